What follows belongs to an exercise in optimizing a design on an open flow for small area and a short achievable clock period; a production flow would make more cautious choices. At most, simulation tests tie the RTL to the original design; equivalence was not proved. Order is by start time. A run may have started before the one above it ended, and the first run may already hold edits. Not every run is shown, and edits may drop behaviour that the tests do not exercise. For runs 2 to 17, 19 to 22, 30, 33 and 34, only the layout was checked, not whether the RTL still works. No activity file was given, so power comes from the tool's default toggle rates.

File: flow/run.sh
#!/bin/bash
# synth_recipe.tcl (not shown) runs the flow's synth.tcl, then flattens the netlist and writes it again
# the make line also repeats each setting of config.mk as NAME=value (left out here)
make -C /OpenROAD-flow-scripts/flow DESIGN_CONFIG=/design/flow/config.mk WORK_HOME=/design/flow/orfs CLKGATE_MAP_FILE= SYNTH_SCRIPT=/design/flow/synth_recipe.tcl finish
File: flow/design.v
`timescale 1ns / 1ps
module pe(
    input wire clk,
    input wire rst,
    input wire load_weight,         
    input wire signed [7:0] in_n,   
    input wire signed [23:0] in_w,  
    output reg signed [7:0] out_s,  
    output reg signed [23:0] out_e  
    );
    reg signed [7:0] weight_reg;
    wire signed [15:0] mult_result;
    assign mult_result = in_n * weight_reg;
    always @(posedge clk or posedge rst) begin
        if (rst) begin
            weight_reg <= 8'd0;
            out_s <= 8'd0;
            out_e <= 24'd0;
        end
        else begin
            if (load_weight) begin
                weight_reg <= in_n;
                out_s <= in_n; 
                out_e <= in_w;
            end
            else begin
                out_s <= in_n;
                out_e <= in_w + {{8{mult_result[15]}}, mult_result}; 
            end
        end
    end
endmodule
`timescale 1ns / 1ps
module skew_buffer(
    input wire clk,
    input wire rst,             
    input wire [31:0] raw_input, 
    output wire [31:0] skewed_output 
    );
    wire [7:0] in0 = raw_input[7:0];
    wire [7:0] in1 = raw_input[15:8];
    wire [7:0] in2 = raw_input[23:16];
    wire [7:0] in3 = raw_input[31:24];
    reg [7:0] d1_1;
    reg [7:0] d2_1, d2_2;
    reg [7:0] d3_1, d3_2, d3_3;
    always @(posedge clk or posedge rst) begin
        if (rst) begin
            d1_1 <= 0;
            d2_1 <= 0; d2_2 <= 0;
            d3_1 <= 0; d3_2 <= 0; d3_3 <= 0;
        end
        else begin
            d1_1 <= in1;
            d2_1 <= in2;
            d2_2 <= d2_1;
            d3_1 <= in3;
            d3_2 <= d3_1;
            d3_3 <= d3_2;
        end
    end
    assign skewed_output[7:0]   = in0;   
    assign skewed_output[15:8]  = d1_1;  
    assign skewed_output[23:16] = d2_2;  
    assign skewed_output[31:24] = d3_3;  
endmodule
`timescale 1ns / 1ps
module systolic_array(
    input wire clk,
    input wire rst,
    input wire load_weight,        
    input wire [31:0] in_n,        
    input wire [95:0] in_w,        
    output wire [31:0] out_s,      
    output wire [95:0] out_e       
    );
    parameter ROWS = 4;
    parameter COLS = 4;
    wire signed [7:0]  conn_n [ROWS:0][COLS-1:0]; 
    wire signed [23:0] conn_w [ROWS-1:0][COLS:0]; 
    genvar i, j;
    generate
        for (j = 0; j < COLS; j = j + 1) begin : INPUT_MAP_N
            assign conn_n[0][j] = in_n[8*j +: 8]; 
        end
        for (i = 0; i < ROWS; i = i + 1) begin : INPUT_MAP_W
            assign conn_w[i][0] = in_w[24*i +: 24];
        end
        for (i = 0; i < ROWS; i = i + 1) begin : ROW_LOOP
            for (j = 0; j < COLS; j = j + 1) begin : COL_LOOP
                pe pe_inst (
                    .clk(clk),
                    .rst(rst),
                    .load_weight(load_weight),
                    .in_n(conn_n[i][j]),      
                    .in_w(conn_w[i][j]),      
                    .out_s(conn_n[i+1][j]),   
                    .out_e(conn_w[i][j+1])    
                );
            end
        end
        for (j = 0; j < COLS; j = j + 1) begin : OUTPUT_MAP_S
            assign out_s[8*j +: 8] = conn_n[ROWS][j];
        end
        for (i = 0; i < ROWS; i = i + 1) begin : OUTPUT_MAP_E
            assign out_e[24*i +: 24] = conn_w[i][COLS];
        end
    endgenerate
endmodule
`timescale 1ns / 1ps
module matrix_accelerator(
    input wire clk,
    input wire rst,
    input wire load_weight,
    input wire [31:0] activation_in, 
    output wire [95:0] result_out    
    );
    wire [31:0] skewed_activations;
    wire [95:0] zero_west_input;
    wire [31:0] array_input_n;
    assign zero_west_input = 96'd0;
    skew_buffer skew_unit (
        .clk(clk),
        .rst(rst),
        .raw_input(activation_in),
        .skewed_output(skewed_activations)
    );
    assign array_input_n = (load_weight) ? activation_in : skewed_activations;
    systolic_array array_core (
        .clk(clk),
        .rst(rst),
        .load_weight(load_weight),
        .in_n(array_input_n),      
        .in_w(zero_west_input),   
        .out_s(),                  
        .out_e(result_out)         
    );
endmodule
File: flow/config.mk
export PLATFORM = sky130hd
export DESIGN_NAME = matrix_accelerator
export DESIGN_NICKNAME = matrix_accelerator
export VERILOG_FILES = /design/flow/design.v
export SDC_FILE = /design/flow/constraint.sdc
export NUM_CORES = 4
export LEC_CHECK = 0
export CAP_MARGIN = 20
export CORE_MARGIN = 2
export CORE_UTILIZATION = 40
export SLEW_MARGIN = 20
File: flow/constraint.sdc
create_clock -name core_clock -period 8.0 [get_ports {clk}]
set_input_delay 1.6000 -clock core_clock [delete_from_list [all_inputs] [get_ports {clk}]]
set_output_delay 1.6000 -clock core_clock [all_outputs]
set_load 0.01 [all_outputs]
==> flow_metrics.env, run 1 <==
export IMPL_cts_buffer_depth=3
export IMPL_grt_use_total=0.185
export IMPL_final_period_utilization=0.950
export IMPL_critPathKind="in -> reg"
export IMPL_worst_ep_arrival_time_ns=8.16
export IMPL_grt_pass1_vias=51600
export IMPL_die_area_sq_mm=0.178
export IMPL_max_freq_ghz=0.132
export IMPL_synthDistinctLibCells=84
export IMPL_root_buffer="clkbuf_16"
export IMPL_cts_buffers=79
export IMPL_grt_overflow=0
export IMPL_largest_reg_flops=352
export IMPL_synth_edff_count=0
export IMPL_crit_fanout=4
export IMPL_setup_violations=0
export IMPL_tightest_slew_ns=0.949
export IMPL_slew_violations=0
export IMPL_holdWs_ns=0.342
export IMPL_clk_latency_ns=0.70
export IMPL_wire_per_inst_um=15.9
export IMPL_outcome="finished clean"
export IMPL_post_route_util=0.451
export IMPL_first_iter_violations=2513
export IMPL_fin_crit_ns=7.60
export IMPL_maxSlewHeadroom=0.363
export IMPL_initial_core_util=0.402
export IMPL_synth_async_reset_ratio=1.00
export IMPL_synth_area_sq_mm=0.0699
export IMPL_syn_area_per_cell_sq_um=9.58
export IMPL_fin_setup_tns_ns=0
export IMPL_cts_setup_buffers=0
export IMPL_rsz0062_at_grt="no"
export IMPL_die_h_um=422
export IMPL_cts_tree="yes"
export IMPL_antenna_found_initial=7
export IMPL_max_stage_delay_ns=0.52
export IMPL_n_fill_cell=16700
export IMPL_drive_gt1_frac=0.0701
export IMPL_yosysSeqAreaShare=0.223
export IMPL_gp_congestion=0.871
export IMPL_rows=153
export IMPL_end_kind="flip-flop"
export IMPL_seq_area_sq_mm=0.0156
export IMPL_core_area_sq_mm=0.174
export IMPL_finalHoldViolations=0
export IMPL_areaGrowthSynthToFinish_pct=12.1
export IMPL_clkTransAtPathRegs_ns=0.06
export IMPL_port_buffers=130
export IMPL_h_tree_depth=3
export IMPL_grt_first_pass_wirelength_um=268000
export IMPL_cts_sinks=624
export IMPL_multi_input_area_sq_mm=0.0490
export IMPL_ios=131
export IMPL_yosys_warnings=3
export IMPL_finalNetCount=9249
export IMPL_drc=0
export IMPL_viasPerCell=4.92
export IMPL_ant_nets=0
export IMPL_cpMaxStageDelayCell="fa_1"
export IMPL_worstPathRequired_ns=8.56
export IMPL_syn_instance_count=7297
export IMPL_drv_cap=0
export IMPL_finalClockSkew_ns=0.0254
export IMPL_grt_start_max_net_pins=128
export IMPL_dp_hpwl_um=131000
export IMPL_via_count=49300
export IMPL_ys_ff_latch=624
export IMPL_die_w_um=422
export IMPL_synth_ff_type="dfrtp_1"
export IMPL_drtPass1Iterations=5
export IMPL_ctsHoldBuffers=0
export IMPL_routed_wl_um=160000
export IMPL_hp_class="reg -> reg"
export IMPL_cp_start_kind="input pin"
==> Yosys cell counts (all sizes together) (9+ instances only) <==
library cell | instances | share of area
nand2 | 627 | 0.034
a21o | 135 | 0.015
clkinv | 12 | 0.00064
nand2b | 91 | 0.0081
xnor2 | 323 | 0.040
a211o | 15 | 0.0019
xor2 | 131 | 0.016
fa | 892 | 0.26
a2111oi | 10 | 0.0013
o41ai | 10 | 0.0015
a31oi | 28 | 0.0025
clkbuf | 104 | 0.0056
a211oi | 36 | 0.0039
nor2 | 362 | 0.019
o31a | 11 | 0.0014
or2 | 11 | 0.00098
nand3b | 13 | 0.0014
and2 | 502 | 0.045
a21boi | 17 | 0.0018
or3 | 26 | 0.0023
o2111ai | 10 | 0.0013
inv | 1295 | 0.070
buf | 20 | 0.0011
o21bai | 91 | 0.0098
mux2 | 134 | 0.022
nand3 | 49 | 0.0035
nor4 | 9 | 0.00081
mux2i | 12 | 0.0017
and3 | 26 | 0.0023
o31ai | 23 | 0.0025
o211ai | 28 | 0.0030
nor3 | 71 | 0.0051
a21oi | 281 | 0.020
ha | 714 | 0.13
dfrtp | 624 | 0.22
nor2b | 75 | 0.0067
nand4 | 18 | 0.0016
o21a | 46 | 0.0050
o21ai | 330 | 0.024
==> area by class of cell <==
type / instances / area share
Timing Repair Buffer: 354 / 0.0389
Clock inverter: 47 / 0.00924
Clock buffer: 98 / 0.0277
Antenna cell: 7 / 0.000223
Multi-Input combinational cell: 5242 / 0.625
Sequential cell: 624 / 0.199
Tap cell: 2325 / 0.0371
Inverter: 1307 / 0.0626
==> per-stage QoR <==
step / cells / instance area, sq um / setup WS [ns]
after global routing: 10000 / 78400 / 0.0149
final: 10000 / 78400 / 0.401
after global placement: 9852 / 75500 / -0.377
after detailed placement: 9852 / 75500 / -0.358
after floorplan: 7297 / 70000 / -2.12
after CTS: 9997 / 78400 / 0.328
==> timing repair <==
action,4_1_cts,5_1_grt
endpoints found under the setup margin,0,1
resized for setup,0,1
endpoints found under the hold margin,0,0
==> per-layer routing <==
metal / wire length (um) / vias up / track usage
li1: - / 23900 / -
met1: 72500 / 24500 / 0.247
met2: 78100 / 630 / 0.316
met3: 4860 / 178 / 0.0212
met4: 4100 / 0 / 0.0511
met5: 0 / - / 0
==> path summary, 6_finish.rpt <==
path                                   startpoint                 to  slack (ns)  cells after the start
worst min register to register  skew_unit.d2_1[4]  skew_unit.d2_2[4]        0.34                      0
worst max register to register          flip-flop          flip-flop        0.80                     25
max in group asynchronous                     rst          async pin        4.82                      4
worst max-delay path            activation_in[31]          flip-flop        0.40                     32
worst min-delay path            skew_unit.d2_1[4]  skew_unit.d2_2[4]        0.34                      0
min in group asynchronous                     rst          async pin        1.36                      2
==> layout by cell type (no fill, tap or decap), types with 45 or more instances in the layout <==
| master | n |
|---|---|
| inv_1 | 1293 |
| fa_1 | 892 |
| ha_1 | 714 |
| nand2_1 | 627 |
| dfrtp_1 | 624 |
| and2_1 | 502 |
| nor2_1 | 362 |
| o21ai_0 | 323 |
| xnor2_1 | 320 |
| a21oi_1 | 281 |
| buf_4 | 219 |
| mux2_2 | 134 |
| a21o_1 | 134 |
| xor2_1 | 131 |
| clkdlybuf4s50_1 | 129 |
| nand2b_1 | 91 |
| o21bai_1 | 90 |
| clkbuf_16 | 80 |
| nor2b_1 | 75 |
| nor3_1 | 71 |
| nand3_1 | 49 |
| o21a_1 | 45 |
==> cells by family (layout without fill, tap and decap cells) <==
| kind of cell | count (synthesis) | count (layout) | share of synthesized area |
|---|---|---|---|
| AND/OR/NAND/NOR | 1908 | 1908 | 0.134 |
| adder cells (fa/ha/maj) | 1606 | 1606 | 0.383 |
| buffers and inverters | 1431 | 1806 | 0.0768 |
| AO/OA/AOI/OAI | 1128 | 1128 | 0.102 |
| flip-flops | 624 | 624 | 0.223 |
| XOR/XNOR | 454 | 454 | 0.0569 |
| multiplexers | 146 | 146 | 0.0233 |
| other | 0 | 7 | 0 |
==> critical path, delay by kind of cell <==
kind	cells	cell delay (ns)
buf+inv	6	0.73
compound gates	14	2.42
simple gates	3	0.36
xor+xnor	3	0.46
fa+ha+maj	6	2.57
Power of run 1 is left out: the tool's default activity adds up to more than one toggle a clock period on the data nets, which glitch-free logic cannot reach.
==> run 2, diff against run 1 <==
==> flow/design.v (replaced) <==
`timescale 1ns / 1ps
module pe #(
    parameter WI = 0,       
    parameter WO = 16       
) (
    input  wire                 clk,
    input  wire                 rst,
    input  wire                 load_weight,
    input  wire                 hold,        
    input  wire [7:0]           in_n,
    input  wire [7:0]           in_m,        
    input  wire [(WI>0?WI:1)-1:0] in_w,
    output reg  [7:0]           out_s,
    output reg  [WO-1:0]        out_e
);
    reg  [7:0]    weight_reg;
    wire [WO-1:0] sum;
    wire [WO-1:0] w_ext;
    generate
        if (WI == 0) begin : C0
            assign w_ext = {WO{1'b0}};
            mac_0_16 mac (.a(in_m), .b(weight_reg), .y(sum));
        end else begin : CJ
            assign w_ext = {{(WO-WI){in_w[WI-1]}}, in_w};
            if (WI == 16)
                mac_16_17 mac (.a(in_m), .b(weight_reg), .e(in_w), .y(sum));
            else if (WO == 17)
                mac_17_17 mac (.a(in_m), .b(weight_reg), .e(in_w), .y(sum));
            else
                mac_17_18 mac (.a(in_m), .b(weight_reg), .e(in_w), .y(sum));
        end
    endgenerate
    always @(posedge clk or posedge rst)
        if (rst) out_s <= 8'd0;
        else     out_s <= in_n;
    always @(posedge clk)
        if (load_weight) weight_reg <= in_n;
    always @(posedge clk)
        if (rst)       out_e <= {WO{1'b0}};
        else if (hold) out_e <= w_ext;
        else           out_e <= sum;
endmodule
module mac_0_16 (
    input  wire [7:0] a,
    input  wire [7:0] b,
    output wire [15:0] y
);
    wire t0 = a[0] & b[0];
    wire t1 = a[0] & b[1];
    wire t2 = a[0] & b[2];
    wire t3 = a[0] & b[3];
    wire t4 = a[0] & b[4];
    wire t5 = a[0] & b[5];
    wire t6 = a[0] & b[6];
    wire t7 = ~(a[0] & b[7]);
    wire t8 = a[1] & b[0];
    wire t9 = a[1] & b[1];
    wire t10 = a[1] & b[2];
    wire t11 = a[1] & b[3];
    wire t12 = a[1] & b[4];
    wire t13 = a[1] & b[5];
    wire t14 = a[1] & b[6];
    wire t15 = ~(a[1] & b[7]);
    wire t16 = a[2] & b[0];
    wire t17 = a[2] & b[1];
    wire t18 = a[2] & b[2];
    wire t19 = a[2] & b[3];
    wire t20 = a[2] & b[4];
    wire t21 = a[2] & b[5];
    wire t22 = a[2] & b[6];
    wire t23 = ~(a[2] & b[7]);
    wire t24 = a[3] & b[0];
    wire t25 = a[3] & b[1];
    wire t26 = a[3] & b[2];
    wire t27 = a[3] & b[3];
    wire t28 = a[3] & b[4];
    wire t29 = a[3] & b[5];
    wire t30 = a[3] & b[6];
    wire t31 = ~(a[3] & b[7]);
    wire t32 = a[4] & b[0];
    wire t33 = a[4] & b[1];
    wire t34 = a[4] & b[2];
    wire t35 = a[4] & b[3];
    wire t36 = a[4] & b[4];
    wire t37 = a[4] & b[5];
    wire t38 = a[4] & b[6];
    wire t39 = ~(a[4] & b[7]);
    wire t40 = a[5] & b[0];
    wire t41 = a[5] & b[1];
    wire t42 = a[5] & b[2];
    wire t43 = a[5] & b[3];
    wire t44 = a[5] & b[4];
    wire t45 = a[5] & b[5];
    wire t46 = a[5] & b[6];
    wire t47 = ~(a[5] & b[7]);
    wire t48 = a[6] & b[0];
    wire t49 = a[6] & b[1];
    wire t50 = a[6] & b[2];
    wire t51 = a[6] & b[3];
    wire t52 = a[6] & b[4];
    wire t53 = a[6] & b[5];
    wire t54 = a[6] & b[6];
    wire t55 = ~(a[6] & b[7]);
    wire t56 = ~(a[7] & b[0]);
    wire t57 = ~(a[7] & b[1]);
    wire t58 = ~(a[7] & b[2]);
    wire t59 = ~(a[7] & b[3]);
    wire t60 = ~(a[7] & b[4]);
    wire t61 = ~(a[7] & b[5]);
    wire t62 = ~(a[7] & b[6]);
    wire t63 = a[7] & b[7];
    wire t64 = t6 ^ t13;
    wire t65 = t6 & t13;
    wire t66 = t7 ^ t14 ^ t21;
    wire t67 = (t7 & t14) | (t7 & t21) | (t14 & t21);
    wire t68 = t28 ^ t35;
    wire t69 = t28 & t35;
    wire t70 = t15 ^ t22 ^ t29;
    wire t71 = (t15 & t22) | (t15 & t29) | (t22 & t29);
    wire t72 = t36 ^ t43 ^ t50;
    wire t73 = (t36 & t43) | (t36 & t50) | (t43 & t50);
    wire t74 = t23 ^ t30 ^ t37;
    wire t75 = (t23 & t30) | (t23 & t37) | (t30 & t37);
    wire t76 = t4 ^ t11;
    wire t77 = t4 & t11;
    wire t78 = t5 ^ t12 ^ t19;
    wire t79 = (t5 & t12) | (t5 & t19) | (t12 & t19);
    wire t80 = t26 ^ t33;
    wire t81 = t26 & t33;
    wire t82 = t20 ^ t27 ^ t34;
    wire t83 = (t20 & t27) | (t20 & t34) | (t27 & t34);
    wire t84 = t41 ^ t48 ^ t64;
    wire t85 = (t41 & t48) | (t41 & t64) | (t48 & t64);
    wire t86 = t42 ^ t49 ^ t56;
    wire t87 = (t42 & t49) | (t42 & t56) | (t49 & t56);
    wire t88 = t66 ^ t68 ^ t65;
    wire t89 = (t66 & t68) | (t66 & t65) | (t68 & t65);
    wire t90 = t57 ^ 1'b1 ^ t70;
    wire t91 = (t57 & 1'b1) | (t57 & t70) | (1'b1 & t70);
    wire t92 = t72 ^ t67 ^ t69;
    wire t93 = (t72 & t67) | (t72 & t69) | (t67 & t69);
    wire t94 = t44 ^ t51 ^ t58;
    wire t95 = (t44 & t51) | (t44 & t58) | (t51 & t58);
    wire t96 = t74 ^ t71 ^ t73;
    wire t97 = (t74 & t71) | (t74 & t73) | (t71 & t73);
    wire t98 = t31 ^ t38 ^ t45;
    wire t99 = (t31 & t38) | (t31 & t45) | (t38 & t45);
    wire t100 = t52 ^ t59 ^ t75;
    wire t101 = (t52 & t59) | (t52 & t75) | (t59 & t75);
    wire t102 = t39 ^ t46 ^ t53;
    wire t103 = (t39 & t46) | (t39 & t53) | (t46 & t53);
    wire t104 = t3 ^ t10;
    wire t105 = t3 & t10;
    wire t106 = t18 ^ t25 ^ t32;
    wire t107 = (t18 & t25) | (t18 & t32) | (t25 & t32);
    wire t108 = t40 ^ t78 ^ t80;
    wire t109 = (t40 & t78) | (t40 & t80) | (t78 & t80);
    wire t110 = t82 ^ t84 ^ t79;
    wire t111 = (t82 & t84) | (t82 & t79) | (t84 & t79);
    wire t112 = t86 ^ t88 ^ t83;
    wire t113 = (t86 & t88) | (t86 & t83) | (t88 & t83);
    wire t114 = t90 ^ t92 ^ t87;
    wire t115 = (t90 & t92) | (t90 & t87) | (t92 & t87);
    wire t116 = t94 ^ t96 ^ t91;
    wire t117 = (t94 & t96) | (t94 & t91) | (t96 & t91);
    wire t118 = t98 ^ t100 ^ t95;
    wire t119 = (t98 & t100) | (t98 & t95) | (t100 & t95);
    wire t120 = t60 ^ t102 ^ t99;
    wire t121 = (t60 & t102) | (t60 & t99) | (t102 & t99);
    wire t122 = t47 ^ t54 ^ t61;
    wire t123 = (t47 & t54) | (t47 & t61) | (t54 & t61);
    wire t124 = t2 ^ t9;
    wire t125 = t2 & t9;
    wire t126 = t17 ^ t24 ^ t104;
    wire t127 = (t17 & t24) | (t17 & t104) | (t24 & t104);
    wire t128 = t76 ^ t106 ^ t105;
    wire t129 = (t76 & t106) | (t76 & t105) | (t106 & t105);
    wire t130 = t77 ^ t108 ^ t107;
    wire t131 = (t77 & t108) | (t77 & t107) | (t108 & t107);
    wire t132 = t81 ^ t110 ^ t109;
    wire t133 = (t81 & t110) | (t81 & t109) | (t110 & t109);
    wire t134 = t85 ^ t112 ^ t111;
    wire t135 = (t85 & t112) | (t85 & t111) | (t112 & t111);
    wire t136 = t89 ^ t114 ^ t113;
    wire t137 = (t89 & t114) | (t89 & t113) | (t114 & t113);
    wire t138 = t93 ^ t116 ^ t115;
    wire t139 = (t93 & t116) | (t93 & t115) | (t116 & t115);
    wire t140 = t97 ^ t118 ^ t117;
    wire t141 = (t97 & t118) | (t97 & t117) | (t118 & t117);
    wire t142 = t101 ^ t120 ^ t119;
    wire t143 = (t101 & t120) | (t101 & t119) | (t120 & t119);
    wire t144 = t103 ^ t122 ^ t121;
    wire t145 = (t103 & t122) | (t103 & t121) | (t122 & t121);
    wire t146 = t55 ^ t62 ^ t123;
    wire t147 = (t55 & t62) | (t55 & t123) | (t62 & t123);
    wire [15:0] ra = {1'b1, t63, t146, t144, t142, t140, t138, t136, t134, t132, t130, t128, t126, t16, t1, t0};
    wire [15:0] rb = {1'b0, t147, t145, t143, t141, t139, t137, t135, t133, t131, t129, t127, t125, t124, t8, 1'b0};
    assign y = ra + rb;
endmodule
module mac_16_17 (
    input  wire [7:0] a,
    input  wire [7:0] b,
    input  wire [15:0] e,
    output wire [16:0] y
);
    wire t0 = a[0] & b[0];
    wire t1 = a[0] & b[1];
    wire t2 = a[0] & b[2];
    wire t3 = a[0] & b[3];
    wire t4 = a[0] & b[4];
    wire t5 = a[0] & b[5];
    wire t6 = a[0] & b[6];
    wire t7 = ~(a[0] & b[7]);
    wire t8 = a[1] & b[0];
    wire t9 = a[1] & b[1];
    wire t10 = a[1] & b[2];
    wire t11 = a[1] & b[3];
    wire t12 = a[1] & b[4];
    wire t13 = a[1] & b[5];
    wire t14 = a[1] & b[6];
    wire t15 = ~(a[1] & b[7]);
    wire t16 = a[2] & b[0];
    wire t17 = a[2] & b[1];
    wire t18 = a[2] & b[2];
    wire t19 = a[2] & b[3];
    wire t20 = a[2] & b[4];
    wire t21 = a[2] & b[5];
    wire t22 = a[2] & b[6];
    wire t23 = ~(a[2] & b[7]);
    wire t24 = a[3] & b[0];
    wire t25 = a[3] & b[1];
    wire t26 = a[3] & b[2];
    wire t27 = a[3] & b[3];
    wire t28 = a[3] & b[4];
    wire t29 = a[3] & b[5];
    wire t30 = a[3] & b[6];
    wire t31 = ~(a[3] & b[7]);
    wire t32 = a[4] & b[0];
    wire t33 = a[4] & b[1];
    wire t34 = a[4] & b[2];
    wire t35 = a[4] & b[3];
    wire t36 = a[4] & b[4];
    wire t37 = a[4] & b[5];
    wire t38 = a[4] & b[6];
    wire t39 = ~(a[4] & b[7]);
    wire t40 = a[5] & b[0];
    wire t41 = a[5] & b[1];
    wire t42 = a[5] & b[2];
    wire t43 = a[5] & b[3];
    wire t44 = a[5] & b[4];
    wire t45 = a[5] & b[5];
    wire t46 = a[5] & b[6];
    wire t47 = ~(a[5] & b[7]);
    wire t48 = a[6] & b[0];
    wire t49 = a[6] & b[1];
    wire t50 = a[6] & b[2];
    wire t51 = a[6] & b[3];
    wire t52 = a[6] & b[4];
    wire t53 = a[6] & b[5];
    wire t54 = a[6] & b[6];
    wire t55 = ~(a[6] & b[7]);
    wire t56 = ~(a[7] & b[0]);
    wire t57 = ~(a[7] & b[1]);
    wire t58 = ~(a[7] & b[2]);
    wire t59 = ~(a[7] & b[3]);
    wire t60 = ~(a[7] & b[4]);
    wire t61 = ~(a[7] & b[5]);
    wire t62 = ~(a[7] & b[6]);
    wire t63 = a[7] & b[7];
    wire t64 = ~e[15];
    wire t65 = t5 ^ t12;
    wire t66 = t5 & t12;
    wire t67 = t6 ^ t13 ^ t20;
    wire t68 = (t6 & t13) | (t6 & t20) | (t13 & t20);
    wire t69 = t27 ^ t34;
    wire t70 = t27 & t34;
    wire t71 = t7 ^ t14 ^ t21;
    wire t72 = (t7 & t14) | (t7 & t21) | (t14 & t21);
    wire t73 = t28 ^ t35 ^ t42;
    wire t74 = (t28 & t35) | (t28 & t42) | (t35 & t42);
    wire t75 = t49 ^ t56;
    wire t76 = t49 & t56;
    wire t77 = t15 ^ t22 ^ t29;
    wire t78 = (t15 & t22) | (t15 & t29) | (t22 & t29);
    wire t79 = t36 ^ t43 ^ t50;
    wire t80 = (t36 & t43) | (t36 & t50) | (t43 & t50);
    wire t81 = t57 ^ e[8] ^ 1'b1;
    wire t82 = (t57 & e[8]) | (t57 & 1'b1) | (e[8] & 1'b1);
    wire t83 = t23 ^ t30 ^ t37;
    wire t84 = (t23 & t30) | (t23 & t37) | (t30 & t37);
    wire t85 = t44 ^ t51 ^ t58;
    wire t86 = (t44 & t51) | (t44 & t58) | (t51 & t58);
    wire t87 = t31 ^ t38 ^ t45;
    wire t88 = (t31 & t38) | (t31 & t45) | (t38 & t45);
    wire t89 = t3 ^ t10;
    wire t90 = t3 & t10;
    wire t91 = t4 ^ t11 ^ t18;
    wire t92 = (t4 & t11) | (t4 & t18) | (t11 & t18);
    wire t93 = t25 ^ t32;
    wire t94 = t25 & t32;
    wire t95 = t19 ^ t26 ^ t33;
    wire t96 = (t19 & t26) | (t19 & t33) | (t26 & t33);
    wire t97 = t40 ^ e[5] ^ t65;
    wire t98 = (t40 & e[5]) | (t40 & t65) | (e[5] & t65);
    wire t99 = t41 ^ t48 ^ e[6];
    wire t100 = (t41 & t48) | (t41 & e[6]) | (t48 & e[6]);
    wire t101 = t67 ^ t69 ^ t66;
    wire t102 = (t67 & t69) | (t67 & t66) | (t69 & t66);
    wire t103 = e[7] ^ t71 ^ t73;
    wire t104 = (e[7] & t71) | (e[7] & t73) | (t71 & t73);
    wire t105 = t75 ^ t68 ^ t70;
    wire t106 = (t75 & t68) | (t75 & t70) | (t68 & t70);
    wire t107 = t77 ^ t79 ^ t81;
    wire t108 = (t77 & t79) | (t77 & t81) | (t79 & t81);
    wire t109 = t72 ^ t74 ^ t76;
    wire t110 = (t72 & t74) | (t72 & t76) | (t74 & t76);
    wire t111 = e[9] ^ t83 ^ t85;
    wire t112 = (e[9] & t83) | (e[9] & t85) | (t83 & t85);
    wire t113 = t78 ^ t80 ^ t82;
    wire t114 = (t78 & t80) | (t78 & t82) | (t80 & t82);
    wire t115 = t52 ^ t59 ^ e[10];
    wire t116 = (t52 & t59) | (t52 & e[10]) | (t59 & e[10]);
    wire t117 = t87 ^ t84 ^ t86;
    wire t118 = (t87 & t84) | (t87 & t86) | (t84 & t86);
    wire t119 = t39 ^ t46 ^ t53;
    wire t120 = (t39 & t46) | (t39 & t53) | (t46 & t53);
    wire t121 = t60 ^ e[11] ^ t88;
    wire t122 = (t60 & e[11]) | (t60 & t88) | (e[11] & t88);
    wire t123 = t47 ^ t54 ^ t61;
    wire t124 = (t47 & t54) | (t47 & t61) | (t54 & t61);
    wire t125 = t2 ^ t9;
    wire t126 = t2 & t9;
    wire t127 = t17 ^ t24 ^ e[3];
    wire t128 = (t17 & t24) | (t17 & e[3]) | (t24 & e[3]);
    wire t129 = e[4] ^ t91 ^ t93;
    wire t130 = (e[4] & t91) | (e[4] & t93) | (t91 & t93);
    wire t131 = t95 ^ t97 ^ t92;
    wire t132 = (t95 & t97) | (t95 & t92) | (t97 & t92);
    wire t133 = t99 ^ t101 ^ t96;
    wire t134 = (t99 & t101) | (t99 & t96) | (t101 & t96);
    wire t135 = t103 ^ t105 ^ t100;
    wire t136 = (t103 & t105) | (t103 & t100) | (t105 & t100);
    wire t137 = t107 ^ t109 ^ t104;
    wire t138 = (t107 & t109) | (t107 & t104) | (t109 & t104);
    wire t139 = t111 ^ t113 ^ t108;
    wire t140 = (t111 & t113) | (t111 & t108) | (t113 & t108);
    wire t141 = t115 ^ t117 ^ t112;
    wire t142 = (t115 & t117) | (t115 & t112) | (t117 & t112);
    wire t143 = t119 ^ t121 ^ t116;
    wire t144 = (t119 & t121) | (t119 & t116) | (t121 & t116);
    wire t145 = e[12] ^ t123 ^ t120;
    wire t146 = (e[12] & t123) | (e[12] & t120) | (t123 & t120);
    wire t147 = t55 ^ t62 ^ e[13];
    wire t148 = (t55 & t62) | (t55 & e[13]) | (t62 & e[13]);
    wire t149 = t1 ^ t8;
    wire t150 = t1 & t8;
    wire t151 = t16 ^ e[2] ^ t125;
    wire t152 = (t16 & e[2]) | (t16 & t125) | (e[2] & t125);
    wire t153 = t89 ^ t127 ^ t126;
    wire t154 = (t89 & t127) | (t89 & t126) | (t127 & t126);
    wire t155 = t90 ^ t129 ^ t128;
    wire t156 = (t90 & t129) | (t90 & t128) | (t129 & t128);
    wire t157 = t94 ^ t131 ^ t130;
    wire t158 = (t94 & t131) | (t94 & t130) | (t131 & t130);
    wire t159 = t98 ^ t133 ^ t132;
    wire t160 = (t98 & t133) | (t98 & t132) | (t133 & t132);
    wire t161 = t102 ^ t135 ^ t134;
    wire t162 = (t102 & t135) | (t102 & t134) | (t135 & t134);
    wire t163 = t106 ^ t137 ^ t136;
    wire t164 = (t106 & t137) | (t106 & t136) | (t137 & t136);
    wire t165 = t110 ^ t139 ^ t138;
    wire t166 = (t110 & t139) | (t110 & t138) | (t139 & t138);
    wire t167 = t114 ^ t141 ^ t140;
    wire t168 = (t114 & t141) | (t114 & t140) | (t141 & t140);
    wire t169 = t118 ^ t143 ^ t142;
    wire t170 = (t118 & t143) | (t118 & t142) | (t143 & t142);
    wire t171 = t122 ^ t145 ^ t144;
    wire t172 = (t122 & t145) | (t122 & t144) | (t145 & t144);
    wire t173 = t124 ^ t147 ^ t146;
    wire t174 = (t124 & t147) | (t124 & t146) | (t147 & t146);
    wire t175 = t63 ^ e[14] ^ t148;
    wire t176 = (t63 & e[14]) | (t63 & t148) | (e[14] & t148);
    wire [16:0] ra = {1'b1, t64, t175, t173, t171, t169, t167, t165, t163, t161, t159, t157, t155, t153, t151, e[1], t0};
    wire [16:0] rb = {1'b0, t176, t174, t172, t170, t168, t166, t164, t162, t160, t158, t156, t154, t152, t150, t149, e[0]};
    assign y = ra + rb;
endmodule
module mac_17_17 (
    input  wire [7:0] a,
    input  wire [7:0] b,
    input  wire [16:0] e,
    output wire [16:0] y
);
    wire t0 = a[0] & b[0];
    wire t1 = a[0] & b[1];
    wire t2 = a[0] & b[2];
    wire t3 = a[0] & b[3];
    wire t4 = a[0] & b[4];
    wire t5 = a[0] & b[5];
    wire t6 = a[0] & b[6];
    wire t7 = ~(a[0] & b[7]);
    wire t8 = a[1] & b[0];
    wire t9 = a[1] & b[1];
    wire t10 = a[1] & b[2];
    wire t11 = a[1] & b[3];
    wire t12 = a[1] & b[4];
    wire t13 = a[1] & b[5];
    wire t14 = a[1] & b[6];
    wire t15 = ~(a[1] & b[7]);
    wire t16 = a[2] & b[0];
    wire t17 = a[2] & b[1];
    wire t18 = a[2] & b[2];
    wire t19 = a[2] & b[3];
    wire t20 = a[2] & b[4];
    wire t21 = a[2] & b[5];
    wire t22 = a[2] & b[6];
    wire t23 = ~(a[2] & b[7]);
    wire t24 = a[3] & b[0];
    wire t25 = a[3] & b[1];
    wire t26 = a[3] & b[2];
    wire t27 = a[3] & b[3];
    wire t28 = a[3] & b[4];
    wire t29 = a[3] & b[5];
    wire t30 = a[3] & b[6];
    wire t31 = ~(a[3] & b[7]);
    wire t32 = a[4] & b[0];
    wire t33 = a[4] & b[1];
    wire t34 = a[4] & b[2];
    wire t35 = a[4] & b[3];
    wire t36 = a[4] & b[4];
    wire t37 = a[4] & b[5];
    wire t38 = a[4] & b[6];
    wire t39 = ~(a[4] & b[7]);
    wire t40 = a[5] & b[0];
    wire t41 = a[5] & b[1];
    wire t42 = a[5] & b[2];
    wire t43 = a[5] & b[3];
    wire t44 = a[5] & b[4];
    wire t45 = a[5] & b[5];
    wire t46 = a[5] & b[6];
    wire t47 = ~(a[5] & b[7]);
    wire t48 = a[6] & b[0];
    wire t49 = a[6] & b[1];
    wire t50 = a[6] & b[2];
    wire t51 = a[6] & b[3];
    wire t52 = a[6] & b[4];
    wire t53 = a[6] & b[5];
    wire t54 = a[6] & b[6];
    wire t55 = ~(a[6] & b[7]);
    wire t56 = ~(a[7] & b[0]);
    wire t57 = ~(a[7] & b[1]);
    wire t58 = ~(a[7] & b[2]);
    wire t59 = ~(a[7] & b[3]);
    wire t60 = ~(a[7] & b[4]);
    wire t61 = ~(a[7] & b[5]);
    wire t62 = ~(a[7] & b[6]);
    wire t63 = a[7] & b[7];
    wire t64 = ~e[16];
    wire t65 = t5 ^ t12;
    wire t66 = t5 & t12;
    wire t67 = t6 ^ t13 ^ t20;
    wire t68 = (t6 & t13) | (t6 & t20) | (t13 & t20);
    wire t69 = t27 ^ t34;
    wire t70 = t27 & t34;
    wire t71 = t7 ^ t14 ^ t21;
    wire t72 = (t7 & t14) | (t7 & t21) | (t14 & t21);
    wire t73 = t28 ^ t35 ^ t42;
    wire t74 = (t28 & t35) | (t28 & t42) | (t35 & t42);
    wire t75 = t49 ^ t56;
    wire t76 = t49 & t56;
    wire t77 = t15 ^ t22 ^ t29;
    wire t78 = (t15 & t22) | (t15 & t29) | (t22 & t29);
    wire t79 = t36 ^ t43 ^ t50;
    wire t80 = (t36 & t43) | (t36 & t50) | (t43 & t50);
    wire t81 = t57 ^ e[8] ^ 1'b1;
    wire t82 = (t57 & e[8]) | (t57 & 1'b1) | (e[8] & 1'b1);
    wire t83 = t23 ^ t30 ^ t37;
    wire t84 = (t23 & t30) | (t23 & t37) | (t30 & t37);
    wire t85 = t44 ^ t51 ^ t58;
    wire t86 = (t44 & t51) | (t44 & t58) | (t51 & t58);
    wire t87 = t31 ^ t38 ^ t45;
    wire t88 = (t31 & t38) | (t31 & t45) | (t38 & t45);
    wire t89 = t3 ^ t10;
    wire t90 = t3 & t10;
    wire t91 = t4 ^ t11 ^ t18;
    wire t92 = (t4 & t11) | (t4 & t18) | (t11 & t18);
    wire t93 = t25 ^ t32;
    wire t94 = t25 & t32;
    wire t95 = t19 ^ t26 ^ t33;
    wire t96 = (t19 & t26) | (t19 & t33) | (t26 & t33);
    wire t97 = t40 ^ e[5] ^ t65;
    wire t98 = (t40 & e[5]) | (t40 & t65) | (e[5] & t65);
    wire t99 = t41 ^ t48 ^ e[6];
    wire t100 = (t41 & t48) | (t41 & e[6]) | (t48 & e[6]);
    wire t101 = t67 ^ t69 ^ t66;
    wire t102 = (t67 & t69) | (t67 & t66) | (t69 & t66);
    wire t103 = e[7] ^ t71 ^ t73;
    wire t104 = (e[7] & t71) | (e[7] & t73) | (t71 & t73);
    wire t105 = t75 ^ t68 ^ t70;
    wire t106 = (t75 & t68) | (t75 & t70) | (t68 & t70);
    wire t107 = t77 ^ t79 ^ t81;
    wire t108 = (t77 & t79) | (t77 & t81) | (t79 & t81);
    wire t109 = t72 ^ t74 ^ t76;
    wire t110 = (t72 & t74) | (t72 & t76) | (t74 & t76);
    wire t111 = e[9] ^ t83 ^ t85;
    wire t112 = (e[9] & t83) | (e[9] & t85) | (t83 & t85);
    wire t113 = t78 ^ t80 ^ t82;
    wire t114 = (t78 & t80) | (t78 & t82) | (t80 & t82);
    wire t115 = t52 ^ t59 ^ e[10];
    wire t116 = (t52 & t59) | (t52 & e[10]) | (t59 & e[10]);
    wire t117 = t87 ^ t84 ^ t86;
    wire t118 = (t87 & t84) | (t87 & t86) | (t84 & t86);
    wire t119 = t39 ^ t46 ^ t53;
    wire t120 = (t39 & t46) | (t39 & t53) | (t46 & t53);
    wire t121 = t60 ^ e[11] ^ t88;
    wire t122 = (t60 & e[11]) | (t60 & t88) | (e[11] & t88);
    wire t123 = t47 ^ t54 ^ t61;
    wire t124 = (t47 & t54) | (t47 & t61) | (t54 & t61);
    wire t125 = t2 ^ t9;
    wire t126 = t2 & t9;
    wire t127 = t17 ^ t24 ^ e[3];
    wire t128 = (t17 & t24) | (t17 & e[3]) | (t24 & e[3]);
    wire t129 = e[4] ^ t91 ^ t93;
    wire t130 = (e[4] & t91) | (e[4] & t93) | (t91 & t93);
    wire t131 = t95 ^ t97 ^ t92;
    wire t132 = (t95 & t97) | (t95 & t92) | (t97 & t92);
    wire t133 = t99 ^ t101 ^ t96;
    wire t134 = (t99 & t101) | (t99 & t96) | (t101 & t96);
    wire t135 = t103 ^ t105 ^ t100;
    wire t136 = (t103 & t105) | (t103 & t100) | (t105 & t100);
    wire t137 = t107 ^ t109 ^ t104;
    wire t138 = (t107 & t109) | (t107 & t104) | (t109 & t104);
    wire t139 = t111 ^ t113 ^ t108;
    wire t140 = (t111 & t113) | (t111 & t108) | (t113 & t108);
    wire t141 = t115 ^ t117 ^ t112;
    wire t142 = (t115 & t117) | (t115 & t112) | (t117 & t112);
    wire t143 = t119 ^ t121 ^ t116;
    wire t144 = (t119 & t121) | (t119 & t116) | (t121 & t116);
    wire t145 = e[12] ^ t123 ^ t120;
    wire t146 = (e[12] & t123) | (e[12] & t120) | (t123 & t120);
    wire t147 = t55 ^ t62 ^ e[13];
    wire t148 = (t55 & t62) | (t55 & e[13]) | (t62 & e[13]);
    wire t149 = t1 ^ t8;
    wire t150 = t1 & t8;
    wire t151 = t16 ^ e[2] ^ t125;
    wire t152 = (t16 & e[2]) | (t16 & t125) | (e[2] & t125);
    wire t153 = t89 ^ t127 ^ t126;
    wire t154 = (t89 & t127) | (t89 & t126) | (t127 & t126);
    wire t155 = t90 ^ t129 ^ t128;
    wire t156 = (t90 & t129) | (t90 & t128) | (t129 & t128);
    wire t157 = t94 ^ t131 ^ t130;
    wire t158 = (t94 & t131) | (t94 & t130) | (t131 & t130);
    wire t159 = t98 ^ t133 ^ t132;
    wire t160 = (t98 & t133) | (t98 & t132) | (t133 & t132);
    wire t161 = t102 ^ t135 ^ t134;
    wire t162 = (t102 & t135) | (t102 & t134) | (t135 & t134);
    wire t163 = t106 ^ t137 ^ t136;
    wire t164 = (t106 & t137) | (t106 & t136) | (t137 & t136);
    wire t165 = t110 ^ t139 ^ t138;
    wire t166 = (t110 & t139) | (t110 & t138) | (t139 & t138);
    wire t167 = t114 ^ t141 ^ t140;
    wire t168 = (t114 & t141) | (t114 & t140) | (t141 & t140);
    wire t169 = t118 ^ t143 ^ t142;
    wire t170 = (t118 & t143) | (t118 & t142) | (t143 & t142);
    wire t171 = t122 ^ t145 ^ t144;
    wire t172 = (t122 & t145) | (t122 & t144) | (t145 & t144);
    wire t173 = t124 ^ t147 ^ t146;
    wire t174 = (t124 & t147) | (t124 & t146) | (t147 & t146);
    wire t175 = t63 ^ e[14] ^ t148;
    wire t176 = (t63 & e[14]) | (t63 & t148) | (e[14] & t148);
    wire t177 = e[15] ^ 1'b1;
    wire t178 = e[15] & 1'b1;
    wire [16:0] ra = {t64, t177, t175, t173, t171, t169, t167, t165, t163, t161, t159, t157, t155, t153, t151, e[1], t0};
    wire [16:0] rb = {t178, t176, t174, t172, t170, t168, t166, t164, t162, t160, t158, t156, t154, t152, t150, t149, e[0]};
    assign y = ra + rb;
endmodule
module mac_17_18 (
    input  wire [7:0] a,
    input  wire [7:0] b,
    input  wire [16:0] e,
    output wire [17:0] y
);
    wire t0 = a[0] & b[0];
    wire t1 = a[0] & b[1];
    wire t2 = a[0] & b[2];
    wire t3 = a[0] & b[3];
    wire t4 = a[0] & b[4];
    wire t5 = a[0] & b[5];
    wire t6 = a[0] & b[6];
    wire t7 = ~(a[0] & b[7]);
    wire t8 = a[1] & b[0];
    wire t9 = a[1] & b[1];
    wire t10 = a[1] & b[2];
    wire t11 = a[1] & b[3];
    wire t12 = a[1] & b[4];
    wire t13 = a[1] & b[5];
    wire t14 = a[1] & b[6];
    wire t15 = ~(a[1] & b[7]);
    wire t16 = a[2] & b[0];
    wire t17 = a[2] & b[1];
    wire t18 = a[2] & b[2];
    wire t19 = a[2] & b[3];
    wire t20 = a[2] & b[4];
    wire t21 = a[2] & b[5];
    wire t22 = a[2] & b[6];
    wire t23 = ~(a[2] & b[7]);
    wire t24 = a[3] & b[0];
    wire t25 = a[3] & b[1];
    wire t26 = a[3] & b[2];
    wire t27 = a[3] & b[3];
    wire t28 = a[3] & b[4];
    wire t29 = a[3] & b[5];
    wire t30 = a[3] & b[6];
    wire t31 = ~(a[3] & b[7]);
    wire t32 = a[4] & b[0];
    wire t33 = a[4] & b[1];
    wire t34 = a[4] & b[2];
    wire t35 = a[4] & b[3];
    wire t36 = a[4] & b[4];
    wire t37 = a[4] & b[5];
    wire t38 = a[4] & b[6];
    wire t39 = ~(a[4] & b[7]);
    wire t40 = a[5] & b[0];
    wire t41 = a[5] & b[1];
    wire t42 = a[5] & b[2];
    wire t43 = a[5] & b[3];
    wire t44 = a[5] & b[4];
    wire t45 = a[5] & b[5];
    wire t46 = a[5] & b[6];
    wire t47 = ~(a[5] & b[7]);
    wire t48 = a[6] & b[0];
    wire t49 = a[6] & b[1];
    wire t50 = a[6] & b[2];
    wire t51 = a[6] & b[3];
    wire t52 = a[6] & b[4];
    wire t53 = a[6] & b[5];
    wire t54 = a[6] & b[6];
    wire t55 = ~(a[6] & b[7]);
    wire t56 = ~(a[7] & b[0]);
    wire t57 = ~(a[7] & b[1]);
    wire t58 = ~(a[7] & b[2]);
    wire t59 = ~(a[7] & b[3]);
    wire t60 = ~(a[7] & b[4]);
    wire t61 = ~(a[7] & b[5]);
    wire t62 = ~(a[7] & b[6]);
    wire t63 = a[7] & b[7];
    wire t64 = ~e[16];
    wire t65 = t5 ^ t12;
    wire t66 = t5 & t12;
    wire t67 = t6 ^ t13 ^ t20;
    wire t68 = (t6 & t13) | (t6 & t20) | (t13 & t20);
    wire t69 = t27 ^ t34;
    wire t70 = t27 & t34;
    wire t71 = t7 ^ t14 ^ t21;
    wire t72 = (t7 & t14) | (t7 & t21) | (t14 & t21);
    wire t73 = t28 ^ t35 ^ t42;
    wire t74 = (t28 & t35) | (t28 & t42) | (t35 & t42);
    wire t75 = t49 ^ t56;
    wire t76 = t49 & t56;
    wire t77 = t15 ^ t22 ^ t29;
    wire t78 = (t15 & t22) | (t15 & t29) | (t22 & t29);
    wire t79 = t36 ^ t43 ^ t50;
    wire t80 = (t36 & t43) | (t36 & t50) | (t43 & t50);
    wire t81 = t57 ^ e[8] ^ 1'b1;
    wire t82 = (t57 & e[8]) | (t57 & 1'b1) | (e[8] & 1'b1);
    wire t83 = t23 ^ t30 ^ t37;
    wire t84 = (t23 & t30) | (t23 & t37) | (t30 & t37);
    wire t85 = t44 ^ t51 ^ t58;
    wire t86 = (t44 & t51) | (t44 & t58) | (t51 & t58);
    wire t87 = t31 ^ t38 ^ t45;
    wire t88 = (t31 & t38) | (t31 & t45) | (t38 & t45);
    wire t89 = t3 ^ t10;
    wire t90 = t3 & t10;
    wire t91 = t4 ^ t11 ^ t18;
    wire t92 = (t4 & t11) | (t4 & t18) | (t11 & t18);
    wire t93 = t25 ^ t32;
    wire t94 = t25 & t32;
    wire t95 = t19 ^ t26 ^ t33;
    wire t96 = (t19 & t26) | (t19 & t33) | (t26 & t33);
    wire t97 = t40 ^ e[5] ^ t65;
    wire t98 = (t40 & e[5]) | (t40 & t65) | (e[5] & t65);
    wire t99 = t41 ^ t48 ^ e[6];
    wire t100 = (t41 & t48) | (t41 & e[6]) | (t48 & e[6]);
    wire t101 = t67 ^ t69 ^ t66;
    wire t102 = (t67 & t69) | (t67 & t66) | (t69 & t66);
    wire t103 = e[7] ^ t71 ^ t73;
    wire t104 = (e[7] & t71) | (e[7] & t73) | (t71 & t73);
    wire t105 = t75 ^ t68 ^ t70;
    wire t106 = (t75 & t68) | (t75 & t70) | (t68 & t70);
    wire t107 = t77 ^ t79 ^ t81;
    wire t108 = (t77 & t79) | (t77 & t81) | (t79 & t81);
    wire t109 = t72 ^ t74 ^ t76;
    wire t110 = (t72 & t74) | (t72 & t76) | (t74 & t76);
    wire t111 = e[9] ^ t83 ^ t85;
    wire t112 = (e[9] & t83) | (e[9] & t85) | (t83 & t85);
    wire t113 = t78 ^ t80 ^ t82;
    wire t114 = (t78 & t80) | (t78 & t82) | (t80 & t82);
    wire t115 = t52 ^ t59 ^ e[10];
    wire t116 = (t52 & t59) | (t52 & e[10]) | (t59 & e[10]);
    wire t117 = t87 ^ t84 ^ t86;
    wire t118 = (t87 & t84) | (t87 & t86) | (t84 & t86);
    wire t119 = t39 ^ t46 ^ t53;
    wire t120 = (t39 & t46) | (t39 & t53) | (t46 & t53);
    wire t121 = t60 ^ e[11] ^ t88;
    wire t122 = (t60 & e[11]) | (t60 & t88) | (e[11] & t88);
    wire t123 = t47 ^ t54 ^ t61;
    wire t124 = (t47 & t54) | (t47 & t61) | (t54 & t61);
    wire t125 = t2 ^ t9;
    wire t126 = t2 & t9;
    wire t127 = t17 ^ t24 ^ e[3];
    wire t128 = (t17 & t24) | (t17 & e[3]) | (t24 & e[3]);
    wire t129 = e[4] ^ t91 ^ t93;
    wire t130 = (e[4] & t91) | (e[4] & t93) | (t91 & t93);
    wire t131 = t95 ^ t97 ^ t92;
    wire t132 = (t95 & t97) | (t95 & t92) | (t97 & t92);
    wire t133 = t99 ^ t101 ^ t96;
    wire t134 = (t99 & t101) | (t99 & t96) | (t101 & t96);
    wire t135 = t103 ^ t105 ^ t100;
    wire t136 = (t103 & t105) | (t103 & t100) | (t105 & t100);
    wire t137 = t107 ^ t109 ^ t104;
    wire t138 = (t107 & t109) | (t107 & t104) | (t109 & t104);
    wire t139 = t111 ^ t113 ^ t108;
    wire t140 = (t111 & t113) | (t111 & t108) | (t113 & t108);
    wire t141 = t115 ^ t117 ^ t112;
    wire t142 = (t115 & t117) | (t115 & t112) | (t117 & t112);
    wire t143 = t119 ^ t121 ^ t116;
    wire t144 = (t119 & t121) | (t119 & t116) | (t121 & t116);
    wire t145 = e[12] ^ t123 ^ t120;
    wire t146 = (e[12] & t123) | (e[12] & t120) | (t123 & t120);
    wire t147 = t55 ^ t62 ^ e[13];
    wire t148 = (t55 & t62) | (t55 & e[13]) | (t62 & e[13]);
    wire t149 = t1 ^ t8;
    wire t150 = t1 & t8;
    wire t151 = t16 ^ e[2] ^ t125;
    wire t152 = (t16 & e[2]) | (t16 & t125) | (e[2] & t125);
    wire t153 = t89 ^ t127 ^ t126;
    wire t154 = (t89 & t127) | (t89 & t126) | (t127 & t126);
    wire t155 = t90 ^ t129 ^ t128;
    wire t156 = (t90 & t129) | (t90 & t128) | (t129 & t128);
    wire t157 = t94 ^ t131 ^ t130;
    wire t158 = (t94 & t131) | (t94 & t130) | (t131 & t130);
    wire t159 = t98 ^ t133 ^ t132;
    wire t160 = (t98 & t133) | (t98 & t132) | (t133 & t132);
    wire t161 = t102 ^ t135 ^ t134;
    wire t162 = (t102 & t135) | (t102 & t134) | (t135 & t134);
    wire t163 = t106 ^ t137 ^ t136;
    wire t164 = (t106 & t137) | (t106 & t136) | (t137 & t136);
    wire t165 = t110 ^ t139 ^ t138;
    wire t166 = (t110 & t139) | (t110 & t138) | (t139 & t138);
    wire t167 = t114 ^ t141 ^ t140;
    wire t168 = (t114 & t141) | (t114 & t140) | (t141 & t140);
    wire t169 = t118 ^ t143 ^ t142;
    wire t170 = (t118 & t143) | (t118 & t142) | (t143 & t142);
    wire t171 = t122 ^ t145 ^ t144;
    wire t172 = (t122 & t145) | (t122 & t144) | (t145 & t144);
    wire t173 = t124 ^ t147 ^ t146;
    wire t174 = (t124 & t147) | (t124 & t146) | (t147 & t146);
    wire t175 = t63 ^ e[14] ^ t148;
    wire t176 = (t63 & e[14]) | (t63 & t148) | (e[14] & t148);
    wire t177 = e[15] ^ 1'b1;
    wire t178 = e[15] & 1'b1;
    wire [17:0] ra = {1'b1, t64, t177, t175, t173, t171, t169, t167, t165, t163, t161, t159, t157, t155, t153, t151, e[1], t0};
    wire [17:0] rb = {1'b0, t178, t176, t174, t172, t170, t168, t166, t164, t162, t160, t158, t156, t154, t152, t150, t149, e[0]};
    assign y = ra + rb;
endmodule
`timescale 1ns / 1ps
module skew_buffer(
    input  wire        clk,
    input  wire        rst,
    input  wire [31:0] raw_input,
    output wire [31:0] skewed_output
);
    reg [7:0] d1_1;
    reg [7:0] d2_1, d2_2;
    reg [7:0] d3_1, d3_2, d3_3;
    always @(posedge clk or posedge rst) begin
        if (rst) begin
            d1_1 <= 0;
            d2_1 <= 0; d2_2 <= 0;
            d3_1 <= 0; d3_2 <= 0; d3_3 <= 0;
        end else begin
            d1_1 <= raw_input[15:8];
            d2_1 <= raw_input[23:16];
            d2_2 <= d2_1;
            d3_1 <= raw_input[31:24];
            d3_2 <= d3_1;
            d3_3 <= d3_2;
        end
    end
    assign skewed_output = {d3_3, d2_2, d1_1, raw_input[7:0]};
endmodule
`timescale 1ns / 1ps
module systolic_array(
    input  wire        clk,
    input  wire        rst,
    input  wire        load_weight,
    input  wire        hold,
    input  wire [31:0] in_n,
    input  wire [31:0] in_m,        
    output wire [95:0] out_e
);
    genvar i, j;
    generate
        for (i = 0; i < 4; i = i + 1) begin : ROW
            wire [7:0]  n0, n1, n2, n3;
            wire [7:0]  m0, m1, m2, m3;
            wire [15:0] e0;
            wire [16:0] e1, e2;
            wire [17:0] e3;
            wire [7:0]  s0, s1, s2, s3;
            if (i == 0) begin : TOP
                assign {n3, n2, n1, n0} = in_n;
                assign {m3, m2, m1, m0} = in_m;
            end else begin : BELOW
                assign {n3, n2, n1, n0} = {ROW[i-1].s3, ROW[i-1].s2, ROW[i-1].s1, ROW[i-1].s0};
                assign {m3, m2, m1, m0} = {n3, n2, n1, n0};
            end
            pe #(.WI(0),  .WO(16)) c0 (clk, rst, load_weight, hold, n0, m0, 1'b0, s0, e0);
            pe #(.WI(16), .WO(17)) c1 (clk, rst, load_weight, hold, n1, m1, e0,   s1, e1);
            pe #(.WI(17), .WO(17)) c2 (clk, rst, load_weight, hold, n2, m2, e1,   s2, e2);
            pe #(.WI(17), .WO(18)) c3 (clk, rst, load_weight, hold, n3, m3, e2,   s3, e3);
            assign out_e[24*i +: 24] = {{6{e3[17]}}, e3};
        end
    endgenerate
endmodule
`timescale 1ns / 1ps
module matrix_accelerator(
    input  wire        clk,
    input  wire        rst,
    input  wire        load_weight,
    input  wire [31:0] activation_in,
    output wire [95:0] result_out
);
    wire [31:0] skewed;
    skew_buffer skew_unit (
        .clk(clk),
        .rst(rst),
        .raw_input(activation_in),
        .skewed_output(skewed)
    );
    reg valid;
    always @(posedge clk or posedge rst)
        if (rst)              valid <= 1'b0;
        else if (load_weight) valid <= 1'b1;
    wire [31:0] in_n = {load_weight ? activation_in[31:8] : skewed[31:8],
                        activation_in[7:0]};
    systolic_array array_core (
        .clk(clk),
        .rst(rst),
        .load_weight(load_weight),
        .hold(load_weight | ~valid),
        .in_n(in_n),
        .in_m(skewed),   
        .out_e(result_out)
    );
endmodule
==> flow_metrics.env, run 2 <==
export IMPL_wl_met3_um=4930
export IMPL_drive_gt1_frac=0.0336
export IMPL_setup_violations=0
export IMPL_ys_ff_latch=545
export IMPL_wire_per_inst_um=17.0
export IMPL_grt_start_max_net_pins=142
export IMPL_dr_max_layer_used="met4"
export IMPL_die_w_um=363
export IMPL_cts_setup_buffers=0
export IMPL_final_period_utilization=0.712
export IMPL_dr_wl_met2_um=56300
export IMPL_outcome="finished clean"
export IMPL_critical_path_startpoint="activation_in[4]"
export IMPL_synth_ff_type="dfxtp_1"
export IMPL_placed_cells=7050
export IMPL_cp_start_kind="input pin"
export IMPL_drc=0
export IMPL_syn_instance_count=5400
export IMPL_diodes=0
export IMPL_worstHoldStart="skew_unit.d3_2[7]"
export IMPL_tightest_slew_ns=0.889
export IMPL_critPathKind="in -> reg"
export IMPL_yosys_warnings=6
export IMPL_r2r_end="array_core.ROW[0].c2.out_e[16]"
export IMPL_r2r_setup_slack_ns=2.66
export IMPL_ctsHoldBuffers=0
export IMPL_layout_commonest_cell="inv_1"
export IMPL_port_buffers=130
export IMPL_reg2regPathDepth=16
export IMPL_worst_ep_arrival_time_ns=6.25
export IMPL_cpMaxStageDelayCell="clkdlybuf4s50_1"
export IMPL_clkTransAtPathRegs_ns=0.07
export IMPL_grt_first_pass_wirelength_um=202000
export IMPL_drtPass1Iterations=5
export IMPL_cp_common_cell="fa_1"
export IMPL_cts_buffer_depth=3
export IMPL_h_tree_depth=3
export IMPL_synth_area_sq_mm=0.0517
export IMPL_finalHoldViolations=0
export IMPL_regMostFlops="array_core.ROW.c3.out_e"
export IMPL_yosysTopAreaCell="fa_1"
export IMPL_yosysSeqAreaShare=0.250
export IMPL_cts_buffers=66
export IMPL_via_count=36100
export IMPL_timing_rr_start="array_core.ROW[0].c2.weight_reg[7]"
export IMPL_grt_use_total=0.189
export IMPL_die_h_um=363
export IMPL_grt_overflow=0
export IMPL_synth_edff_count=128
export IMPL_worstPathRequired_ns=8.55
export IMPL_root_buffer="clkbuf_16"
export IMPL_areaGrowthSynthToFinish_pct=9.84
export IMPL_layout_common_cells="inv_1 (815), nand2_1 (801), fa_1 (732), and2_1 (543), ha_1 (376)"
export IMPL_min_to="skew_unit.d3_3[7]"
export IMPL_hold_depth=0
export IMPL_dp_hpwl_um=94200
export IMPL_cts_tree="yes"
export IMPL_max_stage_delay_ns=0.69
export IMPL_rows=131
export IMPL_final_cells=7171
export IMPL_slew_violations=0
export IMPL_largest_reg_flops=72
export IMPL_synth_top_cell_area_share=0.284
export IMPL_synth_most_common_cell="inv_1"
export IMPL_met1_length_um=58000
export IMPL_viasPerCell=5.04
export IMPL_rsz0062_at_grt="no"
export IMPL_routed_wl_um=122000
export IMPL_max_freq_ghz=0.176
export IMPL_synthDistinctLibCells=77
export IMPL_clk_latency_ns=0.67
export IMPL_finalNetCount=6599
export IMPL_first_iter_violations=1904
export IMPL_grt_pass1_vias=37500
export IMPL_cp_cell_sequence="clkdlybuf4s50_1 > nand2_1 > fa_1 > inv_1 > fa_1 > inv_1 > fa_1 > inv_1 > fa_1 > ha_1 > o21ai_1 > nor2_1 > a221oi_1 > nor4_1 > a211o_1"
export IMPL_end_kind="flip-flop"
export IMPL_crit_fanout=10
export IMPL_antenna_found_initial=0
export IMPL_core_area_sq_mm=0.128
export IMPL_ant_nets=0
export IMPL_finalClockSkew_ns=0.0286
export IMPL_initial_core_util=0.404
export IMPL_maxSlewHeadroom=0.400
export IMPL_gp_congestion=0.867
export IMPL_synth_async_reset_ratio=0.266
export IMPL_drv_cap=0
export IMPL_hp_class="reg -> reg"
export IMPL_die_area_sq_mm=0.132
export IMPL_ios=131
export IMPL_cts_sinks=545
export IMPL_synthTopCellsByCount="inv_1 (816), nand2_1 (802), fa_1 (732), and2_1 (543), ha_1 (376)"
export IMPL_fin_setup_tns_ns=0
export IMPL_syn_area_per_cell_sq_um=9.56
export IMPL_synth_area_leaders="fa_1 (28%), dfxtp_1 (11%), ha_1 (9.1%), edfxtp_1 (7.4%), dfrtp_1 (7.0%)"
export IMPL_fin_crit_ns=5.70
export IMPL_post_route_util=0.444
export IMPL_post_cts_resize_count=0
[run 2: cell families after synthesis]
logic type,after synthesis,share of synthesized area
flops,545,0.250
xor+xnor,175,0.0297
fa+ha+maj,1108,0.375
buf+inv,972,0.0724
compound gates,796,0.0982
mux,39,0.00824
simple gates,1765,0.167
[run 2: per-stage QoR]
step	cell area (sq um)	setup slack [ns]	hold WS, ns
after floorplan	51700	0.0131	0.331
after global placement	54500	1.71	0.332
after global routing	56700	2.05	0.354
after detailed placement	54500	1.64	0.335
final	56700	2.30	0.349
after CTS	56700	2.37	0.350
[run 2: layer usage]
layer  vias up  track usage
met5         -            0
met2       727        0.308
met3       125       0.0211
met1     17900        0.268
met4         0       0.0524
li1      17400            -
[run 2: how the worst max path moves through the flow]
stage | to | slack, ns | cells past startpoint
after floorplan | array_core.ROW[0].c0.out_s[0] | 0.01 | 4
after global placement | array_core.ROW[0].c0.out_e[13] | 1.71 | 15
after detailed placement | array_core.ROW[0].c0.out_e[13] | 1.64 | 15
after CTS | array_core.ROW[0].c0.out_e[13] | 2.37 | 15
after global routing | array_core.ROW[0].c0.out_e[13] | 2.05 | 15
final | array_core.ROW[0].c0.out_e[13] | 2.30 | 15
[run 2: final cells by class]
class	count	area (sq um)
Inverter	816	3070
Tap cell	1662	2080
Sequential cell	545	12900
Multi-Input combinational cell	3883	35000
Clock buffer	80	1830
Timing Repair Buffer	144	1420
Fill cell	12300	71100
Clock inverter	41	385
[run 2: critical path: cells and delay by family]
| family | cells | cell delay (ns) |
|---|---|---|
| compound gates | 3 | 1.14 |
| simple gates | 3 | 0.32 |
| buf+inv | 4 | 0.85 |
| fa+ha+maj | 5 | 2.32 |
Power of run 2 is not shown: the default activity estimate is doubtful for this run.
==> run 3, diff against run 2 <==
--- a/flow/config.mk
+++ b/flow/config.mk
@@ -6,6 +6,8 @@
 export NUM_CORES = 4
 export LEC_CHECK = 0
+export ABC_CLOCK_PERIOD_IN_PS = 4000
 export CAP_MARGIN = 20
 export CORE_MARGIN = 2
 export CORE_UTILIZATION = 40
+export SETUP_SLACK_MARGIN = 3.0
 export SLEW_MARGIN = 20
==> flow_metrics.env, run 3 <==
export IMPL_cts_sinks=545
export IMPL_h_tree_depth=3
export IMPL_routed_wl_um=122000
export IMPL_drc=0
export IMPL_syn_area_per_cell_sq_um=9.56
export IMPL_clk_latency_ns=0.65
export IMPL_antenna_found_initial=0
export IMPL_outcome="finished clean"
export IMPL_synthTopCellsByCount="inv_1 (816), nand2_1 (802), fa_1 (732), and2_1 (543), ha_1 (376)"
export IMPL_ios=131
export IMPL_finalNetCount=6659
export IMPL_grt_overflow=0
export IMPL_hp_class="reg -> reg"
export IMPL_final_period_utilization=0.605
export IMPL_clkTransAtPathRegs_ns=0.06
export IMPL_timing_rr_start="array_core.ROW[1].c2.out_s[1]"
export IMPL_initial_core_util=0.404
export IMPL_largest_reg_flops=72
export IMPL_regMostFlops="array_core.ROW.c3.out_e"
export IMPL_dp_hpwl_um=94400
export IMPL_r2r_setup_slack_ns=3.16
export IMPL_die_h_um=363
export IMPL_synth_ff_type="dfxtp_1"
export IMPL_max_stage_delay_ns=0.56
export IMPL_cts_buffer_depth=3
export IMPL_fin_setup_tns_ns=0
export IMPL_synthDistinctLibCells=77
export IMPL_grt_use_total=0.188
export IMPL_synth_edff_count=128
export IMPL_grt_first_pass_wirelength_um=201000
export IMPL_min_to="skew_unit.d2_2[1]"
export IMPL_cts_tree="yes"
export IMPL_max_freq_ghz=0.206
export IMPL_yosysTopAreaCell="fa_1"
export IMPL_slew_violations=0
export IMPL_maxSlewHeadroom=0.348
export IMPL_diodes=0
export IMPL_grt_pass1_vias=37300
export IMPL_setup_violations=0
export IMPL_grt_start_max_net_pins=108
export IMPL_fin_crit_ns=4.84
export IMPL_ys_ff_latch=545
export IMPL_layout_commonest_cell="inv_1"
export IMPL_ant_nets=0
export IMPL_areaGrowthSynthToFinish_pct=11.5
export IMPL_layout_common_cells="inv_1 (814), nand2_1 (800), fa_1 (732), and2_1 (540), ha_1 (366)"
export IMPL_worstHoldStart="skew_unit.d2_1[1]"
export IMPL_core_area_sq_mm=0.128
export IMPL_synth_area_sq_mm=0.0517
export IMPL_tightest_slew_ns=0.976
export IMPL_finalHoldViolations=0
export IMPL_drive_gt1_frac=0.0580
export IMPL_ctsHoldBuffers=0
export IMPL_via_count=36400
export IMPL_drtPass1Iterations=6
export IMPL_wire_per_inst_um=16.9
export IMPL_root_buffer="clkbuf_16"
export IMPL_critPathKind="reg -> reg"
export IMPL_rsz0062_at_grt="yes"
export IMPL_yosysSeqAreaShare=0.250
export IMPL_viasPerCell=5.03
export IMPL_yosys_warnings=6
export IMPL_synth_top_cell_area_share=0.284
export IMPL_gp_congestion=0.849
export IMPL_first_iter_violations=1799
export IMPL_hold_depth=0
export IMPL_cp_cell_sequence="and2_1 > fa_1 > fa_1 > inv_1 > fa_1 > fa_1 > ha_1 > a21oi_1 > o21ai_0 > a221o_1 > a21oi_1 > mux2i_1 > a211oi_1 > a31o_2"
export IMPL_finalClockSkew_ns=0.0276
export IMPL_drv_cap=0
export IMPL_crit_fanout=10
export IMPL_port_buffers=130
export IMPL_syn_instance_count=5400
export IMPL_synth_async_reset_ratio=0.266
export IMPL_synth_area_leaders="fa_1 (28%), dfxtp_1 (11%), ha_1 (9.1%), edfxtp_1 (7.4%), dfrtp_1 (7.0%)"
export IMPL_die_w_um=363
export IMPL_r2r_end="array_core.ROW[2].c2.out_e[16]"
export IMPL_rows=131
export IMPL_cts_buffers=68
export IMPL_cpMaxStageDelayCell="dfrtp_1"
export IMPL_reg2regPathDepth=14
export IMPL_worstPathRequired_ns=8.55
export IMPL_cp_common_cell="fa_1"
export IMPL_synth_most_common_cell="inv_1"
export IMPL_worst_ep_arrival_time_ns=5.39
export IMPL_end_kind="flip-flop"
export IMPL_die_area_sq_mm=0.132
export IMPL_cp_start_kind="flip-flop"
run 3: worst max path at each step:
| stage | startpoint | to | slack [ns] | cells past startpoint |
|---|---|---|---|---|
| floorplan | activation_in[0] | array_core.ROW[0].c0.out_e[13] | 3.00 | 14 |
| global placement | activation_in[4] | array_core.ROW[0].c0.out_e[12] | 2.12 | 15 |
| detailed placement | activation_in[5] | array_core.ROW[0].c0.out_e[12] | 2.07 | 15 |
| CTS | array_core.ROW[0].c2.weight_reg[7] | array_core.ROW[0].c2.out_e[16] | 2.96 | 17 |
| global route | array_core.ROW[2].c0.weight_reg[7] | array_core.ROW[2].c0.out_e[15] | 2.92 | 15 |
| finish | array_core.ROW[1].c2.out_s[1] | array_core.ROW[2].c2.out_e[16] | 3.16 | 14 |
run 3: what timing repair did:
action / 4_1_cts / 5_1_grt
buffers inserted: 5 / 50
setup endpoints to repair: 10 / 28
gates resized for setup: 21 / 75
pin swaps: 2 / 17
cloned: 0 / 0
run 3: cells by family after synthesis:
family	after synthesis	share of synthesized area
buffers and inverters	972	0.0724
AOI/OAI and AO/OA	796	0.0982
adders and majority gates	1108	0.375
muxes	39	0.00824
xor gates and xnor gates	175	0.0297
and+or+nand+nor	1765	0.167
DFF	545	0.250
run 3: cell type report:
class                           count  area (sq um)
Tap cell                         1662          2080
Clock buffer                       83          1910
Inverter                          816          3070
Fill cell                       12100         70300
Multi-Input combinational cell   3883         35300
Sequential cell                   545         13000
Timing Repair Buffer              202          1840
Clock inverter                     43           444
run 3: per-stage QoR:
step	instance area [sq um]	util	hold WS [ns]	cells	setup slack (ns)
2_1_floorplan	51700	-	0.331	5400	3.00
3_3_place_gp	54600	0.427	0.332	7053	2.12
3_5_place_dp	54600	0.427	0.336	7053	2.07
4_1_cts	57000	0.446	0.350	7184	2.96
5_1_grt	57600	0.450	0.353	7234	2.92
6_report	57600	0.450	0.348	7234	3.16
run 3: worst max-delay path: cells and delay by family, from the launching register on:
| family | cells | cell delay [ns] |
|---|---|---|
| fa+ha+maj | 5 | 2.34 |
| compound gates | 6 | 1.22 |
| buf+inv | 1 | 0.06 |
| mux | 1 | 0.27 |
| flops | 1 | 0.56 |
| simple gates | 1 | 0.28 |
run 3: per-layer routing:
| metal | wire length [um] | vias to the layer above | global-route usage |
|---|---|---|---|
| li1 | - | 17500 | - |
| met5 | 0 | - | 0 |
| met2 | 56200 | 667 | 0.306 |
| met1 | 58800 | 18000 | 0.267 |
| met4 | 2410 | 0 | 0.0511 |
| met3 | 4610 | 146 | 0.0202 |
Power of run 3 is not shown: the default activity estimate is doubtful for this run.
==> run 4, diff against run 3 <==
--- a/flow/config.mk
+++ b/flow/config.mk
@@ -10,4 +10,3 @@
 export CORE_MARGIN = 2
 export CORE_UTILIZATION = 40
-export SETUP_SLACK_MARGIN = 3.0
 export SLEW_MARGIN = 20
==> flow_metrics.env, run 4 <==
export IMPL_synthDistinctLibCells=77
export IMPL_rsz0062_at_grt="no"
export IMPL_layout_commonest_cell="inv_1"
export IMPL_yosysSeqAreaShare=0.250
export IMPL_grt_busiest_layer="met2"
export IMPL_cp_start_kind="input pin"
export IMPL_die_area_sq_mm=0.132
export IMPL_reg2regPathDepth=16
export IMPL_fin_crit_ns=5.70
export IMPL_ios=131
export IMPL_cts_buffer_depth=3
export IMPL_synth_most_common_cell="inv_1"
export IMPL_crit_fanout=10
export IMPL_outcome="finished clean"
export IMPL_cts_sinks=545
export IMPL_synth_area_leaders="fa_1 (28%), dfxtp_1 (11%), ha_1 (9.1%), edfxtp_1 (7.4%), dfrtp_1 (7.0%)"
export IMPL_cts_tree="yes"
export IMPL_use_met1=0.268
export IMPL_hp_class="reg -> reg"
export IMPL_layout_common_cells="inv_1 (815), nand2_1 (801), fa_1 (732), and2_1 (543), ha_1 (376)"
export IMPL_worst_ep_arrival_time_ns=6.25
export IMPL_dp_hpwl_um=94200
export IMPL_synth_area_sq_mm=0.0517
export IMPL_diodes=0
export IMPL_worstPathRequired_ns=8.55
export IMPL_synth_async_reset_ratio=0.266
export IMPL_final_cells=7171
export IMPL_synthTopCellsByCount="inv_1 (816), nand2_1 (802), fa_1 (732), and2_1 (543), ha_1 (376)"
export IMPL_gp_congestion=0.867
export IMPL_min_to="skew_unit.d3_3[7]"
export IMPL_place_area_sq_mm=0.0545
export IMPL_yosys_warnings=6
export IMPL_end_kind="flip-flop"
export IMPL_routed_wl_um=122000
export IMPL_drv_cap=0
export IMPL_initial_core_util=0.404
export IMPL_first_iter_violations=1904
export IMPL_ys_ff_latch=545
export IMPL_ant_nets=0
export IMPL_worstHoldStart="skew_unit.d3_2[7]"
export IMPL_placed_cells=7050
export IMPL_via_count=36100
export IMPL_die_h_um=363
export IMPL_largest_reg_flops=72
export IMPL_finalNetCount=6599
export IMPL_max_freq_ghz=0.176
export IMPL_use_met3=0.0211
export IMPL_grt_use_total=0.189
export IMPL_tightest_slew_ns=0.889
export IMPL_slew_violations=0
export IMPL_drive_gt1_frac=0.0336
export IMPL_grt_pass1_vias=37500
export IMPL_synth_top_cell_area_share=0.284
export IMPL_final_area_sq_mm=0.0567
export IMPL_n_fill_cell=12300
export IMPL_h_tree_depth=3
export IMPL_viasPerCell=5.04
export IMPL_clk_latency_ns=0.67
export IMPL_syn_area_per_cell_sq_um=9.56
export IMPL_hold_depth=0
export IMPL_r2r_end="array_core.ROW[0].c2.out_e[16]"
export IMPL_maxSlewHeadroom=0.400
export IMPL_synth_edff_count=128
export IMPL_ctsHoldBuffers=0
export IMPL_r2r_setup_slack_ns=2.66
export IMPL_fin_setup_tns_ns=0
export IMPL_post_cts_resize_count=0
export IMPL_port_buffers=130
export IMPL_wire_per_inst_um=17.0
export IMPL_final_period_utilization=0.712
export IMPL_areaGrowthSynthToFinish_pct=9.84
export IMPL_timing_rr_start="array_core.ROW[0].c2.weight_reg[7]"
export IMPL_critPathKind="in -> reg"
export IMPL_rows=131
export IMPL_finalHoldViolations=0
export IMPL_setup_violations=0
export IMPL_syn_instance_count=5400
export IMPL_antenna_found_initial=0
export IMPL_drc=0
export IMPL_yosysTopAreaCell="fa_1"
export IMPL_holdWs_ns=0.349
export IMPL_cts_setup_buffers=0
export IMPL_grt_start_max_net_pins=142
export IMPL_root_buffer="clkbuf_16"
export IMPL_drtPass1Iterations=5
export IMPL_synth_ff_type="dfxtp_1"
export IMPL_die_w_um=363
export IMPL_clkTransAtPathRegs_ns=0.07
export IMPL_regMostFlops="array_core.ROW.c3.out_e"
export IMPL_finalClockSkew_ns=0.0286
export IMPL_cts_buffers=66
export IMPL_grtUsageMet2=0.308
export IMPL_grt_first_pass_wirelength_um=202000
export IMPL_grt_overflow=0
export IMPL_core_area_sq_mm=0.128
## run 4: how the worst max path moves through the flow
stage	start	endpoint	slack (ns)	cells after the start
floorplan	rst	array_core.ROW[0].c0.out_s[0]	0.01	4
global placement	activation_in[4]	array_core.ROW[0].c0.out_e[13]	1.71	15
detailed placement	activation_in[4]	array_core.ROW[0].c0.out_e[13]	1.64	15
CTS	activation_in[4]	array_core.ROW[0].c0.out_e[13]	2.37	15
global route	activation_in[4]	array_core.ROW[0].c0.out_e[13]	2.05	15
finish	activation_in[4]	array_core.ROW[0].c0.out_e[13]	2.30	15
## run 4: cell type report
class / count / area (sq um) / area share
Multi-Input combinational cell: 3883 / 35000 / 0.617
Sequential cell: 545 / 12900 / 0.228
Inverter: 816 / 3070 / 0.0541
Tap cell: 1662 / 2080 / 0.0367
Clock buffer: 80 / 1830 / 0.0322
Timing Repair Buffer: 144 / 1420 / 0.0251
Clock inverter: 41 / 385 / 0.00679
## run 4: layer usage
metal	up-vias	part of all wire
met3	125	0.040
met4	0	0.020
met1	17900	0.48
met2	727	0.46
li1	17400	-
met5	-	0
## run 4: per-stage QoR
stage,utilization,setup slack [ns]
floorplan,-,0.0131
detailed placement,0.426,1.64
global route,0.444,2.05
global placement,0.426,1.71
finish,0.444,2.30
CTS,0.444,2.37
## run 4: cell families after synthesis
group                    synth area share
AO/OA/AOI/OAI                      0.0982
XOR/XNOR                           0.0297
adder cells (fa/ha/maj)             0.375
buffers and inverters              0.0724
flip-flops                          0.250
multiplexers                      0.00824
AND/OR/NAND/NOR                     0.167
## run 4: worst max-delay path, stage by stage
cell and delay, ns:
clkdlybuf4s50_1 0.69, nand2_1 0.14, fa_1 0.55, inv_1 0.06, fa_1 0.53, inv_1 0.05
fa_1 0.49, inv_1 0.05, fa_1 0.39, ha_1 0.36, o21ai_1 0.39, nor2_1 0.10
a221oi_1 0.46, nor4_1 0.08, a211o_1 0.29
Power of run 4 is not shown: the default activity estimate is doubtful for this run.
--- run 5: outline of the changes from run 4 ---
flow/design.v: 855 -> 870 lines; modules unchanged: 2
  pe: edited, 41 -> 50 lines, not shown
  mac_0_16: edited, 157 -> 157 lines, not shown
  mac_16_17: edited, 187 -> 187 lines, not shown
  mac_17_17: edited, 189 -> 188 lines, not shown
  mac_17_18: edited, 189 -> 188 lines, shown in part
  csa_fa: new, 4 lines
  csa_ha: new, 4 lines
  systolic_array: edited, 33 -> 33 lines, not shown
==> module mac_17_18 as of run 5, first 41 of 188 lines <==
module mac_17_18 (
    input  wire [7:0] a,
    input  wire [7:0] b,
    input  wire [16:0] e,
    output wire [17:0] y
);
    wire t0 = a[0] & b[0];
    wire t1 = a[0] & b[1];
    wire t2 = a[0] & b[2];
    wire t3 = a[0] & b[3];
    wire t4 = a[0] & b[4];
    wire t5 = a[0] & b[5];
    wire t6 = a[0] & b[6];
    wire t7 = ~(a[0] & b[7]);
    wire t8 = a[1] & b[0];
    wire t9 = a[1] & b[1];
    wire t10 = a[1] & b[2];
    wire t11 = a[1] & b[3];
    wire t12 = a[1] & b[4];
    wire t13 = a[1] & b[5];
    wire t14 = a[1] & b[6];
    wire t15 = ~(a[1] & b[7]);
    wire t16 = a[2] & b[0];
    wire t17 = a[2] & b[1];
    wire t18 = a[2] & b[2];
    wire t19 = a[2] & b[3];
    wire t20 = a[2] & b[4];
    wire t21 = a[2] & b[5];
    wire t22 = a[2] & b[6];
    wire t23 = ~(a[2] & b[7]);
    wire t24 = a[3] & b[0];
    wire t25 = a[3] & b[1];
    wire t26 = a[3] & b[2];
    wire t27 = a[3] & b[3];
    wire t28 = a[3] & b[4];
    wire t29 = a[3] & b[5];
    wire t30 = a[3] & b[6];
    wire t31 = ~(a[3] & b[7]);
    wire t32 = a[4] & b[0];
    wire t33 = a[4] & b[1];
    wire t34 = a[4] & b[2];
==> module csa_fa as of run 5 <==
module csa_fa (input wire a, input wire b, input wire c, output wire s, output wire co);
    assign s  = a ^ b ^ c;
    assign co = (a & b) | (a & c) | (b & c);
endmodule
==> module csa_ha as of run 5 <==
module csa_ha (input wire a, input wire b, output wire s, output wire co);
    assign s  = a ^ b;
    assign co = a & b;
endmodule
--- a/flow/config.mk
+++ b/flow/config.mk
@@ -6,7 +6,7 @@
 export NUM_CORES = 4
 export LEC_CHECK = 0
-export ABC_CLOCK_PERIOD_IN_PS = 4000
 export CAP_MARGIN = 20
 export CORE_MARGIN = 2
 export CORE_UTILIZATION = 40
+export SETUP_SLACK_MARGIN = 3.0
 export SLEW_MARGIN = 20
==> flow_metrics.env, run 5 <==
export IMPL_crit_fanout=9
export IMPL_yosysSeqAreaShare=0.253
export IMPL_rows=131
export IMPL_syn_instance_count=5285
export IMPL_routed_wl_um=121000
export IMPL_synth_top_cell_area_share=0.287
export IMPL_end_kind="flip-flop"
export IMPL_synth_area_sq_mm=0.0511
export IMPL_use_met1=0.271
export IMPL_outcome="finished clean"
export IMPL_cp_start_kind="flip-flop"
export IMPL_tightest_slew_ns=0.786
export IMPL_seq_area_sq_mm=0.0130
export IMPL_r2r_end="array_core.ROW[0].c1.out_e[15]"
export IMPL_fin_setup_tns_ns=0
export IMPL_grt_overflow=0
export IMPL_root_buffer="clkbuf_16"
export IMPL_yosysTopAreaCell="fa_1"
export IMPL_grt_start_max_net_pins=115
export IMPL_n_fill_cell=12200
export IMPL_synth_most_common_cell="inv_1"
export IMPL_drtPass1Iterations=6
export IMPL_synthDistinctLibCells=89
export IMPL_synth_edff_count=128
export IMPL_clk_latency_ns=0.67
export IMPL_cts_buffer_depth=3
export IMPL_hp_class="reg -> reg"
export IMPL_worstPathRequired_ns=8.58
export IMPL_finalClockSkew_ns=0.0340
export IMPL_post_route_util=0.447
export IMPL_critPathKind="reg -> reg"
export IMPL_layout_commonest_cell="inv_1"
export IMPL_worst_ep_arrival_time_ns=5.42
export IMPL_layout_common_cells="inv_1 (808), nand2_1 (795), fa_1 (732), and2_1 (525), ha_1 (367)"
export IMPL_die_h_um=361
export IMPL_crit_family="adder cells"
export IMPL_finalHoldViolations=0
export IMPL_port_buffers=130
export IMPL_first_iter_violations=2023
export IMPL_multi_input_area_sq_mm=0.0347
export IMPL_fin_crit_ns=4.85
export IMPL_r2r_setup_slack_ns=3.15
export IMPL_ys_ff_latch=545
export IMPL_gp_congestion=0.878
export IMPL_drc=0
export IMPL_antenna_found_initial=4
export IMPL_rsz0062_at_grt="yes"
export IMPL_synth_async_reset_ratio=0.266
export IMPL_via_count=35600
export IMPL_maxSlewHeadroom=0.476
export IMPL_finalNetCount=6549
export IMPL_path_buf_inv=3
export IMPL_cpMaxStageDelayCell="fa_1"
export IMPL_synth_area_leaders="fa_1 (29%), dfxtp_1 (11%), ha_1 (9.2%), edfxtp_1 (7.5%), dfrtp_1 (7.1%)"
export IMPL_worstHoldStart="skew_unit.d2_1[0]"
export IMPL_cp_cell_sequence="and2_4 > fa_1 > inv_1 > fa_1 > inv_1 > fa_1 > inv_1 > fa_1 > ha_4 > a21o_1 > a21oi_1 > nor2b_1 > a311o_2 > a31o_1 > or4_1 > a41oi_2"
export IMPL_drv_cap=0
export IMPL_reg2regPathDepth=16
export IMPL_grt_use_total=0.190
export IMPL_drive_gt1_frac=0.0546
export IMPL_fin_ws_ns=3.15
export IMPL_h_tree_depth=3
export IMPL_setup_violations=0
export IMPL_largest_reg_flops=72
export IMPL_areaGrowthSynthToFinish_pct=11.3
export IMPL_synth_ff_type="dfxtp_1"
export IMPL_place_worst_setup_slack_ns=1.98
export IMPL_max_freq_ghz=0.206
export IMPL_core_area_sq_mm=0.127
export IMPL_dp_hpwl_um=93800
export IMPL_final_period_utilization=0.606
export IMPL_cp_common_cell="fa_1"
export IMPL_min_to="skew_unit.d2_2[0]"
export IMPL_use_met3=0.0270
export IMPL_grt_first_pass_wirelength_um=200000
export IMPL_cts_sinks=545
export IMPL_cts_buffers=68
export IMPL_wire_per_inst_um=17.1
export IMPL_hold_depth=0
export IMPL_max_stage_delay_ns=0.52
export IMPL_die_w_um=361
export IMPL_grt_busiest_layer="met2"
export IMPL_yosys_warnings=10
export IMPL_slew_violations=0
export IMPL_timing_rr_start="skew_unit.d1_1[0]"
export IMPL_initial_core_util=0.401
export IMPL_grtUsageMet2=0.300
export IMPL_syn_area_per_cell_sq_um=9.66
export IMPL_ios=131
export IMPL_clkTransAtPathRegs_ns=0.06
export IMPL_die_area_sq_mm=0.131
export IMPL_grt_pass1_vias=37000
export IMPL_synthTopCellsByCount="inv_1 (809), nand2_1 (797), fa_1 (732), and2_1 (530), ha_1 (376)"
export IMPL_regMostFlops="array_core.ROW.c3.out_e"
export IMPL_viasPerCell=5.00
export IMPL_ant_nets=0
export IMPL_cts_tree="yes"
-- run 5: changes by cell type after synthesis, moves of 9 or more --
cell and delta:
clkbuf_1 -23, o21ai_0 -23, o21ai_1 +22, nand4_1 -15, and2_1 -13, o211ai_1 -10, nor3_1 -9
-- run 5: worst max path at each step --
| stage | startpoint | end | slack (ns) | cells after the start |
|---|---|---|---|---|
| after floorplan | activation_in[0] | array_core.ROW[0].c0.out_e[12] | 3.00 | 16 |
| after global placement | activation_in[2] | array_core.ROW[0].c0.out_e[12] | 2.06 | 17 |
| after detailed placement | activation_in[4] | array_core.ROW[0].c0.out_e[12] | 1.98 | 16 |
| after CTS | activation_in[4] | array_core.ROW[0].c0.out_e[12] | 3.00 | 16 |
| after global routing | activation_in[1] | array_core.ROW[0].c0.out_e[12] | 2.97 | 17 |
| final | skew_unit.d1_1[0] | array_core.ROW[0].c1.out_e[15] | 3.15 | 16 |
-- run 5: cell type report --
class | instances | share of cell area
Clock inverter | 35 | 0.00713
Timing Repair Buffer | 189 | 0.0305
Antenna cell | 1 | 0.0000440
Sequential cell | 545 | 0.228
Multi-Input combinational cell | 3793 | 0.611
Tap cell | 1662 | 0.0366
Clock buffer | 90 | 0.0337
Inverter | 809 | 0.0536
-- run 5: routing by layer --
metal	vias to the layer above	routed length, um
met5	-	29
met4	4	2650
met3	154	5350
met2	683	55000
met1	17600	58400
li1	17100	-
-- run 5: cell families after synthesis --
kind of cell	Yosys count	share of synthesized area
AO/OA/AOI/OAI	775	0.0969
XOR/XNOR	168	0.0288
adder cells (fa/ha/maj)	1108	0.379
buffers and inverters	947	0.0722
flip-flops	545	0.253
multiplexers	30	0.00649
AND/OR/NAND/NOR	1712	0.163
-- run 5: stage by stage --
stage / instance area (sq um) / std cells / hold slack (ns)
after detailed placement: 54000 / 6957 / 0.335
after global placement: 54000 / 6957 / 0.332
after CTS: 56400 / 7088 / 0.328
after floorplan: 51100 / 5285 / 0.331
after global routing: 56800 / 7124 / 0.330
final: 56800 / 7124 / 0.329
-- run 5: repair_timing --
action                     CTS  global route
setup endpoints to repair    9            35
hold buffers                 0             0
pin swaps                    1            14
resized for setup           20            87
setup buffers                6            35
Power of run 5 is not shown: the default activity estimate is doubtful for this run.
==> run 6, diff against run 5 <==
--- a/flow/config.mk
+++ b/flow/config.mk
@@ -11,2 +11,4 @@
 export SETUP_SLACK_MARGIN = 3.0
 export SLEW_MARGIN = 20
+export SYNTH_HIERARCHICAL = 1
+export SYNTH_MINIMUM_KEEP_SIZE = 0
==> flow_metrics.env, run 6 <==
export IMPL_outcome="finished clean"
export IMPL_viasPerCell=5.14
export IMPL_grt_busiest_layer="met2"
export IMPL_max_stage_delay_ns=0.72
export IMPL_grt_use_total=0.180
export IMPL_via_count=34000
export IMPL_routed_wl_um=116000
export IMPL_grt_overflow=0
export IMPL_die_h_um=365
export IMPL_drc=0
export IMPL_cts_buffer_depth=3
export IMPL_worstPathRequired_ns=8.50
export IMPL_ctsHoldBuffers=0
export IMPL_yosys_warnings=16
export IMPL_drive_gt1_frac=0.0553
export IMPL_maxSlewHeadroom=0.382
export IMPL_max_freq_ghz=0.210
export IMPL_root_buffer="clkbuf_16"
export IMPL_grt_first_pass_wirelength_um=194000
export IMPL_clkTransAtPathRegs_ns=0.06
export IMPL_core_area_sq_mm=0.129
export IMPL_r2r_setup_slack_ns=3.27
export IMPL_first_iter_violations=1656
export IMPL_slew_violations=0
export IMPL_cts_sinks=545
export IMPL_die_w_um=365
export IMPL_reg2regPathDepth=13
export IMPL_rows=132
export IMPL_setup_violations=0
export IMPL_syn_instance_count=4744
export IMPL_finalNetCount=5957
export IMPL_cpMaxStageDelayCell="clkdlybuf4s50_1"
export IMPL_cp_start_kind="input pin"
export IMPL_cp_cell_sequence="clkdlybuf4s50_1 > nand2_1 > fa_1 > fa_1 > fa_1 > ha_1 > a21oi_2 > o21ai_2 > or3_1 > mux2i_1 > nor2_1 > nor3b_2"
export IMPL_die_area_sq_mm=0.133
export IMPL_layout_commonest_cell="and2_1"
export IMPL_regMostFlops="array_core.ROW.c3.out_e"
export IMPL_ant_nets=0
export IMPL_end_kind="flip-flop"
export IMPL_synth_area_sq_mm=0.0521
export IMPL_rsz0062_at_grt="no"
export IMPL_drtPass1Iterations=5
export IMPL_antenna_found_initial=1
export IMPL_cts_setup_buffers=0
export IMPL_hp_class="reg -> reg"
export IMPL_crit_fanout=10
export IMPL_grtUsageMet2=0.295
export IMPL_grt_pass1_vias=36200
export IMPL_h_tree_depth=3
export IMPL_fin_ws_ns=3.25
export IMPL_syn_area_per_cell_sq_um=11.0
export IMPL_largest_reg_flops=72
export IMPL_dp_hpwl_um=90500
export IMPL_fin_setup_tns_ns=0
export IMPL_initial_core_util=0.403
export IMPL_critPathCapture="array_core.ROW[0].c0.out_e[12]"
export IMPL_drv_cap=0
export IMPL_critical_path_startpoint="activation_in[7]"
export IMPL_timing_rr_start="array_core.ROW[0].c3.S.q[0]"
export IMPL_grt_start_max_net_pins=181
export IMPL_fin_crit_ns=4.75
export IMPL_areaGrowthSynthToFinish_pct=9.01
export IMPL_tightest_slew_ns=0.927
export IMPL_finalHoldViolations=0
export IMPL_port_buffers=130
export IMPL_final_period_utilization=0.594
export IMPL_ios=131
export IMPL_use_met1=0.251
export IMPL_place_worst_setup_slack_ns=2.12
export IMPL_cts_buffers=68
export IMPL_clk_latency_ns=0.65
export IMPL_wire_per_inst_um=17.5
export IMPL_diodes=0
export IMPL_finalClockSkew_ns=0.0250
export IMPL_r2r_end="array_core.ROW[1].c3.out_e[17]"
export IMPL_worstHoldStart="skew_unit.d2_1[5]"
export IMPL_worst_ep_arrival_time_ns=5.25
export IMPL_cp_common_cell="fa_1"
export IMPL_cts_tree="yes"
export IMPL_gp_congestion=0.852
export IMPL_post_cts_resize_count=7
export IMPL_use_met3=0.0263
export IMPL_layout_common_cells="and2_1 (827), fa_1 (729), ha_1 (373), nand2_1 (348), nor2_1 (296)"
export IMPL_critPathKind="in -> reg"
==> run 6: cell count changes in the layout (fill, tap and decap cells not counted), sizes merged, moves of 63 or more <==
cell   change
inv      -676
nand2    -449
and2     +297
mux2i    +195
nor2     +152
nor3b     +63
==> run 6: area by class of cell <==
type	count	area, sq um
inverter	130	488
fill	12200	72500
clock inverter	37	352
tap	1742	2180
sequential	545	12900
clock buffer	85	1870
multi-input combinational	3934	37600
timing repair buffer	135	1360
==> run 6: worst max-delay path, delay by kind of cell <==
kind	cells	cell delay (ns)
AOI/OAI and AO/OA	2	0.27
buffers and inverters	1	0.72
adders and majority gates	4	1.89
muxes	1	0.14
and+or+nand+nor	4	0.63
==> run 6: how the worst min path moves through the flow <==
stage | end | slack (ns) | cells past startpoint
after floorplan | skew_unit.d2_2[0] | 0.33 | 0
after global placement | skew_unit.d2_2[1] | 0.33 | 0
after detailed placement | skew_unit.d3_2[3] | 0.33 | 0
after CTS | skew_unit.d2_2[5] | 0.34 | 0
after global routing | skew_unit.d2_2[5] | 0.35 | 0
final | skew_unit.d2_2[5] | 0.34 | 0
==> run 6: layer usage <==
metal	up-vias	part of all wire
met5	-	0.00016
met2	491	0.47
li1	16100	-
met1	17200	0.48
met3	138	0.033
met4	2	0.021
==> run 6: per-stage QoR <==
| stage | hold slack [ns] | area [sq um] | utilization | cells |
|---|---|---|---|---|
| detailed placement | 0.335 | 54600 | 0.422 | 6486 |
| global route | 0.348 | 56800 | 0.439 | 6608 |
| finish | 0.340 | 56800 | 0.439 | 6608 |
| CTS | 0.344 | 56800 | 0.439 | 6608 |
| floorplan | 0.331 | 52200 | - | 4744 |
| global placement | 0.332 | 54600 | 0.422 | 6486 |
Power of run 6 is not shown: the default activity estimate is doubtful for this run.
==> run 7, diff against run 6 <==
--- a/flow/config.mk
+++ b/flow/config.mk
@@ -9,5 +9,5 @@
 export CORE_MARGIN = 2
 export CORE_UTILIZATION = 40
-export SETUP_SLACK_MARGIN = 3.0
+export SETUP_SLACK_MARGIN = 4.5
 export SLEW_MARGIN = 20
 export SYNTH_HIERARCHICAL = 1
==> flow_metrics.env, run 7 <==
export IMPL_end_kind="flip-flop"
export IMPL_rows=132
export IMPL_grt_first_pass_wirelength_um=206000
export IMPL_die_area_sq_mm=0.133
export IMPL_clkTransAtPathRegs_ns=0.06
export IMPL_maxSlewHeadroom=0.386
export IMPL_areaGrowthSynthToFinish_pct=27.7
export IMPL_dp_hpwl_um=93000
export IMPL_grt_overflow=0
export IMPL_critPathCapture="array_core.ROW[0].c0.out_e[12]"
export IMPL_layout_commonest_cell="fa_1"
export IMPL_initial_core_util=0.403
export IMPL_largest_reg_flops=72
export IMPL_gp_congestion=0.846
export IMPL_routed_wl_um=126000
export IMPL_syn_instance_count=4744
export IMPL_critPathKind="in -> reg"
export IMPL_ant_nets=0
export IMPL_timing_rr_start="array_core.ROW[0].c2.weight_reg[6]"
export IMPL_h_tree_depth=3
export IMPL_wire_per_inst_um=17.7
export IMPL_regMostFlops="array_core.ROW.c3.out_e"
export IMPL_slew_violations=0
export IMPL_hp_class="reg -> reg"
export IMPL_port_buffers=130
export IMPL_setup_violations=0
export IMPL_grt_use_total=0.191
export IMPL_first_iter_violations=1605
export IMPL_die_w_um=365
export IMPL_reg2regPathDepth=14
export IMPL_cts_sinks=545
export IMPL_outcome="finished clean"
export IMPL_core_area_sq_mm=0.129
export IMPL_max_freq_ghz=0.223
export IMPL_finalHoldViolations=0
export IMPL_antenna_found_initial=1
export IMPL_syn_area_per_cell_sq_um=11.0
export IMPL_drive_gt1_frac=0.313
export IMPL_fin_crit_ns=4.49
export IMPL_viasPerCell=5.10
export IMPL_ios=131
export IMPL_drtPass1Iterations=7
export IMPL_cts_tree="yes"
export IMPL_drc=0
export IMPL_cp_start_kind="input pin"
export IMPL_tightest_slew_ns=0.921
export IMPL_crit_fanout=5
export IMPL_finalClockSkew_ns=0.0401
export IMPL_r2r_setup_slack_ns=3.69
export IMPL_drv_cap=0
export IMPL_worstPathRequired_ns=8.51
export IMPL_layout_common_cells="fa_1 (651), and2_1 (650), buf_4 (376), nand2_1 (294), dfxtp_1 (272)"
export IMPL_via_count=36300
export IMPL_root_buffer="clkbuf_16"
export IMPL_finalNetCount=6461
export IMPL_rsz0062_at_grt="yes"
export IMPL_cts_buffer_depth=3
export IMPL_r2r_end="array_core.ROW[0].c2.out_e[12]"
export IMPL_clk_latency_ns=0.67
export IMPL_grt_start_max_net_pins=163
export IMPL_die_h_um=365
export IMPL_cts_buffers=68
export IMPL_critical_path_startpoint="activation_in[4]"
export IMPL_worst_ep_arrival_time_ns=5.01
export IMPL_n_fill_cell=11200
export IMPL_synth_area_sq_mm=0.0521
export IMPL_final_period_utilization=0.562
export IMPL_yosys_warnings=16
export IMPL_fin_setup_tns_ns=0
export IMPL_grt_pass1_vias=38500
==> run 7: cell count changes in the layout (fill, tap and decap cells not counted), moves of 78 or more <==
cell / before / now
and2_4: 1 / 178
and2_1: 827 / 650
a21oi_1: 207 / 88
ha_1: 373 / 227
fa_2: 3 / 81
ha_4: 3 / 139
fa_1: 729 / 651
dfrtp_1: 143 / 32
dfrtp_2: 2 / 113
buf_4: 1 / 376
buf_6: 0 / 124
==> run 7: worst max-delay path: stages <==
cell and delay, ns:
buf_12 0.11, and2_4 0.15, fa_2 0.54, fa_1 0.45, fa_1 0.52, fa_1 0.45, ha_4 0.26, a21oi_4 0.16
o21ai_4 0.09, or3_1 0.32, mux2i_1 0.17, nor2_1 0.05, nor3b_2 0.14
==> run 7: final cells by class <==
cell class	instances	area, sq um	share of cell area
inverter	130	495	0.00745
clock buffer	93	1970	0.0296
tap	1742	2180	0.0328
clock inverter	32	410	0.00617
sequential	545	13100	0.196
multi-input combinational	3934	42700	0.641
antenna	1	2.50	0.0000376
timing repair buffer	639	5750	0.0864
==> run 7: repair_timing <==
item                       CTS  global route
hold buffers                 0             0
buffers inserted           378           124
gates resized for setup    534           306
setup endpoints to repair  190           190
pin swaps                  465           345
==> run 7: per-stage QoR <==
stage	cells	setup slack [ns]	util	hold WS (ns)	instance area, sq um
final	7116	3.51	0.515	0.346	66500
after global routing	7115	3.46	0.515	0.353	66500
after CTS	6991	3.51	0.496	0.348	64200
after detailed placement	6488	2.08	0.441	0.336	57100
after global placement	6488	2.16	0.441	0.334	57100
after floorplan	4744	2.94	-	0.331	54800
==> run 7: how the worst min path moves through the flow <==
stage                                 start                 to  slack [ns]  cells after the start
after floorplan           skew_unit.d2_1[0]  skew_unit.d2_2[0]        0.33                      0
after global placement    skew_unit.d3_2[0]  skew_unit.d3_3[0]        0.33                      0
after detailed placement  skew_unit.d3_2[0]  skew_unit.d3_3[0]        0.34                      0
after CTS                 skew_unit.d2_1[0]  skew_unit.d2_2[0]        0.35                      0
after global routing      skew_unit.d2_1[3]  skew_unit.d2_2[3]        0.35                      0
final                     skew_unit.d2_1[0]  skew_unit.d2_2[0]        0.35                      0
==> run 7: routing by layer <==
layer | GRT usage | share of wire
met5 | 0 | 0.000079
met1 | 0.267 | 0.47
met3 | 0.0227 | 0.031
met2 | 0.316 | 0.48
met4 | 0.0460 | 0.018
Power of run 7 is not shown: the default activity estimate is doubtful for this run.
==> run 8, diff against run 7 <==
--- a/flow/config.mk
+++ b/flow/config.mk
@@ -9,5 +9,5 @@
 export CORE_MARGIN = 2
 export CORE_UTILIZATION = 40
-export SETUP_SLACK_MARGIN = 4.5
+export SETUP_SLACK_MARGIN = 4.0
 export SLEW_MARGIN = 20
 export SYNTH_HIERARCHICAL = 1
==> flow_metrics.env, run 8 <==
export IMPL_yosys_warnings=16
export IMPL_final_period_utilization=0.559
export IMPL_maxSlewHeadroom=0.299
export IMPL_critPathKind="in -> reg"
export IMPL_finalClockSkew_ns=0.0307
export IMPL_synth_area_sq_mm=0.0521
export IMPL_hp_class="reg -> reg"
export IMPL_hold_depth=0
export IMPL_cts_tree="yes"
export IMPL_root_buffer="clkbuf_16"
export IMPL_viasPerCell=5.16
export IMPL_crit_fanout=5
export IMPL_syn_instance_count=4744
export IMPL_max_freq_ghz=0.224
export IMPL_crit_family="adder cells"
export IMPL_drv_cap=0
export IMPL_finalHoldViolations=0
export IMPL_end_kind="flip-flop"
export IMPL_first_iter_violations=1825
export IMPL_port_buffers=130
export IMPL_die_area_sq_mm=0.133
export IMPL_cts_sinks=545
export IMPL_die_h_um=365
export IMPL_clk_latency_ns=0.66
export IMPL_drtPass1Iterations=5
export IMPL_fin_crit_ns=4.47
export IMPL_cp_common_cell="fa_1"
export IMPL_initial_core_util=0.403
export IMPL_ant_nets=0
export IMPL_cpMaxStageDelayCell="fa_2"
export IMPL_layout_common_cells="and2_1 (711), fa_1 (655), buf_4 (421), nand2_1 (300), dfxtp_1 (272)"
export IMPL_cts_buffers=68
export IMPL_ios=131
export IMPL_finalNetCount=6472
export IMPL_worst_ep_arrival_time_ns=4.99
export IMPL_grt_overflow=0
export IMPL_cp_cell_sequence="buf_12 > and2_4 > fa_2 > fa_1 > fa_1 > fa_1 > ha_4 > a21oi_4 > o21ai_4 > or3_1 > mux2i_1 > nor2_1 > nor3b_2"
export IMPL_via_count=36700
export IMPL_multi_input_area_sq_mm=0.0418
export IMPL_drc=0
export IMPL_n_fill_cell=11300
export IMPL_rsz0062_at_grt="yes"
export IMPL_grt_use_total=0.193
export IMPL_slew_violations=0
export IMPL_antenna_found_initial=0
export IMPL_path_buf_inv=1
export IMPL_routed_wl_um=128000
export IMPL_outcome="finished clean"
export IMPL_tightest_slew_ns=1.05
export IMPL_setup_violations=0
export IMPL_drive_gt1_frac=0.286
export IMPL_regMostFlops="array_core.ROW.c3.out_e"
export IMPL_die_w_um=365
export IMPL_worstPathRequired_ns=8.52
export IMPL_wire_per_inst_um=17.9
export IMPL_cp_start_kind="input pin"
export IMPL_areaGrowthSynthToFinish_pct=25.8
export IMPL_grt_start_max_net_pins=194
export IMPL_syn_area_per_cell_sq_um=11.0
export IMPL_diodes=0
export IMPL_gp_congestion=0.860
export IMPL_cts_buffer_depth=3
export IMPL_rows=132
export IMPL_reg2regPathDepth=16
export IMPL_dp_hpwl_um=91800
export IMPL_grt_pass1_vias=39400
export IMPL_layout_commonest_cell="and2_1"
export IMPL_grt_first_pass_wirelength_um=208000
export IMPL_fin_setup_tns_ns=0
export IMPL_cp_depth=13
export IMPL_seq_area_sq_mm=0.0131
export IMPL_h_tree_depth=3
export IMPL_max_stage_delay_ns=0.57
export IMPL_largest_reg_flops=72
export IMPL_clkTransAtPathRegs_ns=0.06
export IMPL_core_area_sq_mm=0.129
[run 8: final cells by class]
cell class	count	share of cell area
clock buffer	86	0.0299
clock inverter	38	0.00578
inverter	130	0.00750
multi-input combinational	3934	0.638
sequential	545	0.199
tap	1742	0.0333
timing repair buffer	650	0.0865
[run 8: repair_timing]
action                                  4_1_cts  5_1_grt
hold buffers                                  0        0
gates resized for setup                     752      344
pin swaps                                   568      381
endpoints found under the setup margin      153      154
buffers inserted                            400      111
[run 8: metal layers]
metal / up-vias / routed length (um) / GRT usage
met1: 18800 / 58500 / 0.259
met3: 200 / 3870 / 0.0244
met2: 600 / 62500 / 0.327
met4: 0 / 3120 / 0.0510
li1: 17200 / - / -
met5: - / 0 / 0
[run 8: worst paths after layout]
kind                                                     from  slack [ns]                        endpoint
max                                          activation_in[4]        3.53  array_core.ROW[0].c0.out_e[12]
min                                         skew_unit.d3_1[5]        0.35               skew_unit.d3_2[5]
max reg2reg                array_core.ROW[0].c3.weight_reg[4]        3.59  array_core.ROW[0].c3.out_e[16]
min reg2reg                                 skew_unit.d3_1[5]        0.35               skew_unit.d3_2[5]
max in group asynchronous                                 rst        5.70               skew_unit.d2_2[5]
min in group asynchronous                                 rst        1.05     array_core.ROW[0].c1.S.q[4]
[run 8: per-stage QoR]
stage | cells | setup slack, ns | util | hold slack, ns | area [sq um]
after CTS | 7014 | 3.50 | 0.489 | 0.348 | 63200
after detailed placement | 6490 | 2.10 | 0.424 | 0.335 | 54800
final | 7125 | 3.53 | 0.507 | 0.347 | 65500
after global routing | 7125 | 3.42 | 0.507 | 0.355 | 65500
after floorplan | 4744 | 2.94 | - | 0.331 | 52400
after global placement | 6490 | 2.15 | 0.424 | 0.333 | 54800
Power of run 8 is not shown: the default activity estimate is doubtful for this run.
--- run 9: outline of the changes from run 8 ---
flow/design.v: 870 -> 887 lines; modules unchanged: 4
  pe: edited, 50 -> 59 lines, not shown
  mac_0_16: edited, 157 -> 158 lines, not shown
  mac_16_17: edited, 187 -> 188 lines, not shown
  mac_17_17: edited, 188 -> 189 lines, not shown
  mac_17_18: edited, 188 -> 189 lines, not shown
  csa_hn: new, 4 lines
  systolic_array: edited, 33 -> 33 lines, not shown
==> module csa_hn as of run 9 <==
module csa_hn (input wire a, input wire b, output wire s, output wire co);
    assign s  = ~(a ^ b);
    assign co = a | b;
endmodule
--- a/flow/config.mk
+++ b/flow/config.mk
@@ -9,5 +9,6 @@
 export CORE_MARGIN = 2
 export CORE_UTILIZATION = 40
-export SETUP_SLACK_MARGIN = 4.0
+export CTS_BUF_LIST = sky130_fd_sc_hd__clkbuf_4 sky130_fd_sc_hd__clkbuf_8
+export SETUP_SLACK_MARGIN = 3.0
 export SLEW_MARGIN = 20
 export SYNTH_HIERARCHICAL = 1
==> flow_metrics.env, run 9 <==
export IMPL_grt_use_total=0.184
export IMPL_grt_start_max_net_pins=149
export IMPL_grtUsageMet2=0.302
export IMPL_fin_setup_tns_ns=0
export IMPL_cts_tree="yes"
export IMPL_post_route_util=0.440
export IMPL_hp_class="reg -> reg"
export IMPL_n_fill_cell=12200
export IMPL_cp_cell_sequence="dlygate4sd2_1 > and2_4 > fa_1 > fa_1 > fa_1 > fa_1 > ha_4 > and3_4 > and2_4 > a2111oi_2 > nor2_1 > xnor2_1 > or3_1"
export IMPL_port_buffers=130
export IMPL_finalHoldViolations=0
export IMPL_viasPerCell=5.16
export IMPL_clk_latency_ns=0.83
export IMPL_cts_sinks=545
export IMPL_antenna_found_initial=1
export IMPL_tightest_slew_ns=0.898
export IMPL_end_kind="flip-flop"
export IMPL_worstPathRequired_ns=8.68
export IMPL_root_buffer="clkbuf_8"
export IMPL_syn_instance_count=4908
export IMPL_cts_buffers=95
export IMPL_h_tree_depth=3
export IMPL_ctsHoldBuffers=0
export IMPL_worst_ep_arrival_time_ns=5.58
export IMPL_cts_buffer_depth=3
export IMPL_ant_nets=0
export IMPL_layout_commonest_cell="nand2_1"
export IMPL_place_area_sq_mm=0.0548
export IMPL_rsz0062_at_grt="yes"
export IMPL_die_area_sq_mm=0.133
export IMPL_slew_violations=0
export IMPL_yosys_warnings=16
export IMPL_clkTransAtPathRegs_ns=0.06
export IMPL_final_area_sq_mm=0.0569
export IMPL_cpMaxStageDelayCell="fa_1"
export IMPL_ios=131
export IMPL_wire_per_inst_um=17.5
export IMPL_die_h_um=365
export IMPL_seq_area_sq_mm=0.0129
export IMPL_via_count=35300
export IMPL_rows=132
export IMPL_maxSlewHeadroom=0.401
export IMPL_gp_congestion=0.864
export IMPL_multi_input_area_sq_mm=0.0378
export IMPL_areaGrowthSynthToFinish_pct=9.28
export IMPL_drtPass1Iterations=5
export IMPL_grt_first_pass_wirelength_um=198000
export IMPL_setup_violations=0
export IMPL_use_met3=0.0246
export IMPL_synth_area_sq_mm=0.0521
export IMPL_fin_crit_ns=4.90
export IMPL_first_iter_violations=2136
export IMPL_routed_wl_um=119000
export IMPL_drive_gt1_frac=0.0746
export IMPL_finalNetCount=6156
export IMPL_cp_start_kind="input pin"
export IMPL_grt_overflow=0
export IMPL_cts_setup_buffers=0
export IMPL_grt_pass1_vias=37300
export IMPL_use_met1=0.260
export IMPL_layout_common_cells="nand2_1 (1,028), fa_1 (839), dfxtp_1 (272), ha_1 (258), and2_1 (257)"
export IMPL_critPathKind="in -> reg"
export IMPL_die_w_um=365
export IMPL_max_freq_ghz=0.204
export IMPL_cp_common_cell="fa_1"
export IMPL_path_buf_inv=1
export IMPL_drv_cap=0
export IMPL_outcome="finished clean"
export IMPL_crit_family="adder cells"
export IMPL_drc=0
export IMPL_largest_reg_flops=72
export IMPL_syn_area_per_cell_sq_um=10.6
export IMPL_final_period_utilization=0.613
export IMPL_initial_core_util=0.403
export IMPL_crit_fanout=10
export IMPL_finalClockSkew_ns=0.0597
export IMPL_dp_hpwl_um=94000
export IMPL_core_area_sq_mm=0.129
export IMPL_max_stage_delay_ns=0.53
export IMPL_regMostFlops="array_core.ROW.c3.out_e"
export IMPL_grt_busiest_layer="met2"
## run 9: cell count changes in the layout (fill, tap and decap cells not counted), sizes merged, moves of 72 or more
cell / before / now
nand2: 348 / 1036
and2: 828 / 264
buf: 527 / 10
nor2: 300 / 136
conb: 0 / 108
fa: 732 / 840
ha: 376 / 268
mux2i: 200 / 108
nor2b: 24 / 116
nor3b: 76 / 4
## run 9: path summary, 6_finish.rpt
kind | start | to | slack (ns) | cells past startpoint
worst max register to register | skew_unit.d1_1[3] | array_core.ROW[0].c1.out_e[14] | 3.21 | 13
worst max-delay path | activation_in[2] | array_core.ROW[0].c0.out_e[13] | 3.10 | 13
min in group asynchronous | rst | array_core.ROW[0].c0.S.q[6] | 1.11 | 2
worst min register to register | skew_unit.d3_1[0] | skew_unit.d3_2[0] | 0.34 | 0
max in group asynchronous | rst | array_core.ROW[2].c1.S.q[3] | 5.69 | 3
worst min-delay path | skew_unit.d3_1[0] | skew_unit.d3_2[0] | 0.34 | 0
## run 9: metrics by stage
stage	hold slack, ns	cells	setup slack, ns
2_1_floorplan	0.331	5000	2.69
3_3_place_gp	0.333	6658	1.78
3_5_place_dp	0.335	6658	1.78
4_1_cts	0.345	6837	3.02
5_1_grt	0.351	6839	2.98
6_report	0.343	6839	3.10
## run 9: cell type report
| type | instances | area share |
|---|---|---|
| Inverter | 130 | 0.00857 |
| Clock inverter | 44 | 0.00872 |
| Timing Repair Buffer | 139 | 0.0244 |
| Tap cell | 1742 | 0.0383 |
| Sequential cell | 545 | 0.227 |
| Antenna cell | 2 | 0.0000879 |
| Multi-Input combinational cell | 4102 | 0.663 |
| Clock buffer | 135 | 0.0296 |
## run 9: layer usage
layer / part of all wire / routed length [um]
met5: 0 / 0
met4: 0.016 / 1900
met3: 0.037 / 4430
met2: 0.47 / 56300
met1: 0.48 / 56700
## run 9: timing repair
| action | in CTS | in global routing |
|---|---|---|
| pin swaps | 0 | 0 |
| gates cloned | 0 | 0 |
| resized for setup | 9 | 19 |
| setup endpoints to repair | 7 | 8 |
Power of run 9 is left out: the tool's default activity adds up to more than one toggle a clock period on the data nets, which glitch-free logic cannot reach.
==> run 10, diff against run 9 <==
--- a/flow/config.mk
+++ b/flow/config.mk
@@ -9,5 +9,4 @@
 export CORE_MARGIN = 2
 export CORE_UTILIZATION = 40
-export CTS_BUF_LIST = sky130_fd_sc_hd__clkbuf_4 sky130_fd_sc_hd__clkbuf_8
 export SETUP_SLACK_MARGIN = 3.0
 export SLEW_MARGIN = 20
==> flow_metrics.env, run 10 <==
export IMPL_cp_common_cell="fa_1"
export IMPL_core_area_sq_mm=0.129
export IMPL_fin_crit_ns=4.93
export IMPL_cp_cell_sequence="clkbuf_4 > nand2_2 > fa_1 > fa_1 > fa_1 > fa_1 > ha_4 > and3_1 > a221o_1 > a2111oi_2 > nor2_1 > xnor2_1 > or3_1"
export IMPL_met1_length_um=56400
export IMPL_wl_met3_um=4250
export IMPL_syn_instance_count=4908
export IMPL_crit_fanout=10
export IMPL_areaGrowthSynthToFinish_pct=9.47
export IMPL_routed_wl_um=119000
export IMPL_critPathKind="in -> reg"
export IMPL_layout_common_cells="nand2_1 (1,028), fa_1 (839), dfxtp_1 (272), ha_1 (258), and2_1 (257)"
export IMPL_n_fill_cell=12100
export IMPL_placed_cells=6658
export IMPL_gp_congestion=0.864
export IMPL_rsz0062_at_grt="yes"
export IMPL_maxSlewHeadroom=0.397
export IMPL_finalHoldViolations=0
export IMPL_initial_core_util=0.403
export IMPL_via_count=35100
export IMPL_ios=131
export IMPL_rows=132
export IMPL_finalClockSkew_ns=0.0411
export IMPL_die_area_sq_mm=0.133
export IMPL_cpMaxStageDelayCell="fa_1"
export IMPL_dp_hpwl_um=94000
export IMPL_die_h_um=365
export IMPL_drv_cap=0
export IMPL_hp_class="reg -> reg"
export IMPL_post_route_util=0.441
export IMPL_setup_violations=0
export IMPL_dr_max_layer_used="met4"
export IMPL_cts_buffer_depth=3
export IMPL_diodes=0
export IMPL_slew_violations=0
export IMPL_antenna_found_initial=0
export IMPL_layout_commonest_cell="nand2_1"
export IMPL_clk_latency_ns=0.67
export IMPL_worst_ep_arrival_time_ns=5.47
export IMPL_first_iter_violations=2144
export IMPL_clkTransAtPathRegs_ns=0.06
export IMPL_synth_area_sq_mm=0.0521
export IMPL_cts_sinks=545
export IMPL_h_tree_depth=3
export IMPL_grt_pass1_vias=37000
export IMPL_finalNetCount=6128
export IMPL_holdWs_ns=0.348
export IMPL_end_kind="flip-flop"
export IMPL_tightest_slew_ns=0.905
export IMPL_syn_area_per_cell_sq_um=10.6
export IMPL_drc=0
export IMPL_port_buffers=130
export IMPL_cts_tree="yes"
export IMPL_worstPathRequired_ns=8.54
export IMPL_largest_reg_flops=72
export IMPL_grt_overflow=0
export IMPL_final_cells=6780
export IMPL_viasPerCell=5.18
export IMPL_grt_use_total=0.184
export IMPL_final_period_utilization=0.616
export IMPL_max_freq_ghz=0.203
export IMPL_cts_buffers=66
export IMPL_drive_gt1_frac=0.0637
export IMPL_regMostFlops="array_core.ROW.c3.out_e"
export IMPL_outcome="finished clean"
export IMPL_max_stage_delay_ns=0.55
export IMPL_die_w_um=365
export IMPL_dr_wl_met2_um=55900
export IMPL_grt_start_max_net_pins=149
export IMPL_drtPass1Iterations=5
export IMPL_yosys_warnings=16
export IMPL_cp_start_kind="input pin"
export IMPL_root_buffer="clkbuf_16"
export IMPL_ant_nets=0
export IMPL_grt_first_pass_wirelength_um=197000
export IMPL_wire_per_inst_um=17.5
export IMPL_fin_setup_tns_ns=0
## run 10: routing by layer
layer  GRT usage  vias to the layer above
li1            -                    16500
met1       0.259                    17800
met2       0.299                      691
met3      0.0218                      137
met4      0.0502                        0
met5           0                        -
## run 10: area by class of cell
type | count | area, sq um | area share
clock buffer | 86 | 1860 | 0.0326
clock inverter | 35 | 418 | 0.00733
inverter | 130 | 488 | 0.00856
multi-input combinational | 4102 | 37800 | 0.662
sequential | 545 | 12900 | 0.227
tap | 1742 | 2180 | 0.0382
timing repair buffer | 140 | 1390 | 0.0244
## run 10: path summary, 6_finish.rpt
kind / slack [ns] / cells past startpoint / endpoint / from
max: 3.07 / 13 / array_core.ROW[0].c0.out_e[13] / activation_in[0]
min in group asynchronous: 1.24 / 2 / array_core.ROW[0].c0.S.q[6] / rst
min reg2reg: 0.35 / 0 / skew_unit.d3_2[0] / skew_unit.d3_1[0]
max in group asynchronous: 5.54 / 3 / array_core.ROW[2].c1.S.q[3] / rst
min: 0.35 / 0 / skew_unit.d3_2[0] / skew_unit.d3_1[0]
max reg2reg: 3.20 / 12 / array_core.ROW[0].c2.out_e[15] / skew_unit.d2_2[3]
## run 10: metrics by stage
step                      instance area [sq um]  setup WS, ns
after detailed placement                  54800          1.78
final                                     57000          3.07
after CTS                                 57000          3.00
after global placement                    54800          1.78
after global routing                      57000          2.92
after floorplan                           52600          2.69
## run 10: timing repair
item / 4_1_cts / 5_1_grt
hold buffers: 0 / 0
setup endpoints to repair: 8 / 10
gates resized for setup: 19 / 19
hold endpoints to repair: 0 / 0
setup buffers: 0 / 1
## run 10: worst max-delay path, delay by kind of cell
kind	cells	cell delay, ns
adders and majority gates	5	2.22
AOI/OAI and AO/OA	2	0.68
xor gates and xnor gates	1	0.12
and+or+nand+nor	4	0.63
buffers and inverters	1	0.19
Power of run 10 is left out for the same reason.
==> run 11, diff against run 10 <==
==> flow/design.v: back to that of run 5 <==
--- a/flow/config.mk
+++ b/flow/config.mk
@@ -6,4 +6,5 @@
 export NUM_CORES = 4
 export LEC_CHECK = 0
+export ABC_AREA = 1
 export CAP_MARGIN = 20
 export CORE_MARGIN = 2
==> flow_metrics.env, run 11 <==
export IMPL_drtPass1Iterations=6
export IMPL_die_h_um=382
export IMPL_cts_setup_buffers=0
export IMPL_outcome="finished clean"
export IMPL_critPathKind="in -> reg"
export IMPL_clk_latency_ns=0.69
export IMPL_areaGrowthSynthToFinish_pct=7.65
export IMPL_finalHoldViolations=0
export IMPL_place_area_sq_mm=0.0592
export IMPL_die_area_sq_mm=0.146
export IMPL_ios=131
export IMPL_final_area_sq_mm=0.0616
export IMPL_maxSlewHeadroom=0.319
export IMPL_cts_sinks=545
export IMPL_largest_reg_flops=72
export IMPL_regMostFlops="array_core.ROW.c3.out_e"
export IMPL_final_period_utilization=0.575
export IMPL_cpMaxStageDelayCell="fa_1"
export IMPL_rows=138
export IMPL_crit_family="adder cells"
export IMPL_via_count=43400
export IMPL_antenna_found_initial=1
export IMPL_max_freq_ghz=0.217
export IMPL_rsz0062_at_grt="no"
export IMPL_root_buffer="clkbuf_16"
export IMPL_cp_start_kind="input pin"
export IMPL_fin_setup_tns_ns=0
export IMPL_grt_start_max_net_pins=116
export IMPL_syn_instance_count=7595
export IMPL_grt_pass1_vias=45300
export IMPL_core_area_sq_mm=0.142
export IMPL_first_iter_violations=2492
export IMPL_max_stage_delay_ns=0.58
export IMPL_path_buf_inv=2
export IMPL_setup_violations=0
export IMPL_cp_common_cell="nand2_1"
export IMPL_port_buffers=130
export IMPL_finalClockSkew_ns=0.0598
export IMPL_cts_buffers=70
export IMPL_n_fill_cell=14200
export IMPL_tightest_slew_ns=1.02
export IMPL_grt_first_pass_wirelength_um=229000
export IMPL_place_worst_setup_slack_ns=2.13
export IMPL_initial_core_util=0.404
export IMPL_h_tree_depth=3
export IMPL_holdWs_ns=0.336
export IMPL_r2r_setup_slack_ns=3.74
export IMPL_clkTransAtPathRegs_ns=0.06
export IMPL_syn_area_per_cell_sq_um=7.53
export IMPL_cp_cell_sequence="dlymetal6s2s_1 > nand2_1 > fa_1 > fa_1 > fa_1 > fa_1 > ha_1 > nand2_1 > nand2_1 > nand2_1 > nand2_1 > a21oi_1 > nand2_1 > nand2_1 > nand2_1 > inv_1 > nor2_2"
export IMPL_drv_cap=0
export IMPL_finalNetCount=8598
export IMPL_cts_buffer_depth=3
export IMPL_ant_nets=0
export IMPL_drive_gt1_frac=0.0477
export IMPL_grt_use_total=0.193
export IMPL_fin_ws_ns=3.40
export IMPL_wire_per_inst_um=14.3
export IMPL_slew_violations=0
export IMPL_end_kind="flip-flop"
export IMPL_routed_wl_um=135000
export IMPL_drc=0
export IMPL_fin_crit_ns=4.60
export IMPL_hp_class="reg -> reg"
export IMPL_grt_overflow=0
export IMPL_layout_common_cells="nand2_1 (2,507), inv_1 (1,640), fa_1 (732), nor2_1 (539), ha_1 (375)"
export IMPL_yosys_warnings=16
export IMPL_viasPerCell=4.62
export IMPL_worst_ep_arrival_time_ns=5.16
export IMPL_crit_fanout=10
export IMPL_cts_tree="yes"
export IMPL_worstPathRequired_ns=8.56
export IMPL_dp_hpwl_um=108000
export IMPL_layout_commonest_cell="nand2_1"
export IMPL_die_w_um=382
export IMPL_gp_congestion=0.874
export IMPL_synth_area_sq_mm=0.0572
export IMPL_ctsHoldBuffers=0
run 11: stage by stage:
stage               std cells  utilization
global placement         9273        0.417
finish                   9404        0.435
global route             9403        0.435
floorplan                7595            -
CTS                      9403        0.435
detailed placement       9273        0.417
run 11: area by class of cell:
cell class	instances	area [sq um]	share of cell area
clock buffer	85	1930	0.0314
antenna	1	2.50	0.0000406
timing repair buffer	137	1370	0.0223
tap	1890	2360	0.0384
clock inverter	45	528	0.00857
inverter	1679	6330	0.103
multi-input combinational	5022	36200	0.587
sequential	545	12900	0.210
run 11: worst reg2reg max path, stage by stage (launching register included):
cell and delay [ns]:
dfrtp_1 0.59, nand2_1 0.15, fa_1 0.55, fa_1 0.58, fa_1 0.44, fa_1 0.48, ha_1 0.40, nand2_1 0.07
inv_1 0.10, nand2_2 0.09, nor3_1 0.14, nand2_1 0.12, nand3_1 0.10, nand2_1 0.05, o21ai_0 0.20, nor2_1 0.08
run 11: worst paths after layout:
check	start	to	cells after the start
max in group asynchronous	rst	array_core.ROW[2].c1.S.q[1]	3
min	skew_unit.d2_1[0]	skew_unit.d2_2[0]	0
min reg2reg	skew_unit.d2_1[0]	skew_unit.d2_2[0]	0
min in group asynchronous	rst	skew_unit.d3_3[0]	2
max	activation_in[0]	array_core.ROW[0].c0.out_e[14]	17
max reg2reg	array_core.ROW[1].c3.S.q[3]	array_core.ROW[2].c3.out_e[13]	15
run 11: timing repair:
item | CTS | global route
pin swaps | 0 | 0
cloned | 0 | 0
gates resized for setup | 5 | 12
setup endpoints to repair | 5 | 8
run 11: routing by layer:
metal | wire, um | GRT usage | vias up
li1 | - | - | 21800
met1 | 59000 | 0.243 | 20700
met2 | 66700 | 0.344 | 788
met3 | 5150 | 0.0240 | 208
met4 | 3990 | 0.0557 | 0
met5 | 0 | 0 | -
Power of run 11 is not shown: the default activity estimate is doubtful for this run.
==> run 12, diff against run 11 <==
--- a/flow/config.mk
+++ b/flow/config.mk
@@ -6,8 +6,7 @@
 export NUM_CORES = 4
 export LEC_CHECK = 0
-export ABC_AREA = 1
 export CAP_MARGIN = 20
 export CORE_MARGIN = 2
-export CORE_UTILIZATION = 40
+export CORE_UTILIZATION = 55
 export SETUP_SLACK_MARGIN = 3.0
 export SLEW_MARGIN = 20
==> flow_metrics.env, run 12 <==
export IMPL_cts_tree="yes"
export IMPL_first_iter_violations=1934
export IMPL_clkTransAtPathRegs_ns=0.06
export IMPL_rows=112
export IMPL_path_buf_inv=1
export IMPL_crit_fanout=10
export IMPL_timing_rr_start="array_core.ROW[3].c3.weight_reg[6]"
export IMPL_critical_path_startpoint="activation_in[1]"
export IMPL_tightest_slew_ns=0.963
export IMPL_drc=0
export IMPL_worstHoldStart="skew_unit.d2_1[7]"
export IMPL_max_freq_ghz=0.211
export IMPL_regMostFlops="array_core.ROW.c3.out_e"
export IMPL_max_stage_delay_ns=0.60
export IMPL_drv_cap=0
export IMPL_place_worst_setup_slack_ns=2.10
export IMPL_rsz0062_at_grt="no"
export IMPL_grt_first_pass_wirelength_um=192000
export IMPL_grt_use_total=0.244
export IMPL_worstPathRequired_ns=8.47
export IMPL_yosys_warnings=16
export IMPL_diodes=0
export IMPL_gp_congestion=0.868
export IMPL_port_buffers=130
export IMPL_die_h_um=312
export IMPL_finalClockSkew_ns=0.0248
export IMPL_worst_ep_arrival_time_ns=5.22
export IMPL_grt_pass1_vias=35200
export IMPL_ios=131
export IMPL_n_fill_cell=8030
export IMPL_syn_area_per_cell_sq_um=11.0
export IMPL_cp_common_cell="fa_1"
export IMPL_setup_violations=0
export IMPL_fin_ws_ns=3.25
export IMPL_cts_buffer_depth=3
export IMPL_outcome="finished clean"
export IMPL_placed_cells=6001
export IMPL_core_area_sq_mm=0.0936
export IMPL_initial_core_util=0.557
export IMPL_routed_wl_um=115000
export IMPL_layout_common_cells="and2_1 (827), fa_1 (729), ha_1 (372), nand2_1 (348), nor2_1 (296)"
export IMPL_syn_instance_count=4744
export IMPL_die_area_sq_mm=0.0972
export IMPL_maxSlewHeadroom=0.358
export IMPL_cts_buffers=69
export IMPL_wire_per_inst_um=18.7
export IMPL_antenna_found_initial=1
export IMPL_cpMaxStageDelayCell="fa_1"
export IMPL_die_w_um=312
export IMPL_ant_nets=0
export IMPL_fin_crit_ns=4.75
export IMPL_areaGrowthSynthToFinish_pct=8.13
export IMPL_drive_gt1_frac=0.0556
export IMPL_end_kind="flip-flop"
export IMPL_root_buffer="clkbuf_16"
export IMPL_final_period_utilization=0.593
export IMPL_h_tree_depth=3
export IMPL_dp_hpwl_um=89800
export IMPL_final_cells=6125
export IMPL_fin_setup_tns_ns=0
export IMPL_viasPerCell=5.48
export IMPL_layout_commonest_cell="and2_1"
export IMPL_cp_cell_sequence="clkbuf_2 > and2_1 > fa_1 > fa_1 > fa_1 > fa_1 > ha_4 > a21oi_1 > o21ai_2 > or3_1 > mux2i_1 > nor2_1 > nor3b_2"
export IMPL_slew_violations=0
export IMPL_via_count=33600
export IMPL_finalHoldViolations=0
export IMPL_finalNetCount=5961
export IMPL_grt_start_max_net_pins=144
export IMPL_cts_sinks=545
export IMPL_clk_latency_ns=0.62
export IMPL_ctsHoldBuffers=0
export IMPL_critPathKind="in -> reg"
export IMPL_grt_overflow=0
export IMPL_crit_family="adder cells"
export IMPL_drtPass1Iterations=5
export IMPL_synth_area_sq_mm=0.0521
export IMPL_cp_start_kind="input pin"
export IMPL_largest_reg_flops=72
export IMPL_hp_class="reg -> reg"
==> run 12: layer usage <==
layer,GRT usage,part of all wire
met1,0.385,0.52
met2,0.360,0.43
met3,0.0317,0.040
met4,0.0460,0.017
met5,0,0
==> run 12: metrics by stage <==
step	area (sq um)	hold slack [ns]	util
global placement	54000	0.332	0.577
detailed placement	54000	0.335	0.577
global route	56300	0.352	0.602
finish	56300	0.339	0.602
CTS	56400	0.340	0.602
floorplan	52200	0.331	-
==> run 12: layout make-up <==
type	instances	area, sq um	area share
Timing Repair Buffer	138	1370	0.0244
Inverter	130	488	0.00866
Clock buffer	96	2040	0.0362
Sequential cell	545	12900	0.229
Clock inverter	28	322	0.00571
Multi-Input combinational cell	3934	37600	0.668
Tap cell	1254	1570	0.0279
==> run 12: worst paths after layout <==
| kind | endpoint | slack [ns] | cells after the start |
|---|---|---|---|
| setup reg to reg | array_core.ROW[3].c3.out_e[17] | 3.41 | 13 |
| max in group asynchronous | skew_unit.d2_2[3] | 5.50 | 4 |
| hold / removal | skew_unit.d2_2[7] | 0.34 | 0 |
| setup / recovery | array_core.ROW[0].c0.out_e[12] | 3.25 | 13 |
| hold reg to reg | skew_unit.d2_2[7] | 0.34 | 0 |
| min in group asynchronous | valid | 1.10 | 2 |
==> run 12: timing repair <==
item,4_1_cts,5_1_grt
resized for setup,7,15
endpoints found under the setup margin,5,5
buffers inserted,0,0
Power of run 12 is not shown: the default activity estimate is doubtful for this run.
==> run 13, diff against run 12 <==
--- a/flow/design.v
+++ b/flow/design.v
@@ -16,18 +16,15 @@
 );
     reg  [7:0]    weight_reg;
-    wire [WO-1:0] sum;
-    wire [WO-1:0] w_ext;
+    wire [WO-1:0] d;         
     generate
         if (WI == 0) begin : C0
-            assign w_ext = {WO{1'b0}};
-            mac_0_16 mac (.a(in_m), .b(weight_reg), .y(sum));
+            mac_0_16 mac (.a(in_m), .b(weight_reg), .hold(hold), .rst(rst), .d(d));
         end else begin : CJ
-            assign w_ext = {{(WO-WI){in_w[WI-1]}}, in_w};
             if (WI == 16)
-                mac_16_17 mac (.a(in_m), .b(weight_reg), .e(in_w), .y(sum));
+                mac_16_17 mac (.a(in_m), .b(weight_reg), .e(in_w), .hold(hold), .rst(rst), .d(d));
             else if (WO == 17)
-                mac_17_17 mac (.a(in_m), .b(weight_reg), .e(in_w), .y(sum));
+                mac_17_17 mac (.a(in_m), .b(weight_reg), .e(in_w), .hold(hold), .rst(rst), .d(d));
             else
-                mac_17_18 mac (.a(in_m), .b(weight_reg), .e(in_w), .y(sum));
+                mac_17_18 mac (.a(in_m), .b(weight_reg), .e(in_w), .hold(hold), .rst(rst), .d(d));
         end
     endgenerate
@@ -46,12 +43,12 @@
         if (load_weight) weight_reg <= in_n;
     always @(posedge clk)
-        if (rst)       out_e <= {WO{1'b0}};
-        else if (hold) out_e <= w_ext;
-        else           out_e <= sum;
+        out_e <= d;
 endmodule
 module mac_0_16 (
     input  wire [7:0] a,
     input  wire [7:0] b,
-    output wire [15:0] y
+    input  wire hold,
+    input  wire rst,
+    output wire [15:0] d
 );
     wire t0 = a[0] & b[0];
@@ -205,5 +202,7 @@
     wire [15:0] ra = {1'b1, t63, t146, t144, t142, t140, t138, t136, t134, t132, t130, t128, t126, t16, t1, t0};
     wire [15:0] rb = {1'b0, t147, t145, t143, t141, t139, t137, t135, t133, t131, t129, t127, t125, t124, t8, 1'b0};
-    assign y = ra + rb;
+    wire [15:0] y = ra + rb;
+    wire [15:0] e_ext = 16'd0;
+    assign d = rst ? 16'd0 : hold ? e_ext : y;
 endmodule
 module mac_16_17 (
@@ -211,5 +210,7 @@
     input  wire [7:0] b,
     input  wire [15:0] e,
-    output wire [16:0] y
+    input  wire hold,
+    input  wire rst,
+    output wire [16:0] d
 );
     wire t0 = a[0] & b[0];
@@ -392,5 +393,7 @@
     wire [16:0] ra = {1'b1, t64, t175, t173, t171, t169, t167, t165, t163, t161, t159, t157, t155, t153, t151, e[1], t0};
     wire [16:0] rb = {1'b0, t176, t174, t172, t170, t168, t166, t164, t162, t160, t158, t156, t154, t152, t150, t149, e[0]};
-    assign y = ra + rb;
+    wire [16:0] y = ra + rb;
+    wire [16:0] e_ext = {{1{e[15]}}, e};
+    assign d = rst ? 17'd0 : hold ? e_ext : y;
 endmodule
 module mac_17_17 (
@@ -398,5 +401,7 @@
     input  wire [7:0] b,
     input  wire [16:0] e,
-    output wire [16:0] y
+    input  wire hold,
+    input  wire rst,
+    output wire [16:0] d
 );
     wire t0 = a[0] & b[0];
@@ -580,5 +585,7 @@
     wire [16:0] ra = {t64, t177, t175, t173, t171, t169, t167, t165, t163, t161, t159, t157, t155, t153, t151, e[1], t0};
     wire [16:0] rb = {e[15], t176, t174, t172, t170, t168, t166, t164, t162, t160, t158, t156, t154, t152, t150, t149, e[0]};
-    assign y = ra + rb;
+    wire [16:0] y = ra + rb;
+    wire [16:0] e_ext = {{0{e[16]}}, e};
+    assign d = rst ? 17'd0 : hold ? e_ext : y;
 endmodule
 module mac_17_18 (
@@ -586,5 +593,7 @@
     input  wire [7:0] b,
     input  wire [16:0] e,
-    output wire [17:0] y
+    input  wire hold,
+    input  wire rst,
+    output wire [17:0] d
 );
     wire t0 = a[0] & b[0];
@@ -768,5 +777,7 @@
     wire [17:0] ra = {1'b1, t64, t177, t175, t173, t171, t169, t167, t165, t163, t161, t159, t157, t155, t153, t151, e[1], t0};
     wire [17:0] rb = {1'b0, e[15], t176, t174, t172, t170, t168, t166, t164, t162, t160, t158, t156, t154, t152, t150, t149, e[0]};
-    assign y = ra + rb;
+    wire [17:0] y = ra + rb;
+    wire [17:0] e_ext = {{1{e[16]}}, e};
+    assign d = rst ? 18'd0 : hold ? e_ext : y;
 endmodule
 module csa_fa (input wire a, input wire b, input wire c, output wire s, output wire co);
--- a/flow/config.mk
+++ b/flow/config.mk
@@ -8,6 +8,6 @@
 export CAP_MARGIN = 20
 export CORE_MARGIN = 2
-export CORE_UTILIZATION = 55
-export SETUP_SLACK_MARGIN = 3.0
+export CORE_UTILIZATION = 40
+export SETUP_SLACK_MARGIN = 3.5
 export SLEW_MARGIN = 20
 export SYNTH_HIERARCHICAL = 1
==> flow_metrics.env, run 13 <==
export IMPL_outcome="finished clean"
export IMPL_finalHoldViolations=0
export IMPL_clkTransAtPathRegs_ns=0.06
export IMPL_critical_path_startpoint="array_core.ROW[0].c2.weight_reg[4]"
export IMPL_viasPerCell=5.29
export IMPL_critPathKind="reg -> reg"
export IMPL_cp_start_kind="flip-flop"
export IMPL_tightest_slew_ns=0.985
export IMPL_finalNetCount=6171
export IMPL_ios=131
export IMPL_rows=131
export IMPL_cts_sinks=545
export IMPL_drc=0
export IMPL_worstPathRequired_ns=8.53
export IMPL_drv_cap=0
export IMPL_areaGrowthSynthToFinish_pct=14.1
export IMPL_antenna_found_initial=3
export IMPL_final_period_utilization=0.562
export IMPL_cts_buffers=68
export IMPL_via_count=35700
export IMPL_layout_common_cells="and2_1 (802), fa_1 (723), nand2_1 (464), ha_1 (323), dfxtp_1 (272)"
export IMPL_dp_hpwl_um=94100
export IMPL_timing_rr_start="array_core.ROW[0].c2.weight_reg[4]"
export IMPL_grt_use_total=0.188
export IMPL_cts_tree="yes"
export IMPL_r2r_end="array_core.ROW[0].c2.out_e[15]"
export IMPL_drive_gt1_frac=0.125
export IMPL_port_buffers=130
export IMPL_worstHoldStart="skew_unit.d2_1[6]"
export IMPL_wire_per_inst_um=18.0
export IMPL_die_area_sq_mm=0.131
export IMPL_fin_crit_ns=4.50
export IMPL_gp_congestion=0.870
export IMPL_final_cells=6746
export IMPL_core_area_sq_mm=0.127
export IMPL_reg2regPathDepth=12
export IMPL_r2r_setup_slack_ns=3.50
export IMPL_first_iter_violations=2029
export IMPL_h_tree_depth=3
export IMPL_ant_nets=0
export IMPL_grt_overflow=0
export IMPL_synth_area_sq_mm=0.0513
export IMPL_setup_violations=0
export IMPL_rsz0062_at_grt="yes"
export IMPL_max_freq_ghz=0.222
export IMPL_finalClockSkew_ns=0.0222
export IMPL_placed_cells=6506
export IMPL_grt_pass1_vias=37400
export IMPL_die_w_um=362
export IMPL_yosys_warnings=16
export IMPL_largest_reg_flops=72
export IMPL_hp_class="reg -> reg"
export IMPL_initial_core_util=0.403
export IMPL_clk_latency_ns=0.65
export IMPL_maxSlewHeadroom=0.343
export IMPL_cts_buffer_depth=3
export IMPL_end_kind="flip-flop"
export IMPL_die_h_um=362
export IMPL_grt_first_pass_wirelength_um=201000
export IMPL_min_to="skew_unit.d2_2[6]"
export IMPL_syn_instance_count=4828
export IMPL_crit_fanout=6
export IMPL_slew_violations=0
export IMPL_syn_area_per_cell_sq_um=10.6
export IMPL_root_buffer="clkbuf_16"
export IMPL_worst_ep_arrival_time_ns=5.03
export IMPL_regMostFlops="array_core.ROW.c3.out_e"
export IMPL_hold_depth=0
export IMPL_drtPass1Iterations=5
export IMPL_layout_commonest_cell="and2_1"
export IMPL_diodes=0
export IMPL_grt_start_max_net_pins=130
export IMPL_fin_setup_tns_ns=0
export IMPL_routed_wl_um=121000
run 13: routing by layer:
metal / wire length [um] / track usage
met5: 0 / 0
met4: 2360 / 0.0412
met3: 4660 / 0.0258
met2: 58500 / 0.315
met1: 55600 / 0.258
run 13: worst max path at each step:
| stage | to | slack (ns) | cells past startpoint |
|---|---|---|---|
| global route | array_core.ROW[0].c2.out_e[15] | 3.37 | 12 |
| CTS | array_core.ROW[0].c0.out_e[15] | 3.46 | 12 |
| finish | array_core.ROW[0].c2.out_e[15] | 3.50 | 12 |
| floorplan | array_core.ROW[0].c0.out_e[15] | 3.04 | 12 |
| detailed placement | array_core.ROW[0].c0.out_e[15] | 2.26 | 12 |
| global placement | array_core.ROW[0].c0.out_e[15] | 2.30 | 12 |
run 13: timing repair:
action / 4_1_cts / 5_1_grt
resized for setup: 92 / 254
pin swaps: 11 / 87
hold buffers: 0 / 0
setup buffers: 29 / 85
setup endpoints to repair: 30 / 69
run 13: final cells by class:
type,instances,area [sq um]
clock buffers,93,1960
clock inverters,33,374
fillers,11800,68800
inverters,174,653
multi-input cells,3986,38100
flip-flops and latches,545,13000
well taps,1662,2080
repair buffers,253,2300
run 13: through the flow:
stage          hold slack (ns)   util  setup slack [ns]  area (sq um)
2_1_floorplan            0.331      -              3.04         51400
3_3_place_gp             0.332  0.426              2.30         54200
3_5_place_dp             0.335  0.426              2.26         54200
4_1_cts                  0.348  0.447              3.46         56900
5_1_grt                  0.353  0.460              3.37         58500
6_report                 0.345  0.460              3.50         58500
run 13: critical path, stage by stage (launching register included):
cell and delay (ns):
edfxtp_1 0.49, and2_4 0.22, fa_1 0.56, fa_1 0.43, fa_1 0.49, fa_2 0.60
ha_4 0.21, a21o_1 0.19, a31oi_1 0.43, nor2_4 0.09, a31oi_4 0.22, nor4_1 0.06
or3_4 0.39
Power of run 13 is not shown: the default activity estimate is doubtful for this run.
==> run 14, diff against run 13 <==
--- a/flow/config.mk
+++ b/flow/config.mk
@@ -9,5 +9,5 @@
 export CORE_MARGIN = 2
 export CORE_UTILIZATION = 40
-export SETUP_SLACK_MARGIN = 3.5
+export SETUP_SLACK_MARGIN = 3.0
 export SLEW_MARGIN = 20
 export SYNTH_HIERARCHICAL = 1
==> flow_metrics.env, run 14 <==
export IMPL_ios=131
export IMPL_worstPathRequired_ns=8.59
export IMPL_viasPerCell=5.32
export IMPL_port_buffers=130
export IMPL_post_route_util=0.445
export IMPL_cts_tree="yes"
export IMPL_max_stage_delay_ns=0.57
export IMPL_rsz0062_at_grt="no"
export IMPL_core_area_sq_mm=0.127
export IMPL_final_period_utilization=0.597
export IMPL_cp_common_cell="fa_1"
export IMPL_syn_instance_count=4828
export IMPL_hp_class="reg -> reg"
export IMPL_critPathKind="in -> reg"
export IMPL_initial_core_util=0.403
export IMPL_wire_per_inst_um=18.0
export IMPL_dr_wl_met2_um=57100
export IMPL_cts_setup_buffers=0
export IMPL_hold_depth=0
export IMPL_fin_setup_tns_ns=0
export IMPL_synth_area_sq_mm=0.0513
export IMPL_grt_first_pass_wirelength_um=200000
export IMPL_r2r_setup_slack_ns=3.27
export IMPL_areaGrowthSynthToFinish_pct=10.6
export IMPL_rows=131
export IMPL_worst_ep_arrival_time_ns=5.37
export IMPL_cts_buffer_depth=3
export IMPL_via_count=35300
export IMPL_cp_cell_sequence="dlygate4sd2_1 > nand2_1 > fa_1 > fa_1 > fa_1 > fa_1 > ha_4 > a21oi_4 > o21ai_2 > a221oi_4 > o211ai_1 > a211oi_2"
export IMPL_cpMaxStageDelayCell="fa_1"
export IMPL_drv_cap=0
export IMPL_clkTransAtPathRegs_ns=0.06
export IMPL_reg2regPathDepth=13
export IMPL_layout_commonest_cell="and2_1"
export IMPL_die_h_um=362
export IMPL_routed_wl_um=119000
export IMPL_timing_rr_start="array_core.ROW[2].c2.S.q[3]"
export IMPL_h_tree_depth=3
export IMPL_antenna_found_initial=0
export IMPL_drive_gt1_frac=0.0571
export IMPL_die_area_sq_mm=0.131
export IMPL_wl_met3_um=4080
export IMPL_drtPass1Iterations=8
export IMPL_root_buffer="clkbuf_16"
export IMPL_layout_common_cells="and2_1 (822), fa_1 (731), nand2_1 (467), ha_1 (373), dfxtp_1 (272)"
export IMPL_yosys_warnings=16
export IMPL_maxSlewHeadroom=0.423
export IMPL_max_freq_ghz=0.209
export IMPL_crit_fanout=10
export IMPL_grt_overflow=0
export IMPL_slew_violations=0
export IMPL_critical_path_startpoint="activation_in[0]"
export IMPL_grt_pass1_vias=37200
export IMPL_die_w_um=362
export IMPL_dr_max_layer_used="met4"
export IMPL_holdWs_ns=0.333
export IMPL_path_buf_inv=1
export IMPL_grt_start_max_net_pins=129
export IMPL_met1_length_um=55900
export IMPL_ant_nets=0
export IMPL_min_to="skew_unit.d3_2[7]"
export IMPL_fin_crit_ns=4.78
export IMPL_finalNetCount=6057
export IMPL_finalHoldViolations=0
export IMPL_finalClockSkew_ns=0.0234
export IMPL_largest_reg_flops=72
export IMPL_worstHoldStart="skew_unit.d3_1[7]"
export IMPL_cts_buffers=70
export IMPL_placed_cells=6504
export IMPL_r2r_end="array_core.ROW[3].c2.out_e[16]"
export IMPL_crit_family="adder cells"
export IMPL_setup_violations=0
export IMPL_grt_use_total=0.188
export IMPL_cp_start_kind="input pin"
export IMPL_gp_congestion=0.855
export IMPL_end_kind="flip-flop"
export IMPL_syn_area_per_cell_sq_um=10.6
export IMPL_clk_latency_ns=0.68
export IMPL_dp_hpwl_um=93900
export IMPL_drc=0
export IMPL_tightest_slew_ns=0.865
export IMPL_cts_sinks=545
export IMPL_diodes=0
export IMPL_final_cells=6634
export IMPL_regMostFlops="array_core.ROW.c3.out_e"
export IMPL_outcome="finished clean"
export IMPL_first_iter_violations=1950
## run 14: stage by stage
stage          cell area [sq um]  worst slack (ns)
2_1_floorplan              51400              3.00
3_3_place_gp               54200              2.31
3_5_place_dp               54200              2.25
4_1_cts                    56700              3.02
5_1_grt                    56700              3.06
6_report                   56700              3.22
## run 14: worst max-delay path by stage
stage	slack [ns]	cells past startpoint	to
after floorplan	3.00	12	array_core.ROW[0].c0.out_e[15]
after global placement	2.31	12	array_core.ROW[0].c0.out_e[15]
after detailed placement	2.25	12	array_core.ROW[0].c0.out_e[15]
after CTS	3.02	12	array_core.ROW[0].c0.out_e[14]
after global routing	3.06	12	array_core.ROW[0].c3.out_e[13]
final	3.22	12	array_core.ROW[0].c0.out_e[15]
## run 14: final cells by class
cell class              count  area, sq um
multi-input cells        3986        37200
clock buffers              90         1920
flip-flops and latches    545        12900
repair buffers            137         1420
inverters                 174          653
well taps                1662         2080
clock inverters            40          566
fillers                 12000        70600
## run 14: per-layer routing
layer / vias up / track usage
li1: 16600 / -
met1: 17900 / 0.260
met2: 608 / 0.314
met3: 142 / 0.0238
met4: 0 / 0.0420
met5: - / 0
## run 14: what timing repair did
action                                  4_1_cts  5_1_grt
gates resized for setup                       2        8
hold buffers                                  0        0
endpoints found under the setup margin        2        9
Power of run 14 is not shown: the default activity estimate is doubtful for this run.
==> run 15, diff against run 14 <==
--- a/flow/design.v
+++ b/flow/design.v
@@ -200,7 +200,69 @@
     wire t146, t147;
     csa_fa ut146 (.a(t55), .b(t62), .c(t123), .s(t146), .co(t147));
+    wire t148 = t0 & 1'b0;
+    wire t149 = t1 & t8;
+    wire t150 = t16 & t124;
+    wire t151 = t126 & t125;
+    wire t152 = t128 & t127;
+    wire t153 = t130 & t129;
+    wire t154 = t132 & t131;
+    wire t155 = t134 & t133;
+    wire t156 = t136 & t135;
+    wire t157 = t138 & t137;
+    wire t158 = t140 & t139;
+    wire t159 = t142 & t141;
+    wire t160 = t144 & t143;
+    wire t161 = t146 & t145;
+    wire t162 = t63 & t147;
+    wire t163 = 1'b1 & 1'b0;
+    wire t164 = t0 ^ 1'b0;
+    wire t165 = t1 ^ t8;
+    wire t166 = t16 ^ t124;
+    wire t167 = t126 ^ t125;
+    wire t168 = t128 ^ t127;
+    wire t169 = t130 ^ t129;
+    wire t170 = t132 ^ t131;
+    wire t171 = t134 ^ t133;
+    wire t172 = t136 ^ t135;
+    wire t173 = t138 ^ t137;
+    wire t174 = t140 ^ t139;
+    wire t175 = t142 ^ t141;
+    wire t176 = t144 ^ t143;
+    wire t177 = t146 ^ t145;
+    wire t178 = t63 ^ t147;
+    wire t179 = 1'b1 ^ 1'b0;
+    wire t180 = t149 | (t165 & t148);
+    wire t181 = t150 | (t166 & t180);
+    wire t182 = t151 | (t167 & t181);
+    wire t183 = t152 | (t168 & t182);
+    wire t184 = t153 | (t169 & t183);
+    wire t185 = t154 | (t170 & t184);
+    wire t186 = t155 | (t171 & t185);
+    wire t187 = t156 | (t172 & t186);
+    wire t188 = t157 | (t173 & t187);
+    wire t189 = t158 | (t174 & t188);
+    wire t190 = t159 | (t175 & t189);
+    wire t191 = t160 | (t176 & t190);
+    wire t192 = t161 | (t177 & t191);
+    wire t193 = t162 | (t178 & t192);
+    wire t194 = t163 | (t179 & t193);
+    wire t195 = t165 ^ t148;
+    wire t196 = t166 ^ t180;
+    wire t197 = t167 ^ t181;
+    wire t198 = t168 ^ t182;
+    wire t199 = t169 ^ t183;
+    wire t200 = t170 ^ t184;
+    wire t201 = t171 ^ t185;
+    wire t202 = t172 ^ t186;
+    wire t203 = t173 ^ t187;
+    wire t204 = t174 ^ t188;
+    wire t205 = t175 ^ t189;
+    wire t206 = t176 ^ t190;
+    wire t207 = t177 ^ t191;
+    wire t208 = t178 ^ t192;
+    wire t209 = t179 ^ t193;
     wire [15:0] ra = {1'b1, t63, t146, t144, t142, t140, t138, t136, t134, t132, t130, t128, t126, t16, t1, t0};
     wire [15:0] rb = {1'b0, t147, t145, t143, t141, t139, t137, t135, t133, t131, t129, t127, t125, t124, t8, 1'b0};
-    wire [15:0] y = ra + rb;
+    wire [15:0] y = {t209, t208, t207, t206, t205, t204, t203, t202, t201, t200, t199, t198, t197, t196, t195, t164};
     wire [15:0] e_ext = 16'd0;
     assign d = rst ? 16'd0 : hold ? e_ext : y;
@@ -391,7 +453,73 @@
     wire t175, t176;
     csa_fa ut175 (.a(t63), .b(e[14]), .c(t148), .s(t175), .co(t176));
+    wire t177 = t0 & e[0];
+    wire t178 = e[1] & t149;
+    wire t179 = t151 & t150;
+    wire t180 = t153 & t152;
+    wire t181 = t155 & t154;
+    wire t182 = t157 & t156;
+    wire t183 = t159 & t158;
+    wire t184 = t161 & t160;
+    wire t185 = t163 & t162;
+    wire t186 = t165 & t164;
+    wire t187 = t167 & t166;
+    wire t188 = t169 & t168;
+    wire t189 = t171 & t170;
+    wire t190 = t173 & t172;
+    wire t191 = t175 & t174;
+    wire t192 = t64 & t176;
+    wire t193 = 1'b1 & 1'b0;
+    wire t194 = t0 ^ e[0];
+    wire t195 = e[1] ^ t149;
+    wire t196 = t151 ^ t150;
+    wire t197 = t153 ^ t152;
+    wire t198 = t155 ^ t154;
+    wire t199 = t157 ^ t156;
+    wire t200 = t159 ^ t158;
+    wire t201 = t161 ^ t160;
+    wire t202 = t163 ^ t162;
+    wire t203 = t165 ^ t164;
+    wire t204 = t167 ^ t166;
+    wire t205 = t169 ^ t168;
+    wire t206 = t171 ^ t170;
+    wire t207 = t173 ^ t172;
+    wire t208 = t175 ^ t174;
+    wire t209 = t64 ^ t176;
+    wire t210 = 1'b1 ^ 1'b0;
+    wire t211 = t178 | (t195 & t177);
+    wire t212 = t179 | (t196 & t211);
+    wire t213 = t180 | (t197 & t212);
+    wire t214 = t181 | (t198 & t213);
+    wire t215 = t182 | (t199 & t214);
+    wire t216 = t183 | (t200 & t215);
+    wire t217 = t184 | (t201 & t216);
+    wire t218 = t185 | (t202 & t217);
+    wire t219 = t186 | (t203 & t218);
+    wire t220 = t187 | (t204 & t219);
+    wire t221 = t188 | (t205 & t220);
+    wire t222 = t189 | (t206 & t221);
+    wire t223 = t190 | (t207 & t222);
+    wire t224 = t191 | (t208 & t223);
+    wire t225 = t192 | (t209 & t224);
+    wire t226 = t193 | (t210 & t225);
+    wire t227 = t195 ^ t177;
+    wire t228 = t196 ^ t211;
+    wire t229 = t197 ^ t212;
+    wire t230 = t198 ^ t213;
+    wire t231 = t199 ^ t214;
+    wire t232 = t200 ^ t215;
+    wire t233 = t201 ^ t216;
+    wire t234 = t202 ^ t217;
+    wire t235 = t203 ^ t218;
+    wire t236 = t204 ^ t219;
+    wire t237 = t205 ^ t220;
+    wire t238 = t206 ^ t221;
+    wire t239 = t207 ^ t222;
+    wire t240 = t208 ^ t223;
+    wire t241 = t209 ^ t224;
+    wire t242 = t210 ^ t225;
     wire [16:0] ra = {1'b1, t64, t175, t173, t171, t169, t167, t165, t163, t161, t159, t157, t155, t153, t151, e[1], t0};
     wire [16:0] rb = {1'b0, t176, t174, t172, t170, t168, t166, t164, t162, t160, t158, t156, t154, t152, t150, t149, e[0]};
-    wire [16:0] y = ra + rb;
+    wire [16:0] y = {t242, t241, t240, t239, t238, t237, t236, t235, t234, t233, t232, t231, t230, t229, t228, t227, t194};
     wire [16:0] e_ext = {{1{e[15]}}, e};
     assign d = rst ? 17'd0 : hold ? e_ext : y;
@@ -583,7 +711,73 @@
     csa_fa ut175 (.a(t63), .b(e[14]), .c(t148), .s(t175), .co(t176));
     wire t177 = ~e[15];
+    wire t178 = t0 & e[0];
+    wire t179 = e[1] & t149;
+    wire t180 = t151 & t150;
+    wire t181 = t153 & t152;
+    wire t182 = t155 & t154;
+    wire t183 = t157 & t156;
+    wire t184 = t159 & t158;
+    wire t185 = t161 & t160;
+    wire t186 = t163 & t162;
+    wire t187 = t165 & t164;
+    wire t188 = t167 & t166;
+    wire t189 = t169 & t168;
+    wire t190 = t171 & t170;
+    wire t191 = t173 & t172;
+    wire t192 = t175 & t174;
+    wire t193 = t177 & t176;
+    wire t194 = t64 & e[15];
+    wire t195 = t0 ^ e[0];
+    wire t196 = e[1] ^ t149;
+    wire t197 = t151 ^ t150;
+    wire t198 = t153 ^ t152;
+    wire t199 = t155 ^ t154;
+    wire t200 = t157 ^ t156;
+    wire t201 = t159 ^ t158;
+    wire t202 = t161 ^ t160;
+    wire t203 = t163 ^ t162;
+    wire t204 = t165 ^ t164;
+    wire t205 = t167 ^ t166;
+    wire t206 = t169 ^ t168;
+    wire t207 = t171 ^ t170;
+    wire t208 = t173 ^ t172;
+    wire t209 = t175 ^ t174;
+    wire t210 = t177 ^ t176;
+    wire t211 = t64 ^ e[15];
+    wire t212 = t179 | (t196 & t178);
+    wire t213 = t180 | (t197 & t212);
+    wire t214 = t181 | (t198 & t213);
+    wire t215 = t182 | (t199 & t214);
+    wire t216 = t183 | (t200 & t215);
+    wire t217 = t184 | (t201 & t216);
+    wire t218 = t185 | (t202 & t217);
+    wire t219 = t186 | (t203 & t218);
+    wire t220 = t187 | (t204 & t219);
+    wire t221 = t188 | (t205 & t220);
+    wire t222 = t189 | (t206 & t221);
+    wire t223 = t190 | (t207 & t222);
+    wire t224 = t191 | (t208 & t223);
+    wire t225 = t192 | (t209 & t224);
+    wire t226 = t193 | (t210 & t225);
+    wire t227 = t194 | (t211 & t226);
+    wire t228 = t196 ^ t178;
+    wire t229 = t197 ^ t212;
+    wire t230 = t198 ^ t213;
+    wire t231 = t199 ^ t214;
+    wire t232 = t200 ^ t215;
+    wire t233 = t201 ^ t216;
+    wire t234 = t202 ^ t217;
+    wire t235 = t203 ^ t218;
+    wire t236 = t204 ^ t219;
+    wire t237 = t205 ^ t220;
+    wire t238 = t206 ^ t221;
+    wire t239 = t207 ^ t222;
+    wire t240 = t208 ^ t223;
+    wire t241 = t209 ^ t224;
+    wire t242 = t210 ^ t225;
+    wire t243 = t211 ^ t226;
     wire [16:0] ra = {t64, t177, t175, t173, t171, t169, t167, t165, t163, t161, t159, t157, t155, t153, t151, e[1], t0};
     wire [16:0] rb = {e[15], t176, t174, t172, t170, t168, t166, t164, t162, t160, t158, t156, t154, t152, t150, t149, e[0]};
-    wire [16:0] y = ra + rb;
+    wire [16:0] y = {t243, t242, t241, t240, t239, t238, t237, t236, t235, t234, t233, t232, t231, t230, t229, t228, t195};
     wire [16:0] e_ext = {{0{e[16]}}, e};
     assign d = rst ? 17'd0 : hold ? e_ext : y;
@@ -775,7 +969,77 @@
     csa_fa ut175 (.a(t63), .b(e[14]), .c(t148), .s(t175), .co(t176));
     wire t177 = ~e[15];
+    wire t178 = t0 & e[0];
+    wire t179 = e[1] & t149;
+    wire t180 = t151 & t150;
+    wire t181 = t153 & t152;
+    wire t182 = t155 & t154;
+    wire t183 = t157 & t156;
+    wire t184 = t159 & t158;
+    wire t185 = t161 & t160;
+    wire t186 = t163 & t162;
+    wire t187 = t165 & t164;
+    wire t188 = t167 & t166;
+    wire t189 = t169 & t168;
+    wire t190 = t171 & t170;
+    wire t191 = t173 & t172;
+    wire t192 = t175 & t174;
+    wire t193 = t177 & t176;
+    wire t194 = t64 & e[15];
+    wire t195 = 1'b1 & 1'b0;
+    wire t196 = t0 ^ e[0];
+    wire t197 = e[1] ^ t149;
+    wire t198 = t151 ^ t150;
+    wire t199 = t153 ^ t152;
+    wire t200 = t155 ^ t154;
+    wire t201 = t157 ^ t156;
+    wire t202 = t159 ^ t158;
+    wire t203 = t161 ^ t160;
+    wire t204 = t163 ^ t162;
+    wire t205 = t165 ^ t164;
+    wire t206 = t167 ^ t166;
+    wire t207 = t169 ^ t168;
+    wire t208 = t171 ^ t170;
+    wire t209 = t173 ^ t172;
+    wire t210 = t175 ^ t174;
+    wire t211 = t177 ^ t176;
+    wire t212 = t64 ^ e[15];
+    wire t213 = 1'b1 ^ 1'b0;
+    wire t214 = t179 | (t197 & t178);
+    wire t215 = t180 | (t198 & t214);
+    wire t216 = t181 | (t199 & t215);
+    wire t217 = t182 | (t200 & t216);
+    wire t218 = t183 | (t201 & t217);
+    wire t219 = t184 | (t202 & t218);
+    wire t220 = t185 | (t203 & t219);
+    wire t221 = t186 | (t204 & t220);
+    wire t222 = t187 | (t205 & t221);
+    wire t223 = t188 | (t206 & t222);
+    wire t224 = t189 | (t207 & t223);
+    wire t225 = t190 | (t208 & t224);
+    wire t226 = t191 | (t209 & t225);
+    wire t227 = t192 | (t210 & t226);
+    wire t228 = t193 | (t211 & t227);
+    wire t229 = t194 | (t212 & t228);
+    wire t230 = t195 | (t213 & t229);
+    wire t231 = t197 ^ t178;
+    wire t232 = t198 ^ t214;
+    wire t233 = t199 ^ t215;
+    wire t234 = t200 ^ t216;
+    wire t235 = t201 ^ t217;
+    wire t236 = t202 ^ t218;
+    wire t237 = t203 ^ t219;
+    wire t238 = t204 ^ t220;
+    wire t239 = t205 ^ t221;
+    wire t240 = t206 ^ t222;
+    wire t241 = t207 ^ t223;
+    wire t242 = t208 ^ t224;
+    wire t243 = t209 ^ t225;
+    wire t244 = t210 ^ t226;
+    wire t245 = t211 ^ t227;
+    wire t246 = t212 ^ t228;
+    wire t247 = t213 ^ t229;
     wire [17:0] ra = {1'b1, t64, t177, t175, t173, t171, t169, t167, t165, t163, t161, t159, t157, t155, t153, t151, e[1], t0};
     wire [17:0] rb = {1'b0, e[15], t176, t174, t172, t170, t168, t166, t164, t162, t160, t158, t156, t154, t152, t150, t149, e[0]};
-    wire [17:0] y = ra + rb;
+    wire [17:0] y = {t247, t246, t245, t244, t243, t242, t241, t240, t239, t238, t237, t236, t235, t234, t233, t232, t231, t196};
     wire [17:0] e_ext = {{1{e[16]}}, e};
     assign d = rst ? 18'd0 : hold ? e_ext : y;
==> flow_metrics.env, run 15 <==
export IMPL_outcome="finished clean"
export IMPL_cts_buffers=61
export IMPL_drc=0
export IMPL_diodes=0
export IMPL_ctsHoldBuffers=0
export IMPL_post_route_util=0.467
export IMPL_cp_common_cell="fa_2"
export IMPL_routed_wl_um=94700
export IMPL_drv_cap=0
export IMPL_port_buffers=130
export IMPL_worstPathRequired_ns=8.60
export IMPL_crit_family="adder cells"
export IMPL_irDropWorstVdd_uv=184
export IMPL_largest_reg_flops=72
export IMPL_maxSlewHeadroom=0.369
export IMPL_finalClockSkew_ns=0.0257
export IMPL_placed_cells=5023
export IMPL_ant_nets=0
export IMPL_worstHoldStart="skew_unit.d3_1[3]"
export IMPL_timing_rr_start="array_core.ROW[0].c3.weight_reg[2]"
export IMPL_critPathKind="reg -> reg"
export IMPL_multi_input_area_sq_mm=0.0316
export IMPL_seq_area_sq_mm=0.0130
export IMPL_powerDensity_mw_per_mm2=324
export IMPL_layout_common_cells="and2_1 (746), fa_1 (735), dfxtp_1 (272), nand2_1 (220), fa_2 (217)"
export IMPL_cts_tree="yes"
export IMPL_path_buf_inv=1
export IMPL_worst_ep_arrival_time_ns=7.69
export IMPL_fin_crit_ns=7.09
export IMPL_viasPerCell=4.73
export IMPL_fin_ws_ns=0.910
export IMPL_crit_fanout=4
export IMPL_initial_core_util=0.402
export IMPL_cpMaxStageDelayCell="fa_1"
export IMPL_max_freq_ghz=0.141
export IMPL_die_w_um=339
export IMPL_regMostFlops="array_core.ROW.c3.out_e"
export IMPL_grt_overflow=0
export IMPL_final_area_sq_mm=0.0523
export IMPL_holdWs_ns=0.344
export IMPL_grt_start_max_net_pins=116
export IMPL_core_area_sq_mm=0.112
export IMPL_die_h_um=339
export IMPL_finalHoldViolations=0
export IMPL_cp_cell_sequence="and2_4 > fa_1 > fa_1 > fa_1 > fa_2 > fa_2 > fa_2 > fa_2 > fa_2 > fa_2 > fa_2 > fa_2 > fa_2 > fa_2 > fa_2 > inv_2 > fa_2 > fa_1 > or2_1 > a21oi_1"
export IMPL_grt_first_pass_wirelength_um=159000
export IMPL_synth_area_sq_mm=0.0450
export IMPL_place_area_sq_mm=0.0481
export IMPL_p_total_mw=16.9
export IMPL_slew_violations=0
export IMPL_cp_start_kind="flip-flop"
export IMPL_drive_gt1_frac=0.209
export IMPL_max_stage_delay_ns=0.58
export IMPL_syn_instance_count=3476
export IMPL_h_tree_depth=2
export IMPL_clk_latency_ns=0.68
export IMPL_via_count=25300
export IMPL_setup_violations=0
export IMPL_end_kind="flip-flop"
export IMPL_p_leak_nw=21.9
export IMPL_wire_per_inst_um=17.7
export IMPL_syn_area_per_cell_sq_um=12.9
export IMPL_final_cells=5341
export IMPL_drtPass1Iterations=5
export IMPL_tightest_slew_ns=0.946
export IMPL_fin_setup_tns_ns=0
export IMPL_n_fill_cell=10100
export IMPL_ios=131
export IMPL_finalNetCount=4915
export IMPL_grt_pass1_vias=28800
export IMPL_first_iter_violations=1107
export IMPL_rows=123
export IMPL_areaGrowthSynthToFinish_pct=16.3
export IMPL_yosys_warnings=16
export IMPL_antenna_found_initial=1
export IMPL_die_area_sq_mm=0.115
export IMPL_grt_use_total=0.172
export IMPL_final_period_utilization=0.886
export IMPL_critical_path_startpoint="array_core.ROW[0].c3.weight_reg[2]"
export IMPL_cts_buffer_depth=3
export IMPL_layout_commonest_cell="and2_1"
export IMPL_cts_sinks=545
export IMPL_dp_hpwl_um=72000
export IMPL_hp_class="reg -> reg"
export IMPL_place_worst_setup_slack_ns=0.0839
export IMPL_root_buffer="clkbuf_16"
export IMPL_clkTransAtPathRegs_ns=0.06
export IMPL_gp_congestion=0.829
export IMPL_rsz0062_at_grt="yes"
==> run 15: report_power, final <==
part | switching [mW] | leakage, nW | total (mW) | internal (mW)
registers | 0.528 | 5.13 | 3.89 | 3.36
logic | 4.94 | 15.8 | 10.1 | 5.11
clock network | 1.24 | 1.04 | 2.98 | 1.75
==> run 15: layout make-up <==
class,instances,share of cell area
clock inverter,43,0.00985
tap,1500,0.0359
timing repair buffer,352,0.0579
multi-input combinational,2638,0.603
clock buffer,73,0.0314
inverter,190,0.0136
sequential,545,0.248
==> run 15: metal layers <==
metal	track usage	wire [um]	vias up
li1	-	-	11400
met1	0.247	44300	13400
met2	0.280	45400	368
met3	0.0206	3060	107
met4	0.0385	1880	0
met5	0	0	-
==> run 15: worst register-to-register path: stages, from the launching register on <==
cell and delay (ns):
edfxtp_1 0.47, and2_4 0.19, fa_1 0.58, fa_1 0.43, fa_1 0.47, fa_2 0.38, fa_2 0.34, fa_2 0.35
fa_2 0.38, fa_2 0.36, fa_2 0.34, fa_2 0.35, fa_2 0.35, fa_2 0.34, fa_2 0.35, fa_2 0.34
inv_2 0.06, fa_2 0.18, fa_1 0.39, or2_1 0.23, a21oi_1 0.13
==> run 15: final timing paths <==
| path | cells past startpoint | slack (ns) | end |
|---|---|---|---|
| max | 20 | 0.91 | array_core.ROW[0].c3.out_e[16] |
| min | 0 | 0.34 | skew_unit.d3_2[3] |
| max reg2reg | 20 | 0.91 | array_core.ROW[0].c3.out_e[16] |
| min reg2reg | 0 | 0.34 | skew_unit.d3_2[3] |
| max in group asynchronous | 4 | 5.65 | skew_unit.d3_3[1] |
| min in group asynchronous | 2 | 1.20 | array_core.ROW[2].c0.S.q[4] |
==> run 15: repair_timing <==
action / CTS / global route
pin swaps: 39 / 51
gates resized for setup: 159 / 44
setup endpoints to repair: 111 / 109
setup buffers: 178 / 24
==> run 16, diff against run 15 <==
--- a/flow/design.v
+++ b/flow/design.v
@@ -233,36 +233,73 @@
     wire t179 = 1'b1 ^ 1'b0;
     wire t180 = t149 | (t165 & t148);
-    wire t181 = t150 | (t166 & t180);
-    wire t182 = t151 | (t167 & t181);
-    wire t183 = t152 | (t168 & t182);
-    wire t184 = t153 | (t169 & t183);
-    wire t185 = t154 | (t170 & t184);
-    wire t186 = t155 | (t171 & t185);
-    wire t187 = t156 | (t172 & t186);
-    wire t188 = t157 | (t173 & t187);
-    wire t189 = t158 | (t174 & t188);
-    wire t190 = t159 | (t175 & t189);
-    wire t191 = t160 | (t176 & t190);
-    wire t192 = t161 | (t177 & t191);
-    wire t193 = t162 | (t178 & t192);
-    wire t194 = t163 | (t179 & t193);
-    wire t195 = t165 ^ t148;
-    wire t196 = t166 ^ t180;
-    wire t197 = t167 ^ t181;
-    wire t198 = t168 ^ t182;
-    wire t199 = t169 ^ t183;
-    wire t200 = t170 ^ t184;
-    wire t201 = t171 ^ t185;
-    wire t202 = t172 ^ t186;
-    wire t203 = t173 ^ t187;
-    wire t204 = t174 ^ t188;
-    wire t205 = t175 ^ t189;
-    wire t206 = t176 ^ t190;
-    wire t207 = t177 ^ t191;
-    wire t208 = t178 ^ t192;
-    wire t209 = t179 ^ t193;
+    wire t181 = t165 & t164;
+    wire t182 = t151 | (t167 & t150);
+    wire t183 = t167 & t166;
+    wire t184 = t153 | (t169 & t152);
+    wire t185 = t169 & t168;
+    wire t186 = t155 | (t171 & t154);
+    wire t187 = t171 & t170;
+    wire t188 = t157 | (t173 & t156);
+    wire t189 = t173 & t172;
+    wire t190 = t159 | (t175 & t158);
+    wire t191 = t175 & t174;
+    wire t192 = t161 | (t177 & t160);
+    wire t193 = t177 & t176;
+    wire t194 = t163 | (t179 & t162);
+    wire t195 = t179 & t178;
+    wire t196 = t182 | (t183 & t180);
+    wire t197 = t183 & t181;
+    wire t198 = t186 | (t187 & t184);
+    wire t199 = t187 & t185;
+    wire t200 = t190 | (t191 & t188);
+    wire t201 = t191 & t189;
+    wire t202 = t194 | (t195 & t192);
+    wire t203 = t195 & t193;
+    wire t204 = t198 | (t199 & t196);
+    wire t205 = t199 & t197;
+    wire t206 = t202 | (t203 & t200);
+    wire t207 = t203 & t201;
+    wire t208 = t206 | (t207 & t204);
+    wire t209 = t207 & t205;
+    wire t210 = t200 | (t201 & t204);
+    wire t211 = t201 & t205;
+    wire t212 = t184 | (t185 & t196);
+    wire t213 = t185 & t197;
+    wire t214 = t188 | (t189 & t204);
+    wire t215 = t189 & t205;
+    wire t216 = t192 | (t193 & t210);
+    wire t217 = t193 & t211;
+    wire t218 = t150 | (t166 & t180);
+    wire t219 = t166 & t181;
+    wire t220 = t152 | (t168 & t196);
+    wire t221 = t168 & t197;
+    wire t222 = t154 | (t170 & t212);
+    wire t223 = t170 & t213;
+    wire t224 = t156 | (t172 & t204);
+    wire t225 = t172 & t205;
+    wire t226 = t158 | (t174 & t214);
+    wire t227 = t174 & t215;
+    wire t228 = t160 | (t176 & t210);
+    wire t229 = t176 & t211;
+    wire t230 = t162 | (t178 & t216);
+    wire t231 = t178 & t217;
+    wire t232 = t165 ^ t148;
+    wire t233 = t166 ^ t180;
+    wire t234 = t167 ^ t218;
+    wire t235 = t168 ^ t196;
+    wire t236 = t169 ^ t220;
+    wire t237 = t170 ^ t212;
+    wire t238 = t171 ^ t222;
+    wire t239 = t172 ^ t204;
+    wire t240 = t173 ^ t224;
+    wire t241 = t174 ^ t214;
+    wire t242 = t175 ^ t226;
+    wire t243 = t176 ^ t210;
+    wire t244 = t177 ^ t228;
+    wire t245 = t178 ^ t216;
+    wire t246 = t179 ^ t230;
     wire [15:0] ra = {1'b1, t63, t146, t144, t142, t140, t138, t136, t134, t132, t130, t128, t126, t16, t1, t0};
     wire [15:0] rb = {1'b0, t147, t145, t143, t141, t139, t137, t135, t133, t131, t129, t127, t125, t124, t8, 1'b0};
-    wire [15:0] y = {t209, t208, t207, t206, t205, t204, t203, t202, t201, t200, t199, t198, t197, t196, t195, t164};
+    wire [15:0] y = {t246, t245, t244, t243, t242, t241, t240, t239, t238, t237, t236, t235, t234, t233, t232, t164};
     wire [15:0] e_ext = 16'd0;
     assign d = rst ? 16'd0 : hold ? e_ext : y;
@@ -488,38 +525,76 @@
     wire t210 = 1'b1 ^ 1'b0;
     wire t211 = t178 | (t195 & t177);
-    wire t212 = t179 | (t196 & t211);
-    wire t213 = t180 | (t197 & t212);
-    wire t214 = t181 | (t198 & t213);
-    wire t215 = t182 | (t199 & t214);
-    wire t216 = t183 | (t200 & t215);
-    wire t217 = t184 | (t201 & t216);
-    wire t218 = t185 | (t202 & t217);
-    wire t219 = t186 | (t203 & t218);
-    wire t220 = t187 | (t204 & t219);
-    wire t221 = t188 | (t205 & t220);
-    wire t222 = t189 | (t206 & t221);
-    wire t223 = t190 | (t207 & t222);
-    wire t224 = t191 | (t208 & t223);
-    wire t225 = t192 | (t209 & t224);
-    wire t226 = t193 | (t210 & t225);
-    wire t227 = t195 ^ t177;
-    wire t228 = t196 ^ t211;
-    wire t229 = t197 ^ t212;
-    wire t230 = t198 ^ t213;
-    wire t231 = t199 ^ t214;
-    wire t232 = t200 ^ t215;
-    wire t233 = t201 ^ t216;
-    wire t234 = t202 ^ t217;
-    wire t235 = t203 ^ t218;
-    wire t236 = t204 ^ t219;
-    wire t237 = t205 ^ t220;
-    wire t238 = t206 ^ t221;
-    wire t239 = t207 ^ t222;
-    wire t240 = t208 ^ t223;
-    wire t241 = t209 ^ t224;
-    wire t242 = t210 ^ t225;
+    wire t212 = t195 & t194;
+    wire t213 = t180 | (t197 & t179);
+    wire t214 = t197 & t196;
+    wire t215 = t182 | (t199 & t181);
+    wire t216 = t199 & t198;
+    wire t217 = t184 | (t201 & t183);
+    wire t218 = t201 & t200;
+    wire t219 = t186 | (t203 & t185);
+    wire t220 = t203 & t202;
+    wire t221 = t188 | (t205 & t187);
+    wire t222 = t205 & t204;
+    wire t223 = t190 | (t207 & t189);
+    wire t224 = t207 & t206;
+    wire t225 = t192 | (t209 & t191);
+    wire t226 = t209 & t208;
+    wire t227 = t213 | (t214 & t211);
+    wire t228 = t214 & t212;
+    wire t229 = t217 | (t218 & t215);
+    wire t230 = t218 & t216;
+    wire t231 = t221 | (t222 & t219);
+    wire t232 = t222 & t220;
+    wire t233 = t225 | (t226 & t223);
+    wire t234 = t226 & t224;
+    wire t235 = t229 | (t230 & t227);
+    wire t236 = t230 & t228;
+    wire t237 = t233 | (t234 & t231);
+    wire t238 = t234 & t232;
+    wire t239 = t237 | (t238 & t235);
+    wire t240 = t238 & t236;
+    wire t241 = t231 | (t232 & t235);
+    wire t242 = t232 & t236;
+    wire t243 = t215 | (t216 & t227);
+    wire t244 = t216 & t228;
+    wire t245 = t219 | (t220 & t235);
+    wire t246 = t220 & t236;
+    wire t247 = t223 | (t224 & t241);
+    wire t248 = t224 & t242;
+    wire t249 = t179 | (t196 & t211);
+    wire t250 = t196 & t212;
+    wire t251 = t181 | (t198 & t227);
+    wire t252 = t198 & t228;
+    wire t253 = t183 | (t200 & t243);
+    wire t254 = t200 & t244;
+    wire t255 = t185 | (t202 & t235);
+    wire t256 = t202 & t236;
+    wire t257 = t187 | (t204 & t245);
+    wire t258 = t204 & t246;
+    wire t259 = t189 | (t206 & t241);
+    wire t260 = t206 & t242;
+    wire t261 = t191 | (t208 & t247);
+    wire t262 = t208 & t248;
+    wire t263 = t193 | (t210 & t239);
+    wire t264 = t210 & t240;
+    wire t265 = t195 ^ t177;
+    wire t266 = t196 ^ t211;
+    wire t267 = t197 ^ t249;
+    wire t268 = t198 ^ t227;
+    wire t269 = t199 ^ t251;
+    wire t270 = t200 ^ t243;
+    wire t271 = t201 ^ t253;
+    wire t272 = t202 ^ t235;
+    wire t273 = t203 ^ t255;
+    wire t274 = t204 ^ t245;
+    wire t275 = t205 ^ t257;
+    wire t276 = t206 ^ t241;
+    wire t277 = t207 ^ t259;
+    wire t278 = t208 ^ t247;
+    wire t279 = t209 ^ t261;
+    wire t280 = t210 ^ t239;
     wire [16:0] ra = {1'b1, t64, t175, t173, t171, t169, t167, t165, t163, t161, t159, t157, t155, t153, t151, e[1], t0};
     wire [16:0] rb = {1'b0, t176, t174, t172, t170, t168, t166, t164, t162, t160, t158, t156, t154, t152, t150, t149, e[0]};
-    wire [16:0] y = {t242, t241, t240, t239, t238, t237, t236, t235, t234, t233, t232, t231, t230, t229, t228, t227, t194};
+    wire [16:0] y = {t280, t279, t278, t277, t276, t275, t274, t273, t272, t271, t270, t269, t268, t267, t266, t265, t194};
     wire [16:0] e_ext = {{1{e[15]}}, e};
     assign d = rst ? 17'd0 : hold ? e_ext : y;
@@ -746,38 +821,76 @@
     wire t211 = t64 ^ e[15];
     wire t212 = t179 | (t196 & t178);
-    wire t213 = t180 | (t197 & t212);
-    wire t214 = t181 | (t198 & t213);
-    wire t215 = t182 | (t199 & t214);
-    wire t216 = t183 | (t200 & t215);
-    wire t217 = t184 | (t201 & t216);
-    wire t218 = t185 | (t202 & t217);
-    wire t219 = t186 | (t203 & t218);
-    wire t220 = t187 | (t204 & t219);
-    wire t221 = t188 | (t205 & t220);
-    wire t222 = t189 | (t206 & t221);
-    wire t223 = t190 | (t207 & t222);
-    wire t224 = t191 | (t208 & t223);
-    wire t225 = t192 | (t209 & t224);
-    wire t226 = t193 | (t210 & t225);
-    wire t227 = t194 | (t211 & t226);
-    wire t228 = t196 ^ t178;
-    wire t229 = t197 ^ t212;
-    wire t230 = t198 ^ t213;
-    wire t231 = t199 ^ t214;
-    wire t232 = t200 ^ t215;
-    wire t233 = t201 ^ t216;
-    wire t234 = t202 ^ t217;
-    wire t235 = t203 ^ t218;
-    wire t236 = t204 ^ t219;
-    wire t237 = t205 ^ t220;
-    wire t238 = t206 ^ t221;
-    wire t239 = t207 ^ t222;
-    wire t240 = t208 ^ t223;
-    wire t241 = t209 ^ t224;
-    wire t242 = t210 ^ t225;
-    wire t243 = t211 ^ t226;
+    wire t213 = t196 & t195;
+    wire t214 = t181 | (t198 & t180);
+    wire t215 = t198 & t197;
+    wire t216 = t183 | (t200 & t182);
+    wire t217 = t200 & t199;
+    wire t218 = t185 | (t202 & t184);
+    wire t219 = t202 & t201;
+    wire t220 = t187 | (t204 & t186);
+    wire t221 = t204 & t203;
+    wire t222 = t189 | (t206 & t188);
+    wire t223 = t206 & t205;
+    wire t224 = t191 | (t208 & t190);
+    wire t225 = t208 & t207;
+    wire t226 = t193 | (t210 & t192);
+    wire t227 = t210 & t209;
+    wire t228 = t214 | (t215 & t212);
+    wire t229 = t215 & t213;
+    wire t230 = t218 | (t219 & t216);
+    wire t231 = t219 & t217;
+    wire t232 = t222 | (t223 & t220);
+    wire t233 = t223 & t221;
+    wire t234 = t226 | (t227 & t224);
+    wire t235 = t227 & t225;
+    wire t236 = t230 | (t231 & t228);
+    wire t237 = t231 & t229;
+    wire t238 = t234 | (t235 & t232);
+    wire t239 = t235 & t233;
+    wire t240 = t238 | (t239 & t236);
+    wire t241 = t239 & t237;
+    wire t242 = t232 | (t233 & t236);
+    wire t243 = t233 & t237;
+    wire t244 = t216 | (t217 & t228);
+    wire t245 = t217 & t229;
+    wire t246 = t220 | (t221 & t236);
+    wire t247 = t221 & t237;
+    wire t248 = t224 | (t225 & t242);
+    wire t249 = t225 & t243;
+    wire t250 = t180 | (t197 & t212);
+    wire t251 = t197 & t213;
+    wire t252 = t182 | (t199 & t228);
+    wire t253 = t199 & t229;
+    wire t254 = t184 | (t201 & t244);
+    wire t255 = t201 & t245;
+    wire t256 = t186 | (t203 & t236);
+    wire t257 = t203 & t237;
+    wire t258 = t188 | (t205 & t246);
+    wire t259 = t205 & t247;
+    wire t260 = t190 | (t207 & t242);
+    wire t261 = t207 & t243;
+    wire t262 = t192 | (t209 & t248);
+    wire t263 = t209 & t249;
+    wire t264 = t194 | (t211 & t240);
+    wire t265 = t211 & t241;
+    wire t266 = t196 ^ t178;
+    wire t267 = t197 ^ t212;
+    wire t268 = t198 ^ t250;
+    wire t269 = t199 ^ t228;
+    wire t270 = t200 ^ t252;
+    wire t271 = t201 ^ t244;
+    wire t272 = t202 ^ t254;
+    wire t273 = t203 ^ t236;
+    wire t274 = t204 ^ t256;
+    wire t275 = t205 ^ t246;
+    wire t276 = t206 ^ t258;
+    wire t277 = t207 ^ t242;
+    wire t278 = t208 ^ t260;
+    wire t279 = t209 ^ t248;
+    wire t280 = t210 ^ t262;
+    wire t281 = t211 ^ t240;
     wire [16:0] ra = {t64, t177, t175, t173, t171, t169, t167, t165, t163, t161, t159, t157, t155, t153, t151, e[1], t0};
     wire [16:0] rb = {e[15], t176, t174, t172, t170, t168, t166, t164, t162, t160, t158, t156, t154, t152, t150, t149, e[0]};
-    wire [16:0] y = {t243, t242, t241, t240, t239, t238, t237, t236, t235, t234, t233, t232, t231, t230, t229, t228, t195};
+    wire [16:0] y = {t281, t280, t279, t278, t277, t276, t275, t274, t273, t272, t271, t270, t269, t268, t267, t266, t195};
     wire [16:0] e_ext = {{0{e[16]}}, e};
     assign d = rst ? 17'd0 : hold ? e_ext : y;
@@ -1006,40 +1119,81 @@
     wire t213 = 1'b1 ^ 1'b0;
     wire t214 = t179 | (t197 & t178);
-    wire t215 = t180 | (t198 & t214);
-    wire t216 = t181 | (t199 & t215);
-    wire t217 = t182 | (t200 & t216);
-    wire t218 = t183 | (t201 & t217);
-    wire t219 = t184 | (t202 & t218);
-    wire t220 = t185 | (t203 & t219);
-    wire t221 = t186 | (t204 & t220);
-    wire t222 = t187 | (t205 & t221);
-    wire t223 = t188 | (t206 & t222);
-    wire t224 = t189 | (t207 & t223);
-    wire t225 = t190 | (t208 & t224);
-    wire t226 = t191 | (t209 & t225);
-    wire t227 = t192 | (t210 & t226);
-    wire t228 = t193 | (t211 & t227);
-    wire t229 = t194 | (t212 & t228);
-    wire t230 = t195 | (t213 & t229);
-    wire t231 = t197 ^ t178;
-    wire t232 = t198 ^ t214;
-    wire t233 = t199 ^ t215;
-    wire t234 = t200 ^ t216;
-    wire t235 = t201 ^ t217;
-    wire t236 = t202 ^ t218;
-    wire t237 = t203 ^ t219;
-    wire t238 = t204 ^ t220;
-    wire t239 = t205 ^ t221;
-    wire t240 = t206 ^ t222;
-    wire t241 = t207 ^ t223;
-    wire t242 = t208 ^ t224;
-    wire t243 = t209 ^ t225;
-    wire t244 = t210 ^ t226;
-    wire t245 = t211 ^ t227;
-    wire t246 = t212 ^ t228;
-    wire t247 = t213 ^ t229;
+    wire t215 = t197 & t196;
+    wire t216 = t181 | (t199 & t180);
+    wire t217 = t199 & t198;
+    wire t218 = t183 | (t201 & t182);
+    wire t219 = t201 & t200;
+    wire t220 = t185 | (t203 & t184);
+    wire t221 = t203 & t202;
+    wire t222 = t187 | (t205 & t186);
+    wire t223 = t205 & t204;
+    wire t224 = t189 | (t207 & t188);
+    wire t225 = t207 & t206;
+    wire t226 = t191 | (t209 & t190);
+    wire t227 = t209 & t208;
+    wire t228 = t193 | (t211 & t192);
+    wire t229 = t211 & t210;
+    wire t230 = t195 | (t213 & t194);
+    wire t231 = t213 & t212;
+    wire t232 = t216 | (t217 & t214);
+    wire t233 = t217 & t215;
+    wire t234 = t220 | (t221 & t218);
+    wire t235 = t221 & t219;
+    wire t236 = t224 | (t225 & t222);
+    wire t237 = t225 & t223;
+    wire t238 = t228 | (t229 & t226);
+    wire t239 = t229 & t227;
+    wire t240 = t234 | (t235 & t232);
+    wire t241 = t235 & t233;
+    wire t242 = t238 | (t239 & t236);
+    wire t243 = t239 & t237;
+    wire t244 = t242 | (t243 & t240);
+    wire t245 = t243 & t241;
+    wire t246 = t236 | (t237 & t240);
+    wire t247 = t237 & t241;
+    wire t248 = t218 | (t219 & t232);
+    wire t249 = t219 & t233;
+    wire t250 = t222 | (t223 & t240);
+    wire t251 = t223 & t241;
+    wire t252 = t226 | (t227 & t246);
+    wire t253 = t227 & t247;
+    wire t254 = t230 | (t231 & t244);
+    wire t255 = t231 & t245;
+    wire t256 = t180 | (t198 & t214);
+    wire t257 = t198 & t215;
+    wire t258 = t182 | (t200 & t232);
+    wire t259 = t200 & t233;
+    wire t260 = t184 | (t202 & t248);
+    wire t261 = t202 & t249;
+    wire t262 = t186 | (t204 & t240);
+    wire t263 = t204 & t241;
+    wire t264 = t188 | (t206 & t250);
+    wire t265 = t206 & t251;
+    wire t266 = t190 | (t208 & t246);
+    wire t267 = t208 & t247;
+    wire t268 = t192 | (t210 & t252);
+    wire t269 = t210 & t253;
+    wire t270 = t194 | (t212 & t244);
+    wire t271 = t212 & t245;
+    wire t272 = t197 ^ t178;
+    wire t273 = t198 ^ t214;
+    wire t274 = t199 ^ t256;
+    wire t275 = t200 ^ t232;
+    wire t276 = t201 ^ t258;
+    wire t277 = t202 ^ t248;
+    wire t278 = t203 ^ t260;
+    wire t279 = t204 ^ t240;
+    wire t280 = t205 ^ t262;
+    wire t281 = t206 ^ t250;
+    wire t282 = t207 ^ t264;
+    wire t283 = t208 ^ t246;
+    wire t284 = t209 ^ t266;
+    wire t285 = t210 ^ t252;
+    wire t286 = t211 ^ t268;
+    wire t287 = t212 ^ t244;
+    wire t288 = t213 ^ t270;
     wire [17:0] ra = {1'b1, t64, t177, t175, t173, t171, t169, t167, t165, t163, t161, t159, t157, t155, t153, t151, e[1], t0};
     wire [17:0] rb = {1'b0, e[15], t176, t174, t172, t170, t168, t166, t164, t162, t160, t158, t156, t154, t152, t150, t149, e[0]};
-    wire [17:0] y = {t247, t246, t245, t244, t243, t242, t241, t240, t239, t238, t237, t236, t235, t234, t233, t232, t231, t196};
+    wire [17:0] y = {t288, t287, t286, t285, t284, t283, t282, t281, t280, t279, t278, t277, t276, t275, t274, t273, t272, t196};
     wire [17:0] e_ext = {{1{e[16]}}, e};
     assign d = rst ? 18'd0 : hold ? e_ext : y;
==> flow_metrics.env, run 16 <==
export IMPL_outcome="finished clean"
export IMPL_maxSlewHeadroom=0.445
export IMPL_core_area_sq_mm=0.122
export IMPL_slew_violations=0
export IMPL_largest_reg_flops=72
export IMPL_worst_ep_arrival_time_ns=5.46
export IMPL_fin_crit_ns=4.88
export IMPL_finalNetCount=5634
export IMPL_die_h_um=354
export IMPL_ios=131
export IMPL_setup_violations=0
export IMPL_grt_use_total=0.177
export IMPL_cts_tree="yes"
export IMPL_synth_area_sq_mm=0.0490
export IMPL_dp_hpwl_um=84100
export IMPL_h_tree_depth=3
export IMPL_fin_setup_tns_ns=0
export IMPL_place_worst_setup_slack_ns=2.01
export IMPL_worstPathRequired_ns=8.58
export IMPL_reg2regPathDepth=14
export IMPL_drtPass1Iterations=7
export IMPL_final_cells=6080
export IMPL_initial_core_util=0.403
export IMPL_cpMaxStageDelayCell="clkdlybuf4s50_1"
export IMPL_regMostFlops="array_core.ROW.c3.out_e"
export IMPL_grt_pass1_vias=33900
export IMPL_p_leak_nw=23.8
export IMPL_fin_ws_ns=3.12
export IMPL_gp_congestion=0.814
export IMPL_final_area_sq_mm=0.0546
export IMPL_rows=128
export IMPL_max_freq_ghz=0.205
export IMPL_root_buffer="clkbuf_16"
export IMPL_tightest_slew_ns=0.832
export IMPL_grt_overflow=0
export IMPL_die_w_um=354
export IMPL_layout_common_cells="fa_1 (838), and2_1 (818), nor2_1 (395), ha_1 (350), dfxtp_1 (272)"
export IMPL_rsz0062_at_grt="yes"
export IMPL_via_count=30400
export IMPL_clk_latency_ns=0.64
export IMPL_p_total_mw=21.2
export IMPL_finalHoldViolations=0
export IMPL_syn_area_per_cell_sq_um=11.5
export IMPL_max_stage_delay_ns=0.71
export IMPL_placed_cells=5922
export IMPL_post_route_util=0.448
export IMPL_cts_buffer_depth=3
export IMPL_clkTransAtPathRegs_ns=0.06
export IMPL_yosys_warnings=16
export IMPL_syn_instance_count=4272
export IMPL_diodes=0
export IMPL_drv_cap=0
export IMPL_critPathKind="in -> reg"
export IMPL_finalClockSkew_ns=0.0312
export IMPL_drive_gt1_frac=0.0790
export IMPL_port_buffers=130
export IMPL_final_period_utilization=0.610
export IMPL_irDropWorstVdd_uv=278
export IMPL_end_kind="flip-flop"
export IMPL_powerDensity_mw_per_mm2=388
export IMPL_cp_start_kind="input pin"
export IMPL_routed_wl_um=106000
export IMPL_grt_first_pass_wirelength_um=179000
export IMPL_areaGrowthSynthToFinish_pct=11.4
export IMPL_first_iter_violations=1421
export IMPL_drc=0
export IMPL_place_area_sq_mm=0.0519
export IMPL_grt_start_max_net_pins=140
export IMPL_hold_depth=0
export IMPL_cp_cell_sequence="clkdlybuf4s50_1 > nand2_1 > fa_1 > fa_1 > fa_1 > ha_4 > a21oi_2 > o211ai_2 > a21oi_2 > a21oi_2 > fa_2 > and2_1"
export IMPL_holdWs_ns=0.345
export IMPL_wire_per_inst_um=17.4
export IMPL_layout_commonest_cell="fa_1"
export IMPL_die_area_sq_mm=0.125
export IMPL_hp_class="reg -> reg"
export IMPL_viasPerCell=5.00
export IMPL_ant_nets=0
export IMPL_cts_sinks=545
export IMPL_cts_buffers=68
export IMPL_antenna_found_initial=0
export IMPL_crit_fanout=10
run 16: cell types whose count changed in the layout (fill, tap and decap cells not counted), moves of 32 or more:
cell,delta
nand2_1,+40
a21o_1,+40
and2_1,+72
and2_4,-56
ha_1,+227
fa_1,+103
xor2_1,+60
nor2_1,+212
o21a_1,+32
buf_4,-169
mux2i_1,-84
fa_2,-211
a21oi_1,+170
xnor2_1,+44
run 16: worst max-delay path: cells and delay by family:
family | cells | cell delay (ns)
AND/OR/NAND/NOR | 2 | 0.22
buffers and inverters | 1 | 0.71
adder cells (fa/ha/maj) | 5 | 2.30
AO/OA/AOI/OAI | 4 | 0.61
run 16: layout make-up:
class	count	area [sq um]
inverters	198	743
repair buffers	172	1620
flip-flops and latches	545	13000
clock buffers	85	1910
fillers	11400	67100
multi-input cells	3414	34900
clock inverters	41	425
well taps	1625	2030
run 16: per-layer routing:
| metal | global-route usage | vias to the layer above | part of all wire |
|---|---|---|---|
| met5 | 0 | - | 0 |
| met4 | 0.0429 | 0 | 0.022 |
| met3 | 0.0233 | 135 | 0.029 |
| met2 | 0.302 | 427 | 0.49 |
| met1 | 0.240 | 15700 | 0.46 |
| li1 | - | 14100 | - |
run 16: power breakdown:
group	switching, mW	internal, mW
Combinational	7.46	6.65
Clock	1.29	1.89
Sequential	0.553	3.35
Total	9.31	11.9
run 16: final timing paths:
path                                                          from                              to  slack (ns)
max in group asynchronous                                      rst               skew_unit.d3_3[1]        5.53
worst max-delay path                              activation_in[7]  array_core.ROW[0].c0.out_e[14]        3.12
worst min register to register                   skew_unit.d3_1[0]               skew_unit.d3_2[0]        0.34
worst max register to register  array_core.ROW[2].c1.weight_reg[6]  array_core.ROW[2].c1.out_e[15]        3.18
min in group asynchronous                                      rst     array_core.ROW[2].c0.S.q[7]        1.19
worst min-delay path                             skew_unit.d3_1[0]               skew_unit.d3_2[0]        0.34
run 16: timing repair:
item                                   4_1_cts  5_1_grt
hold buffers                                 0        0
buffers inserted                             0       32
gates resized for setup                     10       74
pin swaps                                    0        7
endpoints found under the hold margin        0        0
setup endpoints to repair                    8       31
==> run 17, diff against run 16 <==
--- a/flow/design.v
+++ b/flow/design.v
@@ -233,73 +233,86 @@
     wire t179 = 1'b1 ^ 1'b0;
     wire t180 = t149 | (t165 & t148);
-    wire t181 = t165 & t164;
-    wire t182 = t151 | (t167 & t150);
-    wire t183 = t167 & t166;
-    wire t184 = t153 | (t169 & t152);
-    wire t185 = t169 & t168;
-    wire t186 = t155 | (t171 & t154);
-    wire t187 = t171 & t170;
-    wire t188 = t157 | (t173 & t156);
-    wire t189 = t173 & t172;
-    wire t190 = t159 | (t175 & t158);
-    wire t191 = t175 & t174;
-    wire t192 = t161 | (t177 & t160);
-    wire t193 = t177 & t176;
-    wire t194 = t163 | (t179 & t162);
-    wire t195 = t179 & t178;
-    wire t196 = t182 | (t183 & t180);
-    wire t197 = t183 & t181;
-    wire t198 = t186 | (t187 & t184);
-    wire t199 = t187 & t185;
-    wire t200 = t190 | (t191 & t188);
-    wire t201 = t191 & t189;
-    wire t202 = t194 | (t195 & t192);
-    wire t203 = t195 & t193;
-    wire t204 = t198 | (t199 & t196);
-    wire t205 = t199 & t197;
-    wire t206 = t202 | (t203 & t200);
-    wire t207 = t203 & t201;
-    wire t208 = t206 | (t207 & t204);
-    wire t209 = t207 & t205;
-    wire t210 = t200 | (t201 & t204);
-    wire t211 = t201 & t205;
-    wire t212 = t184 | (t185 & t196);
-    wire t213 = t185 & t197;
-    wire t214 = t188 | (t189 & t204);
-    wire t215 = t189 & t205;
-    wire t216 = t192 | (t193 & t210);
-    wire t217 = t193 & t211;
-    wire t218 = t150 | (t166 & t180);
-    wire t219 = t166 & t181;
-    wire t220 = t152 | (t168 & t196);
-    wire t221 = t168 & t197;
-    wire t222 = t154 | (t170 & t212);
-    wire t223 = t170 & t213;
-    wire t224 = t156 | (t172 & t204);
-    wire t225 = t172 & t205;
-    wire t226 = t158 | (t174 & t214);
-    wire t227 = t174 & t215;
-    wire t228 = t160 | (t176 & t210);
-    wire t229 = t176 & t211;
-    wire t230 = t162 | (t178 & t216);
-    wire t231 = t178 & t217;
-    wire t232 = t165 ^ t148;
-    wire t233 = t166 ^ t180;
-    wire t234 = t167 ^ t218;
-    wire t235 = t168 ^ t196;
-    wire t236 = t169 ^ t220;
-    wire t237 = t170 ^ t212;
-    wire t238 = t171 ^ t222;
-    wire t239 = t172 ^ t204;
-    wire t240 = t173 ^ t224;
-    wire t241 = t174 ^ t214;
-    wire t242 = t175 ^ t226;
-    wire t243 = t176 ^ t210;
-    wire t244 = t177 ^ t228;
-    wire t245 = t178 ^ t216;
-    wire t246 = t179 ^ t230;
+    wire t181 = t150 | (t166 & t180);
+    wire t182 = t151 | (t167 & t181);
+    wire t183 = t152 | (t168 & t182);
+    wire t184 = t153 | (t169 & t183);
+    wire t185 = t155 | (t171 & t154);
+    wire t186 = t171 & t170;
+    wire t187 = t156 | (t172 & t155);
+    wire t188 = t172 & t171;
+    wire t189 = t157 | (t173 & t156);
+    wire t190 = t173 & t172;
+    wire t191 = t158 | (t174 & t157);
+    wire t192 = t174 & t173;
+    wire t193 = t159 | (t175 & t158);
+    wire t194 = t175 & t174;
+    wire t195 = t160 | (t176 & t159);
+    wire t196 = t176 & t175;
+    wire t197 = t161 | (t177 & t160);
+    wire t198 = t177 & t176;
+    wire t199 = t162 | (t178 & t161);
+    wire t200 = t178 & t177;
+    wire t201 = t163 | (t179 & t162);
+    wire t202 = t179 & t178;
+    wire t203 = t187 | (t188 & t154);
+    wire t204 = t188 & t170;
+    wire t205 = t189 | (t190 & t185);
+    wire t206 = t190 & t186;
+    wire t207 = t191 | (t192 & t187);
+    wire t208 = t192 & t188;
+    wire t209 = t193 | (t194 & t189);
+    wire t210 = t194 & t190;
+    wire t211 = t195 | (t196 & t191);
+    wire t212 = t196 & t192;
+    wire t213 = t197 | (t198 & t193);
+    wire t214 = t198 & t194;
+    wire t215 = t199 | (t200 & t195);
+    wire t216 = t200 & t196;
+    wire t217 = t201 | (t202 & t197);
+    wire t218 = t202 & t198;
+    wire t219 = t207 | (t208 & t154);
+    wire t220 = t208 & t170;
+    wire t221 = t209 | (t210 & t185);
+    wire t222 = t210 & t186;
+    wire t223 = t211 | (t212 & t203);
+    wire t224 = t212 & t204;
+    wire t225 = t213 | (t214 & t205);
+    wire t226 = t214 & t206;
+    wire t227 = t215 | (t216 & t207);
+    wire t228 = t216 & t208;
+    wire t229 = t217 | (t218 & t209);
+    wire t230 = t218 & t210;
+    wire t231 = t227 | (t228 & t154);
+    wire t232 = t228 & t170;
+    wire t233 = t229 | (t230 & t185);
+    wire t234 = t230 & t186;
+    wire t235 = t154 | (t170 & t184);
+    wire t236 = t185 | (t186 & t184);
+    wire t237 = t203 | (t204 & t184);
+    wire t238 = t205 | (t206 & t184);
+    wire t239 = t219 | (t220 & t184);
+    wire t240 = t221 | (t222 & t184);
+    wire t241 = t223 | (t224 & t184);
+    wire t242 = t225 | (t226 & t184);
+    wire t243 = t231 | (t232 & t184);
+    wire t244 = t233 | (t234 & t184);
+    wire t245 = t165 ^ t148;
+    wire t246 = t166 ^ t180;
+    wire t247 = t167 ^ t181;
+    wire t248 = t168 ^ t182;
+    wire t249 = t169 ^ t183;
+    wire t250 = t170 ^ t184;
+    wire t251 = t171 ^ t235;
+    wire t252 = t172 ^ t236;
+    wire t253 = t173 ^ t237;
+    wire t254 = t174 ^ t238;
+    wire t255 = t175 ^ t239;
+    wire t256 = t176 ^ t240;
+    wire t257 = t177 ^ t241;
+    wire t258 = t178 ^ t242;
+    wire t259 = t179 ^ t243;
     wire [15:0] ra = {1'b1, t63, t146, t144, t142, t140, t138, t136, t134, t132, t130, t128, t126, t16, t1, t0};
     wire [15:0] rb = {1'b0, t147, t145, t143, t141, t139, t137, t135, t133, t131, t129, t127, t125, t124, t8, 1'b0};
-    wire [15:0] y = {t246, t245, t244, t243, t242, t241, t240, t239, t238, t237, t236, t235, t234, t233, t232, t164};
+    wire [15:0] y = {t259, t258, t257, t256, t255, t254, t253, t252, t251, t250, t249, t248, t247, t246, t245, t164};
     wire [15:0] e_ext = 16'd0;
     assign d = rst ? 16'd0 : hold ? e_ext : y;
@@ -525,76 +538,96 @@
     wire t210 = 1'b1 ^ 1'b0;
     wire t211 = t178 | (t195 & t177);
-    wire t212 = t195 & t194;
-    wire t213 = t180 | (t197 & t179);
-    wire t214 = t197 & t196;
-    wire t215 = t182 | (t199 & t181);
-    wire t216 = t199 & t198;
-    wire t217 = t184 | (t201 & t183);
-    wire t218 = t201 & t200;
-    wire t219 = t186 | (t203 & t185);
-    wire t220 = t203 & t202;
-    wire t221 = t188 | (t205 & t187);
-    wire t222 = t205 & t204;
-    wire t223 = t190 | (t207 & t189);
-    wire t224 = t207 & t206;
-    wire t225 = t192 | (t209 & t191);
-    wire t226 = t209 & t208;
-    wire t227 = t213 | (t214 & t211);
-    wire t228 = t214 & t212;
-    wire t229 = t217 | (t218 & t215);
-    wire t230 = t218 & t216;
-    wire t231 = t221 | (t222 & t219);
-    wire t232 = t222 & t220;
-    wire t233 = t225 | (t226 & t223);
-    wire t234 = t226 & t224;
-    wire t235 = t229 | (t230 & t227);
-    wire t236 = t230 & t228;
-    wire t237 = t233 | (t234 & t231);
-    wire t238 = t234 & t232;
-    wire t239 = t237 | (t238 & t235);
-    wire t240 = t238 & t236;
-    wire t241 = t231 | (t232 & t235);
-    wire t242 = t232 & t236;
-    wire t243 = t215 | (t216 & t227);
-    wire t244 = t216 & t228;
-    wire t245 = t219 | (t220 & t235);
-    wire t246 = t220 & t236;
-    wire t247 = t223 | (t224 & t241);
-    wire t248 = t224 & t242;
-    wire t249 = t179 | (t196 & t211);
-    wire t250 = t196 & t212;
-    wire t251 = t181 | (t198 & t227);
-    wire t252 = t198 & t228;
-    wire t253 = t183 | (t200 & t243);
-    wire t254 = t200 & t244;
-    wire t255 = t185 | (t202 & t235);
-    wire t256 = t202 & t236;
-    wire t257 = t187 | (t204 & t245);
-    wire t258 = t204 & t246;
-    wire t259 = t189 | (t206 & t241);
-    wire t260 = t206 & t242;
-    wire t261 = t191 | (t208 & t247);
-    wire t262 = t208 & t248;
-    wire t263 = t193 | (t210 & t239);
-    wire t264 = t210 & t240;
-    wire t265 = t195 ^ t177;
-    wire t266 = t196 ^ t211;
-    wire t267 = t197 ^ t249;
-    wire t268 = t198 ^ t227;
-    wire t269 = t199 ^ t251;
-    wire t270 = t200 ^ t243;
-    wire t271 = t201 ^ t253;
-    wire t272 = t202 ^ t235;
-    wire t273 = t203 ^ t255;
-    wire t274 = t204 ^ t245;
-    wire t275 = t205 ^ t257;
-    wire t276 = t206 ^ t241;
-    wire t277 = t207 ^ t259;
-    wire t278 = t208 ^ t247;
-    wire t279 = t209 ^ t261;
-    wire t280 = t210 ^ t239;
+    wire t212 = t179 | (t196 & t211);
+    wire t213 = t180 | (t197 & t212);
+    wire t214 = t181 | (t198 & t213);
+    wire t215 = t182 | (t199 & t214);
+    wire t216 = t184 | (t201 & t183);
+    wire t217 = t201 & t200;
+    wire t218 = t185 | (t202 & t184);
+    wire t219 = t202 & t201;
+    wire t220 = t186 | (t203 & t185);
+    wire t221 = t203 & t202;
+    wire t222 = t187 | (t204 & t186);
+    wire t223 = t204 & t203;
+    wire t224 = t188 | (t205 & t187);
+    wire t225 = t205 & t204;
+    wire t226 = t189 | (t206 & t188);
+    wire t227 = t206 & t205;
+    wire t228 = t190 | (t207 & t189);
+    wire t229 = t207 & t206;
+    wire t230 = t191 | (t208 & t190);
+    wire t231 = t208 & t207;
+    wire t232 = t192 | (t209 & t191);
+    wire t233 = t209 & t208;
+    wire t234 = t193 | (t210 & t192);
+    wire t235 = t210 & t209;
+    wire t236 = t218 | (t219 & t183);
+    wire t237 = t219 & t200;
+    wire t238 = t220 | (t221 & t216);
+    wire t239 = t221 & t217;
+    wire t240 = t222 | (t223 & t218);
+    wire t241 = t223 & t219;
+    wire t242 = t224 | (t225 & t220);
+    wire t243 = t225 & t221;
+    wire t244 = t226 | (t227 & t222);
+    wire t245 = t227 & t223;
+    wire t246 = t228 | (t229 & t224);
+    wire t247 = t229 & t225;
+    wire t248 = t230 | (t231 & t226);
+    wire t249 = t231 & t227;
+    wire t250 = t232 | (t233 & t228);
+    wire t251 = t233 & t229;
+    wire t252 = t234 | (t235 & t230);
+    wire t253 = t235 & t231;
+    wire t254 = t240 | (t241 & t183);
+    wire t255 = t241 & t200;
+    wire t256 = t242 | (t243 & t216);
+    wire t257 = t243 & t217;
+    wire t258 = t244 | (t245 & t236);
+    wire t259 = t245 & t237;
+    wire t260 = t246 | (t247 & t238);
+    wire t261 = t247 & t239;
+    wire t262 = t248 | (t249 & t240);
+    wire t263 = t249 & t241;
+    wire t264 = t250 | (t251 & t242);
+    wire t265 = t251 & t243;
+    wire t266 = t252 | (t253 & t244);
+    wire t267 = t253 & t245;
+    wire t268 = t262 | (t263 & t183);
+    wire t269 = t263 & t200;
+    wire t270 = t264 | (t265 & t216);
+    wire t271 = t265 & t217;
+    wire t272 = t266 | (t267 & t236);
+    wire t273 = t267 & t237;
+    wire t274 = t183 | (t200 & t215);
+    wire t275 = t216 | (t217 & t215);
+    wire t276 = t236 | (t237 & t215);
+    wire t277 = t238 | (t239 & t215);
+    wire t278 = t254 | (t255 & t215);
+    wire t279 = t256 | (t257 & t215);
+    wire t280 = t258 | (t259 & t215);
+    wire t281 = t260 | (t261 & t215);
+    wire t282 = t268 | (t269 & t215);
+    wire t283 = t270 | (t271 & t215);
+    wire t284 = t272 | (t273 & t215);
+    wire t285 = t195 ^ t177;
+    wire t286 = t196 ^ t211;
+    wire t287 = t197 ^ t212;
+    wire t288 = t198 ^ t213;
+    wire t289 = t199 ^ t214;
+    wire t290 = t200 ^ t215;
+    wire t291 = t201 ^ t274;
+    wire t292 = t202 ^ t275;
+    wire t293 = t203 ^ t276;
+    wire t294 = t204 ^ t277;
+    wire t295 = t205 ^ t278;
+    wire t296 = t206 ^ t279;
+    wire t297 = t207 ^ t280;
+    wire t298 = t208 ^ t281;
+    wire t299 = t209 ^ t282;
+    wire t300 = t210 ^ t283;
     wire [16:0] ra = {1'b1, t64, t175, t173, t171, t169, t167, t165, t163, t161, t159, t157, t155, t153, t151, e[1], t0};
     wire [16:0] rb = {1'b0, t176, t174, t172, t170, t168, t166, t164, t162, t160, t158, t156, t154, t152, t150, t149, e[0]};
-    wire [16:0] y = {t280, t279, t278, t277, t276, t275, t274, t273, t272, t271, t270, t269, t268, t267, t266, t265, t194};
+    wire [16:0] y = {t300, t299, t298, t297, t296, t295, t294, t293, t292, t291, t290, t289, t288, t287, t286, t285, t194};
     wire [16:0] e_ext = {{1{e[15]}}, e};
     assign d = rst ? 17'd0 : hold ? e_ext : y;
@@ -821,76 +854,96 @@
     wire t211 = t64 ^ e[15];
     wire t212 = t179 | (t196 & t178);
-    wire t213 = t196 & t195;
-    wire t214 = t181 | (t198 & t180);
-    wire t215 = t198 & t197;
-    wire t216 = t183 | (t200 & t182);
-    wire t217 = t200 & t199;
-    wire t218 = t185 | (t202 & t184);
-    wire t219 = t202 & t201;
-    wire t220 = t187 | (t204 & t186);
-    wire t221 = t204 & t203;
-    wire t222 = t189 | (t206 & t188);
-    wire t223 = t206 & t205;
-    wire t224 = t191 | (t208 & t190);
-    wire t225 = t208 & t207;
-    wire t226 = t193 | (t210 & t192);
-    wire t227 = t210 & t209;
-    wire t228 = t214 | (t215 & t212);
-    wire t229 = t215 & t213;
-    wire t230 = t218 | (t219 & t216);
-    wire t231 = t219 & t217;
-    wire t232 = t222 | (t223 & t220);
-    wire t233 = t223 & t221;
-    wire t234 = t226 | (t227 & t224);
-    wire t235 = t227 & t225;
-    wire t236 = t230 | (t231 & t228);
-    wire t237 = t231 & t229;
-    wire t238 = t234 | (t235 & t232);
-    wire t239 = t235 & t233;
-    wire t240 = t238 | (t239 & t236);
-    wire t241 = t239 & t237;
-    wire t242 = t232 | (t233 & t236);
-    wire t243 = t233 & t237;
-    wire t244 = t216 | (t217 & t228);
-    wire t245 = t217 & t229;
-    wire t246 = t220 | (t221 & t236);
-    wire t247 = t221 & t237;
-    wire t248 = t224 | (t225 & t242);
-    wire t249 = t225 & t243;
-    wire t250 = t180 | (t197 & t212);
-    wire t251 = t197 & t213;
-    wire t252 = t182 | (t199 & t228);
-    wire t253 = t199 & t229;
-    wire t254 = t184 | (t201 & t244);
-    wire t255 = t201 & t245;
-    wire t256 = t186 | (t203 & t236);
-    wire t257 = t203 & t237;
-    wire t258 = t188 | (t205 & t246);
-    wire t259 = t205 & t247;
-    wire t260 = t190 | (t207 & t242);
-    wire t261 = t207 & t243;
-    wire t262 = t192 | (t209 & t248);
-    wire t263 = t209 & t249;
-    wire t264 = t194 | (t211 & t240);
-    wire t265 = t211 & t241;
-    wire t266 = t196 ^ t178;
-    wire t267 = t197 ^ t212;
-    wire t268 = t198 ^ t250;
-    wire t269 = t199 ^ t228;
-    wire t270 = t200 ^ t252;
-    wire t271 = t201 ^ t244;
-    wire t272 = t202 ^ t254;
-    wire t273 = t203 ^ t236;
-    wire t274 = t204 ^ t256;
-    wire t275 = t205 ^ t246;
-    wire t276 = t206 ^ t258;
-    wire t277 = t207 ^ t242;
-    wire t278 = t208 ^ t260;
-    wire t279 = t209 ^ t248;
-    wire t280 = t210 ^ t262;
-    wire t281 = t211 ^ t240;
+    wire t213 = t180 | (t197 & t212);
+    wire t214 = t181 | (t198 & t213);
+    wire t215 = t182 | (t199 & t214);
+    wire t216 = t183 | (t200 & t215);
+    wire t217 = t185 | (t202 & t184);
+    wire t218 = t202 & t201;
+    wire t219 = t186 | (t203 & t185);
+    wire t220 = t203 & t202;
+    wire t221 = t187 | (t204 & t186);
+    wire t222 = t204 & t203;
+    wire t223 = t188 | (t205 & t187);
+    wire t224 = t205 & t204;
+    wire t225 = t189 | (t206 & t188);
+    wire t226 = t206 & t205;
+    wire t227 = t190 | (t207 & t189);
+    wire t228 = t207 & t206;
+    wire t229 = t191 | (t208 & t190);
+    wire t230 = t208 & t207;
+    wire t231 = t192 | (t209 & t191);
+    wire t232 = t209 & t208;
+    wire t233 = t193 | (t210 & t192);
+    wire t234 = t210 & t209;
+    wire t235 = t194 | (t211 & t193);
+    wire t236 = t211 & t210;
+    wire t237 = t219 | (t220 & t184);
+    wire t238 = t220 & t201;
+    wire t239 = t221 | (t222 & t217);
+    wire t240 = t222 & t218;
+    wire t241 = t223 | (t224 & t219);
+    wire t242 = t224 & t220;
+    wire t243 = t225 | (t226 & t221);
+    wire t244 = t226 & t222;
+    wire t245 = t227 | (t228 & t223);
+    wire t246 = t228 & t224;
+    wire t247 = t229 | (t230 & t225);
+    wire t248 = t230 & t226;
+    wire t249 = t231 | (t232 & t227);
+    wire t250 = t232 & t228;
+    wire t251 = t233 | (t234 & t229);
+    wire t252 = t234 & t230;
+    wire t253 = t235 | (t236 & t231);
+    wire t254 = t236 & t232;
+    wire t255 = t241 | (t242 & t184);
+    wire t256 = t242 & t201;
+    wire t257 = t243 | (t244 & t217);
+    wire t258 = t244 & t218;
+    wire t259 = t245 | (t246 & t237);
+    wire t260 = t246 & t238;
+    wire t261 = t247 | (t248 & t239);
+    wire t262 = t248 & t240;
+    wire t263 = t249 | (t250 & t241);
+    wire t264 = t250 & t242;
+    wire t265 = t251 | (t252 & t243);
+    wire t266 = t252 & t244;
+    wire t267 = t253 | (t254 & t245);
+    wire t268 = t254 & t246;
+    wire t269 = t263 | (t264 & t184);
+    wire t270 = t264 & t201;
+    wire t271 = t265 | (t266 & t217);
+    wire t272 = t266 & t218;
+    wire t273 = t267 | (t268 & t237);
+    wire t274 = t268 & t238;
+    wire t275 = t184 | (t201 & t216);
+    wire t276 = t217 | (t218 & t216);
+    wire t277 = t237 | (t238 & t216);
+    wire t278 = t239 | (t240 & t216);
+    wire t279 = t255 | (t256 & t216);
+    wire t280 = t257 | (t258 & t216);
+    wire t281 = t259 | (t260 & t216);
+    wire t282 = t261 | (t262 & t216);
+    wire t283 = t269 | (t270 & t216);
+    wire t284 = t271 | (t272 & t216);
+    wire t285 = t273 | (t274 & t216);
+    wire t286 = t196 ^ t178;
+    wire t287 = t197 ^ t212;
+    wire t288 = t198 ^ t213;
+    wire t289 = t199 ^ t214;
+    wire t290 = t200 ^ t215;
+    wire t291 = t201 ^ t216;
+    wire t292 = t202 ^ t275;
+    wire t293 = t203 ^ t276;
+    wire t294 = t204 ^ t277;
+    wire t295 = t205 ^ t278;
+    wire t296 = t206 ^ t279;
+    wire t297 = t207 ^ t280;
+    wire t298 = t208 ^ t281;
+    wire t299 = t209 ^ t282;
+    wire t300 = t210 ^ t283;
+    wire t301 = t211 ^ t284;
     wire [16:0] ra = {t64, t177, t175, t173, t171, t169, t167, t165, t163, t161, t159, t157, t155, t153, t151, e[1], t0};
     wire [16:0] rb = {e[15], t176, t174, t172, t170, t168, t166, t164, t162, t160, t158, t156, t154, t152, t150, t149, e[0]};
-    wire [16:0] y = {t281, t280, t279, t278, t277, t276, t275, t274, t273, t272, t271, t270, t269, t268, t267, t266, t195};
+    wire [16:0] y = {t301, t300, t299, t298, t297, t296, t295, t294, t293, t292, t291, t290, t289, t288, t287, t286, t195};
     wire [16:0] e_ext = {{0{e[16]}}, e};
     assign d = rst ? 17'd0 : hold ? e_ext : y;
@@ -1119,81 +1172,106 @@
     wire t213 = 1'b1 ^ 1'b0;
     wire t214 = t179 | (t197 & t178);
-    wire t215 = t197 & t196;
-    wire t216 = t181 | (t199 & t180);
-    wire t217 = t199 & t198;
-    wire t218 = t183 | (t201 & t182);
-    wire t219 = t201 & t200;
-    wire t220 = t185 | (t203 & t184);
-    wire t221 = t203 & t202;
-    wire t222 = t187 | (t205 & t186);
-    wire t223 = t205 & t204;
-    wire t224 = t189 | (t207 & t188);
-    wire t225 = t207 & t206;
-    wire t226 = t191 | (t209 & t190);
-    wire t227 = t209 & t208;
-    wire t228 = t193 | (t211 & t192);
-    wire t229 = t211 & t210;
-    wire t230 = t195 | (t213 & t194);
-    wire t231 = t213 & t212;
-    wire t232 = t216 | (t217 & t214);
-    wire t233 = t217 & t215;
-    wire t234 = t220 | (t221 & t218);
-    wire t235 = t221 & t219;
-    wire t236 = t224 | (t225 & t222);
-    wire t237 = t225 & t223;
-    wire t238 = t228 | (t229 & t226);
-    wire t239 = t229 & t227;
-    wire t240 = t234 | (t235 & t232);
-    wire t241 = t235 & t233;
-    wire t242 = t238 | (t239 & t236);
-    wire t243 = t239 & t237;
-    wire t244 = t242 | (t243 & t240);
-    wire t245 = t243 & t241;
-    wire t246 = t236 | (t237 & t240);
-    wire t247 = t237 & t241;
-    wire t248 = t218 | (t219 & t232);
-    wire t249 = t219 & t233;
-    wire t250 = t222 | (t223 & t240);
-    wire t251 = t223 & t241;
-    wire t252 = t226 | (t227 & t246);
-    wire t253 = t227 & t247;
-    wire t254 = t230 | (t231 & t244);
-    wire t255 = t231 & t245;
-    wire t256 = t180 | (t198 & t214);
-    wire t257 = t198 & t215;
-    wire t258 = t182 | (t200 & t232);
-    wire t259 = t200 & t233;
-    wire t260 = t184 | (t202 & t248);
-    wire t261 = t202 & t249;
-    wire t262 = t186 | (t204 & t240);
-    wire t263 = t204 & t241;
-    wire t264 = t188 | (t206 & t250);
-    wire t265 = t206 & t251;
-    wire t266 = t190 | (t208 & t246);
-    wire t267 = t208 & t247;
-    wire t268 = t192 | (t210 & t252);
-    wire t269 = t210 & t253;
-    wire t270 = t194 | (t212 & t244);
-    wire t271 = t212 & t245;
-    wire t272 = t197 ^ t178;
-    wire t273 = t198 ^ t214;
-    wire t274 = t199 ^ t256;
-    wire t275 = t200 ^ t232;
-    wire t276 = t201 ^ t258;
-    wire t277 = t202 ^ t248;
-    wire t278 = t203 ^ t260;
-    wire t279 = t204 ^ t240;
-    wire t280 = t205 ^ t262;
-    wire t281 = t206 ^ t250;
-    wire t282 = t207 ^ t264;
-    wire t283 = t208 ^ t246;
-    wire t284 = t209 ^ t266;
-    wire t285 = t210 ^ t252;
-    wire t286 = t211 ^ t268;
-    wire t287 = t212 ^ t244;
-    wire t288 = t213 ^ t270;
+    wire t215 = t180 | (t198 & t214);
+    wire t216 = t181 | (t199 & t215);
+    wire t217 = t182 | (t200 & t216);
+    wire t218 = t183 | (t201 & t217);
+    wire t219 = t185 | (t203 & t184);
+    wire t220 = t203 & t202;
+    wire t221 = t186 | (t204 & t185);
+    wire t222 = t204 & t203;
+    wire t223 = t187 | (t205 & t186);
+    wire t224 = t205 & t204;
+    wire t225 = t188 | (t206 & t187);
+    wire t226 = t206 & t205;
+    wire t227 = t189 | (t207 & t188);
+    wire t228 = t207 & t206;
+    wire t229 = t190 | (t208 & t189);
+    wire t230 = t208 & t207;
+    wire t231 = t191 | (t209 & t190);
+    wire t232 = t209 & t208;
+    wire t233 = t192 | (t210 & t191);
+    wire t234 = t210 & t209;
+    wire t235 = t193 | (t211 & t192);
+    wire t236 = t211 & t210;
+    wire t237 = t194 | (t212 & t193);
+    wire t238 = t212 & t211;
+    wire t239 = t195 | (t213 & t194);
+    wire t240 = t213 & t212;
+    wire t241 = t221 | (t222 & t184);
+    wire t242 = t222 & t202;
+    wire t243 = t223 | (t224 & t219);
+    wire t244 = t224 & t220;
+    wire t245 = t225 | (t226 & t221);
+    wire t246 = t226 & t222;
+    wire t247 = t227 | (t228 & t223);
+    wire t248 = t228 & t224;
+    wire t249 = t229 | (t230 & t225);
+    wire t250 = t230 & t226;
+    wire t251 = t231 | (t232 & t227);
+    wire t252 = t232 & t228;
+    wire t253 = t233 | (t234 & t229);
+    wire t254 = t234 & t230;
+    wire t255 = t235 | (t236 & t231);
+    wire t256 = t236 & t232;
+    wire t257 = t237 | (t238 & t233);
+    wire t258 = t238 & t234;
+    wire t259 = t239 | (t240 & t235);
+    wire t260 = t240 & t236;
+    wire t261 = t245 | (t246 & t184);
+    wire t262 = t246 & t202;
+    wire t263 = t247 | (t248 & t219);
+    wire t264 = t248 & t220;
+    wire t265 = t249 | (t250 & t241);
+    wire t266 = t250 & t242;
+    wire t267 = t251 | (t252 & t243);
+    wire t268 = t252 & t244;
+    wire t269 = t253 | (t254 & t245);
+    wire t270 = t254 & t246;
+    wire t271 = t255 | (t256 & t247);
+    wire t272 = t256 & t248;
+    wire t273 = t257 | (t258 & t249);
+    wire t274 = t258 & t250;
+    wire t275 = t259 | (t260 & t251);
+    wire t276 = t260 & t252;
+    wire t277 = t269 | (t270 & t184);
+    wire t278 = t270 & t202;
+    wire t279 = t271 | (t272 & t219);
+    wire t280 = t272 & t220;
+    wire t281 = t273 | (t274 & t241);
+    wire t282 = t274 & t242;
+    wire t283 = t275 | (t276 & t243);
+    wire t284 = t276 & t244;
+    wire t285 = t184 | (t202 & t218);
+    wire t286 = t219 | (t220 & t218);
+    wire t287 = t241 | (t242 & t218);
+    wire t288 = t243 | (t244 & t218);
+    wire t289 = t261 | (t262 & t218);
+    wire t290 = t263 | (t264 & t218);
+    wire t291 = t265 | (t266 & t218);
+    wire t292 = t267 | (t268 & t218);
+    wire t293 = t277 | (t278 & t218);
+    wire t294 = t279 | (t280 & t218);
+    wire t295 = t281 | (t282 & t218);
+    wire t296 = t283 | (t284 & t218);
+    wire t297 = t197 ^ t178;
+    wire t298 = t198 ^ t214;
+    wire t299 = t199 ^ t215;
+    wire t300 = t200 ^ t216;
+    wire t301 = t201 ^ t217;
+    wire t302 = t202 ^ t218;
+    wire t303 = t203 ^ t285;
+    wire t304 = t204 ^ t286;
+    wire t305 = t205 ^ t287;
+    wire t306 = t206 ^ t288;
+    wire t307 = t207 ^ t289;
+    wire t308 = t208 ^ t290;
+    wire t309 = t209 ^ t291;
+    wire t310 = t210 ^ t292;
+    wire t311 = t211 ^ t293;
+    wire t312 = t212 ^ t294;
+    wire t313 = t213 ^ t295;
     wire [17:0] ra = {1'b1, t64, t177, t175, t173, t171, t169, t167, t165, t163, t161, t159, t157, t155, t153, t151, e[1], t0};
     wire [17:0] rb = {1'b0, e[15], t176, t174, t172, t170, t168, t166, t164, t162, t160, t158, t156, t154, t152, t150, t149, e[0]};
-    wire [17:0] y = {t288, t287, t286, t285, t284, t283, t282, t281, t280, t279, t278, t277, t276, t275, t274, t273, t272, t196};
+    wire [17:0] y = {t313, t312, t311, t310, t309, t308, t307, t306, t305, t304, t303, t302, t301, t300, t299, t298, t297, t196};
     wire [17:0] e_ext = {{1{e[16]}}, e};
     assign d = rst ? 18'd0 : hold ? e_ext : y;
--- a/flow/config.mk
+++ b/flow/config.mk
@@ -9,5 +9,5 @@
 export CORE_MARGIN = 2
 export CORE_UTILIZATION = 40
-export SETUP_SLACK_MARGIN = 3.0
+export SETUP_SLACK_MARGIN = 3.5
 export SLEW_MARGIN = 20
 export SYNTH_HIERARCHICAL = 1
==> flow_metrics.env, run 17 <==
export IMPL_wire_per_inst_um=17.9
export IMPL_rows=126
export IMPL_tightest_slew_ns=0.806
export IMPL_drc=0
export IMPL_clkTransAtPathRegs_ns=0.06
export IMPL_path_buf_inv=1
export IMPL_hp_class="reg -> reg"
export IMPL_areaGrowthSynthToFinish_pct=14.3
export IMPL_fin_crit_ns=4.49
export IMPL_synth_area_sq_mm=0.0478
export IMPL_finalNetCount=5540
export IMPL_cts_buffers=67
export IMPL_end_kind="flip-flop"
export IMPL_viasPerCell=5.13
export IMPL_die_h_um=350
export IMPL_maxSlewHeadroom=0.463
export IMPL_layout_commonest_cell="and2_1"
export IMPL_die_area_sq_mm=0.122
export IMPL_worst_ep_arrival_time_ns=5.07
export IMPL_layout_common_cells="and2_1 (807), fa_1 (776), nand2_1 (299), dfxtp_1 (272), ha_1 (268)"
export IMPL_largest_reg_flops=72
export IMPL_routed_wl_um=107000
export IMPL_port_buffers=130
export IMPL_clk_latency_ns=0.64
export IMPL_slew_violations=0
export IMPL_grt_pass1_vias=32800
export IMPL_crit_family="adder cells"
export IMPL_outcome="finished clean"
export IMPL_max_stage_delay_ns=0.55
export IMPL_diodes=0
export IMPL_yosys_warnings=16
export IMPL_fin_ws_ns=3.51
export IMPL_gp_congestion=0.833
export IMPL_place_worst_setup_slack_ns=2.23
export IMPL_cp_start_kind="input pin"
export IMPL_n_fill_cell=10900
export IMPL_worstHoldStart="skew_unit.d3_2[3]"
export IMPL_regMostFlops="array_core.ROW.c3.out_e"
export IMPL_worstPathRequired_ns=8.58
export IMPL_syn_instance_count=4160
export IMPL_syn_area_per_cell_sq_um=11.5
export IMPL_core_area_sq_mm=0.118
export IMPL_drv_cap=0
export IMPL_final_period_utilization=0.562
export IMPL_ant_nets=0
export IMPL_via_count=30700
export IMPL_place_area_sq_mm=0.0506
export IMPL_cts_sinks=545
export IMPL_final_area_sq_mm=0.0546
export IMPL_root_buffer="clkbuf_16"
export IMPL_timing_rr_start="array_core.ROW[0].c3.weight_reg[2]"
export IMPL_cpMaxStageDelayCell="fa_2"
export IMPL_crit_fanout=10
export IMPL_max_freq_ghz=0.223
export IMPL_grt_overflow=0
export IMPL_grt_use_total=0.181
export IMPL_seq_area_sq_mm=0.0130
export IMPL_initial_core_util=0.404
export IMPL_post_route_util=0.462
export IMPL_die_w_um=350
export IMPL_cts_tree="yes"
export IMPL_antenna_found_initial=3
export IMPL_cp_cell_sequence="buf_4 > and2_1 > fa_2 > fa_1 > fa_2 > fa_2 > ha_4 > and2_4 > o2111a_1 > o31a_1 > o21a_1 > nor3_2"
export IMPL_dp_hpwl_um=82500
export IMPL_finalClockSkew_ns=0.0324
export IMPL_drive_gt1_frac=0.111
export IMPL_first_iter_violations=1546
export IMPL_cp_common_cell="fa_2"
export IMPL_critPathKind="in -> reg"
export IMPL_setup_violations=0
export IMPL_drtPass1Iterations=6
export IMPL_fin_setup_tns_ns=0
export IMPL_cts_buffer_depth=3
export IMPL_ios=131
export IMPL_h_tree_depth=3
export IMPL_grt_start_max_net_pins=123
export IMPL_grt_first_pass_wirelength_um=179000
export IMPL_critical_path_startpoint="activation_in[6]"
export IMPL_finalHoldViolations=0
export IMPL_rsz0062_at_grt="yes"
export IMPL_multi_input_area_sq_mm=0.0343
==> run 17: cell types whose count changed in the layout (fill, tap and decap cells not counted), moves of 33 or more <==
cell | previous run | this run
nand2_1 | 260 | 299
nor2_1 | 395 | 230
o21ai_0 | 22 | 55
ha_1 | 350 | 268
buf_4 | 40 | 132
nor3_1 | 6 | 46
fa_1 | 838 | 776
a21oi_1 | 179 | 91
==> run 17: stage by stage <==
step | hold slack, ns | std cells
after detailed placement | 0.335 | 5736
after floorplan | 0.331 | 4160
final | 0.346 | 5992
after global placement | 0.332 | 5736
after global routing | 0.359 | 5992
after CTS | 0.347 | 5937
==> run 17: final timing paths <==
check                                                 end  slack (ns)  cells after the start
min in group asynchronous                           valid        1.18                      2
min reg2reg                             skew_unit.d3_3[3]        0.35                      0
max reg2reg                array_core.ROW[0].c3.out_e[12]        3.60                     13
min                                     skew_unit.d3_3[3]        0.35                      0
max                        array_core.ROW[0].c0.out_e[15]        3.51                     12
max in group asynchronous               skew_unit.d3_3[1]        5.75                      3
==> run 17: routing by layer <==
layer,part of all wire,wire length (um),vias to the layer above,global-route usage
met2,0.47,50400,506,0.292
met1,0.48,51000,15800,0.261
li1,-,-,14300,-
met3,0.034,3700,141,0.0214
met4,0.020,2190,0,0.0443
met5,0,0,-,0
==> run 17: worst register-to-register path, stage by stage (launching register included) <==
cell and delay (ns):
edfxtp_1 0.43, buf_4 0.19, and2_1 0.15, fa_1 0.47
fa_1 0.54, fa_1 0.45, fa_2 0.37, fa_2 0.37
a211oi_4 0.34, buf_4 0.19, o21bai_1 0.14, a31o_2 0.31
a211oi_2 0.25, o31ai_1 0.09
==> run 17: area by class of cell <==
cell class,instances,share of cell area
Timing Repair Buffer,271,0.0438
Inverter,190,0.0131
Sequential cell,545,0.237
Tap cell,1536,0.0352
Clock buffer,84,0.0341
Multi-Input combinational cell,3326,0.628
Clock inverter,40,0.00802
==> run 17: what timing repair did <==
action                                  4_1_cts  5_1_grt
endpoints found under the setup margin       33       52
resized for setup                            88      134
buffers inserted                             77       55
pin swaps                                    14       80
hold buffers                                  0        0
Power of run 17 is not shown: the default activity estimate is doubtful for this run.
## Run 18: large edit since run 17, in outline
flow/design.v: 1377 -> 1386 lines; modules unchanged: 4
  pe: edited, 45 -> 46 lines, not shown
  mac_0_16: edited, 273 -> 273 lines, not shown
  mac_16_17: edited, 315 -> 315 lines, not shown
  mac_17_17: edited, 316 -> 316 lines, not shown
  mac_17_18: edited, 328 -> 328 lines, not shown
  booth_sel: new, 4 lines
  csa_hn: new, 4 lines
  systolic_array: edited, 33 -> 33 lines, not shown
==> module booth_sel as of run 18 <==
module booth_sel (input wire one, input wire two, input wire neg,
                  input wire x, input wire y, output wire pn);
    assign pn = ~(((one & x) | (two & y)) ^ neg);
endmodule
==> module csa_hn as of run 18 <==
module csa_hn (input wire a, input wire b, output wire s, output wire co);
    assign s  = ~(a ^ b);
    assign co = a | b;
endmodule
==> flow_metrics.env, run 18 <==
export IMPL_outcome="finished clean"
export IMPL_h_tree_depth=3
export IMPL_layout_commonest_cell="nand2_1"
export IMPL_cts_sinks=545
export IMPL_finalClockSkew_ns=0.0506
export IMPL_layout_common_cells="nand2_1 (963), fa_1 (905), dfxtp_1 (272), and2_1 (256), ha_1 (183)"
export IMPL_maxSlewHeadroom=0.380
export IMPL_wire_per_inst_um=17.9
export IMPL_clkTransAtPathRegs_ns=0.06
export IMPL_routed_wl_um=110000
export IMPL_final_period_utilization=0.558
export IMPL_first_iter_violations=1574
export IMPL_seq_area_sq_mm=0.0130
export IMPL_ctsHoldBuffers=0
export IMPL_n_fill_cell=11100
export IMPL_fin_setup_tns_ns=0
export IMPL_drc=0
export IMPL_setup_violations=0
export IMPL_max_freq_ghz=0.224
export IMPL_cts_tree="yes"
export IMPL_regMostFlops="array_core.ROW.c3.out_e"
export IMPL_grt_first_pass_wirelength_um=184000
export IMPL_yosys_warnings=16
export IMPL_rows=127
export IMPL_syn_instance_count=4380
export IMPL_rsz0062_at_grt="yes"
export IMPL_multi_input_area_sq_mm=0.0342
export IMPL_die_w_um=352
export IMPL_clk_latency_ns=0.66
export IMPL_worst_ep_arrival_time_ns=5.01
export IMPL_antenna_found_initial=1
export IMPL_drv_cap=0
export IMPL_cts_buffer_depth=3
export IMPL_core_area_sq_mm=0.120
export IMPL_gp_congestion=0.842
export IMPL_grt_use_total=0.187
export IMPL_initial_core_util=0.403
export IMPL_areaGrowthSynthToFinish_pct=12.4
export IMPL_grt_start_max_net_pins=153
export IMPL_drive_gt1_frac=0.0997
export IMPL_grt_overflow=0
export IMPL_die_h_um=352
export IMPL_root_buffer="clkbuf_16"
export IMPL_slew_violations=0
export IMPL_diodes=0
export IMPL_hp_class="reg -> reg"
export IMPL_via_count=31600
export IMPL_ios=131
export IMPL_die_area_sq_mm=0.124
export IMPL_viasPerCell=5.12
export IMPL_tightest_slew_ns=0.930
export IMPL_cp_start_kind="input pin"
export IMPL_worstPathRequired_ns=8.54
export IMPL_crit_fanout=10
export IMPL_port_buffers=130
export IMPL_cts_buffers=68
export IMPL_syn_area_per_cell_sq_um=11.0
export IMPL_ant_nets=0
export IMPL_largest_reg_flops=72
export IMPL_finalHoldViolations=0
export IMPL_dp_hpwl_um=86400
export IMPL_synth_area_sq_mm=0.0484
export IMPL_drtPass1Iterations=5
export IMPL_fin_crit_ns=4.47
export IMPL_grt_pass1_vias=34500
export IMPL_finalNetCount=5638
export IMPL_critPathKind="in -> reg"
export IMPL_end_kind="flip-flop"
==> run 18: area by class of cell <==
class                      instances  area share
sequential                       545       0.239
multi-input combinational       3486       0.630
tap                             1612      0.0371
timing repair buffer             236      0.0391
inverter                         162      0.0112
clock inverter                    47     0.00981
clock buffer                      79      0.0337
==> run 18: routing by layer <==
layer / wire, um / global-route usage / share of wire / vias to the layer above
met5: 0 / 0 / 0 / -
met4: 3290 / 0.0584 / 0.030 / 0
met3: 4270 / 0.0257 / 0.039 / 168
met2: 56800 / 0.332 / 0.52 / 589
met1: 45900 / 0.235 / 0.42 / 16300
li1: - / - / - / 14500
==> run 18: critical path, cell delays in order <==
cell and delay [ns]:
buf_6 0.11, nand2_1 0.08, fa_1 0.56, fa_1 0.44
fa_1 0.48, fa_1 0.56, ha_4 0.23, a21oi_4 0.19
o2111ai_4 0.18, a41oi_2 0.26, mux2_4 0.31
==> run 18: final timing paths <==
kind	from	to	slack (ns)	depth (start not counted)
hold / removal	skew_unit.d3_2[5]	skew_unit.d3_3[5]	0.35	0
min in group asynchronous	rst	array_core.ROW[0].c0.S.q[1]	1.00	2
hold reg to reg	skew_unit.d3_2[5]	skew_unit.d3_3[5]	0.35	0
max in group asynchronous	rst	skew_unit.d3_3[3]	5.83	3
setup reg to reg	array_core.ROW[2].c3.weight_reg[1]	array_core.ROW[2].c3.out_e[15]	3.63	12
setup / recovery	activation_in[0]	array_core.ROW[0].c0.out_e[13]	3.53	11
==> run 18: per-stage QoR <==
step	area [sq um]	cells	worst slack [ns]	util	hold WS, ns
after detailed placement	51000	5945	2.17	0.425	0.336
after CTS	53400	6075	3.47	0.445	0.348
after floorplan	48800	4472	3.05	-	0.331
final	54300	6167	3.53	0.453	0.346
after global placement	51000	5945	2.27	0.425	0.332
after global routing	54300	6167	3.46	0.453	0.353
==> run 18: repair_timing <==
action,in CTS,in global routing
buffers inserted,4,92
gates resized for setup,46,92
setup endpoints to repair,26,70
pin swaps,1,17
Power of run 18 is not shown: the default activity estimate is doubtful for this run.
## Run 19: large edit since run 18, in outline
flow/design.v: 1386 -> 1377 lines; modules unchanged: 4
  pe: edited, 46 -> 45 lines, not shown
  mac_0_16: edited, 273 -> 273 lines, not shown
  mac_16_17: edited, 315 -> 315 lines, not shown
  mac_17_17: edited, 316 -> 316 lines, not shown
  mac_17_18: edited, 328 -> 328 lines, shown in part
  systolic_array: edited, 33 -> 33 lines
  removed: booth_sel, csa_hn
==> module mac_17_18 as of run 19, first 39 of 328 lines <==
module mac_17_18 (
    input  wire [7:0] a,
    input  wire [7:0] b,
    input  wire [16:0] e,
    input  wire hold,
    input  wire rst,
    output wire [17:0] d
);
    wire t0 = a[0] & b[0];
    wire t1 = a[0] & b[1];
    wire t2 = a[0] & b[2];
    wire t3 = a[0] & b[3];
    wire t4 = a[0] & b[4];
    wire t5 = a[0] & b[5];
    wire t6 = a[0] & b[6];
    wire t7 = ~(a[0] & b[7]);
    wire t8 = a[1] & b[0];
    wire t9 = a[1] & b[1];
    wire t10 = a[1] & b[2];
    wire t11 = a[1] & b[3];
    wire t12 = a[1] & b[4];
    wire t13 = a[1] & b[5];
    wire t14 = a[1] & b[6];
    wire t15 = ~(a[1] & b[7]);
    wire t16 = a[2] & b[0];
    wire t17 = a[2] & b[1];
    wire t18 = a[2] & b[2];
    wire t19 = a[2] & b[3];
    wire t20 = a[2] & b[4];
    wire t21 = a[2] & b[5];
    wire t22 = a[2] & b[6];
    wire t23 = ~(a[2] & b[7]);
    wire t24 = a[3] & b[0];
    wire t25 = a[3] & b[1];
    wire t26 = a[3] & b[2];
    wire t27 = a[3] & b[3];
    wire t28 = a[3] & b[4];
    wire t29 = a[3] & b[5];
    wire t30 = a[3] & b[6];
==> module systolic_array, changes in run 19 <==
@@ -13,5 +13,5 @@
             wire [7:0]  n0, n1, n2, n3;
             wire [7:0]  m0, m1, m2, m3;
-            wire [15:0] e0;    
+            wire [15:0] e0;
             wire [16:0] e1, e2;
             wire [17:0] e3;
@@ -27,5 +27,5 @@
             pe #(.WI(16), .WO(17), .SOUTH(i < 3)) c1 (clk, rst, load_weight, hold, n1, m1, e0,   s1, e1);
             pe #(.WI(17), .WO(17), .SOUTH(i < 3)) c2 (clk, rst, load_weight, hold, n2, m2, e1,   s2, e2);
-            pe #(.WI(17), .WO(18), .SOUTH(i < 3), .LAST(1)) c3 (clk, rst, load_weight, hold, n3, m3, e2,   s3, e3);
+            pe #(.WI(17), .WO(18), .SOUTH(i < 3)) c3 (clk, rst, load_weight, hold, n3, m3, e2,   s3, e3);
             assign out_e[24*i +: 24] = {{6{e3[17]}}, e3};
         end
==> flow_metrics.env, run 19 <==
export IMPL_via_count=30400
export IMPL_finalNetCount=5456
export IMPL_drtPass1Iterations=6
export IMPL_seq_area_sq_mm=0.0129
export IMPL_clkTransAtPathRegs_ns=0.06
export IMPL_crit_fanout=10
export IMPL_root_buffer="clkbuf_16"
export IMPL_n_fill_cell=11000
export IMPL_cts_buffers=66
export IMPL_maxSlewHeadroom=0.459
export IMPL_drc=0
export IMPL_ios=131
export IMPL_grt_first_pass_wirelength_um=177000
export IMPL_grt_start_max_net_pins=105
export IMPL_die_h_um=349
export IMPL_fin_setup_tns_ns=0
export IMPL_tightest_slew_ns=0.812
export IMPL_die_area_sq_mm=0.122
export IMPL_critPathKind="in -> reg"
export IMPL_antenna_found_initial=1
export IMPL_yosys_warnings=16
export IMPL_cp_cell_sequence="buf_2 > and2_4 > fa_1 > fa_2 > fa_1 > fa_1 > ha_4 > and2_4 > o2111a_1 > o31a_1 > o21a_1 > nor3_1"
export IMPL_final_cells=5907
export IMPL_areaGrowthSynthToFinish_pct=11.8
export IMPL_final_period_utilization=0.554
export IMPL_gp_congestion=0.847
export IMPL_cp_start_kind="input pin"
export IMPL_drive_gt1_frac=0.0714
export IMPL_outcome="finished clean"
export IMPL_cts_sinks=545
export IMPL_cpMaxStageDelayCell="fa_1"
export IMPL_grt_pass1_vias=33000
export IMPL_synth_area_sq_mm=0.0477
export IMPL_grt_use_total=0.179
export IMPL_grt_overflow=0
export IMPL_rows=126
export IMPL_viasPerCell=5.15
export IMPL_wire_per_inst_um=17.8
export IMPL_setup_violations=0
export IMPL_routed_wl_um=105000
export IMPL_finalHoldViolations=0
export IMPL_ant_nets=0
export IMPL_diodes=0
export IMPL_dp_hpwl_um=82000
export IMPL_cts_tree="yes"
export IMPL_placed_cells=5733
export IMPL_syn_instance_count=4148
export IMPL_finalClockSkew_ns=0.0297
export IMPL_post_route_util=0.451
export IMPL_die_w_um=349
export IMPL_rsz0062_at_grt="yes"
export IMPL_fin_crit_ns=4.43
export IMPL_first_iter_violations=1601
export IMPL_slew_violations=0
export IMPL_layout_commonest_cell="and2_1"
export IMPL_clk_latency_ns=0.65
export IMPL_largest_reg_flops=72
export IMPL_end_kind="flip-flop"
export IMPL_multi_input_area_sq_mm=0.0338
export IMPL_h_tree_depth=3
export IMPL_port_buffers=130
export IMPL_layout_common_cells="and2_1 (810), fa_1 (785), nand2_1 (304), ha_1 (295), dfxtp_1 (272)"
export IMPL_initial_core_util=0.403
export IMPL_hp_class="reg -> reg"
export IMPL_worst_ep_arrival_time_ns=5.01
export IMPL_core_area_sq_mm=0.118
export IMPL_max_freq_ghz=0.226
export IMPL_max_stage_delay_ns=0.54
export IMPL_cp_common_cell="fa_1"
export IMPL_cts_buffer_depth=3
export IMPL_worstPathRequired_ns=8.58
export IMPL_drv_cap=0
export IMPL_syn_area_per_cell_sq_um=11.5
export IMPL_regMostFlops="array_core.ROW.c3.out_e"
==> run 19: layout make-up <==
class	instances	share of cell area
multi-input combinational	3326	0.634
sequential	545	0.242
tap	1536	0.0360
clock buffer	88	0.0346
timing repair buffer	192	0.0334
inverter	186	0.0131
clock inverter	34	0.00694
==> run 19: path summary, 6_finish.rpt <==
| kind | slack (ns) | to | startpoint | cells after the start |
|---|---|---|---|---|
| max | 3.57 | array_core.ROW[0].c0.out_e[14] | activation_in[4] | 12 |
| min | 0.33 | skew_unit.d2_2[4] | skew_unit.d2_1[4] | 0 |
| max reg2reg | 3.61 | array_core.ROW[2].c3.out_e[13] | array_core.ROW[2].c3.weight_reg[5] | 12 |
| min reg2reg | 0.33 | skew_unit.d2_2[4] | skew_unit.d2_1[4] | 0 |
| max in group asynchronous | 5.59 | skew_unit.d3_3[0] | rst | 4 |
| min in group asynchronous | 1.19 | array_core.ROW[1].c2.S.q[2] | rst | 2 |
==> run 19: repair_timing <==
action | CTS | global route
endpoints found under the setup margin | 19 | 34
gates resized for setup | 42 | 56
pin swaps | 7 | 15
hold buffers | 0 | 0
endpoints found under the hold margin | 0 | 0
setup buffers | 15 | 37
==> run 19: stage by stage <==
step                      hold WS [ns]  setup slack (ns)  instance area (sq um)
after floorplan                  0.331              3.05                  47800
after global placement           0.332              2.28                  50600
after detailed placement         0.336              2.26                  50600
after CTS                        0.326              3.50                  52900
after global routing             0.344              3.47                  53400
final                            0.332              3.57                  53400
==> run 19: worst max-delay path: cells and delay by family <==
kind                       cells  cell delay, ns
buffers and inverters          1            0.16
and+or+nand+nor                3            0.49
AOI/OAI and AO/OA              3            0.71
adders and majority gates      5            2.04
==> run 19: per-layer routing <==
layer  GRT usage  wire length, um
met4      0.0409             1620
met1       0.251            49500
met5           0                0
met3      0.0251             3950
met2       0.294            49900
Power of run 19 is not shown: the default activity estimate is doubtful for this run.
==> run 20, diff against run 19 <==
--- a/flow/design.v
+++ b/flow/design.v
@@ -3,5 +3,6 @@
     parameter WI = 0,       
     parameter WO = 16,      
-    parameter SOUTH = 1     
+    parameter SOUTH = 1,    
+    parameter FAST = 0      
 ) (
     input  wire                 clk,
@@ -19,5 +20,8 @@
     generate
         if (WI == 0) begin : C0
-            mac_0_16 mac (.a(in_m), .b(weight_reg), .hold(hold), .rst(rst), .d(d));
+            if (FAST)
+                mac_0_16f mac (.a(in_m), .b(weight_reg), .hold(hold), .rst(rst), .d(d));
+            else
+                mac_0_16 mac (.a(in_m), .b(weight_reg), .hold(hold), .rst(rst), .d(d));
         end else begin : CJ
             if (WI == 16)
@@ -1277,4 +1281,309 @@
     assign d = rst ? 18'd0 : hold ? e_ext : y;
 endmodule
+module mac_0_16f (
+    input  wire [7:0] a,
+    input  wire [7:0] b,
+    input  wire hold,
+    input  wire rst,
+    output wire [15:0] d
+);
+    wire t0 = a[0] & b[0];
+    wire t1 = a[0] & b[1];
+    wire t2 = a[0] & b[2];
+    wire t3 = a[0] & b[3];
+    wire t4 = a[0] & b[4];
+    wire t5 = a[0] & b[5];
+    wire t6 = a[0] & b[6];
+    wire t7 = ~(a[0] & b[7]);
+    wire t8 = a[1] & b[0];
+    wire t9 = a[1] & b[1];
+    wire t10 = a[1] & b[2];
+    wire t11 = a[1] & b[3];
+    wire t12 = a[1] & b[4];
+    wire t13 = a[1] & b[5];
+    wire t14 = a[1] & b[6];
+    wire t15 = ~(a[1] & b[7]);
+    wire t16 = a[2] & b[0];
+    wire t17 = a[2] & b[1];
+    wire t18 = a[2] & b[2];
+    wire t19 = a[2] & b[3];
+    wire t20 = a[2] & b[4];
+    wire t21 = a[2] & b[5];
+    wire t22 = a[2] & b[6];
+    wire t23 = ~(a[2] & b[7]);
+    wire t24 = a[3] & b[0];
+    wire t25 = a[3] & b[1];
+    wire t26 = a[3] & b[2];
+    wire t27 = a[3] & b[3];
+    wire t28 = a[3] & b[4];
+    wire t29 = a[3] & b[5];
+    wire t30 = a[3] & b[6];
+    wire t31 = ~(a[3] & b[7]);
+    wire t32 = a[4] & b[0];
+    wire t33 = a[4] & b[1];
+    wire t34 = a[4] & b[2];
+    wire t35 = a[4] & b[3];
+    wire t36 = a[4] & b[4];
+    wire t37 = a[4] & b[5];
+    wire t38 = a[4] & b[6];
+    wire t39 = ~(a[4] & b[7]);
+    wire t40 = a[5] & b[0];
+    wire t41 = a[5] & b[1];
+    wire t42 = a[5] & b[2];
+    wire t43 = a[5] & b[3];
+    wire t44 = a[5] & b[4];
+    wire t45 = a[5] & b[5];
+    wire t46 = a[5] & b[6];
+    wire t47 = ~(a[5] & b[7]);
+    wire t48 = a[6] & b[0];
+    wire t49 = a[6] & b[1];
+    wire t50 = a[6] & b[2];
+    wire t51 = a[6] & b[3];
+    wire t52 = a[6] & b[4];
+    wire t53 = a[6] & b[5];
+    wire t54 = a[6] & b[6];
+    wire t55 = ~(a[6] & b[7]);
+    wire t56 = ~(a[7] & b[0]);
+    wire t57 = ~(a[7] & b[1]);
+    wire t58 = ~(a[7] & b[2]);
+    wire t59 = ~(a[7] & b[3]);
+    wire t60 = ~(a[7] & b[4]);
+    wire t61 = ~(a[7] & b[5]);
+    wire t62 = ~(a[7] & b[6]);
+    wire t63 = a[7] & b[7];
+    wire t64, t65;
+    csa_ha ut64 (.a(t2), .b(t9), .s(t64), .co(t65));
+    wire t66, t67;
+    csa_fa ut66 (.a(t3), .b(t10), .c(t17), .s(t66), .co(t67));
+    wire t68, t69;
+    csa_ha ut68 (.a(t24), .b(t65), .s(t68), .co(t69));
+    wire t70, t71;
+    csa_fa ut70 (.a(t4), .b(t11), .c(t18), .s(t70), .co(t71));
+    wire t72, t73;
+    csa_fa ut72 (.a(t25), .b(t32), .c(t67), .s(t72), .co(t73));
+    wire t74, t75;
+    csa_ha ut74 (.a(t69), .b(t70), .s(t74), .co(t75));
+    wire t76, t77;
+    csa_fa ut76 (.a(t5), .b(t12), .c(t19), .s(t76), .co(t77));
+    wire t78, t79;
+    csa_fa ut78 (.a(t26), .b(t33), .c(t40), .s(t78), .co(t79));
+    wire t80, t81;
+    csa_fa ut80 (.a(t71), .b(t76), .c(t78), .s(t80), .co(t81));
+    wire t82, t83;
+    csa_ha ut82 (.a(t75), .b(t73), .s(t82), .co(t83));
+    wire t84, t85;
+    csa_fa ut84 (.a(t6), .b(t13), .c(t20), .s(t84), .co(t85));
+    wire t86, t87;
+    csa_fa ut86 (.a(t27), .b(t34), .c(t41), .s(t86), .co(t87));
+    wire t88, t89;
+    csa_fa ut88 (.a(t48), .b(t77), .c(t79), .s(t88), .co(t89));
+    wire t90, t91;
+    csa_fa ut90 (.a(t84), .b(t86), .c(t81), .s(t90), .co(t91));
+    wire t92, t93;
+    csa_ha ut92 (.a(t88), .b(t83), .s(t92), .co(t93));
+    wire t94, t95;
+    csa_fa ut94 (.a(t7), .b(t14), .c(t21), .s(t94), .co(t95));
+    wire t96, t97;
+    csa_fa ut96 (.a(t28), .b(t35), .c(t42), .s(t96), .co(t97));
+    wire t98, t99;
+    csa_fa ut98 (.a(t49), .b(t56), .c(t85), .s(t98), .co(t99));
+    wire t100, t101;
+    csa_fa ut100 (.a(t87), .b(t94), .c(t96), .s(t100), .co(t101));
+    wire t102, t103;
+    csa_fa ut102 (.a(t89), .b(t98), .c(t100), .s(t102), .co(t103));
+    wire t104, t105;
+    csa_ha ut104 (.a(t91), .b(t93), .s(t104), .co(t105));
+    wire t106 = ~(t15 ^ t22);
+    wire t107 = t15 | t22;
+    wire t108, t109;
+    csa_fa ut108 (.a(t29), .b(t36), .c(t43), .s(t108), .co(t109));
+    wire t110, t111;
+    csa_fa ut110 (.a(t50), .b(t57), .c(t95), .s(t110), .co(t111));
+    wire t112, t113;
+    csa_fa ut112 (.a(t97), .b(t106), .c(t108), .s(t112), .co(t113));
+    wire t114, t115;
+    csa_fa ut114 (.a(t99), .b(t101), .c(t110), .s(t114), .co(t115));
+    wire t116, t117;
+    csa_fa ut116 (.a(t112), .b(t103), .c(t114), .s(t116), .co(t117));
+    wire t118, t119;
+    csa_fa ut118 (.a(t23), .b(t30), .c(t37), .s(t118), .co(t119));
+    wire t120, t121;
+    csa_fa ut120 (.a(t44), .b(t51), .c(t58), .s(t120), .co(t121));
+    wire t122, t123;
+    csa_fa ut122 (.a(t107), .b(t109), .c(t118), .s(t122), .co(t123));
+    wire t124, t125;
+    csa_fa ut124 (.a(t120), .b(t111), .c(t113), .s(t124), .co(t125));
+    wire t126, t127;
+    csa_fa ut126 (.a(t122), .b(t115), .c(t124), .s(t126), .co(t127));
+    wire t128, t129;
+    csa_fa ut128 (.a(t31), .b(t38), .c(t45), .s(t128), .co(t129));
+    wire t130, t131;
+    csa_fa ut130 (.a(t52), .b(t59), .c(t119), .s(t130), .co(t131));
+    wire t132, t133;
+    csa_fa ut132 (.a(t121), .b(t128), .c(t123), .s(t132), .co(t133));
+    wire t134, t135;
+    csa_fa ut134 (.a(t130), .b(t125), .c(t132), .s(t134), .co(t135));
+    wire t136, t137;
+    csa_fa ut136 (.a(t39), .b(t46), .c(t53), .s(t136), .co(t137));
+    wire t138, t139;
+    csa_fa ut138 (.a(t60), .b(t129), .c(t136), .s(t138), .co(t139));
+    wire t140, t141;
+    csa_fa ut140 (.a(t131), .b(t138), .c(t133), .s(t140), .co(t141));
+    wire t142, t143;
+    csa_fa ut142 (.a(t47), .b(t54), .c(t61), .s(t142), .co(t143));
+    wire t144, t145;
+    csa_fa ut144 (.a(t137), .b(t142), .c(t139), .s(t144), .co(t145));
+    wire t146, t147;
+    csa_fa ut146 (.a(t55), .b(t62), .c(t143), .s(t146), .co(t147));
+    wire t148 = t0 & 1'b0;
+    wire t149 = t1 & t8;
+    wire t150 = t16 & t64;
+    wire t151 = t66 & t68;
+    wire t152 = t72 & t74;
+    wire t153 = t80 & t82;
+    wire t154 = t90 & t92;
+    wire t155 = t102 & t104;
+    wire t156 = t105 & t116;
+    wire t157 = t117 & t126;
+    wire t158 = t127 & t134;
+    wire t159 = t135 & t140;
+    wire t160 = t141 & t144;
+    wire t161 = t145 & t146;
+    wire t162 = t63 & t147;
+    wire t163 = 1'b1 & 1'b0;
+    wire t164 = t0 ^ 1'b0;
+    wire t165 = t1 ^ t8;
+    wire t166 = t16 ^ t64;
+    wire t167 = t66 ^ t68;
+    wire t168 = t72 ^ t74;
+    wire t169 = t80 ^ t82;
+    wire t170 = t90 ^ t92;
+    wire t171 = t102 ^ t104;
+    wire t172 = t105 ^ t116;
+    wire t173 = t117 ^ t126;
+    wire t174 = t127 ^ t134;
+    wire t175 = t135 ^ t140;
+    wire t176 = t141 ^ t144;
+    wire t177 = t145 ^ t146;
+    wire t178 = t63 ^ t147;
+    wire t179 = 1'b1 ^ 1'b0;
+    wire t180 = t149 | (t165 & t148);
+    wire t181 = t151 | (t167 & t150);
+    wire t182 = t167 & t166;
+    wire t183 = t152 | (t168 & t151);
+    wire t184 = t168 & t167;
+    wire t185 = t153 | (t169 & t152);
+    wire t186 = t169 & t168;
+    wire t187 = t154 | (t170 & t153);
+    wire t188 = t170 & t169;
+    wire t189 = t155 | (t171 & t154);
+    wire t190 = t171 & t170;
+    wire t191 = t156 | (t172 & t155);
+    wire t192 = t172 & t171;
+    wire t193 = t157 | (t173 & t156);
+    wire t194 = t173 & t172;
+    wire t195 = t158 | (t174 & t157);
+    wire t196 = t174 & t173;
+    wire t197 = t159 | (t175 & t158);
+    wire t198 = t175 & t174;
+    wire t199 = t160 | (t176 & t159);
+    wire t200 = t176 & t175;
+    wire t201 = t161 | (t177 & t160);
+    wire t202 = t177 & t176;
+    wire t203 = t162 | (t178 & t161);
+    wire t204 = t178 & t177;
+    wire t205 = t163 | (t179 & t162);
+    wire t206 = t179 & t178;
+    wire t207 = t183 | (t184 & t150);
+    wire t208 = t184 & t166;
+    wire t209 = t185 | (t186 & t181);
+    wire t210 = t186 & t182;
+    wire t211 = t187 | (t188 & t183);
+    wire t212 = t188 & t184;
+    wire t213 = t189 | (t190 & t185);
+    wire t214 = t190 & t186;
+    wire t215 = t191 | (t192 & t187);
+    wire t216 = t192 & t188;
+    wire t217 = t193 | (t194 & t189);
+    wire t218 = t194 & t190;
+    wire t219 = t195 | (t196 & t191);
+    wire t220 = t196 & t192;
+    wire t221 = t197 | (t198 & t193);
+    wire t222 = t198 & t194;
+    wire t223 = t199 | (t200 & t195);
+    wire t224 = t200 & t196;
+    wire t225 = t201 | (t202 & t197);
+    wire t226 = t202 & t198;
+    wire t227 = t203 | (t204 & t199);
+    wire t228 = t204 & t200;
+    wire t229 = t205 | (t206 & t201);
+    wire t230 = t206 & t202;
+    wire t231 = t211 | (t212 & t150);
+    wire t232 = t212 & t166;
+    wire t233 = t213 | (t214 & t181);
+    wire t234 = t214 & t182;
+    wire t235 = t215 | (t216 & t207);
+    wire t236 = t216 & t208;
+    wire t237 = t217 | (t218 & t209);
+    wire t238 = t218 & t210;
+    wire t239 = t219 | (t220 & t211);
+    wire t240 = t220 & t212;
+    wire t241 = t221 | (t222 & t213);
+    wire t242 = t222 & t214;
+    wire t243 = t223 | (t224 & t215);
+    wire t244 = t224 & t216;
+    wire t245 = t225 | (t226 & t217);
+    wire t246 = t226 & t218;
+    wire t247 = t227 | (t228 & t219);
+    wire t248 = t228 & t220;
+    wire t249 = t229 | (t230 & t221);
+    wire t250 = t230 & t222;
+    wire t251 = t239 | (t240 & t150);
+    wire t252 = t240 & t166;
+    wire t253 = t241 | (t242 & t181);
+    wire t254 = t242 & t182;
+    wire t255 = t243 | (t244 & t207);
+    wire t256 = t244 & t208;
+    wire t257 = t245 | (t246 & t209);
+    wire t258 = t246 & t210;
+    wire t259 = t247 | (t248 & t231);
+    wire t260 = t248 & t232;
+    wire t261 = t249 | (t250 & t233);
+    wire t262 = t250 & t234;
+    wire t263 = t150 | (t166 & t180);
+    wire t264 = t181 | (t182 & t180);
+    wire t265 = t207 | (t208 & t180);
+    wire t266 = t209 | (t210 & t180);
+    wire t267 = t231 | (t232 & t180);
+    wire t268 = t233 | (t234 & t180);
+    wire t269 = t235 | (t236 & t180);
+    wire t270 = t237 | (t238 & t180);
+    wire t271 = t251 | (t252 & t180);
+    wire t272 = t253 | (t254 & t180);
+    wire t273 = t255 | (t256 & t180);
+    wire t274 = t257 | (t258 & t180);
+    wire t275 = t259 | (t260 & t180);
+    wire t276 = t261 | (t262 & t180);
+    wire t277 = t165 ^ t148;
+    wire t278 = t166 ^ t180;
+    wire t279 = t167 ^ t263;
+    wire t280 = t168 ^ t264;
+    wire t281 = t169 ^ t265;
+    wire t282 = t170 ^ t266;
+    wire t283 = t171 ^ t267;
+    wire t284 = t172 ^ t268;
+    wire t285 = t173 ^ t269;
+    wire t286 = t174 ^ t270;
+    wire t287 = t175 ^ t271;
+    wire t288 = t176 ^ t272;
+    wire t289 = t177 ^ t273;
+    wire t290 = t178 ^ t274;
+    wire t291 = t179 ^ t275;
+    wire [15:0] ra = {1'b1, t63, t145, t141, t135, t127, t117, t105, t102, t90, t80, t72, t66, t16, t1, t0};
+    wire [15:0] rb = {1'b0, t147, t146, t144, t140, t134, t126, t116, t104, t92, t82, t74, t68, t64, t8, 1'b0};
+    wire [15:0] y = {t291, t290, t289, t288, t287, t286, t285, t284, t283, t282, t281, t280, t279, t278, t277, t164};
+    wire [15:0] e_ext = 16'd0;
+    assign d = rst ? 16'd0 : hold ? e_ext : y;
+endmodule
 module csa_fa (input wire a, input wire b, input wire c, output wire s, output wire co);
     assign s  = a ^ b ^ c;
@@ -1337,5 +1646,5 @@
                 assign {m3, m2, m1, m0} = {n3, n2, n1, n0};
             end
-            pe #(.WI(0),  .WO(16), .SOUTH(i < 3)) c0 (clk, rst, load_weight, hold, n0, m0, 1'b0, s0, e0);
+            pe #(.WI(0),  .WO(16), .SOUTH(i < 3), .FAST(i == 0)) c0 (clk, rst, load_weight, hold, n0, m0, 1'b0, s0, e0);
             pe #(.WI(16), .WO(17), .SOUTH(i < 3)) c1 (clk, rst, load_weight, hold, n1, m1, e0,   s1, e1);
             pe #(.WI(17), .WO(17), .SOUTH(i < 3)) c2 (clk, rst, load_weight, hold, n2, m2, e1,   s2, e2);
==> flow_metrics.env, run 20 <==
export IMPL_powerDensity_mw_per_mm2=403
export IMPL_yosys_warnings=17
export IMPL_reg2regPathDepth=12
export IMPL_tightest_slew_ns=0.758
export IMPL_drv_cap=0
export IMPL_cts_buffer_depth=3
export IMPL_finalNetCount=5494
export IMPL_drtPass1Iterations=7
export IMPL_hold_depth=0
export IMPL_cp_common_cell="fa_2"
export IMPL_wire_per_inst_um=17.7
export IMPL_synth_area_sq_mm=0.0479
export IMPL_port_buffers=130
export IMPL_cts_sinks=545
export IMPL_slew_violations=0
export IMPL_p_leak_nw=23.0
export IMPL_root_buffer="clkbuf_16"
export IMPL_ant_nets=0
export IMPL_drive_gt1_frac=0.0792
export IMPL_worstHoldStart="skew_unit.d3_1[5]"
export IMPL_grt_overflow=0
export IMPL_hp_class="reg -> reg"
export IMPL_fin_setup_tns_ns=0
export IMPL_crit_fanout=4
export IMPL_areaGrowthSynthToFinish_pct=12.5
export IMPL_fin_crit_ns=4.49
export IMPL_finalClockSkew_ns=0.0327
export IMPL_gp_congestion=0.839
export IMPL_routed_wl_um=106000
export IMPL_layout_common_cells="and2_1 (806), fa_1 (777), nand2_1 (309), ha_1 (299), dfxtp_1 (272)"
export IMPL_core_area_sq_mm=0.118
export IMPL_r2r_end="array_core.ROW[2].c2.out_e[16]"
export IMPL_outcome="finished clean"
export IMPL_layout_commonest_cell="and2_1"
export IMPL_drc=0
export IMPL_ios=131
export IMPL_via_count=30800
export IMPL_holdWs_ns=0.346
export IMPL_rows=126
export IMPL_maxSlewHeadroom=0.495
export IMPL_cts_buffers=66
export IMPL_grt_start_max_net_pins=98
export IMPL_cts_tree="yes"
export IMPL_post_route_util=0.455
export IMPL_die_h_um=350
export IMPL_place_worst_setup_slack_ns=2.17
export IMPL_first_iter_violations=1623
export IMPL_fin_ws_ns=3.51
export IMPL_p_total_mw=21.7
export IMPL_worst_ep_arrival_time_ns=5.04
export IMPL_irDropWorstVdd_uv=205
export IMPL_syn_area_per_cell_sq_um=11.5
export IMPL_finalHoldViolations=0
export IMPL_cp_start_kind="input pin"
export IMPL_max_freq_ghz=0.223
export IMPL_timing_rr_start="array_core.ROW[1].c2.S.q[0]"
export IMPL_regMostFlops="array_core.ROW.c3.out_e"
export IMPL_end_kind="flip-flop"
export IMPL_grt_first_pass_wirelength_um=179000
export IMPL_setup_violations=0
export IMPL_critPathKind="in -> reg"
export IMPL_cp_cell_sequence="buf_12 > buf_6 > and2_4 > fa_2 > fa_2 > fa_1 > fa_2 > ha_4 > buf_4 > a31o_4 > a221o_1 > a31oi_2 > mux2i_1"
export IMPL_die_area_sq_mm=0.123
export IMPL_viasPerCell=5.12
export IMPL_dp_hpwl_um=82900
export IMPL_clk_latency_ns=0.64
export IMPL_max_stage_delay_ns=0.58
export IMPL_h_tree_depth=3
export IMPL_rsz0062_at_grt="yes"
export IMPL_syn_instance_count=4175
export IMPL_ctsHoldBuffers=0
export IMPL_grt_use_total=0.181
export IMPL_cpMaxStageDelayCell="fa_2"
export IMPL_min_to="skew_unit.d3_2[5]"
export IMPL_antenna_found_initial=1
export IMPL_r2r_setup_slack_ns=3.53
export IMPL_final_period_utilization=0.561
export IMPL_worstPathRequired_ns=8.56
export IMPL_grt_pass1_vias=33000
export IMPL_clkTransAtPathRegs_ns=0.06
export IMPL_initial_core_util=0.405
export IMPL_die_w_um=350
export IMPL_largest_reg_flops=72
run 20: changes by cell type in the layout (fill, tap and decap cells not counted), sizes merged, moves of 4 or more:
cell / change
buf: +13
nor2: -7
inv: -4
a21oi: +8
fa: -4
nand2: +7
ha: +4
nor3b: +4
nand3: +5
clkinv: -6
run 20: worst max-delay path: cells and delay by family:
kind	cells	cell delay, ns
AO/OA/AOI/OAI	3	0.71
adder cells (fa/ha/maj)	5	2.04
buffers and inverters	3	0.35
multiplexers	1	0.19
AND/OR/NAND/NOR	1	0.15
run 20: routing by layer:
layer / routed length [um] / GRT usage
met1: 50400 / 0.259
met2: 50000 / 0.294
met3: 3770 / 0.0230
met4: 1980 / 0.0435
met5: 0 / 0
run 20: layout make-up:
type | instances | area (sq um)
clock buffer | 87 | 1810
clock inverter | 35 | 474
antenna | 2 | 5.00
fill | 10900 | 64500
inverter | 180 | 676
tap | 1600 | 2000
multi-input combinational | 3359 | 34100
sequential | 545 | 12900
timing repair buffer | 203 | 1900
run 20: where the power goes:
group | leakage, nW | total (mW) | internal (mW) | switching, mW
Sequential | 5.16 | 3.95 | 3.36 | 0.586
Clock | 1.11 | 3.13 | 1.86 | 1.27
Combinational | 16.7 | 14.6 | 6.92 | 7.72
Total | 23.0 | 21.7 | 12.1 | 9.58
run 20: what timing repair did:
| item | 4_1_cts | 5_1_grt |
|---|---|---|
| pin swaps | 17 | 27 |
| setup endpoints to repair | 19 | 37 |
| setup buffers | 30 | 30 |
| resized for setup | 59 | 61 |
run 20: worst max path at each step:
stage	cells after the start	slack, ns	startpoint	to
CTS	12	3.45	activation_in[5]	array_core.ROW[0].c0.out_e[15]
floorplan	12	3.00	activation_in[3]	array_core.ROW[0].c0.out_e[14]
finish	13	3.51	activation_in[5]	array_core.ROW[0].c0.out_e[14]
global placement	12	2.24	activation_in[2]	array_core.ROW[0].c0.out_e[14]
global route	12	3.36	array_core.ROW[1].c2.S.q[0]	array_core.ROW[2].c2.out_e[16]
detailed placement	12	2.17	activation_in[2]	array_core.ROW[0].c0.out_e[15]
run 20: per-stage QoR:
step	area, sq um	cells
after global routing	53900	6010
after detailed placement	50900	5826
after global placement	50900	5826
final	53900	6011
after floorplan	48000	4175
after CTS	53400	5978
==> run 21, diff against run 20 <==
==> flow/design.v: back to that of run 19 <==
--- a/flow/config.mk
+++ b/flow/config.mk
@@ -9,4 +9,6 @@
 export CORE_MARGIN = 2
 export CORE_UTILIZATION = 40
+export CTS_CLUSTER_DIAMETER = 120
+export CTS_CLUSTER_SIZE = 22
 export SETUP_SLACK_MARGIN = 3.5
 export SLEW_MARGIN = 20
==> flow_metrics.env, run 21 <==
export IMPL_outcome="finished clean"
export IMPL_grt_start_max_net_pins=105
export IMPL_slew_violations=0
export IMPL_drtPass1Iterations=5
export IMPL_end_kind="flip-flop"
export IMPL_die_area_sq_mm=0.122
export IMPL_finalClockSkew_ns=0.0347
export IMPL_clk_latency_ns=0.67
export IMPL_via_count=30200
export IMPL_cts_tree="yes"
export IMPL_cts_sinks=545
export IMPL_path_buf_inv=1
export IMPL_antenna_found_initial=2
export IMPL_root_buffer="clkbuf_16"
export IMPL_cp_start_kind="input pin"
export IMPL_gp_congestion=0.847
export IMPL_syn_area_per_cell_sq_um=11.5
export IMPL_crit_family="adder cells"
export IMPL_final_cells=5841
export IMPL_finalNetCount=5418
export IMPL_ios=131
export IMPL_grt_overflow=0
export IMPL_final_period_utilization=0.552
export IMPL_cpMaxStageDelayCell="fa_1"
export IMPL_grt_pass1_vias=32700
export IMPL_viasPerCell=5.17
export IMPL_layout_commonest_cell="and2_1"
export IMPL_cp_common_cell="fa_1"
export IMPL_areaGrowthSynthToFinish_pct=9.23
export IMPL_place_worst_setup_slack_ns=2.26
export IMPL_worst_ep_arrival_time_ns=5.02
export IMPL_grt_first_pass_wirelength_um=175000
export IMPL_fin_ws_ns=3.59
export IMPL_drive_gt1_frac=0.0588
export IMPL_syn_instance_count=4148
export IMPL_largest_reg_flops=72
export IMPL_rows=126
export IMPL_drc=0
export IMPL_ctsHoldBuffers=0
export IMPL_placed_cells=5733
export IMPL_h_tree_depth=1
export IMPL_hp_class="reg -> reg"
export IMPL_fin_crit_ns=4.41
export IMPL_drv_cap=0
export IMPL_n_fill_cell=11000
export IMPL_rsz0062_at_grt="yes"
export IMPL_grtUsageMet2=0.293
export IMPL_worstPathRequired_ns=8.60
export IMPL_fin_setup_tns_ns=0
export IMPL_yosys_warnings=16
export IMPL_crit_fanout=10
export IMPL_tightest_slew_ns=0.811
export IMPL_use_met1=0.249
export IMPL_cp_cell_sequence="clkbuf_4 > and2_4 > fa_1 > fa_2 > fa_1 > fa_1 > ha_4 > and2_4 > o2111a_1 > o31a_1 > o21a_1 > nor3_2"
export IMPL_critPathKind="in -> reg"
export IMPL_wire_per_inst_um=17.8
export IMPL_max_freq_ghz=0.227
export IMPL_cts_buffers=31
export IMPL_die_w_um=349
export IMPL_layout_common_cells="and2_1 (810), fa_1 (783), nand2_1 (304), ha_1 (296), dfxtp_1 (272)"
export IMPL_core_area_sq_mm=0.118
export IMPL_finalHoldViolations=0
export IMPL_grt_busiest_layer="met2"
export IMPL_die_h_um=349
export IMPL_routed_wl_um=104000
export IMPL_max_stage_delay_ns=0.54
export IMPL_dp_hpwl_um=82000
export IMPL_use_met3=0.0206
export IMPL_synth_area_sq_mm=0.0477
export IMPL_regMostFlops="array_core.ROW.c3.out_e"
export IMPL_setup_violations=0
export IMPL_clkTransAtPathRegs_ns=0.09
export IMPL_port_buffers=130
export IMPL_grt_use_total=0.175
export IMPL_ant_nets=0
export IMPL_first_iter_violations=1530
export IMPL_initial_core_util=0.403
export IMPL_maxSlewHeadroom=0.460
export IMPL_post_route_util=0.441
export IMPL_cts_buffer_depth=3
[run 21: worst paths after layout]
kind	depth (start not counted)	end	slack, ns	start
setup / recovery	12	array_core.ROW[0].c0.out_e[14]	3.59	activation_in[3]
hold / removal	0	skew_unit.d2_2[7]	0.35	skew_unit.d2_1[7]
setup reg to reg	12	array_core.ROW[0].c3.out_e[13]	3.61	skew_unit.d3_3[0]
hold reg to reg	0	skew_unit.d2_2[7]	0.35	skew_unit.d2_1[7]
max in group asynchronous	4	skew_unit.d3_3[0]	5.62	rst
min in group asynchronous	2	array_core.ROW[1].c2.S.q[5]	1.16	rst
[run 21: timing repair]
item | CTS | global route
buffers inserted | 12 | 37
endpoints found under the setup margin | 19 | 37
pin swaps | 3 | 17
hold endpoints to repair | 0 | 0
resized for setup | 40 | 64
[run 21: layout make-up]
class                   instances  area (sq um)  share of cell area
multi-input cells            3326         33800               0.649
flip-flops and latches        545         12900               0.248
well taps                    1536          1920              0.0369
repair buffers                189          1760              0.0338
clock buffers                  48           871              0.0167
inverters                     186           698              0.0134
clock inverters                10           105             0.00202
diodes                          1          2.50           0.0000480
[run 21: metal layers]
layer  part of all wire  vias to the layer above  wire length [um]
met5            0.00029                        -                30
met4              0.013                        4              1360
met3              0.036                       80              3730
met2               0.48                      426             49800
met1               0.47                    15700             49200
li1                   -                    14100                 -
[run 21: metrics by stage]
stage	area [sq um]	hold WS [ns]
after global routing	52100	0.357
final	52100	0.354
after detailed placement	50600	0.336
after global placement	50600	0.332
after floorplan	47800	0.331
after CTS	51600	0.356
[run 21: worst register-to-register path: cells and delay by family, from the launching register on]
kind	cells	cell delay, ns
simple gates	4	0.94
flops	1	0.48
compound gates	2	0.58
fa+ha+maj	6	2.28
Power of run 21 is not shown: the default activity estimate is doubtful for this run.
==> run 22, diff against run 21 <==
--- a/flow/config.mk
+++ b/flow/config.mk
@@ -9,7 +9,5 @@
 export CORE_MARGIN = 2
 export CORE_UTILIZATION = 40
-export CTS_CLUSTER_DIAMETER = 120
-export CTS_CLUSTER_SIZE = 22
-export SETUP_SLACK_MARGIN = 3.5
+export SETUP_SLACK_MARGIN = 3.8
 export SLEW_MARGIN = 20
 export SYNTH_HIERARCHICAL = 1
==> flow_metrics.env, run 22 <==
export IMPL_outcome="finished clean"
export IMPL_viasPerCell=5.15
export IMPL_end_kind="flip-flop"
export IMPL_seq_area_sq_mm=0.0130
export IMPL_multi_input_area_sq_mm=0.0353
export IMPL_via_count=31200
export IMPL_n_fill_cell=10600
export IMPL_root_buffer="clkbuf_16"
export IMPL_ios=131
export IMPL_first_iter_violations=1566
export IMPL_grt_use_total=0.184
export IMPL_cts_buffer_depth=3
export IMPL_crit_fanout=8
export IMPL_regMostFlops="array_core.ROW.c3.out_e"
export IMPL_antenna_found_initial=0
export IMPL_ant_nets=0
export IMPL_ctsHoldBuffers=0
export IMPL_layout_common_cells="and2_1 (781), fa_1 (677), nand2_1 (301), dfxtp_1 (272), ha_1 (245)"
export IMPL_fin_ws_ns=3.61
export IMPL_final_period_utilization=0.549
export IMPL_gp_congestion=0.841
export IMPL_dp_hpwl_um=82000
export IMPL_clkTransAtPathRegs_ns=0.06
export IMPL_yosys_warnings=16
export IMPL_dr_max_layer_used="met4"
export IMPL_critPathKind="in -> reg"
export IMPL_drv_cap=0
export IMPL_dr_wl_met2_um=52700
export IMPL_met1_length_um=50400
export IMPL_setup_violations=0
export IMPL_drc=0
export IMPL_grt_first_pass_wirelength_um=181000
export IMPL_finalNetCount=5607
export IMPL_initial_core_util=0.403
export IMPL_largest_reg_flops=72
export IMPL_grt_start_max_net_pins=135
export IMPL_port_buffers=130
export IMPL_place_area_sq_mm=0.0506
export IMPL_maxSlewHeadroom=0.503
export IMPL_rsz0062_at_grt="yes"
export IMPL_place_worst_setup_slack_ns=2.30
export IMPL_wire_per_inst_um=18.0
export IMPL_wl_met3_um=4100
export IMPL_syn_instance_count=4148
export IMPL_cts_buffers=69
export IMPL_syn_area_per_cell_sq_um=11.5
export IMPL_hp_class="reg -> reg"
export IMPL_max_freq_ghz=0.228
export IMPL_worstPathRequired_ns=8.57
export IMPL_drive_gt1_frac=0.179
export IMPL_worst_ep_arrival_time_ns=4.96
export IMPL_cp_start_kind="input pin"
export IMPL_slew_violations=0
export IMPL_synth_area_sq_mm=0.0477
export IMPL_fin_crit_ns=4.39
export IMPL_routed_wl_um=109000
export IMPL_h_tree_depth=3
export IMPL_grt_overflow=0
export IMPL_tightest_slew_ns=0.746
export IMPL_final_area_sq_mm=0.0563
export IMPL_drtPass1Iterations=5
export IMPL_clk_latency_ns=0.64
export IMPL_finalHoldViolations=0
export IMPL_die_w_um=349
export IMPL_cts_tree="yes"
export IMPL_core_area_sq_mm=0.118
export IMPL_grt_pass1_vias=33600
export IMPL_finalClockSkew_ns=0.0244
export IMPL_die_area_sq_mm=0.122
export IMPL_fin_setup_tns_ns=0
export IMPL_layout_commonest_cell="and2_1"
export IMPL_die_h_um=349
export IMPL_areaGrowthSynthToFinish_pct=18.0
export IMPL_rows=126
export IMPL_cts_sinks=545
## run 22: repair_timing
item                       in CTS  in global routing
setup endpoints to repair      75                 91
gates cloned                    0                  0
pin swaps                      99                182
gates resized for setup       248                251
setup buffers                 108                 91
## run 22: final cells by class
| cell class | count | area share |
|---|---|---|
| clock buffers | 90 | 0.0338 |
| diodes | 1 | 0.0000445 |
| clock inverters | 37 | 0.00847 |
| flip-flops and latches | 545 | 0.231 |
| inverters | 186 | 0.0124 |
| well taps | 1536 | 0.0342 |
| repair buffers | 340 | 0.0526 |
| multi-input cells | 3326 | 0.627 |
## run 22: worst paths after layout
path	start	endpoint	slack, ns	depth (start not counted)
worst max-delay path	activation_in[4]	array_core.ROW[0].c0.out_e[14]	3.61	12
worst min-delay path	skew_unit.d3_2[6]	skew_unit.d3_3[6]	0.33	0
worst max register to register	array_core.ROW[1].c2.S.q[0]	array_core.ROW[2].c2.out_e[16]	3.72	13
worst min register to register	skew_unit.d3_2[6]	skew_unit.d3_3[6]	0.33	0
max in group asynchronous	rst	skew_unit.d3_3[1]	5.81	3
min in group asynchronous	rst	array_core.ROW[0].c2.S.q[2]	1.32	2
## run 22: through the flow
stage	hold WS, ns	utilization	instances
2_1_floorplan	0.331	-	4148
3_3_place_gp	0.332	0.428	5734
3_5_place_dp	0.335	0.428	5734
4_1_cts	0.334	0.462	5969
5_1_grt	0.344	0.476	6060
6_report	0.334	0.476	6061
## run 22: worst max-delay path, cell delays in order
cell and delay, ns:
buf_12 0.11, and2_4 0.15, fa_1 0.48, fa_2 0.36, fa_1 0.47, fa_1 0.56
ha_4 0.21, and2_4 0.14, o2111a_1 0.24, o31a_1 0.33, o21a_1 0.21, nor3_2 0.10
## run 22: per-layer routing
metal,up-vias,global-route usage
met1,16100,0.257
met4,0,0.0442
met5,-,0
met3,136,0.0226
li1,14500,-
met2,499,0.304
Power of run 22 is not shown: the default activity estimate is doubtful for this run.
## Run 23: large edit since run 22, in outline
flow/design.v: 1377 -> 1595 lines; modules unchanged: 6
  mac_0_16: edited, 273 -> 326 lines, not shown
  mac_16_17: edited, 315 -> 368 lines, not shown
  mac_17_17: edited, 316 -> 369 lines, not shown
  mac_17_18: edited, 328 -> 381 lines, not shown
  pp_nor: new, 3 lines
  inv8: new, 3 lines
==> module pp_nor as of run 23 <==
module pp_nor (input wire a, input wire b, output wire y);
    assign y = ~(a | b);
endmodule
==> module inv8 as of run 23 <==
module inv8 (input wire [7:0] a, output wire [7:0] y);
    assign y = ~a;
endmodule
--- a/flow/config.mk
+++ b/flow/config.mk
@@ -9,5 +9,7 @@
 export CORE_MARGIN = 2
 export CORE_UTILIZATION = 40
-export SETUP_SLACK_MARGIN = 3.8
+export CTS_CLUSTER_DIAMETER = 120
+export CTS_CLUSTER_SIZE = 22
+export SETUP_SLACK_MARGIN = 3.5
 export SLEW_MARGIN = 20
 export SYNTH_HIERARCHICAL = 1
==> flow_metrics.env, run 23 <==
export IMPL_dp_hpwl_um=88800
export IMPL_via_count=31700
export IMPL_gp_congestion=0.886
export IMPL_final_area_sq_mm=0.0512
export IMPL_fin_setup_tns_ns=0
export IMPL_h_tree_depth=1
export IMPL_synth_area_sq_mm=0.0472
export IMPL_die_area_sq_mm=0.121
export IMPL_port_buffers=130
export IMPL_max_freq_ghz=0.227
export IMPL_syn_area_per_cell_sq_um=10.5
export IMPL_die_h_um=347
export IMPL_worstPathRequired_ns=8.55
export IMPL_grt_first_pass_wirelength_um=182000
export IMPL_cts_sinks=545
export IMPL_grtUsageMet2=0.316
export IMPL_finalNetCount=5704
export IMPL_cts_buffer_depth=3
export IMPL_antenna_found_initial=1
export IMPL_viasPerCell=5.17
export IMPL_layout_common_cells="nor2_1 (1,023), fa_1 (789), inv_1 (419), nand2_1 (316), ha_1 (296)"
export IMPL_n_fill_cell=11100
export IMPL_clk_latency_ns=0.66
export IMPL_end_kind="flip-flop"
export IMPL_routed_wl_um=110000
export IMPL_cp_start_kind="flip-flop"
export IMPL_ctsHoldBuffers=0
export IMPL_maxSlewHeadroom=0.419
export IMPL_areaGrowthSynthToFinish_pct=8.54
export IMPL_grt_busiest_layer="met2"
export IMPL_finalClockSkew_ns=0.0211
export IMPL_finalHoldViolations=0
export IMPL_use_met3=0.0232
export IMPL_clkTransAtPathRegs_ns=0.09
export IMPL_cts_tree="yes"
export IMPL_grt_pass1_vias=34000
export IMPL_first_iter_violations=1943
export IMPL_crit_fanout=7
export IMPL_fin_crit_ns=4.41
export IMPL_fin_ws_ns=3.59
export IMPL_root_buffer="clkbuf_16"
export IMPL_layout_commonest_cell="nor2_1"
export IMPL_ios=131
export IMPL_critPathKind="reg -> reg"
export IMPL_worst_ep_arrival_time_ns=4.96
export IMPL_initial_core_util=0.402
export IMPL_outcome="finished clean"
export IMPL_yosys_warnings=16
export IMPL_tightest_slew_ns=0.872
export IMPL_syn_instance_count=4476
export IMPL_grt_overflow=0
export IMPL_place_worst_setup_slack_ns=2.50
export IMPL_die_w_um=347
export IMPL_wire_per_inst_um=17.9
export IMPL_slew_violations=0
export IMPL_place_area_sq_mm=0.0501
export IMPL_use_met1=0.256
export IMPL_largest_reg_flops=72
export IMPL_grt_start_max_net_pins=123
export IMPL_drive_gt1_frac=0.0558
export IMPL_regMostFlops="array_core.ROW.c3.out_e"
export IMPL_drc=0
export IMPL_setup_violations=0
export IMPL_final_period_utilization=0.551
export IMPL_grt_use_total=0.187
export IMPL_cts_buffers=30
export IMPL_core_area_sq_mm=0.117
export IMPL_rsz0062_at_grt="yes"
export IMPL_ant_nets=0
export IMPL_drv_cap=0
export IMPL_hp_class="reg -> reg"
export IMPL_drtPass1Iterations=5
export IMPL_rows=126
==> run 23: cell type report <==
type | instances | area, sq um | share of cell area
multi-input combinational | 3378 | 32200 | 0.629
clock inverter | 6 | 88.8 | 0.00173
timing repair buffer | 148 | 1440 | 0.0281
sequential | 545 | 12900 | 0.252
tap | 1536 | 1920 | 0.0375
antenna | 2 | 5.00 | 0.0000977
inverter | 462 | 1770 | 0.0345
clock buffer | 50 | 847 | 0.0165
==> run 23: worst paths after layout <==
kind,start,depth (start not counted),end,slack (ns)
setup / recovery,array_core.ROW[0].c2.S.q[0],13,array_core.ROW[1].c2.out_e[16],3.59
hold / removal,skew_unit.d2_1[0],0,skew_unit.d2_2[0],0.35
setup reg to reg,array_core.ROW[0].c2.S.q[0],13,array_core.ROW[1].c2.out_e[16],3.59
hold reg to reg,skew_unit.d2_1[0],0,skew_unit.d2_2[0],0.35
max in group asynchronous,rst,3,skew_unit.d3_2[2],5.89
min in group asynchronous,rst,2,valid,0.95
==> run 23: per-layer routing <==
metal  share of wire  up-vias
li1                -    14700
met1            0.45    16200
met2            0.49      652
met3           0.042      135
met4           0.025        0
met5               0        -
==> run 23: what timing repair did <==
| item | in CTS | in global routing |
|---|---|---|
| pin swaps | 2 | 9 |
| gates cloned | 0 | 0 |
| resized for setup | 16 | 79 |
| setup buffers | 1 | 9 |
| setup endpoints to repair | 11 | 33 |
==> run 23: per-stage QoR <==
| step | hold WS, ns | std cells | utilization |
|---|---|---|---|
| after floorplan | 0.331 | 4476 | - |
| after global placement | 0.332 | 6059 | 0.426 |
| after detailed placement | 0.335 | 6059 | 0.426 |
| after CTS | 0.356 | 6116 | 0.434 |
| after global routing | 0.360 | 6125 | 0.436 |
| final | 0.351 | 6127 | 0.436 |
==> run 23: critical path, cell delays in order, from the launching register on <==
cell and delay [ns]:
dfrtp_1 0.44, inv_2 0.14, nor2_1 0.06, ha_1 0.29, fa_1 0.42, fa_1 0.39
fa_1 0.38, fa_1 0.38, fa_1 0.45, a211oi_4 0.31, o2111ai_2 0.24, and3_1 0.22
a311oi_2 0.25, mux2_1 0.34
Power of run 23 is not shown: the default activity estimate is doubtful for this run.
==> run 24, diff against run 23 <==
==> flow/flow/run.sh (new file) <==
#!/bin/bash
# The standard layout (standard.sh), with plain buffers on the ports in place
# of the delay cells that buffer_ports picks by default. Every port still gets
# its own buffer. make's full output goes to standard.log in this folder.
set -euo pipefail
export BUFFER_PORTS_ARGS="-buffer_cell sky130_fd_sc_hd__buf_2"
bash standard.sh > standard.log 2>&1
==> flow/standard.sh (new file) <==
#!/bin/bash
# synth_recipe.tcl (not shown) runs the flow's synth.tcl, then flattens the netlist and writes it again
# the make line also repeats each setting of config.mk as NAME=value (left out here)
make -C /OpenROAD-flow-scripts/flow DESIGN_CONFIG=/design/flow/config.mk WORK_HOME=/design/flow/orfs CLKGATE_MAP_FILE= SYNTH_SCRIPT=/design/flow/synth_recipe.tcl "${@:-finish}"
removed: flow/run.sh
==> flow_metrics.env, run 24 <==
export IMPL_outcome="finished clean"
export IMPL_worstHoldStart="skew_unit.d2_1[1]"
export IMPL_r2r_setup_slack_ns=3.64
export IMPL_final_period_utilization=0.545
export IMPL_grt_use_total=0.185
export IMPL_timing_rr_start="array_core.ROW[0].c2.weight_reg[1]"
export IMPL_max_freq_ghz=0.229
export IMPL_place_worst_setup_slack_ns=2.99
export IMPL_syn_instance_count=4476
export IMPL_cts_buffers=31
export IMPL_first_iter_violations=2219
export IMPL_syn_area_per_cell_sq_um=10.5
export IMPL_grt_start_max_net_pins=149
export IMPL_critical_path_startpoint="array_core.ROW[0].c2.weight_reg[1]"
export IMPL_initial_core_util=0.402
export IMPL_cts_tree="yes"
export IMPL_core_area_sq_mm=0.117
export IMPL_end_kind="flip-flop"
export IMPL_layout_common_cells="nor2_1 (1,023), fa_1 (788), inv_1 (416), nand2_1 (316), ha_1 (295)"
export IMPL_final_cells=6142
export IMPL_drc=0
export IMPL_r2r_end="array_core.ROW[0].c2.out_e[16]"
export IMPL_ant_nets=0
export IMPL_fin_crit_ns=4.36
export IMPL_hp_class="reg -> reg"
export IMPL_tightest_slew_ns=0.872
export IMPL_routed_wl_um=109000
export IMPL_dp_hpwl_um=88000
export IMPL_setup_violations=0
export IMPL_cts_buffer_depth=3
export IMPL_die_w_um=347
export IMPL_via_count=31800
export IMPL_cp_depth=13
export IMPL_synth_area_sq_mm=0.0472
export IMPL_wire_per_inst_um=17.8
export IMPL_die_area_sq_mm=0.121
export IMPL_placed_cells=6058
export IMPL_grt_pass1_vias=34100
export IMPL_rows=126
export IMPL_finalClockSkew_ns=0.0179
export IMPL_largest_reg_flops=72
export IMPL_areaGrowthSynthToFinish_pct=7.49
export IMPL_final_area_sq_mm=0.0507
export IMPL_cp_start_kind="flip-flop"
export IMPL_clkTransAtPathRegs_ns=0.09
export IMPL_maxSlewHeadroom=0.418
export IMPL_fin_ws_ns=3.64
export IMPL_reg2regPathDepth=13
export IMPL_clk_latency_ns=0.66
export IMPL_drtPass1Iterations=7
export IMPL_slew_violations=0
export IMPL_cpMaxStageDelayCell="fa_1"
export IMPL_path_buf_inv=1
export IMPL_root_buffer="clkbuf_16"
export IMPL_fin_setup_tns_ns=0
export IMPL_gp_congestion=0.893
export IMPL_worstPathRequired_ns=8.55
export IMPL_crit_fanout=7
export IMPL_cp_cell_sequence="inv_2 > nor2_1 > ha_1 > fa_1 > fa_1 > fa_1 > fa_1 > fa_2 > a211oi_4 > o2111ai_4 > and3_1 > a311oi_2 > mux2_1"
export IMPL_max_stage_delay_ns=0.44
export IMPL_ios=131
export IMPL_h_tree_depth=1
export IMPL_rsz0062_at_grt="yes"
export IMPL_drive_gt1_frac=0.0877
export IMPL_finalHoldViolations=0
export IMPL_n_fill_cell=11200
export IMPL_layout_commonest_cell="nor2_1"
export IMPL_crit_family="adder cells"
export IMPL_grt_first_pass_wirelength_um=181000
export IMPL_viasPerCell=5.18
export IMPL_antenna_found_initial=1
export IMPL_port_buffers=130
export IMPL_critPathKind="reg -> reg"
export IMPL_place_area_sq_mm=0.0494
export IMPL_worst_ep_arrival_time_ns=4.91
export IMPL_yosys_warnings=16
export IMPL_critPathCapture="array_core.ROW[0].c2.out_e[16]"
export IMPL_finalNetCount=5720
export IMPL_die_h_um=347
export IMPL_cp_common_cell="fa_1"
export IMPL_grt_overflow=0
export IMPL_cts_sinks=545
export IMPL_drv_cap=0
export IMPL_regMostFlops="array_core.ROW.c3.out_e"
[run 24: per-layer routing]
layer	global-route usage	up-vias	part of all wire
met1	0.258	16200	0.46
li1	-	14700	-
met3	0.0197	131	0.040
met4	0.0372	0	0.023
met5	0	-	0
met2	0.314	691	0.48
[run 24: per-stage QoR]
stage	utilization	hold slack (ns)
floorplan	-	0.331
CTS	0.429	0.356
global route	0.432	0.359
finish	0.432	0.352
global placement	0.421	0.332
detailed placement	0.421	0.335
[run 24: worst min path at each step]
| stage | depth (start not counted) | slack, ns | endpoint |
|---|---|---|---|
| 2_1_floorplan | 0 | 0.33 | skew_unit.d2_2[0] |
| 3_3_place_gp | 0 | 0.33 | skew_unit.d3_2[6] |
| 3_5_place_dp | 0 | 0.33 | skew_unit.d2_2[1] |
| 4_1_cts | 0 | 0.36 | skew_unit.d2_2[6] |
| 5_1_grt | 0 | 0.36 | skew_unit.d3_3[3] |
| 6_report | 0 | 0.35 | skew_unit.d2_2[1] |
[run 24: timing repair]
item / 4_1_cts / 5_1_grt
endpoints found under the setup margin: 4 / 32
resized for setup: 6 / 68
endpoints found under the hold margin: 0 / 0
hold buffers: 0 / 0
setup buffers: 0 / 26
pin swaps: 0 / 6
[run 24: area by class of cell]
cell class | instances | area [sq um] | area share
multi-input cells | 3378 | 32200 | 0.635
diodes | 1 | 2.50 | 0.0000493
clock buffers | 50 | 871 | 0.0172
repair buffers | 163 | 942 | 0.0186
inverters | 462 | 1760 | 0.0346
well taps | 1536 | 1920 | 0.0379
clock inverters | 7 | 76.3 | 0.00150
flip-flops and latches | 545 | 12900 | 0.255
Power of run 24 is not shown: the default activity estimate is doubtful for this run.
==> run 25, diff against run 24 <==
==> flow/run.sh (new file) <==
#!/bin/bash
# synth_recipe.tcl (not shown) runs the flow's synth.tcl, then flattens the netlist and writes it again
# the make line also repeats each setting of config.mk as NAME=value (left out here)
make -C /OpenROAD-flow-scripts/flow DESIGN_CONFIG=/design/flow/config.mk WORK_HOME=/design/flow/orfs CLKGATE_MAP_FILE= SYNTH_SCRIPT=/design/flow/synth_recipe.tcl finish
--- a/flow/config.mk
+++ b/flow/config.mk
@@ -11,5 +11,5 @@
 export CTS_CLUSTER_DIAMETER = 120
 export CTS_CLUSTER_SIZE = 22
-export SETUP_SLACK_MARGIN = 3.5
+export SETUP_SLACK_MARGIN = 3.3
 export SLEW_MARGIN = 20
 export SYNTH_HIERARCHICAL = 1
removed: flow/flow/run.sh
removed: flow/standard.sh
==> flow_metrics.env, run 25 <==
export IMPL_crit_fanout=7
export IMPL_wire_per_inst_um=17.8
export IMPL_cpMaxStageDelayCell="fa_1"
export IMPL_tightest_slew_ns=0.916
export IMPL_reg2regPathDepth=13
export IMPL_diodes=0
export IMPL_grt_pass1_vias=34000
export IMPL_max_freq_ghz=0.218
export IMPL_syn_instance_count=4476
export IMPL_final_period_utilization=0.575
export IMPL_core_area_sq_mm=0.117
export IMPL_ios=131
export IMPL_min_to="skew_unit.d3_2[2]"
export IMPL_routed_wl_um=109000
export IMPL_ctsHoldBuffers=0
export IMPL_antenna_found_initial=3
export IMPL_max_stage_delay_ns=0.56
export IMPL_regMostFlops="array_core.ROW.c3.out_e"
export IMPL_post_route_util=0.434
export IMPL_h_tree_depth=1
export IMPL_dp_hpwl_um=88200
export IMPL_place_worst_setup_slack_ns=2.46
export IMPL_initial_core_util=0.402
export IMPL_gp_congestion=0.896
export IMPL_synth_area_sq_mm=0.0472
export IMPL_worst_ep_arrival_time_ns=5.14
export IMPL_clk_latency_ns=0.66
export IMPL_crit_family="adder cells"
export IMPL_ant_nets=0
export IMPL_first_iter_violations=1987
export IMPL_fin_ws_ns=3.40
export IMPL_finalNetCount=5698
export IMPL_end_kind="flip-flop"
export IMPL_fin_crit_ns=4.60
export IMPL_die_area_sq_mm=0.121
export IMPL_hp_class="reg -> reg"
export IMPL_layout_common_cells="nor2_1 (1,025), fa_1 (794), inv_1 (446), nand2_1 (316), ha_1 (297)"
export IMPL_worstPathRequired_ns=8.54
export IMPL_cts_buffer_depth=3
export IMPL_finalClockSkew_ns=0.0247
export IMPL_die_w_um=347
export IMPL_drv_cap=0
export IMPL_via_count=31700
export IMPL_finalHoldViolations=0
export IMPL_rsz0062_at_grt="yes"
export IMPL_layout_commonest_cell="nor2_1"
export IMPL_largest_reg_flops=72
export IMPL_worstHoldStart="skew_unit.d3_1[2]"
export IMPL_port_buffers=130
export IMPL_cts_sinks=545
export IMPL_die_h_um=347
export IMPL_final_cells=6119
export IMPL_n_fill_cell=11100
export IMPL_syn_area_per_cell_sq_um=10.5
export IMPL_drtPass1Iterations=6
export IMPL_grt_overflow=0
export IMPL_hold_depth=0
export IMPL_cts_buffers=30
export IMPL_cts_tree="yes"
export IMPL_yosys_warnings=16
export IMPL_grt_start_max_net_pins=137
export IMPL_slew_violations=0
export IMPL_drc=0
export IMPL_root_buffer="clkbuf_16"
export IMPL_setup_violations=0
export IMPL_maxSlewHeadroom=0.389
export IMPL_areaGrowthSynthToFinish_pct=8.11
export IMPL_critPathKind="in -> reg"
export IMPL_cp_start_kind="input pin"
export IMPL_grt_use_total=0.185
export IMPL_rows=126
export IMPL_path_buf_inv=2
export IMPL_r2r_end="array_core.ROW[0].c2.out_e[16]"
export IMPL_placed_cells=6058
export IMPL_fin_setup_tns_ns=0
export IMPL_r2r_setup_slack_ns=3.48
export IMPL_outcome="finished clean"
export IMPL_timing_rr_start="skew_unit.d2_2[0]"
export IMPL_clkTransAtPathRegs_ns=0.09
export IMPL_cp_cell_sequence="dlygate4sd2_1 > inv_2 > nor2_1 > fa_2 > fa_2 > fa_1 > fa_1 > ha_4 > nand4_1 > o21ai_1 > or4_1 > and3_1"
export IMPL_grt_first_pass_wirelength_um=182000
export IMPL_drive_gt1_frac=0.0425
export IMPL_viasPerCell=5.18
==> run 25: changes by cell type in the layout (fill, tap and decap cells not counted), sizes merged <==
cell / change
dlygate4sd2: +2
clkdlybuf4s15: +3
clkinv: +3
clkbuf: +2
buf: -149
dlymetal6s2s: +2
inv: -5
clkdlybuf4s50: +120
diode: -1
==> run 25: through the flow <==
| step | area (sq um) | hold slack, ns |
|---|---|---|
| detailed placement | 50000 | 0.335 |
| CTS | 51000 | 0.352 |
| floorplan | 47300 | 0.331 |
| global placement | 50000 | 0.332 |
| global route | 51000 | 0.364 |
| finish | 51000 | 0.350 |
==> run 25: cell type report <==
cell class / instances / area [sq um] / area share
Clock buffer: 51 / 871 / 0.0171
Clock inverter: 5 / 51.3 / 0.00101
Inverter: 462 / 1750 / 0.0342
Multi-Input combinational cell: 3378 / 32100 / 0.629
Sequential cell: 545 / 12900 / 0.253
Tap cell: 1536 / 1920 / 0.0377
Timing Repair Buffer: 142 / 1440 / 0.0281
==> run 25: routing by layer <==
| layer | up-vias | global-route usage | share of wire |
|---|---|---|---|
| li1 | 14700 | - | - |
| met5 | - | 0 | 0 |
| met4 | 0 | 0.0435 | 0.027 |
| met1 | 16200 | 0.257 | 0.46 |
| met2 | 654 | 0.313 | 0.48 |
| met3 | 147 | 0.0206 | 0.036 |
==> run 25: worst max-delay path by stage <==
| stage | from | end | depth (start not counted) | slack [ns] |
|---|---|---|---|---|
| after detailed placement | activation_in[4] | array_core.ROW[0].c0.out_e[14] | 13 | 2.46 |
| after global placement | activation_in[4] | array_core.ROW[0].c0.out_e[13] | 12 | 2.53 |
| after CTS | activation_in[6] | array_core.ROW[0].c0.out_e[14] | 12 | 3.38 |
| after floorplan | activation_in[2] | array_core.ROW[0].c0.out_e[13] | 12 | 3.22 |
| after global routing | skew_unit.d2_2[0] | array_core.ROW[0].c2.out_e[16] | 13 | 3.27 |
| final | activation_in[5] | array_core.ROW[0].c0.out_e[13] | 12 | 3.40 |
==> run 25: timing repair <==
item / in CTS / in global routing
gates resized for setup: 6 / 20
buffers inserted: 0 / 5
endpoints found under the hold margin: 0 / 0
pin swaps: 1 / 2
setup endpoints to repair: 5 / 9
Power of run 25 is not shown: the default activity estimate is doubtful for this run.
==> run 26, diff against run 25 <==
--- a/flow/design.v
+++ b/flow/design.v
@@ -8,5 +8,6 @@
     input  wire                 rst,
     input  wire                 load_weight,
-    input  wire                 hold,        
+    input  wire                 sel_w,       
+    input  wire                 sel_s,       
     input  wire [7:0]           in_n,
     input  wire [7:0]           in_m,        
@@ -19,12 +20,12 @@
     generate
         if (WI == 0) begin : C0
-            mac_0_16 mac (.a(in_m), .b(weight_reg), .hold(hold), .rst(rst), .d(d));
+            mac_0_16 mac (.a(in_m), .b(weight_reg), .se(sel_w), .sy(sel_s), .d(d));
         end else begin : CJ
             if (WI == 16)
-                mac_16_17 mac (.a(in_m), .b(weight_reg), .e(in_w), .hold(hold), .rst(rst), .d(d));
+                mac_16_17 mac (.a(in_m), .b(weight_reg), .e(in_w), .se(sel_w), .sy(sel_s), .d(d));
             else if (WO == 17)
-                mac_17_17 mac (.a(in_m), .b(weight_reg), .e(in_w), .hold(hold), .rst(rst), .d(d));
+                mac_17_17 mac (.a(in_m), .b(weight_reg), .e(in_w), .se(sel_w), .sy(sel_s), .d(d));
             else
-                mac_17_18 mac (.a(in_m), .b(weight_reg), .e(in_w), .hold(hold), .rst(rst), .d(d));
+                mac_17_18 mac (.a(in_m), .b(weight_reg), .e(in_w), .se(sel_w), .sy(sel_s), .d(d));
         end
     endgenerate
@@ -48,6 +49,6 @@
     input  wire [7:0] a,
     input  wire [7:0] b,
-    input  wire hold,
-    input  wire rst,
+    input  wire se,       
+    input  wire sy,       
     output wire [15:0] d
 );
@@ -369,5 +370,5 @@
     wire [15:0] y = {t259, t258, t257, t256, t255, t254, t253, t252, t251, t250, t249, t248, t247, t246, t245, t164};
     wire [15:0] e_ext = 16'd0;
-    assign d = rst ? 16'd0 : hold ? e_ext : y;
+    assign d = ({16{se}} & e_ext) | ({16{sy}} & y);
 endmodule
 module mac_16_17 (
@@ -375,6 +376,6 @@
     input  wire [7:0] b,
     input  wire [15:0] e,
-    input  wire hold,
-    input  wire rst,
+    input  wire se,       
+    input  wire sy,       
     output wire [16:0] d
 );
@@ -737,5 +738,5 @@
     wire [16:0] y = {t300, t299, t298, t297, t296, t295, t294, t293, t292, t291, t290, t289, t288, t287, t286, t285, t194};
     wire [16:0] e_ext = {{1{e[15]}}, e};
-    assign d = rst ? 17'd0 : hold ? e_ext : y;
+    assign d = ({17{se}} & e_ext) | ({17{sy}} & y);
 endmodule
 module mac_17_17 (
@@ -743,6 +744,6 @@
     input  wire [7:0] b,
     input  wire [16:0] e,
-    input  wire hold,
-    input  wire rst,
+    input  wire se,       
+    input  wire sy,       
     output wire [16:0] d
 );
@@ -1106,5 +1107,5 @@
     wire [16:0] y = {t301, t300, t299, t298, t297, t296, t295, t294, t293, t292, t291, t290, t289, t288, t287, t286, t195};
     wire [16:0] e_ext = {{0{e[16]}}, e};
-    assign d = rst ? 17'd0 : hold ? e_ext : y;
+    assign d = ({17{se}} & e_ext) | ({17{sy}} & y);
 endmodule
 module mac_17_18 (
@@ -1112,6 +1113,6 @@
     input  wire [7:0] b,
     input  wire [16:0] e,
-    input  wire hold,
-    input  wire rst,
+    input  wire se,       
+    input  wire sy,       
     output wire [17:0] d
 );
@@ -1487,5 +1488,5 @@
     wire [17:0] y = {t313, t312, t311, t310, t309, t308, t307, t306, t305, t304, t303, t302, t301, t300, t299, t298, t297, t196};
     wire [17:0] e_ext = {{1{e[16]}}, e};
-    assign d = rst ? 18'd0 : hold ? e_ext : y;
+    assign d = ({18{se}} & e_ext) | ({18{sy}} & y);
 endmodule
 module csa_fa (input wire a, input wire b, input wire c, output wire s, output wire co);
@@ -1534,5 +1535,6 @@
     input  wire        rst,
     input  wire        load_weight,
-    input  wire        hold,
+    input  wire        sel_w,       
+    input  wire        sel_s,       
     input  wire [31:0] in_n,
     input  wire [31:0] in_m,        
@@ -1555,8 +1557,8 @@
                 assign {m3, m2, m1, m0} = {n3, n2, n1, n0};
             end
-            pe #(.WI(0),  .WO(16), .SOUTH(i < 3)) c0 (clk, rst, load_weight, hold, n0, m0, 1'b0, s0, e0);
-            pe #(.WI(16), .WO(17), .SOUTH(i < 3)) c1 (clk, rst, load_weight, hold, n1, m1, e0,   s1, e1);
-            pe #(.WI(17), .WO(17), .SOUTH(i < 3)) c2 (clk, rst, load_weight, hold, n2, m2, e1,   s2, e2);
-            pe #(.WI(17), .WO(18), .SOUTH(i < 3)) c3 (clk, rst, load_weight, hold, n3, m3, e2,   s3, e3);
+            pe #(.WI(0),  .WO(16), .SOUTH(i < 3)) c0 (clk, rst, load_weight, sel_w, sel_s, n0, m0, 1'b0, s0, e0);
+            pe #(.WI(16), .WO(17), .SOUTH(i < 3)) c1 (clk, rst, load_weight, sel_w, sel_s, n1, m1, e0,   s1, e1);
+            pe #(.WI(17), .WO(17), .SOUTH(i < 3)) c2 (clk, rst, load_weight, sel_w, sel_s, n2, m2, e1,   s2, e2);
+            pe #(.WI(17), .WO(18), .SOUTH(i < 3)) c3 (clk, rst, load_weight, sel_w, sel_s, n3, m3, e2,   s3, e3);
             assign out_e[24*i +: 24] = {{6{e3[17]}}, e3};
         end
@@ -1582,4 +1584,5 @@
         if (rst)              valid <= 1'b0;
         else if (load_weight) valid <= 1'b1;
+    wire hold = load_weight | ~valid;
     wire [31:0] in_n = {load_weight ? activation_in[31:8] : skewed[31:8],
                         activation_in[7:0]};
@@ -1588,5 +1591,6 @@
         .rst(rst),
         .load_weight(load_weight),
-        .hold(load_weight | ~valid),
+        .sel_w(hold & ~rst),
+        .sel_s(~hold & ~rst),
         .in_n(in_n),
         .in_m(skewed),   
--- a/flow/config.mk
+++ b/flow/config.mk
@@ -11,5 +11,5 @@
 export CTS_CLUSTER_DIAMETER = 120
 export CTS_CLUSTER_SIZE = 22
-export SETUP_SLACK_MARGIN = 3.3
+export SETUP_SLACK_MARGIN = 3.5
 export SLEW_MARGIN = 20
 export SYNTH_HIERARCHICAL = 1
==> flow_metrics.env, run 26 <==
export IMPL_outcome="finished clean"
export IMPL_cpMaxStageDelayCell="fa_1"
export IMPL_layout_commonest_cell="nor2_1"
export IMPL_cts_buffers=34
export IMPL_rows=124
export IMPL_ios=131
export IMPL_drtPass1Iterations=5
export IMPL_end_kind="flip-flop"
export IMPL_irDropWorstVdd_uv=266
export IMPL_die_area_sq_mm=0.119
export IMPL_areaGrowthSynthToFinish_pct=10.1
export IMPL_seq_area_sq_mm=0.0129
export IMPL_powerDensity_mw_per_mm2=383
export IMPL_p_total_mw=19.5
export IMPL_regMostFlops="array_core.ROW.c3.out_e"
export IMPL_root_buffer="clkbuf_16"
export IMPL_die_h_um=345
export IMPL_cp_common_cell="fa_1"
export IMPL_grt_use_total=0.189
export IMPL_grt_start_max_net_pins=127
export IMPL_maxSlewHeadroom=0.468
export IMPL_yosys_warnings=16
export IMPL_core_area_sq_mm=0.115
export IMPL_crit_fanout=7
export IMPL_cts_tree="yes"
export IMPL_via_count=30900
export IMPL_port_buffers=130
export IMPL_path_buf_inv=2
export IMPL_setup_violations=0
export IMPL_final_period_utilization=0.550
export IMPL_reg2regPathDepth=15
export IMPL_n_fill_cell=10800
export IMPL_fin_crit_ns=4.40
export IMPL_clkTransAtPathRegs_ns=0.10
export IMPL_grt_overflow=0
export IMPL_fin_setup_tns_ns=0
export IMPL_ctsHoldBuffers=0
export IMPL_layout_common_cells="nor2_1 (862), fa_1 (796), inv_1 (479), nand2_1 (415), ha_1 (287)"
export IMPL_antenna_found_initial=4
export IMPL_worstHoldStart="skew_unit.d2_1[6]"
export IMPL_hp_class="reg -> reg"
export IMPL_ant_nets=0
export IMPL_wire_per_inst_um=17.7
export IMPL_drc=0
export IMPL_max_stage_delay_ns=0.56
export IMPL_die_w_um=345
export IMPL_finalNetCount=5691
export IMPL_drive_gt1_frac=0.0796
export IMPL_first_iter_violations=1810
export IMPL_routed_wl_um=108000
export IMPL_initial_core_util=0.405
export IMPL_cts_buffer_depth=3
export IMPL_h_tree_depth=2
export IMPL_finalClockSkew_ns=0.0321
export IMPL_syn_area_per_cell_sq_um=10.5
export IMPL_multi_input_area_sq_mm=0.0312
export IMPL_cp_cell_sequence="clkbuf_2 > inv_4 > nor2_2 > fa_1 > fa_2 > fa_1 > fa_1 > ha_4 > a21o_1 > nand2_4 > nand3_4 > o21ba_4 > o311a_1"
export IMPL_dp_hpwl_um=86000
export IMPL_drv_cap=0
export IMPL_max_freq_ghz=0.227
export IMPL_placed_cells=5971
export IMPL_cp_depth=13
export IMPL_gp_congestion=0.888
export IMPL_cts_sinks=545
export IMPL_crit_family="adder cells"
export IMPL_critPathKind="in -> reg"
export IMPL_worst_ep_arrival_time_ns=4.90
export IMPL_timing_rr_start="array_core.ROW[1].c3.S.q[3]"
export IMPL_cp_start_kind="input pin"
export IMPL_grt_first_pass_wirelength_um=178000
export IMPL_viasPerCell=5.08
export IMPL_rsz0062_at_grt="yes"
export IMPL_slew_violations=0
export IMPL_hold_depth=0
export IMPL_p_leak_nw=22.7
export IMPL_final_cells=6086
export IMPL_syn_instance_count=4398
export IMPL_worstPathRequired_ns=8.49
export IMPL_clk_latency_ns=0.62
export IMPL_critical_path_startpoint="activation_in[5]"
export IMPL_grt_pass1_vias=33400
export IMPL_largest_reg_flops=72
export IMPL_synth_area_sq_mm=0.0464
export IMPL_tightest_slew_ns=0.798
export IMPL_finalHoldViolations=0
[run 26: cell types whose count changed in the layout (fill, tap and decap cells not counted), sizes merged, moves of 63 or more]
cell / change
nor2: -160
inv: +100
nand2: +100
o21ai: +96
mux2i: -80
a21oi: -63
[run 26: worst paths after layout]
path | endpoint | slack (ns)
setup / recovery | array_core.ROW[0].c0.out_e[12] | 3.60
hold / removal | skew_unit.d2_2[6] | 0.35
setup reg to reg | array_core.ROW[2].c3.out_e[16] | 3.60
hold reg to reg | skew_unit.d2_2[6] | 0.35
max in group asynchronous | skew_unit.d3_1[3] | 5.72
min in group asynchronous | valid | 1.47
[run 26: routing by layer]
| layer | vias to the layer above | global-route usage | share of wire |
|---|---|---|---|
| li1 | 14300 | - | - |
| met1 | 15800 | 0.259 | 0.45 |
| met2 | 695 | 0.317 | 0.49 |
| met3 | 151 | 0.0272 | 0.044 |
| met4 | 0 | 0.0428 | 0.022 |
| met5 | - | 0 | 0 |
[run 26: what timing repair did]
| item | in CTS | in global routing |
|---|---|---|
| pin swaps | 6 | 29 |
| buffers inserted | 7 | 46 |
| setup endpoints to repair | 30 | 61 |
| gates resized for setup | 53 | 129 |
[run 26: area by class of cell]
cell class                 count  area share
clock inverter                12     0.00245
sequential                   545       0.253
multi-input combinational   3211       0.611
antenna                        1   0.0000490
tap                         1512      0.0371
inverter                     563      0.0426
timing repair buffer         193      0.0348
clock buffer                  49      0.0186
[run 26: metrics by stage]
step / util / hold WS [ns] / setup WS [ns] / area, sq um
final: 0.445 / 0.350 / 3.60 / 51100
after global routing: 0.445 / 0.360 / 3.48 / 51100
after CTS: 0.440 / 0.351 / 3.46 / 50500
after detailed placement: 0.430 / 0.335 / 2.46 / 49300
after global placement: 0.430 / 0.332 / 2.52 / 49300
after floorplan: - / 0.331 / 3.17 / 46500
[run 26: power by group]
| group | switching [mW] | total, mW | internal, mW | leakage, nW |
|---|---|---|---|---|
| clock | 1.05 | 1.91 | 0.863 | 0.520 |
| combinational | 7.35 | 13.8 | 6.45 | 17.1 |
| sequential | 0.477 | 3.83 | 3.35 | 5.16 |
| total | 8.87 | 19.5 | 10.7 | 22.7 |
==> run 27, diff against run 26 <==
--- a/flow/config.mk
+++ b/flow/config.mk
@@ -11,5 +11,5 @@
 export CTS_CLUSTER_DIAMETER = 120
 export CTS_CLUSTER_SIZE = 22
-export SETUP_SLACK_MARGIN = 3.5
+export SETUP_SLACK_MARGIN = 3.65
 export SLEW_MARGIN = 20
 export SYNTH_HIERARCHICAL = 1
==> flow_metrics.env, run 27 <==
export IMPL_final_cells=6201
export IMPL_ant_nets=0
export IMPL_tightest_slew_ns=0.922
export IMPL_initial_core_util=0.405
export IMPL_critPathKind="reg -> reg"
export IMPL_grt_pass1_vias=34000
export IMPL_wire_per_inst_um=17.7
export IMPL_cts_buffers=30
export IMPL_max_freq_ghz=0.230
export IMPL_grt_first_pass_wirelength_um=181000
export IMPL_dp_hpwl_um=86200
export IMPL_layout_commonest_cell="nor2_1"
export IMPL_rsz0062_at_grt="yes"
export IMPL_clkTransAtPathRegs_ns=0.10
export IMPL_via_count=31500
export IMPL_drv_cap=0
export IMPL_cp_cell_sequence="inv_2 > nor2_1 > ha_1 > inv_1 > fa_1 > fa_1 > fa_1 > fa_1 > fa_1 > and4b_1 > a211oi_4 > buf_4 > o21ai_4 > a21oi_2 > o311ai_0"
export IMPL_cp_common_cell="fa_1"
export IMPL_crit_fanout=7
export IMPL_hp_class="reg -> reg"
export IMPL_setup_violations=0
export IMPL_timing_rr_start="array_core.ROW[0].c1.weight_reg[1]"
export IMPL_cp_start_kind="flip-flop"
export IMPL_powerDensity_mw_per_mm2=390
export IMPL_ctsHoldBuffers=0
export IMPL_grt_use_total=0.190
export IMPL_die_h_um=345
export IMPL_cts_tree="yes"
export IMPL_hold_depth=0
export IMPL_grt_start_max_net_pins=145
export IMPL_irDropWorstVdd_uv=237
export IMPL_finalClockSkew_ns=0.0326
export IMPL_p_total_mw=20.4
export IMPL_syn_instance_count=4398
export IMPL_synth_area_sq_mm=0.0464
export IMPL_multi_input_area_sq_mm=0.0316
export IMPL_worst_ep_arrival_time_ns=4.88
export IMPL_antenna_found_initial=1
export IMPL_cts_buffer_depth=3
export IMPL_rows=124
export IMPL_fin_setup_tns_ns=0
export IMPL_layout_common_cells="nor2_1 (845), fa_1 (761), nand2_1 (414), inv_1 (408), ha_1 (274)"
export IMPL_gp_congestion=0.873
export IMPL_first_iter_violations=2078
export IMPL_drive_gt1_frac=0.138
export IMPL_largest_reg_flops=72
export IMPL_min_to="skew_unit.d3_3[5]"
export IMPL_cpMaxStageDelayCell="o311ai_0"
export IMPL_drtPass1Iterations=5
export IMPL_reg2regPathDepth=15
export IMPL_yosys_warnings=16
export IMPL_core_area_sq_mm=0.115
export IMPL_diodes=0
export IMPL_outcome="finished clean"
export IMPL_end_kind="flip-flop"
export IMPL_routed_wl_um=109000
export IMPL_p_leak_nw=23.2
export IMPL_areaGrowthSynthToFinish_pct=13.0
export IMPL_worstHoldStart="skew_unit.d3_2[5]"
export IMPL_slew_violations=0
export IMPL_maxSlewHeadroom=0.385
export IMPL_die_area_sq_mm=0.119
export IMPL_root_buffer="clkbuf_16"
export IMPL_regMostFlops="array_core.ROW.c3.out_e"
export IMPL_ios=131
export IMPL_h_tree_depth=1
export IMPL_fin_crit_ns=4.35
export IMPL_n_fill_cell=10600
export IMPL_r2r_end="array_core.ROW[0].c1.out_e[13]"
export IMPL_finalHoldViolations=0
export IMPL_drc=0
export IMPL_r2r_setup_slack_ns=3.65
export IMPL_cts_sinks=545
export IMPL_worstPathRequired_ns=8.54
export IMPL_final_period_utilization=0.543
export IMPL_finalNetCount=5808
export IMPL_port_buffers=130
export IMPL_syn_area_per_cell_sq_um=10.5
export IMPL_seq_area_sq_mm=0.0130
export IMPL_max_stage_delay_ns=0.43
export IMPL_die_w_um=345
export IMPL_path_buf_inv=3
export IMPL_crit_family="adder cells"
export IMPL_grt_overflow=0
export IMPL_clk_latency_ns=0.66
export IMPL_placed_cells=5967
export IMPL_viasPerCell=5.08
==> run 27: cell types whose count changed in the layout (fill, tap and decap cells not counted), sizes merged <==
cell | previous run | this run
inv | 564 | 556
clkbuf | 53 | 51
clkinvlp | 6 | 11
diode | 1 | 0
clkinv | 5 | 3
buf | 66 | 190
dlymetal6s2s | 1 | 0
==> run 27: repair_timing <==
action | in CTS | in global routing
pin swaps | 24 | 118
resized for setup | 145 | 283
endpoints found under the setup margin | 60 | 75
setup buffers | 50 | 128
==> run 27: layout make-up <==
class                           count  share of cell area
Sequential cell                   545               0.247
Timing Repair Buffer              314              0.0528
Clock inverter                      7             0.00112
Tap cell                         1512              0.0361
Clock buffer                       49              0.0165
Multi-Input combinational cell   3211               0.603
Inverter                          563              0.0432
==> run 27: how the worst max path moves through the flow <==
stage / startpoint / to / slack [ns] / depth (start not counted)
3_5_place_dp: activation_in[1] / array_core.ROW[0].c0.out_e[12] / 2.48 / 13
3_3_place_gp: activation_in[1] / array_core.ROW[0].c0.out_e[12] / 2.54 / 13
4_1_cts: activation_in[5] / array_core.ROW[0].c0.out_e[12] / 3.63 / 13
5_1_grt: array_core.ROW[1].c3.S.q[4] / array_core.ROW[2].c3.out_e[17] / 3.55 / 13
2_1_floorplan: activation_in[1] / array_core.ROW[0].c0.out_e[12] / 3.17 / 13
6_report: array_core.ROW[0].c1.weight_reg[1] / array_core.ROW[0].c1.out_e[13] / 3.65 / 15
==> run 27: where the power goes <==
part | internal [mW] | switching [mW] | total [mW]
logic | 7.16 | 7.71 | 14.9
registers | 3.36 | 0.483 | 3.84
clock network | 0.753 | 0.984 | 1.74
==> run 27: worst reg2reg max path: stages (launching register included) <==
cell      delay (ns)
edfxtp_1        0.42
inv_2           0.16
nor2_1          0.07
ha_1            0.27
inv_1           0.05
fa_1            0.41
fa_1            0.41
fa_1            0.40
fa_1            0.39
fa_1            0.42
and4b_1         0.32
a211oi_4        0.06
buf_4           0.14
o21ai_4         0.18
a21oi_2         0.11
o311ai_0        0.43
==> run 27: metal layers <==
metal / up-vias / global-route usage / share of wire
li1: 14600 / - / -
met1: 16100 / 0.258 / 0.44
met2: 720 / 0.329 / 0.50
met3: 136 / 0.0198 / 0.043
met4: 0 / 0.0411 / 0.018
met5: - / 0 / 0
==> run 27: through the flow <==
step / utilization / worst slack (ns) / cell area, sq um / hold WS, ns
detailed placement: 0.430 / 2.48 / 49300 / 0.335
global route: 0.457 / 3.55 / 52400 / 0.358
finish: 0.457 / 3.65 / 52400 / 0.354
CTS: 0.443 / 3.63 / 50700 / 0.356
floorplan: - / 3.17 / 46500 / 0.331
global placement: 0.430 / 2.54 / 49300 / 0.333
==> run 28, diff against run 27 <==
==> flow/flow/run.sh (new file) <==
#!/bin/bash
# The standard layout (standard.sh), with plain buffers on the ports in place
# of the delay cells that buffer_ports picks by default. Every port still gets
# its own buffer. make's full output goes to standard.log in this folder.
set -euo pipefail
export BUFFER_PORTS_ARGS="-buffer_cell sky130_fd_sc_hd__buf_2"
bash standard.sh > standard.log 2>&1
==> flow/standard.sh (new file) <==
#!/bin/bash
# synth_recipe.tcl (not shown) runs the flow's synth.tcl, then flattens the netlist and writes it again
# the make line also repeats each setting of config.mk as NAME=value (left out here)
make -C /OpenROAD-flow-scripts/flow DESIGN_CONFIG=/design/flow/config.mk WORK_HOME=/design/flow/orfs CLKGATE_MAP_FILE= SYNTH_SCRIPT=/design/flow/synth_recipe.tcl "${@:-finish}"
--- a/flow/config.mk
+++ b/flow/config.mk
@@ -11,5 +11,5 @@
 export CTS_CLUSTER_DIAMETER = 120
 export CTS_CLUSTER_SIZE = 22
-export SETUP_SLACK_MARGIN = 3.65
+export SETUP_SLACK_MARGIN = 3.5
 export SLEW_MARGIN = 20
 export SYNTH_HIERARCHICAL = 1
removed: flow/run.sh
==> flow_metrics.env, run 28 <==
export IMPL_path_buf_inv=2
export IMPL_cp_common_cell="fa_1"
export IMPL_first_iter_violations=1713
export IMPL_maxSlewHeadroom=0.553
export IMPL_drive_gt1_frac=0.101
export IMPL_place_area_sq_mm=0.0487
export IMPL_worstPathRequired_ns=8.55
export IMPL_outcome="finished clean"
export IMPL_die_h_um=345
export IMPL_critPathKind="reg -> reg"
export IMPL_cts_sinks=545
export IMPL_drtPass1Iterations=5
export IMPL_syn_instance_count=4398
export IMPL_cpMaxStageDelayCell="fa_1"
export IMPL_yosys_warnings=16
export IMPL_regMostFlops="array_core.ROW.c3.out_e"
export IMPL_timing_rr_start="array_core.ROW[2].c1.weight_reg[4]"
export IMPL_grt_use_total=0.188
export IMPL_clkTransAtPathRegs_ns=0.10
export IMPL_via_count=31000
export IMPL_routed_wl_um=107000
export IMPL_grt_overflow=0
export IMPL_finalClockSkew_ns=0.0208
export IMPL_h_tree_depth=1
export IMPL_rsz0062_at_grt="yes"
export IMPL_fin_setup_tns_ns=0
export IMPL_rows=124
export IMPL_final_area_sq_mm=0.0502
export IMPL_crit_fanout=7
export IMPL_areaGrowthSynthToFinish_pct=8.29
export IMPL_finalNetCount=5671
export IMPL_worstHoldStart="skew_unit.d3_1[7]"
export IMPL_layout_common_cells="nor2_1 (867), fa_1 (798), inv_1 (482), nand2_1 (415), ha_1 (286)"
export IMPL_hp_class="reg -> reg"
export IMPL_final_period_utilization=0.549
export IMPL_dp_hpwl_um=86600
export IMPL_grt_pass1_vias=33200
export IMPL_post_route_util=0.438
export IMPL_cts_buffer_depth=3
export IMPL_syn_area_per_cell_sq_um=10.5
export IMPL_ios=131
export IMPL_ctsHoldBuffers=0
export IMPL_cts_buffers=31
export IMPL_grt_first_pass_wirelength_um=179000
export IMPL_root_buffer="clkbuf_16"
export IMPL_setup_violations=0
export IMPL_grt_start_max_net_pins=104
export IMPL_wire_per_inst_um=17.7
export IMPL_n_fill_cell=10800
export IMPL_cts_tree="yes"
export IMPL_ant_nets=0
export IMPL_synth_area_sq_mm=0.0464
export IMPL_gp_congestion=0.879
export IMPL_initial_core_util=0.405
export IMPL_diodes=0
export IMPL_tightest_slew_ns=0.670
export IMPL_layout_commonest_cell="nor2_1"
export IMPL_clk_latency_ns=0.66
export IMPL_cp_cell_sequence="inv_4 > nor2_1 > fa_1 > fa_1 > fa_1 > fa_2 > fa_1 > ha_4 > and4b_1 > a211oi_4 > buf_4 > and2b_2 > nor2_1 > xnor2_1 > a22o_1"
export IMPL_antenna_found_initial=7
export IMPL_largest_reg_flops=72
export IMPL_drc=0
export IMPL_drv_cap=0
export IMPL_irDropWorstVdd_uv=227
export IMPL_powerDensity_mw_per_mm2=383
export IMPL_max_freq_ghz=0.228
export IMPL_port_buffers=130
export IMPL_worst_ep_arrival_time_ns=4.94
export IMPL_crit_family="adder cells"
export IMPL_fin_crit_ns=4.39
export IMPL_die_area_sq_mm=0.119
export IMPL_end_kind="flip-flop"
export IMPL_cp_start_kind="flip-flop"
export IMPL_viasPerCell=5.11
export IMPL_core_area_sq_mm=0.115
export IMPL_slew_violations=0
export IMPL_p_leak_nw=22.8
export IMPL_critical_path_startpoint="array_core.ROW[2].c1.weight_reg[4]"
export IMPL_holdWs_ns=0.356
export IMPL_die_w_um=345
export IMPL_finalHoldViolations=0
export IMPL_max_stage_delay_ns=0.57
[run 28: final timing paths]
| kind | slack [ns] | end | cells after the start |
|---|---|---|---|
| max in group asynchronous | 5.90 | skew_unit.d3_1[6] | 4 |
| min in group asynchronous | 1.12 | valid | 3 |
| setup reg to reg | 3.61 | array_core.ROW[2].c1.out_e[10] | 15 |
| hold / removal | 0.36 | skew_unit.d3_2[7] | 0 |
| hold reg to reg | 0.36 | skew_unit.d3_2[7] | 0 |
| setup / recovery | 3.61 | array_core.ROW[2].c1.out_e[10] | 15 |
[run 28: area by class of cell]
type | count | area [sq um] | share of cell area
Clock inverter | 9 | 77.6 | 0.00154
Inverter | 563 | 2180 | 0.0434
Multi-Input combinational cell | 3211 | 31200 | 0.621
Sequential cell | 545 | 12900 | 0.258
Tap cell | 1512 | 1890 | 0.0377
Timing Repair Buffer | 176 | 1050 | 0.0209
Clock buffer | 48 | 892 | 0.0178
[run 28: worst register-to-register path, delay by kind of cell (launching register included)]
kind | cells | cell delay (ns)
simple gates | 4 | 0.62
compound gates | 2 | 0.44
xor+xnor | 1 | 0.07
flops | 1 | 0.45
fa+ha+maj | 6 | 2.41
buf+inv | 2 | 0.29
[run 28: report_power, final]
part           switching (mW)  internal (mW)
logic                    7.36           6.27
registers               0.469           3.35
clock network           0.995          0.785
[run 28: per-layer routing]
layer  share of wire  vias up  global-route usage
met3           0.043      110              0.0195
met4           0.016        2              0.0319
met2            0.49      668               0.322
met5         0.00011        -                   0
met1            0.45    15900               0.263
li1                -    14300                   -
[run 28: repair_timing]
action | in CTS | in global routing
resized for setup | 35 | 127
buffers inserted | 0 | 34
endpoints found under the setup margin | 23 | 53
pin swaps | 1 | 23
[run 28: stage by stage]
stage	setup slack [ns]	std cells	total power [mW]
2_1_floorplan	3.17	4398	14.4
6_report	3.61	6064	19.2
3_3_place_gp	2.99	5972	16.8
4_1_cts	3.42	6030	18.9
5_1_grt	3.48	6064	21.4
3_5_place_dp	2.98	5973	17.0
==> run 29, diff against run 28 <==
--- a/flow/flow/run.sh
+++ b/flow/flow/run.sh
@@ -4,4 +4,4 @@
 # its own buffer. make's full output goes to standard.log in this folder.
 set -euo pipefail
-export BUFFER_PORTS_ARGS="-buffer_cell sky130_fd_sc_hd__buf_2"
+export BUFFER_PORTS_ARGS="-buffer_cell sky130_fd_sc_hd__buf_1"
 bash standard.sh > standard.log 2>&1
--- a/flow/config.mk
+++ b/flow/config.mk
@@ -9,6 +9,7 @@
 export CORE_MARGIN = 2
 export CORE_UTILIZATION = 40
-export CTS_CLUSTER_DIAMETER = 120
-export CTS_CLUSTER_SIZE = 22
+export CTS_BUF_LIST = sky130_fd_sc_hd__clkbuf_8
+export CTS_CLUSTER_DIAMETER = 100
+export CTS_CLUSTER_SIZE = 14
 export SETUP_SLACK_MARGIN = 3.5
 export SLEW_MARGIN = 20
==> flow_metrics.env, run 29 <==
export IMPL_outcome="finished clean"
export IMPL_p_leak_nw=22.4
export IMPL_h_tree_depth=2
export IMPL_final_period_utilization=0.548
export IMPL_areaGrowthSynthToFinish_pct=7.63
export IMPL_max_stage_delay_ns=0.54
export IMPL_layout_common_cells="nor2_1 (867), fa_1 (795), inv_1 (500), nand2_1 (415), ha_1 (286)"
export IMPL_cp_common_cell="fa_1"
export IMPL_n_fill_cell=11000
export IMPL_wire_per_inst_um=17.7
export IMPL_rows=124
export IMPL_met1_length_um=47500
export IMPL_via_count=31000
export IMPL_multi_input_area_sq_mm=0.0312
export IMPL_ctsHoldBuffers=0
export IMPL_maxSlewHeadroom=0.288
export IMPL_grt_overflow=0
export IMPL_dr_wl_met2_um=53200
export IMPL_first_iter_violations=1900
export IMPL_dr_max_layer_used="met4"
export IMPL_die_h_um=345
export IMPL_grt_pass1_vias=33300
export IMPL_largest_reg_flops=72
export IMPL_routed_wl_um=108000
export IMPL_tightest_slew_ns=1.07
export IMPL_drive_gt1_frac=0.0773
export IMPL_timing_rr_start="array_core.ROW[0].c1.S.q[3]"
export IMPL_grt_start_max_net_pins=127
export IMPL_die_w_um=345
export IMPL_worstPathRequired_ns=8.64
export IMPL_dp_hpwl_um=86300
export IMPL_clkTransAtPathRegs_ns=0.11
export IMPL_clk_latency_ns=0.77
export IMPL_initial_core_util=0.405
export IMPL_worst_ep_arrival_time_ns=5.03
export IMPL_root_buffer="clkbuf_8"
export IMPL_finalHoldViolations=0
export IMPL_finalClockSkew_ns=0.0840
export IMPL_cts_sinks=545
export IMPL_critical_path_startpoint="array_core.ROW[0].c1.S.q[3]"
export IMPL_crit_fanout=7
export IMPL_finalNetCount=5686
export IMPL_layout_commonest_cell="nor2_1"
export IMPL_fin_crit_ns=4.39
export IMPL_gp_congestion=0.877
export IMPL_regMostFlops="array_core.ROW.c3.out_e"
export IMPL_cp_start_kind="flip-flop"
export IMPL_drtPass1Iterations=6
export IMPL_worstHoldStart="skew_unit.d3_1[7]"
export IMPL_die_area_sq_mm=0.119
export IMPL_slew_violations=0
export IMPL_cp_cell_sequence="inv_1 > nor2_1 > fa_1 > fa_1 > fa_1 > fa_1 > ha_4 > and4b_1 > a211oi_4 > o21ai_4 > a31o_1 > a211o_1 > nand2_1"
export IMPL_cpMaxStageDelayCell="fa_1"
export IMPL_cts_buffer_depth=3
export IMPL_drc=0
export IMPL_viasPerCell=5.08
export IMPL_hp_class="reg -> reg"
export IMPL_port_buffers=130
export IMPL_grt_first_pass_wirelength_um=179000
export IMPL_end_kind="flip-flop"
export IMPL_critPathKind="reg -> reg"
export IMPL_syn_area_per_cell_sq_um=10.5
export IMPL_antenna_found_initial=3
export IMPL_powerDensity_mw_per_mm2=382
export IMPL_drv_cap=0
export IMPL_core_area_sq_mm=0.115
export IMPL_grt_use_total=0.189
export IMPL_irDropWorstVdd_uv=274
export IMPL_seq_area_sq_mm=0.0129
export IMPL_post_route_util=0.435
export IMPL_wl_met3_um=4820
export IMPL_syn_instance_count=4398
export IMPL_ant_nets=0
export IMPL_cts_tree="yes"
export IMPL_setup_violations=0
export IMPL_yosys_warnings=16
export IMPL_rsz0062_at_grt="yes"
export IMPL_ios=131
export IMPL_cts_buffers=47
export IMPL_fin_setup_tns_ns=0
export IMPL_synth_area_sq_mm=0.0464
export IMPL_max_freq_ghz=0.228
==> run 29: final timing paths <==
check / endpoint / slack, ns / cells after the start
setup / recovery: array_core.ROW[1].c1.out_e[16] / 3.61 / 13
hold / removal: skew_unit.d3_2[7] / 0.35 / 0
setup reg to reg: array_core.ROW[1].c1.out_e[16] / 3.61 / 13
hold reg to reg: skew_unit.d3_2[7] / 0.35 / 0
max in group asynchronous: skew_unit.d3_3[0] / 5.91 / 4
min in group asynchronous: valid / 1.01 / 3
==> run 29: per-layer routing <==
metal,up-vias,global-route usage
li1,14300,-
met1,15800,0.258
met2,702,0.322
met3,130,0.0220
met4,0,0.0436
met5,-,0
==> run 29: what timing repair did <==
action,4_1_cts,5_1_grt
resized for setup,41,118
buffers inserted,3,32
endpoints found under the setup margin,30,57
endpoints found under the hold margin,0,0
pin swaps,2,17
==> run 29: critical path: cells and delay by family, from the launching register on <==
kind                       cells  cell delay (ns)
adders and majority gates      5             2.22
AOI/OAI and AO/OA              4             0.98
DFF                            1             0.46
and+or+nand+nor                3             0.38
buffers and inverters          1             0.23
==> run 29: metrics by stage <==
stage,power (mW),hold slack [ns],cell area [sq um],instances,setup slack [ns]
2_1_floorplan,14.4,0.331,46500,4398,3.17
5_1_grt,21.3,0.360,49900,6094,3.46
4_1_cts,18.8,0.351,49400,6061,3.50
3_3_place_gp,16.7,0.331,48500,5971,2.89
6_report,19.1,0.350,49900,6094,3.61
3_5_place_dp,17.0,0.335,48500,5971,2.85
==> run 29: area by class of cell <==
class,instances,share of cell area
diodes,1,0.0000501
clock buffers,49,0.0135
clock inverters,38,0.00464
inverters,563,0.0435
multi-input cells,3211,0.624
flip-flops and latches,545,0.259
well taps,1512,0.0379
repair buffers,175,0.0172
==> run 29: power breakdown <==
group	switching, mW	internal, mW
Sequential	0.473	3.35
Combinational	7.32	6.23
Clock	1.04	0.646
--- run 30: outline of the changes from run 29 ---
flow/design.v: 1599 -> 1567 lines; modules unchanged: 8
  mac_0_16: edited, 326 -> 318 lines, not shown
  mac_16_17: edited, 368 -> 360 lines, not shown
  mac_17_17: edited, 369 -> 361 lines, not shown
  mac_17_18: edited, 381 -> 373 lines, shown in part
==> module mac_17_18, changes in run 30, first 33 of 191 lines <==
@@ -279,102 +279,94 @@
     wire t217 = t182 | (t200 & t216);
     wire t218 = t183 | (t201 & t217);
-    wire t219 = t185 | (t203 & t184);
-    wire t220 = t203 & t202;
-    wire t221 = t186 | (t204 & t185);
-    wire t222 = t204 & t203;
-    wire t223 = t187 | (t205 & t186);
-    wire t224 = t205 & t204;
-    wire t225 = t188 | (t206 & t187);
-    wire t226 = t206 & t205;
-    wire t227 = t189 | (t207 & t188);
-    wire t228 = t207 & t206;
-    wire t229 = t190 | (t208 & t189);
-    wire t230 = t208 & t207;
-    wire t231 = t191 | (t209 & t190);
-    wire t232 = t209 & t208;
-    wire t233 = t192 | (t210 & t191);
-    wire t234 = t210 & t209;
-    wire t235 = t193 | (t211 & t192);
-    wire t236 = t211 & t210;
-    wire t237 = t194 | (t212 & t193);
-    wire t238 = t212 & t211;
-    wire t239 = t195 | (t213 & t194);
-    wire t240 = t213 & t212;
-    wire t241 = t221 | (t222 & t184);
-    wire t242 = t222 & t202;
-    wire t243 = t223 | (t224 & t219);
-    wire t244 = t224 & t220;
-    wire t245 = t225 | (t226 & t221);
-    wire t246 = t226 & t222;
-    wire t247 = t227 | (t228 & t223);
-    wire t248 = t228 & t224;
--- a/flow/flow/run.sh
+++ b/flow/flow/run.sh
@@ -4,4 +4,4 @@
 # its own buffer. make's full output goes to standard.log in this folder.
 set -euo pipefail
-export BUFFER_PORTS_ARGS="-buffer_cell sky130_fd_sc_hd__buf_1"
+export BUFFER_PORTS_ARGS="-buffer_cell sky130_fd_sc_hd__buf_2"
 bash standard.sh > standard.log 2>&1
--- a/flow/config.mk
+++ b/flow/config.mk
@@ -9,7 +9,6 @@
 export CORE_MARGIN = 2
 export CORE_UTILIZATION = 40
-export CTS_BUF_LIST = sky130_fd_sc_hd__clkbuf_8
-export CTS_CLUSTER_DIAMETER = 100
-export CTS_CLUSTER_SIZE = 14
+export CTS_CLUSTER_DIAMETER = 120
+export CTS_CLUSTER_SIZE = 22
 export SETUP_SLACK_MARGIN = 3.5
 export SLEW_MARGIN = 20
==> flow_metrics.env, run 30 <==
export IMPL_drc=0
export IMPL_rows=124
export IMPL_antenna_found_initial=1
export IMPL_routed_wl_um=106000
export IMPL_hold_depth=0
export IMPL_clkTransAtPathRegs_ns=0.09
export IMPL_worstHoldStart="skew_unit.d3_2[1]"
export IMPL_dp_hpwl_um=84400
export IMPL_cts_tree="yes"
export IMPL_outcome="finished clean"
export IMPL_syn_instance_count=4342
export IMPL_initial_core_util=0.403
export IMPL_finalNetCount=5642
export IMPL_hp_class="reg -> reg"
export IMPL_p_switching_mw=8.74
export IMPL_cts_buffer_depth=3
export IMPL_setup_violations=0
export IMPL_end_kind="flip-flop"
export IMPL_regMostFlops="array_core.ROW.c3.out_e"
export IMPL_drtPass1Iterations=6
export IMPL_tightest_slew_ns=1.04
export IMPL_grt_first_pass_wirelength_um=175000
export IMPL_fin_setup_tns_ns=0
export IMPL_fin_ws_ns=3.51
export IMPL_r2r_setup_slack_ns=3.60
export IMPL_viasPerCell=5.07
export IMPL_grt_start_max_net_pins=83
export IMPL_first_iter_violations=1711
export IMPL_p_int_mw=10.4
export IMPL_clk_latency_ns=0.66
export IMPL_post_route_util=0.441
export IMPL_power_frac_comb=0.710
export IMPL_final_period_utilization=0.562
export IMPL_finalHoldViolations=0
export IMPL_slew_violations=0
export IMPL_ant_nets=0
export IMPL_timing_rr_start="array_core.ROW[3].c3.weight_reg[5]"
export IMPL_worstPathRequired_ns=8.57
export IMPL_cts_sinks=545
export IMPL_fin_crit_ns=4.49
export IMPL_grt_pass1_vias=32900
export IMPL_layout_commonest_cell="nor2_1"
export IMPL_largest_reg_flops=72
export IMPL_rsz0062_at_grt="yes"
export IMPL_die_w_um=343
export IMPL_finalClockSkew_ns=0.0258
export IMPL_synth_area_sq_mm=0.0459
export IMPL_h_tree_depth=1
export IMPL_r2r_end="array_core.ROW[3].c3.out_e[17]"
export IMPL_p_leak_nw=22.6
export IMPL_place_worst_setup_slack_ns=2.77
export IMPL_crit_fanout=6
export IMPL_irDropWorstVdd_uv=218
export IMPL_core_area_sq_mm=0.114
export IMPL_cp_start_kind="input pin"
export IMPL_via_count=30600
export IMPL_switching_share=0.456
export IMPL_min_to="skew_unit.d3_3[1]"
export IMPL_port_buffers=130
export IMPL_worst_ep_arrival_time_ns=5.06
export IMPL_grt_use_total=0.185
export IMPL_reg2regPathDepth=14
export IMPL_drv_cap=0
export IMPL_powerDensity_mw_per_mm2=382
export IMPL_ctsHoldBuffers=0
export IMPL_critPathKind="in -> reg"
export IMPL_cts_buffers=30
export IMPL_max_freq_ghz=0.223
export IMPL_maxSlewHeadroom=0.308
export IMPL_die_area_sq_mm=0.118
export IMPL_die_h_um=343
export IMPL_layout_common_cells="nor2_1 (881), fa_1 (776), inv_1 (479), nand2_1 (391)"
export IMPL_grt_overflow=0
export IMPL_power_frac_seq=0.200
export IMPL_ios=131
export IMPL_yosys_warnings=16
export IMPL_gp_congestion=0.877
export IMPL_root_buffer="clkbuf_16"
export IMPL_syn_area_per_cell_sq_um=10.6
export IMPL_drive_gt1_frac=0.117
export IMPL_areaGrowthSynthToFinish_pct=9.46
export IMPL_clkPwrFrac=0.090
export IMPL_wire_per_inst_um=17.5
## run 30: cell count changes in the layout (fill, tap and decap cells not counted), sizes merged, moves of 16 or more
| cell | delta |
|---|---|
| nand2 | -28 |
| fa | +16 |
| xnor2 | -16 |
| xor2 | -16 |
| nor2 | +16 |
| a211oi | -16 |
| ha | -16 |
| o21a | +16 |
| inv | -19 |
| buf | +32 |
| o31ai | +32 |
## run 30: per-stage QoR
| stage | power (mW) | instances | area, sq um | hold WS [ns] |
|---|---|---|---|---|
| 5_1_grt | 21.4 | 6035 | 50300 | 0.360 |
| 6_report | 19.2 | 6036 | 50300 | 0.353 |
| 4_1_cts | 18.6 | 5988 | 49400 | 0.343 |
| 3_3_place_gp | 16.1 | 5914 | 48200 | 0.333 |
| 2_1_floorplan | 13.8 | 4342 | 46100 | 0.331 |
| 3_5_place_dp | 16.5 | 5914 | 48200 | 0.336 |
## run 30: worst max-delay path, stage by stage
cell and delay [ns]:
buf_6 0.11, inv_6 0.07, nor2_4 0.04, fa_2 0.54
fa_2 0.46, fa_2 0.37, fa_1 0.55, ha_4 0.21
o21a_1 0.17, o31a_1 0.14, o41a_4 0.40, and4_4 0.21
nor4_4 0.19
## run 30: cell type report
cell class | instances | area [sq um]
Inverter | 571 | 2240
Antenna cell | 1 | 2.50
Clock inverter | 5 | 51.3
Clock buffer | 51 | 872
Timing Repair Buffer | 204 | 1280
Fill cell | 10900 | 63800
Multi-Input combinational cell | 3147 | 31000
Sequential cell | 545 | 12900
Tap cell | 1512 | 1890
## run 30: metal layers
| layer | GRT usage | wire, um | vias to the layer above | part of all wire |
|---|---|---|---|---|
| met4 | 0.0366 | 2210 | 0 | 0.021 |
| met5 | 0 | 0 | - | 0 |
| met2 | 0.309 | 50700 | 661 | 0.48 |
| met3 | 0.0182 | 4050 | 115 | 0.038 |
| met1 | 0.262 | 48700 | 15700 | 0.46 |
| li1 | - | - | 14100 | - |
## run 30: power by group through the flow
| stage | logic (mW) | registers (mW) | clock network (mW) |
|---|---|---|---|
| 6_report | 13.6 | 3.84 | 1.73 |
| 2_1_floorplan | 10.1 | 3.74 | 0 |
| 3_5_place_dp | 12.5 | 3.90 | 0 |
| 5_1_grt | 15.5 | 3.91 | 1.90 |
| 4_1_cts | 12.9 | 3.85 | 1.81 |
| 3_3_place_gp | 12.2 | 3.91 | 0 |
## run 30: worst max-delay path by stage
stage	depth (start not counted)	slack (ns)	start	endpoint
6_report	13	3.51	activation_in[2]	array_core.ROW[0].c0.out_e[15]
5_1_grt	13	3.45	activation_in[3]	array_core.ROW[0].c0.out_e[15]
4_1_cts	15	3.43	array_core.ROW[3].c2.weight_reg[1]	array_core.ROW[3].c2.out_e[13]
3_5_place_dp	13	2.77	activation_in[1]	array_core.ROW[0].c0.out_e[15]
3_3_place_gp	13	2.81	activation_in[1]	array_core.ROW[0].c0.out_e[15]
2_1_floorplan	13	2.98	activation_in[1]	array_core.ROW[0].c0.out_e[15]
## run 30: timing repair
action,4_1_cts,5_1_grt
setup endpoints to repair,54,76
pin swaps,13,31
setup buffers,18,47
gates resized for setup,78,176
==> run 31, diff against run 30 <==
--- a/flow/design.v
+++ b/flow/design.v
@@ -291,74 +291,60 @@
     wire t183 = t152 | (t168 & t182);
     wire t184 = t153 | (t169 & t183);
-    wire t185 = t154 | (t170 & t184);
-    wire t186 = t156 | (t172 & t155);
-    wire t187 = t172 & t171;
-    wire t188 = t157 | (t173 & t156);
-    wire t189 = t173 & t172;
-    wire t190 = t158 | (t174 & t157);
-    wire t191 = t174 & t173;
-    wire t192 = t159 | (t175 & t158);
-    wire t193 = t175 & t174;
-    wire t194 = t160 | (t176 & t159);
-    wire t195 = t176 & t175;
-    wire t196 = t161 | (t177 & t160);
-    wire t197 = t177 & t176;
-    wire t198 = t162 | (t178 & t161);
-    wire t199 = t178 & t177;
-    wire t200 = t163 | (t179 & t162);
-    wire t201 = t179 & t178;
-    wire t202 = t188 | (t189 & t155);
-    wire t203 = t189 & t171;
-    wire t204 = t190 | (t191 & t186);
-    wire t205 = t191 & t187;
-    wire t206 = t192 | (t193 & t188);
-    wire t207 = t193 & t189;
-    wire t208 = t194 | (t195 & t190);
-    wire t209 = t195 & t191;
-    wire t210 = t196 | (t197 & t192);
-    wire t211 = t197 & t193;
-    wire t212 = t198 | (t199 & t194);
-    wire t213 = t199 & t195;
-    wire t214 = t200 | (t201 & t196);
-    wire t215 = t201 & t197;
-    wire t216 = t206 | (t207 & t155);
-    wire t217 = t207 & t171;
-    wire t218 = t208 | (t209 & t186);
-    wire t219 = t209 & t187;
-    wire t220 = t210 | (t211 & t202);
-    wire t221 = t211 & t203;
-    wire t222 = t212 | (t213 & t204);
-    wire t223 = t213 & t205;
-    wire t224 = t214 | (t215 & t206);
-    wire t225 = t215 & t207;
-    wire t226 = t224 | (t225 & t155);
-    wire t227 = t225 & t171;
-    wire t228 = t155 | (t171 & t185);
-    wire t229 = t186 | (t187 & t185);
-    wire t230 = t202 | (t203 & t185);
-    wire t231 = t204 | (t205 & t185);
-    wire t232 = t216 | (t217 & t185);
-    wire t233 = t218 | (t219 & t185);
-    wire t234 = t220 | (t221 & t185);
-    wire t235 = t222 | (t223 & t185);
-    wire t236 = t226 | (t227 & t185);
-    wire t237 = t165 ^ t148;
-    wire t238 = t166 ^ t180;
-    wire t239 = t167 ^ t181;
-    wire t240 = t168 ^ t182;
-    wire t241 = t169 ^ t183;
-    wire t242 = t170 ^ t184;
-    wire t243 = t171 ^ t185;
-    wire t244 = t172 ^ t228;
-    wire t245 = t173 ^ t229;
-    wire t246 = t174 ^ t230;
-    wire t247 = t175 ^ t231;
-    wire t248 = t176 ^ t232;
-    wire t249 = t177 ^ t233;
-    wire t250 = t178 ^ t234;
-    wire t251 = t179 ^ t235;
+    wire t185 = t155 | (t171 & t154);
+    wire t186 = t171 & t170;
+    wire t187 = t157 | (t173 & t156);
+    wire t188 = t173 & t172;
+    wire t189 = t159 | (t175 & t158);
+    wire t190 = t175 & t174;
+    wire t191 = t161 | (t177 & t160);
+    wire t192 = t177 & t176;
+    wire t193 = t163 | (t179 & t162);
+    wire t194 = t179 & t178;
+    wire t195 = t187 | (t188 & t185);
+    wire t196 = t188 & t186;
+    wire t197 = t191 | (t192 & t189);
+    wire t198 = t192 & t190;
+    wire t199 = t197 | (t198 & t195);
+    wire t200 = t198 & t196;
+    wire t201 = t189 | (t190 & t195);
+    wire t202 = t190 & t196;
+    wire t203 = t193 | (t194 & t199);
+    wire t204 = t194 & t200;
+    wire t205 = t156 | (t172 & t185);
+    wire t206 = t172 & t186;
+    wire t207 = t158 | (t174 & t195);
+    wire t208 = t174 & t196;
+    wire t209 = t160 | (t176 & t201);
+    wire t210 = t176 & t202;
+    wire t211 = t162 | (t178 & t199);
+    wire t212 = t178 & t200;
+    wire t213 = t154 | (t170 & t184);
+    wire t214 = t185 | (t186 & t184);
+    wire t215 = t205 | (t206 & t184);
+    wire t216 = t195 | (t196 & t184);
+    wire t217 = t207 | (t208 & t184);
+    wire t218 = t201 | (t202 & t184);
+    wire t219 = t209 | (t210 & t184);
+    wire t220 = t199 | (t200 & t184);
+    wire t221 = t211 | (t212 & t184);
+    wire t222 = t203 | (t204 & t184);
+    wire t223 = t165 ^ t148;
+    wire t224 = t166 ^ t180;
+    wire t225 = t167 ^ t181;
+    wire t226 = t168 ^ t182;
+    wire t227 = t169 ^ t183;
+    wire t228 = t170 ^ t184;
+    wire t229 = t171 ^ t213;
+    wire t230 = t172 ^ t214;
+    wire t231 = t173 ^ t215;
+    wire t232 = t174 ^ t216;
+    wire t233 = t175 ^ t217;
+    wire t234 = t176 ^ t218;
+    wire t235 = t177 ^ t219;
+    wire t236 = t178 ^ t220;
+    wire t237 = t179 ^ t221;
     wire [15:0] ra = {1'b1, t63, t145, t141, t135, t127, t117, t105, t102, t90, t80, t72, t66, t16, t1, t0};
     wire [15:0] rb = {1'b0, t147, t146, t144, t140, t134, t126, t116, t104, t92, t82, t74, t68, t64, t8, 1'b0};
-    wire [15:0] y = {t251, t250, t249, t248, t247, t246, t245, t244, t243, t242, t241, t240, t239, t238, t237, t164};
+    wire [15:0] y = {t237, t236, t235, t234, t233, t232, t231, t230, t229, t228, t227, t226, t225, t224, t223, t164};
     wire [15:0] e_ext = 16'd0;
     assign d = ({16{se}} & e_ext) | ({16{sy}} & y);
@@ -641,84 +627,64 @@
     wire t214 = t181 | (t198 & t213);
     wire t215 = t182 | (t199 & t214);
-    wire t216 = t183 | (t200 & t215);
-    wire t217 = t185 | (t202 & t184);
-    wire t218 = t202 & t201;
-    wire t219 = t186 | (t203 & t185);
-    wire t220 = t203 & t202;
-    wire t221 = t187 | (t204 & t186);
-    wire t222 = t204 & t203;
-    wire t223 = t188 | (t205 & t187);
-    wire t224 = t205 & t204;
-    wire t225 = t189 | (t206 & t188);
-    wire t226 = t206 & t205;
-    wire t227 = t190 | (t207 & t189);
-    wire t228 = t207 & t206;
-    wire t229 = t191 | (t208 & t190);
-    wire t230 = t208 & t207;
-    wire t231 = t192 | (t209 & t191);
-    wire t232 = t209 & t208;
-    wire t233 = t193 | (t210 & t192);
-    wire t234 = t210 & t209;
-    wire t235 = t219 | (t220 & t184);
-    wire t236 = t220 & t201;
-    wire t237 = t221 | (t222 & t217);
-    wire t238 = t222 & t218;
-    wire t239 = t223 | (t224 & t219);
-    wire t240 = t224 & t220;
-    wire t241 = t225 | (t226 & t221);
-    wire t242 = t226 & t222;
-    wire t243 = t227 | (t228 & t223);
-    wire t244 = t228 & t224;
-    wire t245 = t229 | (t230 & t225);
-    wire t246 = t230 & t226;
-    wire t247 = t231 | (t232 & t227);
-    wire t248 = t232 & t228;
-    wire t249 = t233 | (t234 & t229);
-    wire t250 = t234 & t230;
-    wire t251 = t239 | (t240 & t184);
-    wire t252 = t240 & t201;
-    wire t253 = t241 | (t242 & t217);
-    wire t254 = t242 & t218;
-    wire t255 = t243 | (t244 & t235);
-    wire t256 = t244 & t236;
-    wire t257 = t245 | (t246 & t237);
-    wire t258 = t246 & t238;
-    wire t259 = t247 | (t248 & t239);
-    wire t260 = t248 & t240;
-    wire t261 = t249 | (t250 & t241);
-    wire t262 = t250 & t242;
-    wire t263 = t259 | (t260 & t184);
-    wire t264 = t260 & t201;
-    wire t265 = t261 | (t262 & t217);
-    wire t266 = t262 & t218;
-    wire t267 = t184 | (t201 & t216);
-    wire t268 = t217 | (t218 & t216);
-    wire t269 = t235 | (t236 & t216);
-    wire t270 = t237 | (t238 & t216);
-    wire t271 = t251 | (t252 & t216);
-    wire t272 = t253 | (t254 & t216);
-    wire t273 = t255 | (t256 & t216);
-    wire t274 = t257 | (t258 & t216);
-    wire t275 = t263 | (t264 & t216);
-    wire t276 = t265 | (t266 & t216);
-    wire t277 = t195 ^ t177;
-    wire t278 = t196 ^ t211;
-    wire t279 = t197 ^ t212;
-    wire t280 = t198 ^ t213;
-    wire t281 = t199 ^ t214;
-    wire t282 = t200 ^ t215;
-    wire t283 = t201 ^ t216;
-    wire t284 = t202 ^ t267;
-    wire t285 = t203 ^ t268;
-    wire t286 = t204 ^ t269;
-    wire t287 = t205 ^ t270;
-    wire t288 = t206 ^ t271;
-    wire t289 = t207 ^ t272;
-    wire t290 = t208 ^ t273;
-    wire t291 = t209 ^ t274;
-    wire t292 = t210 ^ t275;
+    wire t216 = t184 | (t201 & t183);
+    wire t217 = t201 & t200;
+    wire t218 = t186 | (t203 & t185);
+    wire t219 = t203 & t202;
+    wire t220 = t188 | (t205 & t187);
+    wire t221 = t205 & t204;
+    wire t222 = t190 | (t207 & t189);
+    wire t223 = t207 & t206;
+    wire t224 = t192 | (t209 & t191);
+    wire t225 = t209 & t208;
+    wire t226 = t218 | (t219 & t216);
+    wire t227 = t219 & t217;
+    wire t228 = t222 | (t223 & t220);
+    wire t229 = t223 & t221;
+    wire t230 = t228 | (t229 & t226);
+    wire t231 = t229 & t227;
+    wire t232 = t220 | (t221 & t226);
+    wire t233 = t221 & t227;
+    wire t234 = t224 | (t225 & t230);
+    wire t235 = t225 & t231;
+    wire t236 = t185 | (t202 & t216);
+    wire t237 = t202 & t217;
+    wire t238 = t187 | (t204 & t226);
+    wire t239 = t204 & t227;
+    wire t240 = t189 | (t206 & t232);
+    wire t241 = t206 & t233;
+    wire t242 = t191 | (t208 & t230);
+    wire t243 = t208 & t231;
+    wire t244 = t193 | (t210 & t234);
+    wire t245 = t210 & t235;
+    wire t246 = t183 | (t200 & t215);
+    wire t247 = t216 | (t217 & t215);
+    wire t248 = t236 | (t237 & t215);
+    wire t249 = t226 | (t227 & t215);
+    wire t250 = t238 | (t239 & t215);
+    wire t251 = t232 | (t233 & t215);
+    wire t252 = t240 | (t241 & t215);
+    wire t253 = t230 | (t231 & t215);
+    wire t254 = t242 | (t243 & t215);
+    wire t255 = t234 | (t235 & t215);
+    wire t256 = t244 | (t245 & t215);
+    wire t257 = t195 ^ t177;
+    wire t258 = t196 ^ t211;
+    wire t259 = t197 ^ t212;
+    wire t260 = t198 ^ t213;
+    wire t261 = t199 ^ t214;
+    wire t262 = t200 ^ t215;
+    wire t263 = t201 ^ t246;
+    wire t264 = t202 ^ t247;
+    wire t265 = t203 ^ t248;
+    wire t266 = t204 ^ t249;
+    wire t267 = t205 ^ t250;
+    wire t268 = t206 ^ t251;
+    wire t269 = t207 ^ t252;
+    wire t270 = t208 ^ t253;
+    wire t271 = t209 ^ t254;
+    wire t272 = t210 ^ t255;
     wire [16:0] ra = {1'b1, t64, t174, t170, t164, t156, t146, t134, t120, t117, t103, t91, t81, t73, t67, t8, t0};
     wire [16:0] rb = {1'b0, t176, t175, t173, t169, t163, t155, t145, t133, t119, t105, t93, t83, t75, t69, t65, e[0]};
-    wire [16:0] y = {t292, t291, t290, t289, t288, t287, t286, t285, t284, t283, t282, t281, t280, t279, t278, t277, t194};
+    wire [16:0] y = {t272, t271, t270, t269, t268, t267, t266, t265, t264, t263, t262, t261, t260, t259, t258, t257, t194};
     wire [16:0] e_ext = {{1{e[15]}}, e};
     assign d = ({17{se}} & e_ext) | ({17{sy}} & y);
@@ -1002,84 +968,64 @@
     wire t215 = t182 | (t199 & t214);
     wire t216 = t183 | (t200 & t215);
-    wire t217 = t184 | (t201 & t216);
-    wire t218 = t186 | (t203 & t185);
-    wire t219 = t203 & t202;
-    wire t220 = t187 | (t204 & t186);
-    wire t221 = t204 & t203;
-    wire t222 = t188 | (t205 & t187);
-    wire t223 = t205 & t204;
-    wire t224 = t189 | (t206 & t188);
-    wire t225 = t206 & t205;
-    wire t226 = t190 | (t207 & t189);
-    wire t227 = t207 & t206;
-    wire t228 = t191 | (t208 & t190);
-    wire t229 = t208 & t207;
-    wire t230 = t192 | (t209 & t191);
-    wire t231 = t209 & t208;
-    wire t232 = t193 | (t210 & t192);
-    wire t233 = t210 & t209;
-    wire t234 = t194 | (t211 & t193);
-    wire t235 = t211 & t210;
-    wire t236 = t220 | (t221 & t185);
-    wire t237 = t221 & t202;
-    wire t238 = t222 | (t223 & t218);
-    wire t239 = t223 & t219;
-    wire t240 = t224 | (t225 & t220);
-    wire t241 = t225 & t221;
-    wire t242 = t226 | (t227 & t222);
-    wire t243 = t227 & t223;
-    wire t244 = t228 | (t229 & t224);
-    wire t245 = t229 & t225;
-    wire t246 = t230 | (t231 & t226);
-    wire t247 = t231 & t227;
-    wire t248 = t232 | (t233 & t228);
-    wire t249 = t233 & t229;
-    wire t250 = t234 | (t235 & t230);
-    wire t251 = t235 & t231;
-    wire t252 = t240 | (t241 & t185);
-    wire t253 = t241 & t202;
-    wire t254 = t242 | (t243 & t218);
-    wire t255 = t243 & t219;
-    wire t256 = t244 | (t245 & t236);
-    wire t257 = t245 & t237;
-    wire t258 = t246 | (t247 & t238);
-    wire t259 = t247 & t239;
-    wire t260 = t248 | (t249 & t240);
-    wire t261 = t249 & t241;
-    wire t262 = t250 | (t251 & t242);
-    wire t263 = t251 & t243;
-    wire t264 = t260 | (t261 & t185);
-    wire t265 = t261 & t202;
-    wire t266 = t262 | (t263 & t218);
-    wire t267 = t263 & t219;
-    wire t268 = t185 | (t202 & t217);
-    wire t269 = t218 | (t219 & t217);
-    wire t270 = t236 | (t237 & t217);
-    wire t271 = t238 | (t239 & t217);
-    wire t272 = t252 | (t253 & t217);
-    wire t273 = t254 | (t255 & t217);
-    wire t274 = t256 | (t257 & t217);
-    wire t275 = t258 | (t259 & t217);
-    wire t276 = t264 | (t265 & t217);
-    wire t277 = t266 | (t267 & t217);
-    wire t278 = t196 ^ t178;
-    wire t279 = t197 ^ t212;
-    wire t280 = t198 ^ t213;
-    wire t281 = t199 ^ t214;
-    wire t282 = t200 ^ t215;
-    wire t283 = t201 ^ t216;
-    wire t284 = t202 ^ t217;
-    wire t285 = t203 ^ t268;
-    wire t286 = t204 ^ t269;
-    wire t287 = t205 ^ t270;
-    wire t288 = t206 ^ t271;
-    wire t289 = t207 ^ t272;
-    wire t290 = t208 ^ t273;
-    wire t291 = t209 ^ t274;
-    wire t292 = t210 ^ t275;
-    wire t293 = t211 ^ t276;
+    wire t217 = t185 | (t202 & t184);
+    wire t218 = t202 & t201;
+    wire t219 = t187 | (t204 & t186);
+    wire t220 = t204 & t203;
+    wire t221 = t189 | (t206 & t188);
+    wire t222 = t206 & t205;
+    wire t223 = t191 | (t208 & t190);
+    wire t224 = t208 & t207;
+    wire t225 = t193 | (t210 & t192);
+    wire t226 = t210 & t209;
+    wire t227 = t219 | (t220 & t217);
+    wire t228 = t220 & t218;
+    wire t229 = t223 | (t224 & t221);
+    wire t230 = t224 & t222;
+    wire t231 = t229 | (t230 & t227);
+    wire t232 = t230 & t228;
+    wire t233 = t221 | (t222 & t227);
+    wire t234 = t222 & t228;
+    wire t235 = t225 | (t226 & t231);
+    wire t236 = t226 & t232;
+    wire t237 = t186 | (t203 & t217);
+    wire t238 = t203 & t218;
+    wire t239 = t188 | (t205 & t227);
+    wire t240 = t205 & t228;
+    wire t241 = t190 | (t207 & t233);
+    wire t242 = t207 & t234;
+    wire t243 = t192 | (t209 & t231);
+    wire t244 = t209 & t232;
+    wire t245 = t194 | (t211 & t235);
+    wire t246 = t211 & t236;
+    wire t247 = t184 | (t201 & t216);
+    wire t248 = t217 | (t218 & t216);
+    wire t249 = t237 | (t238 & t216);
+    wire t250 = t227 | (t228 & t216);
+    wire t251 = t239 | (t240 & t216);
+    wire t252 = t233 | (t234 & t216);
+    wire t253 = t241 | (t242 & t216);
+    wire t254 = t231 | (t232 & t216);
+    wire t255 = t243 | (t244 & t216);
+    wire t256 = t235 | (t236 & t216);
+    wire t257 = t245 | (t246 & t216);
+    wire t258 = t196 ^ t178;
+    wire t259 = t197 ^ t212;
+    wire t260 = t198 ^ t213;
+    wire t261 = t199 ^ t214;
+    wire t262 = t200 ^ t215;
+    wire t263 = t201 ^ t216;
+    wire t264 = t202 ^ t247;
+    wire t265 = t203 ^ t248;
+    wire t266 = t204 ^ t249;
+    wire t267 = t205 ^ t250;
+    wire t268 = t206 ^ t251;
+    wire t269 = t207 ^ t252;
+    wire t270 = t208 ^ t253;
+    wire t271 = t209 ^ t254;
+    wire t272 = t210 ^ t255;
+    wire t273 = t211 ^ t256;
     wire [16:0] ra = {t64, t176, t174, t170, t164, t156, t146, t134, t120, t117, t103, t91, t81, t73, t67, t8, t0};
     wire [16:0] rb = {e[15], t177, t175, t173, t169, t163, t155, t145, t133, t119, t105, t93, t83, t75, t69, t65, e[0]};
-    wire [16:0] y = {t293, t292, t291, t290, t289, t288, t287, t286, t285, t284, t283, t282, t281, t280, t279, t278, t195};
+    wire [16:0] y = {t273, t272, t271, t270, t269, t268, t267, t266, t265, t264, t263, t262, t261, t260, t259, t258, t195};
     wire [16:0] e_ext = {{0{e[16]}}, e};
     assign d = ({17{se}} & e_ext) | ({17{sy}} & y);
@@ -1365,94 +1311,72 @@
     wire t217 = t182 | (t200 & t216);
     wire t218 = t183 | (t201 & t217);
-    wire t219 = t184 | (t202 & t218);
-    wire t220 = t186 | (t204 & t185);
-    wire t221 = t204 & t203;
-    wire t222 = t187 | (t205 & t186);
-    wire t223 = t205 & t204;
-    wire t224 = t188 | (t206 & t187);
-    wire t225 = t206 & t205;
-    wire t226 = t189 | (t207 & t188);
-    wire t227 = t207 & t206;
-    wire t228 = t190 | (t208 & t189);
-    wire t229 = t208 & t207;
-    wire t230 = t191 | (t209 & t190);
-    wire t231 = t209 & t208;
-    wire t232 = t192 | (t210 & t191);
-    wire t233 = t210 & t209;
-    wire t234 = t193 | (t211 & t192);
-    wire t235 = t211 & t210;
-    wire t236 = t194 | (t212 & t193);
-    wire t237 = t212 & t211;
-    wire t238 = t195 | (t213 & t194);
-    wire t239 = t213 & t212;
-    wire t240 = t222 | (t223 & t185);
-    wire t241 = t223 & t203;
-    wire t242 = t224 | (t225 & t220);
-    wire t243 = t225 & t221;
-    wire t244 = t226 | (t227 & t222);
-    wire t245 = t227 & t223;
-    wire t246 = t228 | (t229 & t224);
-    wire t247 = t229 & t225;
-    wire t248 = t230 | (t231 & t226);
-    wire t249 = t231 & t227;
-    wire t250 = t232 | (t233 & t228);
-    wire t251 = t233 & t229;
-    wire t252 = t234 | (t235 & t230);
-    wire t253 = t235 & t231;
-    wire t254 = t236 | (t237 & t232);
-    wire t255 = t237 & t233;
-    wire t256 = t238 | (t239 & t234);
-    wire t257 = t239 & t235;
-    wire t258 = t244 | (t245 & t185);
-    wire t259 = t245 & t203;
-    wire t260 = t246 | (t247 & t220);
-    wire t261 = t247 & t221;
-    wire t262 = t248 | (t249 & t240);
-    wire t263 = t249 & t241;
-    wire t264 = t250 | (t251 & t242);
-    wire t265 = t251 & t243;
-    wire t266 = t252 | (t253 & t244);
-    wire t267 = t253 & t245;
-    wire t268 = t254 | (t255 & t246);
-    wire t269 = t255 & t247;
-    wire t270 = t256 | (t257 & t248);
-    wire t271 = t257 & t249;
-    wire t272 = t266 | (t267 & t185);
-    wire t273 = t267 & t203;
-    wire t274 = t268 | (t269 & t220);
-    wire t275 = t269 & t221;
-    wire t276 = t270 | (t271 & t240);
-    wire t277 = t271 & t241;
-    wire t278 = t185 | (t203 & t219);
-    wire t279 = t220 | (t221 & t219);
-    wire t280 = t240 | (t241 & t219);
-    wire t281 = t242 | (t243 & t219);
-    wire t282 = t258 | (t259 & t219);
-    wire t283 = t260 | (t261 & t219);
-    wire t284 = t262 | (t263 & t219);
-    wire t285 = t264 | (t265 & t219);
-    wire t286 = t272 | (t273 & t219);
-    wire t287 = t274 | (t275 & t219);
-    wire t288 = t276 | (t277 & t219);
-    wire t289 = t197 ^ t178;
-    wire t290 = t198 ^ t214;
-    wire t291 = t199 ^ t215;
-    wire t292 = t200 ^ t216;
-    wire t293 = t201 ^ t217;
-    wire t294 = t202 ^ t218;
-    wire t295 = t203 ^ t219;
-    wire t296 = t204 ^ t278;
-    wire t297 = t205 ^ t279;
-    wire t298 = t206 ^ t280;
-    wire t299 = t207 ^ t281;
-    wire t300 = t208 ^ t282;
-    wire t301 = t209 ^ t283;
-    wire t302 = t210 ^ t284;
-    wire t303 = t211 ^ t285;
-    wire t304 = t212 ^ t286;
-    wire t305 = t213 ^ t287;
+    wire t219 = t185 | (t203 & t184);
+    wire t220 = t203 & t202;
+    wire t221 = t187 | (t205 & t186);
+    wire t222 = t205 & t204;
+    wire t223 = t189 | (t207 & t188);
+    wire t224 = t207 & t206;
+    wire t225 = t191 | (t209 & t190);
+    wire t226 = t209 & t208;
+    wire t227 = t193 | (t211 & t192);
+    wire t228 = t211 & t210;
+    wire t229 = t195 | (t213 & t194);
+    wire t230 = t213 & t212;
+    wire t231 = t221 | (t222 & t219);
+    wire t232 = t222 & t220;
+    wire t233 = t225 | (t226 & t223);
+    wire t234 = t226 & t224;
+    wire t235 = t229 | (t230 & t227);
+    wire t236 = t230 & t228;
+    wire t237 = t233 | (t234 & t231);
+    wire t238 = t234 & t232;
+    wire t239 = t235 | (t236 & t237);
+    wire t240 = t236 & t238;
+    wire t241 = t223 | (t224 & t231);
+    wire t242 = t224 & t232;
+    wire t243 = t227 | (t228 & t237);
+    wire t244 = t228 & t238;
+    wire t245 = t186 | (t204 & t219);
+    wire t246 = t204 & t220;
+    wire t247 = t188 | (t206 & t231);
+    wire t248 = t206 & t232;
+    wire t249 = t190 | (t208 & t241);
+    wire t250 = t208 & t242;
+    wire t251 = t192 | (t210 & t237);
+    wire t252 = t210 & t238;
+    wire t253 = t194 | (t212 & t243);
+    wire t254 = t212 & t244;
+    wire t255 = t184 | (t202 & t218);
+    wire t256 = t219 | (t220 & t218);
+    wire t257 = t245 | (t246 & t218);
+    wire t258 = t231 | (t232 & t218);
+    wire t259 = t247 | (t248 & t218);
+    wire t260 = t241 | (t242 & t218);
+    wire t261 = t249 | (t250 & t218);
+    wire t262 = t237 | (t238 & t218);
+    wire t263 = t251 | (t252 & t218);
+    wire t264 = t243 | (t244 & t218);
+    wire t265 = t253 | (t254 & t218);
+    wire t266 = t239 | (t240 & t218);
+    wire t267 = t197 ^ t178;
+    wire t268 = t198 ^ t214;
+    wire t269 = t199 ^ t215;
+    wire t270 = t200 ^ t216;
+    wire t271 = t201 ^ t217;
+    wire t272 = t202 ^ t218;
+    wire t273 = t203 ^ t255;
+    wire t274 = t204 ^ t256;
+    wire t275 = t205 ^ t257;
+    wire t276 = t206 ^ t258;
+    wire t277 = t207 ^ t259;
+    wire t278 = t208 ^ t260;
+    wire t279 = t209 ^ t261;
+    wire t280 = t210 ^ t262;
+    wire t281 = t211 ^ t263;
+    wire t282 = t212 ^ t264;
+    wire t283 = t213 ^ t265;
     wire [17:0] ra = {1'b1, t64, t176, t174, t170, t164, t156, t146, t134, t120, t117, t103, t91, t81, t73, t67, t8, t0};
     wire [17:0] rb = {1'b0, e[15], t177, t175, t173, t169, t163, t155, t145, t133, t119, t105, t93, t83, t75, t69, t65, e[0]};
-    wire [17:0] y = {t305, t304, t303, t302, t301, t300, t299, t298, t297, t296, t295, t294, t293, t292, t291, t290, t289, t196};
+    wire [17:0] y = {t283, t282, t281, t280, t279, t278, t277, t276, t275, t274, t273, t272, t271, t270, t269, t268, t267, t196};
     wire [17:0] e_ext = {{1{e[16]}}, e};
     assign d = ({18{se}} & e_ext) | ({18{sy}} & y);
==> flow_metrics.env, run 31 <==
export IMPL_outcome="finished clean"
export IMPL_max_stage_delay_ns=0.47
export IMPL_setup_violations=0
export IMPL_cts_tree="yes"
export IMPL_port_buffers=130
export IMPL_end_kind="flip-flop"
export IMPL_tightest_slew_ns=0.919
export IMPL_grt_overflow=0
export IMPL_crit_family="adder cells"
export IMPL_fin_setup_tns_ns=0
export IMPL_yosys_warnings=16
export IMPL_h_tree_depth=1
export IMPL_die_w_um=345
export IMPL_rows=125
export IMPL_syn_instance_count=4446
export IMPL_final_area_sq_mm=0.0502
export IMPL_drv_cap=0
export IMPL_viasPerCell=5.11
export IMPL_finalNetCount=5714
export IMPL_diodes=0
export IMPL_die_h_um=345
export IMPL_cp_common_cell="fa_1"
export IMPL_wire_per_inst_um=17.4
export IMPL_first_iter_violations=2039
export IMPL_final_period_utilization=0.545
export IMPL_path_buf_inv=2
export IMPL_areaGrowthSynthToFinish_pct=8.07
export IMPL_grt_use_total=0.187
export IMPL_clk_latency_ns=0.65
export IMPL_gp_congestion=0.879
export IMPL_finalHoldViolations=0
export IMPL_p_leak_nw=22.5
export IMPL_largest_reg_flops=72
export IMPL_ios=131
export IMPL_irDropWorstVdd_uv=247
export IMPL_worstPathRequired_ns=8.52
export IMPL_place_area_sq_mm=0.0488
export IMPL_place_worst_setup_slack_ns=3.06
export IMPL_slew_violations=0
export IMPL_die_area_sq_mm=0.119
export IMPL_drive_gt1_frac=0.104
export IMPL_antenna_found_initial=3
export IMPL_worst_ep_arrival_time_ns=4.88
export IMPL_n_fill_cell=11100
export IMPL_switching_share=0.462
export IMPL_rsz0062_at_grt="no"
export IMPL_grt_start_max_net_pins=122
export IMPL_cts_buffer_depth=3
export IMPL_cts_buffers=30
export IMPL_power_frac_comb=0.700
export IMPL_cpMaxStageDelayCell="fa_1"
export IMPL_synth_area_sq_mm=0.0464
export IMPL_routed_wl_um=107000
export IMPL_hp_class="reg -> reg"
export IMPL_power_frac_seq=0.206
export IMPL_finalClockSkew_ns=0.0232
export IMPL_p_switching_mw=8.63
export IMPL_ctsHoldBuffers=0
export IMPL_grt_first_pass_wirelength_um=179000
export IMPL_ant_nets=0
export IMPL_powerDensity_mw_per_mm2=372
export IMPL_post_route_util=0.434
export IMPL_multi_input_area_sq_mm=0.0311
export IMPL_cts_sinks=545
export IMPL_fin_crit_ns=4.36
export IMPL_drtPass1Iterations=5
export IMPL_regMostFlops="array_core.ROW.c3.out_e"
export IMPL_clkTransAtPathRegs_ns=0.09
export IMPL_syn_area_per_cell_sq_um=10.4
export IMPL_max_freq_ghz=0.229
export IMPL_critPathKind="reg -> reg"
export IMPL_grt_pass1_vias=33500
export IMPL_core_area_sq_mm=0.116
export IMPL_maxSlewHeadroom=0.386
export IMPL_via_count=31200
export IMPL_clkPwrFrac=0.094
export IMPL_cp_cell_sequence="inv_2 > nor2_1 > fa_1 > fa_1 > fa_1 > fa_1 > fa_1 > ha_1 > a21o_1 > nand2_2 > a311oi_2 > buf_4 > or3_1 > xnor2_1 > o21ai_1"
export IMPL_crit_fanout=7
export IMPL_fin_ws_ns=3.64
export IMPL_dp_hpwl_um=86600
export IMPL_layout_commonest_cell="nor2_1"
export IMPL_p_int_mw=10.1
export IMPL_drc=0
export IMPL_initial_core_util=0.401
export IMPL_root_buffer="clkbuf_16"
export IMPL_seq_area_sq_mm=0.0129
export IMPL_cp_start_kind="flip-flop"
export IMPL_layout_common_cells="nor2_1 (847), fa_1 (796), inv_1 (496), nand2_1 (412), ha_1 (290)"
[run 31: layout make-up]
| class | count | share of cell area |
|---|---|---|
| tap | 1524 | 0.0380 |
| inverter | 591 | 0.0454 |
| timing repair buffer | 172 | 0.0197 |
| clock inverter | 8 | 0.00172 |
| clock buffer | 48 | 0.0171 |
| sequential | 545 | 0.258 |
| multi-input combinational | 3231 | 0.620 |
[run 31: worst reg2reg max path, delay by kind of cell (launching register included)]
kind / cells / cell delay, ns
buf+inv: 2 / 0.33
simple gates: 3 / 0.50
xor+xnor: 1 / 0.15
fa+ha+maj: 6 / 2.49
compound gates: 3 / 0.37
flops: 1 / 0.41
[run 31: final timing paths]
check                      slack (ns)                             end  depth (start not counted)                               start
setup / recovery                 3.64  array_core.ROW[3].c3.out_e[14]                         15  array_core.ROW[3].c3.weight_reg[5]
hold / removal                   0.35               skew_unit.d3_3[2]                          0                   skew_unit.d3_2[2]
min in group asynchronous        1.12                           valid                          3                                 rst
setup reg to reg                 3.64  array_core.ROW[3].c3.out_e[14]                         15  array_core.ROW[3].c3.weight_reg[5]
max in group asynchronous        6.09               skew_unit.d3_1[0]                          4                                 rst
hold reg to reg                  0.35               skew_unit.d3_3[2]                          0                   skew_unit.d3_2[2]
[run 31: routing by layer]
metal | GRT usage | wire, um | up-vias
met5 | 0 | 30 | -
li1 | - | - | 14400
met1 | 0.264 | 48800 | 16000
met4 | 0.0396 | 2400 | 4
met2 | 0.311 | 51000 | 693
met3 | 0.0197 | 4390 | 133
[run 31: power by group through the flow]
stage / sequential (mW) / combinational, mW / clock (mW)
after CTS: 3.86 / 12.9 / 1.83
after global routing: 3.93 / 15.1 / 1.91
after global placement: 3.92 / 12.5 / 0
after floorplan: 3.74 / 10.3 / 0
after detailed placement: 3.92 / 12.8 / 0
final: 3.85 / 13.1 / 1.75
[run 31: repair_timing]
| item | 4_1_cts | 5_1_grt |
|---|---|---|
| setup endpoints to repair | 13 | 61 |
| resized for setup | 7 | 140 |
| pin swaps | 3 | 13 |
| buffers inserted | 2 | 31 |
[run 31: metrics by stage]
stage / hold slack [ns] / cells / total power, mW
global route: 0.358 / 6119 / 20.9
CTS: 0.355 / 6088 / 18.5
finish: 0.353 / 6119 / 18.7
global placement: 0.333 / 6030 / 16.4
floorplan: 0.331 / 4446 / 14.0
detailed placement: 0.335 / 6030 / 16.7
==> run 32, diff against run 31 <==
--- a/flow/config.mk
+++ b/flow/config.mk
@@ -11,4 +11,5 @@
 export CTS_CLUSTER_DIAMETER = 120
 export CTS_CLUSTER_SIZE = 22
+export PLACE_DENSITY = 0.7
 export SETUP_SLACK_MARGIN = 3.5
 export SLEW_MARGIN = 20
==> flow_metrics.env, run 32 <==
export IMPL_regMostFlops="array_core.ROW.c3.out_e"
export IMPL_max_freq_ghz=0.229
export IMPL_rows=125
export IMPL_drc=0
export IMPL_fin_setup_tns_ns=0
export IMPL_final_area_sq_mm=0.0500
export IMPL_viasPerCell=5.17
export IMPL_clkPwrFrac=0.092
export IMPL_initial_core_util=0.401
export IMPL_power_frac_seq=0.207
export IMPL_drive_gt1_frac=0.0955
export IMPL_grt_pass1_vias=33500
export IMPL_finalClockSkew_ns=0.0237
export IMPL_die_h_um=345
export IMPL_antenna_found_initial=2
export IMPL_irDropWorstVdd_uv=244
export IMPL_layout_common_cells="nor2_1 (848), fa_1 (796), inv_1 (508), nand2_1 (412), ha_1 (293)"
export IMPL_root_buffer="clkbuf_16"
export IMPL_worstPathRequired_ns=8.54
export IMPL_clkTransAtPathRegs_ns=0.10
export IMPL_grt_first_pass_wirelength_um=174000
export IMPL_largest_reg_flops=72
export IMPL_powerDensity_mw_per_mm2=371
export IMPL_syn_instance_count=4446
export IMPL_switching_share=0.464
export IMPL_synth_area_sq_mm=0.0464
export IMPL_cts_sinks=545
export IMPL_grt_start_max_net_pins=167
export IMPL_worst_ep_arrival_time_ns=4.91
export IMPL_n_fill_cell=10800
export IMPL_p_int_mw=9.97
export IMPL_fin_crit_ns=4.37
export IMPL_first_iter_violations=1968
export IMPL_place_area_sq_mm=0.0488
export IMPL_slew_violations=0
export IMPL_layout_commonest_cell="nor2_1"
export IMPL_final_cells=6110
export IMPL_seq_area_sq_mm=0.0129
export IMPL_ant_nets=0
export IMPL_finalNetCount=5703
export IMPL_via_count=31600
export IMPL_ctsHoldBuffers=0
export IMPL_gp_congestion=0.917
export IMPL_port_buffers=130
export IMPL_dp_hpwl_um=83800
export IMPL_cts_buffer_depth=3
export IMPL_grt_overflow=0
export IMPL_holdWs_ns=0.353
export IMPL_ios=131
export IMPL_die_w_um=345
export IMPL_p_switching_mw=8.62
export IMPL_maxSlewHeadroom=0.366
export IMPL_finalHoldViolations=0
export IMPL_clk_latency_ns=0.65
export IMPL_final_period_utilization=0.546
export IMPL_yosys_warnings=16
export IMPL_cp_start_kind="flip-flop"
export IMPL_critPathKind="reg -> reg"
export IMPL_outcome="finished clean"
export IMPL_power_frac_comb=0.701
export IMPL_die_area_sq_mm=0.119
export IMPL_end_kind="flip-flop"
export IMPL_cts_tree="yes"
export IMPL_drtPass1Iterations=7
export IMPL_hp_class="reg -> reg"
export IMPL_multi_input_area_sq_mm=0.0311
export IMPL_tightest_slew_ns=0.950
export IMPL_rsz0062_at_grt="no"
export IMPL_areaGrowthSynthToFinish_pct=7.76
export IMPL_h_tree_depth=1
export IMPL_p_leak_nw=22.5
export IMPL_grt_use_total=0.181
export IMPL_setup_violations=0
export IMPL_cts_buffers=30
export IMPL_crit_fanout=7
export IMPL_wire_per_inst_um=17.1
export IMPL_core_area_sq_mm=0.116
export IMPL_placed_cells=6027
export IMPL_drv_cap=0
export IMPL_syn_area_per_cell_sq_um=10.4
export IMPL_routed_wl_um=104000
==> run 32: layout make-up <==
class | count | area share
timing repair buffer | 161 | 0.0187
sequential | 545 | 0.258
multi-input combinational | 3231 | 0.621
clock buffer | 52 | 0.0171
antenna | 2 | 0.000100
inverter | 591 | 0.0452
clock inverter | 4 | 0.00118
tap | 1524 | 0.0381
==> run 32: path summary, 6_finish.rpt <==
| kind | from | to | slack [ns] | depth (start not counted) |
|---|---|---|---|---|
| max | array_core.ROW[2].c1.S.q[0] | array_core.ROW[3].c1.out_e[14] | 3.63 | 13 |
| min | skew_unit.d2_1[0] | skew_unit.d2_2[0] | 0.35 | 0 |
| max reg2reg | array_core.ROW[2].c1.S.q[0] | array_core.ROW[3].c1.out_e[14] | 3.63 | 13 |
| min reg2reg | skew_unit.d2_1[0] | skew_unit.d2_2[0] | 0.35 | 0 |
| max in group asynchronous | rst | skew_unit.d3_1[5] | 6.16 | 3 |
| min in group asynchronous | rst | valid | 1.14 | 3 |
==> run 32: repair_timing <==
item,CTS,global route
buffers inserted,0,25
resized for setup,2,114
setup endpoints to repair,4,63
pin swaps,1,11
hold endpoints to repair,0,0
==> run 32: layer usage <==
layer  global-route usage  wire (um)  vias to the layer above
met3               0.0227       5300                      138
li1                     -          -                    14400
met5                    0         13                        -
met1                0.251      45800                    16200
met2                0.308      51200                      857
met4               0.0363       2120                        2
==> run 32: power groups by stage <==
stage / combinational [mW] / clock, mW / sequential, mW
detailed placement: 12.7 / 0 / 3.92
floorplan: 10.3 / 0 / 3.74
CTS: 12.8 / 1.77 / 3.85
finish: 13.0 / 1.71 / 3.84
global route: 14.9 / 1.87 / 3.92
global placement: 12.3 / 0 / 3.92
==> run 32: critical path, stage by stage, from the launching register on <==
cell and delay (ns):
dfrtp_1 0.46, inv_2 0.15, nor2_1 0.07, fa_1 0.40
fa_1 0.39, fa_1 0.48, fa_1 0.40, fa_1 0.38
ha_1 0.39, a21oi_1 0.15, o22ai_1 0.13, o31a_1 0.29
or3_1 0.31, a32o_1 0.26
==> run 32: through the flow <==
stage	setup WS, ns	power [mW]	util
after global placement	3.07	16.3	0.421
after CTS	3.50	18.4	0.429
after global routing	3.47	20.7	0.432
after floorplan	3.24	14.0	-
after detailed placement	2.98	16.6	0.421
final	3.63	18.6	0.432
==> run 33, diff against run 32 <==
--- a/flow/design.v
+++ b/flow/design.v
@@ -10,22 +10,22 @@
     input  wire                 sel_w,       
     input  wire                 sel_s,       
-    input  wire [7:0]           in_n,
-    input  wire [7:0]           in_m,        
+    input  wire [7:0]           in_nn,       
+    input  wire [7:0]           in_mn,       
     input  wire [(WI>0?WI:1)-1:0] in_w,
-    output wire [7:0]           out_s,
+    output wire [7:0]           out_sn,      
     output reg  [WO-1:0]        out_e
 );
-    reg  [7:0]    weight_reg;
-    wire [WO-1:0] d;         
+    reg  [7:0]    weight_n;    
+    wire [WO-1:0] d;           
     generate
         if (WI == 0) begin : C0
-            mac_0_16 mac (.a(in_m), .b(weight_reg), .se(sel_w), .sy(sel_s), .d(d));
+            mac_0_16 mac (.an(in_mn), .bn(weight_n), .se(sel_w), .sy(sel_s), .d(d));
         end else begin : CJ
             if (WI == 16)
-                mac_16_17 mac (.a(in_m), .b(weight_reg), .e(in_w), .se(sel_w), .sy(sel_s), .d(d));
+                mac_16_17 mac (.an(in_mn), .bn(weight_n), .e(in_w), .se(sel_w), .sy(sel_s), .d(d));
             else if (WO == 17)
-                mac_17_17 mac (.a(in_m), .b(weight_reg), .e(in_w), .se(sel_w), .sy(sel_s), .d(d));
+                mac_17_17 mac (.an(in_mn), .bn(weight_n), .e(in_w), .se(sel_w), .sy(sel_s), .d(d));
             else
-                mac_17_18 mac (.a(in_m), .b(weight_reg), .e(in_w), .se(sel_w), .sy(sel_s), .d(d));
+                mac_17_18 mac (.an(in_mn), .bn(weight_n), .e(in_w), .se(sel_w), .sy(sel_s), .d(d));
         end
     endgenerate
@@ -34,26 +34,23 @@
             reg [7:0] q;
             always @(posedge clk or posedge rst)
-                if (rst) q <= 8'd0;
-                else     q <= in_n;
-            assign out_s = q;
+                if (rst) q <= 8'hff;
+                else     q <= in_nn;
+            assign out_sn = q;
         end else begin : NS
-            assign out_s = 8'd0;
+            assign out_sn = 8'hff;
         end
     endgenerate
     always @(posedge clk)
-        if (load_weight) weight_reg <= in_n;
+        if (load_weight) weight_n <= in_nn;
     always @(posedge clk)
         out_e <= d;
 endmodule
 module mac_0_16 (
-    input  wire [7:0] a,
-    input  wire [7:0] b,
+    input  wire [7:0] an,    
+    input  wire [7:0] bn,    
     input  wire se,       
     input  wire sy,       
     output wire [15:0] d
 );
-    wire [7:0] an, bn;    
-    inv8 ua (.a(a), .y(an));
-    inv8 ub (.a(b), .y(bn));
     wire t0;
     pp_nor ut0 (.a(an[0]), .b(bn[0]), .y(t0));
@@ -70,5 +67,5 @@
     wire t6;
     pp_nor ut6 (.a(an[0]), .b(bn[6]), .y(t6));
-    wire t7 = ~(a[0] & b[7]);
+    wire t7 = an[0] | bn[7];
     wire t8;
     pp_nor ut8 (.a(an[1]), .b(bn[0]), .y(t8));
@@ -85,5 +82,5 @@
     wire t14;
     pp_nor ut14 (.a(an[1]), .b(bn[6]), .y(t14));
-    wire t15 = ~(a[1] & b[7]);
+    wire t15 = an[1] | bn[7];
     wire t16;
     pp_nor ut16 (.a(an[2]), .b(bn[0]), .y(t16));
@@ -100,5 +97,5 @@
     wire t22;
     pp_nor ut22 (.a(an[2]), .b(bn[6]), .y(t22));
-    wire t23 = ~(a[2] & b[7]);
+    wire t23 = an[2] | bn[7];
     wire t24;
     pp_nor ut24 (.a(an[3]), .b(bn[0]), .y(t24));
@@ -115,5 +112,5 @@
     wire t30;
     pp_nor ut30 (.a(an[3]), .b(bn[6]), .y(t30));
-    wire t31 = ~(a[3] & b[7]);
+    wire t31 = an[3] | bn[7];
     wire t32;
     pp_nor ut32 (.a(an[4]), .b(bn[0]), .y(t32));
@@ -130,5 +127,5 @@
     wire t38;
     pp_nor ut38 (.a(an[4]), .b(bn[6]), .y(t38));
-    wire t39 = ~(a[4] & b[7]);
+    wire t39 = an[4] | bn[7];
     wire t40;
     pp_nor ut40 (.a(an[5]), .b(bn[0]), .y(t40));
@@ -145,5 +142,5 @@
     wire t46;
     pp_nor ut46 (.a(an[5]), .b(bn[6]), .y(t46));
-    wire t47 = ~(a[5] & b[7]);
+    wire t47 = an[5] | bn[7];
     wire t48;
     pp_nor ut48 (.a(an[6]), .b(bn[0]), .y(t48));
@@ -160,12 +157,12 @@
     wire t54;
     pp_nor ut54 (.a(an[6]), .b(bn[6]), .y(t54));
-    wire t55 = ~(a[6] & b[7]);
-    wire t56 = ~(a[7] & b[0]);
-    wire t57 = ~(a[7] & b[1]);
-    wire t58 = ~(a[7] & b[2]);
-    wire t59 = ~(a[7] & b[3]);
-    wire t60 = ~(a[7] & b[4]);
-    wire t61 = ~(a[7] & b[5]);
-    wire t62 = ~(a[7] & b[6]);
+    wire t55 = an[6] | bn[7];
+    wire t56 = an[7] | bn[0];
+    wire t57 = an[7] | bn[1];
+    wire t58 = an[7] | bn[2];
+    wire t59 = an[7] | bn[3];
+    wire t60 = an[7] | bn[4];
+    wire t61 = an[7] | bn[5];
+    wire t62 = an[7] | bn[6];
     wire t63;
     pp_nor ut63 (.a(an[7]), .b(bn[7]), .y(t63));
@@ -351,6 +348,6 @@
 endmodule
 module mac_16_17 (
-    input  wire [7:0] a,
-    input  wire [7:0] b,
+    input  wire [7:0] an,    
+    input  wire [7:0] bn,    
     input  wire [15:0] e,
     input  wire se,       
@@ -358,7 +355,4 @@
     output wire [16:0] d
 );
-    wire [7:0] an, bn;    
-    inv8 ua (.a(a), .y(an));
-    inv8 ub (.a(b), .y(bn));
     wire t0;
     pp_nor ut0 (.a(an[0]), .b(bn[0]), .y(t0));
@@ -375,5 +369,5 @@
     wire t6;
     pp_nor ut6 (.a(an[0]), .b(bn[6]), .y(t6));
-    wire t7 = ~(a[0] & b[7]);
+    wire t7 = an[0] | bn[7];
     wire t8;
     pp_nor ut8 (.a(an[1]), .b(bn[0]), .y(t8));
@@ -390,5 +384,5 @@
     wire t14;
     pp_nor ut14 (.a(an[1]), .b(bn[6]), .y(t14));
-    wire t15 = ~(a[1] & b[7]);
+    wire t15 = an[1] | bn[7];
     wire t16;
     pp_nor ut16 (.a(an[2]), .b(bn[0]), .y(t16));
@@ -405,5 +399,5 @@
     wire t22;
     pp_nor ut22 (.a(an[2]), .b(bn[6]), .y(t22));
-    wire t23 = ~(a[2] & b[7]);
+    wire t23 = an[2] | bn[7];
     wire t24;
     pp_nor ut24 (.a(an[3]), .b(bn[0]), .y(t24));
@@ -420,5 +414,5 @@
     wire t30;
     pp_nor ut30 (.a(an[3]), .b(bn[6]), .y(t30));
-    wire t31 = ~(a[3] & b[7]);
+    wire t31 = an[3] | bn[7];
     wire t32;
     pp_nor ut32 (.a(an[4]), .b(bn[0]), .y(t32));
@@ -435,5 +429,5 @@
     wire t38;
     pp_nor ut38 (.a(an[4]), .b(bn[6]), .y(t38));
-    wire t39 = ~(a[4] & b[7]);
+    wire t39 = an[4] | bn[7];
     wire t40;
     pp_nor ut40 (.a(an[5]), .b(bn[0]), .y(t40));
@@ -450,5 +444,5 @@
     wire t46;
     pp_nor ut46 (.a(an[5]), .b(bn[6]), .y(t46));
-    wire t47 = ~(a[5] & b[7]);
+    wire t47 = an[5] | bn[7];
     wire t48;
     pp_nor ut48 (.a(an[6]), .b(bn[0]), .y(t48));
@@ -465,12 +459,12 @@
     wire t54;
     pp_nor ut54 (.a(an[6]), .b(bn[6]), .y(t54));
-    wire t55 = ~(a[6] & b[7]);
-    wire t56 = ~(a[7] & b[0]);
-    wire t57 = ~(a[7] & b[1]);
-    wire t58 = ~(a[7] & b[2]);
-    wire t59 = ~(a[7] & b[3]);
-    wire t60 = ~(a[7] & b[4]);
-    wire t61 = ~(a[7] & b[5]);
-    wire t62 = ~(a[7] & b[6]);
+    wire t55 = an[6] | bn[7];
+    wire t56 = an[7] | bn[0];
+    wire t57 = an[7] | bn[1];
+    wire t58 = an[7] | bn[2];
+    wire t59 = an[7] | bn[3];
+    wire t60 = an[7] | bn[4];
+    wire t61 = an[7] | bn[5];
+    wire t62 = an[7] | bn[6];
     wire t63;
     pp_nor ut63 (.a(an[7]), .b(bn[7]), .y(t63));
@@ -691,6 +685,6 @@
 endmodule
 module mac_17_17 (
-    input  wire [7:0] a,
-    input  wire [7:0] b,
+    input  wire [7:0] an,    
+    input  wire [7:0] bn,    
     input  wire [16:0] e,
     input  wire se,       
@@ -698,7 +692,4 @@
     output wire [16:0] d
 );
-    wire [7:0] an, bn;    
-    inv8 ua (.a(a), .y(an));
-    inv8 ub (.a(b), .y(bn));
     wire t0;
     pp_nor ut0 (.a(an[0]), .b(bn[0]), .y(t0));
@@ -715,5 +706,5 @@
     wire t6;
     pp_nor ut6 (.a(an[0]), .b(bn[6]), .y(t6));
-    wire t7 = ~(a[0] & b[7]);
+    wire t7 = an[0] | bn[7];
     wire t8;
     pp_nor ut8 (.a(an[1]), .b(bn[0]), .y(t8));
@@ -730,5 +721,5 @@
     wire t14;
     pp_nor ut14 (.a(an[1]), .b(bn[6]), .y(t14));
-    wire t15 = ~(a[1] & b[7]);
+    wire t15 = an[1] | bn[7];
     wire t16;
     pp_nor ut16 (.a(an[2]), .b(bn[0]), .y(t16));
@@ -745,5 +736,5 @@
     wire t22;
     pp_nor ut22 (.a(an[2]), .b(bn[6]), .y(t22));
-    wire t23 = ~(a[2] & b[7]);
+    wire t23 = an[2] | bn[7];
     wire t24;
     pp_nor ut24 (.a(an[3]), .b(bn[0]), .y(t24));
@@ -760,5 +751,5 @@
     wire t30;
     pp_nor ut30 (.a(an[3]), .b(bn[6]), .y(t30));
-    wire t31 = ~(a[3] & b[7]);
+    wire t31 = an[3] | bn[7];
     wire t32;
     pp_nor ut32 (.a(an[4]), .b(bn[0]), .y(t32));
@@ -775,5 +766,5 @@
     wire t38;
     pp_nor ut38 (.a(an[4]), .b(bn[6]), .y(t38));
-    wire t39 = ~(a[4] & b[7]);
+    wire t39 = an[4] | bn[7];
     wire t40;
     pp_nor ut40 (.a(an[5]), .b(bn[0]), .y(t40));
@@ -790,5 +781,5 @@
     wire t46;
     pp_nor ut46 (.a(an[5]), .b(bn[6]), .y(t46));
-    wire t47 = ~(a[5] & b[7]);
+    wire t47 = an[5] | bn[7];
     wire t48;
     pp_nor ut48 (.a(an[6]), .b(bn[0]), .y(t48));
@@ -805,12 +796,12 @@
     wire t54;
     pp_nor ut54 (.a(an[6]), .b(bn[6]), .y(t54));
-    wire t55 = ~(a[6] & b[7]);
-    wire t56 = ~(a[7] & b[0]);
-    wire t57 = ~(a[7] & b[1]);
-    wire t58 = ~(a[7] & b[2]);
-    wire t59 = ~(a[7] & b[3]);
-    wire t60 = ~(a[7] & b[4]);
-    wire t61 = ~(a[7] & b[5]);
-    wire t62 = ~(a[7] & b[6]);
+    wire t55 = an[6] | bn[7];
+    wire t56 = an[7] | bn[0];
+    wire t57 = an[7] | bn[1];
+    wire t58 = an[7] | bn[2];
+    wire t59 = an[7] | bn[3];
+    wire t60 = an[7] | bn[4];
+    wire t61 = an[7] | bn[5];
+    wire t62 = an[7] | bn[6];
     wire t63;
     pp_nor ut63 (.a(an[7]), .b(bn[7]), .y(t63));
@@ -1032,6 +1023,6 @@
 endmodule
 module mac_17_18 (
-    input  wire [7:0] a,
-    input  wire [7:0] b,
+    input  wire [7:0] an,    
+    input  wire [7:0] bn,    
     input  wire [16:0] e,
     input  wire se,       
@@ -1039,7 +1030,4 @@
     output wire [17:0] d
 );
-    wire [7:0] an, bn;    
-    inv8 ua (.a(a), .y(an));
-    inv8 ub (.a(b), .y(bn));
     wire t0;
     pp_nor ut0 (.a(an[0]), .b(bn[0]), .y(t0));
@@ -1056,5 +1044,5 @@
     wire t6;
     pp_nor ut6 (.a(an[0]), .b(bn[6]), .y(t6));
-    wire t7 = ~(a[0] & b[7]);
+    wire t7 = an[0] | bn[7];
     wire t8;
     pp_nor ut8 (.a(an[1]), .b(bn[0]), .y(t8));
@@ -1071,5 +1059,5 @@
     wire t14;
     pp_nor ut14 (.a(an[1]), .b(bn[6]), .y(t14));
-    wire t15 = ~(a[1] & b[7]);
+    wire t15 = an[1] | bn[7];
     wire t16;
     pp_nor ut16 (.a(an[2]), .b(bn[0]), .y(t16));
@@ -1086,5 +1074,5 @@
     wire t22;
     pp_nor ut22 (.a(an[2]), .b(bn[6]), .y(t22));
-    wire t23 = ~(a[2] & b[7]);
+    wire t23 = an[2] | bn[7];
     wire t24;
     pp_nor ut24 (.a(an[3]), .b(bn[0]), .y(t24));
@@ -1101,5 +1089,5 @@
     wire t30;
     pp_nor ut30 (.a(an[3]), .b(bn[6]), .y(t30));
-    wire t31 = ~(a[3] & b[7]);
+    wire t31 = an[3] | bn[7];
     wire t32;
     pp_nor ut32 (.a(an[4]), .b(bn[0]), .y(t32));
@@ -1116,5 +1104,5 @@
     wire t38;
     pp_nor ut38 (.a(an[4]), .b(bn[6]), .y(t38));
-    wire t39 = ~(a[4] & b[7]);
+    wire t39 = an[4] | bn[7];
     wire t40;
     pp_nor ut40 (.a(an[5]), .b(bn[0]), .y(t40));
@@ -1131,5 +1119,5 @@
     wire t46;
     pp_nor ut46 (.a(an[5]), .b(bn[6]), .y(t46));
-    wire t47 = ~(a[5] & b[7]);
+    wire t47 = an[5] | bn[7];
     wire t48;
     pp_nor ut48 (.a(an[6]), .b(bn[0]), .y(t48));
@@ -1146,12 +1134,12 @@
     wire t54;
     pp_nor ut54 (.a(an[6]), .b(bn[6]), .y(t54));
-    wire t55 = ~(a[6] & b[7]);
-    wire t56 = ~(a[7] & b[0]);
-    wire t57 = ~(a[7] & b[1]);
-    wire t58 = ~(a[7] & b[2]);
-    wire t59 = ~(a[7] & b[3]);
-    wire t60 = ~(a[7] & b[4]);
-    wire t61 = ~(a[7] & b[5]);
-    wire t62 = ~(a[7] & b[6]);
+    wire t55 = an[6] | bn[7];
+    wire t56 = an[7] | bn[0];
+    wire t57 = an[7] | bn[1];
+    wire t58 = an[7] | bn[2];
+    wire t59 = an[7] | bn[3];
+    wire t60 = an[7] | bn[4];
+    wire t61 = an[7] | bn[5];
+    wire t62 = an[7] | bn[6];
     wire t63;
     pp_nor ut63 (.a(an[7]), .b(bn[7]), .y(t63));
@@ -1393,7 +1381,4 @@
     assign y = ~(a | b);
 endmodule
-module inv8 (input wire [7:0] a, output wire [7:0] y);
-    assign y = ~a;
-endmodule
 `timescale 1ns / 1ps
 module skew_buffer(
@@ -1401,5 +1386,5 @@
     input  wire        rst,
     input  wire [31:0] raw_input,
-    output wire [31:0] skewed_output
+    output wire [31:0] skewed_output_n    
 );
     reg [7:0] d1_1;
@@ -1408,17 +1393,17 @@
     always @(posedge clk or posedge rst) begin
         if (rst) begin
-            d1_1 <= 0;
-            d2_1 <= 0; d2_2 <= 0;
-            d3_1 <= 0; d3_2 <= 0; d3_3 <= 0;
+            d1_1 <= 8'hff;
+            d2_1 <= 8'hff; d2_2 <= 8'hff;
+            d3_1 <= 8'hff; d3_2 <= 8'hff; d3_3 <= 8'hff;
         end else begin
-            d1_1 <= raw_input[15:8];
-            d2_1 <= raw_input[23:16];
+            d1_1 <= ~raw_input[15:8];
+            d2_1 <= ~raw_input[23:16];
             d2_2 <= d2_1;
-            d3_1 <= raw_input[31:24];
+            d3_1 <= ~raw_input[31:24];
             d3_2 <= d3_1;
             d3_3 <= d3_2;
         end
     end
-    assign skewed_output = {d3_3, d2_2, d1_1, raw_input[7:0]};
+    assign skewed_output_n = {d3_3, d2_2, d1_1, ~raw_input[7:0]};
 endmodule
 `timescale 1ns / 1ps
@@ -1429,12 +1414,12 @@
     input  wire        sel_w,       
     input  wire        sel_s,       
-    input  wire [31:0] in_n,
-    input  wire [31:0] in_m,        
+    input  wire [31:0] in_nn,       
+    input  wire [31:0] in_mn,       
     output wire [95:0] out_e
 );
-    genvar i, j;
+    genvar i;
     generate
         for (i = 0; i < 4; i = i + 1) begin : ROW
-            wire [7:0]  n0, n1, n2, n3;
+            wire [7:0]  n0, n1, n2, n3;    
             wire [7:0]  m0, m1, m2, m3;
             wire [15:0] e0;
@@ -1443,6 +1428,6 @@
             wire [7:0]  s0, s1, s2, s3;
             if (i == 0) begin : TOP
-                assign {n3, n2, n1, n0} = in_n;
-                assign {m3, m2, m1, m0} = in_m;
+                assign {n3, n2, n1, n0} = in_nn;
+                assign {m3, m2, m1, m0} = in_mn;
             end else begin : BELOW
                 assign {n3, n2, n1, n0} = {ROW[i-1].s3, ROW[i-1].s2, ROW[i-1].s1, ROW[i-1].s0};
@@ -1465,10 +1450,10 @@
     output wire [95:0] result_out
 );
-    wire [31:0] skewed;
+    wire [31:0] skewed_n;
     skew_buffer skew_unit (
         .clk(clk),
         .rst(rst),
         .raw_input(activation_in),
-        .skewed_output(skewed)
+        .skewed_output_n(skewed_n)
     );
     reg valid;
@@ -1477,6 +1462,6 @@
         else if (load_weight) valid <= 1'b1;
     wire hold = load_weight | ~valid;
-    wire [31:0] in_n = {load_weight ? activation_in[31:8] : skewed[31:8],
-                        activation_in[7:0]};
+    wire [31:0] in_nn = {load_weight ? ~activation_in[31:8] : skewed_n[31:8],
+                         skewed_n[7:0]};
     systolic_array array_core (
         .clk(clk),
@@ -1485,6 +1470,6 @@
         .sel_w(hold & ~rst),
         .sel_s(~hold & ~rst),
-        .in_n(in_n),
-        .in_m(skewed),   
+        .in_nn(in_nn),
+        .in_mn(skewed_n),   
         .out_e(result_out)
     );
--- a/flow/config.mk
+++ b/flow/config.mk
@@ -11,5 +11,4 @@
 export CTS_CLUSTER_DIAMETER = 120
 export CTS_CLUSTER_SIZE = 22
-export PLACE_DENSITY = 0.7
 export SETUP_SLACK_MARGIN = 3.5
 export SLEW_MARGIN = 20
==> flow_metrics.env, run 33 <==
export IMPL_worstHoldStart="skew_unit.d3_2[7]"
export IMPL_finalClockSkew_ns=0.0258
export IMPL_cts_buffers=31
export IMPL_fin_crit_ns=4.43
export IMPL_ant_nets=0
export IMPL_final_cells=5985
export IMPL_placed_cells=5841
export IMPL_finalNetCount=5591
export IMPL_drc=0
export IMPL_r2r_setup_slack_ns=3.62
export IMPL_cp_common_cell="fa_1"
export IMPL_slew_violations=0
export IMPL_largest_reg_flops=72
export IMPL_r2r_end="array_core.ROW[0].c2.out_e[13]"
export IMPL_min_to="skew_unit.d3_3[7]"
export IMPL_critPathKind="in -> reg"
export IMPL_grt_overflow=0
export IMPL_initial_core_util=0.404
export IMPL_first_iter_violations=1832
export IMPL_seq_area_sq_mm=0.0131
export IMPL_reg2regPathDepth=12
export IMPL_regMostFlops="array_core.ROW.c3.out_e"
export IMPL_die_w_um=344
export IMPL_cp_start_kind="input pin"
export IMPL_n_fill_cell=10800
export IMPL_root_buffer="clkbuf_16"
export IMPL_ctsHoldBuffers=0
export IMPL_cts_sinks=545
export IMPL_via_count=31100
export IMPL_die_h_um=344
export IMPL_maxSlewHeadroom=0.281
export IMPL_clkTransAtPathRegs_ns=0.10
export IMPL_worstPathRequired_ns=8.55
export IMPL_cpMaxStageDelayCell="fa_1"
export IMPL_timing_rr_start="skew_unit.d2_2[1]"
export IMPL_viasPerCell=5.19
export IMPL_final_area_sq_mm=0.0507
export IMPL_syn_instance_count=4267
export IMPL_die_area_sq_mm=0.119
export IMPL_yosys_warnings=16
export IMPL_rsz0062_at_grt="yes"
export IMPL_layout_commonest_cell="nor2_1"
export IMPL_finalHoldViolations=0
export IMPL_p_total_mw=20.1
export IMPL_cp_cell_sequence="buf_2 > clkinvlp_4 > buf_4 > or2_2 > fa_1 > fa_1 > fa_1 > ha_4 > a21o_1 > or4_1 > and3_1"
export IMPL_antenna_found_initial=1
export IMPL_syn_area_per_cell_sq_um=10.9
export IMPL_crit_family="adder cells"
export IMPL_grt_pass1_vias=32500
export IMPL_grt_use_total=0.180
export IMPL_crit_fanout=7
export IMPL_synth_area_sq_mm=0.0463
export IMPL_ios=131
export IMPL_fin_ws_ns=3.57
export IMPL_place_area_sq_mm=0.0487
export IMPL_holdWs_ns=0.345
export IMPL_fin_setup_tns_ns=0
export IMPL_gp_congestion=0.853
export IMPL_path_buf_inv=3
export IMPL_place_worst_setup_slack_ns=2.75
export IMPL_critical_path_startpoint="activation_in[4]"
export IMPL_grt_start_max_net_pins=170
export IMPL_wire_per_inst_um=17.5
export IMPL_port_buffers=130
export IMPL_areaGrowthSynthToFinish_pct=9.43
export IMPL_end_kind="flip-flop"
export IMPL_drive_gt1_frac=0.166
export IMPL_cts_buffer_depth=3
export IMPL_multi_input_area_sq_mm=0.0319
export IMPL_outcome="finished clean"
export IMPL_max_stage_delay_ns=0.56
export IMPL_setup_violations=0
export IMPL_powerDensity_mw_per_mm2=397
export IMPL_core_area_sq_mm=0.115
export IMPL_tightest_slew_ns=1.08
export IMPL_hp_class="reg -> reg"
export IMPL_post_route_util=0.442
export IMPL_layout_common_cells="nor2_1 (863), fa_1 (795), inv_1 (355), ha_1 (285), dfxtp_1 (272)"
export IMPL_irDropWorstVdd_uv=242
export IMPL_cts_tree="yes"
export IMPL_h_tree_depth=1
export IMPL_drtPass1Iterations=5
export IMPL_drv_cap=0
export IMPL_worst_ep_arrival_time_ns=4.98
export IMPL_max_freq_ghz=0.226
export IMPL_rows=124
export IMPL_final_period_utilization=0.554
export IMPL_hold_depth=0
export IMPL_dp_hpwl_um=80900
export IMPL_p_leak_nw=21.8
export IMPL_routed_wl_um=105000
export IMPL_grt_first_pass_wirelength_um=174000
export IMPL_clk_latency_ns=0.65
## run 33: timing repair
| action | in CTS | in global routing |
|---|---|---|
| hold endpoints to repair | 0 | 0 |
| resized for setup | 4 | 66 |
| endpoints found under the setup margin | 9 | 54 |
| pin swaps | 2 | 19 |
| buffers inserted | 5 | 81 |
## run 33: routing by layer
metal | wire length, um | GRT usage | up-vias
met3 | 4230 | 0.0199 | 108
li1 | - | - | 14300
met4 | 1650 | 0.0322 | 0
met1 | 49700 | 0.263 | 16000
met5 | 0 | 0 | -
met2 | 49400 | 0.293 | 652
## run 33: cell type report
| cell class | count | share of cell area |
|---|---|---|
| Inverter | 363 | 0.0274 |
| Tap cell | 1512 | 0.0373 |
| Clock inverter | 9 | 0.00222 |
| Timing Repair Buffer | 224 | 0.0282 |
| Multi-Input combinational cell | 3283 | 0.630 |
| Sequential cell | 545 | 0.258 |
| Antenna cell | 1 | 0.0000494 |
| Clock buffer | 48 | 0.0166 |
## run 33: worst max-delay path by stage
stage,slack [ns],cells after the start,endpoint
after global placement,2.81,12,array_core.ROW[0].c0.out_e[12]
after detailed placement,2.75,13,array_core.ROW[0].c0.out_e[13]
after floorplan,3.11,11,array_core.ROW[0].c0.out_e[12]
after global routing,3.48,11,array_core.ROW[0].c1.out_e[13]
after CTS,3.50,12,array_core.ROW[0].c0.out_e[12]
final,3.57,11,array_core.ROW[0].c0.out_e[12]
## run 33: power breakdown
| part | switching (mW) | internal (mW) | total [mW] |
|---|---|---|---|
| combinational | 7.69 | 6.62 | 14.3 |
| sequential | 0.624 | 3.42 | 4.04 |
| clock | 0.980 | 0.774 | 1.75 |
==> run 34, diff against run 33 <==
--- a/flow/design.v
+++ b/flow/design.v
@@ -209,6 +209,6 @@
     wire t104, t105;
     csa_ha ut104 (.a(t91), .b(t93), .s(t104), .co(t105));
-    wire t106 = ~(t15 ^ t22);
-    wire t107 = t15 | t22;
+    wire t106, t107;
+    csa_fa ut106 (.a(1'b1), .b(t15), .c(t22), .s(t106), .co(t107));
     wire t108, t109;
     csa_fa ut108 (.a(t29), .b(t36), .c(t43), .s(t108), .co(t109));
@@ -526,6 +526,6 @@
     wire t119, t120;
     csa_ha ut119 (.a(t104), .b(t106), .s(t119), .co(t120));
-    wire t121 = ~(e[8] ^ t15);
-    wire t122 = e[8] | t15;
+    wire t121, t122;
+    csa_fa ut121 (.a(1'b1), .b(e[8]), .c(t15), .s(t121), .co(t122));
     wire t123, t124;
     csa_fa ut123 (.a(t22), .b(t29), .c(t36), .s(t123), .co(t124));
@@ -863,6 +863,6 @@
     wire t119, t120;
     csa_ha ut119 (.a(t104), .b(t106), .s(t119), .co(t120));
-    wire t121 = ~(e[8] ^ t15);
-    wire t122 = e[8] | t15;
+    wire t121, t122;
+    csa_fa ut121 (.a(1'b1), .b(e[8]), .c(t15), .s(t121), .co(t122));
     wire t123, t124;
     csa_fa ut123 (.a(t22), .b(t29), .c(t36), .s(t123), .co(t124));
@@ -1201,6 +1201,6 @@
     wire t119, t120;
     csa_ha ut119 (.a(t104), .b(t106), .s(t119), .co(t120));
-    wire t121 = ~(e[8] ^ t15);
-    wire t122 = e[8] | t15;
+    wire t121, t122;
+    csa_fa ut121 (.a(1'b1), .b(e[8]), .c(t15), .s(t121), .co(t122));
     wire t123, t124;
     csa_fa ut123 (.a(t22), .b(t29), .c(t36), .s(t123), .co(t124));
==> flow_metrics.env, run 34 <==
export IMPL_timing_rr_start="array_core.ROW[2].c3.S.q[0]"
export IMPL_die_area_sq_mm=0.119
export IMPL_synth_area_sq_mm=0.0464
export IMPL_max_freq_ghz=0.223
export IMPL_die_h_um=345
export IMPL_hp_class="reg -> reg"
export IMPL_ios=131
export IMPL_powerDensity_mw_per_mm2=397
export IMPL_finalHoldViolations=0
export IMPL_drive_gt1_frac=0.174
export IMPL_routed_wl_um=104000
export IMPL_drc=0
export IMPL_drtPass1Iterations=5
export IMPL_ant_nets=0
export IMPL_maxSlewHeadroom=0.430
export IMPL_antenna_found_initial=0
export IMPL_r2r_setup_slack_ns=3.63
export IMPL_cts_sinks=545
export IMPL_clkPwrFrac=0.087
export IMPL_clk_latency_ns=0.67
export IMPL_largest_reg_flops=72
export IMPL_end_kind="flip-flop"
export IMPL_final_period_utilization=0.560
export IMPL_via_count=30700
export IMPL_setup_violations=0
export IMPL_wire_per_inst_um=17.6
export IMPL_dp_hpwl_um=80700
export IMPL_irDropWorstVdd_uv=227
export IMPL_grt_pass1_vias=32500
export IMPL_power_frac_seq=0.200
export IMPL_grt_first_pass_wirelength_um=173000
export IMPL_first_iter_violations=1822
export IMPL_h_tree_depth=1
export IMPL_cts_buffer_depth=3
export IMPL_holdWs_ns=0.357
export IMPL_p_switching_mw=9.22
export IMPL_place_worst_setup_slack_ns=2.58
export IMPL_rsz0062_at_grt="yes"
export IMPL_rows=124
export IMPL_grt_start_max_net_pins=79
export IMPL_gp_congestion=0.844
export IMPL_syn_area_per_cell_sq_um=11.0
export IMPL_critPathCapture="array_core.ROW[0].c0.out_e[10]"
export IMPL_slew_violations=0
export IMPL_r2r_end="array_core.ROW[3].c3.out_e[14]"
export IMPL_reg2regPathDepth=14
export IMPL_die_w_um=345
export IMPL_switching_share=0.459
export IMPL_worstPathRequired_ns=8.57
export IMPL_clkTransAtPathRegs_ns=0.09
export IMPL_final_cells=5920
export IMPL_initial_core_util=0.405
export IMPL_root_buffer="clkbuf_16"
export IMPL_cts_tree="yes"
export IMPL_layout_commonest_cell="nor2_1"
export IMPL_viasPerCell=5.19
export IMPL_port_buffers=130
export IMPL_worst_ep_arrival_time_ns=5.05
export IMPL_grt_overflow=0
export IMPL_finalClockSkew_ns=0.0386
export IMPL_diodes=0
export IMPL_cp_start_kind="input pin"
export IMPL_layout_common_cells="nor2_1 (817), fa_1 (809), inv_1 (299), dfxtp_1 (272), ha_1 (265)"
export IMPL_place_area_sq_mm=0.0487
export IMPL_post_route_util=0.441
export IMPL_drv_cap=0
export IMPL_fin_setup_tns_ns=0
export IMPL_placed_cells=5793
export IMPL_core_area_sq_mm=0.115
export IMPL_fin_crit_ns=4.48
export IMPL_final_area_sq_mm=0.0506
export IMPL_p_leak_nw=21.6
export IMPL_fin_ws_ns=3.52
export IMPL_regMostFlops="array_core.ROW.c3.out_e"
export IMPL_outcome="finished clean"
export IMPL_yosys_warnings=16
export IMPL_areaGrowthSynthToFinish_pct=9.06
export IMPL_critical_path_startpoint="activation_in[0]"
export IMPL_p_total_mw=20.1
export IMPL_syn_instance_count=4215
export IMPL_finalNetCount=5526
export IMPL_p_int_mw=10.9
export IMPL_power_frac_comb=0.712
export IMPL_crit_fanout=4
export IMPL_tightest_slew_ns=0.855
export IMPL_cts_buffers=31
export IMPL_grt_use_total=0.180
export IMPL_critPathKind="in -> reg"
[run 34: metal layers]
layer | wire length [um] | vias to the layer above | GRT usage
met2 | 49200 | 643 | 0.295
met1 | 48900 | 15900 | 0.260
li1 | - | 14100 | -
met3 | 4410 | 98 | 0.0194
met4 | 1520 | 0 | 0.0322
met5 | 0 | - | 0
[run 34: how the worst min path moves through the flow]
stage | startpoint | end | depth (start not counted)
finish | skew_unit.d3_1[0] | skew_unit.d3_2[0] | 0
global route | skew_unit.d2_1[5] | skew_unit.d2_2[5] | 0
CTS | skew_unit.d2_1[5] | skew_unit.d2_2[5] | 0
detailed placement | skew_unit.d2_1[7] | skew_unit.d2_2[7] | 0
global placement | skew_unit.d3_1[4] | skew_unit.d3_2[4] | 0
floorplan | skew_unit.d2_1[0] | skew_unit.d2_2[0] | 0
[run 34: critical path, stage by stage]
cell	delay (ns)
buf_2	0.10
clkinvlp_4	0.11
or2_4	0.24
fa_1	0.38
fa_2	0.54
fa_1	0.43
fa_1	0.55
ha_4	0.22
o21ai_2	0.09
a21oi_2	0.09
o21a_1	0.20
or3_1	0.30
and3_1	0.18
[run 34: power by group through the flow]
| stage | registers (mW) | logic, mW | clock network (mW) |
|---|---|---|---|
| 6_report | 4.03 | 14.3 | 1.75 |
| 5_1_grt | 4.11 | 16.4 | 1.92 |
| 4_1_cts | 4.05 | 13.8 | 1.83 |
| 3_5_place_dp | 4.10 | 13.6 | 0 |
| 3_3_place_gp | 4.11 | 13.4 | 0 |
| 2_1_floorplan | 3.87 | 11.1 | 0 |
[run 34: timing repair]
action,4_1_cts,5_1_grt
pin swaps,4,35
hold buffers,0,0
gates cloned,0,1
endpoints found under the setup margin,15,57
gates resized for setup,6,76
buffers inserted,9,59
[run 34: layout make-up]
type | count | area (sq um)
Fill cell | 10700 | 64000
Multi-Input combinational cell | 3287 | 32200
Sequential cell | 545 | 13100
Tap cell | 1512 | 1890
Timing Repair Buffer | 210 | 1280
Inverter | 307 | 1170
Clock buffer | 50 | 857
Clock inverter | 8 | 95.1
Timing Repair inverter | 1 | 5.00
==> run 35, diff against run 34 <==
==> flow/design.v: back to that of run 31 <==
--- a/flow/config.mk
+++ b/flow/config.mk
@@ -15,2 +15,3 @@
 export SYNTH_HIERARCHICAL = 1
 export SYNTH_MINIMUM_KEEP_SIZE = 0
+export TNS_END_PERCENT = 20
==> flow_metrics.env, run 35 <==
export IMPL_cp_start_kind="flip-flop"
export IMPL_finalNetCount=5698
export IMPL_p_leak_nw=22.5
export IMPL_drtPass1Iterations=8
export IMPL_drc=0
export IMPL_crit_family="adder cells"
export IMPL_layout_commonest_cell="nor2_1"
export IMPL_setup_violations=0
export IMPL_outcome="finished clean"
export IMPL_yosys_warnings=16
export IMPL_initial_core_util=0.401
export IMPL_placed_cells=6030
export IMPL_cts_tree="yes"
export IMPL_fin_setup_tns_ns=0
export IMPL_hp_class="reg -> reg"
export IMPL_drive_gt1_frac=0.0924
export IMPL_first_iter_violations=1859
export IMPL_layout_common_cells="nor2_1 (854), fa_1 (798), inv_1 (518), nand2_1 (412), ha_1 (291)"
export IMPL_reg2regPathDepth=13
export IMPL_regMostFlops="array_core.ROW.c3.out_e"
export IMPL_cp_common_cell="fa_1"
export IMPL_ctsHoldBuffers=0
export IMPL_end_kind="flip-flop"
export IMPL_grt_use_total=0.187
export IMPL_cts_buffer_depth=3
export IMPL_worst_ep_arrival_time_ns=4.95
export IMPL_worstHoldStart="skew_unit.d3_1[1]"
export IMPL_r2r_end="array_core.ROW[2].c1.out_e[14]"
export IMPL_hold_depth=0
export IMPL_powerDensity_mw_per_mm2=374
export IMPL_drv_cap=0
export IMPL_via_count=31100
export IMPL_maxSlewHeadroom=0.342
export IMPL_antenna_found_initial=3
export IMPL_irDropWorstVdd_uv=224
export IMPL_final_period_utilization=0.550
export IMPL_cp_cell_sequence="inv_2 > nor2_1 > fa_1 > fa_1 > fa_1 > fa_1 > fa_1 > ha_2 > a21oi_1 > o22ai_1 > o31a_1 > or3_1 > a32o_1"
export IMPL_path_buf_inv=1
export IMPL_finalClockSkew_ns=0.0378
export IMPL_root_buffer="clkbuf_16"
export IMPL_p_total_mw=18.7
export IMPL_clk_latency_ns=0.68
export IMPL_timing_rr_start="array_core.ROW[1].c1.S.q[0]"
export IMPL_wire_per_inst_um=17.4
export IMPL_core_area_sq_mm=0.116
export IMPL_place_area_sq_mm=0.0487
export IMPL_port_buffers=130
export IMPL_areaGrowthSynthToFinish_pct=7.58
export IMPL_ios=131
export IMPL_largest_reg_flops=72
export IMPL_holdWs_ns=0.353
export IMPL_worstPathRequired_ns=8.54
export IMPL_max_freq_ghz=0.227
export IMPL_tightest_slew_ns=0.986
export IMPL_min_to="skew_unit.d3_2[1]"
export IMPL_dp_hpwl_um=86200
export IMPL_cts_sinks=545
export IMPL_cts_buffers=31
export IMPL_grt_overflow=0
export IMPL_cp_depth=13
export IMPL_slew_violations=0
export IMPL_ant_nets=0
export IMPL_r2r_setup_slack_ns=3.60
export IMPL_syn_area_per_cell_sq_um=10.4
export IMPL_max_stage_delay_ns=0.47
export IMPL_critPathKind="reg -> reg"
export IMPL_final_area_sq_mm=0.0500
export IMPL_cpMaxStageDelayCell="dfrtp_2"
export IMPL_die_h_um=345
export IMPL_grt_first_pass_wirelength_um=178000
export IMPL_routed_wl_um=106000
export IMPL_viasPerCell=5.10
export IMPL_die_w_um=345
export IMPL_crit_fanout=7
export IMPL_h_tree_depth=1
export IMPL_clkTransAtPathRegs_ns=0.09
export IMPL_fin_crit_ns=4.40
export IMPL_grt_pass1_vias=33400
export IMPL_die_area_sq_mm=0.119
export IMPL_syn_instance_count=4446
export IMPL_rows=125
export IMPL_rsz0062_at_grt="yes"
export IMPL_grt_start_max_net_pins=122
export IMPL_final_cells=6105
export IMPL_finalHoldViolations=0
export IMPL_synth_area_sq_mm=0.0464
export IMPL_gp_congestion=0.888
-- run 35: worst max path at each step --
stage                                            from                        endpoint  slack, ns
after floorplan                      activation_in[3]  array_core.ROW[0].c0.out_e[12]       3.22
after global placement               activation_in[3]  array_core.ROW[0].c0.out_e[13]       3.00
after detailed placement             activation_in[4]  array_core.ROW[0].c0.out_e[15]       2.99
after CTS                 array_core.ROW[2].c1.S.q[0]  array_core.ROW[3].c1.out_e[14]       3.46
after global routing      array_core.ROW[0].c3.S.q[3]  array_core.ROW[1].c3.out_e[14]       3.43
final                     array_core.ROW[1].c1.S.q[0]  array_core.ROW[2].c1.out_e[14]       3.60
-- run 35: area by class of cell --
type | count | area [sq um]
flip-flops and latches | 545 | 12900
repair buffers | 155 | 860
clock inverters | 9 | 93.8
diodes | 2 | 5.00
inverters | 591 | 2230
clock buffers | 48 | 841
well taps | 1524 | 1910
multi-input cells | 3231 | 31100
fillers | 11200 | 65800
-- run 35: layer usage --
metal	GRT usage	part of all wire
met1	0.262	0.45
met4	0.0415	0.023
met2	0.311	0.48
met3	0.0214	0.048
met5	0	0
-- run 35: per-stage QoR --
step / utilization / worst slack [ns]
floorplan: - / 3.22
global placement: 0.421 / 3.00
finish: 0.432 / 3.60
detailed placement: 0.421 / 2.99
CTS: 0.429 / 3.46
global route: 0.432 / 3.43
-- run 35: worst register-to-register path: stages (launching register included) --
cell and delay, ns:
dfrtp_2 0.47, inv_2 0.14, nor2_1 0.08, fa_1 0.42, fa_1 0.40, fa_1 0.47
fa_1 0.40, fa_1 0.40, ha_2 0.35, a21oi_1 0.16, o22ai_1 0.13, o31a_1 0.28
or3_1 0.31, a32o_1 0.27
-- run 35: repair_timing --
action | 4_1_cts | 5_1_grt
gates resized for setup | 4 | 110
pin swaps | 2 | 8
endpoints found under the setup margin | 18 | 67
setup buffers | 1 | 15
-- run 35: power breakdown --
part / total (mW) / switching, mW / internal [mW]
clock: 1.75 / 1.00 / 0.748
combinational: 13.1 / 7.18 / 5.90
sequential: 3.84 / 0.483 / 3.36
total: 18.7 / 8.67 / 10.0
==> run 36, diff against run 35 <==
--- a/flow/config.mk
+++ b/flow/config.mk
@@ -15,3 +15,3 @@
 export SYNTH_HIERARCHICAL = 1
 export SYNTH_MINIMUM_KEEP_SIZE = 0
-export TNS_END_PERCENT = 20
+export TNS_END_PERCENT = 50
==> flow_metrics.env, run 36 <==
export IMPL_cp_start_kind="flip-flop"
export IMPL_grt_start_max_net_pins=63
export IMPL_cts_tree="yes"
export IMPL_die_area_sq_mm=0.119
export IMPL_critPathKind="reg -> reg"
export IMPL_drtPass1Iterations=5
export IMPL_rsz0062_at_grt="yes"
export IMPL_fin_crit_ns=4.40
export IMPL_dr_max_layer_used="met4"
export IMPL_core_area_sq_mm=0.116
export IMPL_wl_met3_um=5040
export IMPL_hp_class="reg -> reg"
export IMPL_largest_reg_flops=72
export IMPL_ios=131
export IMPL_seq_area_sq_mm=0.0129
export IMPL_hold_depth=0
export IMPL_layout_common_cells="nor2_1 (848), fa_1 (797), inv_1 (515), nand2_1 (412), ha_1 (291)"
export IMPL_root_buffer="clkbuf_16"
export IMPL_grt_pass1_vias=33700
export IMPL_drive_gt1_frac=0.0961
export IMPL_finalNetCount=5700
export IMPL_syn_instance_count=4446
export IMPL_irDropWorstVdd_uv=224
export IMPL_synth_area_sq_mm=0.0464
export IMPL_syn_area_per_cell_sq_um=10.4
export IMPL_cts_buffers=29
export IMPL_outcome="finished clean"
export IMPL_cts_sinks=545
export IMPL_crit_fanout=7
export IMPL_die_h_um=345
export IMPL_viasPerCell=5.11
export IMPL_layout_commonest_cell="nor2_1"
export IMPL_dp_hpwl_um=87300
export IMPL_grt_overflow=0
export IMPL_first_iter_violations=1758
export IMPL_port_buffers=130
export IMPL_fin_ws_ns=3.60
export IMPL_reg2regPathDepth=13
export IMPL_clkTransAtPathRegs_ns=0.10
export IMPL_final_period_utilization=0.550
export IMPL_finalClockSkew_ns=0.0259
export IMPL_max_freq_ghz=0.227
export IMPL_drc=0
export IMPL_routed_wl_um=107000
export IMPL_rows=125
export IMPL_initial_core_util=0.401
export IMPL_worstPathRequired_ns=8.54
export IMPL_gp_congestion=0.889
export IMPL_grt_first_pass_wirelength_um=178000
export IMPL_place_worst_setup_slack_ns=3.04
export IMPL_fin_setup_tns_ns=0
export IMPL_maxSlewHeadroom=0.379
export IMPL_dr_wl_met2_um=51200
export IMPL_via_count=31200
export IMPL_areaGrowthSynthToFinish_pct=7.63
export IMPL_worst_ep_arrival_time_ns=4.95
export IMPL_ant_nets=0
export IMPL_setup_violations=0
export IMPL_n_fill_cell=11100
export IMPL_slew_violations=0
export IMPL_tightest_slew_ns=0.931
export IMPL_cts_buffer_depth=3
export IMPL_finalHoldViolations=0
export IMPL_antenna_found_initial=2
export IMPL_multi_input_area_sq_mm=0.0311
export IMPL_post_route_util=0.432
export IMPL_p_leak_nw=22.5
export IMPL_powerDensity_mw_per_mm2=372
export IMPL_wire_per_inst_um=17.5
export IMPL_met1_length_um=47800
export IMPL_regMostFlops="array_core.ROW.c3.out_e"
export IMPL_drv_cap=0
export IMPL_die_w_um=345
export IMPL_grt_use_total=0.187
export IMPL_yosys_warnings=16
export IMPL_h_tree_depth=1
export IMPL_clk_latency_ns=0.66
export IMPL_end_kind="flip-flop"
-- run 36: layer usage --
| layer | vias up | global-route usage |
|---|---|---|
| li1 | 14400 | - |
| met1 | 15900 | 0.255 |
| met2 | 713 | 0.316 |
| met3 | 167 | 0.0254 |
| met4 | 0 | 0.0469 |
| met5 | - | 0 |
-- run 36: what timing repair did --
| item | in CTS | in global routing |
|---|---|---|
| hold buffers | 0 | 0 |
| pin swaps | 3 | 7 |
| gates resized for setup | 5 | 117 |
| endpoints found under the hold margin | 0 | 0 |
| setup endpoints to repair | 14 | 70 |
| setup buffers | 1 | 18 |
-- run 36: path summary, 6_finish.rpt --
path	from	end	slack, ns
worst max-delay path	array_core.ROW[2].c2.S.q[0]	array_core.ROW[3].c2.out_e[13]	3.60
worst min-delay path	skew_unit.d3_2[4]	skew_unit.d3_3[4]	0.34
worst max register to register	array_core.ROW[2].c2.S.q[0]	array_core.ROW[3].c2.out_e[13]	3.60
worst min register to register	skew_unit.d3_2[4]	skew_unit.d3_3[4]	0.34
max in group asynchronous	rst	skew_unit.d2_2[0]	5.92
min in group asynchronous	rst	valid	1.12
-- run 36: layout make-up --
| class | instances | share of cell area |
|---|---|---|
| repair buffers | 159 | 0.0175 |
| multi-input cells | 3231 | 0.623 |
| well taps | 1524 | 0.0382 |
| inverters | 591 | 0.0453 |
| diodes | 1 | 0.0000501 |
| flip-flops and latches | 545 | 0.259 |
| clock inverters | 5 | 0.000801 |
| clock buffers | 49 | 0.0164 |
-- run 36: power by group --
group          switching [mW]  internal, mW
Sequential              0.493          3.36
Combinational            7.18          5.91
Clock                   0.957         0.711
Total                    8.63          9.98
-- run 36: critical path, cell delays in order, from the launching register on --
cell and delay (ns):
dfrtp_1 0.44, inv_2 0.15, nor2_1 0.08, fa_1 0.41, fa_1 0.41, fa_1 0.46
fa_1 0.40, fa_1 0.44, ha_1 0.34, a21o_1 0.21, a21oi_4 0.24, a21oi_1 0.12
or3_1 0.36, a32o_1 0.25
-- run 36: stage by stage --
stage          hold WS (ns)  total power, mW  std cells  cell area (sq um)
3_5_place_dp          0.335             16.7       6031              48800
4_1_cts               0.334             18.5       6086              49600
3_3_place_gp          0.332             16.4       6031              48800
6_report              0.337             18.6       6105              50000
2_1_floorplan         0.331             14.0       4446              46600
5_1_grt               0.345             20.8       6104              50000

[re-timing with driven ports]
The results above use ideal ports. As a check the final layouts listed here were re-extracted and re-timed, cells and wires unchanged. Step 1, drivers: a clkbuf_16 drives clk and a buf_2 each remaining input, both assumed. Step 2 adds t to the input delays and takes it off the output delays; t is the mean of the earliest and latest rising clock arrival at the registers after step 1. Input paths then give back, and output paths get back, about the clock's delay inside the block. Three values: ideal ports, drivers, drivers and shift; two values: the first two.
run | t (ns) | setup slack, ns | latest minus earliest clock arrival (ns) | pins driven straight from the clock port
run 1 | 0.777 | 0.401 / 0.461 / -0.316 | 0.026 / 0.026 | 1
run 2 | 0.734 | 2.304 / 2.357 / 1.624 | 0.030 / 0.029 | 1
run 3 | 0.720 | 3.157 / 3.157 / 2.508 | 0.040 / 0.040 | 1
run 4 | 0.734 | 2.304 / 2.357 / 1.624 | 0.030 / 0.029 | 1
run 5 | 0.728 | 3.155 / 3.155 / 2.499 | 0.041 / 0.041 | 1
run 6 | 0.714 | 3.249 / 3.273 / 2.585 | 0.027 / 0.026 | 1
run 7 | 0.717 | 3.506 / 3.529 / 2.812 | 0.046 / 0.046 | 1
run 8 | 0.718 | 3.528 / 3.553 / 2.834 | 0.036 / 0.035 | 1
run 9 | 0.873 | 3.099 / 3.151 / 2.279 | 0.065 / 0.065 | 1
run 10 | 0.718 | 3.073 / 3.124 / 2.406 | 0.048 / 0.048 | 1
run 11 | 0.734 | 3.400 / 3.440 / 2.706 | 0.061 / 0.061 | 1
run 12 | 0.675 | 3.253 / 3.287 / 2.612 | 0.028 / 0.028 | 1
run 13 | 0.716 | 3.503 / 3.503 / 2.865 | 0.027 / 0.027 | 1
run 14 | 0.746 | 3.222 / 3.271 / 2.534 | 0.024 / 0.023 | 1
run 15 | 0.732 | 0.910 / 0.910 / 0.621 | 0.028 / 0.028 | 1
run 16 | 0.694 | 3.121 / 3.136 / 2.442 | 0.034 / 0.034 | 1
run 17 | 0.703 | 3.506 / 3.539 / 2.836 | 0.044 / 0.044 | 1
run 18 | 0.709 | 3.534 / 3.572 / 2.863 | 0.059 / 0.059 | 1
run 19 | 0.714 | 3.568 / 3.611 / 2.905 | 0.033 / 0.034 | 1
run 20 | 0.696 | 3.513 / 3.534 / 2.845 | 0.035 / 0.035 | 1
run 21 | 0.730 | 3.586 / 3.612 / 2.902 | 0.039 / 0.039 | 1
run 22 | 0.706 | 3.607 / 3.635 / 2.930 | 0.029 / 0.029 | 1
run 23 | 0.724 | 3.589 / 3.589 / 2.885 | 0.026 / 0.025 | 1
run 24 | 0.725 | 3.638 / 3.638 / 2.990 | 0.021 / 0.020 | 1
run 25 | 0.710 | 3.402 / 3.411 / 2.701 | 0.033 / 0.033 | 1
run 26 | 0.680 | 3.597 / 3.603 / 2.927 | 0.037 / 0.038 | 1
run 27 | 0.725 | 3.653 / 3.653 / 2.983 | 0.038 / 0.038 | 1
run 28 | 0.726 | 3.610 / 3.610 / 2.947 | 0.030 / 0.029 | 1
run 29 | 0.799 | 3.612 / 3.612 / 2.859 | 0.085 / 0.085 | 1
run 30 | 0.716 | 3.507 / 3.531 / 2.815 | 0.028 / 0.027 | 1
run 31 | 0.715 | 3.638 / 3.638 / 3.074 | 0.024 / 0.024 | 1
run 32 | 0.709 | 3.629 / 3.629 / 2.968 | 0.029 / 0.030 | 1
run 33 | 0.712 | 3.567 / 3.617 / 2.905 | 0.030 / 0.030 | 1
run 34 | 0.723 | 3.522 / 3.574 / 2.851 | 0.041 / 0.040 | 1
run 35 | 0.735 | 3.596 / 3.596 / 2.987 | 0.045 / 0.044 | 1
run 36 | 0.714 | 3.598 / 3.598 / 3.011 | 0.028 / 0.028 | 1
Met with ideal ports but missed after step 2: setup timing in run 1. The setup slack of run 9, which loses most, moves by +0.052 ns with the drivers and by -0.820 ns with both steps.
